Context: an optimization exercise on an open-source flow, tuned for small area, a short achievable clock period and few clock cycles. The choices shown serve that exercise and are no tape-out recipe. At most, simulation tests tie the RTL to the original design; equivalence was not proved. The runs stand in the order in which they began. Some may have run side by side, so a run need not build on the results above it, and the first need not be the original design. The series may have gaps, and a smaller design here may also do less where the tests do not look. Only the layout flow was run in runs 13 to 19, 38 to 41, 48 and 49; the RTL was not checked for function there.

$ cat flow/run.sh
#!/bin/bash
# synth_recipe.tcl (not shown) runs the flow's synth.tcl, then flattens the netlist and writes it again
# the make line also repeats each setting of config.mk as NAME=value (left out here)
make -C /OpenROAD-flow-scripts/flow DESIGN_CONFIG=/design/flow/config.mk WORK_HOME=/design/flow/orfs CLKGATE_MAP_FILE= SYNTH_SCRIPT=/design/flow/synth_recipe.tcl finish
$ cat flow/config.mk
export PLATFORM = sky130hd
export DESIGN_NAME = MU0
export DESIGN_NICKNAME = MU0
export VERILOG_FILES = /design/flow/design.v
export SDC_FILE = /design/flow/constraint.sdc
export NUM_CORES = 4
export LEC_CHECK = 0
export CAP_MARGIN = 20
export CORE_MARGIN = 2
export CORE_UTILIZATION = 40
export SLEW_MARGIN = 20
$ cat flow/constraint.sdc
create_clock -name core_clock -period 4.5 [get_ports {clk}]
set_input_delay 0.9000 -clock core_clock [delete_from_list [all_inputs] [get_ports {clk}]]
set_output_delay 0.9000 -clock core_clock [all_outputs]
set_load 0.01 [all_outputs]
$ cat flow/design.v
module ACC(in_data, acc_ce, acc_oe, clk,
           out_data, out_to_bus, acc_15, accz);
    input [15:0] in_data;
    input acc_ce, acc_oe, clk;
    output reg [15:0] out_data, out_to_bus;
    output reg acc_15, accz;
    always @(posedge clk) begin
        if (acc_ce)
            out_data <= in_data;
    end
    always @(*) begin
        acc_15 <= out_data[15];
        accz   <= ~|out_data;
    end
    always @(*)
        if (acc_oe)
            out_to_bus <= out_data;
        else 
            out_to_bus <= 16'b0;
endmodule
module ALU(in_A, in_B, alufs, out);
    input [15:0] in_A, in_B;
    input [2:0] alufs;
    output reg [15:0] out;
    always @(*) begin
        case (alufs)
            3'd0: out <= 16'b0;
            3'd1: out <= in_A + in_B;
            3'd2: out <= in_A - in_B;
            3'd3: out <= in_B;
            3'd4: out <= in_B + 1;
            default: out <= 16'b0;
        endcase
    end
endmodule
module IR(in_instruction, ir_ce, clk,
          out_opcode, out_address);
    input [15:0]in_instruction;
    input ir_ce, clk;
    output reg [3:0] out_opcode;
    output reg [11:0] out_address;
    always @(posedge clk)
    if (ir_ce)
        begin
            out_opcode  <= in_instruction[15:12];
            out_address <= in_instruction[11:0];
        end
endmodule
module PC(in_address, pc_ce, clk, out_address);
    input [15:0]in_address;
    input pc_ce, clk;
    output reg [11:0] out_address;
    always @(posedge clk)
        if (pc_ce)
            out_address <= in_address[11:0];
endmodule
module mux_2to1(i0, i1, sel, out);
    parameter WORD = 16;
    input [WORD-1:0]i0, i1;
    input sel;
    output reg [WORD-1:0] out;
    always @(*)
        case (sel)
            1'b0: out    <= i0;
            1'b1: out    <= i1;
            default: out <= i0;
        endcase
endmodule
module control_logic(in_opcode, acc_15, accz, clk, rst_n, a_sel, b_sel,
                     pc_ce, ir_ce, acc_ce, acc_oe, alufs, rnw, memrq);
    input [3:0] in_opcode;
    input acc_15, accz, clk, rst_n;
    output reg [2:0] alufs;
    output reg a_sel, b_sel, pc_ce, ir_ce, acc_ce, acc_oe;
    output reg rnw, memrq;
    reg ft, n_ft;
    reg [6:0] p_state;  
    always @(*)
            p_state <= {in_opcode, ft, accz, acc_15};
    always @(*) begin
        case (in_opcode)
            4'b0000: if(ft == 0) n_ft <= 1; else n_ft <= 0;
            4'b0001: if(ft == 0) n_ft <= 1; else n_ft <= 0;
            4'b0010: if(ft == 0) n_ft <= 1; else n_ft <= 0;
            4'b0011: if(ft == 0) n_ft <= 1; else n_ft <= 0;
            4'b0100: n_ft <= 0;
            4'b0101: n_ft <= 0;
            4'b0110: n_ft <= 0;
            4'b0111: n_ft <= 0;
            default:  n_ft <= 1'b0;
        endcase
    end
    always @(posedge clk) begin
        if(~rst_n) begin
            ft <= 1'b0;  
        end
        else
            ft <= n_ft;
    end
    always @(p_state or rst_n) begin
        if (~rst_n)begin
            {a_sel, b_sel, acc_ce, pc_ce, ir_ce, acc_oe, memrq, rnw} <= {8'b0_0_1_1_1_0__1_1}; alufs <= 0;
        end
        else begin
            casex (p_state)
                7'b0000_0xx: begin {a_sel, b_sel, acc_ce, pc_ce, ir_ce, acc_oe, memrq, rnw} <= {8'b1_1_1_0_0_0__1_1}; alufs <= 3;end
                7'b0000_1xx: begin {a_sel, b_sel, acc_ce, pc_ce, ir_ce, acc_oe, memrq, rnw} <= {8'b0_0_0_1_1_0__1_1}; alufs <= 4;end
                7'b0001_0xx: begin {a_sel, b_sel, acc_ce, pc_ce, ir_ce, acc_oe, memrq, rnw} <= {8'b1_0_0_0_0_1__1_0}; alufs <= 3;end
                7'b0001_1xx: begin {a_sel, b_sel, acc_ce, pc_ce, ir_ce, acc_oe, memrq, rnw} <= {8'b0_0_0_1_1_0__1_1}; alufs <= 4;end
                7'b0010_0xx: begin {a_sel, b_sel, acc_ce, pc_ce, ir_ce, acc_oe, memrq, rnw} <= {8'b1_1_1_0_0_0__1_1}; alufs <= 1;end
                7'b0010_1xx: begin {a_sel, b_sel, acc_ce, pc_ce, ir_ce, acc_oe, memrq, rnw} <= {8'b0_0_0_1_1_0__1_1}; alufs <= 4;end
                7'b0011_0xx: begin {a_sel, b_sel, acc_ce, pc_ce, ir_ce, acc_oe, memrq, rnw} <= {8'b1_1_1_0_0_0__1_1}; alufs <= 2;end
                7'b0011_1xx: begin {a_sel, b_sel, acc_ce, pc_ce, ir_ce, acc_oe, memrq, rnw} <= {8'b0_0_0_1_1_0__1_1}; alufs <= 4;end
                7'b0100_xxx: begin {a_sel, b_sel, acc_ce, pc_ce, ir_ce, acc_oe, memrq, rnw} <= {8'b1_0_0_1_1_0__1_1}; alufs <= 4;end
                7'b0101_xx0: begin {a_sel, b_sel, acc_ce, pc_ce, ir_ce, acc_oe, memrq, rnw} <= {8'b1_0_0_1_1_0__1_1}; alufs <= 4;end
                7'b0101_xx1: begin {a_sel, b_sel, acc_ce, pc_ce, ir_ce, acc_oe, memrq, rnw} <= {8'b0_0_0_1_1_0__1_1}; alufs <= 4;end
                7'b0110_x0x: begin {a_sel, b_sel, acc_ce, pc_ce, ir_ce, acc_oe, memrq, rnw} <= {8'b1_0_0_1_1_0__1_1}; alufs <= 4;end
                7'b0110_x1x: begin {a_sel, b_sel, acc_ce, pc_ce, ir_ce, acc_oe, memrq, rnw} <= {8'b0_0_0_1_1_0__1_1}; alufs <= 4;end
                7'b0111_xxx: begin {a_sel, b_sel, acc_ce, pc_ce, ir_ce, acc_oe, memrq, rnw} <= {8'b1_0_0_0_0_0__0_1}; alufs <= 3;end
                default: begin {a_sel, b_sel, acc_ce, pc_ce, ir_ce, acc_oe, memrq, rnw} <= {8'b1_0_0_0_0_0__0_1}; alufs <= 3;end
            endcase
        end
    end
endmodule
module MU0(in_data, rst_n, clk,
          out_data, out_address, memrq, rnw);
    input [15:0]in_data;
    input rst_n, clk;
    output [15:0] out_data;
    output [11:0] out_address;
    output memrq, rnw;
    wire acc_ce, acc_oe, acc_15, accz;
    wire a_sel, b_sel, pc_ce, ir_ce;
    wire [2:0] alufs;
    wire [3:0] opcode;
    wire [11:0] addr_from_pc, addr_from_ir;
    wire [15:0] data_alu, data_mux, data_acToAlu;
    ACC u_acc(.in_data(data_alu), .acc_ce(acc_ce), .acc_oe(acc_oe), .clk(clk),
           .out_to_bus(out_data), .out_data(data_acToAlu),.acc_15(acc_15), .accz(accz));
    ALU u_alu(.in_A(data_acToAlu), .in_B(data_mux), .alufs(alufs),
           .out(data_alu));
    control_logic u_control_logic(.in_opcode(opcode), .acc_15(acc_15), .accz(accz), .clk(clk), .rst_n(rst_n),
           .a_sel(a_sel), .b_sel(b_sel), .pc_ce(pc_ce), .ir_ce(ir_ce), .acc_ce(acc_ce), .acc_oe(acc_oe), .alufs(alufs),
           .rnw(rnw), .memrq(memrq));
    IR u_ir(.in_instruction(in_data), .ir_ce(ir_ce), .clk(clk),
          .out_opcode(opcode), .out_address(addr_from_ir));
    mux_2to1 #(.WORD(12)) u_mux_a(.i0(addr_from_pc), .i1(addr_from_ir), .sel(a_sel),
                .out(out_address));
    mux_2to1 u_mux_b(.i0({4'b0000,out_address}), .i1(in_data), .sel(b_sel),
                .out(data_mux));
    PC u_pc(.in_address(data_alu), .pc_ce(pc_ce), .clk(clk),
          .out_address(addr_from_pc));
endmodule
==> summary.txt, run 1 <==
max-cap violation count 0; syn nets 497; top-level port count 48; # clock sinks 45; CP Capture Type register; crit path cell chain clkdlybuf4s50_1, o221ai_2, mux2_1, mux2_2, ha_1, fa_1, nor2b_2, o31ai_1, a211oi_1, buf_4, o21ai_0, and4_1, or4b_1; Slew Limit Fails 0; die span in x about 100 um; initial antenna violation count 1; gr ovfl total 0; Setup Crit Path Kind input port to register; CTS tree done; largest net degree at the start of global routing 30; Period minus WS final 4.28 ns; commonest non-fill, non-tap cell in the layout buf_4; Post-Syn Area between 0.004 and 0.005 sq mm; CP peak stage delay roughly 0.54 ns; Critical Path Source Type input port; Inserted Diodes 0; Final GP Congestion 0.927; Arr. time, crit path ~4.3 ns; worst reg2reg path depth 15; Crit. path cell count 13; Ys Warns 7; CTS root buf clkbuf_8; # hold bufs at CTS 0; htree depth 2; antenna viol nets, final 0; cts bufs inserted 5; routed via count roughly 3800; Worst Hold Class register to register; Starting Density 41.2%; Hold Path Stages 2; skew final 0.00966 ns; Avg Cell Area, Syn around 9.1 sq um; Worst path top cell family by delay simple AND/OR/NAND/NOR gates; Core Area slightly below 0.01 sq mm; Tcrit/Tclk final a little over nine tenths; CP required between 4 and 5 ns; worst r2r src u_acc.out_data[11]$_DFFE_PP_; Top FF cell, synth edfxtp_1; TritonRoute pass-1 iters 5; WL/cell approximately 18 um; gr usage total 22.6%; Netlist cell types 59; Die ar. approximately 0.011 sq mm; Critical Path Start rst_n; status timing/DRC/antenna clean; post-synthesis sequential element count 45; non-filler cells, final slightly below 700; post-DP HPWL 9.59 mm; CTS max path bufs 2; Port Buffers 47; placed insts 683; setup repair after global routing missed its margin yes; layout cells sized above 1 17.6%; fmax 234 MHz; commonest cells after routing, fill and taps aside buf_4, clkdlybuf4s50_1, edfxtp_1; Area growth syn-to-layout 30.9%; final setup TNS 0 ns; Fillers about 960; first-pass GRT wire length a little under 20 mm; drt first-iter violations about 230; FF-to-FF setup slack 0.23 ns; register area share after synthesis between 30% and 40%; Clk pin slew, worst setup/hold paths around 0.10 ns; Slew @ Worst Pin ~1.0 ns; Avg Vias per Cell ~5.6; Post-synth ARST share 0%; worst path bufs/invs 2; Clock Latency Late Sink just over 0.3 ns; final core utilization between 50 and 60%; worst hold start u_control_logic.ft$_SDFF_PN0_; setup bufs post-CTS 0; placement row count 36; slowest stage cell, crit path clkdlybuf4s50_1; cts repair resizes 0; chip height about 100 um; Hold Violations, Final 0; critical path peak fanout 4; Setup Viol. Count Final 0; Final #Nets just over 600; vias in the first global route 3762; DRC 0; Post-synth EDFFs between 40 and 50; WL final 12.2 mm; Max-slew headroom a little under a third; Synth Instances ~450
[per-stage QoR]
stage          area, sq um  worst slack (ns)  hold WS (ns)
2_1_floorplan         4050             0.282         0.508
3_3_place_gp          5150           -0.0412         0.678
3_5_place_dp          5150           -0.0961         0.679
4_1_cts               5270            0.0620         0.697
5_1_grt               5300           -0.0317         0.717
6_report              5300             0.219         0.713
[per-layer routing]
metal	GRT usage (%)	share of wire, %	vias up
met1	31.6	47	1846
met5	0	0	-
li1	-	-	1888
met4	4.19	0.75	0
met2	38.0	48	94
met3	2.74	4.4	9
[state kept, by name (all words and copies together) (netlist names)]
signal              count
u_ir.out_opcode         4
u_acc.out_data         16
u_ir.out_address       12
u_control_logic.ft      1
u_pc.out_address       12
[cells by family (layout without fill, tap and decap cells)]
group / Yosys count / count (layout) / share of synthesized area [%]
compound gates: 131 / 131 / 22.0
xor+xnor: 16 / 16 / 3.46
fa+ha+maj: 32 / 32 / 10.3
buf+inv: 45 / 156 / 4.79
flops: 45 / 45 / 33.1
mux: 20 / 20 / 5.04
simple gates: 158 / 158 / 21.3
[worst register-to-register path: cells and delay by family (launching register included)]
kind | cells | cell delay [ns]
compound gates | 4 | 0.67
fa+ha+maj | 2 | 0.63
flops | 1 | 0.43
buf+inv | 2 | 0.32
mux | 2 | 0.67
simple gates | 5 | 1.31
[area by class of cell]
class	count	area (sq um)	area share [%]
flip-flops and latches	45	1340	25.3
repair buffers	118	1010	19.0
well taps	133	166	3.14
multi-input cells	357	2560	48.3
inverters	30	113	2.12
clock buffers	5	68.8	1.30
clock inverters	3	46.3	0.873
[path summary, 6_finish.rpt]
| path | endpoint |
|---|---|
| max reg2reg | u_acc.out_data[14]$_DFFE_PP_ |
| min | u_control_logic.ft$_SDFF_PN0_ |
| max | u_acc.out_data[14]$_DFFE_PP_ |
| min reg2reg | u_control_logic.ft$_SDFF_PN0_ |
[cells in the mapped netlist, types with 3 or more instances]
cell type	instances	area share (%)
ha_1	30	9.3
and2_1	15	2.3
clkbuf_1	9	0.83
nor4_1	4	0.62
o31a_1	3	0.65
a211o_1	5	1.1
xnor2_1	12	2.6
a221o_1	8	2.0
xor2_1	4	0.87
nand3_1	6	0.74
edfxtp_1	44	33
a31oi_1	4	0.62
a21oi_1	32	4.0
o21ai_0	26	3.2
o31ai_1	5	0.93
nor2_1	39	3.6
nor4b_1	3	0.65
nor2b_1	21	3.2
o21a_1	9	1.7
or2_2	5	0.77
a211oi_1	7	1.3
o211ai_1	3	0.56
or3_1	3	0.46
nor3_1	12	1.5
inv_1	30	2.8
nand2b_1	4	0.62
nand2_1	27	2.5
o21bai_1	6	1.1
mux2i_1	17	4.2
and3_1	6	0.93
a21o_1	7	1.3
o22ai_1	3	0.46
Testbench counts, summed over its fixed seeds: cycles 33,004.
Power of run 1 is not shown: the default activity estimate is doubtful for this run.
==> run 2, diff against run 1 <==
==> flow/design.v (replaced) <==
module MU0(in_data, rst_n, clk,
           out_data, out_address, memrq, rnw);
    input  [15:0] in_data;
    input         rst_n, clk;
    output [15:0] out_data;
    output [11:0] out_address;
    output        memrq, rnw;
    reg  [2:0]  st;
    reg  [15:0] ir;
    reg  [11:0] pc;
    reg  [15:0] acc;
    wire       ex   = (st == 3'b000);
    wire       fe   = st[2];
    wire [3:0] op   = ir[15:12];
    wire       hop  = op[3] | (op[2:0] == 3'b111);
    wire       dop  = ~op[3] & ~op[2];
    wire       jop  = ~op[3] & op[2] & ~(op[1] & op[0]);
    wire       accnz = |acc;
    wire       take = (op[1:0] == 2'b00) |
                      (op[1:0] == 2'b01 & ~acc[15]) |
                      (op[1:0] == 2'b10 & accnz);
    wire       sel_s = ex & (dop | (jop & take));
    assign out_address = sel_s ? ir[11:0] : pc;
    assign memrq       = fe | (st[1] & ~st[0]) | (ex & ~hop);
    assign rnw         = ~(ex & (op == 4'b0001));
    assign out_data    = acc;
    wire        lda  = fe & ~st[1] & ~st[0];
    wire        useb = fe & (st[1] | ~st[0]);
    wire        sub  = fe &  st[1] &  st[0];
    wire [15:0] a_op = lda ? 16'd0 : acc;
    wire [15:0] b_op = (useb ? ir : 16'd0) ^ {16{sub}};
    wire [15:0] acc_n = a_op + b_op + {15'd0, sub};
    wire        pc_en = fe | (ex & jop);
    always @(posedge clk) begin
        ir <= in_data;
        if (~rst_n) begin
            st  <= 3'b010;
            pc  <= 12'd0;
            acc <= 16'd0;
        end else begin
            acc <= acc_n;
            if (pc_en)
                pc <= out_address + 12'd1;
            case (st)
                3'b000:  st <= hop ? 3'b001 :
                               jop ? 3'b000 : {1'b1, op[1:0]};
                3'b001:  st <= 3'b001;
                3'b011:  st <= 3'b001;
                default: st <= 3'b000;
            endcase
        end
    end
endmodule
==> summary.txt, run 2 <==
cts bufs inserted 5 (unchanged); Worst Hold Class register to register (unchanged); crit path cell chain nor4_1, and3_1, a21o_1, nand2_1, o21ai_0, clkdlybuf4s50_1 (was clkdlybuf4s50_1, o221ai_2, mux2_1, mux2_2, ha_1, fa_1, nor2b_2, o31ai_1, a211oi_1, buf_4, o21ai_0, and4_1, or4b_1); Top FF cell, synth dfxtp_1 (was edfxtp_1); fmax 269 MHz (was 234 MHz); Hold Path Stages 2 (unchanged); Clk pin slew, worst setup/hold paths 0.09 ns (was 0.10 ns); syn nets 436 (was 497); Synth Instances 402 (was 447); most common cell in the netlist nand2_1 (was edfxtp_1); WL final 8.57 mm (was 12.2 mm); gr ovfl total 0 (unchanged); CP Capture Type output port (was register); critical path peak fanout 25 (was 4); most frequent cells after synthesis nand2_1, dfxtp_1, nor2_1 (was edfxtp_1, nor2_1, a21oi_1); CP required 3.60 ns (was 4.56 ns); routed via count 3021 (was 3837); Post-synth ARST share 0% (unchanged); CTS max path bufs 2 (unchanged); FF-to-FF setup slack 1.21 ns (was 0.23 ns); # hold bufs at CTS 0 (unchanged); Ys Warns 1 (was 7); initial antenna violation count 0 (was 1); Final WS setup 0.785 ns (was 0.219 ns); worst reg2reg path depth 10 (was 15); Critical Path Source Type register (was input port); CTS tree done (unchanged); Clock Latency Late Sink 0.30 ns (was 0.31 ns); skew final 0.00584 ns (was 0.00966 ns); Avg Vias per Cell 5.51 (was 5.55); TritonRoute pass-1 iters 4 (was 5); CTS root buf clkbuf_8 (unchanged); commonest non-fill, non-tap cell in the layout nand2_1 (was buf_4); Starting Density 41.3% (was 41.2%); Final GP Congestion 0.895 (was 0.927); post-DP HPWL 6.40 mm (was 9.59 mm); placement row count 32 (was 36); biggest regs acc (16), ir (16), pc (12) (was u_acc.out_data (16), u_ir.out_address (12), u_pc.out_address (12)); commonest cells after routing, fill and taps aside nand2_1, dfxtp_1, clkdlybuf4s50_1 (was buf_4, clkdlybuf4s50_1, edfxtp_1); top-level port count 48 (unchanged); Tcrit/Tclk final 82.6% (was 95.1%); Post-Syn Area 0.00317 sq mm (was 0.00405 sq mm); # clock sinks 47 (was 45); CP peak stage delay 0.69 ns (was 0.54 ns); setup bufs post-CTS 0 (unchanged); gr usage total 20.4% (was 22.6%); vias in the first global route 2925 (was 3762); Post-synth EDFFs 0 (was 44); Final #Nets 479 (was 607); Avg Cell Area, Syn 7.89 sq um (was 9.06 sq um); htree depth 2 (unchanged); antenna viol nets, final 0 (unchanged); Setup Viol. Count Final 0 (unchanged); cell taking the most area after synthesis dfxtp_1 (was edfxtp_1); drt first-iter violations 171 (was 228); Yosys top cell area share 29.7% (was 32.6%); die span in x 93.0 um (was 105 um); Arr. time, crit path 2.82 ns (was 4.34 ns); Slew Limit Fails 0 (unchanged); Place WS 1.08 ns (was -0.0961 ns); Max-slew headroom 44.5% (was 30.4%); slowest stage cell, crit path a21o_1 (was clkdlybuf4s50_1); layout cells sized above 1 6.05% (was 17.6%); status timing/DRC/antenna clean (unchanged); post-synthesis sequential element count 47 (was 45); Port Buffers 47 (unchanged); DRC 0 (unchanged); WL/cell 15.6 um (was 17.7 um); Final Hold Slack 0.504 ns (was 0.713 ns); final setup TNS 0 ns (unchanged); Slew @ Worst Pin 0.832 ns (was 1.04 ns); Synth area leaders dfxtp_1, nand2_1, xnor2_1 (was edfxtp_1, ha_1, mux2i_1); Netlist cell types 54 (was 59); largest net degree at the start of global routing 26 (was 30); Hold Violations, Final 0 (unchanged); Die ar. 0.00866 sq mm (was 0.0109 sq mm); first-pass GRT wire length 14.2 mm (was 19.6 mm); cts repair resizes 0 (unchanged); Core Area 0.00769 sq mm (was 0.00982 sq mm); register area share after synthesis 29.7% (was 33.1%); Period minus WS final 3.72 ns (was 4.28 ns); max-cap violation count 0 (unchanged); Area growth syn-to-layout 21.8% (was 30.9%); Setup Crit Path Kind register to output port (was input port to register); Inserted Diodes 0 (unchanged); chip height 93.0 um (was 105 um); setup repair after global routing missed its margin no (was yes)
run 2: changes by cell type after synthesis, moves of 8 or more:
cell	previous run	this run
nand2_1	27	57
o21ai_0	26	10
and2_1	15	6
nand3_1	6	18
ha_1	30	15
a21oi_1	32	24
dfxtp_1	1	47
o21a_1	9	1
edfxtp_1	44	0
inv_1	30	9
xnor2_1	12	23
a221o_1	8	0
run 2: kinds of logic (layout without fill, tap and decap cells):
group,count (synthesis),count (layout),share of synthesized area (%)
simple gates,186,186,29.5
xor+xnor,30,30,8.28
fa+ha+maj,16,16,6.55
buf+inv,29,73,4.46
compound gates,82,82,17.7
mux,12,12,3.83
flops,47,47,29.7
run 2: per-layer routing:
metal	part of all wire [%]	track usage [%]	wire, um
met1	49	27.2	4160
met2	46	33.4	3930
met3	3.7	3.63	317
met4	1.9	6.62	159
met5	0	0	0
run 2: worst paths after layout:
kind | from | end
max | acc[3]$_SDFF_PN0_ | out_address[0]
min | pc[11]$_SDFFE_PN0P_ | pc[11]$_SDFFE_PN0P_
max reg2reg | acc[3]$_SDFF_PN0_ | pc[10]$_SDFFE_PN0P_
min reg2reg | pc[11]$_SDFFE_PN0P_ | pc[11]$_SDFFE_PN0P_
run 2: critical path: cells and delay by family (launching register included):
kind                   cells  cell delay, ns
AO/OA/AOI/OAI              2            0.83
AND/OR/NAND/NOR            3            0.77
buffers and inverters      1            0.59
flip-flops                 1            0.32
run 2: per-stage QoR:
stage	util, %	std cells	cell area, sq um
2_1_floorplan	-	402	3170
3_3_place_gp	48.5	540	3730
3_5_place_dp	48.5	540	3730
4_1_cts	50.2	548	3860
5_1_grt	50.2	548	3860
6_report	50.2	548	3860
run 2: cell type report:
class	instances	area [sq um]
Sequential cell	47	941
Inverter	9	33.8
Fill cell	791	3820
Tap cell	102	128
Timing Repair Buffer	56	538
Multi-Input combinational cell	326	2090
Clock buffer	6	72.6
Clock inverter	2	60.1
Testbench counts for the RTL of run 2, summed over its fixed seeds: cycles 33,132.
Power of run 2 is not shown: the default activity estimate is doubtful for this run.
==> run 3, diff against run 2 <==
--- a/flow/design.v
+++ b/flow/design.v
@@ -17,8 +17,4 @@
     wire       jop  = ~op[3] & op[2] & ~(op[1] & op[0]);
-    wire       accnz = |acc;
-    wire       take = (op[1:0] == 2'b00) |
-                      (op[1:0] == 2'b01 & ~acc[15]) |
-                      (op[1:0] == 2'b10 & accnz);
-    wire       sel_s = ex & (dop | (jop & take));
-    assign out_address = sel_s ? ir[11:0] : pc;
+    reg        sel;
+    assign out_address = sel ? ir[11:0] : pc;
     assign memrq       = fe | (st[1] & ~st[0]) | (ex & ~hop);
@@ -26,2 +22,3 @@
     assign out_data    = acc;
+    wire        rs   = (st == 3'b010);
     wire        lda  = fe & ~st[1] & ~st[0];
@@ -29,8 +26,15 @@
     wire        sub  = fe &  st[1] &  st[0];
-    wire [15:0] a_op = lda ? 16'd0 : acc;
+    wire [15:0] a_op = (lda | rs) ? 16'd0 : acc;
     wire [15:0] b_op = (useb ? ir : 16'd0) ^ {16{sub}};
-    wire [15:0] acc_n = a_op + b_op + {15'd0, sub};
+    wire [16:0] sum  = {a_op, 1'b1} + {b_op, sub};
+    wire [15:0] acc_n = sum[16:1];
     wire        pc_en = fe | (ex & jop);
+    wire [3:0]  nop   = in_data[15:12];
+    wire        ntake = (nop[1:0] == 2'b00) |
+                        (nop[1:0] == 2'b01 & ~acc_n[15]) |
+                        (nop[1:0] == 2'b10 & (|acc_n));
+    wire        sel_n = ~(ex & dop) & ~nop[3] & (~nop[2] | ntake);
     always @(posedge clk) begin
-        ir <= in_data;
+        ir  <= in_data;
+        acc <= acc_n;
         if (~rst_n) begin
@@ -38,5 +42,5 @@
             pc  <= 12'd0;
-            acc <= 16'd0;
+            sel <= 1'b0;
         end else begin
-            acc <= acc_n;
+            sel <= sel_n;
             if (pc_en)
==> summary.txt, run 3 <==
layout cells sized above 1 5.38% (was 6.05%); status timing/DRC/antenna clean (unchanged); Yosys top cell area share 32.7% (was 29.7%); Post-Syn Area 0.00294 sq mm (was 0.00317 sq mm); vias in the first global route 2338 (was 2925); commonest cells after routing, fill and taps aside dfxtp_1, clkdlybuf4s50_1, xnor2_1 (was nand2_1, dfxtp_1, clkdlybuf4s50_1); Die ar. 0.00806 sq mm (was 0.00866 sq mm); Area growth syn-to-layout 22.8% (was 21.8%); Post-synth ARST share 0% (unchanged); crit path cell chain xnor2_1, nor2_1, buf_4, nor2b_1, ha_1, a21oi_1, nor3b_2, a211oi_1, o41a_1, and4b_1, or4_4, nor2_1, a21oi_1 (was nor4_1, and3_1, a21o_1, nand2_1, o21ai_0, clkdlybuf4s50_1); Clock Latency Late Sink 0.31 ns (was 0.30 ns); Avg Cell Area, Syn 8.43 sq um (was 7.89 sq um); final setup TNS 0 ns (unchanged); CP Capture Type register (was output port); register area share after synthesis 32.7% (was 29.7%); worst path bufs/invs 1 (unchanged); max-cap violation count 0 (unchanged); Critical Path Source Type register (unchanged); Inserted Diodes 0 (unchanged); biggest regs acc (16), ir (16), pc (12) (unchanged); chip height 89.8 um (was 93.0 um); largest net degree at the start of global routing 24 (was 26); die span in x 89.8 um (was 93.0 um); skew final 0.0133 ns (was 0.00584 ns); Synth Instances 349 (was 402); Tcrit/Tclk final 76.3% (was 82.6%); TritonRoute pass-1 iters 4 (unchanged); commonest non-fill, non-tap cell in the layout dfxtp_1 (was nand2_1); Final #Nets 423 (was 479); setup repair after global routing missed its margin no (unchanged); Max-slew headroom 45.8% (was 44.5%); WL final 6.59 mm (was 8.57 mm); CTS root buf clkbuf_8 (unchanged); Setup Viol. Count Final 0 (unchanged); DRC 0 (unchanged); htree depth 2 (unchanged); fmax 291 MHz (was 269 MHz); placement row count 31 (was 32); CTS tree done (unchanged); antenna viol nets, final 0 (unchanged); multi-input logic area 0.00186 sq mm (was 0.00209 sq mm); Avg Vias per Cell 5.09 (was 5.51); most frequent cells after synthesis dfxtp_1, xnor2_1, nor2_1 (was nand2_1, dfxtp_1, nor2_1); CP peak stage delay 0.55 ns (was 0.69 ns); top-level port count 48 (unchanged); Period minus WS final 3.43 ns (was 3.72 ns); cts bufs inserted 5 (unchanged); # hold bufs at CTS 0 (unchanged); CP required 4.70 ns (was 3.60 ns); register area 961 sq um (was 941 sq um); Setup Crit Path Kind register to register (was register to output port); Netlist cell types 51 (was 54); Port Buffers 47 (unchanged); WL/cell 13.5 um (was 15.6 um); Synth area leaders dfxtp_1, xnor2_1, ha_1 (was dfxtp_1, nand2_1, xnor2_1); Fillers 697 (was 791); Arr. time, crit path 3.63 ns (was 2.82 ns); # clock sinks 48 (was 47); Core Area 0.00718 sq mm (was 0.00769 sq mm); CTS max path bufs 2 (unchanged); Worst Hold Class register to register (unchanged); Ys Warns 1 (unchanged); routed via count 2490 (was 3021); cell taking the most area after synthesis dfxtp_1 (unchanged); post-DP HPWL 5.06 mm (was 6.40 mm); Starting Density 41.0% (was 41.3%); setup bufs post-CTS 0 (unchanged); Top FF cell, synth dfxtp_1 (unchanged); Slew Limit Fails 0 (unchanged); first-pass GRT wire length 11.0 mm (was 14.2 mm); Clk pin slew, worst setup/hold paths 0.10 ns (was 0.09 ns); drt first-iter violations 121 (was 171); syn nets 383 (was 436); most common cell in the netlist dfxtp_1 (was nand2_1); slowest stage cell, crit path dfxtp_1 (was a21o_1); Slew @ Worst Pin 0.812 ns (was 0.832 ns); Post-synth EDFFs 0 (unchanged); cts repair resizes 0 (unchanged); Hold Violations, Final 0 (unchanged); gr ovfl total 0 (unchanged); critical path peak fanout 15 (was 25); Worst path top cell family by delay simple AND/OR/NAND/NOR gates (was compound AO/OA/AOI/OAI gates); gr usage total 16.3% (was 20.4%); post-synthesis sequential element count 48 (was 47); initial antenna violation count 0 (unchanged); Final GP Congestion 0.838 (was 0.895)
[run 3: path summary, 6_finish.rpt]
path,from,to,slack (ns),depth (start not counted)
worst min-delay path,pc[6]$_SDFFE_PN0P_,pc[6]$_SDFFE_PN0P_,0.53,2
worst max register to register,st[1]$_SDFF_PN1_,sel$_SDFF_PN0_,1.07,13
worst max-delay path,st[1]$_SDFF_PN1_,sel$_SDFF_PN0_,1.07,13
worst min register to register,pc[6]$_SDFFE_PN0P_,pc[6]$_SDFFE_PN0P_,0.53,2
[run 3: cell type report]
type | instances | share of cell area (%)
tap | 99 | 3.43
inverter | 15 | 1.56
clock inverter | 3 | 1.28
multi-input combinational | 268 | 51.4
sequential | 48 | 26.6
clock buffer | 5 | 1.90
timing repair buffer | 51 | 13.9
[run 3: worst register-to-register path, cell delays in order, from the launching register on]
cell	delay, ns
dfxtp_1	0.55
xnor2_1	0.12
nor2_1	0.10
buf_4	0.22
nor2b_1	0.08
ha_1	0.34
a21oi_1	0.22
nor3b_2	0.22
a211oi_1	0.12
o41a_1	0.43
and4b_1	0.21
or4_4	0.53
nor2_1	0.13
a21oi_1	0.08
[run 3: through the flow]
stage	util (%)	instances	instance area, sq um	hold slack [ns]	worst slack, ns
3_5_place_dp	48.8	481	3500	0.506	1.13
5_1_grt	50.4	489	3610	0.571	0.800
2_1_floorplan	-	349	2940	0.476	0.890
4_1_cts	50.4	489	3610	0.532	1.09
6_report	50.4	489	3610	0.525	1.07
3_3_place_gp	48.8	481	3500	0.497	1.11
[run 3: cell families after synthesis]
group | count (synthesis) | share of synthesized area, %
DFF | 48 | 32.7
and+or+nand+nor | 128 | 23.5
AOI/OAI and AO/OA | 68 | 15.1
xor gates and xnor gates | 38 | 11.3
adders and majority gates | 16 | 6.80
buffers and inverters | 33 | 4.25
muxes | 18 | 6.38
[run 3: per-layer routing]
metal | vias to the layer above | part of all wire [%] | global-route usage, %
li1 | 1294 | - | -
met3 | 5 | 3.0 | 2.43
met2 | 40 | 47 | 27.2
met5 | - | 0 | 0
met1 | 1151 | 49 | 22.3
met4 | 0 | 0.85 | 3.59
Testbench counts for the RTL of run 3, summed over its fixed seeds: cycles 33,132.
Power of run 3 is not shown: the default activity estimate is doubtful for this run.
==> run 4, diff against run 3 <==
--- a/flow/config.mk
+++ b/flow/config.mk
@@ -7,2 +7,3 @@
 export LEC_CHECK = 0
+export ABC_AREA = 1
 export CAP_MARGIN = 20
==> summary.txt, run 4 <==
status timing/DRC/antenna clean (unchanged); Synth Instances 469 (was 349); top-level port count 48 (unchanged); Die ar. 0.00852 sq mm (was 0.00806 sq mm); slowest stage cell, crit path inv_1 (was dfxtp_1); Yosys top cell area share 30.8% (was 32.7%); CTS tree done (unchanged); setup bufs post-CTS 0 (unchanged); drt first-iter violations 121 (unchanged); Starting Density 40.8% (was 41.0%); post-synthesis sequential element count 48 (unchanged); fmax 306 MHz (was 291 MHz); CP peak stage delay 0.40 ns (was 0.55 ns); Worst Hold Class register to register (unchanged); routed via count 2993 (was 2490); most frequent cells after synthesis nand2_1, inv_1, dfxtp_1 (was dfxtp_1, xnor2_1, nor2_1); syn nets 503 (was 383); Tcrit/Tclk final 72.6% (was 76.3%); Area growth syn-to-layout 21.9% (was 22.8%); cts bufs inserted 5 (unchanged); Slew @ Worst Pin 0.842 ns (was 0.812 ns); Clock Latency Late Sink 0.30 ns (was 0.31 ns); cell taking the most area after synthesis dfxtp_1 (unchanged); setup repair after global routing missed its margin no (unchanged); gr ovfl total 0 (unchanged); post-DP HPWL 6.16 mm (was 5.06 mm); CP Capture Type register (unchanged); placement row count 32 (was 31); Hold Violations, Final 0 (unchanged); CTS root buf clkbuf_8 (unchanged); die span in x 92.3 um (was 89.8 um); Worst path top cell family by delay simple AND/OR/NAND/NOR gates (unchanged); Clk pin slew, worst setup/hold paths 0.10 ns (about the same); initial antenna violation count 0 (unchanged); CP required 4.70 ns (about the same); chip height 92.3 um (was 89.8 um); Avg Vias per Cell 4.84 (was 5.09); commonest non-fill, non-tap cell in the layout nand2_1 (was dfxtp_1); Synth area leaders dfxtp_1, nand2_1, inv_1 (was dfxtp_1, xnor2_1, ha_1); Post-Syn Area 0.00312 sq mm (was 0.00294 sq mm); Final #Nets 550 (was 423); first-pass GRT wire length 13.1 mm (was 11.0 mm); Ys Warns 1 (unchanged); skew final 0.00748 ns (was 0.0133 ns); Critical Path Source Type register (unchanged); Netlist cell types 41 (was 51); TritonRoute pass-1 iters 5 (was 4); Final GP Congestion 0.897 (was 0.838); Core Area 0.00765 sq mm (was 0.00718 sq mm); # clock sinks 48 (unchanged); # hold bufs at CTS 0 (unchanged); Setup Viol. Count Final 0 (unchanged); Slew Limit Fails 0 (unchanged); htree depth 2 (unchanged); Post-synth ARST share 0% (unchanged); final setup TNS 0 ns (unchanged); largest net degree at the start of global routing 24 (unchanged); crit path cell chain buf_4, inv_4, nand2_2, nand2_2, nand2_4, inv_1, nor2_1, ha_1, nand2_1, inv_1, nand2_1, nand2_1, nand2_1, nand2_1, nand3_1, nand2_1, nand2_1, nand2_1, nand3_1, nor2_1, nand4_1, nand2_1, a21oi_2 (was xnor2_1, nor2_1, buf_4, nor2b_1, ha_1, a21oi_1, nor3b_2, a211oi_1, o41a_1, and4b_1, or4_4, nor2_1, a21oi_1); WL final 7.65 mm (was 6.59 mm); Setup Crit Path Kind register to register (unchanged); max-cap violation count 0 (unchanged); Post-synth EDFFs 0 (unchanged); Port Buffers 47 (unchanged); vias in the first global route 2892 (was 2338); commonest cells after routing, fill and taps aside nand2_1, inv_1, dfxtp_1 (was dfxtp_1, clkdlybuf4s50_1, xnor2_1); most common cell in the netlist nand2_1 (was dfxtp_1); Avg Cell Area, Syn 6.65 sq um (was 8.43 sq um); CTS max path bufs 2 (unchanged); Inserted Diodes 0 (unchanged); Max-slew headroom 43.8% (was 45.8%); antenna viol nets, final 0 (unchanged); CP dominant cell by count nand2_1; layout cells sized above 1 8.51% (was 5.38%); cts repair resizes 0 (unchanged); critical path peak fanout 15 (unchanged); Period minus WS final 3.27 ns (was 3.43 ns); Arr. time, crit path 3.47 ns (was 3.63 ns); gr usage total 18.8% (was 16.3%); biggest regs acc (16), ir (16), pc (12) (unchanged); WL/cell 12.4 um (was 13.5 um); register area share after synthesis 30.8% (was 32.7%); worst path bufs/invs 4 (was 1); DRC 0 (unchanged); Top FF cell, synth dfxtp_1 (unchanged)
-- run 4: cell types whose count changed after synthesis, sizes merged, moves of 8 or more --
cell and change:
a21oi +13, and2 -12, clkbuf -9, inv +75, mux2i -12, nand2 +100, nand3 +19, nor2 +22
nor2b -18, o21bai +8, xnor2 -22
-- run 4: cell type report --
| class | count | area [sq um] |
|---|---|---|
| Clock buffer | 6 | 82.6 |
| Clock inverter | 2 | 38.8 |
| Fill cell | 819 | 3840 |
| Inverter | 92 | 349 |
| Multi-Input combinational cell | 320 | 1760 |
| Sequential cell | 48 | 961 |
| Tap cell | 102 | 128 |
| Timing Repair Buffer | 49 | 485 |
-- run 4: final timing paths --
path | cells past startpoint | start | slack, ns | end
worst max-delay path | 23 | st[0]$_SDFF_PN0_ | 1.23 | sel$_SDFF_PN0_
worst min-delay path | 2 | pc[1]$_SDFFE_PN0P_ | 0.48 | pc[1]$_SDFFE_PN0P_
worst max register to register | 23 | st[0]$_SDFF_PN0_ | 1.23 | sel$_SDFF_PN0_
worst min register to register | 2 | pc[1]$_SDFFE_PN0P_ | 0.48 | pc[1]$_SDFFE_PN0P_
-- run 4: through the flow --
stage                     setup slack [ns]  hold slack [ns]  std cells  utilization [%]  cell area [sq um]
after floorplan                       1.78            0.449        469                -               3120
after global placement                1.33            0.470        611             48.2               3680
after detailed placement              1.26            0.477        611             48.2               3680
after CTS                             1.24            0.491        619             49.7               3800
after global routing                 0.858            0.525        619             49.7               3800
final                                 1.23            0.484        619             49.7               3800
-- run 4: cells by family after synthesis --
logic type      Yosys count  share of synthesized area, %
flops                    48                          30.8
buf+inv                 101                          12.8
mux                       1                         0.361
simple gates            215                          31.2
xor+xnor                 18                          5.05
compound gates           70                          13.3
fa+ha+maj                16                          6.42
-- run 4: worst register-to-register path, cell delays in order, from the launching register on --
cell	delay [ns]
dfxtp_1	0.37
buf_4	0.21
inv_4	0.12
nand2_2	0.06
nand2_2	0.10
nand2_4	0.07
inv_1	0.40
nor2_1	0.10
ha_1	0.38
nand2_1	0.10
inv_1	0.06
nand2_1	0.06
nand2_1	0.13
nand2_1	0.08
nand2_1	0.10
nand3_1	0.11
nand2_1	0.10
nand2_1	0.05
nand2_1	0.09
nand3_1	0.08
nor2_1	0.15
nand4_1	0.12
nand2_1	0.08
a21oi_2	0.05
-- run 4: per-layer routing --
metal	global-route usage, %	part of all wire, %	up-vias
met5	0	0	-
met1	24.9	47	1326
met3	2.12	4.2	14
li1	-	-	1560
met2	32.4	46	93
met4	4.85	1.9	0
Power of run 4 is not shown: the default activity estimate is doubtful for this run.
==> run 5, diff against run 4 <==
==> flow/design.v (replaced) <==
module MU0(in_data, rst_n, clk,
           out_data, out_address, memrq, rnw);
    input  [15:0] in_data;
    input         rst_n, clk;
    output [15:0] out_data;
    output [11:0] out_address;
    output        memrq, rnw;
    reg         ex;      
    reg         fe;      
    reg         rs;      
    reg         ka, ub, sb;
    reg         sel;     
    reg  [15:0] ir;
    reg  [11:0] pc;
    reg  [15:0] acc;
    wire [3:0] op   = ir[15:12];
    wire       hop  = op[3] | (op[2:0] == 3'b111);
    wire       dop  = ~op[3] & ~op[2];
    wire       jop  = ~op[3] & op[2] & ~(op[1] & op[0]);
    assign out_address = sel ? ir[11:0] : pc;
    assign memrq       = fe | rs | (ex & ~hop);
    assign rnw         = ~(ex & (op == 4'b0001));
    assign out_data    = acc;
    wire [15:0] a_op  = ka ? acc : 16'd0;
    wire [15:0] b_op  = ub ? ir  : 16'd0;
    wire [16:0] sum   = {a_op, 1'b1} + {b_op, sb};
    wire [15:0] acc_n = sum[16:1];
    wire        pc_en = fe | (ex & jop);
    wire [3:0]  nop   = in_data[15:12];
    wire        ntake = (nop[1:0] == 2'b00) |
                        (nop[1:0] == 2'b01 & ~acc_n[15]) |
                        (nop[1:0] == 2'b10 & (|acc_n));
    wire        sel_n = ~(ex & dop) & ~nop[3] & (~nop[2] | ntake);
    wire        sub_x = ex & (op == 4'b0011);
    always @(posedge clk) begin
        ir  <= in_data ^ {16{sub_x}};
        acc <= acc_n;
        if (~rst_n) begin
            ex  <= 1'b0;
            fe  <= 1'b0;
            rs  <= 1'b1;
            ka  <= 1'b0;
            ub  <= 1'b0;
            sb  <= 1'b0;
            sel <= 1'b0;
            pc  <= 12'd0;
        end else begin
            ex  <= fe | rs | (ex & jop);
            fe  <= ex & dop;
            rs  <= 1'b0;
            ka  <= ~(ex & (op == 4'b0000));
            ub  <= ex & dop & (op[1:0] != 2'b01);
            sb  <= sub_x;
            sel <= sel_n;
            if (pc_en)
                pc <= out_address + 12'd1;
        end
    end
endmodule
--- a/flow/config.mk
+++ b/flow/config.mk
@@ -7,3 +7,2 @@
 export LEC_CHECK = 0
-export ABC_AREA = 1
 export CAP_MARGIN = 20
==> summary.txt, run 5 <==
Avg Cell Area, Syn 9.18 sq um (was 6.65 sq um); CTS root buf clkbuf_8 (unchanged); Final GP Congestion 0.877 (was 0.897); register area share after synthesis 35.2% (was 30.8%); Synth area leaders dfxtp_1, and2_1, ha_1 (was dfxtp_1, nand2_1, inv_1); Post-synth ARST share 0% (unchanged); post-DP HPWL 5.03 mm (was 6.16 mm); vias in the first global route 2202 (was 2892); # hold bufs at CTS 0 (unchanged); Die ar. 0.00795 sq mm (was 0.00852 sq mm); Arr. time, crit path 3.39 ns (was 3.47 ns); FF-to-FF setup slack 1.28 ns (was 1.23 ns); CTS max path bufs 2 (unchanged); status timing/DRC/antenna clean (unchanged); most common cell in the netlist dfxtp_1 (was nand2_1); Final WS setup 1.28 ns (was 1.23 ns); gr ovfl total 0 (unchanged); htree depth 2 (unchanged); placement row count 31 (was 32); r2r endpoint sel$_SDFF_PN0_ (unchanged); chip height 89.2 um (was 92.3 um); cts repair resizes 0 (unchanged); Critical Path Start ka$_SDFF_PN0_ (was st[0]$_SDFF_PN0_); initial antenna violation count 0 (unchanged); TritonRoute pass-1 iters 4 (was 5); Netlist cell types 56 (was 41); Clock Latency Late Sink 0.30 ns (about the same); Ys Warns 1 (unchanged); commonest non-fill, non-tap cell in the layout dfxtp_1 (was nand2_1); Final Hold Slack 0.494 ns (was 0.484 ns); final setup TNS 0 ns (unchanged); cell taking the most area after synthesis dfxtp_1 (unchanged); Core Area 0.00714 sq mm (was 0.00765 sq mm); worst reg2reg path depth 11 (was 23); worst hold start pc[2]$_SDFFE_PN0P_ (was pc[1]$_SDFFE_PN0P_); Worst Hold Class register to register (unchanged); antenna viol nets, final 0 (unchanged); Port Buffers 47 (unchanged); Setup Viol. Count Final 0 (unchanged); fmax 310 MHz (was 306 MHz); Hold Violations, Final 0 (unchanged); Post-synth EDFFs 0 (unchanged); Yosys top cell area share 35.2% (was 30.8%); Critical Path Source Type register (unchanged); drt first-iter violations 66 (was 121); most frequent cells after synthesis dfxtp_1, and2_1, nor2_1 (was nand2_1, inv_1, dfxtp_1); CTS tree done (unchanged); Avg Vias per Cell 5.01 (was 4.84); CP required 4.67 ns (was 4.70 ns); cts bufs inserted 5 (unchanged); Top FF cell, synth dfxtp_1 (unchanged); Slew @ Worst Pin 0.924 ns (was 0.842 ns); Hold Path Sink pc[2]$_SDFFE_PN0P_ (was pc[1]$_SDFFE_PN0P_); commonest cells after routing, fill and taps aside dfxtp_1, clkdlybuf4s50_1, and2_1 (was nand2_1, inv_1, dfxtp_1); Tcrit/Tclk final 71.7% (was 72.6%); routed via count 2305 (was 2993); Slew Limit Fails 0 (unchanged); setup repair after global routing missed its margin no (unchanged); Starting Density 40.6% (was 40.8%); die span in x 89.2 um (was 92.3 um); critical path peak fanout 16 (was 15); Clk pin slew, worst setup/hold paths 0.10 ns (about the same); Inserted Diodes 0 (unchanged); largest net degree at the start of global routing 24 (unchanged); syn nets 351 (was 503); setup bufs post-CTS 0 (unchanged); WL/cell 14.0 um (was 12.4 um); layout cells sized above 1 8.59% (was 8.51%); # clock sinks 51 (was 48); DRC 0 (unchanged); top-level port count 48 (unchanged); skew final 0.00755 ns (was 0.00748 ns); Place WS 1.26 ns (about the same); Final #Nets 396 (was 550); first-pass GRT wire length 10.7 mm (was 13.1 mm); biggest regs acc (16), ir (16), pc (12) (unchanged); worst r2r src ka$_SDFF_PN0_ (was st[0]$_SDFF_PN0_); Post-Syn Area 0.00290 sq mm (was 0.00312 sq mm); WL final 6.44 mm (was 7.65 mm); Synth Instances 316 (was 469); post-synthesis sequential element count 51 (was 48); max-cap violation count 0 (unchanged); Max-slew headroom 38.4% (was 43.8%); gr usage total 17.1% (was 18.8%); Hold Path Stages 2 (unchanged); Setup Crit Path Kind register to register (unchanged); CP Capture Type register (unchanged); Area growth syn-to-layout 22.9% (was 21.9%); Period minus WS final 3.22 ns (was 3.27 ns)
==> run 5: cell count changes after synthesis, moves of 5 or more <==
| cell | delta |
|---|---|
| and2_1 | +32 |
| o21bai_1 | -10 |
| xnor2_1 | +7 |
| inv_2 | -6 |
| nand2_2 | -9 |
| inv_1 | -68 |
| o21ai_0 | -14 |
| xor2_1 | +13 |
| mux2_2 | +9 |
| a21o_1 | +5 |
| nand2_1 | -102 |
| nor2_1 | -17 |
| nand3_1 | -14 |
==> run 5: layout make-up <==
type,count,area [sq um]
Fill cell,700,3570
Multi-Input combinational cell,240,1780
Sequential cell,51,1020
Timing Repair Buffer,48,478
Tap cell,99,124
Clock buffer,5,68.8
Inverter,15,56.3
Clock inverter,2,37.5
==> run 5: stage by stage <==
stage	cell area, sq um	instances	util [%]
5_1_grt	3560	460	49.9
3_5_place_dp	3460	453	48.4
4_1_cts	3560	460	49.9
3_3_place_gp	3460	453	48.4
2_1_floorplan	2900	316	-
6_report	3560	460	49.9
==> run 5: worst max path at each step <==
| stage | endpoint | slack [ns] | cells past startpoint |
|---|---|---|---|
| 4_1_cts | sel$_SDFF_PN0_ | 1.24 | 11 |
| 3_5_place_dp | sel$_SDFF_PN0_ | 1.26 | 11 |
| 3_3_place_gp | sel$_SDFF_PN0_ | 1.39 | 11 |
| 2_1_floorplan | sel$_SDFF_PN0_ | 1.72 | 11 |
| 6_report | sel$_SDFF_PN0_ | 1.28 | 11 |
| 5_1_grt | sel$_SDFF_PN0_ | 1.02 | 11 |
==> run 5: cells by family (layout without fill, tap and decap cells) <==
family | count (synthesis) | after routing | synth area share (%)
flip-flops | 51 | 51 | 35.2
XOR/XNOR | 39 | 39 | 12.0
buffers and inverters | 25 | 70 | 3.49
adder cells (fa/ha/maj) | 17 | 17 | 7.59
multiplexers | 13 | 13 | 4.92
AND/OR/NAND/NOR | 111 | 111 | 21.2
AO/OA/AOI/OAI | 60 | 60 | 15.6
==> run 5: layer usage <==
| layer | share of wire (%) | track usage, % | vias to the layer above |
|---|---|---|---|
| met4 | 0.40 | 3.26 | 0 |
| met5 | 0 | 0 | - |
| met1 | 51 | 24.2 | 1053 |
| met3 | 4.1 | 2.95 | 2 |
| met2 | 45 | 27.7 | 57 |
| li1 | - | - | 1193 |
==> run 5: worst max-delay path: stages (launching register included) <==
cell	delay [ns]
dfxtp_1	0.64
and2_1	0.22
inv_1	0.06
fa_1	0.46
nor2b_4	0.18
o311ai_1	0.11
a21oi_2	0.23
xor2_1	0.10
or4b_1	0.55
nor4_2	0.26
a41o_1	0.22
a2111oi_2	0.06
Testbench counts for the RTL of run 5, summed over its fixed seeds: cycles 33,132.
Power of run 5 is not shown: the default activity estimate is doubtful for this run.
==> run 6, diff against run 5 <==
--- a/flow/config.mk
+++ b/flow/config.mk
@@ -10,2 +10,3 @@
 export CORE_UTILIZATION = 40
+export SETUP_SLACK_MARGIN = 1.5
 export SLEW_MARGIN = 20
==> summary.txt, run 6 <==
Setup Crit Path Kind register to output port (was register to register); Clock Latency Late Sink 0.30 ns (about the same); Critical Path Start sel$_SDFF_PN0_ (was ka$_SDFF_PN0_); Avg Cell Area, Syn 9.18 sq um (unchanged); Avg Vias per Cell 5.06 (was 5.01); TritonRoute pass-1 iters 4 (unchanged); Clk pin slew, worst setup/hold paths 0.09 ns (was 0.10 ns); Compound-Gate Fraction of Synth Area 15.6% (unchanged); Inserted Diodes 0 (unchanged); Die ar. 0.00795 sq mm (unchanged); fmax 343 MHz (was 310 MHz); Period minus WS final 2.92 ns (was 3.22 ns); CTS root buf clkbuf_8 (unchanged); CP peak stage delay 0.71 ns (was 0.64 ns); vias in the first global route 2199 (was 2202); Netlist cell types 56 (unchanged); Fillers 692 (was 700); Critical Path Source Type register (unchanged); Adder-Cell Fraction of Synth Area 7.59% (unchanged); status timing/DRC/antenna clean (unchanged); first-pass GRT wire length 10.7 mm (unchanged); Max-slew headroom 38.1% (was 38.4%); r2r endpoint sel$_SDFF_PN0_ (unchanged); Area growth syn-to-layout 27.5% (was 22.9%); Final GP Congestion 0.877 (unchanged); Hold Path Stages 2 (unchanged); Arr. time, crit path 2.02 ns (was 3.39 ns); placement row count 31 (unchanged); # clock sinks 51 (unchanged); cts bufs inserted 5 (unchanged); Worst Hold Class register to register (unchanged); Hold Violations, Final 0 (unchanged); CTS tree done (unchanged); die span in x 89.2 um (unchanged); antenna viol nets, final 0 (unchanged); chip height 89.2 um (unchanged); Tcrit/Tclk final 64.8% (was 71.7%); Yosys top cell area share 35.2% (unchanged); CP required 3.60 ns (was 4.67 ns); routed via count 2346 (was 2305); Post-synth EDFFs 0 (unchanged); worst r2r src ka$_SDFF_PN0_ (unchanged); Synth area leaders dfxtp_1, and2_1, ha_1 (unchanged); drt first-iter violations 91 (was 66); Final #Nets 400 (was 396); Synth Area in XOR/XNOR 12.0% (unchanged); max-cap violation count 0 (unchanged); Ys Warns 1 (unchanged); mux share of post-synthesis cell area 4.92% (unchanged); WL final 6.59 mm (was 6.44 mm); layout cells sized above 1 12.3% (was 8.59%); worst hold start pc[6]$_SDFFE_PN0P_ (was pc[2]$_SDFFE_PN0P_); critical path peak fanout 12 (was 16); WL/cell 14.2 um (was 14.0 um); initial antenna violation count 0 (unchanged); Slew @ Worst Pin 0.928 ns (was 0.924 ns); commonest cells after routing, fill and taps aside dfxtp_1, clkdlybuf4s50_1, and2_1 (unchanged); biggest regs acc (16), ir (16), pc (12) (unchanged); top-level port count 48 (unchanged); syn nets 351 (unchanged); CP Capture Type output port (was register); gr ovfl total 0 (unchanged); Core Area 0.00714 sq mm (unchanged); cell taking the most area after synthesis dfxtp_1 (unchanged); slowest stage cell, crit path dfxtp_1 (unchanged); htree depth 2 (unchanged); final setup TNS 0 ns (unchanged); Post-Synth Simple-Gate Area 21.2% (unchanged); DRC 0 (unchanged); Worst path top cell family by delay flip-flops (was simple AND/OR/NAND/NOR gates); most common cell in the netlist dfxtp_1 (unchanged); FF-to-FF setup slack 1.62 ns (was 1.28 ns); multi-input logic area 0.00188 sq mm (was 0.00178 sq mm); register area share after synthesis 35.2% (unchanged); worst reg2reg path depth 11 (unchanged); commonest non-fill, non-tap cell in the layout dfxtp_1 (unchanged); largest net degree at the start of global routing 24 (unchanged); most frequent cells after synthesis dfxtp_1, and2_1, nor2_1 (unchanged); Top FF cell, synth dfxtp_1 (unchanged); gr usage total 17.1% (unchanged); Post-Syn Area 0.00290 sq mm (unchanged); register area 0.00103 sq mm (was 0.00102 sq mm); Starting Density 40.6% (unchanged); setup repair after global routing missed its margin no (unchanged); Port Buffers 47 (unchanged); largest family of logic cells by synthesized area simple AND/OR/NAND/NOR gates (unchanged); Synth Instances 316 (unchanged); post-DP HPWL 5.03 mm (unchanged); crit path cell chain mux2i_1, inv_1, clkdlybuf4s50_1 (was and2_1, inv_1, fa_1, nor2b_4, o311ai_1, a21oi_2, xor2_1, or4b_1, nor4_2, a41o_1, a2111oi_2); Slew Limit Fails 0 (unchanged); Hold Path Sink pc[6]$_SDFFE_PN0P_ (was pc[2]$_SDFFE_PN0P_); CTS max path bufs 2 (unchanged); Setup Viol. Count Final 0 (unchanged); Post-synth ARST share 0% (unchanged); skew final 0.0104 ns (was 0.00755 ns); worst path bufs/invs 2 (was 1); post-synthesis sequential element count 51 (unchanged)
## run 6: through the flow
stage	setup slack, ns	cell area, sq um	utilization [%]	hold slack (ns)	std cells
floorplan	1.72	2900	-	0.433	316
global placement	1.39	3460	48.4	0.451	453
detailed placement	1.26	3460	48.4	0.469	453
CTS	1.51	3570	50.0	0.496	460
global route	1.47	3700	51.8	0.517	464
finish	1.58	3700	51.8	0.493	464
## run 6: tightest hold or removal path, stage by stage, from the launching register on
cell and delay, ns:
dfxtp_1 0.34, a21oi_1 0.06, nor2_1 0.07
## run 6: layout make-up
class                   instances  area share, %
well taps                      99           3.35
multi-input cells             240           50.8
flip-flops and latches         51           27.8
inverters                      15           1.52
repair buffers                 52           13.7
clock inverters                 2           1.02
clock buffers                   5           1.86
## run 6: timing repair
| item | in CTS | in global routing |
|---|---|---|
| buffers inserted | 0 | 4 |
| hold endpoints to repair | 0 | 0 |
| hold buffers | 0 | 0 |
| pin swaps | 0 | 5 |
| gates resized for setup | 3 | 15 |
| endpoints found under the setup margin | 1 | 1 |
## run 6: how the worst max path moves through the flow
| stage | end | slack, ns | depth (start not counted) |
|---|---|---|---|
| after floorplan | sel$_SDFF_PN0_ | 1.72 | 11 |
| after global placement | sel$_SDFF_PN0_ | 1.39 | 11 |
| after detailed placement | sel$_SDFF_PN0_ | 1.26 | 11 |
| after CTS | sel$_SDFF_PN0_ | 1.51 | 11 |
| after global routing | sel$_SDFF_PN0_ | 1.47 | 11 |
| final | out_address[4] | 1.58 | 3 |
## run 6: per-layer routing
| metal | share of wire, % | track usage [%] | up-vias |
|---|---|---|---|
| met4 | 0.80 | 3.26 | 0 |
| met3 | 3.5 | 2.95 | 6 |
| met2 | 45 | 27.7 | 56 |
| met5 | 0 | 0 | - |
| met1 | 51 | 24.2 | 1081 |
| li1 | - | - | 1203 |
## run 6: cell families after synthesis
family          count (synthesis)
mux                            13
flops                          51
compound gates                 60
xor+xnor                       39
buf+inv                        25
fa+ha+maj                      17
simple gates                  111
Power of run 6 is not shown: the default activity estimate is doubtful for this run.
==> run 7, diff against run 6 <==
--- a/flow/config.mk
+++ b/flow/config.mk
@@ -10,3 +10,3 @@
 export CORE_UTILIZATION = 40
-export SETUP_SLACK_MARGIN = 1.5
+export SETUP_SLACK_MARGIN = 2.0
 export SLEW_MARGIN = 20
==> summary.txt, run 7 <==
TritonRoute pass-1 iters 4 (unchanged); gr usage total 17.5% (was 17.1%); Netlist cell types 56 (unchanged); Max-slew headroom 39.3% (was 38.1%); Yosys top cell area share 35.2% (unchanged); Core Area 0.00714 sq mm (unchanged); Final Hold Slack 0.495 ns (was 0.493 ns); antenna viol nets, final 0 (unchanged); cell taking the most area after synthesis dfxtp_1 (unchanged); CTS max path bufs 2 (unchanged); Area growth syn-to-layout 31.0% (was 27.5%); Synth area leaders dfxtp_1, and2_1, ha_1 (unchanged); Post-synth EDFFs 0 (unchanged); status timing/DRC/antenna clean (unchanged); Critical Path Source Type register (unchanged); commonest non-fill, non-tap cell in the layout dfxtp_1 (unchanged); CP required 4.70 ns (was 3.60 ns); Final WS setup 1.65 ns (was 1.58 ns); most common cell in the netlist dfxtp_1 (unchanged); post-DP HPWL 5.06 mm (was 5.03 mm); Final GP Congestion 0.822 (was 0.877); die span in x 89.2 um (unchanged); placement row count 31 (unchanged); Ys Warns 1 (unchanged); Slew @ Worst Pin 0.910 ns (was 0.928 ns); Period minus WS final 2.85 ns (was 2.92 ns); Arr. time, crit path 3.05 ns (was 2.02 ns); Tcrit/Tclk final 63.2% (was 64.8%); Clk pin slew, worst setup/hold paths 0.10 ns (was 0.09 ns); Post-synth ARST share 0% (unchanged); WL final 6.93 mm (was 6.59 mm); Starting Density 40.6% (unchanged); Port Buffers 47 (unchanged); Clock Latency Late Sink 0.31 ns (was 0.30 ns); gr ovfl total 0 (unchanged); commonest cells after routing, fill and taps aside dfxtp_1, clkdlybuf4s50_1, and2_1 (unchanged); routed via count 2405 (was 2346); most frequent cells after synthesis dfxtp_1, and2_1, nor2_1 (unchanged); first-pass GRT wire length 10.8 mm (was 10.7 mm); fmax 351 MHz (was 343 MHz); Die ar. 0.00795 sq mm (unchanged); WL/cell 14.8 um (was 14.2 um); Synth Instances 316 (unchanged); final core utilization 53.2% (was 51.8%); post-synthesis sequential element count 51 (unchanged); Worst Hold Class register to register (unchanged); cts bufs inserted 5 (unchanged); vias in the first global route 2256 (was 2199); CP Capture Type register (was output port); Hold Path Stages 2 (unchanged); Final #Nets 404 (was 400); CTS root buf clkbuf_8 (unchanged); Inserted Diodes 0 (unchanged); layout cells sized above 1 19.5% (was 12.3%); Setup Viol. Count Final 0 (unchanged); skew final 0.00494 ns (was 0.0104 ns); # clock sinks 51 (unchanged); max-cap violation count 0 (unchanged); Hold Violations, Final 0 (unchanged); CTS tree done (unchanged); register area share after synthesis 35.2% (unchanged); Post-Syn Area 0.00290 sq mm (unchanged); critical path peak fanout 8 (was 12); drt first-iter violations 90 (was 91); final setup TNS 0 ns (unchanged); Setup Crit Path Kind register to register (was register to output port); chip height 89.2 um (unchanged); largest net degree at the start of global routing 24 (unchanged); syn nets 351 (unchanged); Top FF cell, synth dfxtp_1 (unchanged); Place WS 1.51 ns (was 1.26 ns); initial antenna violation count 0 (unchanged); setup repair after global routing missed its margin yes (was no); Avg Cell Area, Syn 9.18 sq um (unchanged); top-level port count 48 (unchanged); htree depth 2 (unchanged); DRC 0 (unchanged); Avg Vias per Cell 5.13 (was 5.06); worst reg2reg path depth 10 (was 11); Slew Limit Fails 0 (unchanged); biggest regs acc (16), ir (16), pc (12) (unchanged)
## run 7: path summary, 6_finish.rpt
kind | from | endpoint | slack (ns)
hold / removal | pc[3]$_SDFFE_PN0P_ | pc[3]$_SDFFE_PN0P_ | 0.50
hold reg to reg | pc[3]$_SDFFE_PN0P_ | pc[3]$_SDFFE_PN0P_ | 0.50
setup reg to reg | ka$_SDFF_PN0_ | sel$_SDFF_PN0_ | 1.65
setup / recovery | ka$_SDFF_PN0_ | sel$_SDFF_PN0_ | 1.65
## run 7: cell families after synthesis
family,count (synthesis),share of synthesized area [%]
simple gates,111,21.2
compound gates,60,15.6
flops,51,35.2
xor+xnor,39,12.0
buf+inv,25,3.49
fa+ha+maj,17,7.59
mux,13,4.92
## run 7: area by class of cell
type                    instances  area [sq um]
clock buffers                   5          68.8
inverters                      15          56.3
flip-flops and latches         51          1030
fillers                       673          3340
well taps                      99           124
clock inverters                 3          22.5
repair buffers                 56           534
multi-input cells             240          1960
## run 7: worst max-delay path, cell delays in order (launching register included)
cell and delay, ns:
dfxtp_4 0.39, and2_4 0.15, ha_4 0.25, or4_1 0.53, o211ai_2 0.12, a311oi_2 0.08
o31a_1 0.26, o32a_1 0.29, xnor2_1 0.15, a41o_1 0.22, a2111oi_2 0.29
## run 7: repair_timing
action                     CTS  global route
hold endpoints to repair     0             0
hold buffers                 0             0
setup buffers                6             2
pin swaps                    2             8
gates resized for setup     28            14
setup endpoints to repair   17             5
## run 7: through the flow
step                      cells  instance area, sq um
after floorplan             316                  2970
final                       469                  3800
after detailed placement    453                  3530
after global routing        469                  3800
after global placement      453                  3530
after CTS                   467                  3700
## run 7: routing by layer
layer / GRT usage, % / vias up / wire length, um
met4: 3.80 / 0 / 85
met1: 24.6 / 1119 / 3290
met3: 2.77 / 6 / 308
li1: - / 1213 / -
met5: 0 / - / 0
met2: 28.3 / 67 / 3240
Power of run 7 is not shown: the default activity estimate is doubtful for this run.
==> run 8, diff against run 7 <==
==> flow/flow/run.sh (new file) <==
#!/bin/bash
set -euo pipefail
bash standard.sh BUFFER_PORTS_ARGS="-buffer_cell sky130_fd_sc_hd__buf_1" finish > standard.log 2>&1
==> flow/standard.sh (new file) <==
#!/bin/bash
# synth_recipe.tcl (not shown) runs the flow's synth.tcl, then flattens the netlist and writes it again
# the make line also repeats each setting of config.mk as NAME=value (left out here)
make -C /OpenROAD-flow-scripts/flow DESIGN_CONFIG=/design/flow/config.mk WORK_HOME=/design/flow/orfs CLKGATE_MAP_FILE= SYNTH_SCRIPT=/design/flow/synth_recipe.tcl "${@:-finish}"
--- a/flow/config.mk
+++ b/flow/config.mk
@@ -10,3 +10,3 @@
 export CORE_UTILIZATION = 40
-export SETUP_SLACK_MARGIN = 2.0
+export SETUP_SLACK_MARGIN = 1.5
 export SLEW_MARGIN = 20
removed: flow/run.sh
==> summary.txt, run 8 <==
initial antenna violation count 0 (unchanged); Port Buffers 47 (unchanged); CP Capture Type register (unchanged); status timing/DRC/antenna clean (unchanged); CP peak stage delay 0.55 ns (was 0.53 ns); register area share after synthesis 35.2% (unchanged); layout cells sized above 1 13.3% (was 19.5%); largest family of logic cells by synthesized area simple AND/OR/NAND/NOR gates (unchanged); Max-slew headroom 36.3% (was 39.3%); Tcrit/Tclk final 63.9% (was 63.2%); gr ovfl total 0 (unchanged); commonest cells after routing, fill and taps aside dfxtp_1, buf_1, and2_1 (was dfxtp_1, clkdlybuf4s50_1, and2_1); top-level port count 48 (unchanged); routed via count 2370 (was 2405); mux share of post-synthesis cell area 4.92% (unchanged); placement row count 31 (unchanged); Adder-Cell Fraction of Synth Area 7.59% (unchanged); Final Hold Slack 0.493 ns (was 0.495 ns); CTS tree done (unchanged); largest net degree at the start of global routing 24 (unchanged); Synth area leaders dfxtp_1, and2_1, ha_1 (unchanged); CP required 4.69 ns (was 4.70 ns); Period minus WS final 2.88 ns (was 2.85 ns); die span in x 89.2 um (unchanged); Avg Vias per Cell 5.07 (was 5.13); Setup Crit Path Kind register to register (unchanged); commonest non-fill, non-tap cell in the layout dfxtp_1 (unchanged); WL/cell 14.5 um (was 14.8 um); post-DP HPWL 5.11 mm (was 5.06 mm); chip height 89.2 um (unchanged); syn nets 351 (unchanged); Compound-Gate Fraction of Synth Area 15.6% (unchanged); Core Area 0.00714 sq mm (unchanged); Final #Nets 402 (was 404); Avg Cell Area, Syn 9.18 sq um (unchanged); Hold Path Stages 2 (unchanged); most common cell in the netlist dfxtp_1 (unchanged); antenna viol nets, final 0 (unchanged); Slew Limit Fails 0 (unchanged); WL final 6.79 mm (was 6.93 mm); Die ar. 0.00795 sq mm (unchanged); Worst path top cell family by delay simple AND/OR/NAND/NOR gates (was compound AO/OA/AOI/OAI gates); TritonRoute pass-1 iters 4 (unchanged); worst path bufs/invs 1 (was 0); drt first-iter violations 123 (was 90); Clock Latency Late Sink 0.31 ns (about the same); critical path peak fanout 8 (unchanged); Netlist cell types 56 (unchanged); Synth Instances 316 (unchanged); Hold Violations, Final 0 (unchanged); Crit. path cell count 11 (was 10); CTS max path bufs 2 (unchanged); Arr. time, crit path 3.06 ns (was 3.05 ns); Starting Density 40.6% (unchanged); Final GP Congestion 0.892 (was 0.822); Post-Synth Simple-Gate Area 21.2% (unchanged); Worst Hold Class register to register (unchanged); crit path cell chain clkbuf_4, and2_1, ha_2, or2_1, a21oi_2, a21oi_2, xor2_1, or4b_1, nor4_2, a41o_1, a2111oi_2 (was and2_4, ha_4, or4_1, o211ai_2, a311oi_2, o31a_1, o32a_1, xnor2_1, a41o_1, a2111oi_2); setup repair after global routing missed its margin no (was yes); Setup Viol. Count Final 0 (unchanged); fmax 348 MHz (was 351 MHz); Top FF cell, synth dfxtp_1 (unchanged); DRC 0 (unchanged); # clock sinks 51 (unchanged); Inserted Diodes 0 (unchanged); gr usage total 17.2% (was 17.5%); skew final 0.00833 ns (was 0.00494 ns); Critical Path Source Type register (unchanged); Slew @ Worst Pin 0.956 ns (was 0.910 ns); placed insts 453 (unchanged); Post-synth EDFFs 0 (unchanged); CP dominant cell by count a21oi_2; vias in the first global route 2125 (was 2256); final setup TNS 0 ns (unchanged); final core utilization 47.2% (was 53.2%); most frequent cells after synthesis dfxtp_1, and2_1, nor2_1 (unchanged); htree depth 2 (unchanged); Synth Area in XOR/XNOR 12.0% (unchanged); worst reg2reg path depth 11 (was 10); Post-Syn Area 0.00290 sq mm (unchanged); max-cap violation count 0 (unchanged); Clk pin slew, worst setup/hold paths 0.10 ns (about the same); cts bufs inserted 5 (unchanged); cell taking the most area after synthesis dfxtp_1 (unchanged); first-pass GRT wire length 10.4 mm (was 10.8 mm); Post-synth ARST share 0% (unchanged); Ys Warns 1 (unchanged); CTS root buf clkbuf_8 (unchanged); post-synthesis sequential element count 51 (unchanged); biggest regs acc (16), ir (16), pc (12) (unchanged); Yosys top cell area share 35.2% (unchanged); slowest stage cell, crit path or4b_1 (was or4_1); non-filler cells, final 467 (was 469); Area growth syn-to-layout 16.2% (was 31.0%)
==> run 8: changes by cell type in the layout (fill, tap and decap cells not counted), sizes merged <==
cell / before / now
buf: 10 / 52
clkdlybuf4s50: 33 / 0
dlygate4sd2: 12 / 0
clkbuf: 5 / 8
clkinv: 1 / 0
clkinvlp: 0 / 1
dlymetal6s2s: 1 / 0
inv: 17 / 16
==> run 8: final cells by class <==
type	instances	area [sq um]
sequential	51	1030
tap	99	124
timing repair buffer	54	226
clock buffer	6	72.6
clock inverter	2	16.3
fill	729	3770
multi-input combinational	240	1850
inverter	15	56.3
==> run 8: final timing paths <==
path / slack, ns / to / from
max: 1.62 / sel$_SDFF_PN0_ / ka$_SDFF_PN0_
min: 0.49 / pc[3]$_SDFFE_PN0P_ / pc[3]$_SDFFE_PN0P_
max reg2reg: 1.62 / sel$_SDFF_PN0_ / ka$_SDFF_PN0_
min reg2reg: 0.49 / pc[3]$_SDFFE_PN0P_ / pc[3]$_SDFFE_PN0P_
==> run 8: logic make-up after synthesis <==
logic type | after synthesis
buffers and inverters | 25
xor gates and xnor gates | 39
DFF | 51
adders and majority gates | 17
muxes | 13
AOI/OAI and AO/OA | 60
and+or+nand+nor | 111
==> run 8: through the flow <==
step           worst slack, ns  cell area [sq um]
5_1_grt                   1.47               3370
6_report                  1.62               3370
3_5_place_dp              1.31               3160
3_3_place_gp              1.40               3160
4_1_cts                   1.52               3260
2_1_floorplan             1.72               2900
==> run 8: per-layer routing <==
layer	track usage, %	share of wire (%)
met1	23.2	49
met2	28.1	46
met3	3.51	3.8
met4	4.07	1.1
met5	0	0
==> run 8: worst reg2reg max path: stages, from the launching register on <==
cell	delay [ns]
dfxtp_4	0.41
clkbuf_4	0.19
and2_1	0.14
ha_2	0.29
or2_1	0.25
a21oi_2	0.17
a21oi_2	0.06
xor2_1	0.17
or4b_1	0.55
nor4_2	0.25
a41o_1	0.22
a2111oi_2	0.06
==> run 8: what timing repair did <==
| item | CTS | global route |
|---|---|---|
| hold buffers | 0 | 0 |
| gates resized for setup | 3 | 16 |
| setup buffers | 0 | 6 |
| pin swaps | 0 | 2 |
| setup endpoints to repair | 1 | 1 |
| gates cloned | 0 | 0 |
Power of run 8 is not shown: the default activity estimate is doubtful for this run.
==> run 9, diff against run 8 <==
--- a/flow/config.mk
+++ b/flow/config.mk
@@ -7,2 +7,3 @@
 export LEC_CHECK = 0
+export ABC_AREA = 1
 export CAP_MARGIN = 20
==> summary.txt, run 9 <==
status timing/DRC/antenna clean (unchanged); setup repair after global routing missed its margin no (unchanged); drt first-iter violations 93 (was 123); Max-slew headroom 37.2% (was 36.3%); Post-synth ARST share 0% (unchanged); Post-synth EDFFs 0 (unchanged); CP required 3.60 ns (was 4.69 ns); Tcrit/Tclk final 61.0% (was 63.9%); CTS tree done (unchanged); commonest non-fill, non-tap cell in the layout nand2_1 (was dfxtp_1); Yosys top cell area share 31.2% (was 35.2%); Setup Viol. Count Final 0 (unchanged); # clock sinks 51 (unchanged); Ys Warns 1 (unchanged); Final #Nets 584 (was 402); skew final 0.00530 ns (was 0.00833 ns); Area growth syn-to-layout 11.8% (was 16.2%); most common cell in the netlist nand2_1 (was dfxtp_1); non-filler cells, final 655 (was 467); CTS root buf clkbuf_8 (unchanged); Setup Crit Path Kind register to output port (was register to register); most frequent cells after synthesis nand2_1, inv_1, dfxtp_1 (was dfxtp_1, and2_1, nor2_1); Synth area leaders dfxtp_1, nand2_1, inv_1 (was dfxtp_1, and2_1, ha_1); Arr. time, crit path 1.85 ns (was 3.06 ns); placement row count 33 (was 31); top-level port count 48 (unchanged); met3 usage 2.63% (was 3.51%); CTS max path bufs 2 (unchanged); largest net degree at the start of global routing 23 (was 24); Inserted Diodes 0 (unchanged); critical path peak fanout 22 (was 8); cell taking the most area after synthesis dfxtp_1 (unchanged); Hold Violations, Final 0 (unchanged); Post-Syn Area 0.00328 sq mm (was 0.00290 sq mm); GRT busiest layer met2 (unchanged); Slew Limit Fails 0 (unchanged); Final GP Congestion 0.870 (was 0.892); Avg Cell Area, Syn 6.49 sq um (was 9.18 sq um); placed insts 647 (was 453); vias in the first global route 2772 (was 2125); Port Buffers 47 (unchanged); Critical Path Source Type register (unchanged); syn nets 540 (was 351); TritonRoute pass-1 iters 4 (unchanged); met2 GRT Util 31.5% (was 28.1%); setup bufs post-CTS 0 (unchanged); Clk pin slew, worst setup/hold paths 0.10 ns (about the same); initial antenna violation count 0 (unchanged); chip height 94.5 um (was 89.2 um); routed via count 2961 (was 2370); DRC 0 (unchanged); Top FF cell, synth dfxtp_1 (unchanged); Period minus WS final 2.75 ns (was 2.88 ns); # hold bufs at CTS 0 (unchanged); Netlist cell types 34 (was 56); post-synthesis sequential element count 51 (unchanged); final core utilization 45.3% (was 47.2%); post-DP HPWL 6.22 mm (was 5.11 mm); Worst Hold Class register to register (unchanged); Clock Latency Late Sink 0.31 ns (about the same); layout cells sized above 1 5.27% (was 13.3%); Hold Path Stages 2 (unchanged); htree depth 2 (unchanged); cts bufs inserted 5 (unchanged); first-pass GRT wire length 12.9 mm (was 10.4 mm); routing usage on met1 24.3% (was 23.2%); WL/cell 11.7 um (was 14.5 um); CP Capture Type output port (was register); commonest cells after routing, fill and taps aside nand2_1, inv_1, dfxtp_1 (was dfxtp_1, buf_1, and2_1); gr ovfl total 0 (unchanged); Final Hold Slack 0.477 ns (was 0.493 ns); Starting Density 40.5% (was 40.6%); antenna viol nets, final 0 (unchanged); fmax 364 MHz (was 348 MHz); final setup TNS 0 ns (unchanged); Synth Instances 505 (was 316); gr usage total 18.3% (was 17.2%); Core Area 0.00809 sq mm (was 0.00714 sq mm); register area share after synthesis 31.2% (was 35.2%); Avg Vias per Cell 4.52 (was 5.07); biggest regs acc (16), ir (16), pc (12) (unchanged); max-cap violation count 0 (unchanged); die span in x 94.5 um (was 89.2 um); Slew @ Worst Pin 0.939 ns (was 0.956 ns); WL final 7.66 mm (was 6.79 mm); worst reg2reg path depth 16 (was 11); Die ar. 0.00893 sq mm (was 0.00795 sq mm); cts repair resizes 0 (was 3)
==> run 9: cell types whose count changed after synthesis, sizes merged, moves of 5 or more <==
cell | before | now
o21ai | 5 | 22
mux2 | 10 | 1
xor2 | 22 | 9
and3 | 5 | 0
o21bai | 0 | 6
a21o | 5 | 0
a21oi | 23 | 14
nand3 | 10 | 25
and2 | 32 | 4
nand2 | 9 | 162
a31oi | 5 | 0
inv | 15 | 118
==> run 9: critical path: stages (launching register included) <==
cell     delay [ns]
dfxtp_1        0.94
o21ai_0        0.23
inv_1          0.19
buf_1          0.17
==> run 9: worst paths after layout <==
kind | to | slack [ns] | start
max | out_address[8] | 1.75 | sel$_SDFF_PN0_
min | pc[1]$_SDFFE_PN0P_ | 0.48 | pc[1]$_SDFFE_PN0P_
max reg2reg | sel$_SDFF_PN0_ | 1.96 | ka$_SDFF_PN0_
min reg2reg | pc[1]$_SDFFE_PN0P_ | 0.48 | pc[1]$_SDFFE_PN0P_
==> run 9: layout make-up <==
| cell class | instances | area (sq um) |
|---|---|---|
| inverter | 118 | 443 |
| multi-input combinational | 326 | 1760 |
| sequential | 51 | 1020 |
| timing repair buffer | 47 | 176 |
| tap | 105 | 131 |
| fill | 893 | 4430 |
| clock inverter | 2 | 60.1 |
| clock buffer | 6 | 72.6 |
==> run 9: layer usage <==
| layer | wire length (um) | up-vias |
|---|---|---|
| met4 | 61 | 0 |
| li1 | - | 1613 |
| met2 | 3590 | 40 |
| met3 | 206 | 5 |
| met5 | 0 | - |
| met1 | 3810 | 1303 |
==> run 9: cells by family after synthesis <==
logic type                 Yosys count  share of synthesized area, %
adders and majority gates           17                          6.72
buffers and inverters              128                          15.2
AOI/OAI and AO/OA                   47                          8.48
muxes                                2                         0.649
xor gates and xnor gates            27                          7.22
and+or+nand+nor                    233                          30.6
DFF                                 51                          31.2
==> run 9: through the flow <==
| stage | setup WS, ns | area (sq um) |
|---|---|---|
| floorplan | 2.33 | 3280 |
| global placement | 2.05 | 3530 |
| detailed placement | 1.94 | 3530 |
| CTS | 1.74 | 3660 |
| global route | 1.54 | 3660 |
| finish | 1.75 | 3660 |
Power of run 9 is not shown: the default activity estimate is doubtful for this run.
==> run 10, diff against run 9 <==
--- a/flow/design.v
+++ b/flow/design.v
@@ -27,2 +27,4 @@
     wire [15:0] acc_n = sum[16:1];
+    wire [15:0] zk    = {a_op[14:0] | b_op[14:0], sb};
+    wire        acc_nz = |(a_op ^ b_op ^ zk);
     wire        pc_en = fe | (ex & jop);
@@ -31,3 +33,3 @@
                         (nop[1:0] == 2'b01 & ~acc_n[15]) |
-                        (nop[1:0] == 2'b10 & (|acc_n));
+                        (nop[1:0] == 2'b10 & acc_nz);
     wire        sel_n = ~(ex & dop) & ~nop[3] & (~nop[2] | ntake);
--- a/flow/config.mk
+++ b/flow/config.mk
@@ -7,3 +7,2 @@
 export LEC_CHECK = 0
-export ABC_AREA = 1
 export CAP_MARGIN = 20
@@ -11,3 +10,3 @@
 export CORE_UTILIZATION = 40
-export SETUP_SLACK_MARGIN = 1.5
+export SETUP_SLACK_MARGIN = 2.3
 export SLEW_MARGIN = 20
==> summary.txt, run 10 <==
status timing/DRC/antenna clean (unchanged); post-DP HPWL 5.80 mm (was 6.22 mm); layout cells sized above 1 26.4% (was 5.27%); largest net degree at the start of global routing 17 (was 23); Post-synth ARST share 0% (unchanged); critical path peak fanout 2 (was 22); Max-slew headroom 37.1% (was 37.2%); gr ovfl total 0 (unchanged); WL final 8.48 mm (was 7.66 mm); WL/cell 15.1 um (was 11.7 um); max-cap violation count 0 (unchanged); Final GP Congestion 0.821 (was 0.870); Avg Cell Area, Syn 8.45 sq um (was 6.49 sq um); fmax 429 MHz (was 364 MHz); Die ar. 0.00883 sq mm (was 0.00893 sq mm); antenna viol nets, final 0 (unchanged); Avg Vias per Cell 5.04 (was 4.52); register area share after synthesis 31.5% (was 31.2%); initial antenna violation count 0 (unchanged); drt first-iter violations 67 (was 93); Arr. time, crit path 1.43 ns (was 1.85 ns); Setup Crit Path Kind register to output port (unchanged); syn nets 433 (was 540); die span in x 94.0 um (was 94.5 um); Core Area 0.00777 sq mm (was 0.00809 sq mm); CTS root buf clkbuf_8 (unchanged); Top FF cell, synth dfxtp_1 (unchanged); Critical Path Source Type register (unchanged); non-filler cells, final 561 (was 655); Yosys top cell area share 31.5% (was 31.2%); CP required 3.60 ns (about the same); most common cell in the netlist dfxtp_1 (was nand2_1); routed via count 2828 (was 2961); Post-Syn Area 0.00324 sq mm (was 0.00328 sq mm); final setup TNS 0 ns (unchanged); chip height 94.0 um (was 94.5 um); Hold Violations, Final 0 (unchanged); setup repair after global routing missed its margin yes (was no); commonest non-fill, non-tap cell in the layout dfxtp_1 (was nand2_1); Synth Instances 383 (was 505); placed insts 517 (was 647); Post-synth EDFFs 0 (unchanged); Netlist cell types 51 (was 34); Clock Latency Late Sink 0.31 ns (about the same); skew final 0.0106 ns (was 0.00530 ns); vias in the first global route 2781 (was 2772); Period minus WS final 2.33 ns (was 2.75 ns); post-synthesis sequential element count 51 (unchanged); Area growth syn-to-layout 33.5% (was 11.8%); Slew Limit Fails 0 (unchanged); Clk pin slew, worst setup/hold paths 0.09 ns (was 0.10 ns); Ys Warns 1 (unchanged); placement row count 32 (was 33); Worst Hold Class register to register (unchanged); Final #Nets 509 (was 584); cell taking the most area after synthesis dfxtp_1 (unchanged); DRC 0 (unchanged); Slew @ Worst Pin 0.943 ns (was 0.939 ns); most frequent cells after synthesis dfxtp_1, nand2_1, inv_1 (was nand2_1, inv_1, dfxtp_1); htree depth 2 (unchanged); # hold bufs at CTS 0 (unchanged); Synth area leaders dfxtp_1, ha_1, xnor2_1 (was dfxtp_1, nand2_1, inv_1); CTS max path bufs 2 (unchanged); Setup Viol. Count Final 0 (unchanged); Starting Density 41.7% (was 40.5%); top-level port count 48 (unchanged); Inserted Diodes 0 (unchanged); CTS tree done (unchanged); gr usage total 19.0% (was 18.3%); first-pass GRT wire length 13.0 mm (was 12.9 mm); Tcrit/Tclk final 51.8% (was 61.0%); cts bufs inserted 5 (unchanged); CP Capture Type output port (unchanged); TritonRoute pass-1 iters 4 (unchanged); commonest cells after routing, fill and taps aside dfxtp_1, nand2_1, inv_1 (was nand2_1, inv_1, dfxtp_1); Port Buffers 47 (unchanged); # clock sinks 51 (unchanged); biggest regs acc (16), ir (16), pc (12) (unchanged)
## run 10: changes by cell type in the layout (fill, tap and decap cells not counted), moves of 9 or more
cell / before / now
buf_4: 0 / 30
buf_1: 47 / 33
inv_1: 113 / 37
o21ai_0: 13 / 2
buf_6: 0 / 13
nand3_1: 23 / 14
xnor2_1: 18 / 28
a21oi_1: 14 / 27
nand2_1: 156 / 39
xor2_1: 9 / 22
## run 10: stage by stage
| step | hold WS (ns) | setup slack (ns) | instance area [sq um] | util [%] |
|---|---|---|---|---|
| 2_1_floorplan | 0.431 | 2.30 | 3260 | - |
| 3_3_place_gp | 0.441 | 1.91 | 3470 | 44.6 |
| 3_5_place_dp | 0.457 | 1.78 | 3470 | 44.7 |
| 4_1_cts | 0.484 | 2.16 | 4110 | 52.9 |
| 5_1_grt | 0.506 | 2.13 | 4320 | 55.7 |
| 6_report | 0.478 | 2.17 | 4320 | 55.7 |
## run 10: final timing paths
| check | startpoint | to | slack [ns] | cells past startpoint |
|---|---|---|---|---|
| max reg2reg | ub$_SDFF_PN0_ | acc[14]$_DFF_P_ | 2.25 | 11 |
| max | ir[15]$_DFF_P_ | memrq | 2.17 | 4 |
| min reg2reg | pc[10]$_SDFFE_PN0P_ | pc[10]$_SDFFE_PN0P_ | 0.48 | 2 |
| min | pc[10]$_SDFFE_PN0P_ | pc[10]$_SDFFE_PN0P_ | 0.48 | 2 |
## run 10: kinds of logic after synthesis
group,count (synthesis),synth area share [%]
AOI/OAI and AO/OA,72,14.8
xor gates and xnor gates,50,13.5
adders and majority gates,32,12.6
buffers and inverters,56,7.19
DFF,51,31.5
muxes,12,3.98
and+or+nand+nor,110,16.4
## run 10: critical path, stage by stage, from the launching register on
cell and delay [ns]:
dfxtp_2 0.34, nand2b_4 0.14, nor2_4 0.04, or4_4 0.48
buf_6 0.14
## run 10: cell type report
type	count	area [sq um]
Fill cell	724	3440
Multi-Input combinational cell	276	2280
Sequential cell	51	1040
Timing Repair Buffer	84	613
Inverter	41	156
Tap cell	102	128
Clock buffer	5	68.8
Clock inverter	2	37.5
## run 10: layer usage
metal  GRT usage [%]  vias up  share of wire, %
met5               0        -                 0
met4            6.40        0               2.0
met3            4.25       12               4.4
met2            33.3       67                50
met1            23.0     1322                44
li1                -     1427                 -
## run 10: timing repair
action                     CTS  global route
setup endpoints to repair   34            22
gates cloned                 1             0
pin swaps                   13            14
gates resized for setup     71            35
buffers inserted            21            15
Testbench counts for the RTL of run 10, summed over its fixed seeds: cycles 33,132.
Power of run 10 is not shown: the default activity estimate is doubtful for this run.
==> run 11, diff against run 10 <==
--- a/flow/config.mk
+++ b/flow/config.mk
@@ -10,3 +10,3 @@
 export CORE_UTILIZATION = 40
-export SETUP_SLACK_MARGIN = 2.3
+export SETUP_SLACK_MARGIN = 2.6
 export SLEW_MARGIN = 20
==> summary.txt, run 11 <==
status timing/DRC/antenna clean (unchanged); cts bufs inserted 5 (unchanged); Synth Instances 383 (unchanged); slowest stage cell, crit path or4_4 (unchanged); syn nets 433 (unchanged); largest net degree at the start of global routing 17 (unchanged); Avg Cell Area, Syn 8.45 sq um (unchanged); Fillers 706 (was 724); Final Hold Slack 0.479 ns (was 0.478 ns); Top FF cell, synth dfxtp_1 (unchanged); first-pass GRT wire length 13.6 mm (was 13.0 mm); Core Area 0.00777 sq mm (unchanged); placement row count 32 (unchanged); Area growth syn-to-layout 42.8% (was 33.5%); Starting Density 41.7% (unchanged); top-level port count 48 (unchanged); CTS tree done (unchanged); Ys Warns 1 (unchanged); Post-synth ARST share 0% (unchanged); max-cap violation count 0 (unchanged); DRC 0 (unchanged); most frequent cells after synthesis dfxtp_1, nand2_1, inv_1 (unchanged); setup repair after global routing missed its margin yes (unchanged); Arr. time, crit path 1.45 ns (was 1.43 ns); initial antenna violation count 0 (unchanged); CTS max path bufs 2 (unchanged); Inserted Diodes 0 (unchanged); biggest regs acc (16), ir (16), pc (12) (unchanged); vias in the first global route 2918 (was 2781); Final GP Congestion 0.781 (was 0.821); # hold bufs at CTS 0 (unchanged); Setup Viol. Count Final 0 (unchanged); Final #Nets 523 (was 509); CP peak stage delay 0.48 ns (about the same); Avg Vias per Cell 5.10 (was 5.04); CTS root buf clkbuf_8 (unchanged); drt first-iter violations 142 (was 67); Max-slew headroom 65.2% (was 37.1%); skew final 0.00587 ns (was 0.0106 ns); Slew Limit Fails 0 (unchanged); layout cells sized above 1 34.8% (was 26.4%); Worst Hold Class register to register (unchanged); gr ovfl total 0 (unchanged); Tcrit/Tclk final 52.2% (was 51.8%); post-DP HPWL 5.73 mm (was 5.80 mm); Critical Path Source Type register (unchanged); Synth area leaders dfxtp_1, ha_1, xnor2_1 (unchanged); gr usage total 19.7% (was 19.0%); register area 0.00104 sq mm (unchanged); Die ar. 0.00883 sq mm (unchanged); chip height 94.0 um (unchanged); Netlist cell types 51 (unchanged); Period minus WS final 2.35 ns (was 2.33 ns); CP Capture Type output port (unchanged); critical path peak fanout 2 (unchanged); commonest cells after routing, fill and taps aside dfxtp_1, nand2_1, buf_1, buf_4, inv_1 (was dfxtp_1, nand2_1, inv_1); # clock sinks 51 (unchanged); fmax 426 MHz (was 429 MHz); routed via count 2937 (was 2828); register area share after synthesis 31.5% (unchanged); commonest non-fill, non-tap cell in the layout dfxtp_1 (unchanged); Clock Latency Late Sink 0.31 ns (about the same); Port Buffers 47 (unchanged); Yosys top cell area share 31.5% (unchanged); Clk pin slew, worst setup/hold paths 0.10 ns (was 0.09 ns); crit path cell chain nand2b_4, nor2_4, or4_4, buf_6 (unchanged); post-synthesis sequential element count 51 (unchanged); cell taking the most area after synthesis dfxtp_1 (unchanged); multi-input logic area 0.00246 sq mm (was 0.00228 sq mm); Slew @ Worst Pin 0.522 ns (was 0.943 ns); WL/cell 15.3 um (was 15.1 um); htree depth 2 (unchanged); Post-synth EDFFs 0 (unchanged); FF-to-FF setup slack 2.24 ns (was 2.25 ns); antenna viol nets, final 0 (unchanged); die span in x 94.0 um (unchanged); CP required 3.60 ns (about the same); most common cell in the netlist dfxtp_1 (unchanged); TritonRoute pass-1 iters 4 (unchanged); Setup Crit Path Kind register to output port (unchanged); final setup TNS 0 ns (unchanged); WL final 8.80 mm (was 8.48 mm); Hold Violations, Final 0 (unchanged); Post-Syn Area 0.00324 sq mm (unchanged)
==> run 11: cell counts after synthesis <==
Identical to the previous run, type by type.
==> run 11: stage by stage <==
| stage | util [%] | setup WS [ns] | area (sq um) | instances |
|---|---|---|---|---|
| 5_1_grt | 59.5 | 2.10 | 4620 | 576 |
| 2_1_floorplan | - | 2.40 | 3420 | 383 |
| 3_3_place_gp | 46.4 | 1.87 | 3610 | 518 |
| 3_5_place_dp | 46.4 | 1.83 | 3610 | 518 |
| 6_report | 59.5 | 2.15 | 4620 | 576 |
| 4_1_cts | 55.8 | 2.16 | 4330 | 565 |
==> run 11: logic make-up after synthesis <==
family / share of synthesized area [%]
AOI/OAI and AO/OA: 14.8
muxes: 3.98
xor gates and xnor gates: 13.5
and+or+nand+nor: 16.4
adders and majority gates: 12.6
DFF: 31.5
buffers and inverters: 7.19
==> run 11: timing repair <==
item                       CTS  global route
resized for setup           80            46
setup endpoints to repair   54            37
gates cloned                 0             0
setup buffers               39            11
pin swaps                   18            18
==> run 11: path summary, 6_finish.rpt <==
kind / cells after the start / endpoint / from
hold / removal: 2 / pc[6]$_SDFFE_PN0P_ / pc[6]$_SDFFE_PN0P_
setup reg to reg: 11 / sel$_SDFF_PN0_ / ub$_SDFF_PN0_
hold reg to reg: 2 / pc[6]$_SDFFE_PN0P_ / pc[6]$_SDFFE_PN0P_
setup / recovery: 4 / memrq / ir[15]$_DFF_P_
==> run 11: critical path, delay by kind of cell, from the launching register on <==
| family | cells | cell delay, ns |
|---|---|---|
| flip-flops | 1 | 0.34 |
| AND/OR/NAND/NOR | 3 | 0.66 |
| buffers and inverters | 1 | 0.14 |
==> run 11: metal layers <==
metal	wire length (um)	global-route usage (%)
met5	0	0
met4	136	5.68
met3	403	3.61
met2	4290	33.5
met1	3970	25.4
==> run 11: cell type report <==
| type | count | area share (%) |
|---|---|---|
| clock inverters | 2 | 0.352 |
| clock buffers | 6 | 1.79 |
| flip-flops and latches | 51 | 22.4 |
| multi-input cells | 276 | 53.2 |
| inverters | 41 | 3.38 |
| well taps | 102 | 2.76 |
| repair buffers | 98 | 16.0 |
Power of run 11 is not shown: the default activity estimate is doubtful for this run.
==> run 12, diff against run 11 <==
--- a/flow/config.mk
+++ b/flow/config.mk
@@ -10,3 +10,3 @@
 export CORE_UTILIZATION = 40
-export SETUP_SLACK_MARGIN = 2.6
+export SETUP_SLACK_MARGIN = 2.0
 export SLEW_MARGIN = 20
==> summary.txt, run 12 <==
# clock sinks 51 (unchanged); fmax 412 MHz (was 426 MHz); Worst Hold Class register to register (unchanged); CTS root buf clkbuf_8 (unchanged); chip height 94.0 um (unchanged); Die ar. 0.00883 sq mm (unchanged); gr usage total 17.7% (was 19.7%); routed via count 2607 (was 2937); CTS tree done (unchanged); skew final 0.00513 ns (was 0.00587 ns); gr ovfl total 0 (unchanged); most frequent cells after synthesis dfxtp_1, nand2_1, inv_1 (unchanged); WL final 7.40 mm (was 8.80 mm); register area 0.00103 sq mm (was 0.00104 sq mm); Post-synth EDFFs 0 (unchanged); multi-input logic area 0.00199 sq mm (was 0.00246 sq mm); syn nets 433 (unchanged); Worst path top cell family by delay compound AO/OA/AOI/OAI gates (was simple AND/OR/NAND/NOR gates); final setup TNS 0 ns (unchanged); WL/cell 14.1 um (was 15.3 um); Setup Viol. Count Final 0 (unchanged); Final Cell Area 0.00360 sq mm (was 0.00462 sq mm); Fillers 806 (was 706); TritonRoute pass-1 iters 4 (unchanged); status timing/DRC/antenna clean (unchanged); commonest cells after routing, fill and taps aside dfxtp_1, buf_1, nand2_1 (was dfxtp_1, nand2_1, buf_1, buf_4, inv_1); Post-synth ARST share 0% (unchanged); Final #Nets 473 (was 523); Max-slew headroom 35.6% (was 65.2%); Synth area leaders dfxtp_1, ha_1, xnor2_1 (unchanged); Period minus WS final 2.43 ns (was 2.35 ns); Inserted Diodes 0 (unchanged); Setup Crit Path Kind register to register (was register to output port); drt first-iter violations 106 (was 142); biggest regs acc (16), ir (16), pc (12) (unchanged); max-cap violation count 0 (unchanged); Avg Cell Area, Syn 8.45 sq um (unchanged); worst path bufs/invs 1 (unchanged); Ys Warns 1 (unchanged); post-synthesis sequential element count 51 (unchanged); Tcrit/Tclk final 54.0% (was 52.2%); cts bufs inserted 5 (unchanged); Area growth syn-to-layout 11.1% (was 42.8%); initial antenna violation count 0 (unchanged); die span in x 94.0 um (unchanged); Port Buffers 47 (unchanged); setup repair after global routing missed its margin yes (unchanged); routing usage on met1 24.2% (was 25.4%); crit path cell chain and2_1, inv_1, fa_1, nor2b_1, o31a_1, a41oi_2, o21ai_2, nor4_1, a211o_1 (was nand2b_4, nor2_4, or4_4, buf_6); post-DP HPWL 5.74 mm (was 5.73 mm); cell taking the most area after synthesis dfxtp_1 (unchanged); Hold Violations, Final 0 (unchanged); placement row count 32 (unchanged); top-level port count 48 (unchanged); Post-Syn Area 0.00324 sq mm (unchanged); CTS max path bufs 2 (unchanged); Post-DP Area 0.00347 sq mm (was 0.00361 sq mm); Final Hold Slack 0.465 ns (was 0.479 ns); htree depth 2 (unchanged); largest net degree at the start of global routing 21 (was 17); CP peak stage delay 0.46 ns (was 0.48 ns); met3 usage 3.37% (was 3.61%); critical path peak fanout 16 (was 2); Critical Path Source Type register (unchanged); Avg Vias per Cell 4.97 (was 5.10); vias in the first global route 2562 (was 2918); DRC 0 (unchanged); first-pass GRT wire length 12.3 mm (was 13.6 mm); Arr. time, crit path 2.63 ns (was 1.45 ns); Synth Instances 383 (unchanged); CP required 4.70 ns (was 3.60 ns); Clk pin slew, worst setup/hold paths 0.10 ns (about the same); FF-to-FF setup slack 2.07 ns (was 2.24 ns); GRT busiest layer met2 (unchanged); Netlist cell types 51 (unchanged); Starting Density 41.7% (unchanged); slowest stage cell, crit path dfxtp_4 (was or4_4); most common cell in the netlist dfxtp_1 (unchanged); Top FF cell, synth dfxtp_1 (unchanged); Slew Limit Fails 0 (unchanged); Slew @ Worst Pin 0.966 ns (was 0.522 ns); antenna viol nets, final 0 (unchanged); Clock Latency Late Sink 0.30 ns (was 0.31 ns); met2 GRT Util 28.9% (was 33.5%); register area share after synthesis 31.5% (unchanged); Core Area 0.00777 sq mm (unchanged); layout cells sized above 1 6.62% (was 34.8%); Final GP Congestion 0.799 (was 0.781); Yosys top cell area share 31.5% (unchanged); CP Capture Type register (was output port)
## run 12: cell counts after synthesis
Identical to the previous run, type by type.
## run 12: kinds of logic (layout without fill, tap and decap cells)
kind of cell    Yosys count  count (layout)  synth area share (%)
simple gates            110             110                  16.4
buf+inv                  56              96                  7.19
compound gates           72              72                  14.8
xor+xnor                 50              50                  13.5
fa+ha+maj                32              32                  12.6
mux                      12              12                  3.98
flops                    51              51                  31.5
## run 12: path summary, 6_finish.rpt
path,from,endpoint,cells past startpoint
max,ka$_SDFF_PN0_,sel$_SDFF_PN0_,9
max reg2reg,ka$_SDFF_PN0_,sel$_SDFF_PN0_,9
min reg2reg,pc[8]$_SDFFE_PN0P_,pc[8]$_SDFFE_PN0P_,2
min,pc[8]$_SDFFE_PN0P_,pc[8]$_SDFFE_PN0P_,2
## run 12: layer usage
metal  vias up  wire length (um)
met2        40              3440
met5         -                 0
li1       1359                 -
met3         5               262
met4         0                75
met1      1203              3620
## run 12: repair_timing
item / 4_1_cts / 5_1_grt
pin swaps: 0 / 1
gates resized for setup: 5 / 5
setup endpoints to repair: 18 / 10
setup buffers: 0 / 0
hold buffers: 0 / 0
## run 12: area by class of cell
class | count | area share, %
sequential | 51 | 28.7
clock buffer | 5 | 1.91
tap | 102 | 3.55
timing repair buffer | 48 | 5.15
inverter | 41 | 4.28
clock inverter | 2 | 1.04
multi-input combinational | 276 | 55.4
## run 12: metrics by stage
step | util [%] | setup WS [ns] | cells
3_5_place_dp | 44.7 | 1.76 | 518
2_1_floorplan | - | 2.03 | 383
5_1_grt | 46.3 | 1.87 | 525
3_3_place_gp | 44.7 | 1.90 | 518
6_report | 46.3 | 2.07 | 525
4_1_cts | 46.2 | 1.99 | 525
## run 12: tightest hold or removal path, cell delays in order (launching register included)
cell and delay, ns:
dfxtp_1 0.32, nand2_1 0.05, a21oi_1 0.05
Power of run 12 is not shown: the default activity estimate is doubtful for this run.
==> run 13, diff against run 12 <==
--- a/flow/design.v
+++ b/flow/design.v
@@ -25,6 +25,75 @@
     wire [15:0] b_op  = ub ? ir  : 16'd0;
-    wire [16:0] sum   = {a_op, 1'b1} + {b_op, sb};
-    wire [15:0] acc_n = sum[16:1];
+    wire [15:0] pg = a_op ^ b_op;
+    wire [15:0] gg = a_op & b_op;
+    wire cin = sb;
+    wire [15:0] cy;
+    wire g0c = gg[0] | pg[0] & cin;
+    wire G_1_0 = gg[1] | pg[1] & g0c;
+    wire P_1_0 = pg[1] & pg[0];
+    wire G_2_0 = gg[2] | pg[2] & G_1_0;
+    wire P_2_0 = pg[2] & P_1_0;
+    wire G_3_2 = gg[3] | pg[3] & gg[2];
+    wire P_3_2 = pg[3] & pg[2];
+    wire G_3_0 = G_3_2 | P_3_2 & G_1_0;
+    wire P_3_0 = P_3_2 & P_1_0;
+    wire G_4_0 = gg[4] | pg[4] & G_3_0;
+    wire P_4_0 = pg[4] & P_3_0;
+    wire G_5_4 = gg[5] | pg[5] & gg[4];
+    wire P_5_4 = pg[5] & pg[4];
+    wire G_5_0 = G_5_4 | P_5_4 & G_3_0;
+    wire P_5_0 = P_5_4 & P_3_0;
+    wire G_6_4 = gg[6] | pg[6] & G_5_4;
+    wire P_6_4 = pg[6] & P_5_4;
+    wire G_6_0 = G_6_4 | P_6_4 & G_3_0;
+    wire P_6_0 = P_6_4 & P_3_0;
+    wire G_7_6 = gg[7] | pg[7] & gg[6];
+    wire P_7_6 = pg[7] & pg[6];
+    wire G_7_4 = G_7_6 | P_7_6 & G_5_4;
+    wire P_7_4 = P_7_6 & P_5_4;
+    wire G_7_0 = G_7_4 | P_7_4 & G_3_0;
+    wire P_7_0 = P_7_4 & P_3_0;
+    wire G_8_0 = gg[8] | pg[8] & G_7_0;
+    wire P_8_0 = pg[8] & P_7_0;
+    wire G_9_8 = gg[9] | pg[9] & gg[8];
+    wire P_9_8 = pg[9] & pg[8];
+    wire G_9_0 = G_9_8 | P_9_8 & G_7_0;
+    wire P_9_0 = P_9_8 & P_7_0;
+    wire G_10_8 = gg[10] | pg[10] & G_9_8;
+    wire P_10_8 = pg[10] & P_9_8;
+    wire G_10_0 = G_10_8 | P_10_8 & G_7_0;
+    wire P_10_0 = P_10_8 & P_7_0;
+    wire G_11_10 = gg[11] | pg[11] & gg[10];
+    wire P_11_10 = pg[11] & pg[10];
+    wire G_11_8 = G_11_10 | P_11_10 & G_9_8;
+    wire P_11_8 = P_11_10 & P_9_8;
+    wire G_11_0 = G_11_8 | P_11_8 & G_7_0;
+    wire P_11_0 = P_11_8 & P_7_0;
+    wire G_12_8 = gg[12] | pg[12] & G_11_8;
+    wire P_12_8 = pg[12] & P_11_8;
+    wire G_12_0 = G_12_8 | P_12_8 & G_7_0;
+    wire P_12_0 = P_12_8 & P_7_0;
+    wire G_13_12 = gg[13] | pg[13] & gg[12];
+    wire P_13_12 = pg[13] & pg[12];
+    wire G_13_8 = G_13_12 | P_13_12 & G_11_8;
+    wire P_13_8 = P_13_12 & P_11_8;
+    wire G_13_0 = G_13_8 | P_13_8 & G_7_0;
+    wire P_13_0 = P_13_8 & P_7_0;
+    wire G_14_12 = gg[14] | pg[14] & G_13_12;
+    wire P_14_12 = pg[14] & P_13_12;
+    wire G_14_8 = G_14_12 | P_14_12 & G_11_8;
+    wire P_14_8 = P_14_12 & P_11_8;
+    wire G_14_0 = G_14_8 | P_14_8 & G_7_0;
+    wire P_14_0 = P_14_8 & P_7_0;
+    wire G_15_14 = gg[15] | pg[15] & gg[14];
+    wire P_15_14 = pg[15] & pg[14];
+    wire G_15_12 = G_15_14 | P_15_14 & G_13_12;
+    wire P_15_12 = P_15_14 & P_13_12;
+    wire G_15_8 = G_15_12 | P_15_12 & G_11_8;
+    wire P_15_8 = P_15_12 & P_11_8;
+    wire G_15_0 = G_15_8 | P_15_8 & G_7_0;
+    wire P_15_0 = P_15_8 & P_7_0;
+    assign cy = {G_14_0,G_13_0,G_12_0,G_11_0,G_10_0,G_9_0,G_8_0,G_7_0,G_6_0,G_5_0,G_4_0,G_3_0,G_2_0,G_1_0,g0c, cin};
+    wire [15:0] acc_n = pg ^ cy;
     wire [15:0] zk    = {a_op[14:0] | b_op[14:0], sb};
-    wire        acc_nz = |(a_op ^ b_op ^ zk);
+    wire        acc_nz = |(pg ^ zk);
     wire        pc_en = fe | (ex & jop);
==> summary.txt, run 13 <==
chip height 91.5 um (was 94.0 um); Slew @ Worst Pin 0.939 ns (was 0.966 ns); Critical Path Source Type register (unchanged); WL final 6.94 mm (was 7.40 mm); Ys Warns 1 (unchanged); metal3 WL 239 um (was 262 um); largest net degree at the start of global routing 21 (unchanged); gr usage total 17.4% (was 17.7%); Max-slew headroom 37.4% (was 35.6%); Yosys top cell area share 33.3% (was 31.5%); final setup TNS 0 ns (unchanged); layout cells sized above 1 13.3% (was 6.62%); # clock sinks 51 (unchanged); Arr. time, crit path 2.69 ns (was 2.63 ns); Starting Density 41.8% (was 41.7%); Port Buffers 47 (unchanged); Avg Cell Area, Syn 8.81 sq um (was 8.45 sq um); Place WS 1.80 ns (was 1.76 ns); Inserted Diodes 0 (unchanged); cell taking the most area after synthesis dfxtp_1 (unchanged); Period minus WS final 2.44 ns (was 2.43 ns); post-synthesis sequential element count 51 (unchanged); register area 0.00103 sq mm (about the same); max-cap violation count 0 (unchanged); Fillers 725 (was 806); die span in x 91.5 um (was 94.0 um); biggest regs acc (16), ir (16), pc (12) (unchanged); vias in the first global route 2516 (was 2562); TritonRoute pass-1 iters 4 (unchanged); most common cell in the netlist dfxtp_1 (unchanged); met2 wire length 3.38 mm (was 3.44 mm); top-level port count 48 (unchanged); Post-synth EDFFs 0 (unchanged); Clk pin slew, worst setup/hold paths 0.10 ns (about the same); status timing/DRC/antenna clean (unchanged); CP required 4.76 ns (was 4.70 ns); Area growth syn-to-layout 17.1% (was 11.1%); Final WS setup 2.06 ns (was 2.07 ns); Post-Syn Area 0.00307 sq mm (was 0.00324 sq mm); CTS root buf clkbuf_8 (unchanged); placement row count 31 (was 32); Core Area 0.00733 sq mm (was 0.00777 sq mm); CTS max path bufs 2 (unchanged); Final Hold Slack 0.458 ns (was 0.465 ns); CTS tree done (unchanged); first-pass GRT wire length 11.6 mm (was 12.3 mm); most frequent cells after synthesis dfxtp_1, inv_1, nand2_1 (was dfxtp_1, nand2_1, inv_1); Tcrit/Tclk final 54.1% (was 54.0%); Synth area leaders dfxtp_1, ha_1, xor2_1 (was dfxtp_1, ha_1, xnor2_1); multi-input logic area 0.00189 sq mm (was 0.00199 sq mm); Synth Instances 348 (was 383); Worst Hold Class register to register (unchanged); register area share after synthesis 33.3% (was 31.5%); fmax 410 MHz (was 412 MHz); gr ovfl total 0 (unchanged); drt first-iter violations 71 (was 106); Final GP Congestion 0.754 (was 0.799); htree depth 2 (unchanged); Slew Limit Fails 0 (unchanged); Post-synth ARST share 0% (unchanged); Hold Violations, Final 0 (unchanged); commonest cells after routing, fill and taps aside dfxtp_1, buf_1, inv_1 (was dfxtp_1, buf_1, nand2_1); Top FF cell, synth dfxtp_1 (unchanged); Metal-1 WL 3.25 mm (was 3.62 mm); skew final 0.00667 ns (was 0.00513 ns); critical path peak fanout 4 (was 16); Highest Signal Layer met4 (unchanged); Setup Crit Path Kind register to register (unchanged); CP Capture Type register (unchanged); syn nets 400 (was 433); DRC 0 (unchanged); final core utilization 49.0% (was 46.3%); WL/cell 13.7 um (was 14.1 um); cts bufs inserted 5 (unchanged); initial antenna violation count 0 (unchanged); antenna viol nets, final 0 (unchanged); Die ar. 0.00838 sq mm (was 0.00883 sq mm); Netlist cell types 46 (was 51); Clock Latency Late Sink 0.31 ns (was 0.30 ns); post-DP HPWL 5.22 mm (was 5.74 mm); Avg Vias per Cell 4.79 (was 4.97); routed via count 2419 (was 2607); setup repair after global routing missed its margin yes (unchanged); Setup Viol. Count Final 0 (unchanged); Final #Nets 457 (was 473)
[run 13: cell count changes after synthesis, moves of 4 or more]
cell     previous run  this run
buf_2               6         1
o21ai_1             4         0
fa_1                1         5
xor2_1             22        35
xnor2_1            28        11
a21oi_1            33        19
[run 13: kinds of logic (layout without fill, tap and decap cells)]
family                     after synthesis  after routing  synth area share, %
AOI/OAI and AO/OA                       45             45                 9.47
xor gates and xnor gates                46             46                 13.1
adders and majority gates               34             34                 15.1
buffers and inverters                   52            110                 6.90
DFF                                     51             51                 33.3
muxes                                   12             12                 4.20
and+or+nand+nor                        108            108                 17.9
[run 13: cell type report]
type                       count  area share, %
multi-input combinational    245           52.5
clock inverter                 3           1.29
sequential                    51           28.8
timing repair buffer          60           7.63
clock buffer                   5           1.92
inverter                      42           4.39
tap                           99           3.45
[run 13: timing repair]
action | 4_1_cts | 5_1_grt
buffers inserted | 11 | 1
hold buffers | 0 | 0
gates resized for setup | 11 | 7
pin swaps | 9 | 8
setup endpoints to repair | 15 | 5
[run 13: critical path, cell delays in order (launching register included)]
cell     delay, ns
dfxtp_4       0.37
nand2_4       0.08
fa_2          0.20
inv_2         0.04
fa_2          0.33
a21o_1        0.19
a21oi_2       0.16
o21ai_2       0.08
and2_4        0.16
o21a_1        0.20
nor2_2        0.10
fa_1          0.41
inv_1         0.06
[run 13: path summary, 6_finish.rpt]
path	from	end	cells past startpoint	slack, ns
worst max-delay path	ka$_SDFF_PN0_	acc[8]$_DFF_P_	12	2.06
worst min-delay path	pc[9]$_SDFFE_PN0P_	pc[9]$_SDFFE_PN0P_	2	0.46
worst max register to register	ka$_SDFF_PN0_	acc[8]$_DFF_P_	12	2.06
worst min register to register	pc[9]$_SDFFE_PN0P_	pc[9]$_SDFFE_PN0P_	2	0.46
[run 13: per-layer routing]
layer  GRT usage (%)  vias up
met5               0        -
met3            4.15        6
li1                -     1253
met1            21.8     1117
met4            4.29        0
met2            30.0       43
[run 13: metrics by stage]
stage	std cells	area (sq um)
finish	505	3590
global route	505	3590
CTS	504	3560
detailed placement	485	3340
global placement	484	3330
floorplan	348	3100
Power of run 13 is not shown: the default activity estimate is doubtful for this run.
==> run 14, diff against run 13 <==
--- a/flow/config.mk
+++ b/flow/config.mk
@@ -10,3 +10,3 @@
 export CORE_UTILIZATION = 40
-export SETUP_SLACK_MARGIN = 2.0
+export SETUP_SLACK_MARGIN = 1.7
 export SLEW_MARGIN = 20
==> summary.txt, run 14 <==
Area growth syn-to-layout 12.9% (was 17.1%); TritonRoute pass-1 iters 4 (unchanged); antenna viol nets, final 0 (unchanged); initial antenna violation count 0 (unchanged); Ys Warns 1 (unchanged); commonest cells after routing, fill and taps aside dfxtp_1, buf_1, inv_1 (unchanged); Die ar. 0.00838 sq mm (unchanged); most common cell in the netlist dfxtp_1 (unchanged); post-synthesis sequential element count 51 (unchanged); gr usage total 16.3% (was 17.4%); Place WS 1.32 ns (was 1.80 ns); CTS tree done (unchanged); Port Buffers 47 (unchanged); cts bufs inserted 5 (unchanged); Critical Path Start ub$_SDFF_PN0_ (was ka$_SDFF_PN0_); # clock sinks 51 (unchanged); layout cells sized above 1 7.07% (was 13.3%); Synth area leaders dfxtp_1, ha_1, xor2_1 (unchanged); setup repair after global routing missed its margin no (was yes); commonest non-fill, non-tap cell in the layout dfxtp_1; routed via count 2408 (was 2419); Post-synth ARST share 0% (unchanged); Clock Latency Late Sink 0.31 ns (about the same); Core Area 0.00733 sq mm (unchanged); Worst Setup EP acc[8]$_DFF_P_ (unchanged); Post-synth EDFFs 0 (unchanged); DRC 0 (unchanged); Period minus WS final 2.65 ns (was 2.44 ns); Final #Nets 448 (was 457); post-DP HPWL 5.10 mm (was 5.22 mm); Max-slew headroom 39.2% (was 37.4%); first-pass GRT wire length 10.8 mm (was 11.6 mm); Avg Cell Area, Syn 8.81 sq um (unchanged); Starting Density 41.8% (unchanged); die span in x 91.5 um (unchanged); Hold Violations, Final 0 (unchanged); final setup TNS 0 ns (unchanged); # hold bufs at CTS 0 (unchanged); Synth Instances 348 (unchanged); Yosys top cell area share 33.3% (unchanged); Post-Syn Area 0.00307 sq mm (unchanged); worst reg2reg path depth 12 (unchanged); Final WS setup 1.85 ns (was 2.06 ns); Top FF cell, synth dfxtp_1 (unchanged); register area share after synthesis 33.3% (unchanged); htree depth 2 (unchanged); Slew Limit Fails 0 (unchanged); worst r2r src ub$_SDFF_PN0_ (was ka$_SDFF_PN0_); Netlist cell types 46 (unchanged); CP peak stage delay 0.43 ns (was 0.41 ns); r2r endpoint acc[8]$_DFF_P_ (unchanged); crit path cell chain nand2_1, fa_1, inv_1, fa_1, a21o_1, a21oi_2, o21ai_2, and2_1, o21a_1, nor2_1, fa_1, inv_1 (was nand2_4, fa_2, inv_2, fa_2, a21o_1, a21oi_2, o21ai_2, and2_4, o21a_1, nor2_2, fa_1, inv_1); status timing/DRC/antenna clean (unchanged); cell taking the most area after synthesis dfxtp_1 (unchanged); skew final 0.00879 ns (was 0.00667 ns); Tcrit/Tclk final 58.8% (was 54.1%); most frequent cells after synthesis dfxtp_1, inv_1, nand2_1 (unchanged); Critical Path Source Type register (unchanged); gr ovfl total 0 (unchanged); CP Capture Type register (unchanged); Inserted Diodes 0 (unchanged); CP required 4.76 ns (about the same); CTS max path bufs 2 (unchanged); slowest stage cell, crit path fa_1 (unchanged); Slew @ Worst Pin 0.913 ns (was 0.939 ns); top-level port count 48 (unchanged); WL/cell 13.4 um (was 13.7 um); WL final 6.64 mm (was 6.94 mm); CTS root buf clkbuf_8 (unchanged); max-cap violation count 0 (unchanged); Avg Vias per Cell 4.86 (was 4.79); Arr. time, crit path 2.91 ns (was 2.69 ns); Final GP Congestion 0.775 (was 0.754); syn nets 400 (unchanged); FF-to-FF setup slack 1.85 ns (was 2.06 ns); Clk pin slew, worst setup/hold paths 0.09 ns (was 0.10 ns); placement row count 31 (unchanged); largest net degree at the start of global routing 21 (unchanged); placed insts 485 (unchanged); chip height 91.5 um (unchanged); critical path peak fanout 16 (was 4); Crit. path cell count 12 (unchanged); worst path bufs/invs 2 (unchanged); Setup Crit Path Kind register to register (unchanged); vias in the first global route 2304 (was 2516); fmax 378 MHz (was 410 MHz); drt first-iter violations 90 (was 71); biggest regs acc (16), ir (16), pc (12) (unchanged); Worst path top cell family by delay adder cells (unchanged); Worst Hold Class register to register (unchanged); Setup Viol. Count Final 0 (unchanged); non-filler cells, final 495 (was 505); CP dominant cell by count fa_1 (was fa_2)
-- run 14: through the flow --
step / utilization, % / hold slack [ns] / area (sq um)
after floorplan: - / 0.431 / 3070
after global placement: 45.3 / 0.439 / 3320
after detailed placement: 45.3 / 0.443 / 3320
after CTS: 46.8 / 0.456 / 3430
after global routing: 47.2 / 0.501 / 3460
final: 47.2 / 0.453 / 3460
-- run 14: area by class of cell --
class | instances | area [sq um]
Multi-Input combinational cell | 245 | 1840
Inverter | 42 | 158
Clock inverter | 1 | 30.0
Timing Repair Buffer | 51 | 206
Clock buffer | 6 | 72.6
Tap cell | 99 | 124
Sequential cell | 51 | 1030
Fill cell | 725 | 3870
-- run 14: logic make-up (layout without fill, tap and decap cells) --
| kind of cell | after synthesis | in the layout | share of synthesized area (%) |
|---|---|---|---|
| DFF | 51 | 51 | 33.3 |
| muxes | 12 | 12 | 4.20 |
| xor gates and xnor gates | 46 | 46 | 13.1 |
| AOI/OAI and AO/OA | 45 | 45 | 9.47 |
| buffers and inverters | 52 | 100 | 6.90 |
| adders and majority gates | 34 | 34 | 15.1 |
| and+or+nand+nor | 108 | 108 | 17.9 |
-- run 14: routing by layer --
| layer | vias to the layer above | wire length (um) | global-route usage [%] |
|---|---|---|---|
| met1 | 1119 | 3160 | 21.5 |
| met5 | - | 0 | 0 |
| met4 | 0 | 74 | 4.92 |
| met2 | 48 | 3130 | 26.8 |
| met3 | 7 | 268 | 3.32 |
| li1 | 1234 | - | - |
-- run 14: worst min-delay path, delay by kind of cell, from the launching register on --
family / cells / cell delay (ns)
AOI/OAI and AO/OA: 1 / 0.05
DFF: 1 / 0.32
and+or+nand+nor: 1 / 0.05
-- run 14: how the worst min path moves through the flow --
stage / start / cells after the start / to
global placement: pc[9]$_SDFFE_PN0P_ / 2 / pc[9]$_SDFFE_PN0P_
global route: pc[6]$_SDFFE_PN0P_ / 2 / pc[6]$_SDFFE_PN0P_
CTS: pc[9]$_SDFFE_PN0P_ / 2 / pc[9]$_SDFFE_PN0P_
floorplan: pc[0]$_SDFFE_PN0P_ / 2 / pc[0]$_SDFFE_PN0P_
finish: pc[9]$_SDFFE_PN0P_ / 2 / pc[9]$_SDFFE_PN0P_
detailed placement: pc[9]$_SDFFE_PN0P_ / 2 / pc[9]$_SDFFE_PN0P_
-- run 14: what timing repair did --
| action | in CTS | in global routing |
|---|---|---|
| resized for setup | 6 | 2 |
| buffers inserted | 0 | 3 |
| pin swaps | 0 | 1 |
| endpoints found under the setup margin | 7 | 2 |
Power of run 14 is not shown: the default activity estimate is doubtful for this run.
==> run 15, diff against run 14 <==
--- a/flow/config.mk
+++ b/flow/config.mk
@@ -9,4 +9,4 @@
 export CORE_MARGIN = 2
-export CORE_UTILIZATION = 40
-export SETUP_SLACK_MARGIN = 1.7
+export CORE_UTILIZATION = 65
+export SETUP_SLACK_MARGIN = 2.0
 export SLEW_MARGIN = 20
==> summary.txt, run 15 <==
status timing/DRC/antenna clean (unchanged); fmax 404 MHz (was 378 MHz); CTS root buf clkbuf_8 (unchanged); Core Area 0.00444 sq mm (was 0.00733 sq mm); Max-slew headroom 40.9% (was 39.2%); Slew @ Worst Pin 0.887 ns (was 0.913 ns); WL final 6.59 mm (was 6.64 mm); initial antenna violation count 0 (unchanged); Ys Warns 1 (unchanged); first-pass GRT wire length 11.0 mm (was 10.8 mm); CP Capture Type register (unchanged); largest net degree at the start of global routing 21 (unchanged); Clock Latency Late Sink 0.31 ns (about the same); cell taking the most area after synthesis dfxtp_1 (unchanged); vias in the first global route 2401 (was 2304); Post-synth ARST share 0% (unchanged); biggest regs acc (16), ir (16), pc (12) (unchanged); # hold bufs at CTS 0 (unchanged); chip height 72.7 um (was 91.5 um); commonest cells after routing, fill and taps aside dfxtp_1, buf_1, inv_1 (unchanged); DRC 0 (unchanged); Inserted Diodes 0 (unchanged); skew final 0.00793 ns (was 0.00879 ns); WL/cell 14.6 um (was 13.4 um); setup repair after global routing missed its margin yes (was no); top-level port count 48 (unchanged); Top FF cell, synth dfxtp_1 (unchanged); Critical Path Source Type register (unchanged); Area growth syn-to-layout 13.6% (was 12.9%); Final #Nets 452 (was 448); Final GP Congestion 0.879 (was 0.775); cts bufs inserted 5 (unchanged); Setup Viol. Count Final 0 (unchanged); CP required 4.70 ns (was 4.76 ns); gr ovfl total 0 (unchanged); most common cell in the netlist dfxtp_1 (unchanged); multi-input logic area 0.00188 sq mm (was 0.00184 sq mm); Final Hold Slack 0.471 ns (was 0.453 ns); Avg Cell Area, Syn 8.81 sq um (unchanged); Starting Density 69.0% (was 41.8%); routed via count 2481 (was 2408); Clk pin slew, worst setup/hold paths 0.10 ns (was 0.09 ns); Setup Crit Path Kind register to register (unchanged); commonest non-fill, non-tap cell in the layout dfxtp_1 (unchanged); die span in x 72.7 um (was 91.5 um); post-DP HPWL 4.88 mm (was 5.10 mm); Synth Instances 348 (unchanged); Post-Syn Area 0.00307 sq mm (unchanged); final setup TNS 0 ns (unchanged); layout cells sized above 1 11.3% (was 7.07%); Avg Vias per Cell 5.49 (was 4.86); Port Buffers 47 (unchanged); Tcrit/Tclk final 55.0% (was 58.8%); critical path peak fanout 3 (was 16); antenna viol nets, final 0 (unchanged); post-synthesis sequential element count 51 (unchanged); Slew Limit Fails 0 (unchanged); CTS tree done (unchanged); register area share after synthesis 33.3% (unchanged); Arr. time, crit path 2.68 ns (was 2.91 ns); syn nets 400 (unchanged); Synth area leaders dfxtp_1, ha_1, xor2_1 (unchanged); TritonRoute pass-1 iters 4 (unchanged); Yosys top cell area share 33.3% (unchanged); drt first-iter violations 144 (was 90); register area 0.00103 sq mm (about the same); Die ar. 0.00528 sq mm (was 0.00838 sq mm); CTS max path bufs 2 (unchanged); Period minus WS final 2.48 ns (was 2.65 ns); most frequent cells after synthesis dfxtp_1, inv_1, nand2_1 (unchanged); Worst Hold Class register to register (unchanged); gr usage total 26.9% (was 16.3%); Fillers 333 (was 725); final core utilization 78.4% (was 47.2%); Hold Violations, Final 0 (unchanged); htree depth 2 (unchanged); max-cap violation count 0 (unchanged); # clock sinks 51 (unchanged); Post-synth EDFFs 0 (unchanged); non-filler cells, final 452 (was 495); placement row count 24 (was 31); Netlist cell types 46 (unchanged); placed insts 437 (was 485)
-- run 15: repair_timing --
action / 4_1_cts / 5_1_grt
setup buffers: 7 / 1
endpoints found under the hold margin: 0 / 0
pin swaps: 1 / 2
setup endpoints to repair: 14 / 10
resized for setup: 3 / 9
-- run 15: critical path: stages (launching register included) --
cell and delay, ns:
dfxtp_4 0.37, nand2_2 0.07, fa_1 0.38, inv_1 0.08, fa_2 0.21, a21o_1 0.13
a21oi_2 0.06, o21ai_2 0.18, and2_4 0.18, o21a_1 0.15, nor2_2 0.05, fa_1 0.37
xnor2_1 0.14
-- run 15: metrics by stage --
step | setup slack [ns] | area, sq um
finish | 2.02 | 3480
global route | 1.88 | 3480
CTS | 1.99 | 3440
detailed placement | 1.80 | 3270
global placement | 1.90 | 3270
floorplan | 2.01 | 3100
-- run 15: cells by family (layout without fill, tap and decap cells) --
kind of cell,count (synthesis),count (layout),synth area share (%)
and+or+nand+nor,108,108,17.9
xor gates and xnor gates,46,46,13.1
buffers and inverters,52,104,6.90
AOI/OAI and AO/OA,45,45,9.47
adders and majority gates,34,34,15.1
muxes,12,12,4.20
DFF,51,51,33.3
-- run 15: layout make-up --
type | count | area share, %
Clock buffer | 5 | 1.98
Clock inverter | 2 | 1.08
Inverter | 42 | 4.53
Multi-Input combinational cell | 245 | 54.0
Sequential cell | 51 | 29.7
Tap cell | 52 | 1.87
Timing Repair Buffer | 55 | 6.83
-- run 15: worst paths after layout --
kind                 startpoint  cells after the start            endpoint  slack (ns)
min reg2reg  pc[6]$_SDFFE_PN0P_                      2  pc[6]$_SDFFE_PN0P_        0.47
max               ka$_SDFF_PN0_                     12      acc[9]$_DFF_P_        2.02
max reg2reg       ka$_SDFF_PN0_                     12      acc[9]$_DFF_P_        2.02
min          pc[6]$_SDFFE_PN0P_                      2  pc[6]$_SDFFE_PN0P_        0.47
-- run 15: layer usage --
metal	GRT usage [%]	up-vias	share of wire, %
li1	-	1235	-
met4	9.05	0	2.4
met3	5.25	15	3.7
met5	0	-	0
met2	44.4	64	47
met1	35.2	1167	47
Power of run 15 is not shown: the default activity estimate is doubtful for this run.
==> run 16, diff against run 15 <==
--- a/flow/design.v
+++ b/flow/design.v
@@ -20,4 +20,5 @@
     assign out_address = sel ? ir[11:0] : pc;
-    assign memrq       = fe | rs | (ex & ~hop);
-    assign rnw         = ~(ex & (op == 4'b0001));
+    reg         mrq, rd;
+    assign memrq       = mrq;
+    assign rnw         = rd;
     assign out_data    = acc;
@@ -105,2 +106,4 @@
     wire        sub_x = ex & (op == 4'b0011);
+    wire        nex   = fe | rs | (ex & jop);
+    wire        nhop  = nop[3] | (nop[2:0] == 3'b111);
     always @(posedge clk) begin
@@ -116,5 +119,9 @@
             sel <= 1'b0;
+            mrq <= 1'b1;
+            rd  <= 1'b1;
             pc  <= 12'd0;
         end else begin
-            ex  <= fe | rs | (ex & jop);
+            ex  <= nex;
+            mrq <= (ex & dop) | (nex & ~nhop);
+            rd  <= ~(nex & (nop == 4'b0001));
             fe  <= ex & dop;
--- a/flow/config.mk
+++ b/flow/config.mk
@@ -9,3 +9,3 @@
 export CORE_MARGIN = 2
-export CORE_UTILIZATION = 65
+export CORE_UTILIZATION = 40
 export SETUP_SLACK_MARGIN = 2.0
==> summary.txt, run 16 <==
drt first-iter violations 98 (was 144); chip height 92.2 um (was 72.7 um); CP Capture Type register (unchanged); Clock Latency Late Sink 0.31 ns (about the same); crit path cell chain nand2_4, fa_1, inv_1, fa_2, a21oi_2, nor2_1, or2_1, buf_4, a221o_1, a221oi_2, o21ai_1 (was nand2_2, fa_1, inv_1, fa_2, a21o_1, a21oi_2, o21ai_2, and2_4, o21a_1, nor2_2, fa_1, xnor2_1); Arr. time, crit path 2.70 ns (was 2.68 ns); skew final 0.0107 ns (was 0.00793 ns); Worst Hold Class register to register (unchanged); WL/cell 13.5 um (was 14.6 um); Ys Warns 1 (unchanged); Setup Crit Path Kind register to register (unchanged); Setup Viol. Count Final 0 (unchanged); Avg Vias per Cell 4.82 (was 5.49); largest net degree at the start of global routing 19 (was 21); DRC 0 (unchanged); Synth Instances 354 (was 348); Netlist cell types 51 (was 46); CTS tree done (unchanged); top-level port count 48 (unchanged); largest family of logic cells by synthesized area simple AND/OR/NAND/NOR gates (unchanged); TritonRoute pass-1 iters 4 (unchanged); worst path bufs/invs 2 (was 1); final setup TNS 0 ns (unchanged); placement row count 32 (was 24); Critical Path Source Type register (unchanged); Max-slew headroom 33.1% (was 40.9%); Die ar. 0.00850 sq mm (was 0.00528 sq mm); Compound-Gate Fraction of Synth Area 10.4% (was 9.47%); Post-Syn Area 0.00311 sq mm (was 0.00307 sq mm); CTS max path bufs 2 (unchanged); Post-synth ARST share 0% (unchanged); multi-input logic area 0.00191 sq mm (was 0.00188 sq mm); WL final 6.93 mm (was 6.59 mm); Avg Cell Area, Syn 8.79 sq um (was 8.81 sq um); cts bufs inserted 5 (unchanged); antenna viol nets, final 0 (unchanged); commonest cells after routing, fill and taps aside dfxtp_1, buf_1, inv_1 (unchanged); Post-Synth Simple-Gate Area 16.6% (was 17.9%); die span in x 92.2 um (was 72.7 um); post-synthesis sequential element count 53 (was 51); cell taking the most area after synthesis dfxtp_1 (unchanged); Port Buffers 47 (unchanged); Starting Density 40.7% (was 69.0%); slowest stage cell, crit path dfxtp_4 (was fa_1); gr ovfl total 0 (unchanged); Yosys top cell area share 34.1% (was 33.3%); biggest regs acc (16), ir (16), pc (12) (unchanged); Adder-Cell Fraction of Synth Area 14.9% (was 15.1%); layout cells sized above 1 12.4% (was 11.3%); most common cell in the netlist dfxtp_1 (unchanged); critical path peak fanout 4 (was 3); most frequent cells after synthesis dfxtp_1, nand2_1, inv_1 (was dfxtp_1, inv_1, nand2_1); Worst path top cell family by delay compound AO/OA/AOI/OAI gates (was adder cells); max-cap violation count 0 (unchanged); vias in the first global route 2491 (was 2401); status timing/DRC/antenna clean (unchanged); # clock sinks 53 (was 51); CP required 4.70 ns (about the same); post-DP HPWL 5.19 mm (was 4.88 mm); Clk pin slew, worst setup/hold paths 0.10 ns (about the same); commonest non-fill, non-tap cell in the layout dfxtp_1 (unchanged); routed via count 2468 (was 2481); register area share after synthesis 34.1% (was 33.3%); Synth area leaders dfxtp_1, ha_1, xor2_1 (unchanged); Tcrit/Tclk final 55.5% (was 55.0%); initial antenna violation count 0 (unchanged); Slew Limit Fails 0 (unchanged); Final #Nets 461 (was 452); syn nets 406 (was 400); htree depth 2 (unchanged); Inserted Diodes 0 (unchanged); fmax 400 MHz (was 404 MHz); setup repair after global routing missed its margin yes (unchanged); Synth Area in XOR/XNOR 13.5% (was 13.1%); Period minus WS final 2.50 ns (was 2.48 ns); gr usage total 17.1% (was 26.9%); Area growth syn-to-layout 16.4% (was 13.6%); Slew @ Worst Pin 1.00 ns (was 0.887 ns); CTS root buf clkbuf_8 (unchanged); Top FF cell, synth dfxtp_1 (unchanged); register area 0.00107 sq mm (was 0.00103 sq mm); Fillers 750 (was 333); mux share of post-synthesis cell area 4.18% (was 4.20%); Hold Violations, Final 0 (unchanged); CP peak stage delay 0.39 ns (was 0.38 ns); first-pass GRT wire length 11.8 mm (was 11.0 mm); Post-synth EDFFs 0 (unchanged); Final GP Congestion 0.834 (was 0.879); Core Area 0.00765 sq mm (was 0.00444 sq mm)
run 16: changes by cell type after synthesis, sizes merged, moves of 3 or more:
| cell | previous run | this run |
|---|---|---|
| xor2 | 35 | 28 |
| buf | 6 | 3 |
| nand3 | 13 | 9 |
| xnor2 | 11 | 20 |
| a21o | 5 | 2 |
| clkbuf | 4 | 7 |
| nor2b | 1 | 4 |
| nand2b | 4 | 1 |
| nor2 | 16 | 21 |
| o21ai | 6 | 11 |
run 16: worst register-to-register path, cell delays in order (launching register included):
cell      delay [ns]
dfxtp_4         0.39
nand2_4         0.08
fa_1            0.16
inv_1           0.05
fa_2            0.34
a21oi_2         0.17
nor2_1          0.07
or2_1           0.24
buf_4           0.14
a221o_1         0.34
a221oi_2        0.31
o21ai_1         0.10
run 16: path summary, 6_finish.rpt:
check / start / end / slack, ns / cells past startpoint
min: pc[7]$_SDFFE_PN0P_ / pc[7]$_SDFFE_PN0P_ / 0.47 / 2
min reg2reg: pc[7]$_SDFFE_PN0P_ / pc[7]$_SDFFE_PN0P_ / 0.47 / 2
max reg2reg: ka$_SDFF_PN0_ / sel$_SDFF_PN0_ / 2.00 / 11
max: ka$_SDFF_PN0_ / sel$_SDFF_PN0_ / 2.00 / 11
run 16: layout make-up:
type	count	share of cell area [%]
Multi-Input combinational cell	251	52.7
Sequential cell	53	29.6
Timing Repair Buffer	58	7.50
Inverter	40	4.15
Tap cell	102	3.52
Clock buffer	5	1.90
Clock inverter	3	0.587
run 16: layer usage:
layer  vias up  track usage (%)  share of wire, %
met1      1143             23.9                48
met3        11             2.55               3.2
li1       1269                -                 -
met2        45             27.5                47
met4         0             4.60               1.7
met5         -                0                 0
run 16: through the flow:
step	setup WS (ns)	cells	utilization, %	hold slack [ns]	area, sq um
floorplan	1.98	354	-	0.431	3150
global placement	1.86	494	44.3	0.438	3390
detailed placement	1.78	494	44.3	0.452	3390
CTS	1.97	512	47.0	0.467	3600
global route	1.88	512	47.4	0.489	3620
finish	2.00	512	47.4	0.466	3620
run 16: repair_timing:
item	4_1_cts	5_1_grt
setup buffers	10	0
endpoints found under the setup margin	15	6
pin swaps	8	4
hold buffers	0	0
cloned	0	0
resized for setup	8	11
run 16: cells by family after synthesis:
| group | count (synthesis) |
|---|---|
| AND/OR/NAND/NOR | 107 |
| AO/OA/AOI/OAI | 50 |
| multiplexers | 12 |
| adder cells (fa/ha/maj) | 34 |
| flip-flops | 53 |
| buffers and inverters | 50 |
| XOR/XNOR | 48 |
Power of run 16 is not shown: the default activity estimate is doubtful for this run.
==> run 17, diff against run 16 <==
--- a/flow/design.v
+++ b/flow/design.v
@@ -20,5 +20,4 @@
     assign out_address = sel ? ir[11:0] : pc;
-    reg         mrq, rd;
-    assign memrq       = mrq;
-    assign rnw         = rd;
+    assign memrq       = fe | rs | (ex & ~hop);
+    assign rnw         = ~(ex & (op == 4'b0001));
     assign out_data    = acc;
@@ -97,4 +96,3 @@
     wire [15:0] acc_n = pg ^ cy;
-    wire [15:0] zk    = {a_op[14:0] | b_op[14:0], sb};
-    wire        acc_nz = |(pg ^ zk);
+    wire        acc_nz = |acc_n;
     wire        pc_en = fe | (ex & jop);
@@ -106,4 +104,2 @@
     wire        sub_x = ex & (op == 4'b0011);
-    wire        nex   = fe | rs | (ex & jop);
-    wire        nhop  = nop[3] | (nop[2:0] == 3'b111);
     always @(posedge clk) begin
@@ -119,9 +115,5 @@
             sel <= 1'b0;
-            mrq <= 1'b1;
-            rd  <= 1'b1;
             pc  <= 12'd0;
         end else begin
-            ex  <= nex;
-            mrq <= (ex & dop) | (nex & ~nhop);
-            rd  <= ~(nex & (nop == 4'b0001));
+            ex  <= fe | rs | (ex & jop);
             fe  <= ex & dop;
==> summary.txt, run 17 <==
status timing/DRC/antenna clean (unchanged); Die ar. 0.00747 sq mm (was 0.00850 sq mm); skew final 0.00818 ns (was 0.0107 ns); final setup TNS 0 ns (unchanged); most frequent cells after synthesis dfxtp_1, and2_1, nor2_1 (was dfxtp_1, nand2_1, inv_1); post-synthesis sequential element count 51 (was 53); max-cap violation count 0 (unchanged); Setup Crit Path Kind register to register (unchanged); Max-slew headroom 37.3% (was 33.1%); syn nets 333 (was 406); Final Hold Slack 0.461 ns (was 0.466 ns); Arr. time, crit path 3.31 ns (was 2.70 ns); FF-to-FF setup slack 1.38 ns (was 2.00 ns); Clock Latency Late Sink 0.31 ns (about the same); Final #Nets 385 (was 461); gr usage total 16.6% (was 17.1%); fmax 321 MHz (was 400 MHz); Setup Viol. Count Final 0 (unchanged); htree depth 2 (unchanged); Slew Limit Fails 0 (unchanged); Netlist cell types 42 (was 51); vias in the first global route 2110 (was 2491); cts bufs inserted 5 (unchanged); top-level port count 48 (unchanged); initial antenna violation count 0 (unchanged); Ys Warns 1 (unchanged); Final GP Congestion 0.877 (was 0.834); biggest regs acc (16), ir (16), pc (12) (unchanged); # hold bufs at CTS 0 (unchanged); DRC 0 (unchanged); WL final 5.88 mm (was 6.93 mm); CTS tree done (unchanged); Post-synth EDFFs 0 (unchanged); commonest cells after routing, fill and taps aside dfxtp_1, buf_1, and2_1 (was dfxtp_1, buf_1, inv_1); placed insts 415 (was 494); WL/cell 13.7 um (was 13.5 um); largest net degree at the start of global routing 22 (was 19); Avg Vias per Cell 4.92 (was 4.82); post-DP HPWL 4.41 mm (was 5.19 mm); register area share after synthesis 37.6% (was 34.1%); commonest non-fill, non-tap cell in the layout dfxtp_1 (unchanged); # clock sinks 51 (was 53); Critical Path Source Type register (unchanged); TritonRoute pass-1 iters 4 (unchanged); drt first-iter violations 55 (was 98); Core Area 0.00668 sq mm (was 0.00765 sq mm); final core utilization 47.6% (was 47.4%); most common cell in the netlist dfxtp_1 (unchanged); Place WS 1.15 ns (was 1.78 ns); Port Buffers 47 (unchanged); Tcrit/Tclk final 69.3% (was 55.5%); Inserted Diodes 0 (unchanged); Hold Violations, Final 0 (unchanged); Period minus WS final 3.12 ns (was 2.50 ns); cell taking the most area after synthesis dfxtp_1 (unchanged); antenna viol nets, final 0 (unchanged); Post-DP Area 0.00297 sq mm (was 0.00339 sq mm); first-pass GRT wire length 9.76 mm (was 11.8 mm); Worst Hold Class register to register (unchanged); Avg Cell Area, Syn 9.18 sq um (was 8.79 sq um); Area growth syn-to-layout 16.9% (was 16.4%); Slew @ Worst Pin 0.941 ns (was 1.00 ns); Post-Syn Area 0.00272 sq mm (was 0.00311 sq mm); non-filler cells, final 429 (was 512); Final Cell Area 0.00318 sq mm (was 0.00362 sq mm); Post-synth ARST share 0% (unchanged); CP required 4.69 ns (was 4.70 ns); Yosys top cell area share 37.6% (was 34.1%); chip height 86.4 um (was 92.2 um); layout cells sized above 1 11.5% (was 12.4%); die span in x 86.4 um (was 92.2 um); Top FF cell, synth dfxtp_1 (unchanged); CP Capture Type register (unchanged); CTS max path bufs 2 (unchanged); Synth area leaders dfxtp_1, and2_1, xor2_1 (was dfxtp_1, ha_1, xor2_1); setup repair after global routing missed its margin yes (unchanged); Synth Instances 296 (was 354); gr ovfl total 0 (unchanged); routed via count 2111 (was 2468); Clk pin slew, worst setup/hold paths 0.10 ns (about the same); Final WS setup 1.38 ns (was 2.00 ns); placement row count 30 (was 32); CTS root buf clkbuf_8 (unchanged); Starting Density 40.7% (about the same); Fillers 674 (was 750); critical path peak fanout 10 (was 4)
==> run 17: cell count changes in the layout (fill, tap and decap cells not counted), moves of 5 or more <==
cell and change:
or3_1 +5, and2_1 +22, ha_1 -14, nand3_1 -6, xor2_1 -7, nand2_1 -21, nor2_1 +5, inv_1 -22
xnor2_1 -7
==> run 17: worst max-delay path: stages, from the launching register on <==
cell       delay, ns
dfxtp_4         0.36
buf_4           0.15
and2_1          0.17
ha_1            0.34
nand3_1         0.13
nor3_1          0.20
nor2_1          0.08
fa_1            0.48
inv_1           0.05
nor4_2          0.26
nand2_1         0.08
or3_1           0.34
a2111oi_2       0.23
a211oi_1        0.12
==> run 17: kinds of logic after synthesis <==
logic type               share of synthesized area (%)
AO/OA/AOI/OAI                                     11.2
XOR/XNOR                                          11.0
adder cells (fa/ha/maj)                           10.1
buffers and inverters                             3.96
flip-flops                                        37.6
multiplexers                                      6.22
AND/OR/NAND/NOR                                   20.0
==> run 17: path summary, 6_finish.rpt <==
kind                           start                  to  cells past startpoint
hold reg to reg   pc[9]$_SDFFE_PN0P_  pc[9]$_SDFFE_PN0P_                      2
hold / removal    pc[9]$_SDFFE_PN0P_  pc[9]$_SDFFE_PN0P_                      2
setup reg to reg       ub$_SDFF_PN0_      sel$_SDFF_PN0_                     13
setup / recovery       ub$_SDFF_PN0_      sel$_SDFF_PN0_                     13
==> run 17: what timing repair did <==
action | 4_1_cts | 5_1_grt
buffers inserted | 3 | 3
gates cloned | 0 | 0
pin swaps | 3 | 3
endpoints found under the setup margin | 15 | 21
resized for setup | 6 | 11
==> run 17: per-layer routing <==
| layer | routed length [um] | share of wire (%) | vias up | GRT usage, % |
|---|---|---|---|---|
| met5 | 0 | 0 | - | 0 |
| met4 | 59 | 1.0 | 0 | 4.69 |
| met3 | 260 | 4.4 | 5 | 3.81 |
| met2 | 2720 | 46 | 39 | 27.0 |
| met1 | 2840 | 48 | 965 | 22.2 |
| li1 | - | - | 1102 | - |
==> run 17: layout make-up <==
class | count | area, sq um | area share, %
inverters | 19 | 71.3 | 2.24
flip-flops and latches | 51 | 1030 | 32.5
clock inverters | 3 | 20.0 | 0.630
repair buffers | 54 | 229 | 7.20
clock buffers | 5 | 68.8 | 2.17
multi-input cells | 217 | 1660 | 52.1
well taps | 80 | 100 | 3.15
Power of run 17 is not shown: the default activity estimate is doubtful for this run.
==> run 18, diff against run 17 <==
==> flow/design.v (replaced) <==
module MU0(in_data, rst_n, clk,
           out_data, out_address, memrq, rnw);
    input  [15:0] in_data;
    input         rst_n, clk;
    output [15:0] out_data;
    output [11:0] out_address;
    output        memrq, rnw;
    reg         ex;      
    reg         fe;      
    reg         rs;      
    reg         sel;     
    reg         mrq;     
    reg         rd;      
    reg         ka;      
    reg         ub;      
    reg         sb;      
    reg  [15:0] ir;
    reg  [11:0] pc;
    reg  [15:0] acc;
    wire [3:0] op   = ir[15:12];
    wire       dop  = ~op[3] & ~op[2];
    wire       jop  = ~op[3] & op[2] & ~(op[1] & op[0]);
    assign out_address = sel ? ir[11:0] : pc;
    assign memrq       = mrq;
    assign rnw         = rd;
    assign out_data    = acc;
    wire [15:0] a_op  = ka ? acc : 16'd0;
    wire [15:0] b_op  = (ub ? in_data : 16'd0) ^ {16{sb}};
    wire [16:0] sum   = {a_op, 1'b1} + {b_op, sb};
    wire [15:0] acc_n = sum[16:1];
    wire        pc_en = fe | (ex & jop);
    wire        nex   = fe | rs | (ex & jop);
    wire [3:0]  nop   = in_data[15:12];
    wire        nhop  = nop[3] | (nop[2:0] == 3'b111);
    wire        neg   = acc[15] & ~rs;
    wire        nz    = (|acc) & ~rs;
    wire        ntake = (nop[1:0] == 2'b00) |
                        (nop[1:0] == 2'b01 & ~neg) |
                        (nop[1:0] == 2'b10 & nz);
    wire        sel_n = ~(ex & dop) & ~nop[3] & (~nop[2] | ntake);
    always @(posedge clk) begin
        ir  <= in_data;
        acc <= acc_n;
        if (~rst_n) begin
            ex  <= 1'b0;
            fe  <= 1'b0;
            rs  <= 1'b1;
            sel <= 1'b0;
            mrq <= 1'b1;
            rd  <= 1'b1;
            ka  <= 1'b0;
            ub  <= 1'b0;
            sb  <= 1'b0;
            pc  <= 12'd0;
        end else begin
            ex  <= nex;
            fe  <= ex & dop;
            rs  <= 1'b0;
            sel <= sel_n;
            mrq <= (ex & dop) | (nex & ~nhop);
            rd  <= ~(nex & (nop == 4'b0001));
            ka  <= ~(nex & (nop == 4'b0000));
            ub  <= nex & ~nop[3] & ~nop[2] & (nop[1:0] != 2'b01);
            sb  <= nex & (nop == 4'b0011);
            if (pc_en)
                pc <= out_address + 12'd1;
        end
    end
endmodule
==> summary.txt, run 18 <==
status timing/DRC/antenna clean (unchanged); most common cell in the netlist dfxtp_1 (unchanged); Area growth syn-to-layout 16.8% (was 16.9%); cell taking the most area after synthesis dfxtp_1 (unchanged); # clock sinks 53 (was 51); chip height 91.1 um (was 86.4 um); Post-Syn Area 0.00303 sq mm (was 0.00272 sq mm); Ys Warns 1 (unchanged); WL/cell 14.6 um (was 13.7 um); Arr. time, crit path 2.75 ns (was 3.31 ns); Final Hold Slack 0.460 ns (was 0.461 ns); placement row count 31 (was 30); max-cap violation count 0 (unchanged); Core Area 0.00729 sq mm (was 0.00668 sq mm); cts bufs inserted 5 (unchanged); Post-synth ARST share 0% (unchanged); CTS root buf clkbuf_8 (unchanged); routed via count 2615 (was 2111); Top FF cell, synth dfxtp_1 (unchanged); Yosys top cell area share 35.0% (was 37.6%); worst path bufs/invs 1 (was 2); Post-DP Area 0.00327 sq mm (was 0.00297 sq mm); WL final 7.35 mm (was 5.88 mm); # hold bufs at CTS 0 (unchanged); largest net degree at the start of global routing 21 (was 22); fmax 404 MHz (was 321 MHz); CP required 4.77 ns (was 4.69 ns); htree depth 2 (unchanged); Tcrit/Tclk final 55.0% (was 69.3%); die span in x 91.1 um (was 86.4 um); gr usage total 17.7% (was 16.6%); antenna viol nets, final 0 (unchanged); most frequent cells after synthesis dfxtp_1, nand2_1, a21oi_1 (was dfxtp_1, and2_1, nor2_1); CTS max path bufs 2 (unchanged); vias in the first global route 2439 (was 2110); Setup Crit Path Kind input port to register (was register to register); layout cells sized above 1 15.3% (was 11.5%); Starting Density 41.6% (was 40.7%); first-pass GRT wire length 11.8 mm (was 9.76 mm); gr ovfl total 0 (unchanged); Final Cell Area 0.00354 sq mm (was 0.00318 sq mm); drt first-iter violations 85 (was 55); post-DP HPWL 5.47 mm (was 4.41 mm); DRC 0 (unchanged); setup repair after global routing missed its margin yes (unchanged); final setup TNS 0 ns (unchanged); Critical Path Source Type input port (was register); Final GP Congestion 0.863 (was 0.877); Synth Instances 354 (was 296); Final #Nets 437 (was 385); Max-slew headroom 55.5% (was 37.3%); Period minus WS final 2.48 ns (was 3.12 ns); GRT busiest layer met2 (unchanged); syn nets 388 (was 333); met2 GRT Util 29.1% (was 27.0%); register area share after synthesis 35.0% (was 37.6%); skew final 0.00815 ns (was 0.00818 ns); Hold Violations, Final 0 (unchanged); Die ar. 0.00829 sq mm (was 0.00747 sq mm); commonest non-fill, non-tap cell in the layout dfxtp_1 (unchanged); Netlist cell types 56 (was 42); critical path peak fanout 5 (was 10); routing usage on met1 23.6% (was 22.2%); Clock Latency Late Sink 0.32 ns (was 0.31 ns); Avg Cell Area, Syn 8.57 sq um (was 9.18 sq um); top-level port count 48 (unchanged); slowest stage cell, crit path or4b_4 (was fa_1); Post-synth EDFFs 0 (unchanged); biggest regs acc (16), ir (16), pc (12) (unchanged); crit path cell chain buf_1, nand2_1, xnor2_1, ha_1, nand2_2, nor3_1, o31a_1, or4b_4, nand3_2 (was buf_4, and2_1, ha_1, nand3_1, nor3_1, nor2_1, fa_1, inv_1, nor4_2, nand2_1, or3_1, a2111oi_2, a211oi_1); Clk pin slew, worst setup/hold paths 0.11 ns (was 0.10 ns); Port Buffers 47 (unchanged); Worst Hold Class register to register (unchanged); commonest cells after routing, fill and taps aside dfxtp_1, buf_1, nand2_1 (was dfxtp_1, buf_1, and2_1); initial antenna violation count 0 (unchanged); CP peak stage delay 0.51 ns (was 0.48 ns); Slew @ Worst Pin 0.666 ns (was 0.941 ns); CP Capture Type register (unchanged); Inserted Diodes 0 (unchanged); TritonRoute pass-1 iters 5 (was 4); post-synthesis sequential element count 53 (was 51); CTS tree done (unchanged); Slew Limit Fails 0 (unchanged); final core utilization 48.6% (was 47.6%); met3 usage 3.73% (was 3.81%); Avg Vias per Cell 5.20 (was 4.92); Synth area leaders dfxtp_1, xnor2_1, ha_1 (was dfxtp_1, and2_1, xor2_1); Worst path top cell family by delay simple AND/OR/NAND/NOR gates (unchanged); Setup Viol. Count Final 0 (unchanged)
==> run 18: changes by cell type in the layout (fill, tap and decap cells not counted), sizes merged, moves of 5 or more <==
cell / previous run / this run
nand4: 1 / 11
nand2: 16 / 39
nand3: 3 / 16
o21ai: 6 / 11
fa: 5 / 0
a21oi: 20 / 27
and2: 31 / 17
nor2b: 0 / 7
xor2: 21 / 10
inv: 19 / 9
xnor2: 13 / 23
==> run 18: kinds of logic after synthesis <==
group / count (synthesis) / synth area share (%)
AND/OR/NAND/NOR: 147 / 25.5
AO/OA/AOI/OAI: 66 / 14.6
flip-flops: 53 / 35.0
XOR/XNOR: 33 / 9.53
buffers and inverters: 24 / 3.51
adder cells (fa/ha/maj): 16 / 6.60
multiplexers: 15 / 5.32
==> run 18: metal layers <==
layer	vias to the layer above	wire, um
met3	9	256
met2	44	3350
met1	1213	3630
met4	0	104
met5	-	0
li1	1349	-
==> run 18: final cells by class <==
cell class / instances / area, sq um
sequential: 53 / 1070
timing repair buffer: 58 / 263
inverter: 8 / 30.0
clock buffer: 5 / 68.8
fill: 751 / 3750
tap: 99 / 124
multi-input combinational: 277 / 1970
clock inverter: 3 / 21.3
==> run 18: path summary, 6_finish.rpt <==
check | cells past startpoint | endpoint | slack (ns) | startpoint
max | 9 | acc[8]$_DFF_P_ | 2.02 | in_data[1]
min | 2 | pc[6]$_SDFFE_PN0P_ | 0.46 | pc[6]$_SDFFE_PN0P_
max reg2reg | 8 | acc[8]$_DFF_P_ | 2.13 | ub$_SDFF_PN0_
min reg2reg | 2 | pc[6]$_SDFFE_PN0P_ | 0.46 | pc[6]$_SDFFE_PN0P_
==> run 18: metrics by stage <==
stage | setup WS, ns | std cells
after floorplan | 1.95 | 354
after global placement | 1.57 | 484
after detailed placement | 1.57 | 484
after CTS | 1.98 | 493
after global routing | 1.96 | 503
final | 2.02 | 503
==> run 18: what timing repair did <==
item | in CTS | in global routing
setup endpoints to repair | 22 | 7
resized for setup | 5 | 20
pin swaps | 1 | 14
setup buffers | 1 | 10
==> run 18: tightest hold or removal path, delay by kind of cell (launching register included) <==
| family | cells | cell delay, ns |
|---|---|---|
| and+or+nand+nor | 1 | 0.05 |
| DFF | 1 | 0.32 |
| AOI/OAI and AO/OA | 1 | 0.05 |
Power of run 18 is not shown: the default activity estimate is doubtful for this run.
==> run 19, diff against run 18 <==
--- a/flow/design.v
+++ b/flow/design.v
@@ -13,5 +13,2 @@
     reg         rd;      
-    reg         ka;      
-    reg         ub;      
-    reg         sb;      
     reg  [15:0] ir;
@@ -26,5 +23,9 @@
     assign out_data    = acc;
+    wire        lda   = ex & (op == 4'b0000);
+    wire        sub   = ex & (op == 4'b0011);
+    wire        ka    = ~(lda | rs);
+    wire        ub    = ex & dop & (op[1:0] != 2'b01);
     wire [15:0] a_op  = ka ? acc : 16'd0;
-    wire [15:0] b_op  = (ub ? in_data : 16'd0) ^ {16{sb}};
-    wire [16:0] sum   = {a_op, 1'b1} + {b_op, sb};
+    wire [15:0] b_op  = (ub ? in_data : 16'd0) ^ {16{sub}};
+    wire [16:0] sum   = {a_op, 1'b1} + {b_op, sub};
     wire [15:0] acc_n = sum[16:1];
@@ -50,5 +51,2 @@
             rd  <= 1'b1;
-            ka  <= 1'b0;
-            ub  <= 1'b0;
-            sb  <= 1'b0;
             pc  <= 12'd0;
@@ -61,5 +59,2 @@
             rd  <= ~(nex & (nop == 4'b0001));
-            ka  <= ~(nex & (nop == 4'b0000));
-            ub  <= nex & ~nop[3] & ~nop[2] & (nop[1:0] != 2'b01);
-            sb  <= nex & (nop == 4'b0011);
             if (pc_en)
==> summary.txt, run 19 <==
status timing/DRC/antenna clean (unchanged); Final GP Congestion 0.827 (was 0.863); skew final 0.0110 ns (was 0.00815 ns); Core Area 0.00679 sq mm (was 0.00729 sq mm); CTS max path bufs 2 (unchanged); Period minus WS final 2.70 ns (was 2.48 ns); critical path peak fanout 7 (was 5); CP required 4.71 ns (was 4.77 ns); Final Hold Slack 0.457 ns (was 0.460 ns); max-cap violation count 0 (unchanged); Setup Viol. Count Final 0 (unchanged); routing usage on met1 23.6% (about the same); gr usage total 19.1% (was 17.7%); Slew Limit Fails 0 (unchanged); Post-synth EDFFs 0 (unchanged); htree depth 2 (unchanged); Avg Vias per Cell 5.30 (was 5.20); Port Buffers 47 (unchanged); Final #Nets 428 (was 437); r2r endpoint acc[14]$_DFF_P_ (was acc[8]$_DFF_P_); crit path cell chain or3b_4, nor2_4, clkbuf_16, nand2_1, o21ai_1, ha_4, a21oi_2, o21bai_1, nor3_2, a21oi_4, mux2i_1, nand3_1 (was buf_1, nand2_1, xnor2_1, ha_1, nand2_2, nor3_1, o31a_1, or4b_4, nand3_2); drt first-iter violations 111 (was 85); worst r2r src ir[15]$_DFF_P_ (was ub$_SDFF_PN0_); commonest cells after routing, fill and taps aside nand2_1, buf_1, dfxtp_1 (was dfxtp_1, buf_1, nand2_1); routed via count 2602 (was 2615); met2 GRT Util 33.6% (was 29.1%); DRC 0 (unchanged); Die ar. 0.00774 sq mm (was 0.00829 sq mm); Post-synth ARST share 0% (unchanged); layout cells sized above 1 25.3% (was 15.3%); slowest stage cell, crit path or3b_4 (was or4b_4); Netlist cell types 48 (was 56); met3 usage 2.83% (was 3.73%); GRT busiest layer met2 (unchanged); CTS root buf clkbuf_8 (unchanged); register area share after synthesis 35.5% (was 35.0%); cts bufs inserted 5 (unchanged); Synth area leaders dfxtp_1, ha_1, nand2_1 (was dfxtp_1, xnor2_1, ha_1); worst hold start pc[9]$_SDFFE_PN0P_ (was pc[6]$_SDFFE_PN0P_); Tcrit/Tclk final 59.9% (was 55.0%); largest net degree at the start of global routing 23 (was 21); CP Capture Type register (unchanged); Inserted Diodes 0 (unchanged); Synth Instances 334 (was 354); syn nets 368 (was 388); Final Cell Area 0.00371 sq mm (was 0.00354 sq mm); vias in the first global route 2438 (was 2439); Hold Path Sink pc[9]$_SDFFE_PN0P_ (was pc[6]$_SDFFE_PN0P_); setup repair after global routing missed its margin yes (unchanged); cell taking the most area after synthesis dfxtp_1 (unchanged); # clock sinks 50 (was 53); Top FF cell, synth dfxtp_1 (unchanged); gr ovfl total 0 (unchanged); Setup Crit Path Kind register to register (was input port to register); Slew @ Worst Pin 0.637 ns (was 0.666 ns); Hold Violations, Final 0 (unchanged); most frequent cells after synthesis dfxtp_1, nand2_1, o21ai_0 (was dfxtp_1, nand2_1, a21oi_1); WL/cell 15.2 um (was 14.6 um); Clk pin slew, worst setup/hold paths 0.11 ns (about the same); final core utilization 54.6% (was 48.6%); final setup TNS 0 ns (unchanged); Clock Latency Late Sink 0.32 ns (about the same); fmax 371 MHz (was 404 MHz); placement row count 30 (was 31); Ys Warns 1 (unchanged); Worst Hold Class register to register (unchanged); initial antenna violation count 0 (unchanged); FF-to-FF setup slack 1.80 ns (was 2.13 ns); Area growth syn-to-layout 31.5% (was 16.8%); most common cell in the netlist dfxtp_1 (unchanged); die span in x 88.0 um (was 91.1 um); biggest regs acc (16), ir (16), pc (12) (unchanged); # hold bufs at CTS 0 (unchanged); TritonRoute pass-1 iters 4 (was 5); Max-slew headroom 57.4% (was 55.5%); CTS tree done (unchanged); worst reg2reg path depth 12 (was 8); top-level port count 48 (unchanged); Post-Syn Area 0.00282 sq mm (was 0.00303 sq mm); post-DP HPWL 5.30 mm (was 5.47 mm); WL final 7.48 mm (was 7.35 mm); Yosys top cell area share 35.5% (was 35.0%); Avg Cell Area, Syn 8.44 sq um (was 8.57 sq um); chip height 88.0 um (was 91.1 um); Hold Path Stages 2 (unchanged); antenna viol nets, final 0 (unchanged); first-pass GRT wire length 11.5 mm (was 11.8 mm); post-synthesis sequential element count 50 (was 53); Starting Density 41.5% (was 41.6%); Arr. time, crit path 2.91 ns (was 2.75 ns); Post-DP Area 0.00321 sq mm (was 0.00327 sq mm); Critical Path Source Type register (was input port); CP peak stage delay 0.42 ns (was 0.51 ns)
==> run 19: changes by cell type after synthesis, sizes merged, moves of 4 or more <==
cell,before,now
nand2,39,49
nand4,11,4
nor2b,7,2
o21ai,11,33
xnor2,23,17
xor2,10,6
==> run 19: area by class of cell <==
type	instances	area, sq um
multi-input cells	265	2110
repair buffers	62	329
fillers	646	3090
inverters	10	37.5
clock buffers	5	68.8
well taps	96	120
clock inverters	3	28.8
flip-flops and latches	50	1010
==> run 19: critical path: cells and delay by family, from the launching register on <==
kind	cells	cell delay [ns]
buffers and inverters	1	0.20
AND/OR/NAND/NOR	5	1.04
AO/OA/AOI/OAI	4	0.56
flip-flops	1	0.36
multiplexers	1	0.15
adder cells (fa/ha/maj)	1	0.28
==> run 19: what timing repair did <==
item | in CTS | in global routing
buffers inserted | 8 | 6
gates resized for setup | 46 | 25
cloned | 1 | 1
endpoints found under the setup margin | 27 | 12
pin swaps | 20 | 31
==> run 19: cells by family after synthesis <==
kind of cell             after synthesis  synth area share, %
XOR/XNOR                              23                 7.14
AND/OR/NAND/NOR                      130                 23.6
AO/OA/AOI/OAI                         82                 18.7
flip-flops                            50                 35.5
multiplexers                          13                 4.88
buffers and inverters                 20                 3.11
adder cells (fa/ha/maj)               16                 7.10
==> run 19: worst max path at each step <==
stage | start | endpoint | cells past startpoint
finish | ir[15]$_DFF_P_ | acc[14]$_DFF_P_ | 12
global route | ir[15]$_DFF_P_ | acc[14]$_DFF_P_ | 12
CTS | ir[14]$_DFF_P_ | acc[13]$_DFF_P_ | 12
detailed placement | ir[15]$_DFF_P_ | acc[14]$_DFF_P_ | 11
global placement | ir[15]$_DFF_P_ | acc[14]$_DFF_P_ | 11
floorplan | ir[15]$_DFF_P_ | acc[13]$_DFF_P_ | 13
==> run 19: per-stage QoR <==
stage,std cells,setup slack [ns]
floorplan,334,1.90
global placement,467,1.43
detailed placement,467,1.35
CTS,484,1.87
global route,491,1.63
finish,491,1.80
==> run 19: layer usage <==
metal  up-vias  share of wire (%)
li1       1296                  -
met1      1241                 43
met2        56                 51
met3         9                4.4
met4         0                1.7
met5         -                  0
Power of run 19 is not shown: the default activity estimate is doubtful for this run.
==> run 20, diff against run 19 <==
--- a/flow/design.v
+++ b/flow/design.v
@@ -11,4 +11,5 @@
     reg         sel;     
-    reg         mrq;     
-    reg         rd;      
+    reg         ka;      
+    reg         ub;      
+    reg         sb;      
     reg  [15:0] ir;
@@ -17,2 +18,3 @@
     wire [3:0] op   = ir[15:12];
+    wire       hop  = op[3] | (op[2:0] == 3'b111);
     wire       dop  = ~op[3] & ~op[2];
@@ -20,12 +22,8 @@
     assign out_address = sel ? ir[11:0] : pc;
-    assign memrq       = mrq;
-    assign rnw         = rd;
+    assign memrq       = fe | rs | (ex & ~hop);
+    assign rnw         = ~(ex & (op == 4'b0001));
     assign out_data    = acc;
-    wire        lda   = ex & (op == 4'b0000);
-    wire        sub   = ex & (op == 4'b0011);
-    wire        ka    = ~(lda | rs);
-    wire        ub    = ex & dop & (op[1:0] != 2'b01);
     wire [15:0] a_op  = ka ? acc : 16'd0;
-    wire [15:0] b_op  = (ub ? in_data : 16'd0) ^ {16{sub}};
-    wire [16:0] sum   = {a_op, 1'b1} + {b_op, sub};
+    wire [15:0] b_op  = (ub ? in_data : 16'd0) ^ {16{sb}};
+    wire [16:0] sum   = {a_op, 1'b1} + {b_op, sb};
     wire [15:0] acc_n = sum[16:1];
@@ -34,3 +32,2 @@
     wire [3:0]  nop   = in_data[15:12];
-    wire        nhop  = nop[3] | (nop[2:0] == 3'b111);
     wire        neg   = acc[15] & ~rs;
@@ -49,4 +46,5 @@
             sel <= 1'b0;
-            mrq <= 1'b1;
-            rd  <= 1'b1;
+            ka  <= 1'b0;
+            ub  <= 1'b0;
+            sb  <= 1'b0;
             pc  <= 12'd0;
@@ -57,4 +55,5 @@
             sel <= sel_n;
-            mrq <= (ex & dop) | (nex & ~nhop);
-            rd  <= ~(nex & (nop == 4'b0001));
+            ka  <= ~(nex & (nop == 4'b0000));
+            ub  <= nex & ~nop[3] & ~nop[2] & (nop[1:0] != 2'b01);
+            sb  <= nex & (nop == 4'b0011);
             if (pc_en)
==> summary.txt, run 20 <==
max-cap violation count 0 (unchanged); Ys Warns 1 (unchanged); Final GP Congestion 0.879 (was 0.827); DRC 0 (unchanged); Setup Viol. Count Final 0 (unchanged); Final #Nets 419 (was 428); final core utilization 47.7% (was 54.6%); top-level port count 48 (unchanged); status timing/DRC/antenna clean (unchanged); # clock sinks 51 (was 50); WL final 6.89 mm (was 7.48 mm); skew final 0.00769 ns (was 0.0110 ns); Avg Cell Area, Syn 8.85 sq um (was 8.44 sq um); Inserted Diodes 0 (unchanged); layout cells sized above 1 13.5% (was 25.3%); slowest stage cell, crit path ha_1 (was or3b_4); initial antenna violation count 0 (unchanged); Area growth syn-to-layout 15.7% (was 31.5%); routed via count 2487 (was 2602); most frequent cells after synthesis dfxtp_1, nand2_1, xnor2_1 (was dfxtp_1, nand2_1, o21ai_0); biggest regs acc (16), ir (16), pc (12) (unchanged); Core Area 0.00721 sq mm (was 0.00679 sq mm); first-pass GRT wire length 11.2 mm (was 11.5 mm); TritonRoute pass-1 iters 4 (unchanged); Slew Limit Fails 0 (unchanged); Fillers 735 (was 646); Yosys top cell area share 34.3% (was 35.5%); CP required 4.72 ns (was 4.71 ns); gr ovfl total 0 (unchanged); worst path bufs/invs 1 (unchanged); most common cell in the netlist dfxtp_1 (unchanged); Clk pin slew, worst setup/hold paths 0.10 ns (was 0.11 ns); chip height 90.2 um (was 88.0 um); Setup Crit Path Kind input port to register (was register to register); Avg Vias per Cell 5.13 (was 5.30); CP Capture Type register (unchanged); CTS max path bufs 2 (unchanged); die span in x 90.2 um (was 88.0 um); cell taking the most area after synthesis dfxtp_1 (unchanged); cts bufs inserted 5 (unchanged); largest net degree at the start of global routing 20 (was 23); CTS tree done (unchanged); Starting Density 41.2% (was 41.5%); Max-slew headroom 30.7% (was 57.4%); Die ar. 0.00814 sq mm (was 0.00774 sq mm); worst r2r src sb$_SDFF_PN0_ (was ir[15]$_DFF_P_); crit path cell chain buf_8, nand2_4, xnor2_2, ha_1, a21o_1, a221oi_4, o211ai_2, a31o_1, a311oi_2 (was or3b_4, nor2_4, clkbuf_16, nand2_1, o21ai_1, ha_4, a21oi_2, o21bai_1, nor3_2, a21oi_4, mux2i_1, nand3_1); final setup TNS 0 ns (unchanged); worst hold start pc[1]$_SDFFE_PN0P_ (was pc[9]$_SDFFE_PN0P_); Hold Violations, Final 0 (unchanged); Critical Path Start in_data[2] (was ir[15]$_DFF_P_); antenna viol nets, final 0 (unchanged); Post-synth ARST share 0% (unchanged); critical path peak fanout 5 (was 7); Netlist cell types 56 (was 48); Top FF cell, synth dfxtp_1 (unchanged); Port Buffers 47 (unchanged); Arr. time, crit path 2.77 ns (was 2.91 ns); Worst path top cell family by delay compound AO/OA/AOI/OAI gates (was simple AND/OR/NAND/NOR gates); post-DP HPWL 5.20 mm (was 5.30 mm); Final Hold Slack 0.466 ns (was 0.457 ns); commonest cells after routing, fill and taps aside dfxtp_1, nand2_1, buf_1 (was nand2_1, buf_1, dfxtp_1); CTS root buf clkbuf_8 (unchanged); # hold bufs at CTS 0 (unchanged); post-synthesis sequential element count 51 (was 50); drt first-iter violations 111 (unchanged); fmax 391 MHz (was 371 MHz); Post-Syn Area 0.00297 sq mm (was 0.00282 sq mm); Post-synth EDFFs 0 (unchanged); Slew @ Worst Pin 1.03 ns (was 0.637 ns); placement row count 31 (was 30); syn nets 370 (was 368); Critical Path Source Type input port (was register); Synth area leaders dfxtp_1, xnor2_1, ha_1 (was dfxtp_1, ha_1, nand2_1); htree depth 2 (unchanged); vias in the first global route 2338 (was 2438); register area share after synthesis 34.3% (was 35.5%); CP peak stage delay 0.37 ns (was 0.42 ns); Synth Instances 336 (was 334); Clock Latency Late Sink 0.30 ns (was 0.32 ns); commonest non-fill, non-tap cell in the layout dfxtp_1; Tcrit/Tclk final 56.8% (was 59.9%); setup repair after global routing missed its margin yes (unchanged); Period minus WS final 2.56 ns (was 2.70 ns); WL/cell 14.2 um (was 15.2 um); gr usage total 16.8% (was 19.1%); Worst Hold Class register to register (unchanged)
[run 20: changes by cell type after synthesis, sizes merged, moves of 4 or more]
cell	change
nor2	-7
or3	+6
xnor2	+6
a211oi	-4
a21o	+5
and3	+4
o21ai	-23
[run 20: layout make-up]
| class | instances | area [sq um] | area share, % |
|---|---|---|---|
| clock inverters | 2 | 16.3 | 0.473 |
| well taps | 99 | 124 | 3.60 |
| multi-input cells | 266 | 1930 | 56.0 |
| inverters | 9 | 33.8 | 0.982 |
| clock buffers | 6 | 82.6 | 2.40 |
| flip-flops and latches | 51 | 1030 | 29.9 |
| repair buffers | 52 | 229 | 6.66 |
[run 20: layer usage]
| metal | vias to the layer above | part of all wire (%) | global-route usage [%] |
|---|---|---|---|
| li1 | 1294 | - | - |
| met1 | 1149 | 51 | 23.9 |
| met2 | 40 | 45 | 26.3 |
| met3 | 4 | 3.3 | 3.02 |
| met4 | 0 | 0.68 | 4.36 |
| met5 | - | 0 | 0 |
[run 20: timing repair]
| action | 4_1_cts | 5_1_grt |
|---|---|---|
| gates resized for setup | 7 | 19 |
| buffers inserted | 2 | 3 |
| endpoints found under the setup margin | 24 | 7 |
| pin swaps | 2 | 13 |
[run 20: cells by family (layout without fill, tap and decap cells)]
family / count (synthesis) / after routing / synth area share [%]
AND/OR/NAND/NOR: 132 / 132 / 22.8
AO/OA/AOI/OAI: 71 / 71 / 17.7
flip-flops: 51 / 51 / 34.3
XOR/XNOR: 33 / 33 / 10.2
buffers and inverters: 19 / 69 / 3.03
adder cells (fa/ha/maj): 16 / 16 / 6.73
multiplexers: 14 / 14 / 5.22
[run 20: worst reg2reg max path, cell delays in order, from the launching register on]
cell      delay [ns]
dfxtp_2         0.69
xnor2_2         0.12
ha_1            0.37
a21o_1          0.24
a221oi_4        0.36
o211ai_2        0.16
a31o_1          0.25
a311oi_2        0.22
[run 20: stage by stage]
stage / instance area, sq um / std cells / setup slack, ns
after floorplan: 2980 / 336 / 1.92
after global placement: 3230 / 472 / 1.63
after detailed placement: 3230 / 472 / 1.59
after CTS: 3350 / 482 / 2.01
after global routing: 3440 / 485 / 1.91
final: 3440 / 485 / 1.94
[run 20: path summary, 6_finish.rpt]
| path | endpoint | slack (ns) | cells after the start |
|---|---|---|---|
| min reg2reg | pc[1]$_SDFFE_PN0P_ | 0.47 | 2 |
| min | pc[1]$_SDFFE_PN0P_ | 0.47 | 2 |
| max | acc[14]$_DFF_P_ | 1.94 | 9 |
| max reg2reg | acc[14]$_DFF_P_ | 2.01 | 7 |
Testbench counts for the RTL of run 20, summed over its fixed seeds: cycles 33,132.
Power of run 20 is not shown: the default activity estimate is doubtful for this run.
==> run 21, diff against run 20 <==
--- a/flow/config.mk
+++ b/flow/config.mk
@@ -10,3 +10,4 @@
 export CORE_UTILIZATION = 40
-export SETUP_SLACK_MARGIN = 2.0
+export SETUP_SLACK_MARGIN = 2.2
 export SLEW_MARGIN = 20
+export TNS_END_PERCENT = 0
==> summary.txt, run 21 <==
Period minus WS final 2.42 ns (was 2.56 ns); Critical Path Source Type input port (unchanged); first-pass GRT wire length 11.5 mm (was 11.2 mm); gr ovfl total 0 (unchanged); initial antenna violation count 0 (unchanged); fmax 412 MHz (was 391 MHz); Ys Warns 1 (unchanged); routed via count 2575 (was 2487); Clk pin slew, worst setup/hold paths 0.10 ns (about the same); vias in the first global route 2415 (was 2338); htree depth 2 (unchanged); critical path peak fanout 4 (was 5); Slew Limit Fails 0 (unchanged); slowest stage cell, crit path ha_1 (unchanged); Post-synth ARST share 0% (unchanged); Worst path top cell family by delay compound AO/OA/AOI/OAI gates (unchanged); WL/cell 14.4 um (was 14.2 um); final core utilization 50.2% (was 47.7%); Synth Instances 336 (unchanged); CTS max path bufs 2 (unchanged); Area growth syn-to-layout 21.8% (was 15.7%); syn nets 370 (unchanged); final setup TNS 0 ns (unchanged); # hold bufs at CTS 0 (unchanged); layout cells sized above 1 18.8% (was 13.5%); biggest regs acc (16), ir (16), pc (12) (unchanged); antenna viol nets, final 0 (unchanged); worst path bufs/invs 1 (unchanged); TritonRoute pass-1 iters 4 (unchanged); Synth area leaders dfxtp_1, xnor2_1, ha_1 (unchanged); post-DP HPWL 5.23 mm (was 5.20 mm); DRC 0 (unchanged); CP Capture Type register (unchanged); Setup Viol. Count Final 0 (unchanged); Post-synth EDFFs 0 (unchanged); post-synthesis sequential element count 51 (unchanged); Hold Violations, Final 0 (unchanged); commonest cells after routing, fill and taps aside dfxtp_1, nand2_1, buf_1 (unchanged); Netlist cell types 56 (unchanged); Post-Syn Area 0.00297 sq mm (unchanged); most common cell in the netlist dfxtp_1 (unchanged); Port Buffers 47 (unchanged); cell taking the most area after synthesis dfxtp_1 (unchanged); Arr. time, crit path 2.66 ns (was 2.77 ns); placement row count 31 (unchanged); status timing/DRC/antenna clean (unchanged); commonest non-fill, non-tap cell in the layout dfxtp_1 (unchanged); Yosys top cell area share 34.3% (unchanged); top-level port count 48 (unchanged); crit path cell chain buf_4, nand2_2, xnor2_2, ha_1, a21o_1, a221oi_4, o211ai_2, a31o_1, a311oi_2 (was buf_8, nand2_4, xnor2_2, ha_1, a21o_1, a221oi_4, o211ai_2, a31o_1, a311oi_2); Final #Nets 426 (was 419); die span in x 90.2 um (unchanged); Max-slew headroom 29.7% (was 30.7%); # clock sinks 51 (unchanged); Slew @ Worst Pin 1.05 ns (was 1.03 ns); CTS root buf clkbuf_8 (unchanged); Setup Crit Path Kind input port to register (unchanged); Final Hold Slack 0.475 ns (was 0.466 ns); Avg Cell Area, Syn 8.85 sq um (unchanged); CTS tree done (unchanged); gr usage total 17.2% (was 16.8%); Inserted Diodes 0 (unchanged); largest net degree at the start of global routing 20 (unchanged); Tcrit/Tclk final 53.9% (was 56.8%); Worst Hold Class register to register (unchanged); Final GP Congestion 0.881 (was 0.879); Top FF cell, synth dfxtp_1 (unchanged); Die ar. 0.00814 sq mm (unchanged); Core Area 0.00721 sq mm (unchanged); CP required 4.73 ns (was 4.72 ns); Avg Vias per Cell 5.23 (was 5.13); WL final 7.10 mm (was 6.89 mm); CP peak stage delay 0.32 ns (was 0.37 ns); cts bufs inserted 5 (unchanged); max-cap violation count 0 (unchanged); register area share after synthesis 34.3% (unchanged); Starting Density 41.2% (unchanged); chip height 90.2 um (unchanged); setup repair after global routing missed its margin yes (unchanged); most frequent cells after synthesis dfxtp_1, nand2_1, xnor2_1 (unchanged); drt first-iter violations 105 (was 111); Clock Latency Late Sink 0.31 ns (was 0.30 ns); skew final 0.0128 ns (was 0.00769 ns)
## run 21: final cells by class
| cell class | instances | area (sq um) |
|---|---|---|
| clock inverters | 2 | 16.3 |
| repair buffers | 59 | 293 |
| multi-input cells | 266 | 2040 |
| clock buffers | 6 | 82.6 |
| well taps | 99 | 124 |
| fillers | 689 | 3590 |
| flip-flops and latches | 51 | 1030 |
| inverters | 9 | 33.8 |
## run 21: cell families (layout without fill, tap and decap cells)
kind of cell	after synthesis	in the layout	share of synthesized area (%)
AOI/OAI and AO/OA	71	71	17.7
buffers and inverters	19	76	3.03
and+or+nand+nor	132	132	22.8
xor gates and xnor gates	33	33	10.2
muxes	14	14	5.22
adders and majority gates	16	16	6.73
DFF	51	51	34.3
## run 21: worst reg2reg max path, cell delays in order, from the launching register on
cell and delay, ns:
dfxtp_2 0.57, nand2_4 0.12, xnor2_4 0.19, ha_4 0.23
a21o_4 0.23, a221oi_4 0.35, o211ai_2 0.14, a31o_1 0.25
a311oi_2 0.22
## run 21: worst paths after layout
| kind | start | to | slack [ns] | cells past startpoint |
|---|---|---|---|---|
| worst max-delay path | in_data[0] | acc[14]$_DFF_P_ | 2.08 | 9 |
| worst min-delay path | pc[0]$_SDFFE_PN0P_ | pc[0]$_SDFFE_PN0P_ | 0.47 | 2 |
| worst max register to register | ub$_SDFF_PN0_ | acc[14]$_DFF_P_ | 2.13 | 8 |
| worst min register to register | pc[0]$_SDFFE_PN0P_ | pc[0]$_SDFFE_PN0P_ | 0.47 | 2 |
## run 21: what timing repair did
action | CTS | global route
resized for setup | 6 | 41
endpoints found under the hold margin | 0 | 0
pin swaps | 8 | 19
gates cloned | 0 | 0
endpoints found under the setup margin | 28 | 20
setup buffers | 7 | 5
## run 21: through the flow
step,cell area (sq um),std cells,setup slack (ns)
global route,3620,492,1.98
detailed placement,3230,472,1.56
global placement,3230,472,1.59
floorplan,2980,336,1.92
finish,3620,492,2.08
CTS,3390,487,2.04
## run 21: routing by layer
metal / share of wire, % / global-route usage, %
met3: 4.0 / 3.60
met1: 49 / 24.1
met4: 2.5 / 7.05
met5: 0 / 0
met2: 45 / 25.8
Power of run 21 is not shown: the default activity estimate is doubtful for this run.
==> run 22, diff against run 21 <==
==> flow/config.mk (replaced) <==
export PLATFORM = sky130hd
export DESIGN_NAME = MU0
export DESIGN_NICKNAME = MU0
export VERILOG_FILES = /design/flow/design.v
export SDC_FILE = /design/flow/constraint.sdc
export NUM_CORES = 4
export LEC_CHECK = 0
export CAP_MARGIN = 0
export CORE_MARGIN = 2
export CORE_UTILIZATION = 60
export SETUP_SLACK_MARGIN = 2.0
export SLEW_MARGIN = 0
==> summary.txt, run 22 <==
status timing/DRC/antenna clean (unchanged); Fillers 394 (was 689); Top FF cell, synth dfxtp_1 (unchanged); Yosys top cell area share 34.3% (unchanged); commonest cells after routing, fill and taps aside dfxtp_1, nand2_1, buf_1 (unchanged); Hold Violations, Final 0 (unchanged); FF-to-FF setup slack 2.06 ns (was 2.13 ns); CTS tree done (unchanged); syn nets 370 (unchanged); Netlist cell types 56 (unchanged); Post-Syn Area 0.00297 sq mm (unchanged); post-DP HPWL 4.98 mm (was 5.23 mm); Die ar. 0.00554 sq mm (was 0.00814 sq mm); Period minus WS final 2.49 ns (was 2.42 ns); top-level port count 48 (unchanged); vias in the first global route 2279 (was 2415); max-cap violation count 0 (unchanged); cts bufs inserted 5 (unchanged); fmax 401 MHz (was 412 MHz); gr ovfl total 0 (unchanged); most common cell in the netlist dfxtp_1 (unchanged); register area share after synthesis 34.3% (unchanged); Synth area leaders dfxtp_1, xnor2_1, ha_1 (unchanged); chip height 74.4 um (was 90.2 um); cell taking the most area after synthesis dfxtp_1 (unchanged); Area growth syn-to-layout 16.5% (was 21.8%); Arr. time, crit path 2.71 ns (was 2.66 ns); most frequent cells after synthesis dfxtp_1, nand2_1, xnor2_1 (unchanged); DRC 0 (unchanged); r2r endpoint acc[14]$_DFF_P_ (unchanged); gr usage total 24.9% (was 17.2%); post-synthesis sequential element count 51 (unchanged); Avg Cell Area, Syn 8.85 sq um (unchanged); Max-slew headroom 35.4% (was 29.7%); initial antenna violation count 0 (unchanged); Clock Latency Late Sink 0.30 ns (was 0.31 ns); Inserted Diodes 0 (unchanged); # clock sinks 51 (unchanged); Ys Warns 1 (unchanged); slowest stage cell, crit path ha_1 (unchanged); critical path peak fanout 4 (unchanged); Port Buffers 47 (unchanged); commonest non-fill, non-tap cell in the layout dfxtp_1 (unchanged); CP required 4.72 ns (was 4.73 ns); htree depth 2 (unchanged); WL/cell 14.5 um (was 14.4 um); Hold Path Stages 2 (unchanged); Slew Limit Fails 0 (unchanged); placement row count 25 (was 31); Final GP Congestion 0.853 (was 0.881); Hold Path Sink pc[1]$_SDFFE_PN0P_ (was pc[0]$_SDFFE_PN0P_); Core Area 0.00475 sq mm (was 0.00721 sq mm); CTS max path bufs 2 (unchanged); Setup Crit Path Kind input port to register (unchanged); routed via count 2578 (was 2575); setup repair after global routing missed its margin yes (unchanged); layout cells sized above 1 15.3% (was 18.8%); Critical Path Source Type input port (unchanged); CP Capture Type register (unchanged); Slew @ Worst Pin 0.965 ns (was 1.05 ns); worst reg2reg path depth 7 (was 8); Starting Density 62.6% (was 41.2%); worst r2r src sb$_SDFF_PN0_ (was ub$_SDFF_PN0_); antenna viol nets, final 0 (unchanged); die span in x 74.4 um (was 90.2 um); Post-synth ARST share 0% (unchanged); Final #Nets 425 (was 426); CP peak stage delay 0.37 ns (was 0.32 ns); Post-synth EDFFs 0 (unchanged); worst hold start pc[1]$_SDFFE_PN0P_ (was pc[0]$_SDFFE_PN0P_); Setup Viol. Count Final 0 (unchanged); WL final 6.67 mm (was 7.10 mm); first-pass GRT wire length 10.7 mm (was 11.5 mm); Clk pin slew, worst setup/hold paths 0.09 ns (was 0.10 ns); drt first-iter violations 94 (was 105); skew final 0.00516 ns (was 0.0128 ns); biggest regs acc (16), ir (16), pc (12) (unchanged); largest net degree at the start of global routing 20 (unchanged); Synth Instances 336 (unchanged); Worst Hold Class register to register (unchanged); crit path cell chain buf_6, nand2_2, xnor2_1, ha_1, a21o_1, a221oi_4, o211ai_2, a31o_1, a311oi_2 (was buf_4, nand2_2, xnor2_2, ha_1, a21o_1, a221oi_4, o211ai_2, a31o_1, a311oi_2); Tcrit/Tclk final 55.4% (was 53.9%); CTS root buf clkbuf_8 (unchanged); final setup TNS 0 ns (unchanged); Avg Vias per Cell 5.62 (was 5.23); TritonRoute pass-1 iters 5 (was 4)
run 22: cell count changes in the layout (fill, tap and decap cells not counted), moves of 2 or more:
cell     delta
xnor2_2     -3
buf_1       +2
mux2i_2     -2
xnor2_1     +4
ha_2        -2
ha_4        -5
ha_1        +7
buf_4       -2
run 22: logic make-up after synthesis:
group,after synthesis,synth area share (%)
DFF,51,34.3
muxes,14,5.22
xor gates and xnor gates,33,10.2
adders and majority gates,16,6.73
AOI/OAI and AO/OA,71,17.7
buffers and inverters,19,3.03
and+or+nand+nor,132,22.8
run 22: worst max-delay path by stage:
stage	from	end	slack, ns	cells past startpoint
2_1_floorplan	in_data[11]	acc[14]$_DFF_P_	1.92	8
3_3_place_gp	in_data[11]	acc[14]$_DFF_P_	1.67	9
3_5_place_dp	in_data[11]	acc[14]$_DFF_P_	1.59	9
4_1_cts	in_data[2]	acc[14]$_DFF_P_	2.01	9
5_1_grt	in_data[1]	acc[14]$_DFF_P_	1.90	9
6_report	in_data[2]	acc[14]$_DFF_P_	2.01	9
run 22: final cells by class:
cell class / instances / area, sq um / area share, %
clock buffer: 5 / 68.8 / 1.99
inverter: 9 / 33.8 / 0.975
multi-input combinational: 266 / 1940 / 55.9
timing repair buffer: 58 / 270 / 7.80
sequential: 51 / 1030 / 29.7
clock inverter: 3 / 43.8 / 1.26
tap: 67 / 83.8 / 2.42
run 22: what timing repair did:
item,4_1_cts,5_1_grt
buffers inserted,2,9
gates resized for setup,7,18
cloned,0,0
hold buffers,0,0
pin swaps,2,12
endpoints found under the setup margin,22,9
run 22: worst max-delay path: cells and delay by family:
kind            cells  cell delay, ns
compound gates      5            1.20
xor+xnor            1            0.14
fa+ha+maj           1            0.37
buf+inv             1            0.07
simple gates        1            0.04
run 22: routing by layer:
metal	track usage (%)	share of wire, %	vias up
met3	3.52	4.4	6
met2	40.5	49	57
met4	4.76	0.48	0
met5	0	0	-
li1	-	-	1318
met1	35.5	46	1197
run 22: through the flow:
step	worst slack [ns]	cell area [sq um]	utilization (%)	hold slack, ns	cells
6_report	2.01	3470	72.9	0.458	459
5_1_grt	1.90	3470	72.9	0.501	459
4_1_cts	2.01	3330	70.1	0.458	450
3_5_place_dp	1.59	3190	67.0	0.445	440
3_3_place_gp	1.67	3190	67.0	0.438	440
2_1_floorplan	1.92	2980	-	0.431	336
Power of run 22 is not shown: the default activity estimate is doubtful for this run.
==> run 23, diff against run 22 <==
--- a/flow/config.mk
+++ b/flow/config.mk
@@ -7,6 +7,7 @@
 export LEC_CHECK = 0
-export CAP_MARGIN = 0
+export ABC_AREA = 1
+export CAP_MARGIN = 20
 export CORE_MARGIN = 2
-export CORE_UTILIZATION = 60
+export CORE_UTILIZATION = 40
 export SETUP_SLACK_MARGIN = 2.0
-export SLEW_MARGIN = 0
+export SLEW_MARGIN = 20
==> summary.txt, run 23 <==
status timing/DRC/antenna clean (unchanged); Avg Vias per Cell 4.60 (was 5.62); worst r2r src ub$_SDFF_PN0_ (was sb$_SDFF_PN0_); Avg Cell Area, Syn 6.82 sq um (was 8.85 sq um); Synth area leaders dfxtp_1, nand2_1, inv_1 (was dfxtp_1, xnor2_1, ha_1); Tcrit/Tclk final 52.1% (was 55.4%); Core Area 0.00769 sq mm (was 0.00475 sq mm); commonest cells after routing, fill and taps aside nand2_1, inv_1, dfxtp_1 (was dfxtp_1, nand2_1, buf_1); Slew Limit Fails 0 (unchanged); routed via count 2802 (was 2578); Setup Viol. Count Final 0 (unchanged); most frequent cells after synthesis nand2_1, inv_1, dfxtp_1 (was dfxtp_1, nand2_1, xnor2_1); Arr. time, crit path 1.45 ns (was 2.71 ns); CP required 3.60 ns (was 4.72 ns); Post-synth EDFFs 0 (unchanged); Clock Latency Late Sink 0.30 ns (about the same); initial antenna violation count 0 (unchanged); worst reg2reg path depth 11 (was 7); gr usage total 17.1% (was 24.9%); vias in the first global route 2644 (was 2279); Post-synth ARST share 0% (unchanged); worst hold start pc[1]$_SDFFE_PN0P_ (unchanged); drt first-iter violations 111 (was 94); Port Buffers 47 (unchanged); Final GP Congestion 0.862 (was 0.853); biggest regs acc (16), ir (16), pc (12) (unchanged); Fillers 840 (was 394); Netlist cell types 35 (was 56); htree depth 2 (unchanged); Critical Path Source Type register (was input port); # clock sinks 51 (unchanged); FF-to-FF setup slack 2.21 ns (was 2.06 ns); most common cell in the netlist nand2_1 (was dfxtp_1); fmax 426 MHz (was 401 MHz); Hold Path Stages 2 (unchanged); Ys Warns 1 (unchanged); CTS root buf clkbuf_8 (unchanged); CTS tree done (unchanged); Hold Path Sink pc[1]$_SDFFE_PN0P_ (unchanged); Max-slew headroom 53.0% (was 35.4%); setup repair after global routing missed its margin no (was yes); register area share after synthesis 32.3% (was 34.3%); Top FF cell, synth dfxtp_1 (unchanged); post-DP HPWL 5.55 mm (was 4.98 mm); Clk pin slew, worst setup/hold paths 0.09 ns (about the same); CTS max path bufs 2 (unchanged); Synth Instances 464 (was 336); antenna viol nets, final 0 (unchanged); cts bufs inserted 5 (unchanged); skew final 0.00462 ns (was 0.00516 ns); r2r endpoint acc[10]$_DFF_P_ (was acc[14]$_DFF_P_); largest net degree at the start of global routing 24 (was 20); max-cap violation count 0 (unchanged); TritonRoute pass-1 iters 5 (unchanged); Yosys top cell area share 32.3% (was 34.3%); first-pass GRT wire length 11.8 mm (was 10.7 mm); Period minus WS final 2.35 ns (was 2.49 ns); Slew @ Worst Pin 0.703 ns (was 0.965 ns); final setup TNS 0 ns (unchanged); top-level port count 48 (unchanged); Final #Nets 541 (was 425); Area growth syn-to-layout 10.8% (was 16.5%); chip height 92.9 um (was 74.4 um); DRC 0 (unchanged); Post-Syn Area 0.00316 sq mm (was 0.00297 sq mm); layout cells sized above 1 7.10% (was 15.3%); post-synthesis sequential element count 51 (unchanged); critical path peak fanout 13 (was 4); WL/cell 11.7 um (was 14.5 um); setup bufs post-CTS 0 (was 2); commonest non-fill, non-tap cell in the layout nand2_1 (was dfxtp_1); Inserted Diodes 0 (unchanged); cell taking the most area after synthesis dfxtp_1 (unchanged); Setup Crit Path Kind register to output port (was input port to register); syn nets 498 (was 370); Starting Density 41.1% (was 62.6%); placement row count 32 (was 25); Die ar. 0.00864 sq mm (was 0.00554 sq mm); CP Capture Type output port (was register); die span in x 92.9 um (was 74.4 um); gr ovfl total 0 (unchanged); # hold bufs at CTS 0 (unchanged); Worst Hold Class register to register (unchanged); WL final 7.11 mm (was 6.67 mm); Hold Violations, Final 0 (unchanged)
==> run 23: cell count changes in the layout (fill, tap and decap cells not counted), moves of 6 or more <==
cell and change:
xor2_1 +17, nand2_2 +7, nand3_1 +14, and2_1 -16, mux2_2 -8, nor2_1 +22, a21o_1 -6, nand2_1 +93
buf_4 -11, inv_1 +65, xnor2_1 -16, o21ai_0 +7
==> run 23: layout make-up <==
class | instances | area [sq um] | area share [%]
clock buffers | 5 | 68.8 | 1.96
flip-flops and latches | 51 | 1030 | 29.3
multi-input cells | 327 | 1790 | 51.0
clock inverters | 2 | 37.5 | 1.07
well taps | 102 | 128 | 3.64
inverters | 75 | 282 | 8.03
repair buffers | 47 | 176 | 5.03
==> run 23: per-layer routing <==
| metal | track usage, % | vias to the layer above | wire (um) |
|---|---|---|---|
| met4 | 4.90 | 0 | 83 |
| li1 | - | 1513 | - |
| met5 | 0 | - | 0 |
| met1 | 21.7 | 1222 | 3410 |
| met3 | 2.77 | 7 | 248 |
| met2 | 30.0 | 60 | 3370 |
==> run 23: critical path, cell delays in order, from the launching register on <==
cell	delay, ns
dfxtp_4	0.44
inv_2	0.13
or2_1	0.22
o21ai_0	0.11
inv_1	0.10
buf_1	0.14
==> run 23: what timing repair did <==
action	CTS	global route
pin swaps	0	0
gates resized for setup	2	1
endpoints found under the setup margin	2	1
==> run 23: per-stage QoR <==
stage               util [%]  hold WS [ns]  area, sq um  cells  setup WS (ns)
floorplan                  -         0.475         3160    464           2.25
global placement        44.1         0.498         3390    602           1.91
detailed placement      44.1         0.517         3390    602           1.92
CTS                     45.6         0.539         3500    609           2.04
global route            45.6         0.596         3500    609           2.00
finish                  45.6         0.530         3500    609           2.15
==> run 23: logic make-up after synthesis <==
family / share of synthesized area (%)
AND/OR/NAND/NOR: 34.0
buffers and inverters: 11.2
flip-flops: 32.3
AO/OA/AOI/OAI: 7.56
XOR/XNOR: 8.58
adder cells (fa/ha/maj): 6.33
==> run 23: worst max path at each step <==
stage | slack [ns] | from | endpoint
detailed placement | 1.92 | in_data[12] | acc[13]$_DFF_P_
global placement | 1.91 | in_data[3] | acc[10]$_DFF_P_
global route | 2.00 | ub$_SDFF_PN0_ | acc[10]$_DFF_P_
floorplan | 2.25 | in_data[3] | acc[10]$_DFF_P_
CTS | 2.04 | sel$_SDFF_PN0_ | out_address[11]
finish | 2.15 | sel$_SDFF_PN0_ | out_address[11]
Power of run 23 is not shown: the default activity estimate is doubtful for this run.
==> run 24, diff against run 23 <==
--- a/flow/config.mk
+++ b/flow/config.mk
@@ -11,3 +11,3 @@
 export CORE_UTILIZATION = 40
-export SETUP_SLACK_MARGIN = 2.0
+export SETUP_SLACK_MARGIN = 1.8
 export SLEW_MARGIN = 20
==> summary.txt, run 24 <==
Post-synth EDFFs 0 (unchanged); Avg Cell Area, Syn 6.82 sq um (unchanged); Arr. time, crit path 1.53 ns (was 1.45 ns); Yosys top cell area share 32.3% (unchanged); CP peak stage delay 0.48 ns (was 0.44 ns); most common cell in the netlist nand2_1 (unchanged); Final #Nets 541 (unchanged); CP Capture Type output port (unchanged); commonest non-fill, non-tap cell in the layout nand2_1 (unchanged); post-DP HPWL 5.55 mm (unchanged); Netlist cell types 35 (unchanged); Max-slew headroom 53.0% (unchanged); Setup Viol. Count Final 0 (unchanged); layout cells sized above 1 7.10% (unchanged); antenna viol nets, final 0 (unchanged); Synth area leaders dfxtp_1, nand2_1, inv_1 (unchanged); routed via count 2802 (unchanged); syn nets 498 (unchanged); DRC 0 (unchanged); gr ovfl total 0 (unchanged); Place WS 1.92 ns (unchanged); skew final 0.00462 ns (about the same); final setup TNS 0 ns (unchanged); Setup Crit Path Kind register to output port (unchanged); Top FF cell, synth dfxtp_1 (unchanged); # clock sinks 51 (unchanged); Slew Limit Fails 0 (unchanged); critical path peak fanout 13 (unchanged); Period minus WS final 2.43 ns (was 2.35 ns); # hold bufs at CTS 0 (unchanged); Core Area 0.00769 sq mm (unchanged); Critical Path Source Type register (unchanged); Port Buffers 47 (unchanged); Ys Warns 1 (unchanged); WL final 7.11 mm (about the same); Avg Vias per Cell 4.60 (unchanged); Hold Violations, Final 0 (unchanged); Post-synth ARST share 0% (unchanged); Final WS setup 2.07 ns (was 2.15 ns); gr usage total 17.1% (unchanged); cts bufs inserted 5 (unchanged); register area share after synthesis 32.3% (unchanged); Clock Latency Late Sink 0.30 ns (about the same); Slew @ Worst Pin 0.703 ns (unchanged); biggest regs acc (16), ir (16), pc (12) (unchanged); top-level port count 48 (unchanged); CTS root buf clkbuf_8 (unchanged); Fillers 839 (was 840); chip height 92.9 um (unchanged); first-pass GRT wire length 11.8 mm (unchanged); Inserted Diodes 0 (unchanged); Area growth syn-to-layout 10.7% (was 10.8%); placement row count 32 (unchanged); post-synthesis sequential element count 51 (unchanged); Starting Density 41.1% (unchanged); Worst Hold Class register to register (unchanged); CTS tree done (unchanged); Final GP Congestion 0.862 (unchanged); final core utilization 45.6% (about the same); CTS max path bufs 2 (unchanged); die span in x 92.9 um (unchanged); drt first-iter violations 114 (was 111); max-cap violation count 0 (unchanged); Die ar. 0.00864 sq mm (unchanged); Clk pin slew, worst setup/hold paths 0.09 ns (about the same); vias in the first global route 2644 (unchanged); TritonRoute pass-1 iters 5 (unchanged); status timing/DRC/antenna clean (unchanged); cell taking the most area after synthesis dfxtp_1 (unchanged); setup repair after global routing missed its margin no (unchanged); commonest cells after routing, fill and taps aside nand2_1, inv_1, dfxtp_1 (unchanged); CP required 3.60 ns (about the same); initial antenna violation count 0 (unchanged); largest net degree at the start of global routing 24 (unchanged); WL/cell 11.7 um (about the same); slowest stage cell, crit path dfxtp_2 (was dfxtp_4); most frequent cells after synthesis nand2_1, inv_1, dfxtp_1 (unchanged); Post-Syn Area 0.00316 sq mm (unchanged); htree depth 2 (unchanged); fmax 411 MHz (was 426 MHz); Synth Instances 464 (unchanged); Tcrit/Tclk final 54.1% (was 52.1%); crit path cell chain inv_2, or2_1, o21ai_0, inv_1, buf_1 (unchanged)
==> run 24: logic make-up (layout without fill, tap and decap cells) <==
| logic type | count (synthesis) | count (layout) | synth area share [%] |
|---|---|---|---|
| xor+xnor | 31 | 31 | 8.58 |
| flops | 51 | 51 | 32.3 |
| simple gates | 237 | 237 | 34.0 |
| fa+ha+maj | 16 | 16 | 6.33 |
| buf+inv | 86 | 129 | 11.2 |
| compound gates | 43 | 43 | 7.56 |
==> run 24: routing by layer <==
layer	routed length (um)	up-vias	track usage (%)
li1	-	1513	-
met1	3400	1224	21.7
met2	3370	58	30.0
met3	250	7	2.77
met4	83	0	4.90
met5	0	-	0
==> run 24: layout make-up <==
| cell class | count | area (sq um) | area share (%) |
|---|---|---|---|
| repair buffers | 47 | 176 | 5.04 |
| inverters | 75 | 282 | 8.04 |
| well taps | 102 | 128 | 3.64 |
| flip-flops and latches | 51 | 1020 | 29.2 |
| multi-input cells | 327 | 1790 | 51.0 |
| clock inverters | 2 | 37.5 | 1.07 |
| clock buffers | 5 | 68.8 | 1.96 |
==> run 24: worst max-delay path: cells and delay by family (launching register included) <==
family / cells / cell delay (ns)
buf+inv: 3 / 0.41
compound gates: 1 / 0.11
flops: 1 / 0.48
simple gates: 1 / 0.23
==> run 24: worst paths after layout <==
check                           from                  to  slack (ns)  cells after the start
setup reg to reg       ub$_SDFF_PN0_     acc[10]$_DFF_P_        2.21                     11
hold / removal    pc[1]$_SDFFE_PN0P_  pc[1]$_SDFFE_PN0P_        0.53                      2
setup / recovery      sel$_SDFF_PN0_     out_address[11]        2.07                      5
hold reg to reg   pc[1]$_SDFFE_PN0P_  pc[1]$_SDFFE_PN0P_        0.53                      2
==> run 24: timing repair <==
item,in CTS,in global routing
buffers inserted,0,0
setup endpoints to repair,0,5
gates resized for setup,0,2
==> run 24: through the flow <==
stage / cells / hold slack (ns) / instance area (sq um)
3_3_place_gp: 602 / 0.498 / 3390
4_1_cts: 609 / 0.539 / 3500
6_report: 609 / 0.530 / 3500
3_5_place_dp: 602 / 0.517 / 3390
5_1_grt: 609 / 0.596 / 3500
2_1_floorplan: 464 / 0.475 / 3160
Power of run 24 is not shown: the default activity estimate is doubtful for this run.
==> run 25, diff against run 24 <==
--- a/flow/config.mk
+++ b/flow/config.mk
@@ -11,3 +11,3 @@
 export CORE_UTILIZATION = 40
-export SETUP_SLACK_MARGIN = 1.8
+export SETUP_SLACK_MARGIN = 2.4
 export SLEW_MARGIN = 20
==> summary.txt, run 25 <==
die span in x 92.9 um (unchanged); final setup TNS 0 ns (unchanged); Core Area 0.00769 sq mm (unchanged); register area share after synthesis 32.3% (unchanged); worst r2r src ub$_SDFF_PN0_ (unchanged); antenna viol nets, final 0 (unchanged); htree depth 2 (unchanged); DRC 0 (unchanged); Avg Vias per Cell 4.87 (was 4.60); status timing/DRC/antenna clean (unchanged); Netlist cell types 35 (unchanged); skew final 0.00733 ns (was 0.00462 ns); Post-Syn Area 0.00316 sq mm (unchanged); Ys Warns 1 (unchanged); placement row count 32 (unchanged); CTS tree done (unchanged); setup repair after global routing missed its margin yes (was no); # hold bufs at CTS 0 (unchanged); gr usage total 18.2% (was 17.1%); Slew @ Worst Pin 0.617 ns (was 0.703 ns); Slew Limit Fails 0 (unchanged); Clock Latency Late Sink 0.31 ns (was 0.30 ns); top-level port count 48 (unchanged); routed via count 3047 (was 2802); largest net degree at the start of global routing 24 (unchanged); TritonRoute pass-1 iters 6 (was 5); CP Capture Type output port (unchanged); Setup Viol. Count Final 0 (unchanged); Fillers 755 (was 839); drt first-iter violations 125 (was 114); first-pass GRT wire length 12.7 mm (was 11.8 mm); met2 GRT Util 30.8% (was 30.0%); cell taking the most area after synthesis dfxtp_1 (unchanged); most frequent cells after synthesis nand2_1, inv_1, dfxtp_1 (unchanged); Setup Crit Path Kind register to output port (unchanged); Max-slew headroom 58.9% (was 53.0%); max-cap violation count 0 (unchanged); commonest non-fill, non-tap cell in the layout nand2_1 (unchanged); Critical Path Start sel$_SDFF_PN0_ (unchanged); Post-synth ARST share 0% (unchanged); layout cells sized above 1 31.3% (was 7.10%); Starting Density 41.1% (unchanged); Final #Nets 558 (was 541); Port Buffers 47 (unchanged); chip height 92.9 um (unchanged); post-DP HPWL 5.79 mm (was 5.55 mm); biggest regs acc (16), ir (16), pc (12) (unchanged); Worst Hold Class register to register (unchanged); CTS max path bufs 2 (unchanged); Arr. time, crit path 1.24 ns (was 1.53 ns); Avg Cell Area, Syn 6.82 sq um (unchanged); Period minus WS final 2.14 ns (was 2.43 ns); Inserted Diodes 0 (unchanged); # clock sinks 51 (unchanged); met3 usage 2.60% (was 2.77%); WL/cell 13.2 um (was 11.7 um); Clk pin slew, worst setup/hold paths 0.10 ns (was 0.09 ns); initial antenna violation count 0 (unchanged); Worst Setup EP out_address[11] (unchanged); Top FF cell, synth dfxtp_1 (unchanged); vias in the first global route 2758 (was 2644); Yosys top cell area share 32.3% (unchanged); Area growth syn-to-layout 33.7% (was 10.7%); cts bufs inserted 5 (unchanged); syn nets 498 (unchanged); CTS root buf clkbuf_8 (unchanged); commonest cells after routing, fill and taps aside nand2_1, inv_1, dfxtp_1 (unchanged); GRT busiest layer met2 (unchanged); worst reg2reg path depth 11 (unchanged); CP required 3.60 ns (about the same); Final GP Congestion 0.869 (was 0.862); Critical Path Source Type register (unchanged); Die ar. 0.00864 sq mm (unchanged); Hold Violations, Final 0 (unchanged); post-synthesis sequential element count 51 (unchanged); critical path peak fanout 4 (was 13); Tcrit/Tclk final 47.6% (was 54.1%); FF-to-FF setup slack 2.44 ns (was 2.21 ns); Post-synth EDFFs 0 (unchanged); fmax 467 MHz (was 411 MHz); most common cell in the netlist nand2_1 (unchanged); Synth Instances 464 (unchanged); gr ovfl total 0 (unchanged); Synth area leaders dfxtp_1, nand2_1, inv_1 (unchanged); r2r endpoint acc[10]$_DFF_P_ (unchanged); routing usage on met1 23.7% (was 21.7%); WL final 8.26 mm (was 7.11 mm)
-- run 25: cells by family (layout without fill, tap and decap cells) --
logic type,after synthesis,after routing,synth area share (%)
AO/OA/AOI/OAI,43,43,7.56
AND/OR/NAND/NOR,237,237,34.0
flip-flops,51,51,32.3
buffers and inverters,86,146,11.2
adder cells (fa/ha/maj),16,16,6.33
XOR/XNOR,31,31,8.58
-- run 25: final cells by class --
| cell class | instances | area (sq um) | area share, % |
|---|---|---|---|
| clock buffers | 5 | 68.8 | 1.63 |
| clock inverters | 2 | 37.5 | 0.888 |
| inverters | 75 | 289 | 6.84 |
| multi-input cells | 327 | 2270 | 53.8 |
| flip-flops and latches | 51 | 1030 | 24.5 |
| well taps | 102 | 128 | 3.02 |
| repair buffers | 64 | 397 | 9.38 |
-- run 25: timing repair --
item / in CTS / in global routing
hold endpoints to repair: 0 / 0
gates cloned: 0 / 0
setup endpoints to repair: 27 / 23
resized for setup: 23 / 95
pin swaps: 5 / 43
setup buffers: 4 / 13
-- run 25: critical path, cell delays in order (launching register included) --
cell	delay (ns)
dfxtp_4	0.40
inv_8	0.04
or2_1	0.24
o21ai_2	0.07
inv_1	0.06
buf_2	0.13
-- run 25: worst min-delay path by stage --
stage                             from                 end  slack, ns  cells after the start
floorplan           pc[1]$_SDFFE_PN0P_  pc[1]$_SDFFE_PN0P_       0.47                      2
global placement    pc[1]$_SDFFE_PN0P_  pc[1]$_SDFFE_PN0P_       0.50                      2
CTS                 pc[1]$_SDFFE_PN0P_  pc[1]$_SDFFE_PN0P_       0.54                      2
global route        pc[1]$_SDFFE_PN0P_  pc[1]$_SDFFE_PN0P_       0.59                      2
detailed placement  pc[1]$_SDFFE_PN0P_  pc[1]$_SDFFE_PN0P_       0.52                      2
finish              pc[1]$_SDFFE_PN0P_  pc[1]$_SDFFE_PN0P_       0.53                      2
-- run 25: layer usage --
metal  routed length [um]  share of wire (%)  vias up
met5                    0                  0        -
met1                 3690                 45     1417
met4                  147                1.8        0
li1                     -                  -     1541
met3                  307                3.7       11
met2                 4120                 50       78
-- run 25: through the flow --
step,instance area [sq um],worst slack (ns),utilization (%),hold slack (ns),instances
floorplan,3390,2.36,-,0.475,464
global placement,3620,1.97,47.1,0.498,602
detailed placement,3620,1.97,47.1,0.516,602
CTS,3820,2.35,49.7,0.538,613
global route,4230,2.26,55.0,0.590,626
finish,4230,2.36,55.0,0.527,626
Power of run 25 is not shown: the default activity estimate is doubtful for this run.
==> run 26, diff against run 25 <==
--- a/flow/config.mk
+++ b/flow/config.mk
@@ -11,3 +11,3 @@
 export CORE_UTILIZATION = 40
-export SETUP_SLACK_MARGIN = 2.4
+export SETUP_SLACK_MARGIN = 2.6
 export SLEW_MARGIN = 20
==> summary.txt, run 26 <==
status timing/DRC/antenna clean (unchanged); Clock Latency Late Sink 0.31 ns (about the same); Slew Limit Fails 0 (unchanged); WL/cell 13.0 um (was 13.2 um); routed via count 3085 (was 3047); skew final 0.00507 ns (was 0.00733 ns); worst hold start ir[15]$_DFF_P_ (was pc[1]$_SDFFE_PN0P_); most frequent cells after synthesis nand2_1, inv_1, dfxtp_1 (unchanged); Core Area 0.00769 sq mm (unchanged); antenna viol nets, final 0 (unchanged); Critical Path Start in_data[9] (was sel$_SDFF_PN0_); TritonRoute pass-1 iters 5 (was 6); Final GP Congestion 0.876 (was 0.869); Tcrit/Tclk final 48.8% (was 47.6%); Avg Cell Area, Syn 6.82 sq um (unchanged); Max-slew headroom 58.0% (was 58.9%); Yosys top cell area share 32.3% (unchanged); post-synthesis sequential element count 51 (unchanged); Netlist cell types 35 (unchanged); Setup Viol. Count Final 0 (unchanged); register area share after synthesis 32.3% (unchanged); Critical Path Source Type input port (was register); syn nets 498 (unchanged); Synth area leaders dfxtp_1, nand2_1, inv_1 (unchanged); WL final 8.48 mm (was 8.26 mm); Post-synth ARST share 0% (unchanged); CTS tree done (unchanged); Final #Nets 583 (was 558); top-level port count 48 (unchanged); Ys Warns 1 (unchanged); Clk pin slew, worst setup/hold paths 0.10 ns (about the same); Top FF cell, synth dfxtp_1 (unchanged); Port Buffers 47 (unchanged); fmax 455 MHz (was 467 MHz); critical path peak fanout 4 (unchanged); largest net degree at the start of global routing 24 (unchanged); Setup Crit Path Kind input port to register (was register to output port); Period minus WS final 2.20 ns (was 2.14 ns); DRC 0 (unchanged); # hold bufs at CTS 0 (unchanged); die span in x 92.9 um (unchanged); CTS max path bufs 2 (unchanged); Post-Syn Area 0.00316 sq mm (unchanged); final setup TNS 0 ns (unchanged); placement row count 32 (unchanged); Synth Instances 464 (unchanged); # clock sinks 51 (unchanged); htree depth 2 (unchanged); most common cell in the netlist nand2_1 (unchanged); gr ovfl total 0 (unchanged); max-cap violation count 0 (unchanged); layout cells sized above 1 39.5% (was 31.3%); biggest regs acc (16), ir (16), pc (12) (unchanged); first-pass GRT wire length 13.2 mm (was 12.7 mm); Fillers 697 (was 755); CTS root buf clkbuf_8 (unchanged); worst r2r src sb$_SDFF_PN0_ (was ub$_SDFF_PN0_); Arr. time, crit path 2.41 ns (was 1.24 ns); Starting Density 41.1% (unchanged); vias in the first global route 2944 (was 2758); gr usage total 18.8% (was 18.2%); initial antenna violation count 0 (unchanged); Worst Hold Class register to register (unchanged); Area growth syn-to-layout 50.6% (was 33.7%); Inserted Diodes 0 (unchanged); chip height 92.9 um (unchanged); cts bufs inserted 5 (unchanged); Avg Vias per Cell 4.73 (was 4.87); post-DP HPWL 5.79 mm (about the same); setup repair after global routing missed its margin yes (unchanged); Post-synth EDFFs 0 (unchanged); drt first-iter violations 140 (was 125); CP Capture Type register (was output port); CP required 4.71 ns (was 3.60 ns); commonest non-fill, non-tap cell in the layout nand2_1 (unchanged); Die ar. 0.00864 sq mm (unchanged); Slew @ Worst Pin 0.631 ns (was 0.617 ns); Hold Violations, Final 0 (unchanged); commonest cells after routing, fill and taps aside nand2_1, inv_1, dfxtp_1 (unchanged); cell taking the most area after synthesis dfxtp_1 (unchanged)
-- run 26: cell count changes in the layout (fill, tap and decap cells not counted), moves of 3 or more --
cell / delta
buf_6: +22
clkbuf_2: -8
nand2_1: -22
nand2_2: +4
nand2_4: +17
buf_4: +15
buf_2: -3
-- run 26: path summary, 6_finish.rpt --
check                           cells past startpoint  slack (ns)         endpoint
worst max-delay path                               12        2.30  acc[12]$_DFF_P_
worst min-delay path                                3        0.57    fe$_SDFF_PN0_
worst max register to register                     10        2.46  acc[12]$_DFF_P_
worst min register to register                      3        0.57    fe$_SDFF_PN0_
-- run 26: area by class of cell --
cell class	count	area (sq um)	area share, %
clock inverter	2	16.3	0.342
multi-input combinational	327	2490	52.3
timing repair buffer	89	719	15.1
inverter	75	289	6.07
sequential	51	1040	21.8
tap	102	128	2.68
clock buffer	6	82.6	1.73
-- run 26: logic make-up after synthesis --
family | after synthesis | share of synthesized area (%)
and+or+nand+nor | 237 | 34.0
buffers and inverters | 86 | 11.2
DFF | 51 | 32.3
AOI/OAI and AO/OA | 43 | 7.56
xor gates and xnor gates | 31 | 8.58
adders and majority gates | 16 | 6.33
-- run 26: what timing repair did --
item,4_1_cts,5_1_grt
setup buffers,23,19
endpoints found under the hold margin,0,0
resized for setup,76,118
pin swaps,34,63
endpoints found under the setup margin,32,35
-- run 26: routing by layer --
metal  vias up  track usage (%)  share of wire [%]
met5         -                0                  0
met4         0             4.53                1.3
met3        13             2.69                2.5
met2        54             33.9                 51
met1      1428             23.5                 45
li1       1590                -                  -
-- run 26: through the flow --
stage          util [%]  hold slack [ns]  instances  instance area (sq um)  setup slack [ns]
6_report           61.9            0.569        652                   4760              2.30
5_1_grt            61.9            0.617        652                   4760              2.27
4_1_cts            54.2            0.561        633                   4170              2.35
3_5_place_dp       47.1            0.530        602                   3620              1.96
3_3_place_gp       47.1            0.499        602                   3620              1.99
2_1_floorplan         -            0.475        464                   3390              2.36
-- run 26: critical path, cell delays in order --
cell     delay (ns)
buf_1          0.13
nand2_1        0.08
xor2_1         0.14
inv_1          0.09
ha_4           0.32
nand2_1        0.08
inv_1          0.07
nand3_1        0.09
nor3_1         0.22
nand2_1        0.13
nand3_1        0.08
nand2_1        0.06
Power of run 26 is not shown: the default activity estimate is doubtful for this run.
==> run 27, diff against run 26 <==
--- a/flow/config.mk
+++ b/flow/config.mk
@@ -11,3 +11,3 @@
 export CORE_UTILIZATION = 40
-export SETUP_SLACK_MARGIN = 2.6
+export SETUP_SLACK_MARGIN = 2.2
 export SLEW_MARGIN = 20
==> summary.txt, run 27 <==
status timing/DRC/antenna clean (unchanged); fmax 453 MHz (was 455 MHz); CP required 3.60 ns (was 4.71 ns); Yosys top cell area share 32.3% (unchanged); skew final 0.00420 ns (was 0.00507 ns); Area growth syn-to-layout 14.7% (was 50.6%); Hold Violations, Final 0 (unchanged); Netlist cell types 35 (unchanged); Post-Syn Area 0.00316 sq mm (unchanged); top-level port count 48 (unchanged); Port Buffers 47 (unchanged); Post-synth ARST share 0% (unchanged); post-synthesis sequential element count 51 (unchanged); layout cells sized above 1 12.0% (was 39.5%); Ys Warns 1 (unchanged); Core Area 0.00769 sq mm (unchanged); first-pass GRT wire length 11.8 mm (was 13.2 mm); TritonRoute pass-1 iters 4 (was 5); Synth area leaders dfxtp_1, nand2_1, inv_1 (unchanged); biggest regs acc (16), ir (16), pc (12) (unchanged); register area share after synthesis 32.3% (unchanged); Slew @ Worst Pin 0.709 ns (was 0.631 ns); Max-slew headroom 52.6% (was 58.0%); Setup Crit Path Kind register to output port (was input port to register); Final GP Congestion 0.862 (was 0.876); # clock sinks 51 (unchanged); Worst Hold Class register to register (unchanged); syn nets 498 (unchanged); Clock Latency Late Sink 0.30 ns (was 0.31 ns); critical path peak fanout 12 (was 4); commonest non-fill, non-tap cell in the layout nand2_1 (unchanged); Setup Viol. Count Final 0 (unchanged); slowest stage cell, crit path dfxtp_4 (was ha_4); WL/cell 11.8 um (was 13.0 um); most common cell in the netlist nand2_1 (unchanged); Critical Path Source Type register (was input port); Inserted Diodes 0 (unchanged); final setup TNS 0 ns (unchanged); die span in x 92.9 um (unchanged); Final Cell Area 0.00363 sq mm (was 0.00476 sq mm); cts bufs inserted 5 (unchanged); post-DP HPWL 5.55 mm (was 5.79 mm); Top FF cell, synth dfxtp_1 (unchanged); commonest cells after routing, fill and taps aside nand2_1, inv_1, dfxtp_1 (unchanged); antenna viol nets, final 0 (unchanged); Tcrit/Tclk final 49.0% (was 48.8%); chip height 92.9 um (unchanged); drt first-iter violations 139 (was 140); Final WS setup 2.29 ns (was 2.30 ns); WL final 7.21 mm (was 8.48 mm); initial antenna violation count 0 (unchanged); setup repair after global routing missed its margin yes (unchanged); Avg Vias per Cell 4.65 (was 4.73); gr ovfl total 0 (unchanged); cell taking the most area after synthesis dfxtp_1 (unchanged); DRC 0 (unchanged); CP peak stage delay 0.38 ns (was 0.32 ns); htree depth 2 (unchanged); placement row count 32 (unchanged); crit path cell chain inv_4, or2_1, o21ai_0, inv_1, buf_1 (was buf_1, nand2_1, xor2_1, inv_1, ha_4, nand2_1, inv_1, nand3_1, nor3_1, nand2_1, nand3_1, nand2_1); Final #Nets 542 (was 583); Fillers 817 (was 697); max-cap violation count 0 (unchanged); Arr. time, crit path 1.31 ns (was 2.41 ns); CTS root buf clkbuf_8 (unchanged); Clk pin slew, worst setup/hold paths 0.09 ns (was 0.10 ns); CTS max path bufs 2 (unchanged); Slew Limit Fails 0 (unchanged); routed via count 2835 (was 3085); CTS tree done (unchanged); largest net degree at the start of global routing 24 (unchanged); vias in the first global route 2644 (was 2944); Starting Density 41.1% (unchanged); Avg Cell Area, Syn 6.82 sq um (unchanged); CP Capture Type output port (was register); Synth Instances 464 (unchanged); final core utilization 47.2% (was 61.9%); Post-synth EDFFs 0 (unchanged); Place WS 1.92 ns (was 1.96 ns); gr usage total 17.1% (was 18.8%); Post-DP Area 0.00339 sq mm (was 0.00362 sq mm); most frequent cells after synthesis nand2_1, inv_1, dfxtp_1 (unchanged); Die ar. 0.00864 sq mm (unchanged); Period minus WS final 2.21 ns (was 2.20 ns)
-- run 27: cell types whose count changed in the layout (fill, tap and decap cells not counted), moves of 6 or more --
cell,change
a21oi_4,-6
buf_1,+24
buf_2,-6
buf_4,-28
buf_6,-26
ha_1,+8
ha_4,-11
nand2_1,+47
nand2_2,-22
nand2_4,-24
nand3_1,+6
nand3_2,-6
-- run 27: metal layers --
metal  track usage [%]  part of all wire, %  up-vias  wire length (um)
li1                  -                    -     1519                 -
met1              21.7                   48     1263              3440
met2              30.0                   49       49              3520
met3              2.77                  3.0        4               213
met4              4.90                 0.65        0                47
met5                 0                    0        -                 0
-- run 27: layout make-up --
cell class | count | area (sq um) | share of cell area, %
multi-input combinational | 327 | 1890 | 52.2
sequential | 51 | 1030 | 28.4
inverter | 75 | 284 | 7.83
timing repair buffer | 48 | 186 | 5.14
tap | 102 | 128 | 3.52
clock buffer | 5 | 68.8 | 1.90
clock inverter | 2 | 37.5 | 1.03
-- run 27: path summary, 6_finish.rpt --
kind / startpoint / end / slack (ns) / cells past startpoint
setup reg to reg: ka$_SDFF_PN0_ / acc[10]$_DFF_P_ / 2.43 / 10
setup / recovery: sel$_SDFF_PN0_ / out_address[11] / 2.29 / 5
hold / removal: pc[1]$_SDFFE_PN0P_ / pc[1]$_SDFFE_PN0P_ / 0.53 / 2
hold reg to reg: pc[1]$_SDFFE_PN0P_ / pc[1]$_SDFFE_PN0P_ / 0.53 / 2
-- run 27: cells by family (layout without fill, tap and decap cells) --
logic type | Yosys count | in the layout | synth area share [%]
simple gates | 237 | 237 | 34.0
buf+inv | 86 | 130 | 11.2
flops | 51 | 51 | 32.3
compound gates | 43 | 43 | 7.56
xor+xnor | 31 | 31 | 8.58
fa+ha+maj | 16 | 16 | 6.33
-- run 27: critical path, delay by kind of cell (launching register included) --
kind / cells / cell delay, ns
AND/OR/NAND/NOR: 1 / 0.21
AO/OA/AOI/OAI: 1 / 0.11
buffers and inverters: 3 / 0.31
flip-flops: 1 / 0.38
-- run 27: metrics by stage --
| step | hold WS (ns) | instances |
|---|---|---|
| finish | 0.529 | 610 |
| global route | 0.596 | 610 |
| CTS | 0.539 | 609 |
| detailed placement | 0.517 | 602 |
| global placement | 0.498 | 602 |
| floorplan | 0.475 | 464 |
-- run 27: repair_timing --
action / CTS / global route
setup endpoints to repair: 24 / 20
buffers inserted: 0 / 1
gates resized for setup: 2 / 29
hold buffers: 0 / 0
cloned: 0 / 0
Power of run 27 is not shown: the default activity estimate is doubtful for this run.
==> run 28, diff against run 27 <==
--- a/flow/config.mk
+++ b/flow/config.mk
@@ -11,3 +11,4 @@
 export CORE_UTILIZATION = 40
-export SETUP_SLACK_MARGIN = 2.2
+export SETUP_SLACK_MARGIN = 2.3
 export SLEW_MARGIN = 20
+export TNS_END_PERCENT = 0
==> summary.txt, run 28 <==
WL final 7.61 mm (was 7.21 mm); Tcrit/Tclk final 48.0% (was 49.0%); Slew Limit Fails 0 (unchanged); Post-synth EDFFs 0 (unchanged); worst reg2reg path depth 10 (unchanged); initial antenna violation count 0 (unchanged); Area growth syn-to-layout 19.4% (was 14.7%); vias in the first global route 2628 (was 2644); Final GP Congestion 0.852 (was 0.862); antenna viol nets, final 0 (unchanged); most common cell in the netlist nand2_1 (unchanged); Final #Nets 543 (was 542); fmax 463 MHz (was 453 MHz); Post-DP Area 0.00341 sq mm (was 0.00339 sq mm); Top FF cell, synth dfxtp_1 (unchanged); CP required 4.72 ns (was 3.60 ns); Worst Setup EP acc[14]$_DFF_P_ (was out_address[11]); Slew @ Worst Pin 0.725 ns (was 0.709 ns); Setup Viol. Count Final 0 (unchanged); most frequent cells after synthesis nand2_1, inv_1, dfxtp_1 (unchanged); post-synthesis sequential element count 51 (unchanged); final setup TNS 0 ns (unchanged); cell taking the most area after synthesis dfxtp_1 (unchanged); routed via count 2900 (was 2835); Critical Path Source Type input port (was register); biggest regs acc (16), ir (16), pc (12) (unchanged); Avg Vias per Cell 4.74 (was 4.65); CTS root buf clkbuf_8 (unchanged); largest net degree at the start of global routing 24 (unchanged); Period minus WS final 2.16 ns (was 2.21 ns); multi-input logic area 0.00204 sq mm (was 0.00189 sq mm); register area 0.00103 sq mm (unchanged); Final WS setup 2.34 ns (was 2.29 ns); # clock sinks 51 (unchanged); htree depth 2 (unchanged); cts bufs inserted 5 (unchanged); Clock Latency Late Sink 0.31 ns (was 0.30 ns); Post-synth ARST share 0% (unchanged); Port Buffers 47 (unchanged); worst r2r src ka$_SDFF_PN0_ (unchanged); Arr. time, crit path 2.38 ns (was 1.31 ns); Fillers 806 (was 817); drt first-iter violations 121 (was 139); DRC 0 (unchanged); layout cells sized above 1 16.5% (was 12.0%); setup repair after global routing missed its margin yes (unchanged); critical path peak fanout 5 (was 12); die span in x 92.9 um (unchanged); CP Capture Type register (was output port); Synth area leaders dfxtp_1, nand2_1, inv_1 (unchanged); chip height 92.9 um (unchanged); first-pass GRT wire length 12.0 mm (was 11.8 mm); gr ovfl total 0 (unchanged); register area share after synthesis 32.3% (unchanged); CTS max path bufs 2 (unchanged); Ys Warns 1 (unchanged); Inserted Diodes 0 (unchanged); status timing/DRC/antenna clean (unchanged); Yosys top cell area share 32.3% (unchanged); Worst Hold Class register to register (unchanged); Setup Crit Path Kind input port to register (was register to output port); CTS tree done (unchanged); Place WS 1.77 ns (was 1.92 ns); Synth Instances 464 (unchanged); gr usage total 17.3% (was 17.1%); Netlist cell types 35 (unchanged); WL/cell 12.4 um (was 11.8 um); Avg Cell Area, Syn 6.82 sq um (unchanged); commonest cells after routing, fill and taps aside nand2_1, inv_1, dfxtp_1 (unchanged); r2r endpoint acc[14]$_DFF_P_ (was acc[10]$_DFF_P_); Starting Density 41.1% (unchanged); placement row count 32 (unchanged); Core Area 0.00769 sq mm (unchanged); Final Cell Area 0.00378 sq mm (was 0.00363 sq mm); commonest non-fill, non-tap cell in the layout nand2_1 (unchanged); Critical Path Start in_data[7] (was sel$_SDFF_PN0_); Post-Syn Area 0.00316 sq mm (unchanged); top-level port count 48 (unchanged); skew final 0.0102 ns (was 0.00420 ns); max-cap violation count 0 (unchanged); Die ar. 0.00864 sq mm (unchanged); Clk pin slew, worst setup/hold paths 0.10 ns (was 0.09 ns); syn nets 498 (unchanged); FF-to-FF setup slack 2.42 ns (was 2.43 ns); post-DP HPWL 5.76 mm (was 5.55 mm); Hold Violations, Final 0 (unchanged); Max-slew headroom 51.6% (was 52.6%); TritonRoute pass-1 iters 4 (unchanged)
run 28: cell counts after synthesis:
No cell type changed its count.
run 28: through the flow:
step	utilization [%]	cells	hold WS [ns]
CTS	46.2	611	0.550
floorplan	-	464	0.475
finish	49.1	612	0.534
detailed placement	44.4	602	0.526
global route	49.1	612	0.576
global placement	44.4	602	0.499
run 28: logic make-up after synthesis:
group / count (synthesis) / synth area share [%]
AOI/OAI and AO/OA: 43 / 7.56
adders and majority gates: 16 / 6.33
buffers and inverters: 86 / 11.2
and+or+nand+nor: 237 / 34.0
xor gates and xnor gates: 31 / 8.58
DFF: 51 / 32.3
run 28: layout make-up:
class	instances	area share [%]
multi-input cells	327	53.9
flip-flops and latches	51	27.3
well taps	102	3.38
repair buffers	49	5.27
clock buffers	6	2.19
clock inverters	2	0.431
inverters	75	7.52
run 28: worst min-delay path by stage:
stage / from / endpoint / slack, ns / cells past startpoint
global route: pc[1]$_SDFFE_PN0P_ / pc[1]$_SDFFE_PN0P_ / 0.58 / 2
CTS: pc[1]$_SDFFE_PN0P_ / pc[1]$_SDFFE_PN0P_ / 0.55 / 2
floorplan: pc[1]$_SDFFE_PN0P_ / pc[1]$_SDFFE_PN0P_ / 0.47 / 2
global placement: pc[1]$_SDFFE_PN0P_ / pc[1]$_SDFFE_PN0P_ / 0.50 / 2
finish: pc[1]$_SDFFE_PN0P_ / pc[1]$_SDFFE_PN0P_ / 0.53 / 2
detailed placement: pc[1]$_SDFFE_PN0P_ / pc[1]$_SDFFE_PN0P_ / 0.53 / 2
run 28: worst max-delay path, stage by stage:
cell and delay [ns]:
buf_1 0.13, nand2_1 0.08, xor2_1 0.16, inv_1 0.06, ha_2 0.30, a21o_1 0.19, nand2_1 0.06, nand2_1 0.11
a21oi_2 0.19, nand2_1 0.07, nand2_1 0.05, nand2_1 0.04
run 28: metal layers:
layer | track usage, % | routed length, um
met3 | 2.60 | 279
met4 | 4.78 | 97
met5 | 0 | 0
met1 | 22.0 | 3520
met2 | 30.2 | 3710
run 28: repair_timing:
item | 4_1_cts | 5_1_grt
pin swaps | 0 | 1
hold buffers | 0 | 0
buffers inserted | 1 | 1
setup endpoints to repair | 25 | 20
hold endpoints to repair | 0 | 0
resized for setup | 8 | 49
Power of run 28 is not shown: the default activity estimate is doubtful for this run.
==> run 29, diff against run 28 <==
--- a/flow/config.mk
+++ b/flow/config.mk
@@ -11,4 +11,5 @@
 export CORE_UTILIZATION = 40
-export SETUP_SLACK_MARGIN = 2.3
+export CTS_CLUSTER_DIAMETER = 100
+export CTS_CLUSTER_SIZE = 50
+export SETUP_SLACK_MARGIN = 2.2
 export SLEW_MARGIN = 20
-export TNS_END_PERCENT = 0
==> summary.txt, run 29 <==
post-synthesis sequential element count 51 (unchanged); placement row count 32 (unchanged); Slew @ Worst Pin 0.709 ns (was 0.725 ns); gr ovfl total 0 (unchanged); Starting Density 41.1% (unchanged); CTS tree done (unchanged); Final Cell Area 0.00363 sq mm (was 0.00378 sq mm); DRC 0 (unchanged); register area share after synthesis 32.3% (unchanged); WL/cell 11.8 um (was 12.4 um); final core utilization 47.2% (was 49.1%); Die ar. 0.00864 sq mm (unchanged); CP peak stage delay 0.38 ns (was 0.30 ns); Port Buffers 47 (unchanged); gr usage total 17.1% (was 17.3%); Inserted Diodes 0 (unchanged); placed insts 602 (unchanged); status timing/DRC/antenna clean (unchanged); setup repair after global routing missed its margin yes (unchanged); Avg Vias per Cell 4.65 (was 4.74); Synth Instances 464 (unchanged); Slew Limit Fails 0 (unchanged); Arr. time, crit path 1.31 ns (was 2.38 ns); Clock Latency Late Sink 0.30 ns (was 0.31 ns); vias in the first global route 2644 (was 2628); final setup TNS 0 ns (unchanged); Post-Syn Area 0.00316 sq mm (unchanged); Max-slew headroom 52.6% (was 51.6%); first-pass GRT wire length 11.8 mm (was 12.0 mm); critical path peak fanout 12 (was 5); most common cell in the netlist nand2_1 (unchanged); Fillers 817 (was 806); crit path cell chain inv_4, or2_1, o21ai_0, inv_1, buf_1 (was buf_1, nand2_1, xor2_1, inv_1, ha_2, a21o_1, nand2_1, nand2_1, a21oi_2, nand2_1, nand2_1, nand2_1); Synth area leaders dfxtp_1, nand2_1, inv_1 (unchanged); Clk pin slew, worst setup/hold paths 0.09 ns (was 0.10 ns); Area growth syn-to-layout 14.7% (was 19.4%); non-filler cells, final 610 (was 612); # clock sinks 51 (unchanged); antenna viol nets, final 0 (unchanged); CTS root buf clkbuf_8 (unchanged); largest net degree at the start of global routing 24 (unchanged); Top FF cell, synth dfxtp_1 (unchanged); Post-synth EDFFs 0 (unchanged); drt first-iter violations 139 (was 121); worst path bufs/invs 3 (was 2); Final #Nets 542 (was 543); htree depth 2 (unchanged); multi-input logic area 0.00189 sq mm (was 0.00204 sq mm); Setup Viol. Count Final 0 (unchanged); Setup Crit Path Kind register to output port (was input port to register); commonest cells after routing, fill and taps aside nand2_1, inv_1, dfxtp_1 (unchanged); register area 0.00103 sq mm (unchanged); initial antenna violation count 0 (unchanged); syn nets 498 (unchanged); cell taking the most area after synthesis dfxtp_1 (unchanged); biggest regs acc (16), ir (16), pc (12) (unchanged); slowest stage cell, crit path dfxtp_4 (was ha_2); Final GP Congestion 0.862 (was 0.852); Worst path top cell family by delay flip-flops (was simple AND/OR/NAND/NOR gates); commonest non-fill, non-tap cell in the layout nand2_1 (unchanged); CTS max path bufs 2 (unchanged); TritonRoute pass-1 iters 4 (unchanged); chip height 92.9 um (unchanged); Core Area 0.00769 sq mm (unchanged); Post-DP Area 0.00339 sq mm (was 0.00341 sq mm); die span in x 92.9 um (unchanged); most frequent cells after synthesis nand2_1, inv_1, dfxtp_1 (unchanged); WL final 7.21 mm (was 7.61 mm); top-level port count 48 (unchanged); max-cap violation count 0 (unchanged); CP required 3.60 ns (was 4.72 ns); Avg Cell Area, Syn 6.82 sq um (unchanged); cts bufs inserted 5 (unchanged); Tcrit/Tclk final 49.0% (was 48.0%); Yosys top cell area share 32.3% (unchanged); Post-synth ARST share 0% (unchanged); skew final 0.00420 ns (was 0.0102 ns); Critical Path Source Type register (was input port); Period minus WS final 2.21 ns (was 2.16 ns); Ys Warns 1 (unchanged); layout cells sized above 1 12.0% (was 16.5%); post-DP HPWL 5.55 mm (was 5.76 mm); Netlist cell types 35 (unchanged); Worst Hold Class register to register (unchanged); fmax 453 MHz (was 463 MHz); Hold Violations, Final 0 (unchanged); routed via count 2835 (was 2900); CP Capture Type output port (was register)
run 29: cell counts after synthesis:
Identical to the previous run, type by type.
run 29: final timing paths:
kind	from	endpoint	slack, ns	cells past startpoint
max reg2reg	ka$_SDFF_PN0_	acc[10]$_DFF_P_	2.43	10
min reg2reg	pc[1]$_SDFFE_PN0P_	pc[1]$_SDFFE_PN0P_	0.53	2
max	sel$_SDFF_PN0_	out_address[11]	2.29	5
min	pc[1]$_SDFFE_PN0P_	pc[1]$_SDFFE_PN0P_	0.53	2
run 29: layer usage:
metal / vias up / routed length (um) / share of wire (%) / GRT usage [%]
li1: 1519 / - / - / -
met3: 4 / 213 / 3.0 / 2.77
met1: 1263 / 3440 / 48 / 21.7
met2: 49 / 3520 / 49 / 30.0
met5: - / 0 / 0 / 0
met4: 0 / 47 / 0.65 / 4.90
run 29: final cells by class:
class / instances / area share (%)
Multi-Input combinational cell: 327 / 52.2
Sequential cell: 51 / 28.4
Inverter: 75 / 7.83
Timing Repair Buffer: 48 / 5.14
Tap cell: 102 / 3.52
Clock buffer: 5 / 1.90
Clock inverter: 2 / 1.03
run 29: worst reg2reg max path: stages, from the launching register on:
cell	delay, ns
dfxtp_1	0.75
nand2_1	0.11
inv_1	0.08
ha_2	0.30
a21oi_2	0.21
nor2_1	0.06
nor2_1	0.11
nand2_2	0.10
nand2_1	0.07
nand2_1	0.05
xor2_1	0.13
run 29: kinds of logic after synthesis:
group | Yosys count | share of synthesized area (%)
XOR/XNOR | 31 | 8.58
flip-flops | 51 | 32.3
AND/OR/NAND/NOR | 237 | 34.0
AO/OA/AOI/OAI | 43 | 7.56
adder cells (fa/ha/maj) | 16 | 6.33
buffers and inverters | 86 | 11.2
run 29: repair_timing:
item                                    CTS  global route
buffers inserted                          0             1
resized for setup                         2            29
endpoints found under the setup margin   24            20
hold buffers                              0             0
run 29: metrics by stage:
stage                     setup slack [ns]  hold slack, ns
final                                 2.29           0.529
after global routing                  2.18           0.596
after CTS                             2.04           0.539
after detailed placement              1.92           0.517
after global placement                1.91           0.498
after floorplan                       2.25           0.475
Power of run 29 is not shown: the default activity estimate is doubtful for this run.
==> run 30, diff against run 29 <==
--- a/flow/config.mk
+++ b/flow/config.mk
@@ -11,4 +11,3 @@
 export CORE_UTILIZATION = 40
-export CTS_CLUSTER_DIAMETER = 100
-export CTS_CLUSTER_SIZE = 50
+export CTS_BUF_LIST = sky130_fd_sc_hd__clkbuf_16
 export SETUP_SLACK_MARGIN = 2.2
==> summary.txt, run 30 <==
post-DP HPWL 5.55 mm (unchanged); first-pass GRT wire length 11.8 mm (about the same); cell taking the most area after synthesis dfxtp_1 (unchanged); multi-input logic area 0.00198 sq mm (was 0.00189 sq mm); Yosys top cell area share 32.3% (unchanged); final setup TNS 0 ns (unchanged); register area share after synthesis 32.3% (unchanged); Inserted Diodes 0 (unchanged); die span in x 92.9 um (unchanged); biggest regs acc (16), ir (16), pc (12) (unchanged); Die ar. 0.00864 sq mm (unchanged); Tcrit/Tclk final 48.8% (was 49.0%); most common cell in the netlist nand2_1 (unchanged); syn nets 498 (unchanged); Final #Nets 544 (was 542); antenna viol nets, final 0 (unchanged); Post-Syn Area 0.00316 sq mm (unchanged); Clock Latency Late Sink 0.28 ns (was 0.30 ns); critical path peak fanout 5 (was 12); gr usage total 16.9% (was 17.1%); Starting Density 41.1% (unchanged); Slew Limit Fails 0 (unchanged); chip height 92.9 um (unchanged); Synth area leaders dfxtp_1, nand2_1, inv_1 (unchanged); Area growth syn-to-layout 19.7% (was 14.7%); Post-synth EDFFs 0 (unchanged); Avg Vias per Cell 4.65 (about the same); CTS root buf clkbuf_16 (was clkbuf_8); max-cap violation count 0 (unchanged); vias in the first global route 2648 (was 2644); CTS max path bufs 2 (unchanged); Post-synth ARST share 0% (unchanged); status timing/DRC/antenna clean (unchanged); initial antenna violation count 0 (unchanged); largest net degree at the start of global routing 24 (unchanged); drt first-iter violations 134 (was 139); Avg Cell Area, Syn 6.82 sq um (unchanged); routed via count 2843 (was 2835); layout cells sized above 1 14.5% (was 12.0%); Netlist cell types 35 (unchanged); Core Area 0.00769 sq mm (unchanged); commonest non-fill, non-tap cell in the layout nand2_1 (unchanged); commonest cells after routing, fill and taps aside nand2_1, inv_1, dfxtp_1 (unchanged); Hold Violations, Final 0 (unchanged); Synth Instances 464 (unchanged); htree depth 2 (unchanged); top-level port count 48 (unchanged); Fillers 798 (was 817); Setup Crit Path Kind input port to register (was register to output port); TritonRoute pass-1 iters 4 (unchanged); Slew @ Worst Pin 0.711 ns (was 0.709 ns); CP Capture Type register (was output port); Max-slew headroom 52.5% (was 52.6%); # clock sinks 51 (unchanged); setup repair after global routing missed its margin yes (unchanged); WL final 7.31 mm (was 7.21 mm); gr ovfl total 0 (unchanged); most frequent cells after synthesis nand2_1, inv_1, dfxtp_1 (unchanged); register area 0.00103 sq mm (about the same); fmax 456 MHz (was 453 MHz); Ys Warns 1 (unchanged); Final GP Congestion 0.862 (unchanged); cts bufs inserted 5 (unchanged); Worst Hold Class register to register (unchanged); non-filler cells, final 612 (was 610); Critical Path Source Type input port (was register); Period minus WS final 2.19 ns (was 2.21 ns); Clk pin slew, worst setup/hold paths 0.07 ns (was 0.09 ns); skew final 0.00359 ns (was 0.00420 ns); Top FF cell, synth dfxtp_1 (unchanged); placed insts 602 (unchanged); WL/cell 11.9 um (was 11.8 um); placement row count 32 (unchanged); DRC 0 (unchanged); post-synthesis sequential element count 51 (unchanged); Setup Viol. Count Final 0 (unchanged); CTS tree done (unchanged); Port Buffers 47 (unchanged); CP required 4.68 ns (was 3.60 ns); Arr. time, crit path 2.37 ns (was 1.31 ns)
## run 30: cell counts after synthesis
No cell type changed its count.
## run 30: worst paths after layout
| kind | startpoint | endpoint | slack [ns] | cells after the start |
|---|---|---|---|---|
| worst min-delay path | pc[1]$_SDFFE_PN0P_ | pc[1]$_SDFFE_PN0P_ | 0.52 | 2 |
| worst max-delay path | in_data[12] | acc[15]$_DFF_P_ | 2.31 | 10 |
| worst max register to register | sb$_SDFF_PN0_ | acc[15]$_DFF_P_ | 2.41 | 8 |
| worst min register to register | pc[1]$_SDFFE_PN0P_ | pc[1]$_SDFFE_PN0P_ | 0.52 | 2 |
## run 30: final cells by class
cell class                 count  share of cell area, %
timing repair buffer          50                   5.36
clock inverter                 2                  0.992
multi-input combinational    327                   52.3
inverter                      75                   7.50
sequential                    51                   27.1
clock buffer                   5                   3.31
tap                          102                   3.37
## run 30: critical path, stage by stage
cell	delay (ns)
clkbuf_2	0.12
nand2_1	0.08
xor2_1	0.17
inv_1	0.08
ha_2	0.39
nand2_2	0.10
nor4_2	0.27
nand2_1	0.11
nand3b_1	0.09
nand2_1	0.06
## run 30: per-layer routing
metal / share of wire [%] / GRT usage [%] / vias to the layer above
met5: 0 / 0 / -
met4: 0.73 / 3.43 / 0
met3: 3.2 / 2.77 / 6
met2: 50 / 29.9 / 45
met1: 47 / 21.8 / 1269
li1: - / - / 1523
## run 30: kinds of logic (layout without fill, tap and decap cells)
kind of cell | count (synthesis) | count (layout) | synth area share (%)
buf+inv | 86 | 132 | 11.2
fa+ha+maj | 16 | 16 | 6.33
flops | 51 | 51 | 32.3
compound gates | 43 | 43 | 7.56
simple gates | 237 | 237 | 34.0
xor+xnor | 31 | 31 | 8.58
## run 30: stage by stage
step | setup WS (ns) | utilization [%] | instance area (sq um) | hold WS [ns]
2_1_floorplan | 2.25 | - | 3160 | 0.475
3_3_place_gp | 1.91 | 44.1 | 3390 | 0.498
3_5_place_dp | 1.92 | 44.1 | 3390 | 0.517
4_1_cts | 2.08 | 46.3 | 3560 | 0.532
5_1_grt | 2.18 | 49.2 | 3780 | 0.592
6_report | 2.31 | 49.2 | 3780 | 0.523
## run 30: what timing repair did
action,4_1_cts,5_1_grt
pin swaps,0,6
setup endpoints to repair,24,15
hold buffers,0,0
buffers inserted,0,3
resized for setup,2,41
Power of run 30 is not shown: the default activity estimate is doubtful for this run.
==> run 31, diff against run 30 <==
==> flow/flow/run.sh (replaced) <==
#!/bin/bash
# The standard synthesis, then an area-recovering re-map of the
# combinational logic (flip-flops untouched), then the standard layout with
# plain buf_1 cells as the port buffers.
set -euo pipefail
R=orfs/results/$FLOW_PLATFORM/MU0/base
bash standard.sh synth > standard_synth.log 2>&1
cp $R/1_2_yosys.v orfs/1_2_yosys_standard.v
export LIB=$FLOW_HOME/platforms/$FLOW_PLATFORM/lib/sky130_fd_sc_hd__tt_025C_1v80.lib
export NETLIST_IN=orfs/1_2_yosys_standard.v NETLIST_OUT=orfs/1_2_yosys_remap.v
export ABC_SCRIPT=flow/remap.abc ABC_D=2000
YOSYS=$FLOW_HOME/../tools/install/yosys/bin/yosys
[ -x "$YOSYS" ] || YOSYS=yosys
$YOSYS -c flow/remap.tcl > remap.log 2>&1
cp orfs/1_2_yosys_remap.v $R/1_2_yosys.v
rm -f $R/1_synth.odb $R/1_synth.sdc
bash standard.sh BUFFER_PORTS_ARGS="-buffer_cell sky130_fd_sc_hd__buf_1" finish > standard.log 2>&1
==> flow/flow/remap.abc (new file) <==
strash
dch
map -D 2000
topo
buffer -c
upsize -c
dnsize -c
==> flow/flow/remap.tcl (new file) <==
# Re-map the combinational logic of the standard synthesis netlist with an
# area-recovering ABC script. Flip-flops are kept as they are (black boxes),
# so every register keeps its name and cell type.
yosys read_liberty -ignore_miss_func $::env(LIB)
yosys read_verilog $::env(NETLIST_IN)
yosys hierarchy -top $::env(FLOW_TOP)
yosys setattr -mod -set blackbox 1 sky130_fd_sc_hd__dfxtp_1
yosys flatten
yosys opt_clean -purge
yosys abc -liberty $::env(LIB) -dont_use sky130_fd_sc_hd__lpflow_bleeder_1 -dont_use sky130_fd_sc_hd__lpflow_clkbufkapwr_1 -dont_use sky130_fd_sc_hd__lpflow_clkbufkapwr_16 -dont_use sky130_fd_sc_hd__lpflow_clkbufkapwr_2 -dont_use sky130_fd_sc_hd__lpflow_clkbufkapwr_4 -dont_use sky130_fd_sc_hd__lpflow_clkbufkapwr_8 -dont_use sky130_fd_sc_hd__lpflow_clkinvkapwr_1 -dont_use sky130_fd_sc_hd__lpflow_clkinvkapwr_16 -dont_use sky130_fd_sc_hd__lpflow_clkinvkapwr_2 -dont_use sky130_fd_sc_hd__lpflow_clkinvkapwr_4 -dont_use sky130_fd_sc_hd__lpflow_clkinvkapwr_8 -dont_use sky130_fd_sc_hd__lpflow_decapkapwr_12 -dont_use sky130_fd_sc_hd__lpflow_decapkapwr_3 -dont_use sky130_fd_sc_hd__lpflow_decapkapwr_4 -dont_use sky130_fd_sc_hd__lpflow_decapkapwr_6 -dont_use sky130_fd_sc_hd__lpflow_decapkapwr_8 -dont_use sky130_fd_sc_hd__lpflow_inputiso0n_1 -dont_use sky130_fd_sc_hd__lpflow_inputiso0p_1 -dont_use sky130_fd_sc_hd__lpflow_inputiso1n_1 -dont_use sky130_fd_sc_hd__lpflow_inputiso1p_1 -dont_use sky130_fd_sc_hd__lpflow_inputisolatch_1 -dont_use sky130_fd_sc_hd__lpflow_isobufsrc_1 -dont_use sky130_fd_sc_hd__lpflow_isobufsrc_16 -dont_use sky130_fd_sc_hd__lpflow_isobufsrc_2 -dont_use sky130_fd_sc_hd__lpflow_isobufsrc_4 -dont_use sky130_fd_sc_hd__lpflow_isobufsrc_8 -dont_use sky130_fd_sc_hd__lpflow_isobufsrckapwr_16 -dont_use sky130_fd_sc_hd__lpflow_lsbuf_lh_hl_isowell_tap_1 -dont_use sky130_fd_sc_hd__lpflow_lsbuf_lh_hl_isowell_tap_2 -dont_use sky130_fd_sc_hd__lpflow_lsbuf_lh_hl_isowell_tap_4 -dont_use sky130_fd_sc_hd__lpflow_lsbuf_lh_isowell_4 -dont_use sky130_fd_sc_hd__lpflow_lsbuf_lh_isowell_tap_1 -dont_use sky130_fd_sc_hd__lpflow_lsbuf_lh_isowell_tap_2 -dont_use sky130_fd_sc_hd__lpflow_lsbuf_lh_isowell_tap_4 -dont_use sky130_fd_sc_hd__probe_p_8 -dont_use sky130_fd_sc_hd__probec_p_8  -script $::env(ABC_SCRIPT) -D $::env(ABC_D)
yosys opt_clean -purge
yosys hilomap -singleton -hicell sky130_fd_sc_hd__conb_1 HI -locell sky130_fd_sc_hd__conb_1 LO
yosys splitnets
yosys opt_clean -purge
yosys insbuf -buf sky130_fd_sc_hd__buf_4 A X
yosys check
yosys stat -liberty $::env(LIB)
yosys write_verilog -noattr -noexpr -nohex -nodec $::env(NETLIST_OUT)
--- a/flow/config.mk
+++ b/flow/config.mk
@@ -11,3 +11,2 @@
 export CORE_UTILIZATION = 40
-export CTS_BUF_LIST = sky130_fd_sc_hd__clkbuf_16
 export SETUP_SLACK_MARGIN = 2.2
==> summary.txt, run 31 <==
status timing/DRC/antenna clean (unchanged); routed via count 2712 (was 2843); vias in the first global route 2410 (was 2648); gr usage total 16.1% (was 16.9%); Post-Syn Area 0.00307 sq mm (was 0.00316 sq mm); worst r2r src ub$_SDFF_PN0_ (was sb$_SDFF_PN0_); max-cap violation count 0 (unchanged); gr ovfl total 0 (unchanged); Avg Cell Area, Syn 7.15 sq um (was 6.82 sq um); htree depth 2 (unchanged); drt first-iter violations 95 (was 134); r2r endpoint acc[14]$_DFF_P_ (was acc[15]$_DFF_P_); Inserted Diodes 0 (unchanged); Critical Path Source Type input port (unchanged); Final #Nets 514 (was 544); CP Capture Type register (unchanged); placement row count 31 (was 32); Slew Limit Fails 0 (unchanged); Slew @ Worst Pin 0.514 ns (was 0.711 ns); critical path peak fanout 4 (was 5); Max-slew headroom 65.4% (was 52.5%); Ys Warns 1 (unchanged); Worst Hold Class register to register (unchanged); chip height 91.5 um (was 92.9 um); CP required 4.74 ns (was 4.68 ns); FF-to-FF setup slack 2.34 ns (was 2.41 ns); Starting Density 41.8% (was 41.1%); TritonRoute pass-1 iters 4 (unchanged); cts bufs inserted 5 (unchanged); Critical Path Start in_data[9] (was in_data[12]); final setup TNS 0 ns (unchanged); initial antenna violation count 0 (unchanged); Period minus WS final 2.28 ns (was 2.19 ns); syn nets 447 (was 498); largest net degree at the start of global routing 25 (was 24); Final GP Congestion 0.904 (was 0.862); CTS max path bufs 2 (unchanged); Synth Instances 429 (was 464); commonest cells after routing, fill and taps aside nand2_1, inv_1, dfxtp_1 (unchanged); # clock sinks 51 (unchanged); Area growth syn-to-layout 25.1% (was 19.7%); die span in x 91.5 um (was 92.9 um); commonest non-fill, non-tap cell in the layout nand2_1 (unchanged); fmax 439 MHz (was 456 MHz); top-level port count 48 (unchanged); DRC 0 (unchanged); Setup Crit Path Kind input port to register (unchanged); worst reg2reg path depth 13 (was 8); Clk pin slew, worst setup/hold paths 0.10 ns (was 0.07 ns); WL final 7.07 mm (was 7.31 mm); Arr. time, crit path 2.52 ns (was 2.37 ns); Hold Violations, Final 0 (unchanged); layout cells sized above 1 31.2% (was 14.5%); Fillers 723 (was 798); Avg Vias per Cell 4.55 (was 4.65); biggest regs acc (16), ir (16), pc (12) (unchanged); Clock Latency Late Sink 0.31 ns (was 0.28 ns); antenna viol nets, final 0 (unchanged); first-pass GRT wire length 11.1 mm (was 11.8 mm); Die ar. 0.00838 sq mm (was 0.00864 sq mm); setup repair after global routing missed its margin yes (unchanged); post-DP HPWL 5.04 mm (was 5.55 mm); CTS root buf clkbuf_8 (was clkbuf_16); skew final 0.00810 ns (was 0.00359 ns); Setup Viol. Count Final 0 (unchanged); Tcrit/Tclk final 50.6% (was 48.8%); Core Area 0.00733 sq mm (was 0.00769 sq mm); WL/cell 11.9 um (about the same); CTS tree done (unchanged); Worst Setup EP acc[14]$_DFF_P_ (was acc[15]$_DFF_P_); Port Buffers 47 (unchanged)
run 31: changes by cell type in the layout (fill, tap and decap cells not counted), sizes merged, moves of 6 or more:
cell / before / now
xnor2: 5 / 20
buf: 47 / 68
nor2: 40 / 60
o21ai: 16 / 30
inv: 75 / 81
nand3: 26 / 6
xor2: 26 / 14
clkbuf: 8 / 14
nand2: 154 / 100
ha: 16 / 0
run 31: worst min-delay path by stage:
| stage | endpoint | slack [ns] | cells past startpoint | start |
|---|---|---|---|---|
| 6_report | pc[2]$_SDFFE_PN0P_ | 0.47 | 2 | pc[2]$_SDFFE_PN0P_ |
| 5_1_grt | pc[2]$_SDFFE_PN0P_ | 0.48 | 2 | pc[2]$_SDFFE_PN0P_ |
| 4_1_cts | pc[2]$_SDFFE_PN0P_ | 0.47 | 2 | pc[2]$_SDFFE_PN0P_ |
| 3_5_place_dp | pc[10]$_SDFFE_PN0P_ | 0.46 | 2 | pc[10]$_SDFFE_PN0P_ |
| 3_3_place_gp | pc[10]$_SDFFE_PN0P_ | 0.45 | 2 | pc[10]$_SDFFE_PN0P_ |
| 2_1_floorplan | pc[2]$_SDFFE_PN0P_ | 0.44 | 2 | pc[2]$_SDFFE_PN0P_ |
run 31: metal layers:
layer | GRT usage (%) | vias up | wire, um
met5 | 0 | - | 0
met4 | 3.41 | 0 | 86
met3 | 2.99 | 6 | 188
met2 | 25.7 | 40 | 3380
met1 | 22.6 | 1214 | 3410
li1 | - | 1452 | -
run 31: layout make-up:
class	instances	area (sq um)	area share [%]
repair buffers	77	439	11.4
clock buffers	5	68.8	1.79
clock inverters	3	46.3	1.21
inverters	80	313	8.15
multi-input cells	281	1810	47.2
well taps	99	124	3.23
flip-flops and latches	51	1030	26.9
run 31: through the flow:
step                worst slack (ns)  utilization (%)  cell area (sq um)  cells  hold slack (ns)
finish                          2.22             52.3               3840    596            0.470
global route                    2.13             52.3               3840    596            0.484
CTS                             2.20             46.2               3390    566            0.471
detailed placement              1.77             44.3               3250    558            0.456
global placement                1.80             44.3               3250    558            0.450
floorplan                       2.21                -               3070    429            0.438
run 31: repair_timing:
action                                  CTS  global route
hold buffers                              0             0
setup buffers                             0            30
pin swaps                                 0            22
endpoints found under the setup margin   20            22
gates resized for setup                   9            70
run 31: critical path, stage by stage:
cell and delay [ns]:
clkbuf_2 0.11, nand2_2 0.05, xnor2_1 0.14, inv_1 0.07, nand2_1 0.08, inv_2 0.04
nor2_2 0.11, inv_1 0.09, nor2_1 0.13, inv_2 0.09, o21ai_2 0.14, a21oi_1 0.09
o311ai_2 0.29, xor2_1 0.18
Power of run 31 is not shown: the default activity estimate is doubtful for this run.
==> run 32, diff against run 31 <==
--- a/flow/config.mk
+++ b/flow/config.mk
@@ -11,3 +11,3 @@
 export CORE_UTILIZATION = 40
-export SETUP_SLACK_MARGIN = 2.2
+export SETUP_SLACK_MARGIN = 2.0
 export SLEW_MARGIN = 20
==> summary.txt, run 32 <==
# clock sinks 51 (unchanged); htree depth 2 (unchanged); Hold Violations, Final 0 (unchanged); Avg Cell Area, Syn 7.15 sq um (unchanged); Setup Crit Path Kind input port to register (unchanged); DRC 0 (unchanged); Slew Limit Fails 0 (unchanged); TritonRoute pass-1 iters 4 (unchanged); placement row count 31 (unchanged); skew final 0.00695 ns (was 0.00810 ns); Critical Path Source Type input port (unchanged); gr usage total 16.8% (was 16.1%); Ys Warns 1 (unchanged); routed via count 2575 (was 2712); Starting Density 41.8% (unchanged); Max-slew headroom 58.4% (was 65.4%); first-pass GRT wire length 11.4 mm (was 11.1 mm); slowest stage cell, crit path a311oi_1 (was o311ai_2); Final GP Congestion 0.870 (was 0.904); Clk pin slew, worst setup/hold paths 0.09 ns (was 0.10 ns); max-cap violation count 0 (unchanged); Port Buffers 47 (unchanged); setup repair after global routing missed its margin yes (unchanged); Post-Syn Area 0.00307 sq mm (unchanged); CTS tree done (unchanged); drt first-iter violations 80 (was 95); Worst Hold Class register to register (unchanged); CP peak stage delay 0.32 ns (was 0.29 ns); chip height 91.5 um (unchanged); largest net degree at the start of global routing 25 (unchanged); critical path peak fanout 3 (was 4); status timing/DRC/antenna clean (unchanged); Synth Instances 429 (unchanged); commonest cells after routing, fill and taps aside nand2_1, inv_1, dfxtp_1 (unchanged); CP required 4.73 ns (was 4.74 ns); CTS max path bufs 2 (unchanged); Period minus WS final 2.39 ns (was 2.28 ns); Final #Nets 485 (was 514); antenna viol nets, final 0 (unchanged); Die ar. 0.00838 sq mm (unchanged); CTS root buf clkbuf_8 (unchanged); layout cells sized above 1 16.9% (was 31.2%); placed insts 559 (was 558); biggest regs acc (16), ir (16), pc (12) (unchanged); fmax 419 MHz (was 439 MHz); WL final 6.70 mm (was 7.07 mm); initial antenna violation count 0 (unchanged); Slew @ Worst Pin 0.624 ns (was 0.514 ns); vias in the first global route 2452 (was 2410); non-filler cells, final 566 (was 596); Tcrit/Tclk final 53.0% (was 50.6%); syn nets 447 (unchanged); Area growth syn-to-layout 10.6% (was 25.1%); final setup TNS 0 ns (unchanged); Clock Latency Late Sink 0.30 ns (was 0.31 ns); Setup Viol. Count Final 0 (unchanged); Avg Vias per Cell 4.55 (about the same); crit path cell chain buf_1, nand2_1, xnor2_1, inv_2, nor2_1, nor2_1, nand2_1, inv_1, a221o_1, a311oi_1, xor2_1 (was clkbuf_2, nand2_2, xnor2_1, inv_1, nand2_1, inv_2, nor2_2, inv_1, nor2_1, inv_2, o21ai_2, a21oi_1, o311ai_2, xor2_1); top-level port count 48 (unchanged); Arr. time, crit path 2.62 ns (was 2.52 ns); Inserted Diodes 0 (unchanged); CP Capture Type register (unchanged); die span in x 91.5 um (unchanged); post-DP HPWL 5.29 mm (was 5.04 mm); gr ovfl total 0 (unchanged); Core Area 0.00733 sq mm (unchanged); cts bufs inserted 5 (unchanged); commonest non-fill, non-tap cell in the layout nand2_1 (unchanged); WL/cell 11.8 um (was 11.9 um)
run 32: cell count changes in the layout (fill, tap and decap cells not counted), sizes merged:
cell	change
buf	-21
clkbuf	-8
inv	-1
run 32: layer usage:
metal	track usage (%)	up-vias	wire (um)
li1	-	1385	-
met1	22.3	1134	3250
met2	28.6	50	3120
met3	2.99	6	282
met4	3.41	0	48
met5	0	-	0
run 32: cell type report:
class	instances	area, sq um
fillers	763	3940
multi-input cells	281	1630
flip-flops and latches	51	1030
inverters	80	313
repair buffers	48	185
well taps	99	124
clock buffers	5	68.8
clock inverters	2	37.5
run 32: metrics by stage:
| stage | utilization, % | setup slack, ns | area, sq um | hold WS, ns |
|---|---|---|---|---|
| after CTS | 45.8 | 2.02 | 3360 | 0.472 |
| final | 46.2 | 2.11 | 3390 | 0.471 |
| after global routing | 46.2 | 1.94 | 3390 | 0.512 |
| after floorplan | - | 2.05 | 3070 | 0.438 |
| after global placement | 44.3 | 1.74 | 3250 | 0.450 |
| after detailed placement | 44.3 | 1.66 | 3250 | 0.456 |
run 32: final timing paths:
kind	start	endpoint	slack, ns	cells past startpoint
setup reg to reg	ub$_SDFF_PN0_	acc[15]$_DFF_P_	2.15	12
hold reg to reg	pc[6]$_SDFFE_PN0P_	pc[6]$_SDFFE_PN0P_	0.47	2
hold / removal	pc[6]$_SDFFE_PN0P_	pc[6]$_SDFFE_PN0P_	0.47	2
setup / recovery	in_data[13]	acc[15]$_DFF_P_	2.11	11
run 32: critical path: cells and delay by family:
kind | cells | cell delay [ns]
AO/OA/AOI/OAI | 2 | 0.61
XOR/XNOR | 2 | 0.43
buffers and inverters | 3 | 0.26
AND/OR/NAND/NOR | 4 | 0.44
run 32: repair_timing:
item,in CTS,in global routing
resized for setup,4,8
setup buffers,0,0
setup endpoints to repair,22,14
cloned,0,0
hold buffers,0,0
Power of run 32 is not shown: the default activity estimate is doubtful for this run.
==> run 33, diff against run 32 <==
--- a/flow/flow/run.sh
+++ b/flow/flow/run.sh
@@ -10,3 +10,3 @@
 export NETLIST_IN=orfs/1_2_yosys_standard.v NETLIST_OUT=orfs/1_2_yosys_remap.v
-export ABC_SCRIPT=flow/remap.abc ABC_D=2000
+export ABC_SCRIPT=flow/remap.abc ABC_D=1800
 YOSYS=$FLOW_HOME/../tools/install/yosys/bin/yosys
==> flow/flow/remap.abc (replaced) <==
strash
dch
map -D 1800
topo
buffer -c
upsize -c
dnsize -c
--- a/flow/config.mk
+++ b/flow/config.mk
@@ -11,3 +11,3 @@
 export CORE_UTILIZATION = 40
-export SETUP_SLACK_MARGIN = 2.0
+export SETUP_SLACK_MARGIN = 2.2
 export SLEW_MARGIN = 20
==> summary.txt, run 33 <==
chip height 91.7 um (was 91.5 um); vias in the first global route 2540 (was 2452); WL final 7.34 mm (was 6.70 mm); DRC 0 (unchanged); worst r2r src ub$_SDFF_PN0_ (unchanged); setup repair after global routing missed its margin yes (unchanged); gr ovfl total 0 (unchanged); crit path cell chain buf_1, nand2_1, xnor2_2, inv_2, nor2_4, nor2_2, nor2_2, nand2_2, nand2_2, a31oi_4, nor3_2, nand4_1, o311ai_2, xor2_1 (was buf_1, nand2_1, xnor2_1, inv_2, nor2_1, nor2_1, nand2_1, inv_1, a221o_1, a311oi_1, xor2_1); fmax 434 MHz (was 419 MHz); final setup TNS 0 ns (unchanged); syn nets 440 (was 447); # clock sinks 51 (unchanged); Worst Setup EP acc[14]$_DFF_P_ (was acc[15]$_DFF_P_); Final GP Congestion 0.932 (was 0.870); CTS max path bufs 2 (unchanged); Die ar. 0.00841 sq mm (was 0.00838 sq mm); Worst Hold Class register to register (unchanged); Tcrit/Tclk final 51.2% (was 53.0%); commonest non-fill, non-tap cell in the layout nand2_1 (unchanged); Post-Syn Area 0.00308 sq mm (was 0.00307 sq mm); Setup Crit Path Kind input port to register (unchanged); Clock Latency Late Sink 0.31 ns (was 0.30 ns); gr usage total 16.5% (was 16.8%); WL/cell 12.5 um (was 11.8 um); Core Area 0.00737 sq mm (was 0.00733 sq mm); Port Buffers 47 (unchanged); layout cells sized above 1 32.6% (was 16.9%); Area growth syn-to-layout 26.1% (was 10.6%); status timing/DRC/antenna clean (unchanged); Critical Path Source Type input port (unchanged); top-level port count 48 (unchanged); multi-input logic area 0.00191 sq mm (was 0.00163 sq mm); cts bufs inserted 5 (unchanged); Max-slew headroom 65.7% (was 58.4%); Avg Vias per Cell 4.72 (was 4.55); max-cap violation count 0 (unchanged); # hold bufs at CTS 0 (unchanged); first-pass GRT wire length 11.4 mm (about the same); CP peak stage delay 0.24 ns (was 0.32 ns); biggest regs acc (16), ir (16), pc (12) (unchanged); Clk pin slew, worst setup/hold paths 0.10 ns (was 0.09 ns); CP required 4.74 ns (was 4.73 ns); Fillers 690 (was 763); placement row count 31 (unchanged); FF-to-FF setup slack 2.27 ns (was 2.15 ns); Hold Violations, Final 0 (unchanged); slowest stage cell, crit path nor3_2 (was a311oi_1); drt first-iter violations 100 (was 80); CTS root buf clkbuf_8 (unchanged); Avg Cell Area, Syn 7.29 sq um (was 7.15 sq um); CP Capture Type register (unchanged); Starting Density 41.7% (was 41.8%); initial antenna violation count 0 (unchanged); Critical Path Start in_data[3] (was in_data[13]); Inserted Diodes 0 (unchanged); r2r endpoint acc[14]$_DFF_P_ (was acc[15]$_DFF_P_); worst reg2reg path depth 12 (unchanged); post-DP HPWL 5.14 mm (was 5.29 mm); Synth Instances 422 (was 429); htree depth 2 (unchanged); Arr. time, crit path 2.54 ns (was 2.62 ns); Period minus WS final 2.30 ns (was 2.39 ns); commonest cells after routing, fill and taps aside nand2_1, inv_1, dfxtp_1 (unchanged); CTS tree done (unchanged); Slew Limit Fails 0 (unchanged); antenna viol nets, final 0 (unchanged); die span in x 91.7 um (was 91.5 um); Ys Warns 1 (unchanged); skew final 0.00975 ns (was 0.00695 ns); Setup Viol. Count Final 0 (unchanged); Final #Nets 504 (was 485); TritonRoute pass-1 iters 4 (unchanged); largest net degree at the start of global routing 25 (unchanged); critical path peak fanout 3 (unchanged); register area 0.00103 sq mm (about the same); routed via count 2764 (was 2575); Slew @ Worst Pin 0.514 ns (was 0.624 ns)
run 33: changes by cell type in the layout (fill, tap and decap cells not counted), sizes merged, moves of 2 or more:
cell / delta
inv: -5
nor2: -10
nor3: +2
clkbuf: +4
xor2: +2
nand2: +3
buf: +23
a31oi: +3
run 33: timing repair:
item / CTS / global route
pin swaps: 1 / 27
buffers inserted: 0 / 27
setup endpoints to repair: 24 / 13
gates resized for setup: 9 / 82
run 33: worst min-delay path by stage:
stage,startpoint,endpoint,cells after the start
floorplan,pc[2]$_SDFFE_PN0P_,pc[2]$_SDFFE_PN0P_,2
detailed placement,pc[2]$_SDFFE_PN0P_,pc[2]$_SDFFE_PN0P_,2
finish,pc[2]$_SDFFE_PN0P_,pc[2]$_SDFFE_PN0P_,2
CTS,pc[2]$_SDFFE_PN0P_,pc[2]$_SDFFE_PN0P_,2
global placement,pc[6]$_SDFFE_PN0P_,pc[6]$_SDFFE_PN0P_,2
global route,pc[2]$_SDFFE_PN0P_,pc[2]$_SDFFE_PN0P_,2
run 33: area by class of cell:
cell class / instances / share of cell area, %
inverter: 75 / 7.38
timing repair buffer: 74 / 11.1
tap: 99 / 3.19
clock buffer: 6 / 2.13
sequential: 51 / 26.6
multi-input combinational: 279 / 49.2
clock inverter: 2 / 0.419
run 33: worst max-delay path, delay by kind of cell:
family | cells | cell delay [ns]
compound gates | 2 | 0.14
simple gates | 8 | 0.95
buf+inv | 2 | 0.17
xor+xnor | 2 | 0.38
run 33: stage by stage:
step           instances  util, %  setup slack (ns)  hold slack [ns]  cell area (sq um)
2_1_floorplan        422        -              2.20            0.438               3080
3_3_place_gp         551     44.2              1.78            0.450               3250
3_5_place_dp         551     44.2              1.75            0.458               3250
4_1_cts              559     45.8              2.18            0.474               3380
5_1_grt              586     52.7              2.07            0.487               3880
6_report             586     52.7              2.20            0.468               3880
run 33: layer usage:
| layer | wire, um | track usage [%] | part of all wire (%) | vias to the layer above |
|---|---|---|---|---|
| met5 | 0 | 0 | 0 | - |
| met4 | 55 | 3.48 | 0.75 | 0 |
| met3 | 256 | 3.04 | 3.5 | 5 |
| met2 | 3620 | 28.6 | 49 | 51 |
| met1 | 3410 | 21.6 | 46 | 1274 |
| li1 | - | - | - | 1434 |
Power of run 33 is not shown: the default activity estimate is doubtful for this run.
==> run 34, diff against run 33 <==
--- a/flow/flow/run.sh
+++ b/flow/flow/run.sh
@@ -10,3 +10,3 @@
 export NETLIST_IN=orfs/1_2_yosys_standard.v NETLIST_OUT=orfs/1_2_yosys_remap.v
-export ABC_SCRIPT=flow/remap.abc ABC_D=1800
+export ABC_SCRIPT=flow/remap.abc ABC_D=2300
 YOSYS=$FLOW_HOME/../tools/install/yosys/bin/yosys
==> flow/flow/remap.abc (replaced) <==
strash
&get -n
&st
&syn2
&dch
&nf
&put
topo
buffer -c
upsize -c
dnsize -c
--- a/flow/config.mk
+++ b/flow/config.mk
@@ -11,3 +11,3 @@
 export CORE_UTILIZATION = 40
-export SETUP_SLACK_MARGIN = 2.2
+export SETUP_SLACK_MARGIN = 1.8
 export SLEW_MARGIN = 20
==> summary.txt, run 34 <==
htree depth 2 (unchanged); CTS max path bufs 2 (unchanged); Critical Path Source Type input port (unchanged); syn nets 320 (was 440); Clk pin slew, worst setup/hold paths 0.09 ns (was 0.10 ns); max-cap violation count 0 (unchanged); CP required 4.69 ns (was 4.74 ns); CTS tree done (unchanged); Inserted Diodes 0 (unchanged); post-DP HPWL 4.31 mm (was 5.14 mm); Clock Latency Late Sink 0.31 ns (about the same); Setup Viol. Count Final 0 (unchanged); skew final 0.0127 ns (was 0.00975 ns); Final Hold Slack 0.452 ns (was 0.468 ns); drt first-iter violations 79 (was 100); die span in x 86.2 um (was 91.7 um); Slew @ Worst Pin 0.663 ns (was 0.514 ns); final setup TNS 0 ns (unchanged); routed via count 2074 (was 2764); multi-input logic area 0.00153 sq mm (was 0.00191 sq mm); layout cells sized above 1 14.2% (was 32.6%); fmax 378 MHz (was 434 MHz); Final WS setup 1.85 ns (was 2.20 ns); Hold Violations, Final 0 (unchanged); Starting Density 41.8% (was 41.7%); Worst Hold Class register to register (unchanged); Arr. time, crit path 2.84 ns (was 2.54 ns); Place WS 1.39 ns (was 1.75 ns); Slew Limit Fails 0 (unchanged); DRC 0 (unchanged); Post-Syn Area 0.00270 sq mm (was 0.00308 sq mm); WL final 5.66 mm (was 7.34 mm); CTS root buf clkbuf_8 (unchanged); cts bufs inserted 5 (unchanged); WL/cell 13.4 um (was 12.5 um); Area growth syn-to-layout 12.8% (was 26.1%); Final GP Congestion 0.836 (was 0.932); Period minus WS final 2.65 ns (was 2.30 ns); register area 0.00103 sq mm (about the same); gr usage total 16.2% (was 16.5%); commonest non-fill, non-tap cell in the layout dfxtp_1 (was nand2_1); Avg Cell Area, Syn 8.95 sq um (was 7.29 sq um); top-level port count 48 (unchanged); Final #Nets 361 (was 504); Avg Vias per Cell 4.93 (was 4.72); Fillers 668 (was 690); commonest cells after routing, fill and taps aside dfxtp_1, buf_1, nand2_1 (was nand2_1, inv_1, dfxtp_1); Setup Crit Path Kind input port to register (unchanged); Max-slew headroom 55.8% (was 65.7%); placement row count 29 (was 31); CP Capture Type register (unchanged); Core Area 0.00646 sq mm (was 0.00737 sq mm); gr ovfl total 0 (unchanged); Tcrit/Tclk final 58.8% (was 51.2%); critical path peak fanout 3 (unchanged); setup repair after global routing missed its margin yes (unchanged); chip height 86.2 um (was 91.7 um); Port Buffers 47 (unchanged); TritonRoute pass-1 iters 4 (unchanged); # clock sinks 51 (unchanged); vias in the first global route 1977 (was 2540); antenna viol nets, final 0 (unchanged); first-pass GRT wire length 9.43 mm (was 11.4 mm); largest net degree at the start of global routing 26 (was 25); initial antenna violation count 0 (unchanged); Synth Instances 302 (was 422); status timing/DRC/antenna clean (unchanged); biggest regs acc (16), ir (16), pc (12) (unchanged); Ys Warns 1 (unchanged); Die ar. 0.00743 sq mm (was 0.00841 sq mm)
-- run 34: layout make-up --
class	instances	area share [%]
flip-flops and latches	51	33.8
inverters	12	1.56
well taps	77	3.16
clock inverters	3	1.52
repair buffers	53	7.55
clock buffers	5	2.26
multi-input cells	220	50.1
-- run 34: final timing paths --
| path | from | endpoint | slack, ns | depth (start not counted) |
|---|---|---|---|---|
| worst max register to register | sb$_SDFF_PN0_ | acc[14]$_DFF_P_ | 2.04 | 9 |
| worst min register to register | ir[14]$_DFF_P_ | fe$_SDFF_PN0_ | 0.45 | 1 |
| worst min-delay path | ir[14]$_DFF_P_ | fe$_SDFF_PN0_ | 0.45 | 1 |
| worst max-delay path | in_data[0] | acc[11]$_DFF_P_ | 1.85 | 10 |
-- run 34: through the flow --
| step | std cells | util (%) | instance area [sq um] |
|---|---|---|---|
| floorplan | 302 | - | 2700 |
| global placement | 407 | 43.9 | 2840 |
| detailed placement | 407 | 43.9 | 2840 |
| CTS | 415 | 45.8 | 2960 |
| global route | 421 | 47.2 | 3050 |
| finish | 421 | 47.2 | 3050 |
-- run 34: repair_timing --
action / 4_1_cts / 5_1_grt
hold buffers: 0 / 0
setup endpoints to repair: 4 / 5
pin swaps: 0 / 13
gates resized for setup: 3 / 13
setup buffers: 0 / 6
-- run 34: layer usage --
| metal | GRT usage, % | wire, um | up-vias |
|---|---|---|---|
| met4 | 4.69 | 70 | 0 |
| li1 | - | - | 1080 |
| met2 | 25.9 | 2540 | 41 |
| met5 | 0 | 0 | - |
| met1 | 21.9 | 2790 | 945 |
| met3 | 3.81 | 259 | 8 |
-- run 34: worst max-delay path, stage by stage --
cell	delay [ns]
buf_6	0.09
nand2_8	0.05
mux2i_4	0.18
maj3_2	0.36
maj3_2	0.36
a221oi_4	0.33
o311ai_4	0.16
a21boi_2	0.20
o31ai_2	0.08
xnor2_1	0.14
Power of run 34 is not shown: the default activity estimate is doubtful for this run.
==> run 35, diff against run 34 <==
--- a/flow/config.mk
+++ b/flow/config.mk
@@ -11,3 +11,3 @@
 export CORE_UTILIZATION = 40
-export SETUP_SLACK_MARGIN = 1.8
+export SETUP_SLACK_MARGIN = 2.0
 export SLEW_MARGIN = 20
==> summary.txt, run 35 <==
final setup TNS 0 ns (unchanged); r2r endpoint acc[9]$_DFF_P_ (was acc[14]$_DFF_P_); htree depth 2 (unchanged); Period minus WS final 2.59 ns (was 2.65 ns); Avg Cell Area, Syn 8.95 sq um (unchanged); worst hold start ir[14]$_DFF_P_ (unchanged); Arr. time, crit path 2.83 ns (was 2.84 ns); Final #Nets 375 (was 361); Port Buffers 47 (unchanged); CTS max path bufs 2 (unchanged); Hold Path Stages 1 (unchanged); worst r2r src ub$_SDFF_PN0_ (was sb$_SDFF_PN0_); Slew @ Worst Pin 0.656 ns (was 0.663 ns); Ys Warns 1 (unchanged); Final GP Congestion 0.843 (was 0.836); Die ar. 0.00743 sq mm (unchanged); WL final 5.98 mm (was 5.66 mm); CTS root buf clkbuf_8 (unchanged); first-pass GRT wire length 9.68 mm (was 9.43 mm); top-level port count 48 (unchanged); Area growth syn-to-layout 19.2% (was 12.8%); worst reg2reg path depth 9 (unchanged); Worst path top cell family by delay adder cells (was compound AO/OA/AOI/OAI gates); setup repair after global routing missed its margin yes (unchanged); CP peak stage delay 0.35 ns (was 0.36 ns); Final Hold Slack 0.452 ns (about the same); gr usage total 16.2% (about the same); Place WS 1.39 ns (about the same); Slew Limit Fails 0 (unchanged); Setup Crit Path Kind input port to register (unchanged); Post-Syn Area 0.00270 sq mm (unchanged); Core Area 0.00646 sq mm (unchanged); Setup Viol. Count Final 0 (unchanged); TritonRoute pass-1 iters 4 (unchanged); Clock Latency Late Sink 0.30 ns (was 0.31 ns); Tcrit/Tclk final 57.6% (was 58.8%); Hold Path Sink fe$_SDFF_PN0_ (unchanged); biggest regs acc (16), ir (16), pc (12) (unchanged); routed via count 2151 (was 2074); Worst Hold Class register to register (unchanged); antenna viol nets, final 0 (unchanged); FF-to-FF setup slack 1.97 ns (was 2.04 ns); Final WS setup 1.91 ns (was 1.85 ns); status timing/DRC/antenna clean (unchanged); syn nets 320 (unchanged); layout cells sized above 1 20.4% (was 14.2%); CP Capture Type register (unchanged); CTS tree done (unchanged); crit path cell chain buf_8, nand2_8, mux2i_4, maj3_2, maj3_2, a221oi_4, o311ai_4, a21boi_2, buf_4, xor2_1 (was buf_6, nand2_8, mux2i_4, maj3_2, maj3_2, a221oi_4, o311ai_4, a21boi_2, o31ai_2, xnor2_1); Inserted Diodes 0 (unchanged); CP required 4.74 ns (was 4.69 ns); worst path bufs/invs 2 (was 1); CP dominant cell by count maj3_2 (unchanged); slowest stage cell, crit path maj3_2 (unchanged); Clk pin slew, worst setup/hold paths 0.10 ns (was 0.09 ns); WL/cell 13.7 um (was 13.4 um); fmax 385 MHz (was 378 MHz); Synth Instances 302 (unchanged); drt first-iter violations 84 (was 79); vias in the first global route 2059 (was 1977); Max-slew headroom 56.2% (was 55.8%); gr ovfl total 0 (unchanged); Starting Density 41.8% (unchanged); die span in x 86.2 um (unchanged); chip height 86.2 um (unchanged); Hold Violations, Final 0 (unchanged); largest net degree at the start of global routing 26 (unchanged); critical path peak fanout 3 (unchanged); initial antenna violation count 0 (unchanged); post-DP HPWL 4.28 mm (was 4.31 mm); commonest non-fill, non-tap cell in the layout dfxtp_1 (unchanged); # clock sinks 51 (unchanged); skew final 0.00470 ns (was 0.0127 ns); max-cap violation count 0 (unchanged); Avg Vias per Cell 4.94 (was 4.93); commonest cells after routing, fill and taps aside dfxtp_1, buf_1, nand2_1 (unchanged); DRC 0 (unchanged); cts bufs inserted 5 (unchanged); Critical Path Source Type input port (unchanged); placement row count 29 (unchanged)
## run 35: worst max-delay path by stage
| stage | from | slack (ns) | cells past startpoint | to |
|---|---|---|---|---|
| 2_1_floorplan | in_data[0] | 1.75 | 9 | acc[11]$_DFF_P_ |
| 3_3_place_gp | in_data[0] | 1.43 | 10 | acc[11]$_DFF_P_ |
| 3_5_place_dp | in_data[0] | 1.39 | 10 | acc[11]$_DFF_P_ |
| 4_1_cts | in_data[0] | 1.88 | 10 | acc[15]$_DFF_P_ |
| 5_1_grt | in_data[0] | 1.83 | 10 | acc[9]$_DFF_P_ |
| 6_report | in_data[0] | 1.91 | 10 | acc[9]$_DFF_P_ |
## run 35: repair_timing
action | CTS | global route
gates resized for setup | 13 | 18
pin swaps | 14 | 12
buffers inserted | 8 | 12
hold buffers | 0 | 0
endpoints found under the setup margin | 19 | 9
## run 35: through the flow
stage	utilization, %	std cells	area (sq um)
6_report	49.9	435	3220
5_1_grt	49.9	435	3220
4_1_cts	47.1	423	3040
3_5_place_dp	43.9	407	2840
3_3_place_gp	43.9	407	2840
2_1_floorplan	-	302	2700
## run 35: area by class of cell
cell class	instances	area [sq um]
Clock buffer	6	82.6
Fill cell	635	3240
Multi-Input combinational cell	220	1600
Timing Repair Buffer	67	345
Clock inverter	2	16.3
Inverter	12	50.0
Sequential cell	51	1030
Tap cell	77	96.3
## run 35: metal layers
| metal | track usage (%) | share of wire (%) | vias up |
|---|---|---|---|
| met5 | 0 | 0 | - |
| met4 | 4.83 | 1.6 | 0 |
| met1 | 22.5 | 47 | 984 |
| met2 | 25.7 | 47 | 48 |
| met3 | 3.05 | 4.6 | 8 |
| li1 | - | - | 1111 |
Power of run 35 is not shown: the default activity estimate is doubtful for this run.
==> run 36, diff against run 35 <==
--- a/flow/config.mk
+++ b/flow/config.mk
@@ -13 +13,2 @@
 export SLEW_MARGIN = 20
+export TNS_END_PERCENT = 0
==> summary.txt, run 36 <==
# hold bufs at CTS 0 (unchanged); Final GP Congestion 0.835 (was 0.843); Final Cell Area 0.00312 sq mm (was 0.00322 sq mm); Fillers 647 (was 635); cts bufs inserted 5 (unchanged); Ys Warns 1 (unchanged); TritonRoute pass-1 iters 4 (unchanged); Arr. time, crit path 2.77 ns (was 2.83 ns); antenna viol nets, final 0 (unchanged); CTS max path bufs 2 (unchanged); status timing/DRC/antenna clean (unchanged); critical path peak fanout 3 (unchanged); CP Capture Type register (unchanged); gr ovfl total 0 (unchanged); chip height 86.2 um (unchanged); worst reg2reg path depth 9 (unchanged); multi-input logic area 0.00158 sq mm (was 0.00160 sq mm); Port Buffers 47 (unchanged); Clock Latency Late Sink 0.30 ns (about the same); CP peak stage delay 0.35 ns (about the same); CTS root buf clkbuf_8 (unchanged); max-cap violation count 0 (unchanged); Starting Density 41.8% (unchanged); routed via count 2065 (was 2151); r2r endpoint acc[11]$_DFF_P_ (was acc[9]$_DFF_P_); Hold Path Sink fe$_SDFF_PN0_ (unchanged); Slew @ Worst Pin 0.679 ns (was 0.656 ns); Post-Syn Area 0.00270 sq mm (unchanged); Avg Cell Area, Syn 8.95 sq um (unchanged); Setup Crit Path Kind input port to register (unchanged); commonest non-fill, non-tap cell in the layout dfxtp_1 (unchanged); die span in x 86.2 um (unchanged); CTS tree done (unchanged); Worst Hold Class register to register (unchanged); slowest stage cell, crit path maj3_2 (unchanged); Worst path top cell family by delay compound AO/OA/AOI/OAI gates (was adder cells); fmax 388 MHz (was 385 MHz); Critical Path Source Type input port (unchanged); Slew Limit Fails 0 (unchanged); Tcrit/Tclk final 57.3% (was 57.6%); placed insts 407 (unchanged); drt first-iter violations 73 (was 84); DRC 0 (unchanged); non-filler cells, final 425 (was 435); FF-to-FF setup slack 1.99 ns (was 1.97 ns); crit path cell chain buf_8, nand2_8, mux2i_4, maj3_2, maj3_2, a221oi_4, o311ai_4, a21boi_2, o31ai_2, xnor2_1 (was buf_8, nand2_8, mux2i_4, maj3_2, maj3_2, a221oi_4, o311ai_4, a21boi_2, buf_4, xor2_1); htree depth 2 (unchanged); top-level port count 48 (unchanged); Period minus WS final 2.58 ns (was 2.59 ns); WL/cell 13.3 um (was 13.7 um); Crit. path cell count 10 (unchanged); Core Area 0.00646 sq mm (unchanged); Avg Vias per Cell 4.86 (was 4.94); Setup Viol. Count Final 0 (unchanged); WL final 5.67 mm (was 5.98 mm); Die ar. 0.00743 sq mm (unchanged); Synth Instances 302 (unchanged); Hold Path Stages 1 (unchanged); final core utilization 48.3% (was 49.9%); commonest cells after routing, fill and taps aside dfxtp_1, buf_1, nand2_1 (unchanged); setup repair after global routing missed its margin yes (unchanged); Clk pin slew, worst setup/hold paths 0.09 ns (was 0.10 ns); Max-slew headroom 54.7% (was 56.2%); initial antenna violation count 0 (unchanged); register area 0.00103 sq mm (about the same); Area growth syn-to-layout 15.4% (was 19.2%); final setup TNS 0 ns (unchanged); Final #Nets 365 (was 375); Hold Violations, Final 0 (unchanged); gr usage total 16.1% (was 16.2%); worst hold start ir[14]$_DFF_P_ (unchanged); placement row count 29 (unchanged); syn nets 320 (unchanged); largest net degree at the start of global routing 26 (unchanged); biggest regs acc (16), ir (16), pc (12) (unchanged); CP dominant cell by count maj3_2 (unchanged); Inserted Diodes 0 (unchanged); worst r2r src ub$_SDFF_PN0_ (unchanged); first-pass GRT wire length 9.49 mm (was 9.68 mm); CP required 4.69 ns (was 4.74 ns); Post-DP Area 0.00284 sq mm (unchanged); skew final 0.00488 ns (was 0.00470 ns); post-DP HPWL 4.21 mm (was 4.28 mm); worst path bufs/invs 1 (was 2); layout cells sized above 1 17.0% (was 20.4%); vias in the first global route 2009 (was 2059); # clock sinks 51 (unchanged)
[run 36: final cells by class]
class	count	area share [%]
timing repair buffer	57	8.66
sequential	51	33.0
clock inverter	2	0.521
tap	77	3.09
multi-input combinational	220	50.6
inverter	12	1.52
clock buffer	6	2.65
[run 36: how the worst max path moves through the flow]
stage,startpoint,to,slack [ns]
2_1_floorplan,in_data[0],acc[11]$_DFF_P_,1.75
3_3_place_gp,in_data[0],acc[11]$_DFF_P_,1.43
3_5_place_dp,in_data[0],acc[11]$_DFF_P_,1.39
4_1_cts,in_data[1],acc[11]$_DFF_P_,1.87
5_1_grt,in_data[0],acc[11]$_DFF_P_,1.87
6_report,in_data[0],acc[11]$_DFF_P_,1.92
[run 36: timing repair]
item,in CTS,in global routing
hold endpoints to repair,0,0
gates resized for setup,11,13
pin swaps,10,15
setup endpoints to repair,19,23
setup buffers,7,3
[run 36: per-layer routing]
metal,part of all wire (%),up-vias,GRT usage (%)
met3,4.0,5,3.52
li1,-,1091,-
met2,45,38,25.9
met5,0,-,0
met4,0.94,0,3.84
met1,50,931,22.1
[run 36: per-stage QoR]
| step | setup slack (ns) | hold WS, ns |
|---|---|---|
| finish | 1.92 | 0.455 |
| global placement | 1.43 | 0.431 |
| floorplan | 1.75 | 0.422 |
| CTS | 1.87 | 0.455 |
| global route | 1.87 | 0.486 |
| detailed placement | 1.39 | 0.438 |
Power of run 36 is not shown: the default activity estimate is doubtful for this run.
==> run 37, diff against run 36 <==
--- a/flow/config.mk
+++ b/flow/config.mk
@@ -11,4 +11,3 @@
 export CORE_UTILIZATION = 40
-export SETUP_SLACK_MARGIN = 2.0
+export SETUP_SLACK_MARGIN = 1.6
 export SLEW_MARGIN = 20
-export TNS_END_PERCENT = 0
==> summary.txt, run 37 <==
Hold Violations, Final 0 (unchanged); Area growth syn-to-layout 9.03% (was 15.4%); Port Buffers 47 (unchanged); Final GP Congestion 0.824 (was 0.835); htree depth 2 (unchanged); Clk pin slew, worst setup/hold paths 0.09 ns (about the same); gr usage total 15.6% (was 16.1%); cts repair resizes 0 (was 11); worst reg2reg path depth 9 (unchanged); placement row count 29 (unchanged); Core Area 0.00646 sq mm (unchanged); critical path peak fanout 3 (unchanged); post-DP HPWL 4.23 mm (was 4.21 mm); Final Cell Area 0.00295 sq mm (was 0.00312 sq mm); setup bufs post-CTS 0 (was 7); WL/cell 13.3 um (about the same); routed via count 2034 (was 2065); CTS tree done (unchanged); WL final 5.51 mm (was 5.67 mm); cts bufs inserted 5 (unchanged); biggest regs acc (16), ir (16), pc (12) (unchanged); Final Hold Slack 0.452 ns (was 0.455 ns); Setup Viol. Count Final 0 (unchanged); Post-Syn Area 0.00270 sq mm (unchanged); metal3 WL 225 um (unchanged); Final #Nets 355 (was 365); commonest cells after routing, fill and taps aside dfxtp_1, buf_1, nand2_1 (unchanged); layout cells sized above 1 10.4% (was 17.0%); Worst Hold Class register to register (unchanged); Metal-1 WL 2.73 mm (was 2.82 mm); Die ar. 0.00743 sq mm (unchanged); Avg Cell Area, Syn 8.95 sq um (unchanged); first-pass GRT wire length 9.19 mm (was 9.49 mm); drt first-iter violations 55 (was 73); Avg Vias per Cell 4.91 (was 4.86); Clock Latency Late Sink 0.30 ns (about the same); Tcrit/Tclk final 60.8% (was 57.3%); Setup Crit Path Kind input port to register (unchanged); CP required 4.69 ns (about the same); CTS root buf clkbuf_8 (unchanged); Synth Instances 302 (unchanged); CP Capture Type register (unchanged); final core utilization 45.6% (was 48.3%); CTS max path bufs 2 (unchanged); Slew @ Worst Pin 0.665 ns (was 0.679 ns); # hold bufs at CTS 0 (unchanged); DRC 0 (unchanged); Starting Density 41.8% (unchanged); chip height 86.2 um (unchanged); Inserted Diodes 0 (unchanged); Critical Path Source Type input port (unchanged); gr ovfl total 0 (unchanged); fmax 366 MHz (was 388 MHz); Slew Limit Fails 0 (unchanged); final setup TNS 0 ns (unchanged); commonest non-fill, non-tap cell in the layout dfxtp_1 (unchanged); status timing/DRC/antenna clean (unchanged); top-level port count 48 (unchanged); vias in the first global route 1926 (was 2009); initial antenna violation count 0 (unchanged); # clock sinks 51 (unchanged); Highest Signal Layer met4 (unchanged); max-cap violation count 0 (unchanged); TritonRoute pass-1 iters 4 (unchanged); Hold Path Stages 1 (unchanged); syn nets 320 (unchanged); Arr. time, crit path 2.92 ns (was 2.77 ns); Fillers 661 (was 647); Period minus WS final 2.73 ns (was 2.58 ns); setup repair after global routing missed its margin no (was yes); die span in x 86.2 um (unchanged); largest net degree at the start of global routing 26 (unchanged); Ys Warns 1 (unchanged); Post-DP Area 0.00284 sq mm (unchanged); Max-slew headroom 55.6% (was 54.7%); met2 wire length 2.41 mm (was 2.57 mm); antenna viol nets, final 0 (unchanged); skew final 0.00526 ns (was 0.00488 ns)
run 37: worst paths after layout:
check / to / start / slack, ns
hold reg to reg: fe$_SDFF_PN0_ / ir[14]$_DFF_P_ / 0.45
setup / recovery: acc[11]$_DFF_P_ / in_data[0] / 1.77
hold / removal: fe$_SDFF_PN0_ / ir[14]$_DFF_P_ / 0.45
setup reg to reg: acc[11]$_DFF_P_ / ub$_SDFF_PN0_ / 1.91
run 37: routing by layer:
metal  vias to the layer above  global-route usage, %
li1                       1074                      -
met1                       913                   22.0
met2                        38                   23.3
met3                         9                   3.43
met4                         0                   5.82
met5                         -                      0
run 37: cell type report:
class                           count  area, sq um  share of cell area, %
Sequential cell                    51         1020                   34.7
Tap cell                           77         96.3                   3.27
Multi-Input combinational cell    220         1500                   50.7
Inverter                           12         47.5                   1.61
Clock inverter                      2         37.5                   1.27
Timing Repair Buffer               47          178                   6.03
Clock buffer                        5         68.8                   2.34
run 37: metrics by stage:
stage | setup slack [ns] | cells
after floorplan | 1.71 | 302
after global placement | 1.39 | 407
after detailed placement | 1.33 | 407
after CTS | 1.62 | 414
after global routing | 1.65 | 414
final | 1.77 | 414
run 37: critical path: stages:
cell and delay (ns):
clkbuf_2 0.15, nand2_8 0.06, mux2i_2 0.17, maj3_2 0.36, maj3_2 0.36, a221oi_4 0.34
o311ai_4 0.16, a21boi_2 0.20, o31ai_2 0.09, xnor2_1 0.14
Power of run 37 is not shown: the default activity estimate is doubtful for this run.
==> run 38, diff against run 37 <==
--- a/flow/design.v
+++ b/flow/design.v
@@ -11,2 +11,3 @@
     reg         sel;     
+    reg         pcs;     
     reg         ka;      
@@ -21,3 +22,3 @@
     wire       jop  = ~op[3] & op[2] & ~(op[1] & op[0]);
-    assign out_address = sel ? ir[11:0] : pc;
+    assign out_address = {pcs ? pc[11:6] : ir[11:6], sel ? ir[5:0] : pc[5:0]};
     assign memrq       = fe | rs | (ex & ~hop);
@@ -46,2 +47,3 @@
             sel <= 1'b0;
+            pcs <= 1'b1;
             ka  <= 1'b0;
@@ -55,2 +57,3 @@
             sel <= sel_n;
+            pcs <= ~sel_n;
             ka  <= ~(nex & (nop == 4'b0000));
==> flow/flow/run.sh (replaced) <==
#!/bin/bash
set -euo pipefail
bash standard.sh BUFFER_PORTS_ARGS="-buffer_cell sky130_fd_sc_hd__buf_1" finish > standard.log 2>&1
--- a/flow/config.mk
+++ b/flow/config.mk
@@ -11,3 +11,3 @@
 export CORE_UTILIZATION = 40
-export SETUP_SLACK_MARGIN = 1.6
+export SETUP_SLACK_MARGIN = 2.2
 export SLEW_MARGIN = 20
removed: flow/flow/remap.abc
removed: flow/flow/remap.tcl
==> summary.txt, run 38 <==
status timing/DRC/antenna clean (unchanged); gr ovfl total 0 (unchanged); Compound-Gate Fraction of Synth Area around 7.2%; Arr. time, crit path 2.42 ns (was 2.92 ns); first-pass GRT wire length 12.0 mm (was 9.19 mm); Post-synth ARST share 0%; Netlist cell types 33; top-level port count 48 (unchanged); Clock Latency Late Sink 0.30 ns (about the same); Core Area 0.00769 sq mm (was 0.00646 sq mm); CP required 4.71 ns (was 4.69 ns); Max-slew headroom 52.8% (was 55.6%); # clock sinks 52 (was 51); Post-Synth Simple-Gate Area 34.0%; Area growth syn-to-layout 15.9% (was 9.03%); routed via count 2846 (was 2034); skew final 0.00792 ns (was 0.00526 ns); commonest non-fill, non-tap cell in the layout nand2_1 (was dfxtp_1); Post-synth EDFFs 0; Inserted Diodes 0 (unchanged); DRC 0 (unchanged); crit path cell chain buf_1, nand2_1, xor2_1, inv_1, ha_1, a21oi_1, o21ai_2, nand2_1, nand2_2, nand3b_1, nand2_1, nand2_1, nand2_1 (was clkbuf_2, nand2_8, mux2i_2, maj3_2, maj3_2, a221oi_4, o311ai_4, a21boi_2, o31ai_2, xnor2_1); CTS root buf clkbuf_8 (unchanged); Worst path top cell family by delay simple AND/OR/NAND/NOR gates (was compound AO/OA/AOI/OAI gates); Yosys top cell area share approximately a third; Slew Limit Fails 0 (unchanged); Worst Hold Class register to register (unchanged); Setup Viol. Count Final 0 (unchanged); cell taking the most area after synthesis dfxtp_1; Hold Violations, Final 0 (unchanged); cts bufs inserted 5 (unchanged); most common cell in the netlist nand2_1; WL final 7.09 mm (was 5.51 mm); Synth Instances 468 (was 302); setup repair after global routing missed its margin yes (was no); post-DP HPWL 5.45 mm (was 4.23 mm); Final #Nets 550 (was 355); largest net degree at the start of global routing 24 (was 26); die span in x 92.7 um (was 86.2 um); htree depth 2 (unchanged); antenna viol nets, final 0 (unchanged); post-synthesis sequential element count 52; Top FF cell, synth dfxtp_1; Synth area leaders dfxtp_1, nand2_1, inv_1; CP Capture Type register (unchanged); CP peak stage delay 0.33 ns (was 0.36 ns); Adder-Cell Fraction of Synth Area roughly 6.4%; Starting Density 40.9% (was 41.8%); Setup Crit Path Kind input port to register (unchanged); critical path peak fanout 4 (was 3); gr usage total 17.3% (was 15.6%); initial antenna violation count 0 (unchanged); fmax 451 MHz (was 366 MHz); Period minus WS final 2.22 ns (was 2.73 ns); biggest regs acc (16), ir (16), pc (12) (unchanged); Post-Syn Area 0.00315 sq mm (was 0.00270 sq mm); CTS tree done (unchanged); placement row count 32 (was 29); layout cells sized above 1 10.1% (was 10.4%); TritonRoute pass-1 iters 5 (was 4); Die ar. 0.00859 sq mm (was 0.00743 sq mm); Final GP Congestion 0.882 (was 0.824); final setup TNS 0 ns (unchanged); Port Buffers 47 (unchanged); largest family of logic cells by synthesized area simple AND/OR/NAND/NOR gates; WL/cell 11.5 um (was 13.3 um); Avg Vias per Cell 4.61 (was 4.91); Slew @ Worst Pin 0.707 ns (was 0.665 ns); commonest cells after routing, fill and taps aside nand2_1, inv_1, dfxtp_1 (was dfxtp_1, buf_1, nand2_1); Ys Warns 1 (unchanged); Synth Area in XOR/XNOR roughly 8.6%; Avg Cell Area, Syn 6.72 sq um (was 8.95 sq um); register area share after synthesis between 30% and 40%; mux share of post-synthesis cell area 0%; Critical Path Source Type input port (unchanged); vias in the first global route 2637 (was 1926); drt first-iter violations 91 (was 55); worst path bufs/invs 2 (was 1); Tcrit/Tclk final 49.3% (was 60.8%); max-cap violation count 0 (unchanged); Clk pin slew, worst setup/hold paths 0.10 ns (was 0.09 ns); syn nets 502 (was 320); CP dominant cell by count nand2_1 (was maj3_2); CTS max path bufs 2 (unchanged); chip height 92.7 um (was 86.2 um); most frequent cells after synthesis nand2_1, inv_1, dfxtp_1; slowest stage cell, crit path ha_1 (was maj3_2)
[run 38: tightest hold or removal path, cell delays in order, from the launching register on]
cell and delay (ns):
dfxtp_1 0.34, o21ai_0 0.08, nor2_1 0.08
[run 38: path summary, 6_finish.rpt]
kind                   endpoint  cells after the start  slack (ns)                from
max reg2reg     acc[14]$_DFF_P_                     11        2.30       sb$_SDFF_PN0_
min reg2reg  pc[1]$_SDFFE_PN0P_                      2        0.54  pc[1]$_SDFFE_PN0P_
min          pc[1]$_SDFFE_PN0P_                      2        0.54  pc[1]$_SDFFE_PN0P_
max             acc[14]$_DFF_P_                     13        2.28          in_data[1]
[run 38: cell families after synthesis]
| group | count (synthesis) |
|---|---|
| AOI/OAI and AO/OA | 41 |
| xor gates and xnor gates | 31 |
| adders and majority gates | 16 |
| buffers and inverters | 86 |
| DFF | 52 |
| and+or+nand+nor | 242 |
[run 38: through the flow]
step	cell area [sq um]	hold slack [ns]	cells	worst slack [ns]	util, %
floorplan	3150	0.475	468	2.25	-
global placement	3400	0.501	608	1.87	44.3
detailed placement	3400	0.516	608	1.89	44.3
CTS	3530	0.537	615	2.21	46.0
global route	3650	0.546	618	2.13	47.4
finish	3650	0.535	618	2.28	47.4
[run 38: what timing repair did]
action / 4_1_cts / 5_1_grt
gates resized for setup: 2 / 23
endpoints found under the setup margin: 13 / 14
pin swaps: 0 / 6
hold buffers: 0 / 0
cloned: 0 / 0
setup buffers: 0 / 3
endpoints found under the hold margin: 0 / 0
[run 38: layer usage]
metal / vias to the layer above / GRT usage [%] / share of wire, %
met4: 0 / 5.27 / 1.7
met5: - / 0 / 0
met3: 8 / 2.85 / 4.1
met2: 62 / 29.9 / 48
met1: 1248 / 22.1 / 46
li1: 1528 / - / -
[run 38: area by class of cell]
cell class	count	area [sq um]
multi-input combinational	330	1850
clock buffer	5	68.8
sequential	52	1050
inverter	77	289
tap	102	128
clock inverter	2	60.1
timing repair buffer	50	201
fill	819	4040
Power of run 38 is not shown: the default activity estimate is doubtful for this run.
==> run 39, diff against run 38 <==
--- a/flow/config.mk
+++ b/flow/config.mk
@@ -11,3 +11,3 @@
 export CORE_UTILIZATION = 40
-export SETUP_SLACK_MARGIN = 2.2
+export SETUP_SLACK_MARGIN = 2.0
 export SLEW_MARGIN = 20
==> summary.txt, run 39 <==
most common cell in the netlist nand2_1 (unchanged); first-pass GRT wire length 12.0 mm (unchanged); crit path cell chain inv_2, or2_1, o21ai_0, inv_1, buf_1 (was buf_1, nand2_1, xor2_1, inv_1, ha_1, a21oi_1, o21ai_2, nand2_1, nand2_2, nand3b_1, nand2_1, nand2_1, nand2_1); Synth Instances 468 (unchanged); Period minus WS final 2.30 ns (was 2.22 ns); DRC 0 (unchanged); worst path bufs/invs 3 (was 2); Post-Syn Area 0.00315 sq mm (unchanged); drt first-iter violations 122 (was 91); CP peak stage delay 0.47 ns (was 0.33 ns); Starting Density 40.9% (unchanged); cell taking the most area after synthesis dfxtp_1 (unchanged); commonest non-fill, non-tap cell in the layout nand2_1 (unchanged); Clock Latency Late Sink 0.30 ns (about the same); max-cap violation count 0 (unchanged); Area growth syn-to-layout 12.5% (was 15.9%); Avg Cell Area, Syn 6.72 sq um (unchanged); post-DP HPWL 5.45 mm (unchanged); chip height 92.7 um (unchanged); largest net degree at the start of global routing 24 (unchanged); Port Buffers 47 (unchanged); Slew Limit Fails 0 (unchanged); WL final 6.91 mm (was 7.09 mm); antenna viol nets, final 0 (unchanged); htree depth 2 (unchanged); syn nets 502 (unchanged); Hold Violations, Final 0 (unchanged); Ys Warns 1 (unchanged); CTS tree done (unchanged); Synth area leaders dfxtp_1, nand2_1, inv_1 (unchanged); final core utilization 46.0% (was 47.4%); Clk pin slew, worst setup/hold paths 0.09 ns (was 0.10 ns); Worst Hold Class register to register (unchanged); most frequent cells after synthesis nand2_1, inv_1, dfxtp_1 (unchanged); Setup Viol. Count Final 0 (unchanged); register area share after synthesis 33.1% (unchanged); Die ar. 0.00859 sq mm (unchanged); Core Area 0.00769 sq mm (unchanged); die span in x 92.7 um (unchanged); Netlist cell types 33 (unchanged); biggest regs acc (16), ir (16), pc (12) (unchanged); setup bufs post-CTS 0 (unchanged); Slew @ Worst Pin 0.715 ns (was 0.707 ns); TritonRoute pass-1 iters 4 (was 5); gr ovfl total 0 (unchanged); # clock sinks 52 (unchanged); CP Capture Type output port (was register); Max-slew headroom 52.2% (was 52.8%); Worst path top cell family by delay flip-flops (was simple AND/OR/NAND/NOR gates); Yosys top cell area share 33.1% (unchanged); routed via count 2832 (was 2846); Inserted Diodes 0 (unchanged); Post-synth EDFFs 0 (unchanged); placement row count 32 (unchanged); Post-synth ARST share 0% (unchanged); Arr. time, crit path 1.40 ns (was 2.42 ns); CTS max path bufs 2 (unchanged); Critical Path Source Type register (was input port); skew final 0.00838 ns (was 0.00792 ns); setup repair after global routing missed its margin no (was yes); fmax 434 MHz (was 451 MHz); Setup Crit Path Kind register to output port (was input port to register); status timing/DRC/antenna clean (unchanged); layout cells sized above 1 5.85% (was 10.1%); initial antenna violation count 0 (unchanged); gr usage total 17.3% (unchanged); commonest cells after routing, fill and taps aside nand2_1, inv_1, dfxtp_1 (unchanged); slowest stage cell, crit path dfxtp_1 (was ha_1); final setup TNS 0 ns (unchanged); Final #Nets 547 (was 550); Avg Vias per Cell 4.60 (was 4.61); Top FF cell, synth dfxtp_1 (unchanged); post-synthesis sequential element count 52 (unchanged); CTS root buf clkbuf_8 (unchanged); vias in the first global route 2637 (unchanged); Final GP Congestion 0.882 (unchanged); critical path peak fanout 7 (was 4); top-level port count 48 (unchanged); Tcrit/Tclk final 51.2% (was 49.3%); CP required 3.60 ns (was 4.71 ns); WL/cell 11.2 um (was 11.5 um); cts bufs inserted 5 (unchanged)
==> run 39: cell types whose count changed in the layout (fill, tap and decap cells not counted), sizes merged <==
cell and delta:
buf -1, clkbuf -2
==> run 39: path summary, 6_finish.rpt <==
kind | startpoint | cells after the start | endpoint | slack [ns]
setup / recovery | pcs$_SDFF_PN1_ | 5 | out_address[11] | 2.20
hold reg to reg | pc[1]$_SDFFE_PN0P_ | 2 | pc[1]$_SDFFE_PN0P_ | 0.53
setup reg to reg | sb$_SDFF_PN0_ | 11 | acc[14]$_DFF_P_ | 2.27
hold / removal | pc[1]$_SDFFE_PN0P_ | 2 | pc[1]$_SDFFE_PN0P_ | 0.53
==> run 39: timing repair <==
item,4_1_cts,5_1_grt
resized for setup,1,2
setup endpoints to repair,4,3
hold buffers,0,0
==> run 39: cells by family after synthesis <==
group                    count (synthesis)  synth area share [%]
AO/OA/AOI/OAI                           41                  7.20
XOR/XNOR                                31                  8.63
adder cells (fa/ha/maj)                 16                  6.36
buffers and inverters                   86                  10.7
flip-flops                              52                  33.1
AND/OR/NAND/NOR                        242                  34.0
==> run 39: layout make-up <==
cell class | count | area [sq um]
fill | 825 | 4150
tap | 102 | 128
sequential | 52 | 1040
timing repair buffer | 47 | 176
inverter | 77 | 289
multi-input combinational | 330 | 1770
clock inverter | 2 | 60.1
clock buffer | 5 | 68.8
==> run 39: stage by stage <==
step | hold WS (ns) | worst slack (ns) | instance area [sq um] | cells
floorplan | 0.475 | 2.25 | 3150 | 468
CTS | 0.537 | 2.17 | 3530 | 615
finish | 0.535 | 2.20 | 3540 | 615
detailed placement | 0.516 | 1.89 | 3400 | 608
global placement | 0.501 | 1.87 | 3400 | 608
global route | 0.546 | 2.00 | 3540 | 615
==> run 39: per-layer routing <==
layer / GRT usage (%) / vias to the layer above / part of all wire, %
met4: 5.27 / 0 / 1.4
met1: 22.1 / 1237 / 46
li1: - / 1522 / -
met2: 29.9 / 64 / 48
met3: 2.85 / 9 / 4.5
met5: 0 / - / 0
==> run 39: worst register-to-register path, stage by stage (launching register included) <==
cell      delay (ns)
dfxtp_2         0.68
xor2_1          0.20
inv_1           0.07
ha_1            0.34
a21oi_1         0.25
nor2_1          0.06
nor2_1          0.08
nand2_1         0.11
nand3b_1        0.16
nand2_1         0.07
nand2_1         0.06
nand2_1         0.05
Power of run 39 is not shown: the default activity estimate is doubtful for this run.
==> run 40, diff against run 39 <==
--- a/flow/design.v
+++ b/flow/design.v
@@ -11,3 +11,2 @@
     reg         sel;     
-    reg         pcs;     
     reg         ka;      
@@ -22,3 +21,3 @@
     wire       jop  = ~op[3] & op[2] & ~(op[1] & op[0]);
-    assign out_address = {pcs ? pc[11:6] : ir[11:6], sel ? ir[5:0] : pc[5:0]};
+    assign out_address = sel ? ir[11:0] : pc;
     assign memrq       = fe | rs | (ex & ~hop);
@@ -26,6 +25,6 @@
     assign out_data    = acc;
-    wire [15:0] a_op  = ka ? acc : 16'd0;
-    wire [15:0] b_op  = (ub ? in_data : 16'd0) ^ {16{sb}};
-    wire [16:0] sum   = {a_op, 1'b1} + {b_op, sb};
-    wire [15:0] acc_n = sum[16:1];
+    wire [15:0] a_op  = (ka ? acc : 16'd0) ^ {16{sb}};
+    wire [15:0] b_op  = ub ? in_data : 16'd0;
+    wire [15:0] sum   = a_op + b_op;
+    wire [15:0] acc_n = sum ^ {16{sb}};
     wire        pc_en = fe | (ex & jop);
@@ -47,3 +46,2 @@
             sel <= 1'b0;
-            pcs <= 1'b1;
             ka  <= 1'b0;
@@ -57,3 +55,2 @@
             sel <= sel_n;
-            pcs <= ~sel_n;
             ka  <= ~(nex & (nop == 4'b0000));
--- a/flow/config.mk
+++ b/flow/config.mk
@@ -11,3 +11,3 @@
 export CORE_UTILIZATION = 40
-export SETUP_SLACK_MARGIN = 2.0
+export SETUP_SLACK_MARGIN = 2.2
 export SLEW_MARGIN = 20
==> summary.txt, run 40 <==
post-synthesis sequential element count 51 (was 52); Post-synth EDFFs 0 (unchanged); Clk pin slew, worst setup/hold paths 0.10 ns (was 0.09 ns); WL final 7.32 mm (was 6.91 mm); CP required 4.73 ns (was 3.60 ns); FF-to-FF setup slack 2.34 ns (was 2.27 ns); Setup Crit Path Kind input port to register (was register to output port); critical path peak fanout 6 (was 7); syn nets 491 (was 502); Synth Instances 456 (was 468); vias in the first global route 2764 (was 2637); status timing/DRC/antenna clean (unchanged); chip height 93.0 um (was 92.7 um); Setup Viol. Count Final 0 (unchanged); slowest stage cell, crit path nor4_1 (was dfxtp_1); crit path cell chain buf_1, nand2_1, inv_1, ha_1, nand2_1, nor4_1, nand2_4, nand2_1, nand2_1, nand2_1, inv_1 (was inv_2, or2_1, o21ai_0, inv_1, buf_1); gr usage total 18.1% (was 17.3%); Slew @ Worst Pin 0.709 ns (was 0.715 ns); Port Buffers 47 (unchanged); Avg Vias per Cell 4.66 (was 4.60); die span in x 93.0 um (was 92.7 um); fmax 454 MHz (was 434 MHz); Inserted Diodes 0 (unchanged); final setup TNS 0 ns (unchanged); Die ar. 0.00864 sq mm (was 0.00859 sq mm); setup repair after global routing missed its margin no (unchanged); CTS max path bufs 2 (unchanged); biggest regs acc (16), ir (16), pc (12) (unchanged); register area share after synthesis 32.3% (was 33.1%); placement row count 32 (unchanged); Critical Path Start in_data[13] (was pcs$_SDFF_PN1_); Slew Limit Fails 0 (unchanged); Post-Syn Area 0.00317 sq mm (was 0.00315 sq mm); Core Area 0.00769 sq mm (unchanged); CP dominant cell by count nand2_1; # clock sinks 51 (was 52); top-level port count 48 (unchanged); Top FF cell, synth dfxtp_1 (unchanged); largest net degree at the start of global routing 24 (unchanged); Area growth syn-to-layout 16.0% (was 12.5%); CTS tree done (unchanged); commonest cells after routing, fill and taps aside nand2_1, inv_1, dfxtp_1 (unchanged); Tcrit/Tclk final 49.0% (was 51.2%); Crit. path cell count 11 (was 5); routed via count 2832 (unchanged); max-cap violation count 0 (unchanged); Worst Setup EP acc[14]$_DFF_P_ (was out_address[11]); CP Capture Type register (was output port); worst path bufs/invs 3 (unchanged); Ys Warns 1 (unchanged); cell taking the most area after synthesis dfxtp_1 (unchanged); r2r endpoint acc[14]$_DFF_P_ (unchanged); Max-slew headroom 52.6% (was 52.2%); commonest non-fill, non-tap cell in the layout nand2_1 (unchanged); Critical Path Source Type input port (was register); most frequent cells after synthesis nand2_1, inv_1, dfxtp_1 (unchanged); Synth area leaders dfxtp_1, nand2_1, xor2_1 (was dfxtp_1, nand2_1, inv_1); post-DP HPWL 5.72 mm (was 5.45 mm); Arr. time, crit path 2.43 ns (was 1.40 ns); Hold Violations, Final 0 (unchanged); Worst Hold Class register to register (unchanged); # hold bufs at CTS 0 (unchanged); DRC 0 (unchanged); Post-synth ARST share 0% (unchanged); Final #Nets 540 (was 547); WL/cell 12.0 um (was 11.2 um); cts bufs inserted 5 (unchanged); Yosys top cell area share 32.3% (was 33.1%); Clock Latency Late Sink 0.31 ns (was 0.30 ns); Avg Cell Area, Syn 6.94 sq um (was 6.72 sq um); worst hold start pc[1]$_SDFFE_PN0P_ (unchanged); gr ovfl total 0 (unchanged); skew final 0.00519 ns (was 0.00838 ns); TritonRoute pass-1 iters 4 (unchanged); initial antenna violation count 0 (unchanged); Period minus WS final 2.20 ns (was 2.30 ns); htree depth 2 (unchanged); worst r2r src sb$_SDFF_PN0_ (unchanged); drt first-iter violations 124 (was 122); CTS root buf clkbuf_8 (unchanged); most common cell in the netlist nand2_1 (unchanged); worst reg2reg path depth 11 (unchanged); Netlist cell types 33 (unchanged); antenna viol nets, final 0 (unchanged); layout cells sized above 1 11.1% (was 5.85%); Starting Density 41.2% (was 40.9%); Final GP Congestion 0.831 (was 0.882); CP peak stage delay 0.48 ns (was 0.47 ns); Worst path top cell family by delay simple AND/OR/NAND/NOR gates (was flip-flops); first-pass GRT wire length 12.6 mm (was 12.0 mm)
## run 40: cell count changes after synthesis, moves of 3 or more
cell / change
nand2_1: -16
nand2_2: +10
nand3_1: -10
inv_1: -7
xor2_1: +7
nor2_1: -6
nand4_1: +5
nor3_1: -5
xnor2_1: +5
nand3b_1: +4
clkbuf_1: +3
clkbuf_2: -3
nand2_4: -3
## run 40: worst min-delay path by stage
stage	endpoint	slack (ns)	depth (start not counted)
after CTS	pc[1]$_SDFFE_PN0P_	0.53	2
after global placement	pc[1]$_SDFFE_PN0P_	0.50	2
final	pc[1]$_SDFFE_PN0P_	0.53	2
after floorplan	pc[1]$_SDFFE_PN0P_	0.48	2
after global routing	pc[1]$_SDFFE_PN0P_	0.58	2
after detailed placement	pc[1]$_SDFFE_PN0P_	0.51	2
## run 40: stage by stage
step | utilization (%) | hold slack [ns] | cells | instance area [sq um] | setup WS [ns]
2_1_floorplan | - | 0.478 | 456 | 3170 | 2.22
3_3_place_gp | 44.4 | 0.496 | 594 | 3420 | 1.69
3_5_place_dp | 44.4 | 0.509 | 594 | 3420 | 1.56
4_1_cts | 46.5 | 0.532 | 603 | 3580 | 2.19
5_1_grt | 47.8 | 0.582 | 608 | 3670 | 2.20
6_report | 47.8 | 0.533 | 608 | 3670 | 2.30
## run 40: logic make-up (layout without fill, tap and decap cells)
logic type	Yosys count	count (layout)	synth area share, %
buffers and inverters	81	131	10.3
adder cells (fa/ha/maj)	17	17	6.96
XOR/XNOR	43	43	11.9
flip-flops	51	51	32.3
AO/OA/AOI/OAI	44	44	7.55
AND/OR/NAND/NOR	220	220	31.0
## run 40: final cells by class
type                       instances  area (sq um)
clock inverter                     2          38.8
multi-input combinational        324          1870
tap                              102           128
timing repair buffer              54           249
sequential                        51          1030
fill                             819          4010
clock buffer                       6          82.6
inverter                          69           274
## run 40: layer usage
layer	share of wire, %	up-vias	wire length, um	global-route usage, %
met1	47	1262	3410	24.0
met3	3.9	13	287	2.52
met4	2.3	0	170	6.74
met5	0	-	0	0
li1	-	1497	-	-
met2	47	60	3460	30.0
## run 40: repair_timing
action / CTS / global route
gates resized for setup: 9 / 20
setup endpoints to repair: 27 / 9
cloned: 0 / 0
pin swaps: 0 / 6
buffers inserted: 1 / 5
## run 40: worst register-to-register path, stage by stage, from the launching register on
cell and delay [ns]:
dfxtp_1 0.37, buf_12 0.14, clkinv_8 0.10, xor2_1 0.18, ha_1 0.39, nand2_1 0.11
nor4_1 0.50, nand2_4 0.07, nand2_1 0.07, nand2_1 0.04, nand2_1 0.06, inv_1 0.03
Power of run 40 is not shown: the default activity estimate is doubtful for this run.
==> run 41, diff against run 40 <==
--- a/flow/config.mk
+++ b/flow/config.mk
@@ -11,3 +11,3 @@
 export CORE_UTILIZATION = 40
-export SETUP_SLACK_MARGIN = 2.2
+export SETUP_SLACK_MARGIN = 2.0
 export SLEW_MARGIN = 20
==> summary.txt, run 41 <==
gr ovfl total 0 (unchanged); Area growth syn-to-layout 12.2% (was 16.0%); Setup Crit Path Kind register to output port (was input port to register); DRC 0 (unchanged); Slew @ Worst Pin 0.692 ns (was 0.709 ns); CTS root buf clkbuf_8 (unchanged); Worst Hold Class register to register (unchanged); skew final 0.00594 ns (was 0.00519 ns); # hold bufs at CTS 0 (unchanged); largest net degree at the start of global routing 24 (unchanged); Slew Limit Fails 0 (unchanged); CTS tree done (unchanged); setup repair after global routing missed its margin no (unchanged); max-cap violation count 0 (unchanged); Max-slew headroom 53.8% (was 52.6%); setup bufs post-CTS 0 (was 1); Port Buffers 47 (unchanged); final setup TNS 0 ns (unchanged); Critical Path Source Type register (was input port); most common cell in the netlist nand2_1 (unchanged); Die ar. 0.00864 sq mm (unchanged); Ys Warns 1 (unchanged); Tcrit/Tclk final 51.9% (was 49.0%); Setup Viol. Count Final 0 (unchanged); most frequent cells after synthesis nand2_1, inv_1, dfxtp_1 (unchanged); # clock sinks 51 (unchanged); Final #Nets 534 (was 540); chip height 93.0 um (unchanged); critical path peak fanout 13 (was 6); non-filler cells, final 601 (was 608); Inserted Diodes 0 (unchanged); status timing/DRC/antenna clean (unchanged); gr usage total 17.8% (was 18.1%); TritonRoute pass-1 iters 4 (unchanged); register area share after synthesis 32.3% (unchanged); cts bufs inserted 5 (unchanged); Fillers 837 (was 819); Top FF cell, synth dfxtp_1 (unchanged); Post-Syn Area 0.00317 sq mm (unchanged); Post-synth ARST share 0% (unchanged); Arr. time, crit path 1.43 ns (was 2.43 ns); Clk pin slew, worst setup/hold paths 0.09 ns (was 0.10 ns); Synth Instances 456 (unchanged); die span in x 93.0 um (unchanged); Avg Cell Area, Syn 6.94 sq um (unchanged); commonest non-fill, non-tap cell in the layout nand2_1 (unchanged); layout cells sized above 1 7.41% (was 11.1%); post-synthesis sequential element count 51 (unchanged); Clock Latency Late Sink 0.30 ns (was 0.31 ns); biggest regs acc (16), ir (16), pc (12) (unchanged); htree depth 2 (unchanged); CP Capture Type output port (was register); routed via count 2773 (was 2832); Final GP Congestion 0.862 (was 0.831); WL final 7.14 mm (was 7.32 mm); CTS max path bufs 2 (unchanged); Avg Vias per Cell 4.61 (was 4.66); Yosys top cell area share 32.3% (unchanged); initial antenna violation count 0 (unchanged); WL/cell 11.9 um (was 12.0 um); drt first-iter violations 117 (was 124); cell taking the most area after synthesis dfxtp_1 (unchanged); placement row count 32 (unchanged); Synth area leaders dfxtp_1, nand2_1, xor2_1 (unchanged); Starting Density 41.2% (unchanged); vias in the first global route 2689 (was 2764); Netlist cell types 33 (unchanged); slowest stage cell, crit path dfxtp_4 (was nor4_1); Post-synth EDFFs 0 (unchanged); syn nets 491 (unchanged); Period minus WS final 2.33 ns (was 2.20 ns); CP required 3.60 ns (was 4.73 ns); Core Area 0.00769 sq mm (unchanged); first-pass GRT wire length 12.3 mm (was 12.6 mm); post-DP HPWL 5.64 mm (was 5.72 mm); commonest cells after routing, fill and taps aside nand2_1, inv_1, dfxtp_1 (unchanged); crit path cell chain inv_2, or2_1, o21ai_0, inv_1, buf_1 (was buf_1, nand2_1, inv_1, ha_1, nand2_1, nor4_1, nand2_4, nand2_1, nand2_1, nand2_1, inv_1); placed insts 594 (unchanged); fmax 429 MHz (was 454 MHz); antenna viol nets, final 0 (unchanged); Hold Violations, Final 0 (unchanged); top-level port count 48 (unchanged); CP peak stage delay 0.43 ns (was 0.48 ns)
run 41: cell counts after synthesis:
No cell type changed its count.
run 41: per-stage QoR:
| step | hold slack (ns) | worst slack, ns | util (%) | area, sq um |
|---|---|---|---|---|
| global route | 0.576 | 2.01 | 46.2 | 3550 |
| CTS | 0.547 | 2.02 | 45.9 | 3530 |
| finish | 0.542 | 2.17 | 46.2 | 3550 |
| floorplan | 0.478 | 2.14 | - | 3170 |
| global placement | 0.497 | 1.60 | 44.4 | 3410 |
| detailed placement | 0.522 | 1.54 | 44.4 | 3410 |
run 41: kinds of logic after synthesis:
kind of cell	synth area share (%)
AO/OA/AOI/OAI	7.55
XOR/XNOR	11.9
buffers and inverters	10.3
AND/OR/NAND/NOR	31.0
adder cells (fa/ha/maj)	6.96
flip-flops	32.3
run 41: repair_timing:
item,CTS,global route
endpoints found under the hold margin,0,0
pin swaps,0,0
gates resized for setup,5,8
setup endpoints to repair,14,6
run 41: worst paths after layout:
kind | slack [ns] | depth (start not counted) | startpoint | end
max | 2.17 | 5 | sel$_SDFF_PN0_ | out_address[11]
min | 0.54 | 2 | pc[1]$_SDFFE_PN0P_ | pc[1]$_SDFFE_PN0P_
max reg2reg | 2.27 | 17 | sb$_SDFF_PN0_ | acc[14]$_DFF_P_
min reg2reg | 0.54 | 2 | pc[1]$_SDFFE_PN0P_ | pc[1]$_SDFFE_PN0P_
run 41: area by class of cell:
type	count	area [sq um]	area share [%]
clock inverters	2	37.5	1.06
inverters	69	267	7.50
well taps	102	128	3.59
clock buffers	5	68.8	1.94
multi-input cells	324	1830	51.5
flip-flops and latches	51	1030	29.0
repair buffers	48	191	5.39
run 41: critical path, delay by kind of cell, from the launching register on:
| kind | cells | cell delay (ns) |
|---|---|---|
| buffers and inverters | 3 | 0.38 |
| AOI/OAI and AO/OA | 1 | 0.10 |
| DFF | 1 | 0.43 |
| and+or+nand+nor | 1 | 0.22 |
run 41: metal layers:
metal | share of wire, % | up-vias | global-route usage (%) | routed length, um
met3 | 3.1 | 13 | 2.93 | 224
met2 | 46 | 50 | 29.5 | 3270
met1 | 48 | 1221 | 23.4 | 3440
met4 | 2.8 | 0 | 6.50 | 199
met5 | 0 | - | 0 | 0
li1 | - | 1489 | - | -
Power of run 41 is not shown: the default activity estimate is doubtful for this run.
==> run 42, diff against run 41 <==
--- a/flow/design.v
+++ b/flow/design.v
@@ -25,6 +25,6 @@
     assign out_data    = acc;
-    wire [15:0] a_op  = (ka ? acc : 16'd0) ^ {16{sb}};
-    wire [15:0] b_op  = ub ? in_data : 16'd0;
-    wire [15:0] sum   = a_op + b_op;
-    wire [15:0] acc_n = sum ^ {16{sb}};
+    wire [15:0] a_op  = ka ? acc : 16'd0;
+    wire [15:0] b_op  = (ub ? in_data : 16'd0) ^ {16{sb}};
+    wire [16:0] sum   = {a_op, 1'b1} + {b_op, sb};
+    wire [15:0] acc_n = sum[16:1];
     wire        pc_en = fe | (ex & jop);
--- a/flow/config.mk
+++ b/flow/config.mk
@@ -11,3 +11,4 @@
 export CORE_UTILIZATION = 40
-export SETUP_SLACK_MARGIN = 2.0
+export GPL_TIMING_DRIVEN = 0
+export SETUP_SLACK_MARGIN = 2.2
 export SLEW_MARGIN = 20
==> summary.txt, run 42 <==
status timing/DRC/antenna clean (unchanged); gr usage total 18.0% (was 17.8%); worst r2r src sb$_SDFF_PN0_ (unchanged); Slew @ Worst Pin 0.251 ns (was 0.692 ns); most frequent cells after synthesis nand2_1, inv_1, dfxtp_1 (unchanged); Fillers 861 (was 837); DRC 0 (unchanged); Place WS 1.92 ns (was 1.54 ns); skew final 0.0112 ns (was 0.00594 ns); Final Cell Area 0.00374 sq mm (was 0.00355 sq mm); cell taking the most area after synthesis dfxtp_1 (unchanged); Core Area 0.00769 sq mm (unchanged); Top FF cell, synth dfxtp_1 (unchanged); Worst Setup EP out_address[11] (unchanged); Period minus WS final 2.26 ns (was 2.33 ns); Synth area leaders dfxtp_1, nand2_1, inv_1 (was dfxtp_1, nand2_1, xor2_1); largest net degree at the start of global routing 16 (was 24); CTS tree done (unchanged); Arr. time, crit path 1.36 ns (was 1.43 ns); Avg Vias per Cell 4.56 (was 4.61); max-cap violation count 0 (unchanged); # hold bufs at CTS 0 (unchanged); Tcrit/Tclk final 50.3% (was 51.9%); Netlist cell types 35 (was 33); Post-synth ARST share 0% (unchanged); CP required 3.60 ns (about the same); Synth Instances 464 (was 456); htree depth 2 (unchanged); worst reg2reg path depth 10 (was 17); Post-synth EDFFs 0 (unchanged); CTS root buf clkbuf_8 (unchanged); syn nets 498 (was 491); gr ovfl total 0 (unchanged); fmax 442 MHz (was 429 MHz); CP Capture Type output port (unchanged); Clock Latency Late Sink 0.31 ns (was 0.30 ns); Worst Hold Class register to register (unchanged); commonest non-fill, non-tap cell in the layout nand2_1 (unchanged); post-synthesis sequential element count 51 (unchanged); Final #Nets 557 (was 534); Clk pin slew, worst setup/hold paths 0.10 ns (was 0.09 ns); Final WS setup 2.24 ns (was 2.17 ns); Area growth syn-to-layout 18.4% (was 12.2%); Hold Violations, Final 0 (unchanged); TritonRoute pass-1 iters 4 (unchanged); Final Hold Slack 0.532 ns (was 0.542 ns); WL final 7.49 mm (was 7.14 mm); commonest cells after routing, fill and taps aside nand2_1, inv_1, dfxtp_1 (unchanged); Ys Warns 1 (unchanged); vias in the first global route 2656 (was 2689); biggest regs acc (16), ir (16), pc (12) (unchanged); Starting Density 41.1% (was 41.2%); multi-input logic area 0.00189 sq mm (was 0.00183 sq mm); Critical Path Source Type register (unchanged); most common cell in the netlist nand2_1 (unchanged); first-pass GRT wire length 12.3 mm (unchanged); # clock sinks 51 (unchanged); critical path peak fanout 6 (was 13); FF-to-FF setup slack 2.41 ns (was 2.27 ns); Critical Path Start sel$_SDFF_PN0_ (unchanged); Avg Cell Area, Syn 6.82 sq um (was 6.94 sq um); placement row count 32 (unchanged); Final GP Congestion 0.853 (was 0.862); register area share after synthesis 32.3% (about the same); Inserted Diodes 0 (unchanged); Yosys top cell area share 32.3% (about the same); antenna viol nets, final 0 (unchanged); Port Buffers 47 (unchanged); CTS max path bufs 2 (unchanged); post-DP HPWL 5.85 mm (was 5.64 mm); top-level port count 48 (unchanged); register area 0.00102 sq mm (was 0.00103 sq mm); Setup Crit Path Kind register to output port (unchanged); initial antenna violation count 0 (unchanged); chip height 92.9 um (was 93.0 um); Die ar. 0.00864 sq mm (about the same); final setup TNS 0 ns (unchanged); Post-Syn Area 0.00316 sq mm (was 0.00317 sq mm); Setup Viol. Count Final 0 (unchanged); routed via count 2851 (was 2773); die span in x 92.9 um (was 93.0 um); WL/cell 12.0 um (was 11.9 um); r2r endpoint acc[15]$_DFF_P_ (was acc[14]$_DFF_P_); Slew Limit Fails 0 (unchanged); Post-DP Area 0.00347 sq mm (was 0.00341 sq mm); Max-slew headroom 83.1% (was 53.8%); layout cells sized above 1 14.7% (was 7.41%); setup repair after global routing missed its margin yes (was no); drt first-iter violations 150 (was 117); cts bufs inserted 5 (unchanged)
-- run 42: area by class of cell --
class	count	share of cell area (%)
plain buffers	11	2.37
multi-input cells	327	50.6
repair buffers	52	5.88
clock buffers	5	1.84
inverters	75	7.58
flip-flops and latches	51	27.4
well taps	102	3.41
clock inverters	2	1.00
-- run 42: per-stage QoR --
step | instances | util [%]
final | 625 | 48.7
after global routing | 625 | 48.7
after CTS | 620 | 46.6
after detailed placement | 613 | 45.1
after global placement | 613 | 45.1
after floorplan | 464 | -
-- run 42: routing by layer --
| layer | up-vias | GRT usage [%] | part of all wire [%] |
|---|---|---|---|
| li1 | 1545 | - | - |
| met1 | 1251 | 23.1 | 47 |
| met2 | 49 | 31.0 | 49 |
| met3 | 6 | 2.44 | 2.8 |
| met4 | 0 | 5.76 | 1.2 |
| met5 | - | 0 | 0 |
-- run 42: how the worst min path moves through the flow --
stage / startpoint / end / slack [ns] / cells past startpoint
CTS: pc[1]$_SDFFE_PN0P_ / pc[1]$_SDFFE_PN0P_ / 0.53 / 2
finish: pc[1]$_SDFFE_PN0P_ / pc[1]$_SDFFE_PN0P_ / 0.53 / 2
floorplan: pc[1]$_SDFFE_PN0P_ / pc[1]$_SDFFE_PN0P_ / 0.47 / 2
detailed placement: pc[1]$_SDFFE_PN0P_ / pc[1]$_SDFFE_PN0P_ / 0.51 / 2
global route: pc[1]$_SDFFE_PN0P_ / pc[1]$_SDFFE_PN0P_ / 0.57 / 2
global placement: pc[1]$_SDFFE_PN0P_ / pc[1]$_SDFFE_PN0P_ / 0.50 / 2
-- run 42: critical path: stages (launching register included) --
cell	delay, ns
dfxtp_4	0.39
inv_4	0.03
buf_6	0.12
or2_1	0.23
o21ai_2	0.07
inv_1	0.07
buf_2	0.14
-- run 42: cells by family after synthesis --
group / synth area share [%]
AO/OA/AOI/OAI: 7.56
XOR/XNOR: 8.58
adder cells (fa/ha/maj): 6.33
buffers and inverters: 11.2
flip-flops: 32.3
AND/OR/NAND/NOR: 34.0
-- run 42: what timing repair did --
item	CTS	global route
buffers inserted	0	5
resized for setup	5	39
pin swaps	0	2
setup endpoints to repair	10	13
Testbench counts for the RTL of run 42, summed over its fixed seeds: cycles 33,132.
Power of run 42 is not shown: the default activity estimate is doubtful for this run.
==> run 43, diff against run 42 <==
--- a/flow/config.mk
+++ b/flow/config.mk
@@ -8,7 +8,6 @@
 export ABC_AREA = 1
-export CAP_MARGIN = 20
+export CAP_MARGIN = 0
 export CORE_MARGIN = 2
 export CORE_UTILIZATION = 40
-export GPL_TIMING_DRIVEN = 0
 export SETUP_SLACK_MARGIN = 2.2
-export SLEW_MARGIN = 20
+export SLEW_MARGIN = 0
==> summary.txt, run 43 <==
status timing/DRC/antenna clean (unchanged); antenna viol nets, final 0 (unchanged); WL final 7.21 mm (was 7.49 mm); CTS max path bufs 2 (unchanged); Post-Synth Simple-Gate Area 34.0% (unchanged); Port Buffers 47 (unchanged); routed via count 2835 (was 2851); non-filler cells, final 610 (was 625); post-synthesis sequential element count 51 (unchanged); worst reg2reg path depth 10 (unchanged); top-level port count 48 (unchanged); Inserted Diodes 0 (unchanged); Top FF cell, synth dfxtp_1 (unchanged); Arr. time, crit path 1.31 ns (was 1.36 ns); r2r endpoint acc[10]$_DFF_P_ (was acc[15]$_DFF_P_); CP required 3.60 ns (about the same); Period minus WS final 2.21 ns (was 2.26 ns); post-DP HPWL 5.55 mm (was 5.85 mm); vias in the first global route 2644 (was 2656); Worst Hold Class register to register (unchanged); syn nets 498 (unchanged); max-cap violation count 0 (unchanged); layout cells sized above 1 12.0% (was 14.7%); Post-synth EDFFs 0 (unchanged); CTS root buf clkbuf_8 (unchanged); most common cell in the netlist nand2_1 (unchanged); Max-slew headroom 52.6% (was 83.1%); largest family of logic cells by synthesized area simple AND/OR/NAND/NOR gates (unchanged); Ys Warns 1 (unchanged); Tcrit/Tclk final 49.0% (was 50.3%); largest net degree at the start of global routing 24 (was 16); initial antenna violation count 0 (unchanged); Synth Area in XOR/XNOR 8.58% (unchanged); biggest regs acc (16), ir (16), pc (12) (unchanged); critical path peak fanout 12 (was 6); setup repair after global routing missed its margin yes (unchanged); Final GP Congestion 0.862 (was 0.853); Clk pin slew, worst setup/hold paths 0.09 ns (was 0.10 ns); Clock Latency Late Sink 0.30 ns (was 0.31 ns); FF-to-FF setup slack 2.43 ns (was 2.41 ns); CP Capture Type output port (unchanged); drt first-iter violations 139 (was 150); TritonRoute pass-1 iters 4 (unchanged); worst hold start pc[1]$_SDFFE_PN0P_ (unchanged); Hold Violations, Final 0 (unchanged); Post-Syn Area 0.00316 sq mm (unchanged); cts bufs inserted 5 (unchanged); Slew Limit Fails 0 (unchanged); Adder-Cell Fraction of Synth Area 6.33% (unchanged); Setup Viol. Count Final 0 (unchanged); fmax 453 MHz (was 442 MHz); Synth area leaders dfxtp_1, nand2_1, inv_1 (unchanged); Hold Path Sink pc[1]$_SDFFE_PN0P_ (unchanged); Synth Instances 464 (unchanged); Die ar. 0.00864 sq mm (unchanged); Setup Crit Path Kind register to output port (unchanged); commonest cells after routing, fill and taps aside nand2_1, inv_1, dfxtp_1 (unchanged); chip height 92.9 um (unchanged); most frequent cells after synthesis nand2_1, inv_1, dfxtp_1 (unchanged); mux share of post-synthesis cell area 0% (unchanged); CTS tree done (unchanged); worst r2r src ka$_SDFF_PN0_ (was sb$_SDFF_PN0_); gr ovfl total 0 (unchanged); placed insts 602 (was 613); placement row count 32 (unchanged); DRC 0 (unchanged); Avg Cell Area, Syn 6.82 sq um (unchanged); Area growth syn-to-layout 14.7% (was 18.4%); # clock sinks 51 (unchanged); WL/cell 11.8 um (was 12.0 um); Core Area 0.00769 sq mm (unchanged); commonest non-fill, non-tap cell in the layout nand2_1 (unchanged); Post-synth ARST share 0% (unchanged); Compound-Gate Fraction of Synth Area 7.56% (unchanged); Critical Path Source Type register (unchanged); cell taking the most area after synthesis dfxtp_1 (unchanged); gr usage total 17.1% (was 18.0%); die span in x 92.9 um (unchanged); Yosys top cell area share 32.3% (unchanged); Hold Path Stages 2 (unchanged); Starting Density 41.1% (unchanged); register area share after synthesis 32.3% (unchanged); final setup TNS 0 ns (unchanged); Final #Nets 542 (was 557); Avg Vias per Cell 4.65 (was 4.56); Slew @ Worst Pin 0.709 ns (was 0.251 ns); skew final 0.00420 ns (was 0.0112 ns); first-pass GRT wire length 11.8 mm (was 12.3 mm); htree depth 2 (unchanged); Netlist cell types 35 (unchanged); Final Hold Slack 0.529 ns (was 0.532 ns)
==> run 43: critical path, cell delays in order (launching register included) <==
cell and delay (ns):
dfxtp_4 0.38, inv_4 0.07, or2_1 0.21, o21ai_0 0.11
inv_1 0.10, buf_1 0.14
==> run 43: worst max path at each step <==
| stage | start | endpoint | depth (start not counted) |
|---|---|---|---|
| 6_report | sel$_SDFF_PN0_ | out_address[11] | 5 |
| 5_1_grt | in_data[9] | acc[12]$_DFF_P_ | 13 |
| 4_1_cts | sel$_SDFF_PN0_ | out_address[11] | 5 |
| 3_5_place_dp | in_data[12] | acc[13]$_DFF_P_ | 11 |
| 3_3_place_gp | in_data[3] | acc[10]$_DFF_P_ | 12 |
| 2_1_floorplan | in_data[3] | acc[10]$_DFF_P_ | 11 |
==> run 43: through the flow <==
step	instance area (sq um)	worst slack [ns]	util, %
after floorplan	3160	2.25	-
after global placement	3390	1.91	44.1
after detailed placement	3390	1.92	44.1
after CTS	3500	2.04	45.6
after global routing	3630	2.18	47.2
final	3630	2.29	47.2
==> run 43: cells by family (layout without fill, tap and decap cells) <==
| kind of cell | after synthesis | count (layout) |
|---|---|---|
| and+or+nand+nor | 237 | 237 |
| buffers and inverters | 86 | 130 |
| DFF | 51 | 51 |
| AOI/OAI and AO/OA | 43 | 43 |
| xor gates and xnor gates | 31 | 31 |
| adders and majority gates | 16 | 16 |
==> run 43: final cells by class <==
class                      count  area (sq um)
multi-input combinational    327          1890
tap                          102           128
timing repair buffer          48           186
inverter                      75           284
fill                         817          4060
clock inverter                 2          37.5
clock buffer                   5          68.8
sequential                    51          1030
==> run 43: per-layer routing <==
layer	track usage (%)	vias to the layer above	share of wire, %
li1	-	1519	-
met1	21.7	1263	48
met2	30.0	49	49
met3	2.77	4	3.0
met4	4.90	0	0.65
met5	0	-	0
==> run 43: repair_timing <==
action / CTS / global route
endpoints found under the hold margin: 0 / 0
gates resized for setup: 2 / 29
endpoints found under the setup margin: 24 / 20
hold buffers: 0 / 0
pin swaps: 0 / 0
buffers inserted: 0 / 1
Power of run 43 is not shown: the default activity estimate is doubtful for this run.
==> run 44, diff against run 43 <==
--- a/flow/config.mk
+++ b/flow/config.mk
@@ -8,6 +8,7 @@
 export ABC_AREA = 1
-export CAP_MARGIN = 0
+export CAP_MARGIN = 20
 export CORE_MARGIN = 2
 export CORE_UTILIZATION = 40
+export PLACE_DENSITY = 0.8
 export SETUP_SLACK_MARGIN = 2.2
-export SLEW_MARGIN = 0
+export SLEW_MARGIN = 20
==> summary.txt, run 44 <==
WL final 7.45 mm (was 7.21 mm); skew final 0.00735 ns (was 0.00420 ns); Critical Path Source Type input port (was register); first-pass GRT wire length 12.4 mm (was 11.8 mm); TritonRoute pass-1 iters 4 (unchanged); Synth area leaders dfxtp_1, nand2_1, inv_1 (unchanged); Hold Path Sink pc[1]$_SDFFE_PN0P_ (unchanged); Clk pin slew, worst setup/hold paths 0.10 ns (was 0.09 ns); Critical Path Start in_data[3] (was sel$_SDFF_PN0_); Core Area 0.00769 sq mm (unchanged); biggest regs acc (16), ir (16), pc (12) (unchanged); fmax 449 MHz (was 453 MHz); Post-synth EDFFs 0 (unchanged); most frequent cells after synthesis nand2_1, inv_1, dfxtp_1 (unchanged); Yosys top cell area share 32.3% (unchanged); CTS max path bufs 2 (unchanged); Area growth syn-to-layout 14.5% (was 14.7%); routing usage on met1 22.9% (was 21.7%); Inserted Diodes 0 (unchanged); Final WS setup 2.27 ns (was 2.29 ns); Arr. time, crit path 2.43 ns (was 1.31 ns); Setup Crit Path Kind input port to register (was register to output port); Avg Cell Area, Syn 6.82 sq um (unchanged); Hold Path Stages 2 (unchanged); Slew @ Worst Pin 0.677 ns (was 0.709 ns); r2r endpoint acc[14]$_DFF_P_ (was acc[10]$_DFF_P_); Place WS 1.90 ns (was 1.92 ns); CP Capture Type register (was output port); Post-Syn Area 0.00316 sq mm (unchanged); initial antenna violation count 0 (unchanged); WL/cell 12.2 um (was 11.8 um); Final GP Congestion 0.939 (was 0.862); htree depth 2 (unchanged); gr ovfl total 0 (unchanged); routed via count 2947 (was 2835); Ys Warns 1 (unchanged); met2 GRT Util 29.5% (was 30.0%); most common cell in the netlist nand2_1 (unchanged); Die ar. 0.00864 sq mm (unchanged); post-synthesis sequential element count 51 (unchanged); final setup TNS 0 ns (unchanged); Worst Hold Class register to register (unchanged); CTS root buf clkbuf_8 (unchanged); max-cap violation count 0 (unchanged); Slew Limit Fails 0 (unchanged); placement row count 32 (unchanged); syn nets 498 (unchanged); commonest cells after routing, fill and taps aside nand2_1, inv_1, dfxtp_1 (unchanged); register area share after synthesis 32.3% (unchanged); DRC 0 (unchanged); commonest non-fill, non-tap cell in the layout nand2_1 (unchanged); setup repair after global routing missed its margin no (was yes); FF-to-FF setup slack 2.42 ns (was 2.43 ns); Netlist cell types 35 (unchanged); vias in the first global route 2793 (was 2644); chip height 92.9 um (unchanged); Final #Nets 543 (was 542); CP required 4.71 ns (was 3.60 ns); cts bufs inserted 5 (unchanged); worst r2r src ub$_SDFF_PN0_ (was ka$_SDFF_PN0_); top-level port count 48 (unchanged); Synth Instances 464 (unchanged); post-DP HPWL 5.67 mm (was 5.55 mm); critical path peak fanout 5 (was 12); worst reg2reg path depth 12 (was 10); Clock Latency Late Sink 0.30 ns (about the same); met3 usage 2.93% (was 2.77%); GRT busiest layer met2 (unchanged); Starting Density 41.1% (unchanged); Top FF cell, synth dfxtp_1 (unchanged); Period minus WS final 2.23 ns (was 2.21 ns); Post-synth ARST share 0% (unchanged); Hold Violations, Final 0 (unchanged); layout cells sized above 1 12.0% (about the same); antenna viol nets, final 0 (unchanged); # clock sinks 51 (unchanged); cell taking the most area after synthesis dfxtp_1 (unchanged); Tcrit/Tclk final 49.5% (was 49.0%); drt first-iter violations 139 (unchanged); die span in x 92.9 um (unchanged); largest net degree at the start of global routing 24 (unchanged); Max-slew headroom 54.8% (was 52.6%); Setup Viol. Count Final 0 (unchanged); CTS tree done (unchanged); status timing/DRC/antenna clean (unchanged); gr usage total 17.6% (was 17.1%); Port Buffers 47 (unchanged); worst hold start pc[1]$_SDFFE_PN0P_ (unchanged); Avg Vias per Cell 4.82 (was 4.65)
## run 44: metal layers
metal / up-vias / part of all wire (%)
li1: 1520 / -
met1: 1354 / 46
met2: 63 / 48
met3: 10 / 5.1
met4: 0 / 1.2
met5: - / 0
## run 44: worst max-delay path: stages
cell	delay, ns
buf_1	0.11
nand2_1	0.08
xor2_1	0.21
inv_1	0.08
ha_2	0.31
a21oi_2	0.20
nor2_1	0.07
nor2_1	0.11
nand2_2	0.09
nand3_1	0.10
nand2_1	0.06
nand2_1	0.06
nand2_1	0.05
## run 44: worst max path at each step
stage	to	slack, ns	depth (start not counted)
finish	acc[14]$_DFF_P_	2.27	13
global route	acc[14]$_DFF_P_	2.16	13
CTS	acc[14]$_DFF_P_	2.24	13
detailed placement	acc[14]$_DFF_P_	1.90	13
global placement	acc[15]$_DFF_P_	1.95	10
floorplan	acc[10]$_DFF_P_	2.25	11
## run 44: cell families after synthesis
group | Yosys count | synth area share (%)
compound gates | 43 | 7.56
xor+xnor | 31 | 8.58
fa+ha+maj | 16 | 6.33
buf+inv | 86 | 11.2
flops | 51 | 32.3
simple gates | 237 | 34.0
## run 44: metrics by stage
stage                     cells  utilization, %  hold WS (ns)  area, sq um
after floorplan             464               -         0.475         3160
after global placement      602            44.1         0.499         3390
after detailed placement    602            44.1         0.520         3390
after CTS                   611            45.6         0.549         3510
after global routing        612            47.1         0.583         3620
final                       612            47.1         0.551         3620
## run 44: cell type report
class / count / area [sq um]
Clock buffer: 6 / 82.6
Multi-Input combinational cell: 327 / 1890
Sequential cell: 51 / 1030
Inverter: 75 / 284
Clock inverter: 2 / 16.3
Timing Repair Buffer: 49 / 194
Tap cell: 102 / 128
Fill cell: 796 / 4070
## run 44: timing repair
action	4_1_cts	5_1_grt
buffers inserted	1	1
pin swaps	0	2
setup endpoints to repair	24	9
resized for setup	4	25
cloned	0	0
hold buffers	0	0
Power of run 44 is not shown: the default activity estimate is doubtful for this run.
==> run 45, diff against run 44 <==
--- a/flow/config.mk
+++ b/flow/config.mk
@@ -10,4 +10,3 @@
 export CORE_MARGIN = 2
-export CORE_UTILIZATION = 40
-export PLACE_DENSITY = 0.8
+export CORE_UTILIZATION = 65
 export SETUP_SLACK_MARGIN = 2.2
==> summary.txt, run 45 <==
Post-Syn Area 0.00316 sq mm (unchanged); placement row count 25 (was 32); Setup Crit Path Kind input port to register (unchanged); drt first-iter violations 109 (was 139); Setup Viol. Count Final 0 (unchanged); most frequent cells after synthesis nand2_1, inv_1, dfxtp_1 (unchanged); commonest cells after routing, fill and taps aside nand2_1, inv_1, dfxtp_1 (unchanged); Netlist cell types 35 (unchanged); CP required 4.70 ns (was 4.71 ns); commonest non-fill, non-tap cell in the layout nand2_1 (unchanged); vias in the first global route 2685 (was 2793); CTS max path bufs 2 (unchanged); TritonRoute pass-1 iters 4 (unchanged); Port Buffers 47 (unchanged); first-pass GRT wire length 11.2 mm (was 12.4 mm); Ys Warns 1 (unchanged); WL/cell 11.8 um (was 12.2 um); gr ovfl total 0 (unchanged); CP dominant cell by count nand2_1 (unchanged); cts bufs inserted 5 (unchanged); worst r2r src ka$_SDFF_PN0_ (was ub$_SDFF_PN0_); Worst Hold Class register to register (unchanged); r2r endpoint acc[10]$_DFF_P_ (was acc[14]$_DFF_P_); worst reg2reg path depth 10 (was 12); crit path cell chain buf_1, nand2_1, xor2_1, inv_1, ha_4, a21oi_1, o21ai_4, nand2_1, nand2_2, nand2_1, nand2_1, xor2_1 (was buf_1, nand2_1, xor2_1, inv_1, ha_2, a21oi_2, nor2_1, nor2_1, nand2_2, nand3_1, nand2_1, nand2_1, nand2_1); CTS root buf clkbuf_8 (unchanged); critical path peak fanout 4 (was 5); post-synthesis sequential element count 51 (unchanged); final core utilization 75.6% (was 47.1%); Worst path top cell family by delay compound AO/OA/AOI/OAI gates (was simple AND/OR/NAND/NOR gates); Hold Violations, Final 0 (unchanged); fmax 451 MHz (was 449 MHz); Arr. time, crit path 2.42 ns (was 2.43 ns); Avg Cell Area, Syn 6.82 sq um (unchanged); worst hold start pc[1]$_SDFFE_PN0P_ (unchanged); initial antenna violation count 0 (unchanged); Period minus WS final 2.22 ns (was 2.23 ns); Final WS setup 2.28 ns (was 2.27 ns); largest net degree at the start of global routing 24 (unchanged); met2 GRT Util 46.9% (was 29.5%); status timing/DRC/antenna clean (unchanged); worst path bufs/invs 2 (unchanged); routing usage on met1 31.8% (was 22.9%); Clock Latency Late Sink 0.30 ns (about the same); # clock sinks 51 (unchanged); Area growth syn-to-layout 12.9% (was 14.5%); CP peak stage delay 0.31 ns (about the same); gr usage total 26.2% (was 17.6%); WL final 6.83 mm (was 7.45 mm); Fillers 380 (was 796); die span in x 73.8 um (was 92.9 um); register area share after synthesis 32.3% (unchanged); Place WS 1.93 ns (was 1.90 ns); Inserted Diodes 0 (unchanged); Core Area 0.00472 sq mm (was 0.00769 sq mm); Final #Nets 543 (unchanged); layout cells sized above 1 12.0% (unchanged); Post-synth ARST share 0% (unchanged); Starting Density 67.0% (was 41.1%); skew final 0.00901 ns (was 0.00735 ns); Final GP Congestion 0.943 (was 0.939); FF-to-FF setup slack 2.37 ns (was 2.42 ns); Avg Vias per Cell 5.03 (was 4.82); post-DP HPWL 5.20 mm (was 5.67 mm); Clk pin slew, worst setup/hold paths 0.10 ns (about the same); syn nets 498 (unchanged); register area 0.00103 sq mm (unchanged); multi-input logic area 0.00187 sq mm (was 0.00189 sq mm); final setup TNS 0 ns (unchanged); max-cap violation count 0 (unchanged); Hold Path Sink pc[1]$_SDFFE_PN0P_ (unchanged); top-level port count 48 (unchanged); Critical Path Source Type input port (unchanged); Max-slew headroom 53.9% (was 54.8%); htree depth 2 (unchanged); slowest stage cell, crit path a21oi_1 (was ha_2); chip height 73.8 um (was 92.9 um); Yosys top cell area share 32.3% (unchanged); Synth area leaders dfxtp_1, nand2_1, inv_1 (unchanged); antenna viol nets, final 0 (unchanged); Top FF cell, synth dfxtp_1 (unchanged); setup repair after global routing missed its margin no (unchanged); most common cell in the netlist nand2_1 (unchanged); routed via count 2902 (was 2947); GRT busiest layer met2 (unchanged); Hold Path Stages 2 (unchanged); Post-synth EDFFs 0 (unchanged); Die ar. 0.00544 sq mm (was 0.00864 sq mm); Slew Limit Fails 0 (unchanged); biggest regs acc (16), ir (16), pc (12) (unchanged); DRC 0 (unchanged); Slew @ Worst Pin 0.690 ns (was 0.677 ns); CTS tree done (unchanged); # hold bufs at CTS 0 (unchanged); cell taking the most area after synthesis dfxtp_1 (unchanged); met3 usage 4.80% (was 2.93%); Tcrit/Tclk final 49.3% (was 49.5%); CP Capture Type register (unchanged); Synth Instances 464 (unchanged)
## run 45: routing by layer
layer	part of all wire (%)	vias up
li1	-	1515
met1	45	1311
met2	50	63
met3	3.2	13
met4	1.8	0
met5	0	-
## run 45: worst max path at each step
stage,slack (ns),endpoint,from,depth (start not counted)
after floorplan,2.25,acc[10]$_DFF_P_,in_data[3],11
after global placement,1.91,acc[15]$_DFF_P_,in_data[12],10
after detailed placement,1.93,acc[15]$_DFF_P_,in_data[2],14
after CTS,2.08,out_address[11],sel$_SDFF_PN0_,5
after global routing,2.18,acc[14]$_DFF_P_,in_data[1],13
final,2.28,acc[10]$_DFF_P_,in_data[1],12
## run 45: cell families (layout without fill, tap and decap cells)
kind of cell | count (synthesis) | after routing | share of synthesized area [%]
AO/OA/AOI/OAI | 43 | 43 | 7.56
XOR/XNOR | 31 | 31 | 8.58
adder cells (fa/ha/maj) | 16 | 16 | 6.33
buffers and inverters | 86 | 132 | 11.2
flip-flops | 51 | 51 | 32.3
AND/OR/NAND/NOR | 237 | 237 | 34.0
## run 45: final cells by class
class,count,share of cell area [%]
Sequential cell,51,28.8
Clock buffer,5,1.93
Inverter,75,7.88
Clock inverter,3,1.23
Multi-Input combinational cell,327,52.4
Tap cell,67,2.35
Timing Repair Buffer,49,5.43
## run 45: repair_timing
item,CTS,global route
resized for setup,2,27
setup endpoints to repair,24,16
pin swaps,0,3
buffers inserted,0,2
## run 45: worst min-delay path, cell delays in order (launching register included)
cell and delay, ns:
dfxtp_1 0.33, o21ai_0 0.08, nor2_1 0.09
## run 45: through the flow
stage	cells	hold slack (ns)	area [sq um]
global placement	567	0.502	3350
finish	577	0.532	3570
detailed placement	567	0.506	3350
global route	577	0.596	3570
CTS	575	0.535	3460
floorplan	464	0.475	3160
Power of run 45 is not shown: the default activity estimate is doubtful for this run.
==> run 46, diff against run 45 <==
--- a/flow/config.mk
+++ b/flow/config.mk
@@ -10,4 +10,4 @@
 export CORE_MARGIN = 2
-export CORE_UTILIZATION = 65
-export SETUP_SLACK_MARGIN = 2.2
+export CORE_UTILIZATION = 55
+export SETUP_SLACK_MARGIN = 2.3
 export SLEW_MARGIN = 20
==> summary.txt, run 46 <==
CTS root buf clkbuf_8 (unchanged); fmax 466 MHz (was 451 MHz); cts bufs inserted 5 (unchanged); crit path cell chain inv_4, or2_1, o21ai_2, inv_1, buf_1 (was buf_1, nand2_1, xor2_1, inv_1, ha_4, a21oi_1, o21ai_4, nand2_1, nand2_2, nand2_1, nand2_1, xor2_1); Arr. time, crit path 1.25 ns (was 2.42 ns); CP required 3.60 ns (was 4.70 ns); commonest cells after routing, fill and taps aside nand2_1, inv_1, dfxtp_1 (unchanged); Tcrit/Tclk final 47.7% (was 49.3%); top-level port count 48 (unchanged); chip height 79.8 um (was 73.8 um); Final WS setup 2.35 ns (was 2.28 ns); Post-Syn Area 0.00316 sq mm (unchanged); Setup Crit Path Kind register to output port (was input port to register); antenna viol nets, final 0 (unchanged); Starting Density 57.1% (was 67.0%); Ys Warns 1 (unchanged); gr usage total 23.4% (was 26.2%); Core Area 0.00554 sq mm (was 0.00472 sq mm); biggest regs acc (16), ir (16), pc (12) (unchanged); # clock sinks 51 (unchanged); Synth area leaders dfxtp_1, nand2_1, inv_1 (unchanged); Port Buffers 47 (unchanged); multi-input logic area 0.00205 sq mm (was 0.00187 sq mm); Slew @ Worst Pin 0.692 ns (was 0.690 ns); vias in the first global route 2680 (was 2685); Inserted Diodes 0 (unchanged); Clock Latency Late Sink 0.31 ns (was 0.30 ns); max-cap violation count 0 (unchanged); layout cells sized above 1 16.8% (was 12.0%); Post-synth EDFFs 0 (unchanged); DRC 0 (unchanged); placed insts 572 (was 567); register area 0.00103 sq mm (unchanged); largest net degree at the start of global routing 24 (unchanged); placement row count 27 (was 25); TritonRoute pass-1 iters 4 (unchanged); Area growth syn-to-layout 19.0% (was 12.9%); Yosys top cell area share 32.3% (unchanged); Worst Hold Class register to register (unchanged); Period minus WS final 2.15 ns (was 2.22 ns); Final GP Congestion 0.911 (was 0.943); non-filler cells, final 583 (was 577); Post-synth ARST share 0% (unchanged); Place WS 1.87 ns (was 1.93 ns); FF-to-FF setup slack 2.52 ns (was 2.37 ns); slowest stage cell, crit path dfxtp_4 (was a21oi_1); skew final 0.00812 ns (was 0.00901 ns); syn nets 498 (unchanged); Critical Path Source Type register (was input port); # hold bufs at CTS 0 (unchanged); gr ovfl total 0 (unchanged); Synth Instances 464 (unchanged); WL final 7.12 mm (was 6.83 mm); Clk pin slew, worst setup/hold paths 0.10 ns (about the same); Final #Nets 544 (was 543); post-DP HPWL 5.43 mm (was 5.20 mm); routed via count 2907 (was 2902); Top FF cell, synth dfxtp_1 (unchanged); Final Cell Area 0.00376 sq mm (was 0.00357 sq mm); CTS max path bufs 2 (unchanged); Hold Path Stages 2 (unchanged); cell taking the most area after synthesis dfxtp_1 (unchanged); initial antenna violation count 0 (unchanged); Max-slew headroom 53.8% (was 53.9%); final setup TNS 0 ns (unchanged); critical path peak fanout 12 (was 4); setup repair after global routing missed its margin no (unchanged); Fillers 518 (was 380); commonest non-fill, non-tap cell in the layout nand2_1 (unchanged); status timing/DRC/antenna clean (unchanged); first-pass GRT wire length 11.8 mm (was 11.2 mm); Avg Cell Area, Syn 6.82 sq um (unchanged); Post-DP Area 0.00339 sq mm (was 0.00335 sq mm); Slew Limit Fails 0 (unchanged); CTS tree done (unchanged); post-synthesis sequential element count 51 (unchanged); Netlist cell types 35 (unchanged); die span in x 79.8 um (was 73.8 um); Setup Viol. Count Final 0 (unchanged); most common cell in the netlist nand2_1 (unchanged); drt first-iter violations 98 (was 109); most frequent cells after synthesis nand2_1, inv_1, dfxtp_1 (unchanged); CP Capture Type output port (was register); WL/cell 12.2 um (was 11.8 um); register area share after synthesis 32.3% (unchanged); htree depth 2 (unchanged); worst reg2reg path depth 11 (was 10); CP peak stage delay 0.38 ns (was 0.31 ns); Die ar. 0.00637 sq mm (was 0.00544 sq mm); Avg Vias per Cell 4.99 (was 5.03); Hold Violations, Final 0 (unchanged)
run 46: final timing paths:
check,from,to
hold / removal,pc[1]$_SDFFE_PN0P_,pc[1]$_SDFFE_PN0P_
setup reg to reg,ub$_SDFF_PN0_,acc[10]$_DFF_P_
hold reg to reg,pc[1]$_SDFFE_PN0P_,pc[1]$_SDFFE_PN0P_
setup / recovery,sel$_SDFF_PN0_,out_address[11]
run 46: cell families (layout without fill, tap and decap cells):
logic type                 count (synthesis)  after routing  share of synthesized area (%)
DFF                                       51             51                           32.3
xor gates and xnor gates                  31             31                           8.58
and+or+nand+nor                          237            237                           34.0
AOI/OAI and AO/OA                         43             43                           7.56
buffers and inverters                     86            133                           11.2
adders and majority gates                 16             16                           6.33
run 46: cell type report:
type,instances,area share [%]
inverter,75,7.55
clock inverter,3,0.765
tap,72,2.39
multi-input combinational,327,54.6
sequential,51,27.4
clock buffer,5,1.83
timing repair buffer,50,5.55
run 46: through the flow:
stage               utilization, %  hold WS [ns]
finish                        67.9         0.530
floorplan                        -         0.475
global placement              61.2         0.504
detailed placement            61.2         0.510
CTS                           63.6         0.534
global route                  67.9         0.611
run 46: critical path: cells and delay by family, from the launching register on:
family	cells	cell delay [ns]
flops	1	0.38
buf+inv	3	0.25
simple gates	1	0.23
compound gates	1	0.07
run 46: per-layer routing:
layer | GRT usage, % | part of all wire [%] | up-vias
li1 | - | - | 1512
met1 | 30.1 | 46 | 1334
met5 | 0 | 0 | -
met4 | 6.95 | 1.3 | 0
met3 | 4.52 | 3.7 | 9
met2 | 39.6 | 49 | 52
run 46: repair_timing:
item / in CTS / in global routing
endpoints found under the hold margin: 0 / 0
pin swaps: 0 / 5
buffers inserted: 1 / 2
setup endpoints to repair: 25 / 23
resized for setup: 7 / 48
Power of run 46 is not shown: the default activity estimate is doubtful for this run.
==> run 47, diff against run 46 <==
--- a/flow/config.mk
+++ b/flow/config.mk
@@ -11,3 +11,3 @@
 export CORE_UTILIZATION = 55
-export SETUP_SLACK_MARGIN = 2.3
+export SETUP_SLACK_MARGIN = 2.2
 export SLEW_MARGIN = 20
==> summary.txt, run 47 <==
Critical Path Source Type register (unchanged); largest net degree at the start of global routing 24 (unchanged); Synth area leaders dfxtp_1, nand2_1, inv_1 (unchanged); CTS root buf clkbuf_8 (unchanged); post-DP HPWL 5.21 mm (was 5.43 mm); gr ovfl total 0 (unchanged); commonest non-fill, non-tap cell in the layout nand2_1 (unchanged); antenna viol nets, final 0 (unchanged); Slew @ Worst Pin 0.708 ns (was 0.692 ns); Setup Crit Path Kind register to output port (unchanged); CP Capture Type output port (unchanged); WL/cell 11.5 um (was 12.2 um); most frequent cells after synthesis nand2_1, inv_1, dfxtp_1 (unchanged); Setup Viol. Count Final 0 (unchanged); CP required 3.60 ns (about the same); TritonRoute pass-1 iters 4 (unchanged); die span in x 79.8 um (unchanged); setup repair after global routing missed its margin yes (was no); initial antenna violation count 0 (unchanged); DRC 0 (unchanged); top-level port count 48 (unchanged); placement row count 27 (unchanged); first-pass GRT wire length 11.4 mm (was 11.8 mm); Final #Nets 543 (was 544); cts bufs inserted 5 (unchanged); Post-synth ARST share 0% (unchanged); max-cap violation count 0 (unchanged); Avg Cell Area, Syn 6.82 sq um (unchanged); Post-Syn Area 0.00316 sq mm (unchanged); Starting Density 57.1% (unchanged); Arr. time, crit path 1.27 ns (was 1.25 ns); Ys Warns 1 (unchanged); Core Area 0.00554 sq mm (unchanged); Area growth syn-to-layout 12.7% (was 19.0%); vias in the first global route 2592 (was 2680); final setup TNS 0 ns (unchanged); syn nets 498 (unchanged); Period minus WS final 2.17 ns (was 2.15 ns); gr usage total 22.2% (was 23.4%); biggest regs acc (16), ir (16), pc (12) (unchanged); crit path cell chain inv_4, or2_1, o21ai_0, inv_1, buf_1 (was inv_4, or2_1, o21ai_2, inv_1, buf_1); register area 0.00103 sq mm (unchanged); Inserted Diodes 0 (unchanged); Tcrit/Tclk final 48.3% (was 47.7%); Avg Vias per Cell 4.85 (was 4.99); Port Buffers 47 (unchanged); Worst Hold Class register to register (unchanged); CTS max path bufs 2 (unchanged); Clk pin slew, worst setup/hold paths 0.10 ns (about the same); Final GP Congestion 0.918 (was 0.911); most common cell in the netlist nand2_1 (unchanged); multi-input logic area 0.00187 sq mm (was 0.00205 sq mm); Post-synth EDFFs 0 (unchanged); skew final 0.00712 ns (was 0.00812 ns); Netlist cell types 35 (unchanged); commonest cells after routing, fill and taps aside nand2_1, inv_1, dfxtp_1 (unchanged); Max-slew headroom 52.7% (was 53.8%); drt first-iter violations 86 (was 98); Hold Violations, Final 0 (unchanged); chip height 79.8 um (unchanged); critical path peak fanout 12 (unchanged); cell taking the most area after synthesis dfxtp_1 (unchanged); Top FF cell, synth dfxtp_1 (unchanged); routed via count 2820 (was 2907); Synth Instances 464 (unchanged); Die ar. 0.00637 sq mm (unchanged); layout cells sized above 1 11.8% (was 16.8%); WL final 6.72 mm (was 7.12 mm); post-synthesis sequential element count 51 (unchanged); # clock sinks 51 (unchanged); slowest stage cell, crit path dfxtp_4 (unchanged); Yosys top cell area share 32.3% (unchanged); Fillers 555 (was 518); htree depth 2 (unchanged); CTS tree done (unchanged); CP peak stage delay 0.38 ns (about the same); register area share after synthesis 32.3% (unchanged); status timing/DRC/antenna clean (unchanged); Slew Limit Fails 0 (unchanged); Clock Latency Late Sink 0.30 ns (was 0.31 ns); fmax 460 MHz (was 466 MHz)
[run 47: cell counts after synthesis]
No cell type changed its count.
[run 47: kinds of logic (layout without fill, tap and decap cells)]
logic type	Yosys count	in the layout	share of synthesized area [%]
compound gates	43	43	7.56
xor+xnor	31	31	8.58
fa+ha+maj	16	16	6.33
buf+inv	86	132	11.2
flops	51	51	32.3
simple gates	237	237	34.0
[run 47: final cells by class]
type	instances	area share (%)
inverters	75	7.97
repair buffers	49	5.44
clock buffers	6	2.32
flip-flops and latches	51	28.9
well taps	72	2.53
clock inverters	2	0.456
multi-input cells	327	52.4
[run 47: repair_timing]
action | CTS | global route
pin swaps | 0 | 1
setup endpoints to repair | 24 | 22
setup buffers | 0 | 2
resized for setup | 2 | 27
endpoints found under the hold margin | 0 | 0
hold buffers | 0 | 0
[run 47: through the flow]
step / setup slack (ns) / util [%] / cells / area, sq um / hold slack, ns
2_1_floorplan: 2.25 / - / 464 / 3160 / 0.475
3_3_place_gp: 1.93 / 60.6 / 572 / 3360 / 0.502
3_5_place_dp: 1.94 / 60.6 / 572 / 3360 / 0.511
4_1_cts: 2.07 / 62.4 / 580 / 3460 / 0.534
5_1_grt: 2.17 / 64.3 / 582 / 3560 / 0.599
6_report: 2.33 / 64.3 / 582 / 3560 / 0.528
[run 47: path summary, 6_finish.rpt]
path	start	to	slack (ns)	depth (start not counted)
setup / recovery	sel$_SDFF_PN0_	out_address[11]	2.33	5
hold / removal	pc[1]$_SDFFE_PN0P_	pc[1]$_SDFFE_PN0P_	0.53	2
setup reg to reg	ub$_SDFF_PN0_	acc[12]$_DFF_P_	2.51	13
hold reg to reg	pc[1]$_SDFFE_PN0P_	pc[1]$_SDFFE_PN0P_	0.53	2
[run 47: critical path: cells and delay by family, from the launching register on]
family	cells	cell delay, ns
AO/OA/AOI/OAI	1	0.11
flip-flops	1	0.38
AND/OR/NAND/NOR	1	0.20
buffers and inverters	3	0.29
[run 47: metal layers]
layer	track usage (%)	up-vias	wire [um]
li1	-	1514	-
met1	28.0	1262	3250
met2	39.7	42	3240
met5	0	-	0
met3	3.73	2	200
met4	4.58	0	24
Power of run 47 is not shown: the default activity estimate is doubtful for this run.
==> run 48, diff against run 47 <==
--- a/flow/design.v
+++ b/flow/design.v
@@ -8,4 +8,2 @@
     reg         ex;      
-    reg         fe;      
-    reg         rs;      
     reg         sel;     
@@ -17,2 +15,4 @@
     reg  [15:0] acc;
+    wire       fe   = sb & ~ub;                 
+    wire       rs   = ~(ex | sb | ka | ub);     
     wire [3:0] op   = ir[15:12];
@@ -43,4 +43,2 @@
             ex  <= 1'b0;
-            fe  <= 1'b0;
-            rs  <= 1'b1;
             sel <= 1'b0;
@@ -52,4 +50,2 @@
             ex  <= nex;
-            fe  <= ex & dop;
-            rs  <= 1'b0;
             sel <= sel_n;
@@ -57,3 +53,3 @@
             ub  <= nex & ~nop[3] & ~nop[2] & (nop[1:0] != 2'b01);
-            sb  <= nex & (nop == 4'b0011);
+            sb  <= (nex & (nop == 4'b0011)) | (ex & dop);
             if (pc_en)
--- a/flow/config.mk
+++ b/flow/config.mk
@@ -11,3 +11,3 @@
 export CORE_UTILIZATION = 55
-export SETUP_SLACK_MARGIN = 2.2
+export SETUP_SLACK_MARGIN = 2.0
 export SLEW_MARGIN = 20
==> summary.txt, run 48 <==
status timing/DRC/antenna clean (unchanged); setup repair after global routing missed its margin yes (unchanged); Yosys top cell area share 30.9% (was 32.3%); Final GP Congestion 0.912 (was 0.918); CTS root buf clkbuf_8 (unchanged); antenna viol nets, final 0 (unchanged); Setup Viol. Count Final 0 (unchanged); largest family of logic cells by synthesized area simple AND/OR/NAND/NOR gates (unchanged); CTS max path bufs 2 (unchanged); Port Buffers 47 (unchanged); FF-to-FF setup slack 2.31 ns (was 2.51 ns); max-cap violation count 0 (unchanged); first-pass GRT wire length 11.6 mm (was 11.4 mm); Post-Synth Simple-Gate Area 34.2% (was 34.0%); Post-synth EDFFs 0 (unchanged); commonest cells after routing, fill and taps aside nand2_1, inv_1, buf_1 (was nand2_1, inv_1, dfxtp_1); layout cells sized above 1 9.38% (was 11.8%); Die ar. 0.00640 sq mm (was 0.00637 sq mm); critical path peak fanout 20 (was 12); CP required 3.60 ns (about the same); routed via count 2748 (was 2820); Setup Crit Path Kind register to output port (unchanged); die span in x 80.0 um (was 79.8 um); Core Area 0.00554 sq mm (unchanged); initial antenna violation count 0 (unchanged); Worst Hold Class register to register (unchanged); Starting Density 57.4% (was 57.1%); WL final 6.71 mm (was 6.72 mm); largest net degree at the start of global routing 22 (was 24); r2r endpoint acc[10]$_DFF_P_ (was acc[12]$_DFF_P_); register area share after synthesis 30.9% (was 32.3%); gr usage total 23.2% (was 22.2%); worst reg2reg path depth 10 (was 13); Post-synth ARST share 0% (unchanged); post-DP HPWL 5.24 mm (was 5.21 mm); fmax 411 MHz (was 460 MHz); syn nets 502 (was 498); cell taking the most area after synthesis dfxtp_1 (unchanged); Synth Area in XOR/XNOR 8.26% (was 8.58%); GRT busiest layer met2 (unchanged); met2 GRT Util 39.0% (was 39.7%); Tcrit/Tclk final 54.1% (was 48.3%); vias in the first global route 2581 (was 2592); Synth Instances 468 (was 464); skew final 0.00681 ns (was 0.00712 ns); Critical Path Start sb$_SDFF_PN0_ (was sel$_SDFF_PN0_); Area growth syn-to-layout 10.0% (was 12.7%); worst r2r src sb$_SDFF_PN0_ (was ub$_SDFF_PN0_); gr ovfl total 0 (unchanged); Hold Violations, Final 0 (unchanged); DRC 0 (unchanged); Top FF cell, synth dfxtp_1 (unchanged); most common cell in the netlist nand2_1 (unchanged); Compound-Gate Fraction of Synth Area 8.50% (was 7.56%); Ys Warns 1 (unchanged); Slew @ Worst Pin 0.767 ns (was 0.708 ns); Adder-Cell Fraction of Synth Area 6.30% (was 6.33%); post-synthesis sequential element count 49 (was 51); # clock sinks 49 (was 51); chip height 80.0 um (was 79.8 um); met3 usage 4.07% (was 3.73%); drt first-iter violations 78 (was 86); Critical Path Source Type register (unchanged); final setup TNS 0 ns (unchanged); WL/cell 11.5 um (about the same); Inserted Diodes 0 (unchanged); Avg Vias per Cell 4.71 (was 4.85); Netlist cell types 34 (was 35); cts bufs inserted 5 (unchanged); Avg Cell Area, Syn 6.79 sq um (was 6.82 sq um); routing usage on met1 30.3% (was 28.0%); Slew Limit Fails 0 (unchanged); Worst Setup EP memrq (was out_address[11]); placement row count 27 (unchanged); mux share of post-synthesis cell area 0% (unchanged); Post-Syn Area 0.00318 sq mm (was 0.00316 sq mm); Max-slew headroom 48.9% (was 52.7%); Period minus WS final 2.44 ns (was 2.17 ns); Synth area leaders dfxtp_1, nand2_1, inv_1 (unchanged); TritonRoute pass-1 iters 4 (unchanged); most frequent cells after synthesis nand2_1, inv_1, dfxtp_1 (unchanged); CTS tree done (unchanged); Clock Latency Late Sink 0.30 ns (about the same); htree depth 2 (unchanged); Final #Nets 545 (was 543); Arr. time, crit path 1.54 ns (was 1.27 ns); biggest regs acc (16), ir (16), pc (12) (unchanged); top-level port count 48 (unchanged); Clk pin slew, worst setup/hold paths 0.09 ns (was 0.10 ns); CP Capture Type output port (unchanged); commonest non-fill, non-tap cell in the layout nand2_1 (unchanged)
-- run 48: changes by cell type after synthesis, sizes merged, moves of 3 or more --
cell,change
o21ai,+4
nand3,-3
a21oi,-3
nand3b,+3
nand2,+3
inv,+4
-- run 48: worst min path at each step --
stage,start,endpoint,slack [ns],depth (start not counted)
after global routing,pc[0]$_SDFFE_PN0P_,pc[0]$_SDFFE_PN0P_,0.53,2
after CTS,pc[0]$_SDFFE_PN0P_,pc[0]$_SDFFE_PN0P_,0.48,2
final,pc[0]$_SDFFE_PN0P_,pc[0]$_SDFFE_PN0P_,0.48,2
after detailed placement,pc[0]$_SDFFE_PN0P_,pc[0]$_SDFFE_PN0P_,0.47,2
after floorplan,pc[0]$_SDFFE_PN0P_,pc[0]$_SDFFE_PN0P_,0.45,2
after global placement,pc[0]$_SDFFE_PN0P_,pc[0]$_SDFFE_PN0P_,0.46,2
-- run 48: what timing repair did --
item,CTS,global route
gates resized for setup,3,5
hold buffers,0,0
endpoints found under the setup margin,8,9
setup buffers,0,0
pin swaps,0,0
-- run 48: per-stage QoR --
| stage | utilization, % | hold slack [ns] | instances | cell area (sq um) | worst slack (ns) |
|---|---|---|---|---|---|
| after floorplan | - | 0.447 | 468 | 3180 | 2.25 |
| after CTS | 63.0 | 0.482 | 584 | 3490 | 1.98 |
| after detailed placement | 60.7 | 0.468 | 576 | 3370 | 1.86 |
| after global routing | 63.1 | 0.529 | 584 | 3500 | 1.96 |
| final | 63.1 | 0.476 | 584 | 3500 | 2.06 |
| after global placement | 60.7 | 0.460 | 576 | 3370 | 1.88 |
-- run 48: final cells by class --
| type | instances | area, sq um |
|---|---|---|
| Clock buffer | 6 | 82.6 |
| Fill cell | 535 | 2040 |
| Tap cell | 72 | 90.1 |
| Timing Repair Buffer | 47 | 178 |
| Clock inverter | 2 | 37.5 |
| Multi-Input combinational cell | 329 | 1820 |
| Sequential cell | 49 | 988 |
| Inverter | 79 | 299 |
-- run 48: worst max-delay path: stages (launching register included) --
cell	delay (ns)
dfxtp_2	0.68
inv_2	0.14
nand3_1	0.18
o211ai_1	0.10
buf_1	0.13
-- run 48: kinds of logic (layout without fill, tap and decap cells) --
logic type,after synthesis,after routing
flops,49,49
xor+xnor,30,30
simple gates,236,236
fa+ha+maj,16,16
buf+inv,90,134
compound gates,47,47
-- run 48: routing by layer --
| metal | vias up | part of all wire [%] |
|---|---|---|
| li1 | 1516 | - |
| met1 | 1186 | 49 |
| met2 | 39 | 46 |
| met3 | 7 | 2.8 |
| met4 | 0 | 1.2 |
| met5 | - | 0 |
Power of run 48 is not shown: the default activity estimate is doubtful for this run.
==> run 49, diff against run 48 <==
--- a/flow/config.mk
+++ b/flow/config.mk
@@ -11,3 +11,3 @@
 export CORE_UTILIZATION = 55
-export SETUP_SLACK_MARGIN = 2.0
+export SETUP_SLACK_MARGIN = 2.2
 export SLEW_MARGIN = 20
==> summary.txt, run 49 <==
final core utilization 65.6% (was 63.1%); most frequent cells after synthesis nand2_1, inv_1, dfxtp_1 (unchanged); met3 usage 4.07% (unchanged); Period minus WS final 2.20 ns (was 2.44 ns); placed insts 576 (unchanged); critical path peak fanout 13 (was 20); FF-to-FF setup slack 2.48 ns (was 2.31 ns); largest net degree at the start of global routing 22 (unchanged); commonest cells after routing, fill and taps aside nand2_1, inv_1, dfxtp_1, buf_1, nor2_1 (was nand2_1, inv_1, buf_1); Post-synth EDFFs 0 (unchanged); multi-input logic area 0.00192 sq mm (was 0.00182 sq mm); worst reg2reg path depth 12 (was 10); Hold Path Sink pc[0]$_SDFFE_PN0P_ (unchanged); CP required 3.60 ns (about the same); commonest non-fill, non-tap cell in the layout nand2_1 (unchanged); routing usage on met1 30.3% (unchanged); Ys Warns 1 (unchanged); Post-Syn Area 0.00318 sq mm (unchanged); Setup Crit Path Kind register to output port (unchanged); post-synthesis sequential element count 49 (unchanged); WL final 7.01 mm (was 6.71 mm); Area growth syn-to-layout 14.3% (was 10.0%); Setup Viol. Count Final 0 (unchanged); syn nets 502 (unchanged); post-DP HPWL 5.24 mm (unchanged); Worst Hold Class register to register (unchanged); Core Area 0.00554 sq mm (unchanged); slowest stage cell, crit path dfxtp_4 (was dfxtp_2); crit path cell chain inv_4, or2_1, o21ai_0, inv_1, buf_1 (was inv_2, nand3_1, o211ai_1, buf_1); setup repair after global routing missed its margin yes (unchanged); worst hold start pc[0]$_SDFFE_PN0P_ (unchanged); first-pass GRT wire length 11.6 mm (about the same); register area 996 sq um (was 988 sq um); Final Hold Slack 0.477 ns (was 0.476 ns); Starting Density 57.4% (unchanged); final setup TNS 0 ns (unchanged); gr ovfl total 0 (unchanged); CTS tree done (unchanged); Critical Path Source Type register (unchanged); Inserted Diodes 0 (unchanged); Avg Cell Area, Syn 6.79 sq um (unchanged); top-level port count 48 (unchanged); Slew @ Worst Pin 0.779 ns (was 0.767 ns); cell taking the most area after synthesis dfxtp_1 (unchanged); gr usage total 23.2% (about the same); cts bufs inserted 5 (unchanged); CTS root buf clkbuf_8 (unchanged); drt first-iter violations 107 (was 78); Final #Nets 548 (was 545); Yosys top cell area share 30.9% (unchanged); Port Buffers 47 (unchanged); Synth Instances 468 (unchanged); max-cap violation count 0 (unchanged); r2r endpoint acc[9]$_DFF_P_ (was acc[10]$_DFF_P_); GRT busiest layer met2 (unchanged); most common cell in the netlist nand2_1 (unchanged); Netlist cell types 34 (unchanged); placement row count 27 (unchanged); skew final 0.00607 ns (was 0.00681 ns); die span in x 80.0 um (unchanged); Top FF cell, synth dfxtp_1 (unchanged); TritonRoute pass-1 iters 4 (unchanged); Post-synth ARST share 0% (unchanged); register area share after synthesis 30.9% (unchanged); CTS max path bufs 2 (unchanged); Avg Vias per Cell 4.84 (was 4.71); Max-slew headroom 48.1% (was 48.9%); met2 GRT Util 39.2% (was 39.0%); initial antenna violation count 0 (unchanged); Hold Path Stages 2 (unchanged); CP peak stage delay 0.37 ns (was 0.68 ns); Arr. time, crit path 1.30 ns (was 1.54 ns); Synth area leaders dfxtp_1, nand2_1, inv_1 (unchanged); htree depth 2 (unchanged); Die ar. 0.00640 sq mm (unchanged); antenna viol nets, final 0 (unchanged); Slew Limit Fails 0 (unchanged); CP Capture Type output port (unchanged); routed via count 2843 (was 2748); vias in the first global route 2583 (was 2581); biggest regs acc (16), ir (16), pc (12) (unchanged); DRC 0 (unchanged); chip height 80.0 um (unchanged); status timing/DRC/antenna clean (unchanged); Hold Violations, Final 0 (unchanged); Tcrit/Tclk final 48.8% (was 54.1%); layout cells sized above 1 13.4% (was 9.38%); Clock Latency Late Sink 0.30 ns (about the same); worst r2r src sb$_SDFF_PN0_ (unchanged); Final GP Congestion 0.912 (unchanged); WL/cell 11.9 um (was 11.5 um); # clock sinks 49 (unchanged); Fillers 521 (was 535); non-filler cells, final 587 (was 584); fmax 456 MHz (was 411 MHz); Clk pin slew, worst setup/hold paths 0.10 ns (was 0.09 ns)
## run 49: worst max path at each step
| stage | start | end | slack (ns) | cells past startpoint |
|---|---|---|---|---|
| 5_1_grt | in_data[13] | acc[15]$_DFF_P_ | 2.13 | 11 |
| 3_5_place_dp | in_data[12] | acc[13]$_DFF_P_ | 1.86 | 10 |
| 3_3_place_gp | in_data[12] | acc[15]$_DFF_P_ | 1.88 | 12 |
| 2_1_floorplan | in_data[3] | acc[10]$_DFF_P_ | 2.25 | 11 |
| 4_1_cts | sb$_SDFF_PN0_ | memrq | 2.22 | 4 |
| 6_report | sel$_SDFF_PN0_ | out_address[11] | 2.30 | 5 |
## run 49: cells by family (layout without fill, tap and decap cells)
logic type / after synthesis / count (layout) / synth area share [%]
AO/OA/AOI/OAI: 47 / 47 / 8.50
XOR/XNOR: 30 / 30 / 8.26
adder cells (fa/ha/maj): 16 / 16 / 6.30
buffers and inverters: 90 / 137 / 11.8
flip-flops: 49 / 49 / 30.9
AND/OR/NAND/NOR: 236 / 236 / 34.2
## run 49: final cells by class
| type | instances | area share (%) |
|---|---|---|
| clock buffer | 6 | 2.27 |
| multi-input combinational | 329 | 52.9 |
| sequential | 49 | 27.4 |
| clock inverter | 2 | 1.03 |
| timing repair buffer | 50 | 5.65 |
| inverter | 79 | 8.23 |
| tap | 72 | 2.48 |
## run 49: stage by stage
stage / cell area (sq um) / setup slack, ns
after floorplan: 3180 / 2.25
after global placement: 3370 / 1.88
after detailed placement: 3370 / 1.86
after CTS: 3510 / 2.22
after global routing: 3630 / 2.13
final: 3630 / 2.30
## run 49: critical path, delay by kind of cell, from the launching register on
family                 cells  cell delay, ns
AND/OR/NAND/NOR            1            0.21
AO/OA/AOI/OAI              1            0.10
flip-flops                 1            0.37
buffers and inverters      3            0.30
## run 49: layer usage
| metal | vias to the layer above | routed length, um |
|---|---|---|
| met1 | 1268 | 3370 |
| li1 | 1526 | - |
| met2 | 42 | 3370 |
| met5 | - | 0 |
| met3 | 7 | 183 |
| met4 | 0 | 83 |
## run 49: what timing repair did
item,in CTS,in global routing
endpoints found under the setup margin,25,8
resized for setup,8,22
setup buffers,1,2
hold buffers,0,0
pin swaps,0,3
cloned,0,0
Power of run 49 is not shown: the default activity estimate is doubtful for this run.
==> run 50, diff against run 49 <==
--- a/flow/design.v
+++ b/flow/design.v
@@ -8,2 +8,4 @@
     reg         ex;      
+    reg         fe;      
+    reg         rs;      
     reg         sel;     
@@ -15,4 +17,2 @@
     reg  [15:0] acc;
-    wire       fe   = sb & ~ub;                 
-    wire       rs   = ~(ex | sb | ka | ub);     
     wire [3:0] op   = ir[15:12];
@@ -43,2 +43,4 @@
             ex  <= 1'b0;
+            fe  <= 1'b0;
+            rs  <= 1'b1;
             sel <= 1'b0;
@@ -50,2 +52,4 @@
             ex  <= nex;
+            fe  <= ex & dop;
+            rs  <= 1'b0;
             sel <= sel_n;
@@ -53,3 +57,3 @@
             ub  <= nex & ~nop[3] & ~nop[2] & (nop[1:0] != 2'b01);
-            sb  <= (nex & (nop == 4'b0011)) | (ex & dop);
+            sb  <= nex & (nop == 4'b0011);
             if (pc_en)
--- a/flow/config.mk
+++ b/flow/config.mk
@@ -10,3 +10,3 @@
 export CORE_MARGIN = 2
-export CORE_UTILIZATION = 55
+export CORE_UTILIZATION = 50
 export SETUP_SLACK_MARGIN = 2.2
==> summary.txt, run 50 <==
status timing/DRC/antenna clean (unchanged); Die ar. 0.00698 sq mm (was 0.00640 sq mm); most common cell in the netlist nand2_1 (unchanged); Tcrit/Tclk final 48.6% (was 48.8%); Worst Hold Class register to register (unchanged); max-cap violation count 0 (unchanged); Post-Syn Area 0.00316 sq mm (was 0.00318 sq mm); TritonRoute pass-1 iters 4 (unchanged); largest net degree at the start of global routing 24 (was 22); Clock Latency Late Sink 0.31 ns (was 0.30 ns); Setup Crit Path Kind register to output port (unchanged); placed insts 575 (was 576); gr ovfl total 0 (unchanged); Avg Cell Area, Syn 6.82 sq um (was 6.79 sq um); Post-synth EDFFs 0 (unchanged); final setup TNS 0 ns (unchanged); gr usage total 20.7% (was 23.2%); Max-slew headroom 52.9% (was 48.1%); commonest non-fill, non-tap cell in the layout nand2_1 (unchanged); worst path bufs/invs 3 (unchanged); most frequent cells after synthesis nand2_1, inv_1, dfxtp_1 (unchanged); Post-synth ARST share 0% (unchanged); CP peak stage delay 0.38 ns (was 0.37 ns); Clk pin slew, worst setup/hold paths 0.10 ns (about the same); multi-input logic area 0.00188 sq mm (was 0.00192 sq mm); setup repair after global routing missed its margin yes (unchanged); Final GP Congestion 0.872 (was 0.912); non-filler cells, final 584 (was 587); chip height 83.5 um (was 80.0 um); Slew Limit Fails 0 (unchanged); syn nets 498 (was 502); # clock sinks 51 (was 49); # hold bufs at CTS 0 (unchanged); Synth Instances 464 (was 468); WL final 6.88 mm (was 7.01 mm); WL/cell 11.8 um (was 11.9 um); die span in x 83.5 um (was 80.0 um); register area share after synthesis 32.3% (was 30.9%); Fillers 598 (was 521); Area growth syn-to-layout 13.5% (was 14.3%); biggest regs acc (16), ir (16), pc (12) (unchanged); slowest stage cell, crit path dfxtp_4 (unchanged); CP Capture Type output port (unchanged); first-pass GRT wire length 12.0 mm (was 11.6 mm); Synth area leaders dfxtp_1, nand2_1, inv_1 (unchanged); Hold Violations, Final 0 (unchanged); vias in the first global route 2662 (was 2583); commonest cells after routing, fill and taps aside nand2_1, inv_1, dfxtp_1 (was nand2_1, inv_1, dfxtp_1, buf_1, nor2_1); DRC 0 (unchanged); FF-to-FF setup slack 2.47 ns (was 2.48 ns); placement row count 28 (was 27); Ys Warns 1 (unchanged); layout cells sized above 1 12.4% (was 13.4%); Setup Viol. Count Final 0 (unchanged); skew final 0.00652 ns (was 0.00607 ns); Avg Vias per Cell 4.76 (was 4.84); Worst path top cell family by delay flip-flops (unchanged); critical path peak fanout 12 (was 13); post-DP HPWL 5.41 mm (was 5.24 mm); Arr. time, crit path 1.29 ns (was 1.30 ns); CTS max path bufs 2 (unchanged); Yosys top cell area share 32.3% (was 30.9%); Slew @ Worst Pin 0.705 ns (was 0.779 ns); top-level port count 48 (unchanged); fmax 458 MHz (was 456 MHz); drt first-iter violations 96 (was 107); Top FF cell, synth dfxtp_1 (unchanged); cell taking the most area after synthesis dfxtp_1 (unchanged); Period minus WS final 2.19 ns (was 2.20 ns); Final #Nets 543 (was 548); register area 0.00103 sq mm (was 996 sq um); antenna viol nets, final 0 (unchanged); Final Hold Slack 0.526 ns (was 0.477 ns); Inserted Diodes 0 (unchanged); Critical Path Source Type register (unchanged); crit path cell chain inv_4, or2_1, o21ai_0, inv_1, buf_1 (unchanged); cts bufs inserted 5 (unchanged); routed via count 2782 (was 2843); CTS tree done (unchanged); initial antenna violation count 0 (unchanged); post-synthesis sequential element count 51 (was 49); CTS root buf clkbuf_8 (unchanged); CP required 3.60 ns (about the same); Port Buffers 47 (unchanged); Core Area 0.00603 sq mm (was 0.00554 sq mm); Starting Density 52.5% (was 57.4%); htree depth 2 (unchanged); Netlist cell types 35 (was 34)
run 50: cell types whose count changed in the layout (fill, tap and decap cells not counted), moves of 3 or more:
cell and delta:
nand2_2 -7, inv_1 -5, nand3_1 +3, o21ai_0 -3
dfxtp_1 +3, ha_2 +3, nand3b_1 -3, nand2_1 +5
run 50: cell families (layout without fill, tap and decap cells):
logic type	after synthesis	count (layout)	share of synthesized area (%)
buffers and inverters	86	131	11.2
and+or+nand+nor	237	237	34.0
adders and majority gates	16	16	6.33
DFF	51	51	32.3
AOI/OAI and AO/OA	43	43	7.56
xor gates and xnor gates	31	31	8.58
run 50: worst paths after layout:
| kind | from | endpoint | depth (start not counted) |
|---|---|---|---|
| min reg2reg | pc[1]$_SDFFE_PN0P_ | pc[1]$_SDFFE_PN0P_ | 2 |
| max reg2reg | ka$_SDFF_PN0_ | acc[6]$_DFF_P_ | 9 |
| max | sel$_SDFF_PN0_ | out_address[11] | 5 |
| min | pc[1]$_SDFFE_PN0P_ | pc[1]$_SDFFE_PN0P_ | 2 |
run 50: cell type report:
class | count | area share [%]
Clock buffer | 5 | 1.92
Timing Repair Buffer | 49 | 5.44
Clock inverter | 2 | 1.05
Inverter | 75 | 7.91
Tap cell | 75 | 2.61
Multi-Input combinational cell | 327 | 52.4
Sequential cell | 51 | 28.7
run 50: repair_timing:
item                                    4_1_cts  5_1_grt
endpoints found under the setup margin       24       16
resized for setup                             2       30
buffers inserted                              0        2
pin swaps                                     0        2
run 50: layer usage:
layer | global-route usage (%) | share of wire (%)
met5 | 0 | 0
met4 | 4.55 | 1.2
met1 | 27.3 | 49
met3 | 2.97 | 2.8
met2 | 36.1 | 47
run 50: worst reg2reg max path, stage by stage (launching register included):
cell	delay, ns
dfxtp_1	0.68
nand2_1	0.11
inv_1	0.09
ha_1	0.28
a21oi_1	0.22
o21ai_2	0.11
nand2_1	0.09
nand2_2	0.08
buf_4	0.14
xor2_1	0.13
run 50: through the flow:
stage / area [sq um] / worst slack, ns / utilization, %
final: 3590 / 2.31 / 59.6
after global routing: 3590 / 2.16 / 59.6
after CTS: 3470 / 2.05 / 57.6
after detailed placement: 3360 / 1.92 / 55.8
after global placement: 3360 / 1.94 / 55.8
after floorplan: 3160 / 2.25 / -
Testbench counts for the RTL of run 50, summed over its fixed seeds: cycles 33,132.
Power of run 50 is not shown: the default activity estimate is doubtful for this run.
==> run 51, diff against run 50 <==
--- a/flow/config.mk
+++ b/flow/config.mk
@@ -10,4 +10,4 @@
 export CORE_MARGIN = 2
-export CORE_UTILIZATION = 50
-export SETUP_SLACK_MARGIN = 2.2
+export CORE_UTILIZATION = 55
+export SETUP_SLACK_MARGIN = 2.1
 export SLEW_MARGIN = 20
==> summary.txt, run 51 <==
r2r endpoint acc[10]$_DFF_P_ (was acc[6]$_DFF_P_); layout cells sized above 1 8.25% (was 12.4%); Critical Path Source Type register (unchanged); Clk pin slew, worst setup/hold paths 0.09 ns (was 0.10 ns); # hold bufs at CTS 0 (unchanged); Post-Syn Area 0.00316 sq mm (unchanged); worst reg2reg path depth 11 (was 9); Avg Cell Area, Syn 6.82 sq um (unchanged); Final GP Congestion 0.918 (was 0.872); vias in the first global route 2592 (was 2662); antenna viol nets, final 0 (unchanged); CTS max path bufs 2 (unchanged); Setup Viol. Count Final 0 (unchanged); Inserted Diodes 0 (unchanged); worst hold start pc[1]$_SDFFE_PN0P_ (unchanged); Tcrit/Tclk final 49.4% (was 48.6%); fmax 450 MHz (was 458 MHz); skew final 0.00543 ns (was 0.00652 ns); final setup TNS 0 ns (unchanged); Port Buffers 47 (unchanged); Top FF cell, synth dfxtp_1 (unchanged); DRC 0 (unchanged); Worst Hold Class register to register (unchanged); Clock Latency Late Sink 0.29 ns (was 0.31 ns); FF-to-FF setup slack 2.45 ns (was 2.47 ns); max-cap violation count 0 (unchanged); Hold Path Sink pc[1]$_SDFFE_PN0P_ (unchanged); Hold Violations, Final 0 (unchanged); largest net degree at the start of global routing 24 (unchanged); chip height 79.8 um (was 83.5 um); CP required 3.60 ns (about the same); Yosys top cell area share 32.3% (unchanged); TritonRoute pass-1 iters 4 (unchanged); gr usage total 22.2% (was 20.7%); Post-synth EDFFs 0 (unchanged); gr ovfl total 0 (unchanged); status timing/DRC/antenna clean (unchanged); Synth Instances 464 (unchanged); first-pass GRT wire length 11.4 mm (was 12.0 mm); # clock sinks 51 (unchanged); routed via count 2812 (was 2782); Post-synth ARST share 0% (unchanged); biggest regs acc (16), ir (16), pc (12) (unchanged); Fillers 566 (was 598); worst r2r src ub$_SDFF_PN0_ (was ka$_SDFF_PN0_); Starting Density 57.1% (was 52.5%); Netlist cell types 35 (unchanged); commonest cells after routing, fill and taps aside nand2_1, inv_1, dfxtp_1 (unchanged); most common cell in the netlist nand2_1 (unchanged); Arr. time, crit path 1.32 ns (was 1.29 ns); Hold Path Stages 2 (unchanged); cts bufs inserted 5 (unchanged); critical path peak fanout 12 (unchanged); Avg Vias per Cell 4.84 (was 4.76); CTS tree done (unchanged); initial antenna violation count 0 (unchanged); top-level port count 48 (unchanged); syn nets 498 (unchanged); Max-slew headroom 52.7% (was 52.9%); Period minus WS final 2.22 ns (was 2.19 ns); post-DP HPWL 5.21 mm (was 5.41 mm); post-synthesis sequential element count 51 (unchanged); Slew @ Worst Pin 0.708 ns (was 0.705 ns); placement row count 27 (was 28); Post-DP Area 0.00336 sq mm (about the same); WL/cell 11.5 um (was 11.8 um); Core Area 0.00554 sq mm (was 0.00603 sq mm); htree depth 2 (unchanged); commonest non-fill, non-tap cell in the layout nand2_1 (unchanged); most frequent cells after synthesis nand2_1, inv_1, dfxtp_1 (unchanged); CP Capture Type output port (unchanged); Synth area leaders dfxtp_1, nand2_1, inv_1 (unchanged); Final #Nets 542 (was 543); Ys Warns 1 (unchanged); Setup Crit Path Kind register to output port (unchanged); setup repair after global routing missed its margin yes (unchanged); CTS root buf clkbuf_8 (unchanged); Die ar. 0.00637 sq mm (was 0.00698 sq mm); register area share after synthesis 32.3% (unchanged); Final Cell Area 0.00348 sq mm (was 0.00359 sq mm); cell taking the most area after synthesis dfxtp_1 (unchanged); drt first-iter violations 89 (was 96); die span in x 79.8 um (was 83.5 um); WL final 6.68 mm (was 6.88 mm); Slew Limit Fails 0 (unchanged); Area growth syn-to-layout 10.0% (was 13.5%)
==> run 51: stage by stage <==
step	utilization, %	cells	hold slack, ns	worst slack, ns
after floorplan	-	464	0.475	2.25
after global placement	60.6	572	0.502	1.93
after detailed placement	60.6	572	0.511	1.94
after CTS	62.4	580	0.534	2.07
after global routing	62.8	581	0.599	2.07
final	62.8	581	0.536	2.28
==> run 51: what timing repair did <==
| action | CTS | global route |
|---|---|---|
| endpoints found under the setup margin | 15 | 10 |
| gates resized for setup | 2 | 7 |
| setup buffers | 0 | 1 |
==> run 51: cells by family (layout without fill, tap and decap cells) <==
kind of cell / after synthesis / after routing / synth area share [%]
and+or+nand+nor: 237 / 237 / 34.0
AOI/OAI and AO/OA: 43 / 43 / 7.56
DFF: 51 / 51 / 32.3
adders and majority gates: 16 / 16 / 6.33
xor gates and xnor gates: 31 / 31 / 8.58
buffers and inverters: 86 / 131 / 11.2
==> run 51: worst max-delay path by stage <==
| stage | from | to | depth (start not counted) |
|---|---|---|---|
| after floorplan | in_data[3] | acc[10]$_DFF_P_ | 11 |
| after global placement | in_data[12] | acc[13]$_DFF_P_ | 11 |
| after detailed placement | in_data[8] | acc[15]$_DFF_P_ | 13 |
| after CTS | sel$_SDFF_PN0_ | out_address[11] | 5 |
| after global routing | in_data[2] | acc[13]$_DFF_P_ | 14 |
| final | sel$_SDFF_PN0_ | out_address[11] | 5 |
==> run 51: metal layers <==
layer	part of all wire (%)	vias to the layer above	global-route usage, %
met5	0	-	0
met4	0.57	0	4.58
met3	3.1	4	3.73
met2	47	42	39.7
met1	49	1252	28.0
li1	-	1514	-
==> run 51: worst max-delay path, stage by stage (launching register included) <==
cell and delay (ns):
dfxtp_4 0.36, inv_2 0.18, or2_1 0.13, o21ai_0 0.11, inv_1 0.09, buf_1 0.16
==> run 51: area by class of cell <==
class	count	area [sq um]	area share (%)
multi-input combinational	327	1800	51.6
tap	72	90.1	2.59
clock buffer	6	82.6	2.37
inverter	75	282	8.09
timing repair buffer	48	184	5.29
clock inverter	2	16.3	0.467
sequential	51	1030	29.6
Power of run 51 is not shown: the default activity estimate is doubtful for this run.

[re-timing with driven ports]
Ports are ideal in the flow. The routed layouts listed here were re-timed in OpenROAD. Step 1 (the two cells are an assumption about what drives the block):
set clk [get_ports {clk}]
set_driving_cell -lib_cell sky130_fd_sc_hd__clkbuf_16 $clk
set_driving_cell -lib_cell sky130_fd_sc_hd__buf_2 [delete_from_list [all_inputs] $clk]
Step 2 times the ports against the registers' clock, not the clock port: input delays grow and output delays shrink by t, the midpoint of the rising clock arrivals with the driver on. Slacks: no drivers / after step 1 / after step 2; pairs: no drivers / after step 1.
run	shift t [ns]	setup slack, ns	worst data-port slew with drivers (ns)
run 1	0.335	0.219 / 0.227 / -0.108	0.04
run 2	0.328	0.785 / 0.752 / 1.080	0.04
run 3	0.328	1.067 / 1.067 / 1.067	0.03
run 4	0.326	1.234 / 1.234 / 1.234	0.03
run 5	0.324	1.275 / 1.275 / 1.275	0.03
run 6	0.329	1.584 / 1.555 / 1.617	0.04
run 7	0.333	1.655 / 1.655 / 1.655	0.04
run 8	0.335	1.623 / 1.623 / 1.623	0.04
run 9	0.335	1.753 / 1.722 / 1.964	0.03
run 10	0.339	2.168 / 2.135 / 2.091	0.03
run 11	0.345	2.150 / 2.114 / 2.109	0.03
run 12	0.334	2.072 / 2.052 / 2.072	0.03
run 13	0.337	2.063 / 2.062 / 2.063	0.03
run 14	0.337	1.853 / 1.853 / 1.853	0.03
run 15	0.329	2.024 / 2.024 / 2.024	0.04
run 16	0.335	2.002 / 2.002 / 2.002	0.03
run 17	0.332	1.381 / 1.381 / 1.381	0.03
run 18	0.345	2.024 / 2.031 / 1.686	0.04
run 19	0.344	1.802 / 1.802 / 1.802	0.04
run 20	0.327	1.943 / 1.924 / 1.597	0.05
run 21	0.331	2.075 / 2.060 / 1.735	0.05
run 22	0.323	2.007 / 2.000 / 1.677	0.04
run 23	0.329	2.155 / 2.125 / 1.866	0.03
run 24	0.329	2.068 / 2.038 / 1.866	0.03
run 25	0.335	2.356 / 2.326 / 2.042	0.06
run 26	0.335	2.304 / 2.305 / 1.970	0.05
run 27	0.327	2.294 / 2.264 / 1.991	0.03
run 28	0.329	2.338 / 2.322 / 2.015	0.04
run 29	0.327	2.294 / 2.264 / 1.991	0.03
run 30	0.312	2.305 / 2.292 / 2.001	0.03
run 31	0.331	2.223 / 2.211 / 1.893	0.05
run 32	0.330	2.114 / 2.118 / 1.788	0.03
run 33	0.330	2.198 / 2.166 / 1.836	0.07
run 34	0.334	1.852 / 1.844 / 1.511	0.04
run 35	0.327	1.906 / 1.884 / 1.557	0.05
run 36	0.328	1.923 / 1.901 / 1.573	0.05
run 37	0.328	1.765 / 1.770 / 1.442	0.04
run 38	0.328	2.283 / 2.287 / 1.966	0.04
run 39	0.330	2.196 / 2.165 / 1.881	0.05
run 40	0.343	2.297 / 2.284 / 1.949	0.04
run 41	0.332	2.167 / 2.134 / 1.928	0.03
run 42	0.331	2.238 / 2.208 / 1.988	0.03
run 43	0.327	2.294 / 2.264 / 1.991	0.03
run 44	0.328	2.275 / 2.279 / 1.951	0.03
run 45	0.326	2.283 / 2.258 / 1.963	0.04
run 46	0.341	2.355 / 2.323 / 2.065	0.05
run 47	0.320	2.325 / 2.297 / 2.023	0.05
run 48	0.332	2.065 / 2.034 / 1.956	0.05
run 49	0.332	2.305 / 2.274 / 2.004	0.05
run 50	0.334	2.315 / 2.285 / 2.006	0.05
run 51	0.320	2.277 / 2.249 / 1.962	0.05
Met with ideal ports but missed after step 2: setup timing in run 1. The setup slack of run 33, which loses most, moves by -0.032 ns with the drivers and by -0.362 ns with both steps.
